This is an optimization exercise on Yosys and OpenROAD, whose aim is small area, not a production implementation. At most, simulation tests tie the RTL to the original design; equivalence was not proved. Runs are listed by start time; runs that overlapped did not see each other's results, and the first one shown may already differ from the original design. Not every run is shown, and edits may drop behaviour that the tests do not exercise. No functional check of the RTL was part of runs 2 to 8. The flow treats the clock pin as an ideal source, which a real chip does not have. No activity file was given, so power comes from the tool's default toggle rates.

`flow/run.sh`:
```
#!/bin/bash
# synth_recipe.tcl (not shown) runs the flow's synth.tcl, then flattens the netlist and writes it again
# the make line also repeats each setting of config.mk as NAME=value (left out here)
make -C /OpenROAD-flow-scripts/flow DESIGN_CONFIG=/design/flow/config.mk WORK_HOME=/design/flow/orfs CLKGATE_MAP_FILE= SYNTH_SCRIPT=/design/flow/synth_recipe.tcl finish
```
`flow/config.mk`:
```
export PLATFORM = sky130hd
export DESIGN_NAME = sd_slv_top
export DESIGN_NICKNAME = sd_slv_top
export VERILOG_FILES = /design/flow/design.v
export SDC_FILE = /design/flow/constraint.sdc
export NUM_CORES = 4
export LEC_CHECK = 0
export CAP_MARGIN = 20
export CORE_MARGIN = 2
export CORE_UTILIZATION = 40
export PLACE_DENSITY = 0.6
export SLEW_MARGIN = 20
```
`flow/constraint.sdc`:
```
create_clock -name core_clock -period 10.0 [get_ports {CLK}]
set_input_delay 2.0000 -clock core_clock [delete_from_list [all_inputs] [get_ports {CLK}]]
set_output_delay 2.0000 -clock core_clock [all_outputs]
set_load 0.01 [all_outputs]
```
`flow/design.v`:
```
module sd_slv_reg(
  rst, clk, 
  csdR
);
input          rst;
input          clk;
output [126:0] csdR;
reg    [126:0] csdR;
always @ (posedge clk or posedge rst) begin
  if(rst) begin
    csdR <= 127'h0;
  end
  else begin
    csdR <= {
      2'b00,
      6'b00_0000,
      8'h00,
      8'h00,
      8'h32,
      12'b010110110101,
      4'h0,
      1'b1,
      1'b0,
      1'b0,
      1'b0,
      2'b00,
      12'h000,
      3'b000,
      3'b000,
      3'b000,
      3'b000,
      3'b000,
      1'b0,
      7'b0000000,
      7'b0000000,
      1'b0,
      2'b00,
      3'b000,
      4'h0,
      1'b0,
      5'b00000,
      1'b0,
      1'b0,
      1'b0,
      1'b0,
      2'b00,
      2'b00,
      7'b0000000
    };
  end
end
endmodule
module sd_slv_cmr(
  rst, clk, cmd_in, ind_clr, size, ind, arg, ok, rsp_end, acmd_06, c_state,
  crc_clrq, cmd_inq2, crc_calc_enq, crc_clac, rca_q, 
  cmd_16, cmd_17, blk_len_by, bus_width, start_add_q
);
input         rst;
input         clk;    
input         cmd_in; 
input        ind_clr; 
input         size  ; 
output [ 5:0] ind;    
output [31:0] arg;    
output        ok;     
output   rsp_end;     
input    acmd_06;
input  [3:0] c_state; 
output        crc_clrq;
output        cmd_inq2;
output        crc_calc_enq;
input   [6:0] crc_clac;
output [15:0]    rca_q;
input         cmd_16;
input         cmd_17;
output [31:0] blk_len_by;
output [ 1:0] bus_width;
output [31:0] start_add_q;
reg           ok;     
wire          ok1;
wire          oki;
reg       rsp_end;    
wire      rsp_endi;   
reg [1:0] ps, ns;
parameter IDLE=2'b00;
parameter CINP=2'b01; 
parameter CRCM=2'b10; 
reg        crc_calc_enq;  
wire       crc_calc_eni;  
reg        crc_from_cmq;  
wire       crc_from_cmi;  
reg  [6:0] crc_regq;
wire [6:0] crc_regi;
reg        cmd_q;
wire       cmd_start;
wire       rsp_start;
reg  [7:0] rsp_cnt_q;
wire [7:0] rsp_cnt_i;
reg  [7:0] cmd_cnt_q;
wire [7:0] cmd_cnt_i;
reg  crc_clrq;
wire crc_clri;
reg  cmd_inq1, cmd_inq2;
reg         ind_shiftq;
wire        ind_shifti;
reg  [ 5:0] ind;    
wire [ 5:0] indi; 
reg         arg_shiftq;
wire        arg_shifti;
reg  [31:0] arg;    
wire [31:0] argi; 
reg  [15:0] rca_q;
wire [15:0] rca_i;
reg         rca_shift_q;
wire        rca_shift_i;
reg  [31:0] blk_len_by;
wire [31:0] blk_len_byi;
reg  [31:0] cmd_reg_in_q;
wire [31:0] cmd_reg_in_i;
reg         reg_shift_q;
wire        reg_shift_i;
reg  [ 1:0] bus_width;
wire [ 1:0] bus_widthi;
reg  [ 1:0] bus_width_q;
wire [ 1:0] bus_width_i;
reg  [31:0] start_add_q;
wire [31:0] start_add_i;
assign rca_shift_i=
(!rca_shift_q && cmd_cnt_q == 8'd8) || (rca_shift_q && cmd_cnt_q != 8'd23);
assign rca_i=rca_shift_q ? {rca_q[14:0], cmd_in} : rca_q;
assign reg_shift_i=
(!reg_shift_q && cmd_cnt_q == 8'd8) || (reg_shift_q && cmd_cnt_q != 8'd39);
assign cmd_reg_in_i=reg_shift_q ? {cmd_reg_in_q[30:0], cmd_in} : cmd_reg_in_q;
assign blk_len_byi=cmd_16  ? cmd_reg_in_q      : blk_len_by;
assign start_add_i=cmd_17  ? cmd_reg_in_q      : start_add_q;
assign bus_widthi =acmd_06 ? cmd_reg_in_q[1:0] : bus_width;
assign crc_calc_eni=
(!crc_calc_enq && cmd_start) || 
( crc_calc_enq && cmd_cnt_q != 8'd41  && !size) ||
( crc_calc_enq && cmd_cnt_q != 8'd129 &&  size);
assign crc_regi    =crc_from_cmq ? {crc_regq[5:0], cmd_in} : crc_regq;
assign crc_from_cmi=
(!crc_from_cmq && cmd_cnt_q == 8'd39  && !size) || 
(!crc_from_cmq && cmd_cnt_q == 8'd127 &&  size) || 
( crc_from_cmq && cmd_cnt_q != 8'd46  && !size) ||
( crc_from_cmq && cmd_cnt_q != 8'd134 &&  size);
assign cmd_start=!(|cmd_cnt_q) && !(|rsp_cnt_q) && ( cmd_in && !cmd_q);
assign rsp_start=!(|cmd_cnt_q) && !(|rsp_cnt_q) && (!cmd_in && !cmd_q);
assign rsp_endi =rsp_cnt_q == 8'd135;
assign rsp_cnt_i=
( rsp_cnt_q == 8'd0   && rsp_start) ? 8'd2              : 
( rsp_cnt_q == 8'd47  && !size    ) ? 8'd0              :
( rsp_cnt_q == 8'd135 &&  size    ) ? 8'd0              :
(|rsp_cnt_q)                        ?(rsp_cnt_q + 8'd1) :
rsp_cnt_q;
assign cmd_cnt_i=
( cmd_cnt_q == 8'd0   && cmd_start) ? 8'd2              : 
( cmd_cnt_q == 8'd47  && !size    ) ? 8'd0              :
( cmd_cnt_q == 8'd135 &&  size    ) ? 8'd0              :
(|cmd_cnt_q)                        ?(cmd_cnt_q + 8'd1) :
cmd_cnt_q;
assign crc_clri=(
  (!size && cmd_cnt_q == 8'd46) || (size && cmd_cnt_q == 8'd133) ||
  (!size && rsp_cnt_q == 8'd46) || (size && rsp_cnt_q == 8'd133)
);
assign oki     =crc_clrq && (crc_clac == crc_regq);
assign ind_shifti=
(!ind_shiftq && cmd_start) || (ind_shiftq && cmd_cnt_q != 8'd7);
assign indi=
ind_clr    ? 6'd0               :
ind_shiftq ? {ind[4:0], cmd_in} : 
ind;
assign arg_shifti=
(!arg_shiftq && cmd_cnt_q == 8'd7) || 
( arg_shiftq && cmd_cnt_q != 8'd39);
assign argi=arg_shiftq ? {arg[30:0], cmd_in} : arg;
always @ (posedge clk or posedge rst) begin
  if(rst) begin
    cmd_q       <= 1'b1;
    cmd_cnt_q   <= 8'd0;
    rsp_cnt_q   <= 8'd0;
    crc_calc_enq<= 1'b0;
    crc_regq    <= 7'h0;
    crc_from_cmq<= 1'b0;
    cmd_inq1    <= 1'b1;
    cmd_inq2    <= 1'b1;
    crc_clrq    <= 1'b0;
    ok          <= 1'b0;
    ind_shiftq  <= 1'b0;
    ind         <= 6'h0;
    arg_shiftq  <= 1'b0;
    arg         <=32'h0;
    rsp_end     <= 1'b0;
    rca_q       <=16'h0;
    rca_shift_q <= 1'b0;
    blk_len_by  <=32'h0;
    start_add_q <= 1'b0;
    cmd_reg_in_q<=32'h0;
    bus_width   <= 1'b0;
    bus_width_q <= 1'b0;
    reg_shift_q <= 1'b0;
  end else begin
    cmd_q       <= cmd_in;
    cmd_cnt_q   <= cmd_cnt_i;
    rsp_cnt_q   <= rsp_cnt_i;
    crc_calc_enq<= crc_calc_eni;
    crc_regq    <= crc_regi;
    crc_from_cmq<= crc_from_cmi;
    cmd_inq1    <= cmd_in;
    cmd_inq2    <= cmd_inq1;
    crc_clrq    <= crc_clri;
    ok          <= oki;
    ind_shiftq  <= ind_shifti;
    ind         <= indi;
    arg_shiftq  <= arg_shifti;
    arg         <= argi;
    rsp_end     <= rsp_endi;
    rca_q       <= rca_i;
    rca_shift_q <= rca_shift_i;
    blk_len_by  <= blk_len_byi;
    start_add_q <= start_add_i;
    cmd_reg_in_q<= cmd_reg_in_i;
    bus_width   <= bus_widthi;
    bus_width_q <= bus_width_i;
    reg_shift_q <= reg_shift_i;
  end
end
endmodule
module sd_slv_fsm(
  rst, clk, ind, arg, ok, clr, rsp_end, rca_q,
  ocr_o, 
  cmd_55, acmd_41, e_acmd_41, acmd_06, cmd_02, cmd_03, cmd_07, cmd_09, cmd_10, 
  cmd_16, cmd_17,
  size, c_state
);
  input         rst;
  input         clk;    
  input  [ 5:0] ind;    
  input  [31:0] arg;    
  input         ok;     
  input        clr;     
  input    rsp_end;     
  input [ 15:0] rca_q;
  output        ocr_o;  
  output        cmd_55; 
  output       acmd_41; 
  output     e_acmd_41; 
  output       acmd_06; 
  output        cmd_02; 
  output        cmd_03; 
  output        cmd_07; 
  output        cmd_09; 
  output        cmd_10; 
  output        cmd_16; 
  output        cmd_17; 
  output          size; 
  output [3:0] c_state; 
  reg           ocr_o;  
  wire          ocr_i;  
  reg [3:0] c_state;  
  reg [3:0] n_state;  
  parameter CS_IDLE =4'd0;
  parameter CS_RDEAY=4'd1;
  parameter CS_IDENT=4'd2;
  parameter CS_STBY =4'd3;
  parameter CS_TRAN =4'd4;
  parameter CS_DATA =4'd5;
  parameter CS_RCV  =4'd6;
  parameter CS_PRG  =4'd7;
  parameter CS_DIS  =4'd8;
  reg    cmd_00;
  wire   cmd_00i;
  reg    cmd_55;
  wire   cmd_55i;
  reg    acmd_41;
  wire   acmd_41i;
  reg  e_acmd_41; 
  wire e_acmd_41i; 
  reg    acmd_06;
  wire   acmd_06i;
  reg    cmd_02;
  wire   cmd_02i;
  reg    cmd_03;
  wire   cmd_03i;
  reg    cmd_07;
  wire   cmd_07i;
  reg    cmd_09;
  wire   cmd_09i;
  reg    cmd_10;
  wire   cmd_10i;
  reg    cmd_16;
  wire   cmd_16i;
  reg    cmd_17;
  wire   cmd_17i;
  reg    size;
  wire   sizei;
  assign  cmd_00i=
  ok ? (ind == 6'd0 ) :  cmd_00;
  assign  cmd_02i=ok ? (ind == 6'd2 ) : cmd_02  ? 1'b0 : cmd_02;
  assign  cmd_03i=ok ? (ind == 6'd3 ) : cmd_03  ? 1'b0 : cmd_03;
  assign  cmd_07i=ok ? (ind == 6'd7 ) : cmd_07  ? 1'b0 : cmd_07;
  assign  cmd_09i=ok ? (ind == 6'd9 ) : cmd_09  ? 1'b0 : cmd_09;
  assign  cmd_10i=ok ? (ind == 6'd10) : cmd_10  ? 1'b0 : cmd_10;
  assign  cmd_16i=ok ? (ind == 6'd16) : cmd_16  ? 1'b0 : cmd_16;
  assign  cmd_17i=ok ? (ind == 6'd17) : cmd_17  ? 1'b0 : cmd_17;
  assign  cmd_55i=ok ? (ind == 6'd55) : cmd_55  ? 1'b0 : cmd_55;
  assign acmd_41i=ok ? (ind == 6'd41) : acmd_41 ? 1'b0 : acmd_41;
  assign acmd_06i=ok ? (ind == 6'd6 ) : acmd_06 ? 1'b0 : acmd_06;
  assign ocr_i=cmd_55 & acmd_41;
  assign sizei=
  (ok && (ind == 6'd55 || ind == 6'd41)) ? 1'b0 :
  (ok && (ind == 6'd2  || ind == 6'd10 || ind == 6'd9)) ? 1'b1 :
  (rsp_end                             ) ? 1'b0 :
  size;
  assign e_acmd_41i=(ok && ind == 6'd41) || (e_acmd_41 && !clr);
  always @(*) begin
    n_state=c_state;
    case (c_state)
      CS_IDLE : begin
        if(acmd_41) n_state=CS_RDEAY;
	else        n_state=CS_IDLE;
      end
      CS_RDEAY: begin
        if(cmd_00) n_state=CS_IDLE;
	else begin
          if(cmd_02) n_state=CS_IDENT;
	  else       n_state=CS_RDEAY;
	end
      end
      CS_IDENT: begin
        if(cmd_00) n_state=CS_IDLE;
	else begin
          if(cmd_03) n_state=CS_STBY;
	  else       n_state=CS_IDENT;
	end
      end
      CS_STBY : begin
        if(cmd_00) n_state=CS_IDLE;
	else begin
          if(cmd_07 && rca_q == 16'h1234) n_state=CS_TRAN;
	  else                        n_state=CS_STBY;
	end
      end
      CS_TRAN : begin
        if(cmd_00) n_state=CS_IDLE;
      end
      CS_DATA : begin
        if(cmd_00) n_state=CS_IDLE;
      end
      CS_RCV  : begin
        if(cmd_00) n_state=CS_IDLE;
      end
      CS_PRG  : begin
        if(cmd_00) n_state=CS_IDLE;
      end
      CS_DIS  : begin
        if(cmd_00) n_state=CS_IDLE;
      end
      default : begin
        n_state=CS_IDLE;
      end
    endcase
  end  
  always @ (posedge clk or posedge rst) begin
    if(rst) begin
      c_state <= CS_IDLE;
       cmd_00 <= 1'b0;
       cmd_55 <= 1'b0;
       cmd_02 <= 1'b0;
       cmd_03 <= 1'b0;
       cmd_07 <= 1'b0;
       cmd_09 <= 1'b0;
       cmd_10 <= 1'b0;
       cmd_16 <= 1'b0;
       cmd_17 <= 1'b0;
      acmd_41 <= 1'b0;
    e_acmd_41 <= 1'b0;
      acmd_06 <= 1'b0;
      ocr_o   <= 1'b0;
         size <= 1'b0;
    end else begin
      c_state <= n_state;
       cmd_00 <=    cmd_00i;
       cmd_55 <=    cmd_55i;
       cmd_02 <=    cmd_02i;
       cmd_03 <=    cmd_03i;
       cmd_07 <=    cmd_07i;
       cmd_09 <=    cmd_09i;
       cmd_10 <=    cmd_10i;
       cmd_16 <=    cmd_16i;
       cmd_17 <=    cmd_17i;
      acmd_41 <=   acmd_41i;
    e_acmd_41 <= e_acmd_41i;
      acmd_06 <=   acmd_06i;
      ocr_o   <=   ocr_i;
         size <=   sizei;
    end
  end
endmodule
module sd_slv_rsp (
  rst, clk, din, size, crc, start, 
  cmd_od, cmd_oe, cmd_od1, cmd_oe1, 
  crc_calc, crc_clrq, ind_clr
);
  input          rst;
  input          clk;    
  input  [135:0] din;    
  input         size;    
  input  [  6:0] crc;    
  input        start;    
  output      cmd_od;    
  output      cmd_oe;    
  output      cmd_od1;   
  output      cmd_oe1;   
  output      crc_calc;
  output      crc_clrq;
  output      ind_clr;
  reg        start_q;
  reg  [  7:0] cnt_q;
  wire [  7:0] cnt_i;
  reg  [135:0] din_q;    
  wire [135:0] din_i;    
  reg          cmd_oe;
  wire         cmd_oei;
  reg          crc_clrq;
  wire         crc_clri;
  reg          cmd_oe1;
  wire         cmd_oe1i;
  reg          cmd_od1;
  wire         cmd_od1i;
  reg          cmd_od0;
  reg          crc_calc;
  wire         crc_calci;
  reg          crc_mux;
  wire         crc_muxi;
  reg  [  6:0] crc_q;
  wire [  6:0] crc_i;
  reg          ind_clr;
  wire         ind_clri;
  assign cnt_i=
  (start && !start_q &&  size) ? 8'd137 :
  (start && !start_q && !size) ? 8'd49  :
  (|cnt_q)                     ? (cnt_q - 8'd1) :
  cnt_q;
  assign din_i  =!(|cnt_q) ? din : {din_q[134:0], 1'b0};
  assign cmd_oei=(!cmd_oe && start && !start_q) || (cmd_oe && cnt_q != 8'd2);
  assign cmd_od=din_q[135];
  assign crc_clri=(cnt_q == 8'd1);
  assign cmd_oe1i =
  (!size && !cmd_oe1 && cnt_q == 8'd48 ) || 
  ( size && !cmd_oe1 && cnt_q == 8'd136) || 
  (          cmd_oe1 && cnt_q != 8'd0 );
  assign ind_clri=cmd_oe1i & ~cmd_oe1;
  assign crc_calci=
  (!crc_calc && start && !start_q && !size) || 
  (!crc_calc && cnt_q == 8'd130   &&  size) || 
  ( crc_calc && cnt_q != 8'd10);
  assign crc_muxi=(!crc_mux && cnt_q == 8'd9) || (crc_mux && cnt_q != 8'd2);
  assign cmd_od1i=!crc_mux ? cmd_od0 : crc_q[6];
  assign crc_i   =!crc_mux ? crc : {crc_q[6:0], 1'b0};
  always @ (posedge clk or posedge rst) begin
    if(rst) begin
      cnt_q   <= 8'h0;
      start_q <= 1'b0;
      din_q   <= 136'h0;
      cmd_oe  <= 1'b0;
      crc_clrq<= 1'b0;
      cmd_oe1 <= 1'b0;
      ind_clr <= 1'b0;
      cmd_od1 <= 1'b0;
      cmd_od0 <= 1'b0;
      crc_calc<= 1'b0;
      crc_mux <= 1'b0;
      crc_q   <= 7'd0;
    end else begin
      cnt_q   <= cnt_i;
      start_q <= start;
      din_q   <= din_i;
      cmd_oe  <= cmd_oei;
      crc_clrq<= crc_clri;
      cmd_oe1 <= cmd_oe1i;
      ind_clr <= ind_clri;
      cmd_od1 <= cmd_od1i;
      cmd_od0 <= cmd_od;
      crc_calc<= crc_calci;
      crc_mux <= crc_muxi;
      crc_q   <= crc_i;
    end
  end  
endmodule
module sd_slv_cr7(rst, clk, clr, din, cen, all_one, crc);
  input        rst;
  input        clk;
  input        clr;
  input        din;
  input        cen;
  input        all_one;  
  output [6:0] crc;
  reg  q6, q5, q4, q3, q2, q1, q0;
  wire d6, d5, d4, d3, d2, d1, d0;
  assign d0=din^q6;
  assign d1=q0;
  assign d2=q1;
  assign d3=q2^d0;
  assign d4=q3;
  assign d5=q4;
  assign d6=q5;
  assign crc={q6, q5, q4, q3, q2, q1, q0};
always @ (posedge clk or posedge rst) begin
  if(rst) begin
    q0<=1'b0;
    q1<=1'b0;
    q2<=1'b0;
    q3<=1'b0;
    q4<=1'b0;
    q5<=1'b0;
    q6<=1'b0;
  end else begin
    if(clr) begin
        q0<=1'b0;
        q1<=1'b0;
        q2<=1'b0;
        q3<=1'b0;
        q4<=1'b0;
        q5<=1'b0;
        q6<=1'b0;
    end else begin
      if(all_one) begin
        q0<=1'b1;
        q1<=1'b1;
        q2<=1'b1;
        q3<=1'b1;
        q4<=1'b1;
        q5<=1'b1;
        q6<=1'b1;
      end else begin
        if(cen) begin
          q0<=d0;
          q1<=d1;
          q2<=d2;
          q3<=d3;
          q4<=d4;
          q5<=d5;
          q6<=d6;
        end
      end
    end
  end
end
endmodule
module sd_slv_c16(rst, clk, clr, din, cen, sft, q);
  input         rst;
  input         clk;
  input         clr;
  input         din;
  input         cen;
  input         sft;  
  output        q  ;
  reg  [15:0] C;
  wire [15:0] d;
  wire [15:0] dCrc;
  wire i;
  assign q=C[15];
  assign i=din ^ C[15];
  assign d=cen ? dCrc : sft ? {C[14:0], 1'b0} : C;
  assign dCrc=
  {C[14:12], C[11], C[10:5]  , C[4], C[3:0] , 1'b0} ^
  {3'b000  , i    , 6'b000000, i   , 4'b0000, i   };
always @ (posedge clk or posedge rst) begin
  if(rst) begin
    C <= 16'h0;
  end else begin
    if(clr) begin
      C <= 16'h0;
    end else begin
      C<=d;
    end
  end
end
endmodule
module sd_slv_rom(a, e, s, q, ck);
  input  [ 9:0] a;  
  input         e;  
  input         s;  
  output [ 3:0] q;
  input         ck;
  wire   [15:0] O;
  wire   [ 3:0] d;
  reg    [ 3:0] q;
  always @ (posedge ck) q <= d;
  assign d=
  (e && ~s && a[9:8] == 2'h0) ? O[ 3: 0] :
  (e && ~s && a[9:8] == 2'h1) ? O[ 7: 4] :
  (e && ~s && a[9:8] == 2'h2) ? O[11: 8] :
  (e && ~s && a[9:8] == 2'h3) ? O[15:12] :
  (e &&  s                  ) ? {q[0], q[3:1]} : 
  4'b1111;  
  localparam [255:0] INIT0 =
    256'b1010101010101010101010101010101010101010101010101010101010101010101010101010101010101010101010101010101010101010101010101010101010101010101010101010101010101010101010101010101010101010101010101010101010101010101010101010101010101010101010101010101010101010;
  localparam [255:0] INIT1 =
    256'b1100110011001100110011001100110011001100110011001100110011001100110011001100110011001100110011001100110011001100110011001100110011001100110011001100110011001100110011001100110011001100110011001100110011001100110011001100110011001100110011001100110011001101;
  localparam [255:0] INIT2 =
    256'b1111000011110000111100001111000011110000111100001111000011110000111100001111000011110000111100001111000011110000111100001111000011110000111100001111000011110000111100001111000011110000111100001111000011110000111100001111000011110000111100001111000011110000;
  localparam [255:0] INIT3 =
    256'b1111111100000000111111110000000011111111000000001111111100000000111111110000000011111111000000001111111100000000111111110000000011111111000000001111111100000000111111110000000011111111000000001111111100000000111111110000000011111111000000001111111100000001;
  localparam [255:0] INIT4 =
    256'b1111111111111111000000000000000011111111111111110000000000000000111111111111111100000000000000001111111111111111000000000000000011111111111111110000000000000000111111111111111100000000000000001111111111111111000000000000000011111111111111110000000000000000;
  localparam [255:0] INIT5 =
    256'b1111111111111111111111111111111100000000000000000000000000000000111111111111111111111111111111110000000000000000000000000000000011111111111111111111111111111111000000000000000000000000000000001111111111111111111111111111111100000000000000000000000000000000;
  localparam [255:0] INIT6 =
    256'b1111111111111111111111111111111111111111111111111111111111111111000000000000000000000000000000000000000000000000000000000000000011111111111111111111111111111111111111111111111111111111111111110000000000000000000000000000000000000000000000000000000000000000;
  localparam [255:0] INIT7 =
    256'b1111111111111111111111111111111111111111111111111111111111111111111111111111111111111111111111111111111111111111111111111111111100000000000000000000000000000000000000000000000000000000000000000000000000000000000000000000000000000000000000000000000000000000;
  localparam [255:0] INIT8 =
    256'b1010101010101010101010101010101010101010101010101010101010101010101010101010101010101010101010101010101010101010101010101010101010101010101010101010101010101010101010101010101010101010101010101010101010101010101010101010101010101010101010101010101010101010;
  localparam [255:0] INIT9 =
    256'b1100110011001100110011001100110011001100110011001100110011001100110011001100110011001100110011001100110011001100110011001100110011001100110011001100110011001100110011001100110011001100110011001100110011001100110011001100110011001100110011001100110011001100;
  localparam [255:0] INIT10 =
    256'b1111000011110000111100001111000011110000111100001111000011110000111100001111000011110000111100001111000011110000111100001111000011110000111100001111000011110000111100001111000011110000111100001111000011110000111100001111000011110000111100001111000011110000;
  localparam [255:0] INIT11 =
    256'b1111111100000000111111110000000011111111000000001111111100000000111111110000000011111111000000001111111100000000111111110000000011111111000000001111111100000000111111110000000011111111000000001111111100000000111111110000000011111111000000001111111100000000;
  localparam [255:0] INIT12 =
    256'b1111111111111111000000000000000011111111111111110000000000000000111111111111111100000000000000001111111111111111000000000000000011111111111111110000000000000000111111111111111100000000000000001111111111111111000000000000000011111111111111110000000000000000;
  localparam [255:0] INIT13 =
    256'b1111111111111111111111111111111100000000000000000000000000000000111111111111111111111111111111110000000000000000000000000000000011111111111111111111111111111111000000000000000000000000000000001111111111111111111111111111111100000000000000000000000000000000;
  localparam [255:0] INIT14 =
    256'b1111111111111111111111111111111111111111111111111111111111111111000000000000000000000000000000000000000000000000000000000000000011111111111111111111111111111111111111111111111111111111111111110000000000000000000000000000000000000000000000000000000000000000;
  localparam [255:0] INIT15 =
    256'b1111111111111111111111111111111111111111111111111111111111111111111111111111111111111111111111111111111111111111111111111111111100000000000000000000000000000000000000000000000000000000000000000000000000000000000000000000000000000000000000000000000000000000;
  assign O[0] = INIT0[a[7:0]];
  assign O[1] = INIT1[a[7:0]];
  assign O[2] = INIT2[a[7:0]];
  assign O[3] = INIT3[a[7:0]];
  assign O[4] = INIT4[a[7:0]];
  assign O[5] = INIT5[a[7:0]];
  assign O[6] = INIT6[a[7:0]];
  assign O[7] = INIT7[a[7:0]];
  assign O[8] = INIT8[a[7:0]];
  assign O[9] = INIT9[a[7:0]];
  assign O[10] = INIT10[a[7:0]];
  assign O[11] = INIT11[a[7:0]];
  assign O[12] = INIT12[a[7:0]];
  assign O[13] = INIT13[a[7:0]];
  assign O[14] = INIT14[a[7:0]];
  assign O[15] = INIT15[a[7:0]];
endmodule
module sd_slv_adg (
  rst, clk, bus_width, read, ldad, adln,
  addr, shift, en_rom, sft, stop_en, readq, mem_enq, crc_enq
);
  input  rst;
  input  clk;
  input  [1:0] bus_width;  
  input        read     ;  
  input  [9:0] ldad     ;  
  input  [9:0] adln     ;  
  output [9:0] addr     ;  
  output       shift    ;  
  output       en_rom   ;  
  output       sft      ;  
  output       stop_en  ;  
  output       readq    ;  
  output       mem_enq  ;  
  output       crc_enq  ;  
  reg          readq    ;  
  reg          en_romq  ;  
  reg          en_rom   ;  
  wire         en_romi  ;  
  reg          sft      ;  
  wire         sfti     ;  
  reg          stop_en  ;  
  wire         stop_eni ;  
  reg    [9:0] addr     ;  
  wire   [9:0] addri    ;  
  reg    [9:0] addrend  ;  
  wire   [9:0] addrendi ;  
  reg    [1:0] bitCnt   ;  
  wire   [1:0] bitCnti  ;  
  reg   [10:0] bit1Cnt  ;  
  wire  [10:0] bit1Cnti ;  
  reg          shift    ;  
  wire         shifti   ;  
  reg    [9:0] add_lim;
  wire   [9:0] add_limi;
  reg    [3:0] crcCnt;
  wire   [3:0] crcCnti;
  reg          mem_enq;
  wire         mem_eni;
  reg          crc_enq;
  wire         crc_eni;
  wire         crc_endi;
  reg          crc_endq;
  assign crc_eni=
  (!crc_enq && en_rom && !en_romq) || 
  ( crc_enq && bit1Cnt !=  addrend         && bus_width == 2'b10) ||
  ( crc_enq && bit1Cnt != {addrend, 2'b00} && bus_width == 2'b00);
  assign mem_eni=en_rom;
  assign add_limi=(adln*2);
  assign addrendi=read ? (ldad + add_lim) : addrend;
  assign addri=
  read                                      ? ldad   :
  (en_rom && bus_width == 2'b10)            ? addr+1 :  
  (en_rom && bus_width == 2'b00 && &bitCnt) ? addr+1 :  
  addr;
  assign bitCnti=
  (bus_width == 2'b10          ) ?          2'b00 :
  (bus_width == 2'b00 && read  ) ? bitCnt + 2'b01 : 
  (bus_width == 2'b00 && en_rom) ? bitCnt + 2'b01 : 
  bitCnt;
  assign bit1Cnti=
  readq                                               ?           11'd1 :
  (bit1Cnt == {addrend, 2'b00} && bus_width == 2'b00) ?           11'd0 :
  (bit1Cnt ==  addrend         && bus_width == 2'b10) ?           11'd0 :
  (bit1Cnt   != 11'h0                               ) ? bit1Cnt + 11'd1 :
  bit1Cnt;
  assign shifti=
  (bitCnt != 2'b11 && bus_width == 2'b00) ? 1'b1 : 1'b0;
  assign en_romi=
  (!en_rom && read) || 
  ( en_rom && bit1Cnt != addrend          && bus_width == 2'b10) ||
  ( en_rom && bit1Cnt != {addrend, 2'b00} && bus_width == 2'b00);
  assign crc_endi=crcCnt != 4'd15;
  assign sfti=(
    (!sft && !crc_eni && crc_enq) ||  
    ( sft && crc_endq           )
  );
  assign stop_eni=~sfti & sft;
  assign crcCnti=
  (crcCnt != 4'd0) ? (crcCnt + 4'd1) :  
  sft              ?           4'd1  : crcCnt;
  always @ (posedge clk or posedge rst) begin
    if(rst) begin
      add_lim <= 10'h0;
      addr    <= 10'h0;
      addrend <= 10'h0;
      bitCnt  <=  2'h0;
      bit1Cnt <= 11'd0;
      shift   <=  1'b0;
      en_rom  <=  1'b0;
      en_romq <=  1'b0;
      sft     <=  1'b0;
      stop_en <=  1'b0;
      crcCnt  <=  4'd0;
      crc_endq<=  1'b0;
      readq   <=  1'b0;  
      mem_enq <=  1'b0;
      crc_enq <=  1'b0;
    end
    else begin
      add_lim <= add_limi;
      addr    <= addri;
      addrend <= addrendi;
      bitCnt  <= bitCnti;
      bit1Cnt <= bit1Cnti;
      shift   <= shifti;
      en_romq <= en_rom;
      en_rom  <= en_romi;
      sft     <= sfti;
      stop_en <= stop_eni;
      crcCnt  <= crcCnti;
      crc_endq<= crc_endi;
      readq   <= read;  
      mem_enq <= mem_eni;
      crc_enq <= crc_eni;
    end
  end
endmodule
module sd_slv_Rmx (
  rst, clk,
  read, cen, stop_en, cen_rom,
  din, crc,
  ei, e,
  crcC, dout
);
  input  rst;
  input  clk;
  input        read; 
  input        cen ; 
  input     stop_en; 
  input     cen_rom; 
  input  [3:0] din;  
  input  [3:0] crc;  
  input        ei ;
  output       e  ;
  output       crcC; 
  output [3:0] dout;
  reg    [3:0] dout;
  wire   [3:0] douti;
  reg    [3:0] dinq;
  reg          cen_romq;
  reg          readq   ;
  reg          cenq    ;
  reg          e       ;
  reg          stop_enq;
  reg    [3:0] crcq    ;  
  assign douti=
  readq   ? 4'h0 : 
  cen_romq? dinq : 
  stop_en ? 4'hf :
  cenq    ? crcq : 1'b1;
  assign crcC =read;
  always @ (posedge clk or posedge rst) begin
    if(rst) begin
      dinq    <= 4'h0;
      dout    <= 4'h0;
      e       <= 1'b0;
      readq   <= 1'b0;
      cen_romq<= 1'b0;
      cenq    <= 1'b0;
      crcq    <= 4'h0;
      stop_enq<= 1'b0;
    end else begin
      dinq    <= din;
      dout    <= douti;
      e       <= ei;
      readq   <= read;
      cen_romq<= cen_rom;
      cenq    <= cen;
      crcq    <= crc;
      stop_enq<= stop_en;
    end
  end
endmodule
module sd_slv_mem (
  rst, clk,
  bus_width, read, ldad, adln,
  e, q
);
  input  rst;
  input  clk;
  input  [1:0] bus_width;  
  input        read     ;  
  input  [9:0] ldad     ;  
  input  [9:0] adln     ;  
  output       e        ;  
  output [3:0] q        ;  
  wire   [9:0] addr     ;  
  wire         shift    ;  
  wire         sft      ;  
  wire   [3:0] qi       ;  
  wire         cen_rom  ;  
  wire         crcC     ;  
  wire [3:0]   crc_16   ;  
  wire         stop_en  ;
  wire         ei       ;
  wire mem_enq;
  wire readq;    
  wire crc_enq;  
  assign ei=mem_enq|sft|stop_en;
  sd_slv_adg u_adg (  
    .rst(rst),
    .clk(clk),
    .bus_width(bus_width),  
    .read     (read     ),  
    .ldad     (ldad     ),  
    .adln     (adln     ),  
    .addr     (addr     ),  
    .shift    (shift    ),  
    .en_rom   (cen_rom  ),  
    .sft      (sft      ),  
    .stop_en  (stop_en  ),  
    .readq    (readq    ),  
    .mem_enq  (mem_enq  ),  
    .crc_enq  (crc_enq  )   
  ); 
  sd_slv_rom u_rom (
    .a(addr   ),  
    .e(cen_rom),  
    .s(shift  ),  
    .q(qi     ),  
    .ck(clk   ) 
  ); 
  sd_slv_c16 u_c16A (
    .rst(rst    ),
    .clk(clk    ),
    .clr(crcC   ),
    .din(qi[0]  ),
    .cen(crc_enq), 
    .sft(sft    ), 
    .q  (crc_16[0]) 
  ); 
  sd_slv_c16 u_c16B (
    .rst(rst    ),
    .clk(clk    ),
    .clr(crcC   ),
    .din(qi[1]  ),
    .cen(crc_enq), 
    .sft(sft    ), 
    .q  (crc_16[1]) 
  ); 
  sd_slv_c16 u_c16C (
    .rst(rst    ),
    .clk(clk    ),
    .clr(crcC   ),
    .din(qi[2]  ),
    .cen(crc_enq), 
    .sft(sft    ), 
    .q  (crc_16[2]) 
  ); 
  sd_slv_c16 u_c16D (
    .rst(rst    ),
    .clk(clk    ),
    .clr(crcC   ),
    .din(qi[3]  ),
    .cen(crc_enq), 
    .sft(sft    ), 
    .q  (crc_16[3]) 
  ); 
  sd_slv_Rmx u_Rmx ( 
    .rst    (rst    ),
    .clk    (clk    ),
    .read   (readq  ),  
    .cen    (sft    ),  
    .stop_en(stop_en),  
    .cen_rom(cen_rom),  
    .din    (qi     ),  
    .crc    (crc_16 ),  
    .ei     (ei     ),
    .e      (e      ),
    .crcC(crcC  ),  
    .dout(q     )
  ); 
endmodule
module sd_slv_top(CLK, rst, CMD_i, CMD_o, CMD_oe, DATA_o, DATA_oe);
  input        CLK;
  input        rst;
  input        CMD_i;   
  output       CMD_o;   
  output       CMD_oe;  
  output [3:0] DATA_o;  
  output [3:0] DATA_oe; 
  wire         CMD;     
  wire  [ 5:0] ind;
  wire  [31:0] arg;
  wire         ok;
  wire         ocr_o;
  wire         cmd_55;
  wire         cmd_02;
  wire         cmd_03;
  wire         cmd_07;
  wire         cmd_09;
  wire         cmd_10;
  wire         cmd_16;
  wire         cmd_17;
  wire        acmd_41;
  wire      e_acmd_41;
  wire        acmd_06;
  wire [135:0] rsp;
  wire         size;
  wire         start_rsp;
  wire         rsp_end;
  wire         crc_clrq;
  wire         cmd_inq2;
  wire         crc_calc_enq;
  wire   [6:0] crc_clac;
  wire         rsp_oe;
  wire         rsp_od;
  wire         rsp_oe1;
  wire         rsp_od1;
  wire         crc_calc;
  wire         rsp_clrq;
  wire [ 15:0] rca_q;
  wire [126:0] csdR;
  wire [ 31:0] blk_len_by;
  wire [  1:0] bus_width;
  wire [  3:0] c_state;
  wire [ 31:0] start_add_q;
  wire       clr_mx;
  wire       din_mx;
  wire       cen_mx;
  wire       ind_clr;
  assign rsp=cmd_55 ? {
    27'b00_110111_0000000000000000000, c_state, 9'b000000000, 8'b0000000_1,
    88'h0
  } : 
  acmd_41 ? {
    27'b00_111111_0000000000000000000, c_state, 9'b000100000, 8'b1111111_1,
    88'h0
  } : 
  acmd_06 ? {
    27'b00_000110_0000000000000000000, c_state, 9'b000100000, 8'b0000000_1,
    88'h0
  } : 
  cmd_02                    ? {8'b00_111111, 127'h201234567, 1'b1} :
  (cmd_10 && rca_q == 16'h1234) ? {8'b00_111111, 127'h201234567, 1'b1} :
  (cmd_09 && rca_q == 16'h1234) ? {8'b00_111111, csdR, 1'b1} :
  cmd_03 ? {8'b00_000011, 16'h1234, 16'h0, 8'h01, 88'h0} :
  cmd_07 ? {
    27'b00_000111_0000000000000000000, c_state, 9'b000000000, 8'b0000000_1,
    88'h0
  } : 
  cmd_16 ? { 
    27'b00_010000_0000000000000000000, c_state, 9'b000000000, 8'b0000000_1,
    88'h0
  } : 
  cmd_17 ? { 
    27'b00_010001_0000000000000000000, c_state, 9'b000000000, 8'b0000000_1,
    88'h0
  } : 
  {136{1'b1}};
  assign start_rsp=
  cmd_55|acmd_41|cmd_02|cmd_03|cmd_10|cmd_09|cmd_07|cmd_16|acmd_06|cmd_17;
  assign CMD    = rsp_oe1 ? rsp_od1 : CMD_i;
  assign CMD_o  = rsp_od1;
  assign CMD_oe = rsp_oe1;
  sd_slv_reg u_reg (
    .rst(rst),
    .clk(CLK),
    .csdR(csdR)
  );  
  sd_slv_cmr u_cmr (
    .rst(rst),
    .clk(CLK),
    .cmd_in(CMD),
    .ind_clr(ind_clr),
    .size(size ), 
    .ind(ind),
    .arg(arg),
    .ok (ok ),
    .rsp_end(rsp_end),
    .acmd_06(acmd_06),
    .c_state(c_state),   
    .crc_clrq(crc_clrq),
    .cmd_inq2(cmd_inq2),
    .crc_calc_enq(crc_calc_enq),
    .crc_clac(crc_clac),
    .rca_q(rca_q),           
    .cmd_16     (cmd_16     ), 
    .cmd_17     (cmd_17     ), 
    .blk_len_by (blk_len_by ), 
    .bus_width  (bus_width  ), 
    .start_add_q(start_add_q)  
  ); 
  sd_slv_fsm u_fsm (
    .rst(rst),
    .clk(CLK),
    .ind(ind),
    .arg(arg),
    .ok (ok ),
    .clr(clr_mx),
    .rsp_end(rsp_end),
    .rca_q(rca_q),  
    .ocr_o  (ocr_o  ),
    .cmd_55 (cmd_55 ),
    .acmd_41(acmd_41),
    .e_acmd_41(e_acmd_41),
    .acmd_06(acmd_06),
    .cmd_02 (cmd_02 ),
    .cmd_03 (cmd_03 ),
    .cmd_07 (cmd_07 ),
    .cmd_09 (cmd_09 ),
    .cmd_10 (cmd_10 ),
    .cmd_16 (cmd_16 ),
    .cmd_17 (cmd_17 ),
    .size(size)      ,   
    .c_state(c_state)    
  ); 
  sd_slv_rsp u_rsp (
    .rst(rst),
    .clk(CLK),
    .din (rsp ),  
    .size(size),  
    .crc  (crc_clac ),
    .start(start_rsp),   
    .cmd_od (rsp_od ),   
    .cmd_oe (rsp_oe ),
    .cmd_od1(rsp_od1),   
    .cmd_oe1(rsp_oe1),
    .crc_calc(crc_calc),
    .crc_clrq(rsp_clrq),
    .ind_clr (ind_clr)
  ); 
  assign clr_mx=rsp_oe ? rsp_clrq : crc_clrq;
  assign din_mx=rsp_oe ? rsp_od   : cmd_inq2;
  assign cen_mx=rsp_oe ? crc_calc : crc_calc_enq;
  sd_slv_cr7 u_crc7 (
    .rst(rst),  
    .clk(CLK),  
    .clr(clr_mx),     
    .din(din_mx),     
    .cen(cen_mx),     
    .all_one(e_acmd_41),  
    .crc(crc_clac)    
  ); 
  wire [3:0] mem_data;
  wire       mem_Doen;
  sd_slv_mem u_mem (  
    .rst(rst),
    .clk(CLK),
    .bus_width(bus_width  ),
    .read     (cmd_17     ),
    .ldad(start_add_q[9:0]),
    .adln( blk_len_by[9:0]),
    .e(mem_Doen),
    .q(mem_data) 
  ); 
  assign DATA_o    = mem_data;
  assign DATA_oe[3] = bus_width == 2'b10 && mem_Doen;
  assign DATA_oe[2] = bus_width == 2'b10 && mem_Doen;
  assign DATA_oe[1] = bus_width == 2'b10 && mem_Doen;
  assign DATA_oe[0] =                       mem_Doen;
endmodule
```
==> results of run 1 <==
final cells by class:
cell class,instances,share of cell area (%)
Clock buffer,69,7.03
Clock inverter,10,0.499
Inverter,33,0.678
Multi-Input combinational cell,972,33.0
Sequential cell,407,54.0
Tap cell,539,3.58
Timing Repair Buffer,23,1.14
where the power goes:
group | switching, mW | internal [mW] | leakage [nW]
Sequential | 0.0297 | 1.72 | 4.80
Combinational | 0.263 | 0.179 | 2.46
Clock | 0.638 | 0.933 | 0.691
how the worst min path moves through the flow:
stage | startpoint | endpoint
after global routing | u_cmr.cmd_q | u_cmr.cmd_inq2
after CTS | u_cmr.cmd_q | u_cmr.cmd_inq2
final | u_cmr.blk_len_by[3] | u_mem.u_adg.add_lim[4]
after floorplan | u_cmr.blk_len_by[0] | u_mem.u_adg.add_lim[1]
after detailed placement | u_cmr.blk_len_by[3] | u_mem.u_adg.add_lim[4]
after global placement | u_cmr.blk_len_by[0] | u_mem.u_adg.add_lim[1]
logic make-up after synthesis:
family	synth area share, %
and+or+nand+nor	12.2
muxes	5.23
DFF	60.3
adders and majority gates	2.20
xor gates and xnor gates	4.26
buffers and inverters	2.97
other	0.0222
AOI/OAI and AO/OA	12.8
worst reg2reg max path, stage by stage, from the launching register on:
cell	delay (ns)
dfrtp_1	0.41
inv_1	0.12
ha_1	0.22
nand2b_1	0.19
or4_4	0.64
buf_4	0.69
nand2_1	0.19
xnor2_1	0.17
nor2_1	0.05
through the flow:
stage / cell area, um2 / worst slack (ns) / utilization, % / hold WS (ns) / cells
6_report: 18800 / 6.07 / 45.1 / 0.368 / 2053
5_1_grt: 18800 / 5.99 / 45.1 / 0.369 / 2053
4_1_cts: 18800 / 6.04 / 45.1 / 0.369 / 2053
3_5_place_dp: 17400 / 6.15 / 41.7 / 0.360 / 1974
3_3_place_gp: 17400 / 6.17 / 41.7 / 0.356 / 1974
2_1_floorplan: 16900 / 2.57 / - / 0.350 / 1499
sequential cells by signal, indices dropped and copies added (netlist names), 6 cells and up:
name and cells:
u_cmr.blk_len_by 9, u_cmr.cmd_cnt_q 8, u_cmr.cmd_reg_in_q 10, u_cmr.crc_regq 7, u_cmr.ind 6, u_cmr.rca_q 16
u_cmr.rsp_cnt_q 8, u_cmr.start_add_q 10, u_mem.u_adg.add_lim 9, u_mem.u_adg.addr 10, u_mem.u_adg.addrend 10, u_mem.u_adg.bit1Cnt 11
u_mem.u_c16A.C 16, u_mem.u_c16B.C 16, u_mem.u_c16C.C 16, u_mem.u_c16D.C 16, u_rsp.cnt_q 8, u_rsp.crc_q 7
u_rsp.din_q 136
layout by cell type, fill, tap and decap left out, types with 10 or more instances in the layout:
cell / synthesis / routed
a211oi_1: 11 / 11
a21o_1: 120 / 120
inv_1: 33 / 32
o21ai_0: 51 / 51
clkdlybuf4s50_1: 0 / 12
nand4_1: 15 / 15
nor2_1: 107 / 106
clkbuf_1: 59 / 11
a31oi_1: 15 / 15
a21oi_1: 97 / 96
clkbuf_8: 0 / 15
mux2_2: 65 / 65
dfrtp_1: 401 / 400
ha_1: 28 / 28
mux2i_1: 15 / 15
xnor2_1: 43 / 43
buf_4: 10 / 10
nand2_1: 187 / 187
nor3_1: 29 / 29
xor2_1: 39 / 39
nand3_1: 33 / 33
clkbuf_16: 0 / 43
metal layers:
layer	vias to the layer above	track usage, %	part of all wire, %
li1	5106	-	-
met1	5172	20.3	50
met2	121	21.5	45
met3	36	2.65	3.2
met4	0	4.38	1.9
met5	-	0	0
==> metrics.csv, run 1 <==
stage,metric,value,unit
cells_and_area,fillcell total,3856,
floorplan,I/O Pins,13,
route,antenna-violating nets left,0,
route,# DRC,0,
synthesis,area fraction of the dominant cell type after synthesis,59.5,%
synthesis,leading area contributor after synthesis,dfrtp_1,
timing,minimum clock period after layout,3.93,ns
placement,RePlAce Congestion,0.820,
worst_setup_path,arrival time worst endpoint,1.93,ns
synthesis,syn nets,1531,
timing,Final Hold Fails,0,
cts,clk root buf,clkbuf_16,
grt,first-pass GRT wire length,52.0,mm
synthesis,cell with the most instances after synthesis,dfrtp_1,
route,Starting DRT DRC Count,777,
floorplan,Die W,209,um
worst_setup_path,reg2reg end,u_rsp.cnt_q[2],
worst_setup_path,critical path depth,2,
grt,Total GRT Usage,14.0,%
worst_setup_path,crit path max-delay cell type,clkdlybuf4s50_1,
min_path,Worst Hold Class,flip-flop to flip-flop,
cts,CTS Hold Bufs,0,
synthesis,"Distinct cells, synth",67,
cts,clock-pin slew on the worst setup and hold paths,0.06,ns
job,max_cap viols,0,
synthesis,#FFs+latches synth,407,
timing,Slew Limit Fails,0,
run_status,status,"complete, no violations",
cells_and_area,ant diodes,0,
timing,fin crit share,39.3,%
synthesis,synth top area cells,"dfrtp_1 59%, a21o_1 5.3%, mux2_2 4.3%, nand2_1 4.2%, a21oi_1 2.9%",
power,Leakage,7.95,nW
cts,CTS tree,yes,
synthesis,post-synthesis sequential area ratio,60.3,%
cts,clock latency (worst-skew pair),0.55,ns
timing,max_slew headroom,34.2,%
worst_setup_path,worst flop-to-flop path startpoint,u_rsp.cnt_q[0],
timing,Fmax,254,MHz
synthesis,Mean Syn Cell Area,11.3,um2
route,drt wl/cell,14.4,um
worst_setup_path,r2r setup slk,7.16,ns
timing,RSZ-0062 raised after global routing,no,
synthesis,YS warnings,9,
synthesis,top_reg_cell synth,dfrtp_1,
timing,Sum Neg Setup Slack,0,ns
timing,Worst Skew,0.0212,ns
floorplan,placement row count,75,
worst_setup_path,"slowest stage delay, CP",0.55,ns
floorplan,core area,0.0418,mm2
route,Via density,5.08,
cts,H-tree Lvls,2,
synthesis,Post-synth top cells,"401 x dfrtp_1, 187 x nand2_1, 120 x a21o_1",
worst_setup_path,Worst Setup SP,u_cmr.bus_width[0],
synthesis,Netlist Area Pre-Place,0.0169,mm2
cells_and_area,area of the multi-input gates,0.00622,mm2
cts,CTS buffer count,43,
worst_setup_path,Worst Setup End Kind,primary output,
worst_setup_path,Top delay family on crit path,buffers and inverters,
worst_setup_path,Register-to-Register Path Depth,8,
grt,GRT overflow,0,
synthesis,number of enable flip-flop cells after synthesis,0,
worst_setup_path,Worst Setup Path Type,flip-flop to primary output,
power,total power,3.76,mW
worst_setup_path,Worst Setup EP,DATA_oe[1],
cts,Sink Count,407,
timing,Worst-Margin Slew,0.986,ns
cts,Clock Path Buffers,3,
cts,# resized after CTS,0,
placement,Post-DP HPWL,17.6,mm
power,"IR drop worst, VDD",140,uV
worst_setup_path,Required @ worst endpoint,8.00,ns
grt,antenna violations before repair,0,
power,P per Cell Area,200,mW/mm2
worst_setup_path,CP Cell Sequence,and3b_1 > clkdlybuf4s50_1,
route,Routed WL,29.6,mm
cts,number of post-CTS setup repair buffers,0,
route,DRT Pass-1 Iters,4,
worst_setup_path,WP buf/inv,1,
grt,vias in the first global route,10400,
worst_setup_path,crit-path max FO,12,
route,vias,10400,
synthesis,async set or reset register ratio after synthesis,99.0,%
synthesis,Post-Syn Instances,1499,
floorplan,Die Footprint,0.0438,mm2
placement,I/O Buffers,12,
cells_and_area,Register Area,0.0102,mm2
cells_and_area,Layout area overhead,11.6,%
floorplan,Die H,209,um
timing,Final setup viols,0,
min_path,Hold Path Depth,0,
floorplan,Initial Utilization,40.4,%
cells_and_area,Final #Nets,1512,
worst_setup_path,crit start category,flip-flop,
grt,pin count of the biggest net entering global routing,164,
cells_and_area,share of post-route cells with drive strength above 1,10.8,%
==> inputs of run 2 (changes only) <==
--- a/flow/design.v
+++ b/flow/design.v
@@ -51,7 +51,7 @@
 end
 endmodule
 module sd_slv_cmr(
-  rst, clk, cmd_in, ind_clr, size, ind, arg, ok, rsp_end, acmd_06, c_state,
+  rst, clk, cmd_in, ind_clr, size, ind, ok, rsp_end, acmd_06,
   crc_clrq, cmd_inq2, crc_calc_enq, crc_clac, rca_q, 
   cmd_16, cmd_17, blk_len_by, bus_width, start_add_q
 );
@@ -61,11 +61,9 @@
 input        ind_clr; 
 input         size  ; 
 output [ 5:0] ind;    
-output [31:0] arg;    
 output        ok;     
 output   rsp_end;     
 input    acmd_06;
-input  [3:0] c_state; 
 output        crc_clrq;
 output        cmd_inq2;
 output        crc_calc_enq;
@@ -73,338 +71,165 @@
 output [15:0]    rca_q;
 input         cmd_16;
 input         cmd_17;
-output [31:0] blk_len_by;
+output [ 9:0] blk_len_by;
 output [ 1:0] bus_width;
-output [31:0] start_add_q;
-reg           ok;     
-wire          ok1;
-wire          oki;
-reg       rsp_end;    
-wire      rsp_endi;   
-reg [1:0] ps, ns;
-parameter IDLE=2'b00;
-parameter CINP=2'b01; 
-parameter CRCM=2'b10; 
-reg        crc_calc_enq;  
-wire       crc_calc_eni;  
-reg        crc_from_cmq;  
-wire       crc_from_cmi;  
+output [ 9:0] start_add_q;
+reg           ok;
+reg       rsp_end;
+reg        crc_calc_enq;
+reg        crc_from_cmq;
 reg  [6:0] crc_regq;
-wire [6:0] crc_regi;
-reg        cmd_q;
-wire       cmd_start;
-wire       rsp_start;
-reg  [7:0] rsp_cnt_q;
-wire [7:0] rsp_cnt_i;
-reg  [7:0] cmd_cnt_q;
-wire [7:0] cmd_cnt_i;
-reg  crc_clrq;
-wire crc_clri;
-reg  cmd_inq1, cmd_inq2;
-reg         ind_shiftq;
-wire        ind_shifti;
-reg  [ 5:0] ind;    
-wire [ 5:0] indi; 
-reg         arg_shiftq;
-wire        arg_shifti;
-reg  [31:0] arg;    
-wire [31:0] argi; 
-reg  [15:0] rca_q;
-wire [15:0] rca_i;
-reg         rca_shift_q;
-wire        rca_shift_i;
-reg  [31:0] blk_len_by;
-wire [31:0] blk_len_byi;
-reg  [31:0] cmd_reg_in_q;
-wire [31:0] cmd_reg_in_i;
-reg         reg_shift_q;
-wire        reg_shift_i;
-reg  [ 1:0] bus_width;
-wire [ 1:0] bus_widthi;
-reg  [ 1:0] bus_width_q;
-wire [ 1:0] bus_width_i;
-reg  [31:0] start_add_q;
-wire [31:0] start_add_i;
-assign rca_shift_i=
-(!rca_shift_q && cmd_cnt_q == 8'd8) || (rca_shift_q && cmd_cnt_q != 8'd23);
-assign rca_i=rca_shift_q ? {rca_q[14:0], cmd_in} : rca_q;
-assign reg_shift_i=
-(!reg_shift_q && cmd_cnt_q == 8'd8) || (reg_shift_q && cmd_cnt_q != 8'd39);
-assign cmd_reg_in_i=reg_shift_q ? {cmd_reg_in_q[30:0], cmd_in} : cmd_reg_in_q;
-assign blk_len_byi=cmd_16  ? cmd_reg_in_q      : blk_len_by;
-assign start_add_i=cmd_17  ? cmd_reg_in_q      : start_add_q;
-assign bus_widthi =acmd_06 ? cmd_reg_in_q[1:0] : bus_width;
-assign crc_calc_eni=
-(!crc_calc_enq && cmd_start) || 
-( crc_calc_enq && cmd_cnt_q != 8'd41  && !size) ||
-( crc_calc_enq && cmd_cnt_q != 8'd129 &&  size);
-assign crc_regi    =crc_from_cmq ? {crc_regq[5:0], cmd_in} : crc_regq;
-assign crc_from_cmi=
-(!crc_from_cmq && cmd_cnt_q == 8'd39  && !size) || 
-(!crc_from_cmq && cmd_cnt_q == 8'd127 &&  size) || 
-( crc_from_cmq && cmd_cnt_q != 8'd46  && !size) ||
-( crc_from_cmq && cmd_cnt_q != 8'd134 &&  size);
-assign cmd_start=!(|cmd_cnt_q) && !(|rsp_cnt_q) && ( cmd_in && !cmd_q);
-assign rsp_start=!(|cmd_cnt_q) && !(|rsp_cnt_q) && (!cmd_in && !cmd_q);
-assign rsp_endi =rsp_cnt_q == 8'd135;
-assign rsp_cnt_i=
-( rsp_cnt_q == 8'd0   && rsp_start) ? 8'd2              : 
-( rsp_cnt_q == 8'd47  && !size    ) ? 8'd0              :
-( rsp_cnt_q == 8'd135 &&  size    ) ? 8'd0              :
-(|rsp_cnt_q)                        ?(rsp_cnt_q + 8'd1) :
-rsp_cnt_q;
-assign cmd_cnt_i=
-( cmd_cnt_q == 8'd0   && cmd_start) ? 8'd2              : 
-( cmd_cnt_q == 8'd47  && !size    ) ? 8'd0              :
-( cmd_cnt_q == 8'd135 &&  size    ) ? 8'd0              :
-(|cmd_cnt_q)                        ?(cmd_cnt_q + 8'd1) :
-cmd_cnt_q;
-assign crc_clri=(
-  (!size && cmd_cnt_q == 8'd46) || (size && cmd_cnt_q == 8'd133) ||
-  (!size && rsp_cnt_q == 8'd46) || (size && rsp_cnt_q == 8'd133)
-);
-assign oki     =crc_clrq && (crc_clac == crc_regq);
-assign ind_shifti=
-(!ind_shiftq && cmd_start) || (ind_shiftq && cmd_cnt_q != 8'd7);
-assign indi=
-ind_clr    ? 6'd0               :
-ind_shiftq ? {ind[4:0], cmd_in} : 
-ind;
-assign arg_shifti=
-(!arg_shiftq && cmd_cnt_q == 8'd7) || 
-( arg_shiftq && cmd_cnt_q != 8'd39);
-assign argi=arg_shiftq ? {arg[30:0], cmd_in} : arg;
+reg        cmd_q;       
+reg        cmd_inq2;    
+reg  [7:0] cnt_q;       
+reg        rsp_q;       
+reg        crc_clrq;
+reg  [5:0] ind;
+reg [15:0] rca_q;
+reg  [9:0] cmd_reg_in_q;
+reg  [9:0] blk_len_by;
+reg  [9:0] start_add_q;
+reg  [1:0] bus_width;
+wire       idle     =!(|cnt_q);
+wire       start    =idle && !cmd_q;
+wire [7:0] cmd_cnt  =rsp_q ? 8'd0 : cnt_q;
+wire       cnt_end  =(cnt_q == 8'd47 && !size) || (cnt_q == 8'd135 && size);
+wire       cmd_start=start &&  cmd_in;
+wire ind_shift=!rsp_q && cnt_q[7:3] == 5'd0 && cnt_q[2:1] != 2'd0;
+wire rca_shift=!rsp_q && cnt_q >= 8'd9 && cnt_q <= 8'd23;
+wire reg_shift=!rsp_q && cnt_q >= 8'd9 && cnt_q <= 8'd39;
+wire crc_calc_eni=
+  (!crc_calc_enq && cmd_start) ||
+  ( crc_calc_enq && cmd_cnt != 8'd41  && !size) ||
+  ( crc_calc_enq && cmd_cnt != 8'd129 &&  size);
+wire crc_from_cmi=
+  (!crc_from_cmq && cmd_cnt == 8'd39  && !size) || 
+  (!crc_from_cmq && cmd_cnt == 8'd127 &&  size) || 
+  ( crc_from_cmq && cmd_cnt != 8'd46  && !size) ||
+  ( crc_from_cmq && cmd_cnt != 8'd134 &&  size);
+wire crc_clri=(!size && cnt_q == 8'd46) || (size && cnt_q == 8'd133);
 always @ (posedge clk or posedge rst) begin
   if(rst) begin
     cmd_q       <= 1'b1;
-    cmd_cnt_q   <= 8'd0;
-    rsp_cnt_q   <= 8'd0;
+    cmd_inq2    <= 1'b1;
+    cnt_q       <= 8'd0;
+    rsp_q       <= 1'b0;
     crc_calc_enq<= 1'b0;
     crc_regq    <= 7'h0;
     crc_from_cmq<= 1'b0;
-    cmd_inq1    <= 1'b1;
-    cmd_inq2    <= 1'b1;
     crc_clrq    <= 1'b0;
     ok          <= 1'b0;
-    ind_shiftq  <= 1'b0;
     ind         <= 6'h0;
-    arg_shiftq  <= 1'b0;
-    arg         <=32'h0;
     rsp_end     <= 1'b0;
     rca_q       <=16'h0;
-    rca_shift_q <= 1'b0;
-    blk_len_by  <=32'h0;
-    start_add_q <= 1'b0;
-    cmd_reg_in_q<=32'h0;
-    bus_width   <= 1'b0;
-    bus_width_q <= 1'b0;
-    reg_shift_q <= 1'b0;
+    blk_len_by  <=10'h0;
+    start_add_q <=10'h0;
+    cmd_reg_in_q<=10'h0;
+    bus_width   <= 2'b0;
   end else begin
     cmd_q       <= cmd_in;
-    cmd_cnt_q   <= cmd_cnt_i;
-    rsp_cnt_q   <= rsp_cnt_i;
+    cmd_inq2    <= cmd_q;
+    cnt_q       <= start ? 8'd2 : (cnt_end || idle) ? 8'd0 : cnt_q + 8'd1;
+    if (start) rsp_q <= !cmd_in;
     crc_calc_enq<= crc_calc_eni;
-    crc_regq    <= crc_regi;
+    if (crc_from_cmq) crc_regq <= {crc_regq[5:0], cmd_in};
     crc_from_cmq<= crc_from_cmi;
-    cmd_inq1    <= cmd_in;
-    cmd_inq2    <= cmd_inq1;
     crc_clrq    <= crc_clri;
-    ok          <= oki;
-    ind_shiftq  <= ind_shifti;
-    ind         <= indi;
-    arg_shiftq  <= arg_shifti;
-    arg         <= argi;
-    rsp_end     <= rsp_endi;
-    rca_q       <= rca_i;
-    rca_shift_q <= rca_shift_i;
-    blk_len_by  <= blk_len_byi;
-    start_add_q <= start_add_i;
-    cmd_reg_in_q<= cmd_reg_in_i;
-    bus_width   <= bus_widthi;
-    bus_width_q <= bus_width_i;
-    reg_shift_q <= reg_shift_i;
+    ok          <= crc_clrq && (crc_clac == crc_regq);
+    if (ind_clr) ind <= 6'd0;
+    else if (ind_shift) ind <= {ind[4:0], cmd_in};
+    rsp_end     <= rsp_q && cnt_q == 8'd135;
+    if (rca_shift) rca_q <= {rca_q[14:0], cmd_in};
+    if (cmd_16)  blk_len_by  <= cmd_reg_in_q;
+    if (cmd_17)  start_add_q <= cmd_reg_in_q;
+    if (acmd_06) bus_width   <= cmd_reg_in_q[1:0];
+    if (reg_shift) cmd_reg_in_q <= {cmd_reg_in_q[8:0], cmd_in};
   end
 end
 endmodule
 module sd_slv_fsm(
-  rst, clk, ind, arg, ok, clr, rsp_end, rca_q,
-  ocr_o, 
-  cmd_55, acmd_41, e_acmd_41, acmd_06, cmd_02, cmd_03, cmd_07, cmd_09, cmd_10, 
-  cmd_16, cmd_17,
-  size, c_state
+  rst, clk, ind, ok, clr, rsp_end, rca_ok,
+  cmd_c, e_acmd_41, size, c_state
 );
   input         rst;
   input         clk;    
   input  [ 5:0] ind;    
-  input  [31:0] arg;    
   input         ok;     
   input        clr;     
   input    rsp_end;     
-  input [ 15:0] rca_q;
-  output        ocr_o;  
-  output        cmd_55; 
-  output       acmd_41; 
+  input     rca_ok;     
+  output [ 3:0] cmd_c;  
   output     e_acmd_41; 
-  output       acmd_06; 
-  output        cmd_02; 
-  output        cmd_03; 
-  output        cmd_07; 
-  output        cmd_09; 
-  output        cmd_10; 
-  output        cmd_16; 
-  output        cmd_17; 
   output          size; 
-  output [3:0] c_state; 
-  reg           ocr_o;  
-  wire          ocr_i;  
-  reg [3:0] c_state;  
-  reg [3:0] n_state;  
-  parameter CS_IDLE =4'd0;
-  parameter CS_RDEAY=4'd1;
-  parameter CS_IDENT=4'd2;
-  parameter CS_STBY =4'd3;
-  parameter CS_TRAN =4'd4;
-  parameter CS_DATA =4'd5;
-  parameter CS_RCV  =4'd6;
-  parameter CS_PRG  =4'd7;
-  parameter CS_DIS  =4'd8;
-  reg    cmd_00;
-  wire   cmd_00i;
-  reg    cmd_55;
-  wire   cmd_55i;
-  reg    acmd_41;
-  wire   acmd_41i;
-  reg  e_acmd_41; 
-  wire e_acmd_41i; 
-  reg    acmd_06;
-  wire   acmd_06i;
-  reg    cmd_02;
-  wire   cmd_02i;
-  reg    cmd_03;
-  wire   cmd_03i;
-  reg    cmd_07;
-  wire   cmd_07i;
-  reg    cmd_09;
-  wire   cmd_09i;
-  reg    cmd_10;
-  wire   cmd_10i;
-  reg    cmd_16;
-  wire   cmd_16i;
-  reg    cmd_17;
-  wire   cmd_17i;
-  reg    size;
-  wire   sizei;
-  assign  cmd_00i=
-  ok ? (ind == 6'd0 ) :  cmd_00;
-  assign  cmd_02i=ok ? (ind == 6'd2 ) : cmd_02  ? 1'b0 : cmd_02;
-  assign  cmd_03i=ok ? (ind == 6'd3 ) : cmd_03  ? 1'b0 : cmd_03;
-  assign  cmd_07i=ok ? (ind == 6'd7 ) : cmd_07  ? 1'b0 : cmd_07;
-  assign  cmd_09i=ok ? (ind == 6'd9 ) : cmd_09  ? 1'b0 : cmd_09;
-  assign  cmd_10i=ok ? (ind == 6'd10) : cmd_10  ? 1'b0 : cmd_10;
-  assign  cmd_16i=ok ? (ind == 6'd16) : cmd_16  ? 1'b0 : cmd_16;
-  assign  cmd_17i=ok ? (ind == 6'd17) : cmd_17  ? 1'b0 : cmd_17;
-  assign  cmd_55i=ok ? (ind == 6'd55) : cmd_55  ? 1'b0 : cmd_55;
-  assign acmd_41i=ok ? (ind == 6'd41) : acmd_41 ? 1'b0 : acmd_41;
-  assign acmd_06i=ok ? (ind == 6'd6 ) : acmd_06 ? 1'b0 : acmd_06;
-  assign ocr_i=cmd_55 & acmd_41;
-  assign sizei=
-  (ok && (ind == 6'd55 || ind == 6'd41)) ? 1'b0 :
-  (ok && (ind == 6'd2  || ind == 6'd10 || ind == 6'd9)) ? 1'b1 :
-  (rsp_end                             ) ? 1'b0 :
-  size;
-  assign e_acmd_41i=(ok && ind == 6'd41) || (e_acmd_41 && !clr);
+  output [ 2:0] c_state; 
+  localparam C_02=4'd0, C_NO=4'd1, C_55=4'd2, C_41=4'd3, C_06=4'd4,
+             C_07=4'd5, C_16=4'd6, C_17=4'd7, C_03=4'd8, C_09=4'd9,
+             C_10=4'd10;
+  parameter CS_IDLE =3'd0;
+  parameter CS_RDEAY=3'd1;
+  parameter CS_IDENT=3'd2;
+  parameter CS_STBY =3'd3;
+  parameter CS_TRAN =3'd4;
+  reg  [3:0] cmd_c;
+  reg  [3:0] cmd_ci;
+  reg        cmd_00;
+  reg  e_acmd_41;
+  reg        size;
+  reg  [2:0] c_state;
+  reg  [2:0] n_state;
+  always @(*) begin
+    case (ind)
+      6'd2   : cmd_ci=C_02;
+      6'd3   : cmd_ci=C_03;
+      6'd6   : cmd_ci=C_06;
+      6'd7   : cmd_ci=C_07;
+      6'd9   : cmd_ci=C_09;
+      6'd10  : cmd_ci=C_10;
+      6'd16  : cmd_ci=C_16;
+      6'd17  : cmd_ci=C_17;
+      6'd41  : cmd_ci=C_41;
+      6'd55  : cmd_ci=C_55;
+      default: cmd_ci=C_NO;
+    endcase
+  end
   always @(*) begin
     n_state=c_state;
     case (c_state)
-      CS_IDLE : begin
-        if(acmd_41) n_state=CS_RDEAY;
-	else        n_state=CS_IDLE;
-      end
-      CS_RDEAY: begin
-        if(cmd_00) n_state=CS_IDLE;
-	else begin
-          if(cmd_02) n_state=CS_IDENT;
-	  else       n_state=CS_RDEAY;
-	end
-      end
-      CS_IDENT: begin
-        if(cmd_00) n_state=CS_IDLE;
-	else begin
-          if(cmd_03) n_state=CS_STBY;
-	  else       n_state=CS_IDENT;
-	end
-      end
-      CS_STBY : begin
-        if(cmd_00) n_state=CS_IDLE;
-	else begin
-          if(cmd_07 && rca_q == 16'h1234) n_state=CS_TRAN;
-	  else                        n_state=CS_STBY;
-	end
-      end
-      CS_TRAN : begin
-        if(cmd_00) n_state=CS_IDLE;
-      end
-      CS_DATA : begin
-        if(cmd_00) n_state=CS_IDLE;
-      end
-      CS_RCV  : begin
-        if(cmd_00) n_state=CS_IDLE;
-      end
-      CS_PRG  : begin
-        if(cmd_00) n_state=CS_IDLE;
-      end
-      CS_DIS  : begin
-        if(cmd_00) n_state=CS_IDLE;
-      end
-      default : begin
-        n_state=CS_IDLE;
-      end
+      CS_IDLE : if(cmd_c == C_41) n_state=CS_RDEAY;
+      CS_RDEAY: if(cmd_00) n_state=CS_IDLE; else if(cmd_c == C_02) n_state=CS_IDENT;
+      CS_IDENT: if(cmd_00) n_state=CS_IDLE; else if(cmd_c == C_03) n_state=CS_STBY;
+      CS_STBY : if(cmd_00) n_state=CS_IDLE; else if(cmd_c == C_07 && rca_ok) n_state=CS_TRAN;
+      CS_TRAN : if(cmd_00) n_state=CS_IDLE;
+      default : n_state=CS_IDLE;
     endcase
-  end  
+  end
   always @ (posedge clk or posedge rst) begin
     if(rst) begin
-      c_state <= CS_IDLE;
-       cmd_00 <= 1'b0;
-       cmd_55 <= 1'b0;
-       cmd_02 <= 1'b0;
-       cmd_03 <= 1'b0;
-       cmd_07 <= 1'b0;
-       cmd_09 <= 1'b0;
-       cmd_10 <= 1'b0;
-       cmd_16 <= 1'b0;
-       cmd_17 <= 1'b0;
-      acmd_41 <= 1'b0;
-    e_acmd_41 <= 1'b0;
-      acmd_06 <= 1'b0;
-      ocr_o   <= 1'b0;
-         size <= 1'b0;
+      c_state   <= CS_IDLE;
+      cmd_c     <= C_NO;
+      cmd_00    <= 1'b0;
+      e_acmd_41 <= 1'b0;
+      size      <= 1'b0;
     end else begin
-      c_state <= n_state;
-       cmd_00 <=    cmd_00i;
-       cmd_55 <=    cmd_55i;
-       cmd_02 <=    cmd_02i;
-       cmd_03 <=    cmd_03i;
-       cmd_07 <=    cmd_07i;
-       cmd_09 <=    cmd_09i;
-       cmd_10 <=    cmd_10i;
-       cmd_16 <=    cmd_16i;
-       cmd_17 <=    cmd_17i;
-      acmd_41 <=   acmd_41i;
-    e_acmd_41 <= e_acmd_41i;
-      acmd_06 <=   acmd_06i;
-      ocr_o   <=   ocr_i;
-         size <=   sizei;
+      c_state   <= n_state;
+      cmd_c     <= ok ? cmd_ci : C_NO;
+      if (ok) cmd_00 <= ind == 6'd0;
+      e_acmd_41 <= (ok && ind == 6'd41) || (e_acmd_41 && !clr);
+      if (ok && (ind == 6'd55 || ind == 6'd41)) size <= 1'b0;
+      else if (ok && (ind == 6'd2 || ind == 6'd10 || ind == 6'd9)) size <= 1'b1;
+      else if (rsp_end) size <= 1'b0;
     end
   end
 endmodule
 module sd_slv_rsp (
-  rst, clk, din, size, crc, start, 
+  rst, clk, sel, cst, size, crc, start, 
   cmd_od, cmd_oe, cmd_od1, cmd_oe1, 
   crc_calc, crc_clrq, ind_clr
 );
   input          rst;
   input          clk;    
-  input  [135:0] din;    
+  input  [  3:0] sel;    
+  input  [  2:0] cst;    
   input         size;    
   input  [  6:0] crc;    
   input        start;    
@@ -415,11 +240,14 @@
   output      crc_calc;
   output      crc_clrq;
   output      ind_clr;
+  localparam S_CID=4'd0, S_ONE=4'd1, S_55=4'd2, S_41=4'd3, S_06=4'd4,
+             S_07=4'd5, S_16=4'd6, S_17=4'd7, S_03=4'd8, S_CSD=4'd9;
   reg        start_q;
   reg  [  7:0] cnt_q;
   wire [  7:0] cnt_i;
-  reg  [135:0] din_q;    
-  wire [135:0] din_i;    
+  reg  [  3:0] sel_q;
+  reg  [  2:0] cst_q;
+  reg  [  7:0] idx_q;
   reg          cmd_oe;
   wire         cmd_oei;
   reg          crc_clrq;
@@ -442,9 +270,23 @@
   (start && !start_q && !size) ? 8'd49  :
   (|cnt_q)                     ? (cnt_q - 8'd1) :
   cnt_q;
-  assign din_i  =!(|cnt_q) ? din : {din_q[134:0], 1'b0};
+  reg [135:0] v;
+  always @(*) begin
+    case (sel_q)
+      S_55 : v={2'b00,6'd55,19'd0,1'b0,cst_q,9'b000000000,8'b0000000_1,88'h0};
+      S_41 : v={2'b00,6'd63,19'd0,1'b0,cst_q,9'b000100000,8'b1111111_1,88'h0};
+      S_06 : v={2'b00,6'd6 ,19'd0,1'b0,cst_q,9'b000100000,8'b0000000_1,88'h0};
+      S_07 : v={2'b00,6'd7 ,19'd0,1'b0,cst_q,9'b000000000,8'b0000000_1,88'h0};
+      S_16 : v={2'b00,6'd16,19'd0,1'b0,cst_q,9'b000000000,8'b0000000_1,88'h0};
+      S_17 : v={2'b00,6'd17,19'd0,1'b0,cst_q,9'b000000000,8'b0000000_1,88'h0};
+      S_03 : v={8'b00_000011,16'h1234,16'h0,8'h01,88'h0};
+      S_CID: v={8'b00_111111,127'h201234567,1'b1};
+      S_CSD: v={8'b00_111111,127'h192da840000000000000000000,1'b1};
+      default: v={136{1'b1}};
+    endcase
+  end
+  assign cmd_od=(idx_q < 8'd136) ? v[8'd135 - idx_q] : 1'b0;
   assign cmd_oei=(!cmd_oe && start && !start_q) || (cmd_oe && cnt_q != 8'd2);
-  assign cmd_od=din_q[135];
   assign crc_clri=(cnt_q == 8'd1);
   assign cmd_oe1i =
   (!size && !cmd_oe1 && cnt_q == 8'd48 ) || 
@@ -462,7 +304,9 @@
     if(rst) begin
       cnt_q   <= 8'h0;
       start_q <= 1'b0;
-      din_q   <= 136'h0;
+      sel_q   <= S_CID;
+      cst_q   <= 3'd0;
+      idx_q   <= 8'd0;
       cmd_oe  <= 1'b0;
       crc_clrq<= 1'b0;
       cmd_oe1 <= 1'b0;
@@ -475,7 +319,13 @@
     end else begin
       cnt_q   <= cnt_i;
       start_q <= start;
-      din_q   <= din_i;
+      if (!(|cnt_q)) begin
+        sel_q <= sel;
+        cst_q <= cst;
+        idx_q <= 8'd0;
+      end else if (!(idx_q[7] && idx_q[3])) begin
+        idx_q <= idx_q + 8'd1;
+      end
       cmd_oe  <= cmd_oei;
       crc_clrq<= crc_clri;
       cmd_oe1 <= cmd_oe1i;
@@ -931,23 +781,10 @@
   output [3:0] DATA_oe; 
   wire         CMD;     
   wire  [ 5:0] ind;
-  wire  [31:0] arg;
   wire         ok;
-  wire         ocr_o;
-  wire         cmd_55;
-  wire         cmd_02;
-  wire         cmd_03;
-  wire         cmd_07;
-  wire         cmd_09;
-  wire         cmd_10;
-  wire         cmd_16;
-  wire         cmd_17;
-  wire        acmd_41;
+  wire  [ 3:0] cmd_c;
   wire      e_acmd_41;
-  wire        acmd_06;
-  wire [135:0] rsp;
   wire         size;
-  wire         start_rsp;
   wire         rsp_end;
   wire         crc_clrq;
   wire         cmd_inq2;
@@ -960,140 +797,97 @@
   wire         crc_calc;
   wire         rsp_clrq;
   wire [ 15:0] rca_q;
-  wire [126:0] csdR;
-  wire [ 31:0] blk_len_by;
+  wire [  9:0] blk_len_by;
   wire [  1:0] bus_width;
-  wire [  3:0] c_state;
-  wire [ 31:0] start_add_q;
+  wire [  2:0] c_state;
+  wire [  9:0] start_add_q;
   wire       clr_mx;
   wire       din_mx;
   wire       cen_mx;
   wire       ind_clr;
-  assign rsp=cmd_55 ? {
-    27'b00_110111_0000000000000000000, c_state, 9'b000000000, 8'b0000000_1,
-    88'h0
-  } : 
-  acmd_41 ? {
-    27'b00_111111_0000000000000000000, c_state, 9'b000100000, 8'b1111111_1,
-    88'h0
-  } : 
-  acmd_06 ? {
-    27'b00_000110_0000000000000000000, c_state, 9'b000100000, 8'b0000000_1,
-    88'h0
-  } : 
-  cmd_02                    ? {8'b00_111111, 127'h201234567, 1'b1} :
-  (cmd_10 && rca_q == 16'h1234) ? {8'b00_111111, 127'h201234567, 1'b1} :
-  (cmd_09 && rca_q == 16'h1234) ? {8'b00_111111, csdR, 1'b1} :
-  cmd_03 ? {8'b00_000011, 16'h1234, 16'h0, 8'h01, 88'h0} :
-  cmd_07 ? {
-    27'b00_000111_0000000000000000000, c_state, 9'b000000000, 8'b0000000_1,
-    88'h0
-  } : 
-  cmd_16 ? { 
-    27'b00_010000_0000000000000000000, c_state, 9'b000000000, 8'b0000000_1,
-    88'h0
-  } : 
-  cmd_17 ? { 
-    27'b00_010001_0000000000000000000, c_state, 9'b000000000, 8'b0000000_1,
-    88'h0
-  } : 
-  {136{1'b1}};
-  assign start_rsp=
-  cmd_55|acmd_41|cmd_02|cmd_03|cmd_10|cmd_09|cmd_07|cmd_16|acmd_06|cmd_17;
+  wire       rca_ok = rca_q == 16'h1234;
+  wire [3:0] rsp_sel =
+    (cmd_c == 4'd10) ? (rca_ok ? 4'd0 : 4'd1) :
+    (cmd_c == 4'd9 ) ? (rca_ok ? 4'd9 : 4'd1) :
+    cmd_c;
+  wire start_rsp = cmd_c != 4'd1;
   assign CMD    = rsp_oe1 ? rsp_od1 : CMD_i;
   assign CMD_o  = rsp_od1;
   assign CMD_oe = rsp_oe1;
-  sd_slv_reg u_reg (
-    .rst(rst),
-    .clk(CLK),
-    .csdR(csdR)
-  );  
   sd_slv_cmr u_cmr (
     .rst(rst),
     .clk(CLK),
     .cmd_in(CMD),
     .ind_clr(ind_clr),
-    .size(size ), 
+    .size(size ),
     .ind(ind),
-    .arg(arg),
     .ok (ok ),
     .rsp_end(rsp_end),
-    .acmd_06(acmd_06),
-    .c_state(c_state),   
+    .acmd_06(cmd_c == 4'd4),
     .crc_clrq(crc_clrq),
     .cmd_inq2(cmd_inq2),
     .crc_calc_enq(crc_calc_enq),
     .crc_clac(crc_clac),
-    .rca_q(rca_q),           
-    .cmd_16     (cmd_16     ), 
-    .cmd_17     (cmd_17     ), 
-    .blk_len_by (blk_len_by ), 
-    .bus_width  (bus_width  ), 
-    .start_add_q(start_add_q)  
-  ); 
+    .rca_q(rca_q),
+    .cmd_16     (cmd_c == 4'd6),
+    .cmd_17     (cmd_c == 4'd7),
+    .blk_len_by (blk_len_by ),
+    .bus_width  (bus_width  ),
+    .start_add_q(start_add_q)
+  );
   sd_slv_fsm u_fsm (
     .rst(rst),
     .clk(CLK),
     .ind(ind),
-    .arg(arg),
     .ok (ok ),
     .clr(clr_mx),
     .rsp_end(rsp_end),
-    .rca_q(rca_q),  
-    .ocr_o  (ocr_o  ),
-    .cmd_55 (cmd_55 ),
-    .acmd_41(acmd_41),
+    .rca_ok(rca_ok),
+    .cmd_c(cmd_c),
     .e_acmd_41(e_acmd_41),
-    .acmd_06(acmd_06),
-    .cmd_02 (cmd_02 ),
-    .cmd_03 (cmd_03 ),
-    .cmd_07 (cmd_07 ),
-    .cmd_09 (cmd_09 ),
-    .cmd_10 (cmd_10 ),
-    .cmd_16 (cmd_16 ),
-    .cmd_17 (cmd_17 ),
-    .size(size)      ,   
-    .c_state(c_state)    
-  ); 
+    .size(size),
+    .c_state(c_state)
+  );
   sd_slv_rsp u_rsp (
     .rst(rst),
     .clk(CLK),
-    .din (rsp ),  
-    .size(size),  
+    .sel (rsp_sel ),
+    .cst (c_state ),
+    .size(size),
     .crc  (crc_clac ),
-    .start(start_rsp),   
-    .cmd_od (rsp_od ),   
+    .start(start_rsp),
+    .cmd_od (rsp_od ),
     .cmd_oe (rsp_oe ),
-    .cmd_od1(rsp_od1),   
+    .cmd_od1(rsp_od1),
     .cmd_oe1(rsp_oe1),
     .crc_calc(crc_calc),
     .crc_clrq(rsp_clrq),
     .ind_clr (ind_clr)
-  ); 
+  );
   assign clr_mx=rsp_oe ? rsp_clrq : crc_clrq;
   assign din_mx=rsp_oe ? rsp_od   : cmd_inq2;
   assign cen_mx=rsp_oe ? crc_calc : crc_calc_enq;
   sd_slv_cr7 u_crc7 (
     .rst(rst),  
     .clk(CLK),  
-    .clr(clr_mx),     
-    .din(din_mx),     
-    .cen(cen_mx),     
-    .all_one(e_acmd_41),  
-    .crc(crc_clac)    
-  ); 
+    .clr(clr_mx),
+    .din(din_mx),
+    .cen(cen_mx),
+    .all_one(e_acmd_41),
+    .crc(crc_clac)
+  );
   wire [3:0] mem_data;
   wire       mem_Doen;
-  sd_slv_mem u_mem (  
+  sd_slv_mem u_mem (
     .rst(rst),
     .clk(CLK),
     .bus_width(bus_width  ),
-    .read     (cmd_17     ),
-    .ldad(start_add_q[9:0]),
-    .adln( blk_len_by[9:0]),
+    .read     (cmd_c == 4'd7),
+    .ldad(start_add_q),
+    .adln(blk_len_by ),
     .e(mem_Doen),
     .q(mem_data) 
-  ); 
+  );
   assign DATA_o    = mem_data;
   assign DATA_oe[3] = bus_width == 2'b10 && mem_Doen;
   assign DATA_oe[2] = bus_width == 2'b10 && mem_Doen;
==> run 2 against run 1 <==
Against the previous run:
- synthesized cell count shrank 15%
- global-route usage increased by 0.66 points
- synthesized area is 25% lower
- largest power group unchanged
- design area down 26%
==> metrics.csv, run 2 <==
stage,metric,value,unit,change
route,DRT Pass-1 Iters,5,,+1
synthesis,Netlist Area Pre-Place,0.0127,mm2,-25%
cells_and_area,most frequent cells in the layout,"261 x dfrtp_1, 245 x nand2_1, 96 x a21oi_1",,
placement,Area after DPL,0.0130,mm2,-25%
route,Starting DRT DRC Count,713,,-8.2%
worst_setup_path,"slowest stage delay, CP",0.56,ns,about the same
timing,minimum clock period after layout,3.83,ns,-0.0973 ns
floorplan,core area,0.0314,mm2,-25%
power,Logic pwr share,18.7,%,+6.9 points
power,Clk network pwr share,35.4,%,-6.4 points
placement,RePlAce Congestion,0.840,,+2.5%
cells_and_area,final instance area,0.0140,mm2,-26%
job,max_cap viols,0,,unchanged
cells_and_area,Layout area overhead,10.3,%,
route,Routed WL,23.5,mm,-21%
floorplan,I/O Pins,13,,unchanged
synthesis,#FFs+latches synth,269,,-34%
timing,Slew Limit Fails,0,,unchanged
floorplan,placement row count,65,,-13%
grt,first-pass GRT wire length,41.6,mm,-20%
placement,I/O Buffers,12,,unchanged
timing,Fmax,261,MHz,+2.5%
cts,clock-pin slew on the worst setup and hold paths,0.06,ns,about the same
route,antenna-violating nets left,0,,unchanged
worst_setup_path,crit path max-delay cell type,clkdlybuf4s50_1,,
synthesis,cell with the most instances after synthesis,dfrtp_1,,
synthesis,"Distinct cells, synth",78,,+16%
worst_setup_path,Required @ worst endpoint,8.00,ns,about the same
synthesis,post-synthesis sequential area ratio,52.9,%,-7.3 points
route,drt wl/cell,14.0,um,-2.6%
route,vias,8632,,-17%
min_path,Worst Hold Class,flip-flop to flip-flop,,
synthesis,syn nets,1313,,-14%
worst_setup_path,Register-to-Register Path Depth,10,,+2
synthesis,top_reg_cell synth,dfrtp_1,,
cts,clock latency (worst-skew pair),0.56,ns,about the same
timing,Worst-Margin Slew,0.918,ns,-0.0680 ns
cells_and_area,"most common cell after layout, fill and taps aside",dfrtp_1,,
synthesis,YS warnings,8,,-1
grt,pin count of the biggest net entering global routing,116,,-29%
floorplan,Die W,182,um,-13%
cts,CTS buffer count,29,,-33%
cells_and_area,share of post-route cells with drive strength above 1,10.1,%,-0.62 points
worst_setup_path,reg2reg end,u_crc7.q3,,
power,Int Pwr,2.13,mW,-25%
worst_setup_path,CP Cell Sequence,nand2_1 > nor2_1 > clkdlybuf4s50_1,,
timing,Sum Neg Setup Slack,0,ns,unchanged
worst_setup_path,crit start category,flip-flop,,
run_status,status,"complete, no violations",,
timing,Worst Skew,0.0201,ns,-0.00112 ns
route,Via density,5.16,,+1.5%
worst_setup_path,r2r setup slk,6.79,ns,-0.37 ns
timing,fin crit share,38.3,%,-0.97 points
timing,RSZ-0062 raised after global routing,no,,
synthesis,synth top area cells,"dfrtp_1 52%, nand2_1 7.2%, mux2_2 4.5%, xor2_1 3.9%, a21oi_1 3.8%",,
worst_setup_path,arrival time worst endpoint,1.83,ns,-0.10 ns
power,switching share of total power,29.9,%,+5.2 points
synthesis,Post-synth top cells,"262 x dfrtp_1, 245 x nand2_1, 96 x a21oi_1",,
floorplan,Initial Utilization,40.4,%,about the same
worst_setup_path,Worst Setup Path Type,flip-flop to primary output,,
floorplan,Die Footprint,0.0332,mm2,-24%
power,Leakage,6.36,nW,-20%
cts,# resized after CTS,0,,unchanged
cts,clk root buf,clkbuf_16,,
grt,vias in the first global route,8419,,-19%
timing,max_slew headroom,38.8,%,+4.5 points
cells_and_area,ant diodes,0,,unchanged
worst_setup_path,crit-path max FO,9,,-3
power,P per Cell Area,217,mW/mm2,+8.7%
timing,Final setup viols,0,,unchanged
synthesis,leading area contributor after synthesis,dfrtp_1,,
cts,Sink Count,269,,-34%
synthesis,Post-Syn Instances,1281,,-15%
grt,antenna violations before repair,0,,unchanged
cts,Clock Path Buffers,3,,unchanged
synthesis,Mean Syn Cell Area,9.91,um2,-12%
placement,Post-DP HPWL,14.8,mm,-16%
cts,H-tree Lvls,1,,-1
synthesis,number of enable flip-flop cells after synthesis,0,,unchanged
cts,CTS Hold Bufs,0,,unchanged
floorplan,Die H,182,um,-13%
grt,Total GRT Usage,14.7,%,+0.66 points
worst_setup_path,Worst Setup EP,DATA_oe[3],,
timing,Final Hold Fails,0,,unchanged
route,# DRC,0,,unchanged
power,Reg power frac,46.0,%,-0.4 points
grt,GRT overflow,0,,unchanged
power,"IR drop worst, VDD",184,uV,+31%
cts,CTS tree,yes,,
power,P_sw,910,uW,-2.2%
worst_setup_path,worst flop-to-flop path startpoint,u_rsp.idx_q[3],,
worst_setup_path,Worst Setup SP,u_cmr.bus_width[1],,
synthesis,area fraction of the dominant cell type after synthesis,51.7,%,-7.8 points
cells_and_area,Final #Nets,1282,,-15%
worst_setup_path,Worst Setup End Kind,primary output,,
synthesis,async set or reset register ratio after synthesis,98.5,%,-0.50 points
cts,number of post-CTS setup repair buffers,0,,unchanged
run 2: cell count changes in the layout (fill, tap and decap cells not counted), sizes merged, moves of 10 or more:
cell / previous run / this run
nor3: 29 / 16
nand2: 188 / 245
a31oi: 15 / 5
dfrtp: 401 / 262
xnor2: 43 / 29
nor2: 107 / 92
a21o: 120 / 4
o21ai: 52 / 64
clkbuf: 69 / 38
xor2: 39 / 56
mux2: 65 / 51
run 2: logic make-up (layout without fill, tap and decap cells):
kind of cell | Yosys count | after routing | share of synthesized area, %
and+or+nand+nor | 485 | 485 | 17.7
adders and majority gates | 29 | 29 | 2.92
DFF | 269 | 269 | 52.9
xor gates and xnor gates | 86 | 86 | 6.04
buffers and inverters | 120 | 110 | 4.16
AOI/OAI and AO/OA | 227 | 227 | 10.6
muxes | 65 | 65 | 5.63
run 2: per-layer routing:
metal	wire (um)	global-route usage [%]	part of all wire, %	vias to the layer above
met5	0	0	0	-
met3	692	2.22	2.9	30
li1	-	-	-	4298
met2	11100	24.0	47	99
met4	425	3.71	1.8	0
met1	11300	20.7	48	4205
run 2: power by group through the flow:
stage,sequential (mW),clock [mW],combinational (mW)
2_1_floorplan,1.31,0,0.550
3_3_place_gp,1.41,0,0.554
3_5_place_dp,1.42,0,0.568
4_1_cts,1.40,1.11,0.572
5_1_grt,1.42,1.16,0.653
6_report,1.40,1.07,0.568
run 2: worst min path at each step:
stage,from,end,slack [ns],cells past startpoint
after floorplan,u_cmr.blk_len_by[0],u_mem.u_adg.add_lim[1],0.35,0
after global placement,u_cmr.blk_len_by[8],u_mem.u_adg.add_lim[9],0.36,0
after detailed placement,u_cmr.blk_len_by[0],u_mem.u_adg.add_lim[1],0.36,0
after CTS,u_cmr.blk_len_by[5],u_mem.u_adg.add_lim[6],0.36,0
after global routing,u_cmr.blk_len_by[5],u_mem.u_adg.add_lim[6],0.36,0
final,u_cmr.blk_len_by[5],u_mem.u_adg.add_lim[6],0.35,0
run 2: cell type report:
class,count,area (um2)
clock buffer,38,800
fill,2999,17400
multi-input combinational,892,5470
timing repair buffer,20,200
inverter,38,150
clock inverter,14,165
sequential,269,6720
tap,402,503
run 2: worst max-delay path, delay by kind of cell, from the launching register on:
family / cells / cell delay, ns
flip-flops: 1 / 0.48
buffers and inverters: 1 / 0.56
AND/OR/NAND/NOR: 2 / 0.24
run 2: metrics by stage:
| stage | setup WS (ns) | cells | hold slack [ns] | util, % | power (mW) |
|---|---|---|---|---|---|
| after floorplan | 0.708 | 1281 | 0.350 | - | 1.86 |
| after global placement | 5.71 | 1620 | 0.357 | 41.4 | 1.97 |
| after detailed placement | 5.69 | 1620 | 0.359 | 41.4 | 1.98 |
| after CTS | 6.12 | 1672 | 0.362 | 44.5 | 3.08 |
| after global routing | 6.05 | 1673 | 0.361 | 44.6 | 3.24 |
| final | 6.17 | 1673 | 0.355 | 44.6 | 3.04 |
==> inputs of run 3 (changes only) <==
--- a/flow/design.v
+++ b/flow/design.v
@@ -52,7 +52,7 @@
 endmodule
 module sd_slv_cmr(
   rst, clk, cmd_in, ind_clr, size, ind, ok, rsp_end, acmd_06,
-  crc_clrq, cmd_inq2, crc_calc_enq, crc_clac, rca_q, 
+  crc_clrq, cmd_inq2, crc_calc_enq, crc_clac, rca_ok, 
   cmd_16, cmd_17, blk_len_by, bus_width, start_add_q
 );
 input         rst;
@@ -68,7 +68,7 @@
 output        cmd_inq2;
 output        crc_calc_enq;
 input   [6:0] crc_clac;
-output [15:0]    rca_q;
+output        rca_ok;    
 input         cmd_16;
 input         cmd_17;
 output [ 9:0] blk_len_by;
@@ -85,7 +85,9 @@
 reg        rsp_q;       
 reg        crc_clrq;
 reg  [5:0] ind;
-reg [15:0] rca_q;
+reg        rca_ok;
+reg        rca_lb;
+reg        rca_exp;
 reg  [9:0] cmd_reg_in_q;
 reg  [9:0] blk_len_by;
 reg  [9:0] start_add_q;
@@ -107,6 +109,12 @@
   (!crc_from_cmq && cmd_cnt == 8'd127 &&  size) || 
   ( crc_from_cmq && cmd_cnt != 8'd46  && !size) ||
   ( crc_from_cmq && cmd_cnt != 8'd134 &&  size);
+always @(*) begin
+  case (cnt_q[4:0])
+    5'd11, 5'd14, 5'd18, 5'd19, 5'd21: rca_exp=1'b1;
+    default: rca_exp=1'b0;
+  endcase
+end
 wire crc_clri=(!size && cnt_q == 8'd46) || (size && cnt_q == 8'd133);
 always @ (posedge clk or posedge rst) begin
   if(rst) begin
@@ -121,10 +129,10 @@
     ok          <= 1'b0;
     ind         <= 6'h0;
     rsp_end     <= 1'b0;
-    rca_q       <=16'h0;
+    rca_ok      <= 1'b0;
+    rca_lb      <= 1'b0;
     blk_len_by  <=10'h0;
     start_add_q <=10'h0;
-    cmd_reg_in_q<=10'h0;
     bus_width   <= 2'b0;
   end else begin
     cmd_q       <= cmd_in;
@@ -139,13 +147,18 @@
     if (ind_clr) ind <= 6'd0;
     else if (ind_shift) ind <= {ind[4:0], cmd_in};
     rsp_end     <= rsp_q && cnt_q == 8'd135;
-    if (rca_shift) rca_q <= {rca_q[14:0], cmd_in};
+    if (rca_shift) begin
+      rca_ok <= (cnt_q == 8'd9 ? !rca_lb : rca_ok) && (cmd_in == rca_exp);
+      if (cnt_q == 8'd23) rca_lb <= cmd_in;
+    end
     if (cmd_16)  blk_len_by  <= cmd_reg_in_q;
     if (cmd_17)  start_add_q <= cmd_reg_in_q;
     if (acmd_06) bus_width   <= cmd_reg_in_q[1:0];
-    if (reg_shift) cmd_reg_in_q <= {cmd_reg_in_q[8:0], cmd_in};
   end
 end
+always @ (posedge clk) begin
+  if (reg_shift) cmd_reg_in_q <= {cmd_reg_in_q[8:0], cmd_in};
+end
 endmodule
 module sd_slv_fsm(
   rst, clk, ind, ok, clr, rsp_end, rca_ok,
@@ -304,39 +317,35 @@
     if(rst) begin
       cnt_q   <= 8'h0;
       start_q <= 1'b0;
-      sel_q   <= S_CID;
-      cst_q   <= 3'd0;
-      idx_q   <= 8'd0;
       cmd_oe  <= 1'b0;
       crc_clrq<= 1'b0;
       cmd_oe1 <= 1'b0;
       ind_clr <= 1'b0;
-      cmd_od1 <= 1'b0;
-      cmd_od0 <= 1'b0;
       crc_calc<= 1'b0;
       crc_mux <= 1'b0;
-      crc_q   <= 7'd0;
     end else begin
       cnt_q   <= cnt_i;
       start_q <= start;
-      if (!(|cnt_q)) begin
-        sel_q <= sel;
-        cst_q <= cst;
-        idx_q <= 8'd0;
-      end else if (!(idx_q[7] && idx_q[3])) begin
-        idx_q <= idx_q + 8'd1;
-      end
       cmd_oe  <= cmd_oei;
       crc_clrq<= crc_clri;
       cmd_oe1 <= cmd_oe1i;
       ind_clr <= ind_clri;
-      cmd_od1 <= cmd_od1i;
-      cmd_od0 <= cmd_od;
       crc_calc<= crc_calci;
       crc_mux <= crc_muxi;
-      crc_q   <= crc_i;
     end
   end  
+  always @ (posedge clk) begin
+    if (!(|cnt_q)) begin
+      sel_q <= sel;
+      cst_q <= cst;
+      idx_q <= 8'd0;
+    end else if (!(idx_q[7] && idx_q[3])) begin
+      idx_q <= idx_q + 8'd1;
+    end
+    cmd_od1 <= cmd_od1i;
+    cmd_od0 <= cmd_od;
+    crc_q   <= crc_i;
+  end
 endmodule
 module sd_slv_cr7(rst, clk, clr, din, cen, all_one, crc);
   input        rst;
@@ -416,15 +425,11 @@
   assign dCrc=
   {C[14:12], C[11], C[10:5]  , C[4], C[3:0] , 1'b0} ^
   {3'b000  , i    , 6'b000000, i   , 4'b0000, i   };
-always @ (posedge clk or posedge rst) begin
-  if(rst) begin
+always @ (posedge clk) begin
+  if(clr) begin
     C <= 16'h0;
   end else begin
-    if(clr) begin
-      C <= 16'h0;
-    end else begin
-      C<=d;
-    end
+    C<=d;
   end
 end
 endmodule
@@ -546,7 +551,7 @@
   ( crc_enq && bit1Cnt != {addrend, 2'b00} && bus_width == 2'b00);
   assign mem_eni=en_rom;
   assign add_limi=(adln*2);
-  assign addrendi=read ? (ldad + add_lim) : addrend;
+  assign addrendi=read ? (ldad + {adln[8:0], 1'b0}) : addrend;
   assign addri=
   read                                      ? ldad   :
   (en_rom && bus_width == 2'b10)            ? addr+1 :  
@@ -580,12 +585,8 @@
   sft              ?           4'd1  : crcCnt;
   always @ (posedge clk or posedge rst) begin
     if(rst) begin
-      add_lim <= 10'h0;
-      addr    <= 10'h0;
-      addrend <= 10'h0;
       bitCnt  <=  2'h0;
       bit1Cnt <= 11'd0;
-      shift   <=  1'b0;
       en_rom  <=  1'b0;
       en_romq <=  1'b0;
       sft     <=  1'b0;
@@ -597,12 +598,8 @@
       crc_enq <=  1'b0;
     end
     else begin
-      add_lim <= add_limi;
-      addr    <= addri;
-      addrend <= addrendi;
       bitCnt  <= bitCnti;
       bit1Cnt <= bit1Cnti;
-      shift   <= shifti;
       en_romq <= en_rom;
       en_rom  <= en_romi;
       sft     <= sfti;
@@ -614,6 +611,11 @@
       crc_enq <= crc_eni;
     end
   end
+  always @ (posedge clk) begin
+    addr    <= addri;
+    addrend <= addrendi;
+    shift   <= shifti;
+  end
 endmodule
 module sd_slv_Rmx (
   rst, clk,
@@ -651,25 +653,22 @@
   assign crcC =read;
   always @ (posedge clk or posedge rst) begin
     if(rst) begin
-      dinq    <= 4'h0;
-      dout    <= 4'h0;
       e       <= 1'b0;
       readq   <= 1'b0;
       cen_romq<= 1'b0;
       cenq    <= 1'b0;
-      crcq    <= 4'h0;
-      stop_enq<= 1'b0;
     end else begin
-      dinq    <= din;
-      dout    <= douti;
       e       <= ei;
       readq   <= read;
       cen_romq<= cen_rom;
       cenq    <= cen;
-      crcq    <= crc;
-      stop_enq<= stop_en;
     end
   end
+  always @ (posedge clk) begin
+    dinq    <= din;
+    dout    <= douti;
+    crcq    <= crc;
+  end
 endmodule
 module sd_slv_mem (
   rst, clk,
@@ -796,7 +795,7 @@
   wire         rsp_od1;
   wire         crc_calc;
   wire         rsp_clrq;
-  wire [ 15:0] rca_q;
+  wire         rca_ok;
   wire [  9:0] blk_len_by;
   wire [  1:0] bus_width;
   wire [  2:0] c_state;
@@ -805,7 +804,6 @@
   wire       din_mx;
   wire       cen_mx;
   wire       ind_clr;
-  wire       rca_ok = rca_q == 16'h1234;
   wire [3:0] rsp_sel =
     (cmd_c == 4'd10) ? (rca_ok ? 4'd0 : 4'd1) :
     (cmd_c == 4'd9 ) ? (rca_ok ? 4'd9 : 4'd1) :
@@ -828,7 +826,7 @@
     .cmd_inq2(cmd_inq2),
     .crc_calc_enq(crc_calc_enq),
     .crc_clac(crc_clac),
-    .rca_q(rca_q),
+    .rca_ok(rca_ok),
     .cmd_16     (cmd_c == 4'd6),
     .cmd_17     (cmd_c == 4'd7),
     .blk_len_by (blk_len_by ),
--- a/flow/config.mk
+++ b/flow/config.mk
@@ -5,6 +5,7 @@
 export SDC_FILE = /design/flow/constraint.sdc
 export NUM_CORES = 4
 export LEC_CHECK = 0
+export ABC_AREA = 1
 export CAP_MARGIN = 20
 export CORE_MARGIN = 2
 export CORE_UTILIZATION = 40
==> run 3 against run 2 <==
Against the previous run:
- hold slack better by 0.014 ns
- wire length shrank 3.6%
- first-iteration DRC count decreased by 17%
- largest cell class unchanged
==> metrics.csv, run 3 <==
stage,metric,value,unit,change
worst_setup_path,CP Cell Sequence,inv_1 > nor2_1 > inv_1 > nor2_1 > clkdlybuf4s50_1,,
worst_setup_path,Required @ worst endpoint,8.00,ns,about the same
floorplan,I/O Pins,13,,unchanged
grt,vias in the first global route,8277,,-1.7%
route,vias,8861,,+2.7%
cts,clk root buf,clkbuf_16,,
synthesis,YS warnings,8,,unchanged
synthesis,Netlist Area Pre-Place,0.0114,mm2,-10%
route,drt wl/cell,12.6,um,-10%
synthesis,leading area contributor after synthesis,dfrtp_1,,
worst_setup_path,Register-to-Register Path Depth,18,,+8
placement,placed cells,1751,,+8.1%
min_path,Hold Path Depth,0,,unchanged
synthesis,area fraction of the dominant cell type after synthesis,23.7,%,-28 points
placement,Setup WS pre-CTS,6.11,ns,+0.421 ns
synthesis,post-synthesis sequential area ratio,51.3,%,-1.6 points
worst_setup_path,Worst Setup Path Type,flip-flop to primary output,,
synthesis,Mean Syn Cell Area,8.17,um2,-17%
worst_setup_path,crit-path max FO,5,,-4
timing,final worst slack,6.14,ns,-0.0304 ns
grt,routing usage on met2,24.7,%,+0.78 points
grt,grt peak-use layer,met2,,
placement,RePlAce Congestion,0.861,,+2.5%
synthesis,number of enable flip-flop cells after synthesis,37,,+37
floorplan,Die Footprint,0.0299,mm2,-9.8%
cts,clock-pin slew on the worst setup and hold paths,0.06,ns,about the same
synthesis,syn nets,1428,,+8.8%
timing,Slew Limit Fails,0,,unchanged
timing,max_slew headroom,36.9,%,-1.8 points
worst_setup_path,crit start category,flip-flop,,
timing,RSZ-0062 raised after global routing,no,,
floorplan,placement row count,61,,-6.2%
timing,Worst Skew,0.0109,ns,-0.00925 ns
cts,CTS buffer count,27,,-6.9%
route,antenna-violating nets left,0,,unchanged
route,# DRC,0,,unchanged
placement,Post-DP HPWL,15.6,mm,+5.2%
placement,Area after DPL,0.0119,mm2,-8.6%
route,Via density,4.92,,-4.6%
run_status,status,"complete, no violations",,
route,DRT Pass-1 Iters,5,,unchanged
cells_and_area,final instance area,0.0127,mm2,-9.3%
worst_setup_path,worst flop-to-flop path startpoint,u_rsp.idx_q[3],,
worst_setup_path,"slowest stage delay, CP",0.56,ns,about the same
cells_and_area,share of post-route cells with drive strength above 1,5.13,%,-5.0 points
timing,Sum Neg Setup Slack,0,ns,unchanged
grt,met3 GRT Util,2.40,%,+0.18 points
cells_and_area,Finished Layout Cells,1800,,+7.6%
timing,fin crit share,38.6,%,+0.30 points
floorplan,Die W,173,um,-5.1%
synthesis,Post-Syn Instances,1396,,+9.0%
synthesis,Post-synth top cells,"244 x nand2_1, 220 x nor2_1, 166 x inv_1",,
min_path,WHS Endpoint,u_cmr.cmd_inq2,,
cts,clock latency (worst-skew pair),0.52,ns,-0.04 ns
route,Routed WL,22.7,mm,-3.6%
cts,# resized after CTS,0,,unchanged
cts,CTS tree,yes,,
cts,Clock Path Buffers,3,,unchanged
grt,GRT overflow,0,,unchanged
worst_setup_path,Worst Setup End Kind,primary output,,
min_path,worst hold start,u_cmr.cmd_q,,
synthesis,top_reg_cell synth,dfrtp_1,,
min_path,Worst Hold Class,flip-flop to flip-flop,,
timing,Final Hold Fails,0,,unchanged
cells_and_area,Layout area overhead,11.3,%,
timing,Fmax,259,MHz,-0.79%
cells_and_area,"most common cell after layout, fill and taps aside",nand2_1,,
floorplan,core area,0.0279,mm2,-11%
worst_setup_path,r2r setup slk,7.26,ns,+0.47 ns
grt,first-pass GRT wire length,39.1,mm,-5.8%
worst_setup_path,reg2reg end,u_crc7.q3,,
timing,Worst-Margin Slew,0.946,ns,+0.0277 ns
grt,antenna violations before repair,0,,unchanged
grt,pin count of the biggest net entering global routing,84,,-28%
synthesis,async set or reset register ratio after synthesis,45.1,%,-53 points
job,max_cap viols,0,,unchanged
cells_and_area,Final #Nets,1434,,+12%
synthesis,"Distinct cells, synth",51,,-35%
placement,I/O Buffers,12,,unchanged
worst_setup_path,arrival time worst endpoint,1.86,ns,+0.03 ns
cts,number of post-CTS setup repair buffers,0,,unchanged
synthesis,cell with the most instances after synthesis,nand2_1,,
cells_and_area,ant diodes,0,,unchanged
cells_and_area,fillcell total,2807,,-6.4%
route,Starting DRT DRC Count,592,,-17%
floorplan,Die H,173,um,-5.1%
cts,Sink Count,246,,-8.6%
timing,Final setup viols,0,,unchanged
cts,CTS Hold Bufs,0,,unchanged
synthesis,synth top area cells,"dfrtp_1 24%, dfxtp_1 17%, edfxtp_1 9.7%, nand2_1 8.0%, nor2_1 7.2%",,
grt,Total GRT Usage,15.1,%,+0.45 points
cells_and_area,most frequent cells in the layout,"244 x nand2_1, 219 x nor2_1, 165 x inv_1",,
cts,H-tree Lvls,1,,unchanged
synthesis,#FFs+latches synth,246,,-8.6%
timing,minimum clock period after layout,3.86,ns,+0.0304 ns
worst_setup_path,crit path max-delay cell type,clkdlybuf4s50_1,,
floorplan,Initial Utilization,40.9,%,+0.43 points
grt,M1 GR Usage,21.2,%,+0.51 points
run 3: changes by cell type in the layout (fill, tap and decap cells not counted), moves of 26 or more:
cell / delta
nand3_1: +31
dfrtp_1: -153
mux2_2: -51
dfxtp_1: +94
nor2_1: +128
edfxtp_1: +37
o21ai_0: +91
xor2_1: -26
a21oi_1: -52
inv_1: +130
run 3: final cells by class:
cell class,count,area [um2],area share (%)
sequential,246,5850,46.1
multi-input combinational,937,4740,37.4
clock buffer,34,722,5.68
inverter,173,652,5.13
tap,378,473,3.72
timing repair buffer,17,161,1.27
clock inverter,15,92.6,0.729
run 3: per-layer routing:
metal | up-vias | part of all wire (%)
li1 | 4596 | -
met1 | 4068 | 50
met2 | 155 | 44
met3 | 42 | 4.0
met4 | 0 | 1.9
met5 | - | 0
run 3: logic make-up (layout without fill, tap and decap cells):
logic type,Yosys count,after routing,synth area share (%)
compound gates,269,269,13.2
xor+xnor,39,39,2.99
fa+ha+maj,29,29,3.25
buf+inv,213,239,7.19
flops,246,246,51.3
mux,1,1,0.0877
simple gates,599,599,22.0
run 3: worst max path at each step:
stage	start	endpoint	slack [ns]	depth (start not counted)
global placement	rst	u_rsp.cnt_q[3]	6.11	3
floorplan	rst	u_cmr.blk_len_by[0]	5.07	1
detailed placement	rst	u_rsp.cnt_q[7]	6.11	3
global route	u_cmr.bus_width[1]	DATA_oe[1]	6.01	5
CTS	u_cmr.bus_width[1]	DATA_oe[3]	6.12	5
finish	u_cmr.bus_width[1]	DATA_oe[3]	6.14	5
run 3: critical path, delay by kind of cell (launching register included):
kind | cells | cell delay [ns]
buffers and inverters | 3 | 0.70
DFF | 1 | 0.40
and+or+nand+nor | 2 | 0.24
run 3: through the flow:
step	hold WS, ns	util [%]
6_report	0.369	45.5
5_1_grt	0.372	45.5
4_1_cts	0.370	45.4
3_5_place_dp	0.360	42.5
3_3_place_gp	0.364	42.5
2_1_floorplan	0.354	-
Power of run 3 is not shown: the default activity estimate is doubtful for this run.
==> inputs of run 4 (changes only) <==
--- a/flow/config.mk
+++ b/flow/config.mk
@@ -9,5 +9,6 @@
 export CAP_MARGIN = 20
 export CORE_MARGIN = 2
 export CORE_UTILIZATION = 40
+export CTS_BUF_LIST = sky130_fd_sc_hd__clkbuf_4 sky130_fd_sc_hd__clkbuf_8
 export PLACE_DENSITY = 0.6
 export SLEW_MARGIN = 20
==> run 4 against run 3 <==
Against the previous run:
- flip-flop and latch count unchanged
- global-route usage up 0.32 points
- maximum frequency down 0.61%
- clock-buffer cell count up 36
- still clean
- synthesized cell count unchanged
- critical endpoint unchanged
- critical path type unchanged
==> metrics.csv, run 4 <==
stage,metric,value,unit,change
cts,Clock Path Buffers,3,,unchanged
timing,RSZ-0062 raised after global routing,no,,
grt,antenna violations before repair,0,,unchanged
worst_setup_path,crit start category,flip-flop,,
route,Starting DRT DRC Count,616,,+4.1%
synthesis,Post-synth top cells,"244 x nand2_1, 220 x nor2_1, 166 x inv_1",,
cts,Sink Count,246,,unchanged
timing,minimum clock period after layout,3.89,ns,+0.0238 ns
floorplan,Die Footprint,0.0299,mm2,unchanged
synthesis,synth top area cells,"dfrtp_1 24%, dfxtp_1 17%, edfxtp_1 9.7%, nand2_1 8.0%, nor2_1 7.2%",,
timing,Slew Limit Fails,0,,unchanged
synthesis,syn nets,1428,,unchanged
synthesis,Netlist Area Pre-Place,0.0114,mm2,unchanged
grt,first-pass GRT wire length,39.7,mm,+1.4%
cells_and_area,share of post-route cells with drive strength above 1,7.43,%,+2.3 points
worst_setup_path,Worst Setup Path Type,flip-flop to primary output,,
timing,Fmax,257,MHz,-0.61%
route,drt wl/cell,12.5,um,-0.62%
grt,vias in the first global route,8419,,+1.7%
synthesis,leading area contributor after synthesis,dfrtp_1,,
timing,Sum Neg Setup Slack,0,ns,unchanged
cells_and_area,"most common cell after layout, fill and taps aside",nand2_1,,
floorplan,Initial Utilization,40.9,%,unchanged
min_path,Worst Hold Class,flip-flop to flip-flop,,
grt,pin count of the biggest net entering global routing,84,,unchanged
run_status,status,"complete, no violations",,
timing,Final setup viols,0,,unchanged
synthesis,YS warnings,8,,unchanged
placement,Area after DPL,0.0119,mm2,unchanged
floorplan,I/O Pins,13,,unchanged
cts,CTS tree,yes,,
synthesis,"Distinct cells, synth",51,,unchanged
cts,CTS Hold Bufs,0,,unchanged
timing,max_slew headroom,38.0,%,+1.0 points
cells_and_area,fillcell total,2807,,unchanged
route,DRT Pass-1 Iters,5,,unchanged
synthesis,#FFs+latches synth,246,,unchanged
route,routed wl met2,10.2,mm,+1.8%
cts,clock latency (worst-skew pair),0.56,ns,+0.04 ns
route,Routed WL,22.9,mm,+1.1%
route,met3 wire length,838,um,-6.7%
cells_and_area,ant diodes,0,,unchanged
cells_and_area,final instance area,0.0128,mm2,+0.80%
placement,Post-DP HPWL,15.6,mm,unchanged
synthesis,Post-Syn Instances,1396,,unchanged
route,# DRC,0,,unchanged
timing,Worst-Margin Slew,0.931,ns,-0.0155 ns
worst_setup_path,Required @ worst endpoint,8.00,ns,about the same
cts,number of post-CTS setup repair buffers,0,,unchanged
route,antenna-violating nets left,0,,unchanged
route,Via density,4.91,,-0.28%
route,highest metal used,met4,,
cts,# resized after CTS,0,,unchanged
synthesis,Mean Syn Cell Area,8.17,um2,unchanged
route,Metal-1 WL,11.4,mm,+0.49%
floorplan,placement row count,61,,unchanged
timing,Final Hold Fails,0,,unchanged
grt,GRT overflow,0,,unchanged
synthesis,cell with the most instances after synthesis,nand2_1,,
cells_and_area,Final Util,45.8,%,+0.36 points
synthesis,post-synthesis sequential area ratio,51.3,%,unchanged
worst_setup_path,arrival time worst endpoint,1.89,ns,+0.03 ns
floorplan,Die H,173,um,unchanged
timing,fin crit share,38.9,%,+0.24 points
cells_and_area,Layout area overhead,12.2,%,
cts,clock-pin slew on the worst setup and hold paths,0.06,ns,about the same
synthesis,area fraction of the dominant cell type after synthesis,23.7,%,unchanged
floorplan,Die W,173,um,unchanged
route,vias,8988,,+1.4%
floorplan,core area,0.0279,mm2,unchanged
grt,Total GRT Usage,15.5,%,+0.32 points
cells_and_area,Final #Nets,1450,,+1.1%
timing,Worst Skew,0.0268,ns,+0.0159 ns
synthesis,number of enable flip-flop cells after synthesis,37,,unchanged
synthesis,async set or reset register ratio after synthesis,45.1,%,unchanged
worst_setup_path,Worst Setup End Kind,primary output,,
worst_setup_path,crit-path max FO,5,,unchanged
cts,clk root buf,clkbuf_8,,
cells_and_area,most frequent cells in the layout,"244 x nand2_1, 219 x nor2_1, 165 x inv_1",,
placement,RePlAce Congestion,0.861,,unchanged
cts,H-tree Lvls,2,,+1
placement,I/O Buffers,12,,unchanged
job,max_cap viols,0,,unchanged
synthesis,top_reg_cell synth,dfrtp_1,,
cts,CTS buffer count,43,,+59%
run 4: cell families (layout without fill, tap and decap cells):
| logic type | count (synthesis) | count (layout) | share of synthesized area [%] |
|---|---|---|---|
| AO/OA/AOI/OAI | 269 | 269 | 13.2 |
| XOR/XNOR | 39 | 39 | 2.99 |
| adder cells (fa/ha/maj) | 29 | 29 | 3.25 |
| buffers and inverters | 213 | 270 | 7.19 |
| flip-flops | 246 | 246 | 51.3 |
| multiplexers | 1 | 1 | 0.0877 |
| AND/OR/NAND/NOR | 599 | 599 | 22.0 |
run 4: layout make-up:
class	instances	area [um2]	share of cell area, %
clock buffers	70	826	6.45
clock inverters	10	90.1	0.704
inverters	173	652	5.09
multi-input cells	937	4740	37.1
flip-flops and latches	246	5850	45.7
well taps	378	473	3.69
repair buffers	17	161	1.26
run 4: worst max-delay path, stage by stage (launching register included):
cell	delay [ns]
dfrtp_1	0.39
inv_1	0.05
nor2_1	0.08
inv_1	0.10
nor2_1	0.16
clkdlybuf4s50_1	0.56
run 4: final timing paths:
path	start	to	slack, ns	cells past startpoint
max reg2reg	u_rsp.idx_q[3]	u_crc7.q3	7.26	18
min reg2reg	u_cmr.cmd_q	u_cmr.cmd_inq2	0.34	0
min	u_cmr.cmd_q	u_cmr.cmd_inq2	0.34	0
max	u_cmr.bus_width[1]	DATA_oe[3]	6.11	5
min in group asynchronous	rst	u_mem.u_adg.crcCnt[0]	1.83	2
max in group asynchronous	rst	u_cmr.crc_calc_enq	7.11	3
run 4: metrics by stage:
stage / hold slack (ns) / worst slack [ns] / std cells
floorplan: 0.354 / 5.07 / 1396
global placement: 0.364 / 6.11 / 1751
detailed placement: 0.360 / 6.11 / 1751
CTS: 0.349 / 6.07 / 1831
global route: 0.354 / 5.97 / 1831
finish: 0.343 / 6.11 / 1831
run 4: routing by layer:
metal,vias up,global-route usage [%]
met3,45,2.51
li1,4640,-
met4,0,5.23
met5,-,0
met2,151,24.8
met1,4152,21.3
Power of run 4 is not shown: the default activity estimate is doubtful for this run.
==> inputs of run 5 (changes only) <==
--- a/flow/design.v
+++ b/flow/design.v
@@ -417,19 +417,15 @@
   output        q  ;
   reg  [15:0] C;
   wire [15:0] d;
-  wire [15:0] dCrc;
   wire i;
   assign q=C[15];
-  assign i=din ^ C[15];
-  assign d=cen ? dCrc : sft ? {C[14:0], 1'b0} : C;
-  assign dCrc=
-  {C[14:12], C[11], C[10:5]  , C[4], C[3:0] , 1'b0} ^
-  {3'b000  , i    , 6'b000000, i   , 4'b0000, i   };
+  assign i=cen & (din ^ C[15]);
+  assign d={C[14:12], C[11]^i, C[10:5], C[4]^i, C[3:0], i};
 always @ (posedge clk) begin
   if(clr) begin
     C <= 16'h0;
   end else begin
-    C<=d;
+    C <= d;
   end
 end
 endmodule
==> flow/config.mk (replaced) <==
export PLATFORM = sky130hd
export DESIGN_NAME = sd_slv_top
export DESIGN_NICKNAME = sd_slv_top
export VERILOG_FILES = /design/flow/design.v
export SDC_FILE = /design/flow/constraint.sdc
export NUM_CORES = 4
export LEC_CHECK = 0
export CAP_MARGIN = 20
export CORE_MARGIN = 2
export CORE_UTILIZATION = 40
export CTS_CLUSTER_DIAMETER = 60
export CTS_CLUSTER_SIZE = 30
export PLACE_DENSITY = 0.6
export SLEW_MARGIN = 20
==> run 5 against run 4 <==
Against the previous run:
- still clean on timing, DRC and antenna
- synthesized area shrank 4.4%
- register-to-register slack lost 0.19 ns
- clock-buffer cell count down 46
- synthesized cell count shrank 23%
- hold slack improved by 0.022 ns
- first-iteration DRC count fell by 44%
- largest cell class unchanged
==> metrics.csv, run 5 <==
stage,metric,value,unit,change
power,Reg power frac,48.3,%,
route,Routed WL,20.1,mm,-12%
grt,pin count of the biggest net entering global routing,82,,-2.4%
route,vias,7253,,-19%
cts,CTS Hold Bufs,0,,unchanged
cells_and_area,Final #Nets,1095,,-24%
power,Clk network pwr share,43.3,%,
timing,Final setup viols,0,,unchanged
worst_setup_path,Top delay family on crit path,buffers and inverters,,
synthesis,synth top area cells,"dfrtp_1 25%, dfxtp_1 18%, edfxtp_1 10%, xor2_1 4.0%, nor2_1 3.9%",,
synthesis,Post-synth top cells,"113 x nor2_1, 108 x dfrtp_1, 104 x nand2_1",,
min_path,Worst Hold Class,flip-flop to flip-flop,,
timing,Final Hold Fails,0,,unchanged
power,"IR drop worst, VDD",172,uV,
floorplan,core area,0.0269,mm2,-3.8%
placement,Post-DP HPWL,13.5,mm,-14%
synthesis,"Distinct cells, synth",66,,+29%
timing,RSZ-0062 raised after global routing,no,,
power,P per Cell Area,191,mW/mm2,
synthesis,Post-Syn Instances,1080,,-23%
route,Starting DRT DRC Count,347,,-44%
timing,Worst Skew,0.0234,ns,-0.00347 ns
power,switching share of total power,28.8,%,
timing,final worst slack,6.12,ns,+0.00498 ns
placement,RePlAce Congestion,0.817,,-5.1%
cells_and_area,Layout area overhead,11.5,%,
floorplan,I/O Pins,13,,unchanged
worst_setup_path,Worst Setup SP,u_cmr.bus_width[0],,
worst_setup_path,crit path max-delay cell type,clkdlybuf4s50_1,,
cells_and_area,most frequent cells in the layout,"113 x nor2_1, 107 x dfrtp_1, 104 x nand2_1",,
timing,Worst-Margin Slew,1.05,ns,+0.123 ns
floorplan,Die W,169,um,-2.2%
synthesis,cell with the most instances after synthesis,nor2_1,,
route,drt wl/cell,14.1,um,+13%
job,max_cap viols,0,,unchanged
synthesis,async set or reset register ratio after synthesis,45.1,%,unchanged
timing,max_slew headroom,29.8,%,-8.2 points
worst_setup_path,Worst Setup Path Type,flip-flop to primary output,,
power,total power,2.32,mW,
synthesis,syn nets,1112,,-22%
synthesis,top_reg_cell synth,dfrtp_1,,
grt,antenna violations before repair,0,,unchanged
power,Leakage,5.18,nW,
grt,GRT overflow,0,,unchanged
route,antenna-violating nets left,0,,unchanged
worst_setup_path,arrival time worst endpoint,1.88,ns,about the same
synthesis,#FFs+latches synth,246,,unchanged
synthesis,Netlist Area Pre-Place,0.0109,mm2,-4.4%
timing,Sum Neg Setup Slack,0,ns,unchanged
cts,Sink Count,246,,unchanged
worst_setup_path,crit-path max FO,7,,+2
cts,# resized after CTS,0,,unchanged
cts,clock-pin slew on the worst setup and hold paths,0.08,ns,+0.02 ns
run_status,status,"complete, no violations",,
timing,hold_ws,0.366,ns,+0.0222 ns
cells_and_area,Finished Layout Cells,1422,,-22%
route,# DRC,0,,unchanged
synthesis,area fraction of the dominant cell type after synthesis,24.8,%,+1.1 points
worst_setup_path,critical path depth,3,,-2
cts,Clock Path Buffers,3,,unchanged
floorplan,Die Footprint,0.0286,mm2,-4.3%
placement,Setup WS pre-CTS,6.09,ns,-0.0270 ns
cts,number of post-CTS setup repair buffers,0,,unchanged
cts,clk root buf,clkbuf_16,,
worst_setup_path,Register-to-Register Path Depth,10,,-8
power,Logic pwr share,8.4,%,
placement,I/O Buffers,12,,unchanged
cts,CTS buffer count,24,,-44%
synthesis,leading area contributor after synthesis,dfrtp_1,,
cts,clock latency (worst-skew pair),0.55,ns,about the same
min_path,Hold Path Depth,0,,unchanged
worst_setup_path,crit start category,flip-flop,,
placement,placed cells,1378,,-21%
worst_setup_path,"slowest stage delay, CP",0.54,ns,-0.02 ns
grt,first-pass GRT wire length,34.1,mm,-14%
timing,Slew Limit Fails,0,,unchanged
cells_and_area,"most common cell after layout, fill and taps aside",nor2_1,,
worst_setup_path,WP buf/inv,2,,-1
power,P_sw,668,uW,
synthesis,YS warnings,8,,unchanged
timing,minimum clock period after layout,3.88,ns,-0.00498 ns
worst_setup_path,CP Cell Sequence,inv_1 > and3_1 > clkdlybuf4s50_1,,
cells_and_area,ant diodes,0,,unchanged
timing,fin crit share,38.8,%,-0.050 points
floorplan,Die H,169,um,-2.2%
synthesis,number of enable flip-flop cells after synthesis,37,,unchanged
floorplan,placement row count,60,,-1.6%
grt,Total GRT Usage,14.2,%,-1.2 points
worst_setup_path,reg2reg end,u_crc7.q0,,
worst_setup_path,worst flop-to-flop path startpoint,u_rsp.idx_q[3],,
route,Via density,5.10,,+3.9%
worst_setup_path,r2r setup slk,7.07,ns,-0.19 ns
worst_setup_path,Required @ worst endpoint,8.00,ns,about the same
worst_setup_path,Worst Setup EP,DATA_oe[3],,
cts,H-tree Lvls,1,,-1
synthesis,post-synthesis sequential area ratio,53.6,%,+2.3 points
route,DRT Pass-1 Iters,5,,unchanged
grt,vias in the first global route,6909,,-18%
timing,Fmax,258,MHz,+0.13%
worst_setup_path,Worst Setup End Kind,primary output,,
cells_and_area,share of post-route cells with drive strength above 1,8.14,%,+0.71 points
floorplan,Initial Utilization,40.6,%,-0.24 points
synthesis,Mean Syn Cell Area,10.1,um2,+24%
power,Int Pwr,1.65,mW,
cts,CTS tree,yes,,
-- run 5: cell count changes after synthesis, sizes merged, moves of 23 or more --
cell / before / now
o21ai: 157 / 53
inv: 170 / 42
nor2b: 0 / 65
mux2: 0 / 27
nor2: 224 / 113
xnor2: 9 / 32
nand2: 247 / 104
nand3: 63 / 32
-- run 5: worst min-delay path by stage --
stage / end / start / slack (ns)
2_1_floorplan: u_mem.u_Rmx.crcq[1] / u_mem.u_c16B.C[15] / 0.35
3_3_place_gp: u_mem.u_Rmx.crcq[1] / u_mem.u_c16B.C[15] / 0.35
3_5_place_dp: u_mem.u_Rmx.crcq[0] / u_mem.u_c16A.C[15] / 0.36
4_1_cts: u_mem.u_Rmx.crcq[2] / u_mem.u_c16C.C[15] / 0.37
5_1_grt: u_mem.u_Rmx.dinq[3] / u_mem.u_rom.q[3] / 0.38
6_report: u_mem.u_Rmx.crcq[2] / u_mem.u_c16C.C[15] / 0.37
-- run 5: power by group through the flow --
| stage | Clock (mW) | Combinational [mW] | Sequential (mW) |
|---|---|---|---|
| 6_report | 1.00 | 0.194 | 1.12 |
| 5_1_grt | 1.07 | 0.224 | 1.13 |
| 4_1_cts | 1.04 | 0.195 | 1.12 |
| 3_5_place_dp | 0 | 0.194 | 1.14 |
| 3_3_place_gp | 0 | 0.191 | 1.14 |
| 2_1_floorplan | 0 | 0.183 | 1.10 |
-- run 5: cells by family (layout without fill, tap and decap cells) --
kind of cell	after synthesis	count (layout)	synth area share, %
flops	246	246	53.6
fa+ha+maj	30	30	3.49
compound gates	160	160	9.16
mux	39	39	3.89
simple gates	422	422	19.3
xor+xnor	83	83	6.79
buf+inv	100	101	3.73
-- run 5: layout make-up --
class / count / area, um2
Multi-Input combinational cell: 734 / 4660
Clock inverter: 20 / 314
Timing Repair Buffer: 15 / 146
Tap cell: 341 / 427
Fill cell: 2544 / 14700
Inverter: 42 / 160
Clock buffer: 24 / 601
Sequential cell: 246 / 5860
-- run 5: through the flow --
step / util, % / area [um2]
detailed placement: 41.8 / 11200
global route: 45.3 / 12200
finish: 45.3 / 12200
CTS: 45.2 / 12200
global placement: 41.8 / 11200
floorplan: - / 10900
-- run 5: per-layer routing --
layer  GRT usage [%]  wire (um)  vias to the layer above
met1            20.0      10000                     3470
li1                -          -                     3664
met4            3.79        476                        0
met2            22.8       9000                       93
met3            2.47        629                       26
met5               0          0                        -
==> inputs of run 6 (changes only) <==
--- a/flow/config.mk
+++ b/flow/config.mk
@@ -7,8 +7,8 @@
 export LEC_CHECK = 0
 export CAP_MARGIN = 20
 export CORE_MARGIN = 2
-export CORE_UTILIZATION = 40
+export CORE_UTILIZATION = 70
 export CTS_CLUSTER_DIAMETER = 60
 export CTS_CLUSTER_SIZE = 30
-export PLACE_DENSITY = 0.6
+export PLACE_DENSITY = 0.85
 export SLEW_MARGIN = 20
==> run 6 against run 5 <==
Against the previous run:
- flip-flop and latch count stayed put
- hold slack better by 0.0036 ns
- synthesized cell count stayed put
- first-iteration DRC count is 21% higher
- largest power group unchanged
- clock power is 34% lower
- utilization is 31 points higher
- highest routed layer unchanged
- maximum frequency is 1.3% higher
- combinational power hardly changed
==> metrics.csv, run 6 <==
stage,metric,value,unit,change
synthesis,number of enable flip-flop cells after synthesis,37,,unchanged
synthesis,synth top area cells,"dfrtp_1 25%, dfxtp_1 18%, edfxtp_1 10%, xor2_1 4.0%, nor2_1 3.9%",,
synthesis,#FFs+latches synth,246,,unchanged
power,Leakage,4.97,nW,-3.9%
power,"IR drop worst, VDD",129,uV,-25%
power,P per Cell Area,171,mW/mm2,-10%
timing,fin crit share,38.3,%,-0.50 points
min_path,worst hold start,u_mem.u_c16B.C[15],,
floorplan,Initial Utilization,71.8,%,+31 points
grt,GRT overflow,0,,unchanged
floorplan,I/O Pins,13,,unchanged
placement,Setup WS pre-CTS,6.22,ns,+0.134 ns
cells_and_area,"most common cell after layout, fill and taps aside",nor2_1,,
cells_and_area,share of post-route cells with drive strength above 1,6.40,%,-1.7 points
timing,RSZ-0062 raised after global routing,no,,
synthesis,Netlist Area Pre-Place,0.0109,mm2,unchanged
synthesis,YS warnings,8,,unchanged
route,antenna-violating nets left,0,,unchanged
route,# DRC,0,,unchanged
route,drt wl/cell,15.3,um,+8.2%
grt,vias in the first global route,6658,,-3.6%
cts,CTS tree,yes,,
floorplan,Die W,129,um,-24%
grt,pin count of the biggest net entering global routing,76,,-7.3%
timing,max_slew headroom,30.6,%,+0.81 points
timing,final worst slack,6.17,ns,+0.0501 ns
cells_and_area,most frequent cells in the layout,"113 x nor2_1, 107 x dfrtp_1, 104 x nand2_1",,
worst_setup_path,crit start category,flip-flop,,
grt,Total GRT Usage,23.9,%,+9.7 points
cells_and_area,Layout area overhead,5.85,%,
floorplan,Die H,129,um,-24%
worst_setup_path,"slowest stage delay, CP",0.54,ns,about the same
cts,clk root buf,clkbuf_16,,
cts,H-tree Lvls,1,,unchanged
floorplan,Die Footprint,0.0166,mm2,-42%
synthesis,area fraction of the dominant cell type after synthesis,24.8,%,unchanged
timing,Final setup viols,0,,unchanged
timing,minimum clock period after layout,3.83,ns,-0.0501 ns
placement,Post-DP HPWL,12.9,mm,-3.9%
worst_setup_path,crit path max-delay cell type,clkdlybuf4s50_1,,
route,Via density,5.89,,+16%
cts,clock latency (worst-skew pair),0.50,ns,-0.05 ns
cts,CTS Hold Bufs,0,,unchanged
cts,number of post-CTS setup repair buffers,0,,unchanged
cts,Sink Count,246,,unchanged
synthesis,async set or reset register ratio after synthesis,45.1,%,unchanged
cts,CTS buffer count,15,,-38%
cts,# resized after CTS,0,,unchanged
floorplan,core area,0.0152,mm2,-43%
route,DRT Pass-1 Iters,5,,unchanged
placement,RePlAce Congestion,0.900,,+10%
cts,clock-pin slew on the worst setup and hold paths,0.10,ns,+0.02 ns
timing,Sum Neg Setup Slack,0,ns,unchanged
grt,antenna violations before repair,0,,unchanged
worst_setup_path,worst flop-to-flop path startpoint,u_rsp.idx_q[3],,
placement,I/O Buffers,12,,unchanged
cells_and_area,Final #Nets,1086,,-0.82%
synthesis,Post-Syn Instances,1080,,unchanged
min_path,Worst Hold Class,flip-flop to flip-flop,,
worst_setup_path,crit-path max FO,7,,unchanged
cells_and_area,ant diodes,0,,unchanged
route,vias,7372,,+1.6%
synthesis,post-synthesis sequential area ratio,53.6,%,unchanged
synthesis,leading area contributor after synthesis,dfrtp_1,,
job,max_cap viols,0,,unchanged
worst_setup_path,Worst Setup End Kind,primary output,,
synthesis,syn nets,1112,,unchanged
worst_setup_path,Worst Setup Path Type,flip-flop to primary output,,
synthesis,cell with the most instances after synthesis,nor2_1,,
worst_setup_path,Required @ worst endpoint,8.00,ns,about the same
cells_and_area,Final Util,76.0,%,+31 points
cts,Clock Path Buffers,3,,unchanged
timing,Fmax,261,MHz,+1.3%
run_status,status,"complete, no violations",,
worst_setup_path,arrival time worst endpoint,1.83,ns,-0.05 ns
timing,Slew Limit Fails,0,,unchanged
timing,Worst-Margin Slew,1.03,ns,-0.0256 ns
worst_setup_path,CP Cell Sequence,inv_1 > and3_1 > clkdlybuf4s50_1,,
route,Routed WL,19.1,mm,-4.9%
floorplan,placement row count,45,,-25%
synthesis,"Distinct cells, synth",66,,unchanged
route,Starting DRT DRC Count,421,,+21%
timing,Final Hold Fails,0,,unchanged
grt,first-pass GRT wire length,32.3,mm,-5.2%
worst_setup_path,Worst Setup SP,u_cmr.bus_width[0],,
synthesis,Mean Syn Cell Area,10.1,um2,unchanged
synthesis,top_reg_cell synth,dfrtp_1,,
timing,Worst Skew,0.0312,ns,+0.00783 ns
synthesis,Post-synth top cells,"113 x nor2_1, 108 x dfrtp_1, 104 x nand2_1",,
-- run 6: cell counts after synthesis --
No cell type changed its count.
-- run 6: where the power goes --
group          switching (mW)  internal, mW  total (mW)
Sequential             0.0680          1.05        1.12
Clock                   0.359         0.302       0.660
Combinational           0.115        0.0791       0.194
Total                   0.542          1.43        1.98
-- run 6: layer usage --
layer	global-route usage (%)	part of all wire (%)	up-vias
li1	-	-	3633
met1	36.4	49	3553
met2	37.2	45	163
met3	3.20	4.2	23
met4	5.18	1.7	0
met5	0	0	-
-- run 6: critical path, delay by kind of cell (launching register included) --
family                 cells  cell delay, ns
AND/OR/NAND/NOR            1            0.21
buffers and inverters      2            0.68
flip-flops                 1            0.46
-- run 6: final cells by class --
class,instances,area [um2]
clock buffer,16,379
tap,188,235
sequential,246,5860
timing repair buffer,15,143
inverter,42,160
clock inverter,10,126
multi-input combinational,734,4650
fill,1027,3650
-- run 6: kinds of logic after synthesis --
family	after synthesis	synth area share, %
AO/OA/AOI/OAI	160	9.16
XOR/XNOR	83	6.79
adder cells (fa/ha/maj)	30	3.49
buffers and inverters	100	3.73
flip-flops	246	53.6
multiplexers	39	3.89
AND/OR/NAND/NOR	422	19.3
-- run 6: per-stage QoR --
step	instance area, um2	std cells	power (mW)	hold slack, ns
finish	11600	1251	1.98	0.369
global route	11600	1251	2.06	0.377
CTS	11600	1251	1.99	0.370
detailed placement	11000	1225	1.33	0.354
global placement	11000	1225	1.32	0.353
floorplan	10900	1080	1.28	0.349
-- run 6: path summary, 6_finish.rpt --
kind,end,slack (ns),depth (start not counted)
worst max-delay path,DATA_oe[1],6.17,3
worst min-delay path,u_mem.u_Rmx.crcq[1],0.37,0
worst max register to register,u_crc7.q0,7.10,10
worst min register to register,u_mem.u_Rmx.crcq[1],0.37,0
max in group asynchronous,u_crc7.q0,6.84,3
min in group asynchronous,u_cmr.start_add_q[7],1.87,2
==> inputs of run 7 (changes only) <==
--- a/flow/design.v
+++ b/flow/design.v
@@ -255,7 +255,6 @@
   output      ind_clr;
   localparam S_CID=4'd0, S_ONE=4'd1, S_55=4'd2, S_41=4'd3, S_06=4'd4,
              S_07=4'd5, S_16=4'd6, S_17=4'd7, S_03=4'd8, S_CSD=4'd9;
-  reg        start_q;
   reg  [  7:0] cnt_q;
   wire [  7:0] cnt_i;
   reg  [  3:0] sel_q;
@@ -279,8 +278,8 @@
   reg          ind_clr;
   wire         ind_clri;
   assign cnt_i=
-  (start && !start_q &&  size) ? 8'd137 :
-  (start && !start_q && !size) ? 8'd49  :
+  (start &&  size) ? 8'd137 :
+  (start && !size) ? 8'd49  :
   (|cnt_q)                     ? (cnt_q - 8'd1) :
   cnt_q;
   reg [135:0] v;
@@ -299,7 +298,7 @@
     endcase
   end
   assign cmd_od=(idx_q < 8'd136) ? v[8'd135 - idx_q] : 1'b0;
-  assign cmd_oei=(!cmd_oe && start && !start_q) || (cmd_oe && cnt_q != 8'd2);
+  assign cmd_oei=(!cmd_oe && start) || (cmd_oe && cnt_q != 8'd2);
   assign crc_clri=(cnt_q == 8'd1);
   assign cmd_oe1i =
   (!size && !cmd_oe1 && cnt_q == 8'd48 ) || 
@@ -307,7 +306,7 @@
   (          cmd_oe1 && cnt_q != 8'd0 );
   assign ind_clri=cmd_oe1i & ~cmd_oe1;
   assign crc_calci=
-  (!crc_calc && start && !start_q && !size) || 
+  (!crc_calc && start && !size) || 
   (!crc_calc && cnt_q == 8'd130   &&  size) || 
   ( crc_calc && cnt_q != 8'd10);
   assign crc_muxi=(!crc_mux && cnt_q == 8'd9) || (crc_mux && cnt_q != 8'd2);
@@ -316,7 +315,6 @@
   always @ (posedge clk or posedge rst) begin
     if(rst) begin
       cnt_q   <= 8'h0;
-      start_q <= 1'b0;
       cmd_oe  <= 1'b0;
       crc_clrq<= 1'b0;
       cmd_oe1 <= 1'b0;
@@ -325,7 +323,6 @@
       crc_mux <= 1'b0;
     end else begin
       cnt_q   <= cnt_i;
-      start_q <= start;
       cmd_oe  <= cmd_oei;
       crc_clrq<= crc_clri;
       cmd_oe1 <= cmd_oe1i;
--- a/flow/config.mk
+++ b/flow/config.mk
@@ -8,7 +8,7 @@
 export CAP_MARGIN = 20
 export CORE_MARGIN = 2
 export CORE_UTILIZATION = 70
-export CTS_CLUSTER_DIAMETER = 60
-export CTS_CLUSTER_SIZE = 30
+export CTS_CLUSTER_DIAMETER = 50
+export CTS_CLUSTER_SIZE = 40
 export PLACE_DENSITY = 0.85
 export SLEW_MARGIN = 20
==> run 7 against run 6 <==
Against the previous run:
- still clean on timing, DRC and antenna
- total power is 12% higher
- clock power is 33% higher
- maximum frequency is 1.3% lower
- via count is 1.7% higher
- setup slack worse by 0.049 ns
- hold slack worse by 0.0075 ns
- clock-buffer cell count is 6 higher
- final cell count is 0.64% higher
- critical path depth is 1 lower
- critical path type unchanged
==> metrics.csv, run 7 <==
stage,metric,value,unit,change
cells_and_area,Layout area overhead,8.72,%,
timing,Sum Neg Setup Slack,0,ns,unchanged
floorplan,Die W,128,um,-0.48%
power,Reg power frac,51.4,%,-5.3 points
floorplan,Die H,128,um,-0.48%
worst_setup_path,CP Cell Sequence,and3_1 > clkdlybuf4s50_1,,
synthesis,cell with the most instances after synthesis,nand2_1,,
timing,final worst slack,6.12,ns,-0.0493 ns
power,Leakage,5.02,nW,+0.88%
timing,minimum clock period after layout,3.88,ns,+0.0493 ns
cells_and_area,Final #Nets,1088,,+0.18%
grt,vias in the first global route,7055,,+6.0%
floorplan,Initial Utilization,71.4,%,-0.44 points
timing,Final Hold Fails,0,,unchanged
job,max_cap viols,0,,unchanged
route,antenna-violating nets left,0,,unchanged
grt,antenna violations before repair,0,,unchanged
cts,# resized after CTS,0,,unchanged
timing,max_slew headroom,31.7,%,+1.1 points
synthesis,post-synthesis sequential area ratio,53.9,%,+0.30 points
floorplan,placement row count,45,,unchanged
placement,Setup WS pre-CTS,6.22,ns,+0.00182 ns
placement,placed cells,1221,,-0.33%
cts,clk root buf,clkbuf_16,,
min_path,Worst Hold Class,flip-flop to flip-flop,,
timing,Slew Limit Fails,0,,unchanged
route,Starting DRT DRC Count,589,,+40%
cells_and_area,Finished Layout Cells,1259,,+0.64%
synthesis,Mean Syn Cell Area,10.1,um2,-0.15%
floorplan,Die Footprint,0.0164,mm2,-0.95%
placement,I/O Buffers,12,,unchanged
route,vias,7499,,+1.7%
placement,Post-DP HPWL,13.2,mm,+2.5%
grt,first-pass GRT wire length,34.2,mm,+6.0%
cts,CTS buffer count,21,,+6
synthesis,area fraction of the dominant cell type after synthesis,24.8,%,about the same
worst_setup_path,crit start category,flip-flop,,
synthesis,Netlist Area Pre-Place,0.0108,mm2,-0.99%
grt,GRT overflow,0,,unchanged
timing,fin crit share,38.8,%,+0.49 points
cells_and_area,most frequent cells in the layout,"108 x nand2_1, 106 x nor2_1, 106 x dfrtp_1",,
synthesis,synth top area cells,"dfrtp_1 25%, dfxtp_1 18%, edfxtp_1 10%, nand2_1 3.8%, xnor2_1 3.7%",,
timing,Worst Skew,0.0263,ns,-0.00487 ns
route,Via density,5.96,,+1.1%
timing,Final setup viols,0,,unchanged
worst_setup_path,Worst Setup Path Type,flip-flop to primary output,,
grt,Total GRT Usage,25.6,%,+1.7 points
worst_setup_path,"slowest stage delay, CP",0.56,ns,+0.02 ns
cells_and_area,final instance area,0.0117,mm2,+1.7%
placement,Area after DPL,0.0110,mm2,-0.54%
power,"IR drop worst, VDD",168,uV,+30%
worst_setup_path,Required @ worst endpoint,8.00,ns,about the same
cts,Sink Count,245,,-0.41%
route,DRT Pass-1 Iters,5,,unchanged
cts,H-tree Lvls,1,,unchanged
worst_setup_path,Worst Setup End Kind,primary output,,
timing,RSZ-0062 raised after global routing,no,,
cells_and_area,"most common cell after layout, fill and taps aside",nand2_1,,
synthesis,Post-Syn Instances,1071,,-0.83%
synthesis,async set or reset register ratio after synthesis,44.9,%,-0.22 points
worst_setup_path,arrival time worst endpoint,1.88,ns,+0.05 ns
timing,Worst-Margin Slew,1.03,ns,-0.00282 ns
run_status,status,"complete, no violations",,
power,Int Pwr,1.59,mW,+11%
route,Routed WL,20.6,mm,+7.4%
synthesis,syn nets,1103,,-0.81%
floorplan,core area,0.0151,mm2,-0.37%
synthesis,number of enable flip-flop cells after synthesis,37,,unchanged
worst_setup_path,crit path max-delay cell type,clkdlybuf4s50_1,,
power,switching share of total power,27.9,%,+0.49 points
route,drt wl/cell,16.3,um,+6.8%
synthesis,Post-synth top cells,"108 x nand2_1, 107 x dfrtp_1, 106 x nor2_1",,
worst_setup_path,crit-path max FO,9,,+2
synthesis,leading area contributor after synthesis,dfrtp_1,,
grt,pin count of the biggest net entering global routing,65,,-14%
timing,Fmax,258,MHz,-1.3%
power,Logic pwr share,8.8,%,-1.0 points
synthesis,YS warnings,8,,unchanged
cells_and_area,fillcell total,969,,-5.6%
synthesis,"Distinct cells, synth",66,,unchanged
route,# DRC,0,,unchanged
synthesis,top_reg_cell synth,dfrtp_1,,
synthesis,#FFs+latches synth,245,,-0.41%
floorplan,I/O Pins,13,,unchanged
power,Clk network pwr share,39.8,%,+6.4 points
cts,clock-pin slew on the worst setup and hold paths,0.08,ns,-0.02 ns
power,P per Cell Area,188,mW/mm2,+9.9%
power,P_sw,616,uW,+14%
cts,number of post-CTS setup repair buffers,0,,unchanged
cells_and_area,share of post-route cells with drive strength above 1,7.38,%,+0.98 points
cts,CTS Hold Bufs,0,,unchanged
cts,CTS tree,yes,,
placement,RePlAce Congestion,0.854,,-5.1%
cells_and_area,ant diodes,0,,unchanged
cts,Clock Path Buffers,3,,unchanged
cts,clock latency (worst-skew pair),0.52,ns,+0.02 ns
==> run 7: path summary, 6_finish.rpt <==
path / start / to / slack, ns / cells past startpoint
hold reg to reg: u_cmr.cmd_q / u_cmr.cmd_inq2 / 0.36 / 0
min in group asynchronous: rst / u_mem.u_adg.crcCnt[1] / 1.95 / 2
setup / recovery: u_cmr.bus_width[1] / DATA_oe[1] / 6.12 / 2
max in group asynchronous: rst / u_mem.u_adg.readq / 6.94 / 3
hold / removal: u_cmr.cmd_q / u_cmr.cmd_inq2 / 0.36 / 0
setup reg to reg: u_rsp.idx_q[3] / u_crc7.q0 / 6.74 / 9
==> run 7: area by class of cell <==
class | instances | area, um2 | area share (%)
sequential | 245 | 5830 | 49.6
tap | 188 | 235 | 2.00
clock buffer | 22 | 551 | 4.69
inverter | 39 | 149 | 1.27
clock inverter | 16 | 206 | 1.76
multi-input combinational | 733 | 4630 | 39.4
timing repair buffer | 16 | 150 | 1.28
==> run 7: power by group through the flow <==
| stage | Clock [mW] | Sequential [mW] | Combinational [mW] |
|---|---|---|---|
| 3_5_place_dp | 0 | 1.15 | 0.190 |
| 2_1_floorplan | 0 | 1.10 | 0.179 |
| 4_1_cts | 0.891 | 1.13 | 0.194 |
| 3_3_place_gp | 0 | 1.15 | 0.180 |
| 6_report | 0.877 | 1.13 | 0.194 |
| 5_1_grt | 0.927 | 1.14 | 0.220 |
==> run 7: cell families after synthesis <==
group           count (synthesis)  share of synthesized area (%)
mux                            37                           3.70
fa+ha+maj                      29                           3.43
flops                         245                           53.9
buf+inv                        93                           3.35
simple gates                  420                           19.2
compound gates                161                           9.25
xor+xnor                       86                           7.10
==> run 7: layer usage <==
metal | wire [um] | share of wire [%] | vias to the layer above | track usage (%)
met5 | 0 | 0 | - | 0
met4 | 396 | 1.9 | 0 | 7.37
met3 | 787 | 3.8 | 36 | 3.26
met2 | 9980 | 49 | 170 | 42.7
met1 | 9390 | 46 | 3655 | 35.6
li1 | - | - | 3638 | -
==> run 7: critical path, delay by kind of cell, from the launching register on <==
family	cells	cell delay, ns
buffers and inverters	1	0.56
DFF	1	0.53
and+or+nand+nor	1	0.26
==> run 7: per-stage QoR <==
| step | utilization, % | total power, mW | hold slack (ns) |
|---|---|---|---|
| 2_1_floorplan | - | 1.28 | 0.349 |
| 3_3_place_gp | 72.5 | 1.33 | 0.351 |
| 3_5_place_dp | 72.5 | 1.34 | 0.354 |
| 4_1_cts | 77.5 | 2.22 | 0.358 |
| 5_1_grt | 77.6 | 2.29 | 0.364 |
| 6_report | 77.6 | 2.21 | 0.362 |
==> inputs of run 8 (changes only) <==
--- a/flow/config.mk
+++ b/flow/config.mk
@@ -7,8 +7,8 @@
 export LEC_CHECK = 0
 export CAP_MARGIN = 20
 export CORE_MARGIN = 2
-export CORE_UTILIZATION = 70
-export CTS_CLUSTER_DIAMETER = 50
-export CTS_CLUSTER_SIZE = 40
-export PLACE_DENSITY = 0.85
+export CORE_UTILIZATION = 80
+export CTS_CLUSTER_DIAMETER = 60
+export CTS_CLUSTER_SIZE = 30
+export PLACE_DENSITY = 0.9
 export SLEW_MARGIN = 20
==> run 8 against run 7 <==
Against the previous run:
- synthesized area unchanged
- die area fell by 12%
- combinational power about the same
- largest cell class unchanged
- wire length rose by 9.0%
- critical endpoint is now DATA_oe[3]
- critical path type unchanged
- clock power is 21% lower
- still clean
- clock skew up 0.0085 ns
- critical path depth grew 1
- non-clock buffer count down 1
- clock-buffer cell count decreased by 5
- utilization rose by 9.4 points
==> metrics.csv, run 8 <==
stage,metric,value,unit,change
run_status,status,"complete, no violations",,
timing,Worst Skew,0.0348,ns,+0.00846 ns
min_path,Worst Hold Class,flip-flop to flip-flop,,
timing,max_slew headroom,28.1,%,-3.6 points
synthesis,leading area contributor after synthesis,dfrtp_1,,
power,P per Cell Area,175,mW/mm2,-6.6%
cts,CTS Hold Bufs,0,,unchanged
route,# DRC,0,,unchanged
power,"IR drop worst, VDD",175,uV,+3.8%
worst_setup_path,Worst Setup End Kind,primary output,,
cells_and_area,share of post-route cells with drive strength above 1,6.05,%,-1.3 points
cts,CTS tree,yes,,
floorplan,core area,0.0132,mm2,-13%
cells_and_area,Layout area overhead,6.61,%,
synthesis,#FFs+latches synth,245,,unchanged
timing,Fmax,258,MHz,+0.29%
floorplan,Die W,120,um,-6.3%
timing,minimum clock period after layout,3.87,ns,-0.0114 ns
cells_and_area,area of the multi-input gates,0.00463,mm2,unchanged
timing,Sum Neg Setup Slack,0,ns,unchanged
worst_setup_path,crit path max-delay cell type,clkdlybuf4s50_1,,
cts,H-tree Lvls,1,,unchanged
timing,fin crit share,38.7,%,-0.11 points
placement,I/O Buffers,12,,unchanged
synthesis,Post-Syn Instances,1071,,unchanged
worst_setup_path,arrival time worst endpoint,1.87,ns,about the same
cells_and_area,most frequent cells in the layout,"108 x nand2_1, 106 x nor2_1, 106 x dfrtp_1",,
worst_setup_path,Register-to-Register Path Depth,9,,unchanged
floorplan,Die H,120,um,-6.3%
timing,hold_ws,0.372,ns,+0.0106 ns
cells_and_area,final instance area,0.0115,mm2,-1.9%
cts,number of post-CTS setup repair buffers,0,,unchanged
route,vias,7787,,+3.8%
synthesis,area fraction of the dominant cell type after synthesis,24.8,%,unchanged
placement,Setup WS pre-CTS,6.14,ns,-0.0787 ns
cells_and_area,fillcell total,669,,-31%
cts,clock latency (worst-skew pair),0.51,ns,about the same
route,antenna-violating nets left,0,,unchanged
cts,Clock Path Buffers,3,,unchanged
route,DRT Pass-1 Iters,6,,+1
grt,vias in the first global route,7471,,+5.9%
cells_and_area,ant diodes,0,,unchanged
placement,RePlAce Congestion,0.875,,+2.5%
synthesis,Mean Syn Cell Area,10.1,um2,unchanged
synthesis,top_reg_cell synth,dfrtp_1,,
synthesis,Netlist Area Pre-Place,0.0108,mm2,unchanged
timing,Worst-Margin Slew,1.08,ns,+0.0536 ns
cts,clock-pin slew on the worst setup and hold paths,0.11,ns,+0.03 ns
grt,GRT overflow,0,,unchanged
route,Starting DRT DRC Count,1024,,+74%
cts,# resized after CTS,0,,unchanged
timing,RSZ-0062 raised after global routing,no,,
synthesis,syn nets,1103,,unchanged
synthesis,async set or reset register ratio after synthesis,44.9,%,unchanged
worst_setup_path,worst flop-to-flop path startpoint,u_rsp.idx_q[3],,
route,drt wl/cell,18.2,um,+11%
timing,Final setup viols,0,,unchanged
placement,Area after DPL,0.0110,mm2,-0.27%
cells_and_area,"most common cell after layout, fill and taps aside",nand2_1,,
cells_and_area,Register Area,0.00583,mm2,unchanged
worst_setup_path,reg2reg end,u_crc7.q0,,
placement,Post-DP HPWL,13.8,mm,+4.3%
worst_setup_path,r2r setup slk,6.60,ns,-0.14 ns
route,Routed WL,22.4,mm,+9.0%
timing,Final Hold Fails,0,,unchanged
synthesis,synth top area cells,"dfrtp_1 25%, dfxtp_1 18%, edfxtp_1 10%, nand2_1 3.8%, xnor2_1 3.7%",,
grt,Total GRT Usage,31.7,%,+6.1 points
worst_setup_path,crit-path max FO,7,,-2
floorplan,Initial Utilization,81.6,%,+10 points
cts,Sink Count,245,,unchanged
grt,pin count of the biggest net entering global routing,80,,+23%
synthesis,number of enable flip-flop cells after synthesis,37,,unchanged
grt,first-pass GRT wire length,37.0,mm,+7.9%
min_path,worst hold start,u_mem.u_c16C.C[15],,
floorplan,placement row count,42,,-6.7%
worst_setup_path,Required @ worst endpoint,8.00,ns,about the same
cts,clk root buf,clkbuf_16,,
worst_setup_path,CP Cell Sequence,inv_1 > and3_1 > clkdlybuf4s50_1,,
route,Via density,6.31,,+5.9%
synthesis,cell with the most instances after synthesis,nand2_1,,
grt,antenna violations before repair,0,,unchanged
synthesis,"Distinct cells, synth",66,,unchanged
worst_setup_path,crit start category,flip-flop,,
power,Leakage,4.91,nW,-2.2%
worst_setup_path,Worst Setup Path Type,flip-flop to primary output,,
synthesis,YS warnings,8,,unchanged
timing,Slew Limit Fails,0,,unchanged
synthesis,Post-synth top cells,"108 x nand2_1, 107 x dfrtp_1, 106 x nor2_1",,
min_path,WHS Endpoint,u_mem.u_Rmx.crcq[2],,
cells_and_area,Final #Nets,1081,,-0.64%
floorplan,I/O Pins,13,,unchanged
cts,CTS buffer count,15,,-29%
floorplan,Die Footprint,0.0145,mm2,-12%
timing,final worst slack,6.13,ns,+0.0114 ns
min_path,Hold Path Depth,0,,unchanged
cells_and_area,Final Util,87.0,%,+9.4 points
synthesis,post-synthesis sequential area ratio,53.9,%,unchanged
worst_setup_path,"slowest stage delay, CP",0.56,ns,about the same
job,max_cap viols,0,,unchanged
-- run 8: cell counts after synthesis --
Identical to the previous run, type by type.
-- run 8: metrics by stage --
stage | std cells | power (mW)
floorplan | 1071 | 1.28
global placement | 1207 | 1.33
detailed placement | 1207 | 1.34
CTS | 1233 | 2.02
global route | 1234 | 2.09
finish | 1234 | 2.02
-- run 8: cell families (layout without fill, tap and decap cells) --
logic type                 after synthesis  in the layout  synth area share (%)
AOI/OAI and AO/OA                      161            161                  9.25
adders and majority gates               29             29                  3.43
muxes                                   37             37                  3.70
xor gates and xnor gates                86             86                  7.10
buffers and inverters                   93             80                  3.35
and+or+nand+nor                        420            420                  19.2
DFF                                    245            245                  53.9
-- run 8: worst max-delay path by stage --
stage,startpoint,end,slack (ns),depth (start not counted)
global placement,rst,u_mem.u_adg.readq,6.20,3
global route,u_cmr.bus_width[0],DATA_oe[1],6.03,3
CTS,u_cmr.bus_width[0],DATA_oe[3],6.13,3
floorplan,rst,u_cmr.blk_len_by[0],5.10,1
finish,u_cmr.bus_width[0],DATA_oe[3],6.13,3
detailed placement,rst,u_mem.u_adg.readq,6.14,3
-- run 8: where the power goes --
group / switching, mW / internal, mW
clock network: 0.379 / 0.310
logic: 0.118 / 0.0766
registers: 0.0816 / 1.06
-- run 8: metal layers --
metal	routed length, um	GRT usage (%)
met2	10800	51.1
met1	9520	45.2
met3	1340	4.43
met4	726	10.5
met5	0	0
-- run 8: critical path, delay by kind of cell (launching register included) --
family	cells	cell delay, ns
buf+inv	2	0.69
flops	1	0.47
simple gates	1	0.21
-- run 8: layout make-up --
type | count | area share, %
clock buffers | 17 | 3.32
clock inverters | 9 | 1.29
inverters | 39 | 1.29
multi-input cells | 733 | 40.2
flip-flops and latches | 245 | 50.6
well taps | 176 | 1.91
repair buffers | 15 | 1.41
==> inputs of run 9 (changes only) <==
--- a/flow/design.v
+++ b/flow/design.v
@@ -432,65 +432,16 @@
   input         s;  
   output [ 3:0] q;
   input         ck;
-  wire   [15:0] O;
+  wire   [ 3:0] O;
   wire   [ 3:0] d;
   reg    [ 3:0] q;
   always @ (posedge ck) q <= d;
+  wire   z = a == 10'd0;
+  assign O = a[8] ? a[7:4] : {a[3] | z, a[2], a[1] | z, a[0]};
   assign d=
-  (e && ~s && a[9:8] == 2'h0) ? O[ 3: 0] :
-  (e && ~s && a[9:8] == 2'h1) ? O[ 7: 4] :
-  (e && ~s && a[9:8] == 2'h2) ? O[11: 8] :
-  (e && ~s && a[9:8] == 2'h3) ? O[15:12] :
-  (e &&  s                  ) ? {q[0], q[3:1]} : 
+  (e && ~s) ? O :
+  (e &&  s) ? {q[0], q[3:1]} : 
   4'b1111;  
-  localparam [255:0] INIT0 =
-    256'b1010101010101010101010101010101010101010101010101010101010101010101010101010101010101010101010101010101010101010101010101010101010101010101010101010101010101010101010101010101010101010101010101010101010101010101010101010101010101010101010101010101010101010;
-  localparam [255:0] INIT1 =
-    256'b1100110011001100110011001100110011001100110011001100110011001100110011001100110011001100110011001100110011001100110011001100110011001100110011001100110011001100110011001100110011001100110011001100110011001100110011001100110011001100110011001100110011001101;
-  localparam [255:0] INIT2 =
-    256'b1111000011110000111100001111000011110000111100001111000011110000111100001111000011110000111100001111000011110000111100001111000011110000111100001111000011110000111100001111000011110000111100001111000011110000111100001111000011110000111100001111000011110000;
-  localparam [255:0] INIT3 =
-    256'b1111111100000000111111110000000011111111000000001111111100000000111111110000000011111111000000001111111100000000111111110000000011111111000000001111111100000000111111110000000011111111000000001111111100000000111111110000000011111111000000001111111100000001;
-  localparam [255:0] INIT4 =
-    256'b1111111111111111000000000000000011111111111111110000000000000000111111111111111100000000000000001111111111111111000000000000000011111111111111110000000000000000111111111111111100000000000000001111111111111111000000000000000011111111111111110000000000000000;
-  localparam [255:0] INIT5 =
-    256'b1111111111111111111111111111111100000000000000000000000000000000111111111111111111111111111111110000000000000000000000000000000011111111111111111111111111111111000000000000000000000000000000001111111111111111111111111111111100000000000000000000000000000000;
-  localparam [255:0] INIT6 =
-    256'b1111111111111111111111111111111111111111111111111111111111111111000000000000000000000000000000000000000000000000000000000000000011111111111111111111111111111111111111111111111111111111111111110000000000000000000000000000000000000000000000000000000000000000;
-  localparam [255:0] INIT7 =
-    256'b1111111111111111111111111111111111111111111111111111111111111111111111111111111111111111111111111111111111111111111111111111111100000000000000000000000000000000000000000000000000000000000000000000000000000000000000000000000000000000000000000000000000000000;
-  localparam [255:0] INIT8 =
-    256'b1010101010101010101010101010101010101010101010101010101010101010101010101010101010101010101010101010101010101010101010101010101010101010101010101010101010101010101010101010101010101010101010101010101010101010101010101010101010101010101010101010101010101010;
-  localparam [255:0] INIT9 =
-    256'b1100110011001100110011001100110011001100110011001100110011001100110011001100110011001100110011001100110011001100110011001100110011001100110011001100110011001100110011001100110011001100110011001100110011001100110011001100110011001100110011001100110011001100;
-  localparam [255:0] INIT10 =
-    256'b1111000011110000111100001111000011110000111100001111000011110000111100001111000011110000111100001111000011110000111100001111000011110000111100001111000011110000111100001111000011110000111100001111000011110000111100001111000011110000111100001111000011110000;
-  localparam [255:0] INIT11 =
-    256'b1111111100000000111111110000000011111111000000001111111100000000111111110000000011111111000000001111111100000000111111110000000011111111000000001111111100000000111111110000000011111111000000001111111100000000111111110000000011111111000000001111111100000000;
-  localparam [255:0] INIT12 =
-    256'b1111111111111111000000000000000011111111111111110000000000000000111111111111111100000000000000001111111111111111000000000000000011111111111111110000000000000000111111111111111100000000000000001111111111111111000000000000000011111111111111110000000000000000;
-  localparam [255:0] INIT13 =
-    256'b1111111111111111111111111111111100000000000000000000000000000000111111111111111111111111111111110000000000000000000000000000000011111111111111111111111111111111000000000000000000000000000000001111111111111111111111111111111100000000000000000000000000000000;
-  localparam [255:0] INIT14 =
-    256'b1111111111111111111111111111111111111111111111111111111111111111000000000000000000000000000000000000000000000000000000000000000011111111111111111111111111111111111111111111111111111111111111110000000000000000000000000000000000000000000000000000000000000000;
-  localparam [255:0] INIT15 =
-    256'b1111111111111111111111111111111111111111111111111111111111111111111111111111111111111111111111111111111111111111111111111111111100000000000000000000000000000000000000000000000000000000000000000000000000000000000000000000000000000000000000000000000000000000;
-  assign O[0] = INIT0[a[7:0]];
-  assign O[1] = INIT1[a[7:0]];
-  assign O[2] = INIT2[a[7:0]];
-  assign O[3] = INIT3[a[7:0]];
-  assign O[4] = INIT4[a[7:0]];
-  assign O[5] = INIT5[a[7:0]];
-  assign O[6] = INIT6[a[7:0]];
-  assign O[7] = INIT7[a[7:0]];
-  assign O[8] = INIT8[a[7:0]];
-  assign O[9] = INIT9[a[7:0]];
-  assign O[10] = INIT10[a[7:0]];
-  assign O[11] = INIT11[a[7:0]];
-  assign O[12] = INIT12[a[7:0]];
-  assign O[13] = INIT13[a[7:0]];
-  assign O[14] = INIT14[a[7:0]];
-  assign O[15] = INIT15[a[7:0]];
 endmodule
 module sd_slv_adg (
   rst, clk, bus_width, read, ldad, adln,
--- a/flow/config.mk
+++ b/flow/config.mk
@@ -7,8 +7,8 @@
 export LEC_CHECK = 0
 export CAP_MARGIN = 20
 export CORE_MARGIN = 2
-export CORE_UTILIZATION = 80
+export CORE_UTILIZATION = 70
 export CTS_CLUSTER_DIAMETER = 60
 export CTS_CLUSTER_SIZE = 30
-export PLACE_DENSITY = 0.9
+export PLACE_DENSITY = 0.85
 export SLEW_MARGIN = 20
==> run 9 against run 8 <==
Against the previous run:
- design area increased by 0.79%
- setup slack lost 0.041 ns
- synthesized cell count rose by 2.1%
- critical path type unchanged
- highest routed layer unchanged
==> metrics.csv, run 9 <==
stage,metric,value,unit,change
synthesis,adder-cell share of the synthesized area,3.27,%,-0.16 points
power,"IR drop worst, VDD",152,uV,-13%
route,antenna-violating nets left,0,,unchanged
timing,fin crit share,39.1,%,+0.41 points
cts,clock latency (worst-skew pair),0.49,ns,-0.02 ns
floorplan,Die H,129,um,+7.3%
min_path,Worst Hold Class,flip-flop to flip-flop,,
grt,antenna violations before repair,0,,unchanged
cts,CTS tree,yes,,
worst_setup_path,Register-to-Register Path Depth,10,,+1
grt,Total GRT Usage,24.7,%,-7.0 points
placement,RePlAce Congestion,0.883,,+0.93%
synthesis,async set or reset register ratio after synthesis,44.9,%,unchanged
cts,Sink Count,245,,unchanged
timing,Slew Limit Fails,0,,unchanged
cts,# resized after CTS,0,,unchanged
grt,GRT overflow,0,,unchanged
synthesis,Post-Syn Instances,1094,,+2.1%
placement,I/O Buffers,12,,unchanged
placement,Setup WS pre-CTS,6.23,ns,+0.0865 ns
cts,clk root buf,clkbuf_16,,
power,Leakage,4.95,nW,+0.98%
synthesis,post-synthesis sequential area ratio,53.3,%,-0.65 points
cells_and_area,Finished Layout Cells,1283,,+4.0%
cts,H-tree Lvls,1,,unchanged
synthesis,"Distinct cells, synth",69,,+4.5%
timing,RSZ-0062 raised after global routing,no,,
timing,max_slew headroom,39.9,%,+12 points
synthesis,fraction of synthesized area in multiplexers,3.64,%,-0.067 points
placement,Post-DP HPWL,13.6,mm,-1.7%
timing,Sum Neg Setup Slack,0,ns,unchanged
route,# DRC,0,,unchanged
placement,Area after DPL,0.0111,mm2,+1.3%
synthesis,synth top area cells,"dfrtp_1 24%, dfxtp_1 18%, edfxtp_1 10%, xor2_1 4.1%, nand2_1 3.8%",,
floorplan,Die W,129,um,+7.3%
timing,Worst-Margin Slew,0.900,ns,-0.178 ns
floorplan,I/O Pins,13,,unchanged
min_path,Hold Path Depth,0,,unchanged
floorplan,placement row count,45,,+7.1%
worst_setup_path,worst flop-to-flop path startpoint,u_rsp.idx_q[3],,
cts,Clock Path Buffers,3,,unchanged
synthesis,Mean Syn Cell Area,10.0,um2,-0.91%
floorplan,Initial Utilization,71.7,%,-9.9 points
placement,placed cells,1258,,+4.2%
cells_and_area,final instance area,0.0116,mm2,+0.79%
min_path,WHS Endpoint,u_mem.u_Rmx.crcq[1],,
floorplan,core area,0.0153,mm2,+15%
cells_and_area,Final #Nets,1095,,+1.3%
cells_and_area,Layout area overhead,6.17,%,
cts,number of post-CTS setup repair buffers,0,,unchanged
worst_setup_path,Worst Setup End Kind,primary output,,
job,max_cap viols,0,,unchanged
cells_and_area,ant diodes,0,,unchanged
synthesis,Synth Area in Compound Gates,9.35,%,+0.095 points
timing,Fmax,256,MHz,-1.0%
cells_and_area,share of post-route cells with drive strength above 1,5.69,%,-0.36 points
synthesis,YS warnings,8,,unchanged
synthesis,Post-synth top cells,"111 x nand2_1, 107 x dfrtp_1, 104 x nor2_1",,
worst_setup_path,reg2reg end,u_crc7.q0,,
min_path,worst hold start,u_mem.u_c16B.C[15],,
route,Starting DRT DRC Count,597,,-42%
floorplan,Die Footprint,0.0166,mm2,+15%
grt,first-pass GRT wire length,33.6,mm,-9.0%
worst_setup_path,Required @ worst endpoint,8.00,ns,about the same
route,vias,7446,,-4.4%
synthesis,cell with the most instances after synthesis,nand2_1,,
worst_setup_path,Worst Setup Path Type,flip-flop to primary output,,
synthesis,top_reg_cell synth,dfrtp_1,,
power,P per Cell Area,173,mW/mm2,-1.4%
route,drt wl/cell,15.4,um,-15%
run_status,status,"complete, no violations",,
route,Via density,5.80,,-8.0%
worst_setup_path,crit-path max FO,7,,unchanged
cts,CTS Hold Bufs,0,,unchanged
worst_setup_path,r2r setup slk,6.89,ns,+0.29 ns
synthesis,combinational family with the most area after synthesis,simple AND/OR/NAND/NOR gates,,
worst_setup_path,arrival time worst endpoint,1.91,ns,+0.04 ns
cts,clock-pin slew on the worst setup and hold paths,0.11,ns,about the same
synthesis,simple-gate share of the synthesized area,19.4,%,+0.19 points
timing,Final Hold Fails,0,,unchanged
cts,CTS buffer count,15,,unchanged
synthesis,area fraction of the dominant cell type after synthesis,24.5,%,-0.30 points
grt,vias in the first global route,6943,,-7.1%
grt,pin count of the biggest net entering global routing,84,,+5.0%
timing,minimum clock period after layout,3.91,ns,+0.0408 ns
synthesis,leading area contributor after synthesis,dfrtp_1,,
timing,final worst slack,6.09,ns,-0.0408 ns
synthesis,Netlist Area Pre-Place,0.0109,mm2,+1.2%
timing,Worst Skew,0.0217,ns,-0.0131 ns
synthesis,number of enable flip-flop cells after synthesis,37,,unchanged
route,Routed WL,19.8,mm,-12%
synthesis,syn nets,1125,,+2.0%
worst_setup_path,crit start category,flip-flop,,
route,DRT Pass-1 Iters,5,,-1
synthesis,Synth Area in XOR/XNOR,7.17,%,+0.075 points
timing,Final setup viols,0,,unchanged
synthesis,#FFs+latches synth,245,,unchanged
cells_and_area,most frequent cells in the layout,"111 x nand2_1, 106 x dfrtp_1, 104 x nor2_1",,
cells_and_area,"most common cell after layout, fill and taps aside",nand2_1,,
## run 9: cell count changes in the layout (fill, tap and decap cells not counted), moves of 5 or more
cell     delta
xor2_1     +12
xnor2_1    -10
a21oi_1     +6
inv_1       +6
nand4_1     -6
nor3_1      +6
inv_12      +5
## run 9: area by class of cell
type | count | area, um2
multi-input combinational | 743 | 4690
clock inverter | 9 | 134
timing repair buffer | 16 | 154
tap | 211 | 264
fill | 1030 | 3650
sequential | 245 | 5830
clock buffer | 16 | 379
inverter | 43 | 164
## run 9: per-layer routing
metal	wire length, um	GRT usage [%]
met5	0	0
met4	271	3.90
met3	841	3.04
met2	9080	39.4
met1	9600	37.6
## run 9: worst max-delay path, cell delays in order, from the launching register on
cell             delay (ns)
dfrtp_1                0.46
inv_1                  0.13
and3_1                 0.24
clkdlybuf4s50_1        0.58
## run 9: kinds of logic after synthesis
family	Yosys count
compound gates	164
xor+xnor	88
fa+ha+maj	28
buf+inv	106
flops	245
mux	37
simple gates	426
## run 9: metrics by stage
step / hold WS (ns) / util, % / total power [mW]
after detailed placement: 0.356 / 72.7 / 1.35
final: 0.372 / 76.1 / 2.01
after global placement: 0.350 / 72.7 / 1.34
after global routing: 0.383 / 76.1 / 2.10
after floorplan: 0.349 / - / 1.30
after CTS: 0.371 / 76.1 / 2.02
## run 9: how the worst max path moves through the flow
| stage | slack, ns | start | end |
|---|---|---|---|
| finish | 6.09 | u_cmr.bus_width[0] | DATA_oe[3] |
| global route | 6.01 | u_cmr.bus_width[0] | DATA_oe[3] |
| CTS | 6.08 | u_cmr.bus_width[0] | DATA_oe[3] |
| detailed placement | 6.23 | rst | u_rsp.cnt_q[2] |
| global placement | 6.26 | rst | u_rsp.cnt_q[2] |
| floorplan | 5.10 | rst | u_cmr.blk_len_by[0] |
## run 9: power by group
part	leakage [nW]	internal, mW	switching, mW
logic	2.15	0.0798	0.121
registers	2.56	1.06	0.0776
clock network	0.246	0.306	0.366
==> inputs of run 10 (changes only) <==
==> flow/flow/run.sh (new file) <==
#!/bin/bash
# Own flow: the standard layout, with the clock tree built without
# dummy load cells (CTS_ARGS replaces ORFS's clock_tree_synthesis arguments).
set -euo pipefail
export CTS_ARGS="-sink_clustering_enable -repair_clock_nets -sink_clustering_size 30 -sink_clustering_max_diameter 60 -dont_use_dummy_load"
bash standard.sh > standard.log 2>&1
==> flow/standard.sh (new file) <==
#!/bin/bash
# synth_recipe.tcl (not shown) runs the flow's synth.tcl, then flattens the netlist and writes it again
# the make line also repeats each setting of config.mk as NAME=value (left out here)
make -C /OpenROAD-flow-scripts/flow DESIGN_CONFIG=/design/flow/config.mk WORK_HOME=/design/flow/orfs CLKGATE_MAP_FILE= SYNTH_SCRIPT=/design/flow/synth_recipe.tcl "${@:-finish}"
--- a/flow/config.mk
+++ b/flow/config.mk
@@ -8,7 +8,5 @@
 export CAP_MARGIN = 20
 export CORE_MARGIN = 2
 export CORE_UTILIZATION = 70
-export CTS_CLUSTER_DIAMETER = 60
-export CTS_CLUSTER_SIZE = 30
 export PLACE_DENSITY = 0.85
 export SLEW_MARGIN = 20
removed: flow/run.sh
==> run 10 against run 9 <==
Against the previous run:
- clock power decreased by 16%
- critical path type unchanged
- maximum frequency increased by 0.34%
- sequential power about the same
- clock skew increased by 0.019 ns
==> metrics.csv, run 10 <==
stage,metric,value,unit,change
timing,Sum Neg Setup Slack,0,ns,unchanged
min_path,Worst Hold Class,flip-flop to flip-flop,,
timing,Slew Limit Fails,0,,unchanged
route,Routed WL,19.8,mm,about the same
synthesis,#FFs+latches synth,245,,unchanged
job,max_cap viols,0,,unchanged
worst_setup_path,Required @ worst endpoint,8.00,ns,about the same
grt,GRT overflow,0,,unchanged
cells_and_area,Finished Layout Cells,1273,,-0.78%
cells_and_area,fillcell total,1061,,+3.0%
cts,Sink Count,245,,unchanged
cells_and_area,final instance area,0.0115,mm2,-1.2%
timing,RSZ-0062 raised after global routing,no,,
synthesis,YS warnings,8,,unchanged
worst_setup_path,arrival time worst endpoint,1.90,ns,about the same
cells_and_area,"most common cell after layout, fill and taps aside",nand2_1,,
grt,pin count of the biggest net entering global routing,84,,unchanged
timing,Worst-Margin Slew,0.898,ns,-0.00217 ns
synthesis,post-synthesis sequential area ratio,53.3,%,unchanged
timing,hold_ws,0.371,ns,-0.00101 ns
worst_setup_path,Worst Setup Path Type,flip-flop to primary output,,
power,Leakage,4.89,nW,-1.2%
placement,RePlAce Congestion,0.883,,unchanged
cells_and_area,Register Area,0.00583,mm2,unchanged
route,Starting DRT DRC Count,591,,-1.0%
timing,max_slew headroom,40.0,%,+0.15 points
synthesis,cell with the most instances after synthesis,nand2_1,,
timing,Final setup viols,0,,unchanged
placement,placed cells,1258,,unchanged
timing,minimum clock period after layout,3.90,ns,-0.0131 ns
synthesis,Post-synth top cells,"111 x nand2_1, 107 x dfrtp_1, 104 x nor2_1",,
cells_and_area,Final #Nets,1095,,unchanged
worst_setup_path,Worst Setup End Kind,primary output,,
timing,fin crit share,39.0,%,-0.13 points
cells_and_area,most frequent cells in the layout,"111 x nand2_1, 106 x dfrtp_1, 104 x nor2_1",,
floorplan,Initial Utilization,71.7,%,unchanged
cells_and_area,Layout area overhead,4.91,%,
power,total power,1.90,mW,-5.3%
cts,clock-pin slew on the worst setup and hold paths,0.11,ns,about the same
route,# DRC,0,,unchanged
worst_setup_path,crit-path max FO,7,,unchanged
route,drt wl/cell,15.6,um,+0.86%
synthesis,area fraction of the dominant cell type after synthesis,24.5,%,unchanged
floorplan,Die W,129,um,unchanged
cts,number of post-CTS setup repair buffers,0,,unchanged
grt,first-pass GRT wire length,33.6,mm,-0.12%
placement,Post-DP HPWL,13.6,mm,unchanged
grt,antenna violations before repair,0,,unchanged
floorplan,core area,0.0153,mm2,unchanged
cts,# resized after CTS,0,,unchanged
timing,Fmax,257,MHz,+0.34%
route,vias,7426,,-0.27%
cts,CTS buffer count,15,,unchanged
placement,I/O Buffers,12,,unchanged
cts,CTS tree,yes,,
cells_and_area,ant diodes,0,,unchanged
cts,CTS Hold Bufs,0,,unchanged
cells_and_area,area of the multi-input gates,0.00469,mm2,unchanged
synthesis,leading area contributor after synthesis,dfrtp_1,,
synthesis,syn nets,1125,,unchanged
route,Via density,5.83,,+0.51%
grt,Total GRT Usage,24.7,%,about the same
synthesis,top_reg_cell synth,dfrtp_1,,
floorplan,I/O Pins,13,,unchanged
run_status,status,"complete, no violations",,
worst_setup_path,crit start category,flip-flop,,
floorplan,placement row count,45,,unchanged
power,P per Cell Area,166,mW/mm2,-4.2%
synthesis,Netlist Area Pre-Place,0.0109,mm2,unchanged
synthesis,Post-Syn Instances,1094,,unchanged
floorplan,Die H,129,um,unchanged
route,antenna-violating nets left,0,,unchanged
synthesis,async set or reset register ratio after synthesis,44.9,%,unchanged
synthesis,"Distinct cells, synth",69,,unchanged
floorplan,Die Footprint,0.0166,mm2,unchanged
synthesis,synth top area cells,"dfrtp_1 24%, dfxtp_1 18%, edfxtp_1 10%, xor2_1 4.1%, nand2_1 3.8%",,
timing,Worst Skew,0.0403,ns,+0.0186 ns
timing,Final Hold Fails,0,,unchanged
placement,Area after DPL,0.0111,mm2,unchanged
route,DRT Pass-1 Iters,5,,unchanged
cells_and_area,share of post-route cells with drive strength above 1,4.90,%,-0.79 points
grt,vias in the first global route,6953,,+0.14%
synthesis,Mean Syn Cell Area,10.0,um2,unchanged
synthesis,number of enable flip-flop cells after synthesis,37,,unchanged
power,"IR drop worst, VDD",179,uV,+17%
cts,clock latency (worst-skew pair),0.49,ns,about the same
==> run 10: cell count changes in the layout (fill, tap and decap cells not counted) <==
cell,previous run,this run
clkinv_4,1,0
inv_12,5,0
clkbuf_1,1,0
inv_8,1,0
clkinv_8,2,0
==> run 10: per-layer routing <==
| metal | GRT usage, % | share of wire (%) |
|---|---|---|
| met5 | 0 | 0 |
| met4 | 4.28 | 1.5 |
| met2 | 39.3 | 46 |
| met3 | 3.24 | 4.2 |
| met1 | 37.3 | 49 |
==> run 10: final cells by class <==
class / count / area share, %
repair buffers: 16 / 1.34
clock buffers: 15 / 3.27
flip-flops and latches: 245 / 50.8
well taps: 211 / 2.30
multi-input cells: 743 / 40.8
inverters: 43 / 1.43
==> run 10: cell families (layout without fill, tap and decap cells) <==
logic type / Yosys count / after routing / share of synthesized area, %
buffers and inverters: 106 / 74 / 3.85
AOI/OAI and AO/OA: 164 / 164 / 9.35
DFF: 245 / 245 / 53.3
xor gates and xnor gates: 88 / 88 / 7.17
adders and majority gates: 28 / 28 / 3.27
muxes: 37 / 37 / 3.64
and+or+nand+nor: 426 / 426 / 19.4
==> run 10: worst max-delay path, stage by stage (launching register included) <==
cell and delay (ns):
dfrtp_1 0.46, inv_1 0.13, and3_1 0.24, clkdlybuf4s50_1 0.57
==> run 10: final timing paths <==
kind | from | end | slack (ns) | cells after the start
worst max-delay path | u_cmr.bus_width[0] | DATA_oe[3] | 6.10 | 3
worst min-delay path | u_mem.u_c16B.C[15] | u_mem.u_Rmx.crcq[1] | 0.37 | 0
worst max register to register | u_rsp.idx_q[3] | u_crc7.q0 | 6.89 | 10
worst min register to register | u_mem.u_c16B.C[15] | u_mem.u_Rmx.crcq[1] | 0.37 | 0
max in group asynchronous | rst | u_crc7.q2 | 7.12 | 3
min in group asynchronous | rst | u_mem.u_adg.bitCnt[1] | 1.82 | 2
==> run 10: where the power goes <==
| part | switching [mW] | internal (mW) | leakage [nW] |
|---|---|---|---|
| clock network | 0.298 | 0.268 | 0.185 |
| registers | 0.0770 | 1.06 | 2.56 |
| logic | 0.121 | 0.0798 | 2.15 |
| total | 0.496 | 1.41 | 4.89 |
==> run 10: metrics by stage <==
step / setup slack, ns / util (%)
floorplan: 5.10 / -
finish: 6.10 / 75.2
global route: 6.02 / 75.2
CTS: 6.08 / 75.2
detailed placement: 6.23 / 72.7
global placement: 6.26 / 72.7
==> inputs of run 11 (changes only) <==
==> flow/flow/run.sh (replaced) <==
#!/bin/bash
# Own flow: the standard layout, with the clock tree built without
# dummy load cells (CTS_ARGS replaces ORFS's clock_tree_synthesis arguments).
set -euo pipefail
export CTS_ARGS="-sink_clustering_enable -repair_clock_nets -sink_clustering_size 30 -sink_clustering_max_diameter 60 -dont_use_dummy_load -buf_list {sky130_fd_sc_hd__clkbuf_8 sky130_fd_sc_hd__clkbuf_16}"
bash standard.sh > standard.log 2>&1
==> run 11 against run 10 <==
Against the previous run:
- still clean
- non-clock buffer count did not move
- hold slack did not move
- register-to-register slack barely moved
- via count did not move
- critical endpoint unchanged
- largest cell class unchanged
==> metrics.csv, run 11 <==
stage,metric,value,unit,change
worst_setup_path,Required @ worst endpoint,8.00,ns,about the same
synthesis,leading area contributor after synthesis,dfrtp_1,,
power,Leakage,4.89,nW,unchanged
power,"IR drop worst, VDD",179,uV,unchanged
cells_and_area,Final #Nets,1095,,unchanged
min_path,Worst Hold Class,flip-flop to flip-flop,,
route,# DRC,0,,unchanged
worst_setup_path,crit-path max FO,7,,unchanged
cts,number of post-CTS setup repair buffers,0,,unchanged
timing,max_slew headroom,40.0,%,unchanged
cells_and_area,share of post-route cells with drive strength above 1,4.90,%,unchanged
synthesis,cell with the most instances after synthesis,nand2_1,,
timing,Sum Neg Setup Slack,0,ns,unchanged
grt,Total GRT Usage,24.7,%,unchanged
route,vias,7426,,unchanged
placement,I/O Buffers,12,,unchanged
route,Via density,5.83,,unchanged
synthesis,Mean Syn Cell Area,10.0,um2,unchanged
floorplan,Initial Utilization,71.7,%,unchanged
floorplan,core area,0.0153,mm2,unchanged
floorplan,Die W,129,um,unchanged
timing,fin crit share,39.0,%,unchanged
cells_and_area,most frequent cells in the layout,"111 x nand2_1, 106 x dfrtp_1, 104 x nor2_1",,
timing,Worst-Margin Slew,0.898,ns,unchanged
cts,# resized after CTS,0,,unchanged
timing,minimum clock period after layout,3.90,ns,unchanged
timing,hold_ws,0.371,ns,unchanged
timing,Final Hold Fails,0,,unchanged
worst_setup_path,crit start category,flip-flop,,
synthesis,number of enable flip-flop cells after synthesis,37,,unchanged
worst_setup_path,arrival time worst endpoint,1.90,ns,about the same
cells_and_area,"most common cell after layout, fill and taps aside",nand2_1,,
synthesis,top_reg_cell synth,dfrtp_1,,
placement,RePlAce Congestion,0.883,,unchanged
cells_and_area,Layout area overhead,4.91,%,unchanged
grt,GRT overflow,0,,unchanged
route,Starting DRT DRC Count,591,,unchanged
cells_and_area,Finished Layout Cells,1273,,unchanged
run_status,status,"complete, no violations",,
worst_setup_path,Worst Setup End Kind,primary output,,
cts,Sink Count,245,,unchanged
job,max_cap viols,0,,unchanged
synthesis,area fraction of the dominant cell type after synthesis,24.5,%,unchanged
synthesis,Netlist Area Pre-Place,0.0109,mm2,unchanged
grt,vias in the first global route,6953,,unchanged
timing,Final setup viols,0,,unchanged
cts,CTS tree,yes,,
grt,pin count of the biggest net entering global routing,84,,unchanged
power,P per Cell Area,166,mW/mm2,unchanged
timing,RSZ-0062 raised after global routing,no,,
route,drt wl/cell,15.6,um,unchanged
cts,CTS buffer count,15,,unchanged
synthesis,Post-synth top cells,"111 x nand2_1, 107 x dfrtp_1, 104 x nor2_1",,
floorplan,Die H,129,um,unchanged
floorplan,placement row count,45,,unchanged
synthesis,"Distinct cells, synth",69,,unchanged
placement,placed cells,1258,,unchanged
cts,CTS Hold Bufs,0,,unchanged
timing,Slew Limit Fails,0,,unchanged
synthesis,synth top area cells,"dfrtp_1 24%, dfxtp_1 18%, edfxtp_1 10%, xor2_1 4.1%, nand2_1 3.8%",,
timing,Fmax,257,MHz,unchanged
grt,first-pass GRT wire length,33.6,mm,unchanged
worst_setup_path,Worst Setup Path Type,flip-flop to primary output,,
route,Routed WL,19.8,mm,unchanged
synthesis,post-synthesis sequential area ratio,53.3,%,unchanged
floorplan,I/O Pins,13,,unchanged
timing,Worst Skew,0.0403,ns,unchanged
grt,antenna violations before repair,0,,unchanged
cells_and_area,fillcell total,1061,,unchanged
synthesis,async set or reset register ratio after synthesis,44.9,%,unchanged
synthesis,#FFs+latches synth,245,,unchanged
cts,clock latency (worst-skew pair),0.49,ns,about the same
cts,clock-pin slew on the worst setup and hold paths,0.11,ns,about the same
placement,Post-DP HPWL,13.6,mm,unchanged
synthesis,YS warnings,8,,unchanged
cells_and_area,Final Util,75.2,%,unchanged
route,antenna-violating nets left,0,,unchanged
route,DRT Pass-1 Iters,5,,unchanged
synthesis,Post-Syn Instances,1094,,unchanged
cells_and_area,ant diodes,0,,unchanged
floorplan,Die Footprint,0.0166,mm2,unchanged
synthesis,syn nets,1125,,unchanged
[run 11: critical path: stages, from the launching register on]
cell and delay (ns):
dfrtp_1 0.46, inv_1 0.13, and3_1 0.24, clkdlybuf4s50_1 0.57
[run 11: worst paths after layout]
path                                    startpoint               endpoint  slack [ns]  depth (start not counted)
worst max-delay path            u_cmr.bus_width[0]             DATA_oe[3]        6.10                          3
worst min-delay path            u_mem.u_c16B.C[15]    u_mem.u_Rmx.crcq[1]        0.37                          0
worst max register to register      u_rsp.idx_q[3]              u_crc7.q0        6.89                         10
worst min register to register  u_mem.u_c16B.C[15]    u_mem.u_Rmx.crcq[1]        0.37                          0
max in group asynchronous                      rst              u_crc7.q2        7.12                          3
min in group asynchronous                      rst  u_mem.u_adg.bitCnt[1]        1.82                          2
[run 11: layer usage]
metal / wire length [um] / share of wire [%] / vias to the layer above / global-route usage (%)
met5: 0 / 0 / - / 0
met4: 301 / 1.5 / 0 / 4.28
met3: 832 / 4.2 / 22 / 3.24
met2: 9020 / 46 / 171 / 39.3
met1: 9660 / 49 / 3589 / 37.3
li1: - / - / 3644 / -
[run 11: where the power goes]
group          switching [mW]  total [mW]  internal [mW]
logic                   0.121       0.200         0.0798
registers              0.0770        1.14           1.06
clock network           0.298       0.566          0.268
[run 11: cell families (layout without fill, tap and decap cells)]
family          Yosys count  count (layout)  share of synthesized area (%)
simple gates            426             426                           19.4
flops                   245             245                           53.3
compound gates          164             164                           9.35
buf+inv                 106              74                           3.85
xor+xnor                 88              88                           7.17
mux                      37              37                           3.64
fa+ha+maj                28              28                           3.27
[run 11: layout make-up]
cell class	instances	area (um2)	share of cell area [%]
clock buffers	15	375	3.27
inverters	43	164	1.43
multi-input cells	743	4690	40.8
flip-flops and latches	245	5830	50.8
well taps	211	264	2.30
repair buffers	16	154	1.34
[run 11: stage by stage]
step | setup WS [ns] | power, mW | cell area, um2
2_1_floorplan | 5.10 | 1.30 | 10900
3_3_place_gp | 6.26 | 1.34 | 11100
3_5_place_dp | 6.23 | 1.35 | 11100
4_1_cts | 6.08 | 1.91 | 11500
5_1_grt | 6.02 | 1.99 | 11500
6_report | 6.10 | 1.90 | 11500
==> inputs of run 12 (changes only) <==
==> flow/flow/run.sh (replaced) <==
#!/bin/bash
# Own flow: the standard layout (standard.sh), with two changes:
# - the clock tree is built without dummy load cells, with sink clusters of
#   up to 35 registers within 80 um (CTS_ARGS replaces ORFS's
#   clock_tree_synthesis arguments);
# - the port buffers are the smallest buffer (BUFFER_PORTS_ARGS).
set -euo pipefail
export CTS_ARGS="-sink_clustering_enable -repair_clock_nets -sink_clustering_size 35 -sink_clustering_max_diameter 80 -dont_use_dummy_load"
export BUFFER_PORTS_ARGS="-buffer_cell sky130_fd_sc_hd__buf_1"
bash standard.sh > standard.log 2>&1
==> run 12 against run 11 <==
Against the previous run:
- clock power is 11% lower
- hold slack worse by 0.014 ns
- maximum frequency is 12% higher
- setup slack better by 0.43 ns
- total power is 3.3% lower
- die area stayed put
- largest cell class unchanged
- sequential power hardly changed
- final cell count is 0.31% lower
- register-to-register slack better by 0.10 ns
- via count is 0.32% lower
- critical path depth stayed put
- highest routed layer unchanged
- global-route usage is 0.11 points lower
- critical endpoint unchanged
==> metrics.csv, run 12 <==
stage,metric,value,unit,change
placement,RePlAce Congestion,0.864,,-2.2%
cells_and_area,ant diodes,0,,unchanged
cts,Sink Count,245,,unchanged
placement,I/O Buffers,12,,unchanged
grt,pin count of the biggest net entering global routing,83,,-1.2%
synthesis,synth top area cells,"dfrtp_1 24%, dfxtp_1 18%, edfxtp_1 10%, xor2_1 4.1%, nand2_1 3.8%",,
synthesis,YS warnings,8,,unchanged
worst_setup_path,Top delay family on crit path,flip-flops,,
timing,Worst Skew,0.0648,ns,+0.0245 ns
synthesis,#FFs+latches synth,245,,unchanged
worst_setup_path,"slowest stage delay, CP",0.47,ns,-0.10 ns
cells_and_area,Final #Nets,1091,,-0.37%
worst_setup_path,crit path max-delay cell type,dfrtp_1,,
cts,clock-pin slew on the worst setup and hold paths,0.12,ns,about the same
worst_setup_path,crit start category,flip-flop,,
synthesis,leading area contributor after synthesis,dfrtp_1,,
worst_setup_path,Register-to-Register Path Depth,10,,unchanged
min_path,WHS Endpoint,u_mem.u_Rmx.crcq[1],,
floorplan,placement row count,45,,unchanged
cts,number of post-CTS setup repair buffers,0,,unchanged
route,Routed WL,19.5,mm,-1.4%
synthesis,Mean Syn Cell Area,10.0,um2,unchanged
synthesis,area fraction of the dominant cell type after synthesis,24.5,%,unchanged
route,vias,7402,,-0.32%
cells_and_area,share of post-route cells with drive strength above 1,4.54,%,-0.36 points
cts,clock latency (worst-skew pair),0.49,ns,about the same
cts,CTS Hold Bufs,0,,unchanged
min_path,Hold Path Depth,0,,unchanged
route,# DRC,0,,unchanged
grt,GRT overflow,0,,unchanged
cells_and_area,final instance area,0.0113,mm2,-1.4%
worst_setup_path,reg2reg end,u_crc7.q0,,
worst_setup_path,Worst Setup End Kind,primary output,,
floorplan,core area,0.0153,mm2,unchanged
timing,Slew Limit Fails,0,,unchanged
grt,Total GRT Usage,24.6,%,-0.11 points
cells_and_area,"most common cell after layout, fill and taps aside",nand2_1,,
timing,Final Hold Fails,0,,unchanged
floorplan,Die H,129,um,unchanged
worst_setup_path,r2r setup slk,6.99,ns,+0.10 ns
timing,Sum Neg Setup Slack,0,ns,unchanged
worst_setup_path,WP buf/inv,2,,unchanged
synthesis,async set or reset register ratio after synthesis,44.9,%,unchanged
grt,vias in the first global route,6965,,+0.17%
floorplan,I/O Pins,13,,unchanged
synthesis,Post-synth top cells,"111 x nand2_1, 107 x dfrtp_1, 104 x nor2_1",,
job,max_cap viols,0,,unchanged
timing,minimum clock period after layout,3.47,ns,-0.427 ns
worst_setup_path,crit-path max FO,7,,unchanged
cts,CTS tree,yes,,
worst_setup_path,Required @ worst endpoint,8.00,ns,about the same
min_path,Worst Hold Class,flip-flop to flip-flop,,
timing,Worst-Margin Slew,0.975,ns,+0.0766 ns
timing,RSZ-0062 raised after global routing,no,,
power,Leakage,4.82,nW,-1.5%
run_status,status,"complete, no violations",,
grt,antenna violations before repair,0,,unchanged
timing,fin crit share,34.7,%,-4.3 points
worst_setup_path,Worst Setup Path Type,flip-flop to primary output,,
synthesis,"Distinct cells, synth",69,,unchanged
route,antenna-violating nets left,0,,unchanged
synthesis,top_reg_cell synth,dfrtp_1,,
worst_setup_path,worst flop-to-flop path startpoint,u_rsp.idx_q[3],,
route,Via density,5.83,,about the same
placement,Area after DPL,0.0110,mm2,-0.74%
power,"IR drop worst, VDD",153,uV,-15%
cells_and_area,most frequent cells in the layout,"111 x nand2_1, 106 x dfrtp_1, 104 x nor2_1",,
floorplan,Die Footprint,0.0166,mm2,unchanged
worst_setup_path,CP Cell Sequence,inv_1 > and3_1 > buf_1,,
cts,CTS buffer count,12,,-3
synthesis,Netlist Area Pre-Place,0.0109,mm2,unchanged
placement,Post-DP HPWL,13.4,mm,-1.6%
timing,Fmax,288,MHz,+12%
timing,max_slew headroom,34.5,%,-5.5 points
route,drt wl/cell,15.4,um,-1.1%
synthesis,cell with the most instances after synthesis,nand2_1,,
synthesis,syn nets,1125,,unchanged
cts,# resized after CTS,0,,unchanged
grt,first-pass GRT wire length,33.3,mm,-0.88%
synthesis,post-synthesis sequential area ratio,53.3,%,unchanged
floorplan,Initial Utilization,71.7,%,unchanged
floorplan,Die W,129,um,unchanged
route,Starting DRT DRC Count,492,,-17%
route,DRT Pass-1 Iters,5,,unchanged
cells_and_area,Final Util,74.2,%,-1.0 points
timing,Final setup viols,0,,unchanged
cells_and_area,Layout area overhead,3.47,%,
synthesis,Post-Syn Instances,1094,,unchanged
min_path,worst hold start,u_mem.u_c16B.C[15],,
power,P per Cell Area,163,mW/mm2,-1.9%
worst_setup_path,arrival time worst endpoint,1.47,ns,-0.43 ns
synthesis,number of enable flip-flop cells after synthesis,37,,unchanged
-- run 12: changes by cell type in the layout (fill, tap and decap cells not counted), sizes merged --
| cell | previous run | this run |
|---|---|---|
| buf | 4 | 15 |
| clkbuf | 15 | 12 |
| clkdlybuf4s50 | 12 | 0 |
-- run 12: worst reg2reg max path, stage by stage, from the launching register on --
cell and delay (ns):
dfxtp_1 0.63, inv_1 0.18, ha_1 0.47, or2_0 0.14, a21oi_1 0.07, o31ai_1 0.28
a21oi_1 0.10, o311ai_1 0.60, nor4_1 0.10, nor4_1 0.26, o21ai_1 0.09
-- run 12: through the flow --
step                setup slack (ns)  power, mW  instances  hold WS (ns)
floorplan                       5.10       1.30       1094         0.349
global placement                6.54       1.34       1257         0.353
detailed placement              6.52       1.35       1257         0.355
CTS                             6.52       1.85       1269         0.352
global route                    6.44       1.93       1269         0.364
finish                          6.53       1.84       1269         0.357
-- run 12: report_power, final --
group | internal, mW | switching, mW
registers | 1.06 | 0.0765
clock network | 0.217 | 0.285
logic | 0.0798 | 0.124
total | 1.35 | 0.485
-- run 12: worst max-delay path by stage --
stage | cells after the start | endpoint | start
global placement | 3 | u_mem.u_adg.readq | rst
CTS | 3 | DATA_oe[3] | u_cmr.bus_width[0]
floorplan | 1 | u_cmr.blk_len_by[0] | rst
finish | 3 | DATA_oe[3] | u_cmr.bus_width[0]
global route | 3 | DATA_oe[2] | u_cmr.bus_width[0]
detailed placement | 3 | u_mem.u_adg.readq | rst
-- run 12: logic make-up after synthesis --
family | after synthesis | synth area share, %
flops | 245 | 53.3
simple gates | 426 | 19.4
buf+inv | 106 | 3.85
fa+ha+maj | 28 | 3.27
xor+xnor | 88 | 7.17
compound gates | 164 | 9.35
mux | 37 | 3.64
-- run 12: per-layer routing --
layer | wire (um) | share of wire, % | vias up | GRT usage [%]
li1 | - | - | 3649 | -
met1 | 9400 | 48 | 3544 | 37.4
met2 | 8940 | 46 | 182 | 38.4
met3 | 820 | 4.2 | 27 | 2.54
met4 | 372 | 1.9 | 0 | 6.39
met5 | 0 | 0 | - | 0
-- run 12: final cells by class --
cell class,instances,area (um2)
flip-flops and latches,245,5830
inverters,43,164
clock buffers,12,300
fillers,1066,3940
multi-input cells,743,4690
repair buffers,15,71.3
well taps,211,264
==> inputs of run 13 (changes only) <==
==> flow/flow/run.sh (replaced) <==
#!/bin/bash
# Own flow: the standard layout (standard.sh), with two changes:
# - the clock tree is built without dummy load cells, with sink clusters of
#   up to 30 registers within 100 um (CTS_ARGS replaces ORFS's
#   clock_tree_synthesis arguments);
# - the port buffers are the smallest buffer (BUFFER_PORTS_ARGS).
set -euo pipefail
export CTS_ARGS="-sink_clustering_enable -repair_clock_nets -sink_clustering_size 30 -sink_clustering_max_diameter 100 -dont_use_dummy_load"
export BUFFER_PORTS_ARGS="-buffer_cell sky130_fd_sc_hd__buf_1"
bash standard.sh > standard.log 2>&1
==> run 13 against run 12 <==
Against the previous run:
- largest power group unchanged
- utilization stayed put
- clock skew fell by 0.022 ns
- critical path type unchanged
- critical endpoint unchanged
- highest routed layer unchanged
- hold slack better by 0.013 ns
==> metrics.csv, run 13 <==
stage,metric,value,unit,change
run_status,status,"complete, no violations",,
worst_setup_path,critical path depth,3,,unchanged
power,P per Cell Area,163,mW/mm2,about the same
placement,RePlAce Congestion,0.864,,unchanged
cts,CTS Hold Bufs,0,,unchanged
floorplan,Initial Utilization,71.7,%,unchanged
cells_and_area,Layout area overhead,3.47,%,unchanged
cells_and_area,most frequent cells in the layout,"111 x nand2_1, 106 x dfrtp_1, 104 x nor2_1",,
worst_setup_path,worst flop-to-flop path startpoint,u_rsp.idx_q[3],,
cts,# resized after CTS,0,,unchanged
timing,fin crit share,34.7,%,about the same
cts,number of post-CTS setup repair buffers,0,,unchanged
route,Metal-1 WL,9.50,mm,+1.1%
worst_setup_path,Required @ worst endpoint,8.00,ns,about the same
job,max_cap viols,0,,unchanged
synthesis,Post-Syn Instances,1094,,unchanged
worst_setup_path,CP Cell Sequence,inv_1 > and3_1 > buf_1,,
worst_setup_path,"slowest stage delay, CP",0.46,ns,about the same
power,"IR drop worst, VDD",171,uV,+12%
synthesis,Mean Syn Cell Area,10.0,um2,unchanged
cells_and_area,ant diodes,0,,unchanged
grt,GRT overflow,0,,unchanged
synthesis,cell with the most instances after synthesis,nand2_1,,
synthesis,syn nets,1125,,unchanged
timing,Worst Skew,0.0430,ns,-0.0218 ns
timing,minimum clock period after layout,3.47,ns,+0.00105 ns
worst_setup_path,crit-path max FO,7,,unchanged
synthesis,Netlist Area Pre-Place,0.0109,mm2,unchanged
route,DRT Pass-1 Iters,5,,unchanged
worst_setup_path,reg2reg end,u_crc7.q0,,
route,highest metal used,met4,,
timing,Fmax,288,MHz,about the same
worst_setup_path,crit path max-delay cell type,dfrtp_1,,
min_path,worst hold start,u_mem.u_c16A.C[15],,
floorplan,Die H,129,um,unchanged
timing,hold_ws,0.370,ns,+0.0131 ns
floorplan,core area,0.0153,mm2,unchanged
placement,I/O Buffers,12,,unchanged
synthesis,area fraction of the dominant cell type after synthesis,24.5,%,unchanged
synthesis,synth top area cells,"dfrtp_1 24%, dfxtp_1 18%, edfxtp_1 10%, xor2_1 4.1%, nand2_1 3.8%",,
worst_setup_path,Top delay family on crit path,flip-flops,,
cells_and_area,"most common cell after layout, fill and taps aside",nand2_1,,
power,Int Pwr,1.36,mW,about the same
timing,RSZ-0062 raised after global routing,no,,
placement,Post-DP HPWL,13.4,mm,unchanged
floorplan,Die Footprint,0.0166,mm2,unchanged
power,Leakage,4.82,nW,unchanged
grt,antenna violations before repair,0,,unchanged
cts,clock-pin slew on the worst setup and hold paths,0.11,ns,about the same
worst_setup_path,WP buf/inv,2,,unchanged
route,# DRC,0,,unchanged
power,switching share of total power,26.3,%,about the same
timing,Worst-Margin Slew,0.993,ns,+0.0179 ns
cts,clock latency (worst-skew pair),0.47,ns,-0.02 ns
floorplan,Die W,129,um,unchanged
cts,Sink Count,245,,unchanged
grt,vias in the first global route,6893,,-1.0%
cts,CTS buffer count,12,,unchanged
cells_and_area,share of post-route cells with drive strength above 1,4.54,%,unchanged
route,vias,7348,,-0.73%
route,Routed WL,19.5,mm,about the same
timing,Sum Neg Setup Slack,0,ns,unchanged
synthesis,async set or reset register ratio after synthesis,44.9,%,unchanged
synthesis,Post-synth top cells,"111 x nand2_1, 107 x dfrtp_1, 104 x nor2_1",,
synthesis,leading area contributor after synthesis,dfrtp_1,,
cells_and_area,Final Util,74.2,%,unchanged
worst_setup_path,Worst Setup Path Type,flip-flop to primary output,,
synthesis,#FFs+latches synth,245,,unchanged
power,Reg power frac,61.7,%,about the same
worst_setup_path,Worst Setup EP,DATA_oe[3],,
grt,Total GRT Usage,24.4,%,-0.22 points
power,Logic pwr share,10.9,%,-0.2 points
worst_setup_path,Worst Setup End Kind,primary output,,
power,P_sw,484,uW,about the same
timing,Final Hold Fails,0,,unchanged
synthesis,number of enable flip-flop cells after synthesis,37,,unchanged
floorplan,I/O Pins,13,,unchanged
synthesis,top_reg_cell synth,dfrtp_1,,
route,antenna-violating nets left,0,,unchanged
timing,Slew Limit Fails,0,,unchanged
cells_and_area,Final #Nets,1091,,unchanged
min_path,Worst Hold Class,flip-flop to flip-flop,,
route,routed wl met2,8.87,mm,-0.68%
route,drt wl/cell,15.4,um,about the same
worst_setup_path,Register-to-Register Path Depth,10,,unchanged
synthesis,YS warnings,8,,unchanged
floorplan,placement row count,45,,unchanged
grt,pin count of the biggest net entering global routing,83,,unchanged
synthesis,post-synthesis sequential area ratio,53.3,%,unchanged
route,met3 wire length,847,um,+3.3%
timing,max_slew headroom,33.3,%,-1.2 points
cts,CTS tree,yes,,
timing,Final setup viols,0,,unchanged
grt,first-pass GRT wire length,33.1,mm,-0.60%
route,Starting DRT DRC Count,541,,+10%
worst_setup_path,Worst Setup SP,u_cmr.bus_width[0],,
worst_setup_path,arrival time worst endpoint,1.47,ns,about the same
route,Via density,5.79,,-0.73%
power,Clk network pwr share,27.4,%,about the same
worst_setup_path,crit start category,flip-flop,,
synthesis,"Distinct cells, synth",69,,unchanged
worst_setup_path,r2r setup slk,7.04,ns,+0.05 ns
-- run 13: metal layers --
layer / vias to the layer above / global-route usage (%)
met5: - / 0
met4: 0 / 5.43
met3: 26 / 2.79
met2: 180 / 38.4
met1: 3496 / 37.0
li1: 3646 / -
-- run 13: layout make-up --
class / count / area (um2)
Clock buffer: 12 / 300
Fill cell: 1071 / 3940
Inverter: 43 / 164
Multi-Input combinational cell: 743 / 4690
Sequential cell: 245 / 5830
Tap cell: 211 / 264
Timing Repair Buffer: 15 / 71.3
-- run 13: cells by family (layout without fill, tap and decap cells) --
logic type / count (synthesis) / after routing / share of synthesized area [%]
xor gates and xnor gates: 88 / 88 / 7.17
adders and majority gates: 28 / 28 / 3.27
and+or+nand+nor: 426 / 426 / 19.4
muxes: 37 / 37 / 3.64
DFF: 245 / 245 / 53.3
AOI/OAI and AO/OA: 164 / 164 / 9.35
buffers and inverters: 106 / 70 / 3.85
-- run 13: how the worst min path moves through the flow --
stage,cells after the start,to
after detailed placement,0,u_mem.u_Rmx.crcq[0]
after CTS,0,u_mem.u_Rmx.crcq[0]
after global routing,0,u_mem.u_Rmx.crcq[0]
after global placement,0,u_mem.u_Rmx.crcq[0]
final,0,u_mem.u_Rmx.crcq[0]
after floorplan,0,u_mem.u_Rmx.crcq[1]
-- run 13: worst register-to-register path, stage by stage, from the launching register on --
cell      delay, ns
dfxtp_1        0.63
inv_1          0.18
ha_1           0.47
or2_0          0.14
a21oi_1        0.07
o31ai_1        0.25
a21oi_1        0.10
o311ai_1       0.59
nor4_1         0.10
nor4_1         0.26
o21ai_1        0.09
-- run 13: per-stage QoR --
step	cells	cell area, um2	worst slack (ns)	power [mW]
2_1_floorplan	1094	10900	5.10	1.30
3_3_place_gp	1257	11000	6.54	1.34
3_5_place_dp	1257	11000	6.52	1.35
4_1_cts	1269	11300	6.52	1.85
5_1_grt	1269	11300	6.44	1.93
6_report	1269	11300	6.53	1.84
-- run 13: power by group through the flow --
| stage | Sequential (mW) | Combinational, mW | Clock [mW] |
|---|---|---|---|
| after floorplan | 1.11 | 0.195 | 0 |
| final | 1.13 | 0.201 | 0.503 |
| after CTS | 1.13 | 0.201 | 0.515 |
| after global routing | 1.14 | 0.231 | 0.552 |
| after detailed placement | 1.15 | 0.201 | 0 |
| after global placement | 1.15 | 0.189 | 0 |
==> inputs of run 14 (changes only) <==
==> flow/flow/run.sh (replaced) <==
#!/bin/bash
# Own flow: the standard layout (standard.sh) with three changes.
# 1. After the standard synthesis, the combinational logic is mapped again
#    by Yosys/ABC for area (reopt.tcl). The flip-flops are left exactly as
#    the standard synthesis made them: same instances, names and cells.
# 2. The clock tree is built without dummy load cells, with sink clusters of
#    up to 30 registers within 100 um (CTS_ARGS replaces ORFS's
#    clock_tree_synthesis arguments).
# 3. The port buffers are the smallest buffer (BUFFER_PORTS_ARGS).
# Each tool's output goes to a log of its own in the work folder.
set -euo pipefail
export CTS_ARGS="-sink_clustering_enable -repair_clock_nets -sink_clustering_size 30 -sink_clustering_max_diameter 100 -dont_use_dummy_load"
export BUFFER_PORTS_ARGS="-buffer_cell sky130_fd_sc_hd__buf_1"

bash standard.sh synth > synth.log 2>&1

R=orfs/results/sky130hd/sd_slv_top/base
cp "$R/1_2_yosys.v" 1_2_yosys_standard.v
YOSYS=yosys
if [[ -x "$FLOW_HOME/../tools/install/yosys/bin/yosys" ]]; then
  YOSYS="$FLOW_HOME/../tools/install/yosys/bin/yosys"
fi
export REOPT_LIB="$FLOW_HOME/platforms/sky130hd/lib/sky130_fd_sc_hd__tt_025C_1v80.lib"
export REOPT_IN=1_2_yosys_standard.v
export REOPT_OUT=1_2_yosys_reopt.v
"$YOSYS" -c flow/reopt.tcl > reopt.log 2>&1
cp 1_2_yosys_reopt.v "$R/1_2_yosys.v"
rm -f "$R/1_synth.odb" "$R/1_synth.sdc"

bash standard.sh > standard.log 2>&1
==> flow/flow/reopt.tcl (new file) <==
# Map the combinational logic of the standard synthesis again, for area.
# The flip-flop cells are read as black boxes, so they and their names stay
# as they are; every other cell is read as its Liberty function and mapped
# again by ABC, without the platform's don't-use cells.
yosys -import
set lib $::env(REOPT_LIB)
set dont_use {
  sky130_fd_sc_hd__probe_p_8 sky130_fd_sc_hd__probec_p_8
  sky130_fd_sc_hd__lpflow_bleeder_1
  sky130_fd_sc_hd__lpflow_clkbufkapwr_1 sky130_fd_sc_hd__lpflow_clkbufkapwr_16
  sky130_fd_sc_hd__lpflow_clkbufkapwr_2 sky130_fd_sc_hd__lpflow_clkbufkapwr_4
  sky130_fd_sc_hd__lpflow_clkbufkapwr_8
  sky130_fd_sc_hd__lpflow_clkinvkapwr_1 sky130_fd_sc_hd__lpflow_clkinvkapwr_16
  sky130_fd_sc_hd__lpflow_clkinvkapwr_2 sky130_fd_sc_hd__lpflow_clkinvkapwr_4
  sky130_fd_sc_hd__lpflow_clkinvkapwr_8
  sky130_fd_sc_hd__lpflow_decapkapwr_12 sky130_fd_sc_hd__lpflow_decapkapwr_3
  sky130_fd_sc_hd__lpflow_decapkapwr_4 sky130_fd_sc_hd__lpflow_decapkapwr_6
  sky130_fd_sc_hd__lpflow_decapkapwr_8
  sky130_fd_sc_hd__lpflow_inputiso0n_1 sky130_fd_sc_hd__lpflow_inputiso0p_1
  sky130_fd_sc_hd__lpflow_inputiso1n_1 sky130_fd_sc_hd__lpflow_inputiso1p_1
  sky130_fd_sc_hd__lpflow_inputisolatch_1
  sky130_fd_sc_hd__lpflow_isobufsrc_1 sky130_fd_sc_hd__lpflow_isobufsrc_16
  sky130_fd_sc_hd__lpflow_isobufsrc_2 sky130_fd_sc_hd__lpflow_isobufsrc_4
  sky130_fd_sc_hd__lpflow_isobufsrc_8 sky130_fd_sc_hd__lpflow_isobufsrckapwr_16
  sky130_fd_sc_hd__lpflow_lsbuf_lh_hl_isowell_tap_1
  sky130_fd_sc_hd__lpflow_lsbuf_lh_hl_isowell_tap_2
  sky130_fd_sc_hd__lpflow_lsbuf_lh_hl_isowell_tap_4
  sky130_fd_sc_hd__lpflow_lsbuf_lh_isowell_4
  sky130_fd_sc_hd__lpflow_lsbuf_lh_isowell_tap_1
  sky130_fd_sc_hd__lpflow_lsbuf_lh_isowell_tap_2
  sky130_fd_sc_hd__lpflow_lsbuf_lh_isowell_tap_4
}
set du_args {}
foreach c $dont_use { lappend du_args -dont_use $c }

read_liberty -ignore_miss_func $lib
blackbox sky130_fd_sc_hd__df* sky130_fd_sc_hd__edf* sky130_fd_sc_hd__sdf* sky130_fd_sc_hd__dl* sky130_fd_sc_hd__conb_1
read_verilog $::env(REOPT_IN)
hierarchy -top sd_slv_top
tee -o reopt_stat_before.txt stat -liberty $lib
flatten
opt_clean
# the cells ABC places need their interfaces
read_liberty -lib -overwrite -ignore_miss_func $lib
abc -liberty $lib {*}$du_args
opt_clean -purge
setundef -zero
splitnets
opt_clean -purge
hilomap -singleton -hicell sky130_fd_sc_hd__conb_1 HI -locell sky130_fd_sc_hd__conb_1 LO
insbuf -buf sky130_fd_sc_hd__buf_4 A X
hierarchy -top sd_slv_top
check -assert -mapped
tee -o reopt_stat_after.txt stat -liberty $lib
write_verilog -noattr -nohex -nodec $::env(REOPT_OUT)
==> run 14 against run 13 <==
Against the previous run:
- critical path type is now flip-flop to flip-flop
- non-clock buffer count increased by 5
- hold slack improved by 0.0026 ns
- total power increased by 27%
- setup slack got worse by 0.050 ns
- sequential share of layout area increased by 3.7 points
- die area decreased by 8.8%
- critical endpoint is now u_mem.u_adg.addrend[9]
- combinational power increased by 140%
- still clean
- via count decreased by 5.4%
- largest power group unchanged
- global-route usage increased by 0.89 points
==> metrics.csv, run 14 <==
stage,metric,value,unit,change
worst_setup_path,arrival time worst endpoint,3.74,ns,+2.27 ns
cells_and_area,ant diodes,0,,unchanged
cts,CTS Hold Bufs,0,,unchanged
timing,max_slew headroom,42.2,%,+8.8 points
power,"IR drop worst, VDD",235,uV,+37%
timing,Sum Neg Setup Slack,0,ns,unchanged
grt,first-pass GRT wire length,31.0,mm,-6.4%
route,Starting DRT DRC Count,665,,+23%
floorplan,placement row count,43,,-4.4%
cells_and_area,Finished Layout Cells,1145,,-9.8%
grt,Total GRT Usage,25.3,%,+0.89 points
cts,clock latency (worst-skew pair),0.47,ns,about the same
synthesis,syn nets,940,,-16%
cells_and_area,Register Area,0.00583,mm2,unchanged
timing,Final Hold Fails,0,,unchanged
cts,CTS buffer count,12,,unchanged
cts,Sink Count,245,,unchanged
floorplan,Die W,123,um,-4.5%
route,DRT Pass-1 Iters,5,,unchanged
cells_and_area,"most common cell after layout, fill and taps aside",dfrtp_1,,
timing,fin crit share,35.2,%,+0.50 points
route,Via density,6.07,,+4.9%
route,Routed WL,18.5,mm,-5.0%
timing,Final setup viols,0,,unchanged
cts,clock-pin slew on the worst setup and hold paths,0.11,ns,about the same
route,drt wl/cell,16.2,um,+5.3%
worst_setup_path,crit start category,flip-flop,,
worst_setup_path,Worst Setup Path Type,flip-flop to flip-flop,,
route,vias,6953,,-5.4%
cells_and_area,Layout area overhead,6.07,%,
floorplan,Initial Utilization,71.7,%,about the same
timing,Fmax,284,MHz,-1.4%
worst_setup_path,Worst Setup End Kind,flip-flop,,
grt,antenna violations before repair,0,,unchanged
synthesis,Netlist Area Pre-Place,0.00995,mm2,-9.0%
worst_setup_path,Required @ worst endpoint,10.22,ns,+2.22 ns
timing,Slew Limit Fails,0,,unchanged
synthesis,YS warnings,8,,unchanged
power,Leakage,4.30,nW,-11%
floorplan,Die Footprint,0.0152,mm2,-8.8%
floorplan,I/O Pins,13,,unchanged
placement,placed cells,1133,,-9.9%
floorplan,core area,0.0139,mm2,-9.0%
run_status,status,"complete, no violations",,
floorplan,Die H,123,um,-4.5%
power,P per Cell Area,222,mW/mm2,+36%
timing,Worst Skew,0.0451,ns,+0.00207 ns
cells_and_area,area of the multi-input gates,0.00399,mm2,-15%
power,total power,2.34,mW,+27%
timing,Worst-Margin Slew,0.868,ns,-0.125 ns
job,max_cap viols,0,,unchanged
worst_setup_path,crit-path max FO,4,,-3
cts,CTS tree,yes,,
min_path,Worst Hold Class,flip-flop to flip-flop,,
placement,RePlAce Congestion,0.920,,+6.4%
cts,# resized after CTS,0,,unchanged
synthesis,Post-Syn Instances,937,,-14%
timing,minimum clock period after layout,3.52,ns,+0.0503 ns
grt,GRT overflow,0,,unchanged
synthesis,Mean Syn Cell Area,10.6,um2,+6.2%
route,# DRC,0,,unchanged
grt,pin count of the biggest net entering global routing,69,,-17%
cells_and_area,Final #Nets,970,,-11%
cts,number of post-CTS setup repair buffers,0,,unchanged
cells_and_area,Final Util,76.0,%,+1.9 points
grt,vias in the first global route,6460,,-6.3%
cells_and_area,fillcell total,956,,-11%
placement,I/O Buffers,12,,unchanged
cells_and_area,share of post-route cells with drive strength above 1,2.59,%,-1.9 points
route,antenna-violating nets left,0,,unchanged
cells_and_area,most frequent cells in the layout,"106 x dfrtp_1, 105 x nor2_1, 98 x dfxtp_1",,
timing,RSZ-0062 raised after global routing,no,,
placement,Post-DP HPWL,12.4,mm,-7.2%
## run 14: cell types whose count changed in the layout (fill, tap and decap cells not counted), moves of 9 or more
| cell | previous run | this run |
|---|---|---|
| xnor2_1 | 36 | 45 |
| nand2_1 | 111 | 90 |
| xor2_1 | 51 | 18 |
| mux2_1 | 0 | 22 |
| mux2_2 | 22 | 0 |
| inv_1 | 42 | 0 |
| nand3_1 | 34 | 15 |
| nor3_1 | 24 | 41 |
| ha_1 | 27 | 0 |
| clkinv_1 | 0 | 26 |
| o21ai_0 | 49 | 36 |
## run 14: final cells by class
| class | instances | area share [%] |
|---|---|---|
| clock buffers | 12 | 2.85 |
| repair buffers | 20 | 0.996 |
| flip-flops and latches | 245 | 55.2 |
| well taps | 180 | 2.13 |
| inverters | 27 | 0.984 |
| multi-input cells | 661 | 37.8 |
## run 14: per-layer routing
layer | up-vias | routed length, um | track usage, % | share of wire (%)
li1 | 3364 | - | - | -
met1 | 3339 | 8240 | 34.6 | 44
met2 | 213 | 9040 | 43.4 | 49
met3 | 37 | 844 | 2.77 | 4.6
met4 | 0 | 419 | 6.61 | 2.3
met5 | - | 0 | 0 | 0
## run 14: metrics by stage
| stage | hold WS [ns] | setup slack (ns) | cell area (um2) |
|---|---|---|---|
| floorplan | 0.346 | 6.11 | 9950 |
| global placement | 0.353 | 6.58 | 10300 |
| detailed placement | 0.354 | 6.52 | 10300 |
| CTS | 0.375 | 6.48 | 10600 |
| global route | 0.383 | 6.37 | 10600 |
| finish | 0.373 | 6.48 | 10600 |
## run 14: critical path: stages, from the launching register on
cell and delay [ns]:
dfrtp_1 0.43, nor2_1 0.14, o21ai_0 0.14, maj3_1 0.41, maj3_1 0.40, maj3_1 0.41, maj3_1 0.41, maj3_1 0.41
maj3_1 0.39, xnor2_1 0.14
## run 14: power breakdown
part           leakage, nW  switching (mW)  internal (mW)
combinational         1.60           0.265          0.215
clock                0.148           0.284          0.217
sequential            2.55           0.205           1.15
## run 14: worst paths after layout
check	startpoint	end	slack (ns)	cells after the start
worst min register to register	u_mem.u_c16C.C[15]	u_mem.u_Rmx.crcq[2]	0.37	0
max in group asynchronous	rst	u_crc7.q4	7.16	3
min in group asynchronous	rst	u_cmr.cnt_q[7]	1.55	2
worst min-delay path	u_mem.u_c16C.C[15]	u_mem.u_Rmx.crcq[2]	0.37	0
worst max register to register	u_cmr.start_add_q[2]	u_mem.u_adg.addrend[9]	6.48	9
worst max-delay path	u_cmr.start_add_q[2]	u_mem.u_adg.addrend[9]	6.48	9
==> inputs of run 15 (changes only) <==
--- a/flow/flow/run.sh
+++ b/flow/flow/run.sh
@@ -9,7 +9,7 @@
 # 3. The port buffers are the smallest buffer (BUFFER_PORTS_ARGS).
 # Each tool's output goes to a log of its own in the work folder.
 set -euo pipefail
-export CTS_ARGS="-sink_clustering_enable -repair_clock_nets -sink_clustering_size 30 -sink_clustering_max_diameter 100 -dont_use_dummy_load"
+export CTS_ARGS="-sink_clustering_enable -repair_clock_nets -sink_clustering_size 30 -sink_clustering_max_diameter 100 -dont_use_dummy_load -root_buf sky130_fd_sc_hd__clkbuf_8 -sink_clustering_buffer sky130_fd_sc_hd__clkbuf_16"
 export BUFFER_PORTS_ARGS="-buffer_cell sky130_fd_sc_hd__buf_1"
 
 bash standard.sh synth > synth.log 2>&1
==> run 15 against run 14 <==
Against the previous run:
- largest cell class unchanged
- clock power shrank 6.4%
- global-route usage shrank 0.22 points
- critical endpoint unchanged
- synthesized area is the same
- flip-flop and latch count is the same
- utilization shrank 0.24 points
- total power shrank 1.4%
- die area is the same
==> metrics.csv, run 15 <==
stage,metric,value,unit,change
synthesis,Mean Syn Cell Area,10.6,um2,unchanged
cts,CTS Hold Bufs,0,,unchanged
cells_and_area,"most common cell after layout, fill and taps aside",dfrtp_1,,
min_path,Hold Path Depth,0,,unchanged
cts,CTS buffer count,12,,unchanged
worst_setup_path,CP Cell Sequence,nor2_1 > o21ai_0 > maj3_1 > maj3_1 > maj3_1 > maj3_1 > maj3_1 > maj3_1 > xnor2_1,,
power,Int Pwr,1.56,mW,-1.7%
cells_and_area,ant diodes,0,,unchanged
grt,pin count of the biggest net entering global routing,69,,unchanged
power,Leakage,4.28,nW,-0.36%
timing,final worst slack,6.50,ns,+0.0190 ns
cts,Sink Count,245,,unchanged
worst_setup_path,crit-path most repeated cell,maj3_1,,
placement,Setup WS pre-CTS,6.52,ns,unchanged
floorplan,I/O Pins,13,,unchanged
grt,GRT overflow,0,,unchanged
floorplan,Die H,123,um,unchanged
timing,Final setup viols,0,,unchanged
worst_setup_path,Worst Setup Path Type,flip-flop to flip-flop,,
route,vias,6934,,-0.27%
worst_setup_path,arrival time worst endpoint,3.75,ns,about the same
timing,RSZ-0062 raised after global routing,no,,
worst_setup_path,"slowest stage delay, CP",0.41,ns,-0.02 ns
timing,max_slew headroom,42.4,%,+0.29 points
timing,Worst-Margin Slew,0.863,ns,-0.00430 ns
floorplan,Die Footprint,0.0152,mm2,unchanged
min_path,WHS Endpoint,u_mem.u_Rmx.crcq[2],,
route,drt wl/cell,16.1,um,-0.83%
worst_setup_path,critical path depth,9,,unchanged
job,max_cap viols,0,,unchanged
cells_and_area,area of the multi-input gates,0.00399,mm2,unchanged
timing,Final Hold Fails,0,,unchanged
worst_setup_path,Top delay family on crit path,adder cells,,
cells_and_area,fillcell total,964,,+0.84%
placement,Post-DP HPWL,12.4,mm,unchanged
cts,# resized after CTS,0,,unchanged
cells_and_area,Register Area,0.00583,mm2,unchanged
synthesis,Netlist Area Pre-Place,0.00995,mm2,unchanged
cts,CTS tree,yes,,
route,# DRC,0,,unchanged
route,Routed WL,18.4,mm,-0.83%
route,highest metal used,met4,,
worst_setup_path,crit path max-delay cell type,dfrtp_1,,
min_path,worst hold start,u_mem.u_c16C.C[15],,
timing,Slew Limit Fails,0,,unchanged
timing,fin crit share,35.0,%,-0.19 points
route,met3 wire length,749,um,-11%
grt,Total GRT Usage,25.1,%,-0.22 points
power,Clk network pwr share,20.3,%,-1.1 points
cells_and_area,Final #Nets,970,,unchanged
floorplan,placement row count,43,,unchanged
route,Via density,6.06,,-0.27%
route,antenna-violating nets left,0,,unchanged
placement,I/O Buffers,12,,unchanged
timing,hold_ws,0.369,ns,-0.00443 ns
cells_and_area,Finished Layout Cells,1145,,unchanged
worst_setup_path,reg2reg end,u_mem.u_adg.addrend[9],,
worst_setup_path,WP buf/inv,0,,unchanged
power,total power,2.31,mW,-1.4%
cells_and_area,share of post-route cells with drive strength above 1,2.59,%,unchanged
run_status,status,"complete, no violations",,
timing,minimum clock period after layout,3.50,ns,-0.0190 ns
synthesis,YS warnings,8,,unchanged
worst_setup_path,worst flop-to-flop path startpoint,u_cmr.start_add_q[2],,
power,Reg power frac,58.8,%,+0.8 points
synthesis,syn nets,940,,unchanged
route,routed wl met2,8.97,mm,-0.84%
cts,clock latency (worst-skew pair),0.51,ns,+0.04 ns
timing,Sum Neg Setup Slack,0,ns,unchanged
cts,number of post-CTS setup repair buffers,0,,unchanged
floorplan,Die W,123,um,unchanged
cts,clock-pin slew on the worst setup and hold paths,0.11,ns,about the same
worst_setup_path,crit-path max FO,4,,unchanged
grt,vias in the first global route,6442,,-0.28%
floorplan,core area,0.0139,mm2,unchanged
power,Logic pwr share,20.8,%,+0.3 points
cells_and_area,Layout area overhead,5.73,%,
worst_setup_path,Required @ worst endpoint,10.25,ns,+0.03 ns
placement,RePlAce Congestion,0.920,,unchanged
power,switching share of total power,32.4,%,+0.23 points
worst_setup_path,r2r setup slk,6.50,ns,+0.02 ns
synthesis,Post-Syn Instances,937,,unchanged
power,P_sw,748,uW,-0.68%
power,"IR drop worst, VDD",232,uV,-1.4%
route,DRT Pass-1 Iters,6,,+1
timing,Fmax,286,MHz,+0.54%
placement,Area after DPL,0.0103,mm2,unchanged
worst_setup_path,crit start category,flip-flop,,
route,Metal-1 WL,8.28,mm,+0.46%
timing,Worst Skew,0.0460,ns,+0.000893 ns
worst_setup_path,Register-to-Register Path Depth,9,,unchanged
route,Starting DRT DRC Count,669,,+0.60%
worst_setup_path,Worst Setup End Kind,flip-flop,,
power,P per Cell Area,219,mW/mm2,-1.1%
cells_and_area,Final Util,75.8,%,-0.24 points
cells_and_area,final instance area,0.0105,mm2,-0.32%
cells_and_area,most frequent cells in the layout,"106 x dfrtp_1, 105 x nor2_1, 98 x dfxtp_1",,
floorplan,Initial Utilization,71.7,%,unchanged
min_path,Worst Hold Class,flip-flop to flip-flop,,
placement,placed cells,1133,,unchanged
grt,first-pass GRT wire length,30.8,mm,-0.53%
grt,antenna violations before repair,0,,unchanged
## run 15: area by class of cell
class	count	area share (%)
repair buffers	20	0.999
clock buffers	12	2.53
inverters	27	0.987
well taps	180	2.14
multi-input cells	661	37.9
flip-flops and latches	245	55.4
## run 15: power groups by stage
stage / Sequential [mW] / Clock [mW] / Combinational, mW
after floorplan: 1.31 / 0 / 0.379
after global placement: 1.37 / 0 / 0.449
after detailed placement: 1.37 / 0 / 0.470
after CTS: 1.35 / 0.477 / 0.477
after global routing: 1.38 / 0.512 / 0.538
final: 1.36 / 0.469 / 0.481
## run 15: worst max path at each step
stage / startpoint / to / slack (ns)
after CTS: u_cmr.bus_width[0] / DATA_oe[2] / 6.49
after global placement: u_cmr.start_add_q[2] / u_mem.u_adg.addrend[9] / 6.58
after global routing: u_cmr.bus_width[0] / DATA_oe[2] / 6.36
final: u_cmr.start_add_q[2] / u_mem.u_adg.addrend[9] / 6.50
after floorplan: rst / u_cmr.blk_len_by[0] / 6.11
after detailed placement: u_cmr.start_add_q[2] / u_mem.u_adg.addrend[9] / 6.52
## run 15: routing by layer
metal	global-route usage (%)	vias up
met5	0	-
met4	6.32	0
met3	2.77	38
met2	42.9	195
met1	34.5	3344
li1	-	3357
==> inputs of run 16 (changes only) <==
--- a/flow/config.mk
+++ b/flow/config.mk
@@ -7,6 +7,6 @@
 export LEC_CHECK = 0
 export CAP_MARGIN = 20
 export CORE_MARGIN = 2
-export CORE_UTILIZATION = 70
-export PLACE_DENSITY = 0.85
+export CORE_UTILIZATION = 80
+export PLACE_DENSITY = 0.9
 export SLEW_MARGIN = 20
==> run 16 against run 15 <==
Against the previous run:
- global-route usage grew 8.8 points
- clock power is essentially flat
- still clean
- design area is essentially flat
- register-to-register slack lost 0.20 ns
==> metrics.csv, run 16 <==
stage,metric,value,unit,change
timing,minimum clock period after layout,3.71,ns,+0.203 ns
grt,vias in the first global route,7244,,+12%
synthesis,syn nets,940,,unchanged
timing,Worst-Margin Slew,1.05,ns,+0.192 ns
route,Starting DRT DRC Count,842,,+26%
route,DRT Pass-1 Iters,9,,+3
timing,Worst Skew,0.0570,ns,+0.0111 ns
timing,Final Hold Fails,0,,unchanged
power,"IR drop worst, VDD",261,uV,+13%
floorplan,I/O Pins,13,,unchanged
cells_and_area,ant diodes,0,,unchanged
grt,Total GRT Usage,33.8,%,+8.8 points
worst_setup_path,Worst Setup End Kind,flip-flop,,
route,drt wl/cell,19.1,um,+19%
cells_and_area,area of the multi-input gates,0.00399,mm2,about the same
timing,hold_ws,0.372,ns,+0.00370 ns
grt,antenna violations before repair,0,,unchanged
route,Routed WL,21.6,mm,+17%
timing,Slew Limit Fails,0,,unchanged
timing,Final setup viols,0,,unchanged
worst_setup_path,Top delay family on crit path,adder cells,,
placement,placed cells,1119,,-1.2%
synthesis,Mean Syn Cell Area,10.6,um2,unchanged
floorplan,core area,0.0121,mm2,-13%
worst_setup_path,crit path max-delay cell type,maj3_1,,
worst_setup_path,crit start category,flip-flop,,
route,antenna-violating nets left,0,,unchanged
floorplan,Die H,116,um,-6.2%
worst_setup_path,Required @ worst endpoint,10.26,ns,about the same
route,Via density,6.49,,+7.2%
cells_and_area,Register Area,0.00583,mm2,unchanged
cells_and_area,final instance area,0.0105,mm2,about the same
placement,RePlAce Congestion,0.916,,-0.36%
grt,first-pass GRT wire length,35.7,mm,+16%
placement,Area after DPL,0.0102,mm2,-0.29%
worst_setup_path,CP Cell Sequence,nor2_1 > o21ai_0 > maj3_1 > maj3_1 > maj3_1 > maj3_1 > maj3_1 > maj3_1 > xnor2_1,,
synthesis,YS warnings,8,,unchanged
route,# DRC,0,,unchanged
cells_and_area,Final #Nets,969,,-0.10%
timing,RSZ-0062 raised after global routing,no,,
synthesis,Netlist Area Pre-Place,0.00995,mm2,unchanged
worst_setup_path,WP buf/inv,0,,unchanged
job,max_cap viols,0,,unchanged
floorplan,Die Footprint,0.0133,mm2,-12%
synthesis,Post-Syn Instances,937,,unchanged
power,P per Cell Area,221,mW/mm2,+0.98%
cells_and_area,Layout area overhead,5.66,%,about the same
worst_setup_path,arrival time worst endpoint,3.97,ns,+0.22 ns
cts,clock latency (worst-skew pair),0.52,ns,about the same
cts,Sink Count,245,,unchanged
floorplan,Die W,116,um,-6.2%
route,vias,7347,,+6.0%
cts,CTS Hold Bufs,0,,unchanged
floorplan,Initial Utilization,82.5,%,+11 points
run_status,status,"complete, no violations",,
cts,CTS buffer count,12,,unchanged
grt,GRT overflow,0,,unchanged
worst_setup_path,crit-path max FO,4,,unchanged
worst_setup_path,crit-path most repeated cell,maj3_1,,
power,Leakage,4.28,nW,about the same
cells_and_area,share of post-route cells with drive strength above 1,2.59,%,+0.0027 points
grt,pin count of the biggest net entering global routing,82,,+19%
cts,number of post-CTS setup repair buffers,0,,unchanged
timing,fin crit share,37.1,%,+2.0 points
placement,I/O Buffers,12,,unchanged
placement,Setup WS pre-CTS,6.38,ns,-0.139 ns
cells_and_area,most frequent cells in the layout,"106 x dfrtp_1, 105 x nor2_1, 98 x dfxtp_1",,
timing,max_slew headroom,27.9,%,-15 points
cts,clock-pin slew on the worst setup and hold paths,0.12,ns,about the same
floorplan,placement row count,40,,-7.0%
worst_setup_path,Worst Setup Path Type,flip-flop to flip-flop,,
cells_and_area,fillcell total,575,,-40%
cts,# resized after CTS,0,,unchanged
cts,CTS tree,yes,,
placement,Post-DP HPWL,14.8,mm,+19%
timing,Sum Neg Setup Slack,0,ns,unchanged
cells_and_area,"most common cell after layout, fill and taps aside",dfrtp_1,,
worst_setup_path,"slowest stage delay, CP",0.44,ns,+0.03 ns
timing,final worst slack,6.29,ns,-0.203 ns
cells_and_area,Finished Layout Cells,1132,,-1.1%
timing,Fmax,270,MHz,-5.5%
min_path,Worst Hold Class,flip-flop to flip-flop,,
run 16: report_power, final:
group | switching [mW] | internal (mW)
sequential | 0.211 | 1.15
combinational | 0.278 | 0.213
clock | 0.282 | 0.190
total | 0.771 | 1.56
run 16: layout make-up:
cell class | instances | area share (%)
inverter | 27 | 0.988
clock buffer | 12 | 2.54
timing repair buffer | 19 | 1.04
sequential | 245 | 55.5
multi-input combinational | 661 | 38.0
tap | 168 | 2.00
run 16: worst register-to-register path, delay by kind of cell, from the launching register on:
kind / cells / cell delay [ns]
XOR/XNOR: 1 / 0.14
adder cells (fa/ha/maj): 6 / 2.53
AO/OA/AOI/OAI: 1 / 0.18
AND/OR/NAND/NOR: 1 / 0.17
flip-flops: 1 / 0.43
run 16: per-stage QoR:
step | util (%) | power (mW)
after global placement | 84.8 | 1.81
after detailed placement | 84.8 | 1.85
final | 87.2 | 2.33
after CTS | 87.0 | 2.31
after floorplan | - | 1.69
after global routing | 87.2 | 2.45
run 16: metal layers:
layer / up-vias / GRT usage [%] / wire length [um]
li1: 3355 / - / -
met1: 3538 / 43.3 / 8510
met2: 358 / 58.1 / 10900
met3: 96 / 4.76 / 1250
met4: 0 / 14.8 / 906
met5: - / 0 / 0
run 16: worst paths after layout:
check                                          start                     end  slack (ns)  depth (start not counted)
worst min register to register    u_mem.u_c16B.C[15]     u_mem.u_Rmx.crcq[1]        0.37                          0
worst max register to register  u_cmr.start_add_q[2]  u_mem.u_adg.addrend[9]        6.29                          9
min in group asynchronous                        rst      u_cmr.bus_width[1]        1.49                          2
max in group asynchronous                        rst          u_rsp.cnt_q[6]        7.41                          3
worst max-delay path            u_cmr.start_add_q[2]  u_mem.u_adg.addrend[9]        6.29                          9
worst min-delay path              u_mem.u_c16B.C[15]     u_mem.u_Rmx.crcq[1]        0.37                          0
==> inputs of run 17 (changes only) <==
--- a/flow/design.v
+++ b/flow/design.v
@@ -479,8 +479,6 @@
   wire  [10:0] bit1Cnti ;  
   reg          shift    ;  
   wire         shifti   ;  
-  reg    [9:0] add_lim;
-  wire   [9:0] add_limi;
   reg    [3:0] crcCnt;
   wire   [3:0] crcCnti;
   reg          mem_enq;
@@ -494,7 +492,6 @@
   ( crc_enq && bit1Cnt !=  addrend         && bus_width == 2'b10) ||
   ( crc_enq && bit1Cnt != {addrend, 2'b00} && bus_width == 2'b00);
   assign mem_eni=en_rom;
-  assign add_limi=(adln*2);
   assign addrendi=read ? (ldad + {adln[8:0], 1'b0}) : addrend;
   assign addri=
   read                                      ? ldad   :
--- a/flow/config.mk
+++ b/flow/config.mk
@@ -7,6 +7,6 @@
 export LEC_CHECK = 0
 export CAP_MARGIN = 20
 export CORE_MARGIN = 2
-export CORE_UTILIZATION = 80
-export PLACE_DENSITY = 0.9
+export CORE_UTILIZATION = 70
+export PLACE_DENSITY = 0.85
 export SLEW_MARGIN = 20
==> run 17 against run 16 <==
Against the previous run:
- design area about the same
- clock skew up 0.0029 ns
- sequential share of layout area fell by 0.053 points
==> metrics.csv, run 17 <==
stage,metric,value,unit,change
run_status,status,"complete, no violations",,
synthesis,Post-Syn Instances,937,,unchanged
synthesis,Mean Syn Cell Area,10.6,um2,about the same
timing,final worst slack,6.45,ns,+0.156 ns
cts,number of post-CTS setup repair buffers,0,,unchanged
cells_and_area,most frequent cells in the layout,"106 x dfrtp_1, 99 x nor2_1, 98 x dfxtp_1",,
worst_setup_path,CP Cell Sequence,nor2b_1 > and2_0 > buf_1,,
grt,GRT overflow,0,,unchanged
floorplan,I/O Pins,13,,unchanged
cts,CTS tree,yes,,
synthesis,syn nets,940,,unchanged
grt,pin count of the biggest net entering global routing,74,,-9.8%
cells_and_area,ant diodes,0,,unchanged
floorplan,Initial Utilization,71.7,%,-11 points
grt,antenna violations before repair,0,,unchanged
worst_setup_path,"slowest stage delay, CP",0.45,ns,about the same
floorplan,placement row count,43,,+7.5%
worst_setup_path,worst flop-to-flop path startpoint,u_rsp.idx_q[3],,
worst_setup_path,WP buf/inv,1,,+1
cts,clock-pin slew on the worst setup and hold paths,0.11,ns,about the same
grt,vias in the first global route,6300,,-13%
placement,Post-DP HPWL,12.3,mm,-17%
placement,placed cells,1131,,+1.1%
worst_setup_path,Register-to-Register Path Depth,11,,+2
timing,minimum clock period after layout,3.55,ns,-0.156 ns
route,# DRC,0,,unchanged
min_path,worst hold start,u_mem.u_c16C.C[15],,
route,DRT Pass-1 Iters,6,,-3
worst_setup_path,Top delay family on crit path,flip-flops,,
cts,CTS Hold Bufs,0,,unchanged
min_path,Worst Hold Class,flip-flop to flip-flop,,
placement,I/O Buffers,12,,unchanged
synthesis,Netlist Area Pre-Place,0.00995,mm2,about the same
worst_setup_path,crit-path max FO,7,,+3
cells_and_area,"most common cell after layout, fill and taps aside",dfrtp_1,,
timing,RSZ-0062 raised after global routing,no,,
power,"IR drop worst, VDD",204,uV,-22%
route,Metal-1 WL,8.74,mm,+2.7%
timing,Sum Neg Setup Slack,0,ns,unchanged
placement,Setup WS pre-CTS,6.55,ns,+0.164 ns
cells_and_area,Finished Layout Cells,1143,,+0.97%
route,Routed WL,17.9,mm,-17%
cts,CTS buffer count,12,,unchanged
route,routed wl met2,8.24,mm,-25%
cts,# resized after CTS,0,,unchanged
min_path,WHS Endpoint,u_mem.u_Rmx.crcq[2],,
worst_setup_path,Worst Setup Path Type,flip-flop to primary output,,
timing,Worst Skew,0.0600,ns,+0.00291 ns
cells_and_area,Layout area overhead,5.73,%,about the same
cells_and_area,Final #Nets,968,,-0.10%
timing,Fmax,282,MHz,+4.4%
route,vias,6760,,-8.0%
timing,Final setup viols,0,,unchanged
worst_setup_path,arrival time worst endpoint,1.55,ns,-2.42 ns
synthesis,YS warnings,8,,unchanged
floorplan,Die W,123,um,+6.7%
cells_and_area,share of post-route cells with drive strength above 1,2.49,%,-0.10 points
power,total power,1.90,mW,-18%
worst_setup_path,Worst Setup End Kind,primary output,,
route,highest metal used,met4,,
timing,max_slew headroom,41.0,%,+13 points
timing,fin crit share,35.5,%,-1.6 points
worst_setup_path,crit start category,flip-flop,,
timing,Slew Limit Fails,0,,unchanged
grt,first-pass GRT wire length,29.7,mm,-17%
floorplan,Die Footprint,0.0152,mm2,+14%
power,P per Cell Area,181,mW/mm2,-18%
route,drt wl/cell,15.6,um,-18%
worst_setup_path,crit path max-delay cell type,dfrtp_1,,
timing,Worst-Margin Slew,0.885,ns,-0.170 ns
grt,Total GRT Usage,24.1,%,-9.8 points
worst_setup_path,Required @ worst endpoint,8.00,ns,-2.26 ns
cts,clock latency (worst-skew pair),0.51,ns,about the same
route,antenna-violating nets left,0,,unchanged
route,Starting DRT DRC Count,519,,-38%
worst_setup_path,reg2reg end,u_crc7.q3,,
floorplan,core area,0.0139,mm2,+15%
route,met3 wire length,588,um,-53%
min_path,Hold Path Depth,0,,unchanged
route,Via density,5.91,,-8.9%
placement,RePlAce Congestion,0.907,,-1.0%
job,max_cap viols,0,,unchanged
timing,Final Hold Fails,0,,unchanged
cts,Sink Count,245,,unchanged
worst_setup_path,r2r setup slk,6.99,ns,+0.70 ns
floorplan,Die H,123,um,+6.7%
power,Leakage,4.29,nW,+0.23%
run 17: cell count changes in the layout (fill, tap and decap cells not counted), sizes merged, moves of 5 or more:
cell   change
maj3       -5
a21oi      +6
nor2       -6
mux2i      -6
nor3      -14
and2       +6
o21ai      +5
nor2b      +9
run 17: worst max path at each step:
stage	from	endpoint	slack [ns]	cells after the start
after detailed placement	rst	u_mem.u_adg.readq	6.55	3
after global routing	u_cmr.bus_width[0]	DATA_oe[2]	6.32	3
final	u_cmr.bus_width[0]	DATA_oe[1]	6.45	3
after floorplan	rst	u_cmr.blk_len_by[0]	6.11	1
after global placement	rst	u_mem.u_adg.readq	6.56	3
after CTS	u_cmr.bus_width[0]	DATA_oe[1]	6.43	3
run 17: metrics by stage:
step | util (%) | area [um2] | hold slack [ns]
after floorplan | - | 9950 | 0.346
after global placement | 73.8 | 10200 | 0.355
after detailed placement | 73.9 | 10300 | 0.359
after CTS | 75.8 | 10500 | 0.377
after global routing | 75.8 | 10500 | 0.387
final | 75.8 | 10500 | 0.374
run 17: layout make-up:
cell class / count / area (um2)
clock buffers: 12 / 267
fillers: 930 / 3360
inverters: 24 / 92.6
multi-input cells: 664 / 4020
flip-flops and latches: 245 / 5830
well taps: 180 / 225
repair buffers: 18 / 90.1
run 17: routing by layer:
layer	track usage (%)	up-vias
met5	0	-
met4	4.69	0
met3	2.63	22
met2	38.7	136
met1	36.0	3235
li1	-	3367
run 17: power by group:
part	leakage, nW	total, mW	internal (mW)	switching, mW
Clock	0.132	0.472	0.190	0.282
Sequential	2.57	1.20	1.08	0.114
Combinational	1.59	0.230	0.100	0.129
==> inputs of run 18 (changes only) <==
==> flow/flow/run.sh (replaced) <==
#!/bin/bash
# Own flow: the standard layout (standard.sh) with three changes.
# 1. After the standard synthesis, the combinational logic is optimised and
#    mapped again by Yosys/ABC for area (reopt.tcl). The flip-flops are left
#    exactly as the standard synthesis made them: same instances, names and
#    cells. The new netlist is used only if Yosys proves it equivalent to the
#    standard one (reopt_equiv.tcl); otherwise the standard netlist is kept.
# 2. The clock tree is built without dummy load cells, with a clkbuf_8 root
#    and clkbuf_16 sink buffers over clusters of up to 30 registers within
#    100 um (CTS_ARGS replaces ORFS's clock_tree_synthesis arguments).
# 3. The port buffers are the smallest buffer (BUFFER_PORTS_ARGS).
# Each tool's output goes to a log of its own in the work folder.
set -euo pipefail
export CTS_ARGS="-sink_clustering_enable -repair_clock_nets -sink_clustering_size 30 -sink_clustering_max_diameter 100 -dont_use_dummy_load -root_buf sky130_fd_sc_hd__clkbuf_8 -sink_clustering_buffer sky130_fd_sc_hd__clkbuf_16"
export BUFFER_PORTS_ARGS="-buffer_cell sky130_fd_sc_hd__buf_1"

bash standard.sh synth > synth.log 2>&1

R=orfs/results/sky130hd/sd_slv_top/base
cp "$R/1_2_yosys.v" 1_2_yosys_standard.v
YOSYS=yosys
if [[ -x "$FLOW_HOME/../tools/install/yosys/bin/yosys" ]]; then
  YOSYS="$FLOW_HOME/../tools/install/yosys/bin/yosys"
fi
export REOPT_LIB="$FLOW_HOME/platforms/sky130hd/lib/sky130_fd_sc_hd__tt_025C_1v80.lib"
export REOPT_SCRIPT="$PWD/flow/reopt.abc"
export REOPT_IN=1_2_yosys_standard.v
export REOPT_OUT=1_2_yosys_reopt.v
if "$YOSYS" -c flow/reopt.tcl > reopt.log 2>&1 &&
   "$YOSYS" -c flow/reopt_equiv.tcl > reopt_equiv.log 2>&1; then
  echo "using the re-optimised netlist" > reopt_result.txt
  cp 1_2_yosys_reopt.v "$R/1_2_yosys.v"
  rm -f "$R/1_synth.odb" "$R/1_synth.sdc"
else
  echo "keeping the standard netlist" > reopt_result.txt
fi

bash standard.sh > standard.log 2>&1
==> flow/flow/reopt.abc (new file) <==
strash
&get -n
&deepsyn -T 180
&put
&get -n
&dch -f
&nf -R 1000
&put
--- a/flow/flow/reopt.tcl
+++ b/flow/flow/reopt.tcl
@@ -42,7 +42,7 @@
 opt_clean
 # the cells ABC places need their interfaces
 read_liberty -lib -overwrite -ignore_miss_func $lib
-abc -liberty $lib {*}$du_args
+abc -liberty $lib {*}$du_args -script $::env(REOPT_SCRIPT)
 opt_clean -purge
 setundef -zero
 splitnets
==> flow/flow/reopt_equiv.tcl (new file) <==
# Prove the re-optimised netlist equivalent to the standard one: both read
# with the cells' Liberty functions, registers paired by their (unchanged)
# instance names, the auto-named internal nets hidden so only real names pair.
yosys -import
read_liberty -ignore_miss_func $::env(REOPT_LIB)
read_verilog $::env(REOPT_IN)
yosys rename sd_slv_top gold
read_verilog $::env(REOPT_OUT)
yosys rename sd_slv_top gate
flatten gold gate
opt_clean gold gate
yosys rename -hide gold/w:_* gate/w:_*
async2sync
equiv_make gold gate equiv
hierarchy -top equiv
equiv_simple -seq 2 equiv
equiv_induct equiv
equiv_status -assert equiv
==> run 18 against run 17 <==
Against the previous run:
- flip-flop and latch count is the same
- non-clock buffer count down 2
- clock skew shrank 0.0029 ns
- sequential share of layout area is 2.4 points higher
- utilization is essentially flat
- synthesized cell count decreased by 4.2%
- register-to-register slack improved by 0.11 ns
- die area is 4.0% lower
- global-route usage rose by 1.5 points
- wire length is 0.60% higher
- design area decreased by 4.2%
- hold slack lost 0.00081 ns
- largest power group unchanged
==> metrics.csv, run 18 <==
stage,metric,value,unit,change
cts,CTS tree,yes,,
power,Leakage,4.16,nW,-2.9%
route,DRT Pass-1 Iters,7,,+1
timing,Worst Skew,0.0571,ns,-0.00287 ns
synthesis,YS warnings,8,,unchanged
floorplan,core area,0.0133,mm2,-4.2%
worst_setup_path,Worst Setup Path Type,flip-flop to primary output,,
timing,final worst slack,6.46,ns,+0.0137 ns
cts,clock latency (worst-skew pair),0.50,ns,about the same
cells_and_area,ant diodes,0,,unchanged
floorplan,Initial Utilization,71.8,%,+0.090 points
route,antenna-violating nets left,0,,unchanged
floorplan,I/O Pins,13,,unchanged
power,Logic pwr share,19.0,%,+6.9 points
grt,first-pass GRT wire length,30.4,mm,+2.2%
synthesis,Mean Syn Cell Area,10.6,um2,about the same
placement,Post-DP HPWL,12.7,mm,+3.7%
synthesis,syn nets,901,,-4.1%
timing,Final Hold Fails,0,,unchanged
worst_setup_path,r2r setup slk,7.10,ns,+0.11 ns
cts,CTS Hold Bufs,0,,unchanged
placement,I/O Buffers,12,,unchanged
power,switching share of total power,31.3,%,+3.7 points
route,Via density,5.96,,+0.79%
grt,vias in the first global route,6336,,+0.57%
floorplan,Die H,121,um,-2.0%
floorplan,Die Footprint,0.0146,mm2,-4.0%
route,Routed WL,18.0,mm,+0.60%
worst_setup_path,Worst Setup End Kind,primary output,,
timing,max_slew headroom,37.1,%,-3.9 points
worst_setup_path,WP buf/inv,2,,+1
worst_setup_path,crit start category,flip-flop,,
cts,clock-pin slew on the worst setup and hold paths,0.11,ns,about the same
min_path,WHS Endpoint,u_mem.u_Rmx.crcq[1],,
floorplan,placement row count,42,,-2.3%
min_path,worst hold start,u_mem.u_c16B.C[15],,
job,max_cap viols,0,,unchanged
worst_setup_path,CP Cell Sequence,clkinv_1 > nor3b_1 > buf_1,,
min_path,Worst Hold Class,flip-flop to flip-flop,,
cts,# resized after CTS,0,,unchanged
route,Starting DRT DRC Count,565,,+8.9%
power,"IR drop worst, VDD",180,uV,-12%
worst_setup_path,Register-to-Register Path Depth,14,,+3
cts,CTS buffer count,12,,unchanged
power,Reg power frac,60.0,%,-3.1 points
worst_setup_path,critical path depth,3,,unchanged
timing,Sum Neg Setup Slack,0,ns,unchanged
cts,Sink Count,245,,unchanged
synthesis,Netlist Area Pre-Place,0.00954,mm2,-4.1%
cells_and_area,Final #Nets,927,,-4.2%
grt,Total GRT Usage,25.6,%,+1.5 points
power,P_sw,690,uW,+31%
worst_setup_path,reg2reg end,u_crc7.q3,,
cells_and_area,most frequent cells in the layout,"111 x nor2_1, 107 x dfrtp_1, 98 x dfxtp_1",,
placement,Setup WS pre-CTS,6.64,ns,+0.0953 ns
power,P per Cell Area,218,mW/mm2,+21%
grt,antenna violations before repair,0,,unchanged
timing,Slew Limit Fails,0,,unchanged
worst_setup_path,"slowest stage delay, CP",0.42,ns,-0.03 ns
cells_and_area,"most common cell after layout, fill and taps aside",nor2_1,,
cells_and_area,share of post-route cells with drive strength above 1,2.28,%,-0.21 points
timing,Fmax,283,MHz,+0.39%
synthesis,Post-Syn Instances,898,,-4.2%
worst_setup_path,crit path max-delay cell type,dfrtp_1,,
worst_setup_path,arrival time worst endpoint,1.54,ns,about the same
worst_setup_path,worst flop-to-flop path startpoint,u_rsp.idx_q[1],,
timing,minimum clock period after layout,3.54,ns,-0.0137 ns
floorplan,Die W,121,um,-2.0%
cts,number of post-CTS setup repair buffers,0,,unchanged
route,vias,6545,,-3.2%
grt,pin count of the biggest net entering global routing,64,,-14%
run_status,status,"complete, no violations",,
cells_and_area,Layout area overhead,5.66,%,about the same
grt,GRT overflow,0,,unchanged
worst_setup_path,Top delay family on crit path,flip-flops,,
route,drt wl/cell,16.4,um,+4.7%
worst_setup_path,crit-path max FO,4,,-3
worst_setup_path,Required @ worst endpoint,8.00,ns,about the same
timing,Final setup viols,0,,unchanged
placement,RePlAce Congestion,0.906,,about the same
power,Int Pwr,1.51,mW,+9.9%
timing,RSZ-0062 raised after global routing,no,,
timing,Worst-Margin Slew,0.934,ns,+0.0491 ns
timing,fin crit share,35.4,%,-0.14 points
route,# DRC,0,,unchanged
min_path,Hold Path Depth,0,,unchanged
power,Clk network pwr share,21.0,%,-3.8 points
run 18: worst register-to-register path, delay by kind of cell (launching register included):
kind / cells / cell delay, ns
flops: 1 / 0.61
compound gates: 8 / 1.06
mux: 1 / 0.14
xor+xnor: 1 / 0.30
simple gates: 4 / 0.64
run 18: metrics by stage:
step                      std cells  utilization, %  total power [mW]  area [um2]  hold WS [ns]
after detailed placement       1086            73.8              1.74        9810         0.359
final                          1098            75.9              2.20       10100         0.374
after global placement         1086            73.8              1.70        9810         0.357
after floorplan                 898               -              1.61        9540         0.350
after CTS                      1098            75.8              2.20       10100         0.374
after global routing           1098            75.9              2.32       10100         0.391
run 18: cell type report:
| type | instances | area, um2 |
|---|---|---|
| Tap cell | 176 | 220 |
| Fill cell | 920 | 3210 |
| Timing Repair Buffer | 16 | 75.1 |
| Clock buffer | 12 | 267 |
| Sequential cell | 245 | 5830 |
| Inverter | 34 | 130 |
| Multi-Input combinational cell | 615 | 3560 |
run 18: worst max-delay path by stage:
stage	to	start	slack, ns
floorplan	u_cmr.blk_len_by[0]	rst	6.11
global placement	u_cmr.crc_regq[1]	rst	6.69
detailed placement	u_cmr.crc_regq[3]	rst	6.64
CTS	DATA_oe[3]	u_cmr.bus_width[1]	6.46
global route	DATA_oe[3]	u_cmr.bus_width[1]	6.32
finish	DATA_oe[3]	u_cmr.bus_width[1]	6.46
run 18: metal layers:
layer	share of wire (%)	vias to the layer above	GRT usage, %
li1	-	3184	-
met4	3.0	0	8.36
met5	0	-	0
met1	46	3115	36.8
met3	4.1	49	3.21
met2	47	197	40.9
run 18: power groups by stage:
stage	clock network, mW	registers [mW]	logic, mW
after floorplan	0	1.28	0.327
after global placement	0	1.32	0.380
after detailed placement	0	1.33	0.408
after CTS	0.471	1.31	0.413
after global routing	0.506	1.34	0.473
final	0.463	1.32	0.417
==> inputs of run 19 (changes only) <==
--- a/flow/config.mk
+++ b/flow/config.mk
@@ -8,5 +8,6 @@
 export CAP_MARGIN = 20
 export CORE_MARGIN = 2
 export CORE_UTILIZATION = 70
+export GPL_TIMING_DRIVEN = 0
 export PLACE_DENSITY = 0.85
 export SLEW_MARGIN = 20
==> run 19 against run 18 <==
Against the previous run:
- register-to-register slack worse by 0.10 ns
- largest power group unchanged
- combinational power down 1%
- flip-flop and latch count unchanged
- clock skew up 0.017 ns
- global-route usage up 1.2 points
- sequential share of layout area down 0.44 points
- final cell count up 0.27%
- critical path depth up 1
- synthesized area unchanged
- still clean
- utilization up 0.59 points
==> metrics.csv, run 19 <==
stage,metric,value,unit,change
run_status,status,"complete, no violations",,
power,Reg power frac,59.8,%,-0.2 points
floorplan,I/O Pins,13,,unchanged
worst_setup_path,Worst Setup Path Type,flip-flop to primary output,,
worst_setup_path,Required @ worst endpoint,8.00,ns,about the same
route,# DRC,0,,unchanged
job,max_cap viols,0,,unchanged
synthesis,syn nets,901,,unchanged
timing,fin crit share,37.7,%,+2.3 points
placement,placed cells,1088,,+0.18%
power,P_sw,684,uW,-0.82%
route,antenna-violating nets left,0,,unchanged
worst_setup_path,crit start category,flip-flop,,
cells_and_area,Layout area overhead,6.49,%,
floorplan,Die W,121,um,unchanged
min_path,Hold Path Depth,2,,+2
worst_setup_path,CP Cell Sequence,clkinv_1 > nor3b_1 > buf_4 > buf_1,,
floorplan,Die H,121,um,unchanged
power,Logic pwr share,18.8,%,-0.2 points
worst_setup_path,Worst Setup End Kind,primary output,,
min_path,Worst Hold Class,flip-flop to flip-flop,,
cells_and_area,"most common cell after layout, fill and taps aside",nor2_1,,
synthesis,Post-Syn Instances,898,,unchanged
cts,number of post-CTS setup repair buffers,0,,unchanged
floorplan,core area,0.0133,mm2,unchanged
power,total power,2.20,mW,-0.21%
power,P per Cell Area,216,mW/mm2,-0.98%
cells_and_area,ant diodes,0,,unchanged
timing,Worst Skew,0.0740,ns,+0.0169 ns
floorplan,Die Footprint,0.0146,mm2,unchanged
grt,pin count of the biggest net entering global routing,76,,+19%
power,Leakage,4.19,nW,+0.74%
worst_setup_path,Register-to-Register Path Depth,9,,-5
route,DRT Pass-1 Iters,5,,-2
cts,# resized after CTS,0,,unchanged
cts,clock latency (worst-skew pair),0.51,ns,about the same
timing,Fmax,265,MHz,-6.2%
cells_and_area,Finished Layout Cells,1101,,+0.27%
timing,Slew Limit Fails,0,,unchanged
timing,max_slew headroom,36.4,%,-0.72 points
grt,antenna violations before repair,0,,unchanged
cells_and_area,most frequent cells in the layout,"111 x nor2_1, 106 x dfrtp_1, 98 x dfxtp_1",,
route,vias,6572,,+0.41%
route,Routed WL,18.5,mm,+2.9%
route,Starting DRT DRC Count,434,,-23%
cts,CTS tree,yes,,
synthesis,Mean Syn Cell Area,10.6,um2,unchanged
floorplan,Initial Utilization,71.8,%,unchanged
timing,Final Hold Fails,0,,unchanged
cells_and_area,share of post-route cells with drive strength above 1,2.70,%,+0.43 points
cts,clock-pin slew on the worst setup and hold paths,0.11,ns,about the same
timing,minimum clock period after layout,3.77,ns,+0.234 ns
placement,Setup WS pre-CTS,6.64,ns,+0.00257 ns
synthesis,Netlist Area Pre-Place,0.00954,mm2,unchanged
worst_setup_path,"slowest stage delay, CP",0.43,ns,about the same
worst_setup_path,crit-path max FO,4,,unchanged
timing,final worst slack,6.23,ns,-0.234 ns
timing,hold_ws,0.372,ns,-0.00160 ns
synthesis,YS warnings,8,,unchanged
cts,CTS buffer count,12,,unchanged
worst_setup_path,crit path max-delay cell type,dfrtp_1,,
timing,Worst-Margin Slew,0.945,ns,+0.0106 ns
power,switching share of total power,31.2,%,-0.19 points
grt,first-pass GRT wire length,31.7,mm,+4.3%
grt,vias in the first global route,6575,,+3.8%
cells_and_area,Final #Nets,930,,+0.32%
cts,CTS Hold Bufs,0,,unchanged
timing,RSZ-0062 raised after global routing,no,,
worst_setup_path,arrival time worst endpoint,1.77,ns,+0.23 ns
route,drt wl/cell,16.8,um,+2.7%
grt,Total GRT Usage,26.8,%,+1.2 points
power,"IR drop worst, VDD",212,uV,+18%
timing,Final setup viols,0,,unchanged
placement,I/O Buffers,12,,unchanged
cts,Sink Count,245,,unchanged
floorplan,placement row count,42,,unchanged
placement,RePlAce Congestion,0.931,,+2.8%
placement,Post-DP HPWL,12.6,mm,-1.0%
power,Clk network pwr share,21.4,%,+0.4 points
power,Int Pwr,1.51,mW,about the same
timing,Sum Neg Setup Slack,0,ns,unchanged
grt,GRT overflow,0,,unchanged
route,Via density,5.97,,+0.14%
run 19: cell type report:
type                    count  area, um2
fillers                   903       3130
flip-flops and latches    245       5830
multi-input cells         615       3560
repair buffers             15        120
inverters                  34        133
well taps                 176        220
clock buffers              12        267
plain buffers               4       30.0
run 19: critical path: cells and delay by family (launching register included):
family | cells | cell delay, ns
buffers and inverters | 3 | 0.45
flip-flops | 1 | 0.43
AND/OR/NAND/NOR | 1 | 0.37
run 19: path summary, 6_finish.rpt:
check	from	endpoint	slack (ns)
worst max-delay path	u_cmr.bus_width[1]	DATA_oe[1]	6.23
worst min-delay path	u_rsp.crc_q[1]	u_rsp.crc_q[2]	0.37
worst max register to register	u_fsm.cmd_c[0]	u_mem.u_adg.bitCnt[1]	7.00
worst min register to register	u_rsp.crc_q[1]	u_rsp.crc_q[2]	0.37
max in group asynchronous	rst	u_cmr.cmd_inq2	7.86
min in group asynchronous	rst	u_cmr.cnt_q[4]	1.44
run 19: routing by layer:
layer  vias to the layer above  GRT usage [%]  share of wire [%]
li1                       3195              -                  -
met1                      3193           35.4                 43
met2                       157           48.0                 52
met3                        27           2.83                3.6
met4                         0           6.10                1.6
met5                         -              0                  0
run 19: stage by stage:
| stage | cell area, um2 | util [%] |
|---|---|---|
| after floorplan | 9540 | - |
| after global placement | 9810 | 73.8 |
| after CTS | 10100 | 76.2 |
| after global routing | 10200 | 76.4 |
| final | 10200 | 76.4 |
| after detailed placement | 9860 | 74.2 |
run 19: power groups by stage:
stage               combinational, mW  sequential (mW)  clock (mW)
CTS                             0.410             1.31       0.479
detailed placement              0.408             1.33           0
global placement                0.387             1.32           0
finish                          0.412             1.31       0.471
global route                    0.469             1.34       0.513
floorplan                       0.327             1.28           0
==> inputs of run 20 (changes only) <==
--- a/flow/design.v
+++ b/flow/design.v
@@ -83,7 +83,7 @@
 reg        cmd_inq2;    
 reg  [7:0] cnt_q;       
 reg        rsp_q;       
-reg        crc_clrq;
+wire       crc_clrq;
 reg  [5:0] ind;
 reg        rca_ok;
 reg        rca_lb;
@@ -115,17 +115,15 @@
     default: rca_exp=1'b0;
   endcase
 end
-wire crc_clri=(!size && cnt_q == 8'd46) || (size && cnt_q == 8'd133);
+assign crc_clrq=(!size && cnt_q == 8'd47) || (size && cnt_q == 8'd134);
 always @ (posedge clk or posedge rst) begin
   if(rst) begin
     cmd_q       <= 1'b1;
-    cmd_inq2    <= 1'b1;
     cnt_q       <= 8'd0;
     rsp_q       <= 1'b0;
     crc_calc_enq<= 1'b0;
     crc_regq    <= 7'h0;
     crc_from_cmq<= 1'b0;
-    crc_clrq    <= 1'b0;
     ok          <= 1'b0;
     ind         <= 6'h0;
     rsp_end     <= 1'b0;
@@ -136,13 +134,11 @@
     bus_width   <= 2'b0;
   end else begin
     cmd_q       <= cmd_in;
-    cmd_inq2    <= cmd_q;
     cnt_q       <= start ? 8'd2 : (cnt_end || idle) ? 8'd0 : cnt_q + 8'd1;
     if (start) rsp_q <= !cmd_in;
     crc_calc_enq<= crc_calc_eni;
     if (crc_from_cmq) crc_regq <= {crc_regq[5:0], cmd_in};
     crc_from_cmq<= crc_from_cmi;
-    crc_clrq    <= crc_clri;
     ok          <= crc_clrq && (crc_clac == crc_regq);
     if (ind_clr) ind <= 6'd0;
     else if (ind_shift) ind <= {ind[4:0], cmd_in};
@@ -157,6 +153,7 @@
   end
 end
 always @ (posedge clk) begin
+  cmd_inq2 <= cmd_q;
   if (reg_shift) cmd_reg_in_q <= {cmd_reg_in_q[8:0], cmd_in};
 end
 endmodule
@@ -445,7 +442,7 @@
 endmodule
 module sd_slv_adg (
   rst, clk, bus_width, read, ldad, adln,
-  addr, shift, en_rom, sft, stop_en, readq, mem_enq, crc_enq
+  addr, shift, en_rom, sft, readq, mem_enq, crc_enq
 );
   input  rst;
   input  clk;
@@ -457,7 +454,6 @@
   output       shift    ;  
   output       en_rom   ;  
   output       sft      ;  
-  output       stop_en  ;  
   output       readq    ;  
   output       mem_enq  ;  
   output       crc_enq  ;  
@@ -467,8 +463,6 @@
   wire         en_romi  ;  
   reg          sft      ;  
   wire         sfti     ;  
-  reg          stop_en  ;  
-  wire         stop_eni ;  
   reg    [9:0] addr     ;  
   wire   [9:0] addri    ;  
   reg    [9:0] addrend  ;  
@@ -520,7 +514,6 @@
     (!sft && !crc_eni && crc_enq) ||  
     ( sft && crc_endq           )
   );
-  assign stop_eni=~sfti & sft;
   assign crcCnti=
   (crcCnt != 4'd0) ? (crcCnt + 4'd1) :  
   sft              ?           4'd1  : crcCnt;
@@ -531,7 +524,6 @@
       en_rom  <=  1'b0;
       en_romq <=  1'b0;
       sft     <=  1'b0;
-      stop_en <=  1'b0;
       crcCnt  <=  4'd0;
       crc_endq<=  1'b0;
       readq   <=  1'b0;  
@@ -544,7 +536,6 @@
       en_romq <= en_rom;
       en_rom  <= en_romi;
       sft     <= sfti;
-      stop_en <= stop_eni;
       crcCnt  <= crcCnti;
       crc_endq<= crc_endi;
       readq   <= read;  
@@ -560,20 +551,18 @@
 endmodule
 module sd_slv_Rmx (
   rst, clk,
-  read, cen, stop_en, cen_rom,
+  read, cen, cen_rom,
   din, crc,
-  ei, e,
+  e,
   crcC, dout
 );
   input  rst;
   input  clk;
   input        read; 
   input        cen ; 
-  input     stop_en; 
   input     cen_rom; 
   input  [3:0] din;  
   input  [3:0] crc;  
-  input        ei ;
   output       e  ;
   output       crcC; 
   output [3:0] dout;
@@ -584,8 +573,9 @@
   reg          readq   ;
   reg          cenq    ;
   reg          e       ;
-  reg          stop_enq;
   reg    [3:0] crcq    ;  
+  wire stop_en = cenq & ~cen;
+  wire ei = cen_romq | cen | cenq;
   assign douti=
   readq   ? 4'h0 : 
   cen_romq? dinq : 
@@ -631,12 +621,9 @@
   wire         cen_rom  ;  
   wire         crcC     ;  
   wire [3:0]   crc_16   ;  
-  wire         stop_en  ;
-  wire         ei       ;
   wire mem_enq;
   wire readq;    
   wire crc_enq;  
-  assign ei=mem_enq|sft|stop_en;
   sd_slv_adg u_adg (  
     .rst(rst),
     .clk(clk),
@@ -648,7 +635,6 @@
     .shift    (shift    ),  
     .en_rom   (cen_rom  ),  
     .sft      (sft      ),  
-    .stop_en  (stop_en  ),  
     .readq    (readq    ),  
     .mem_enq  (mem_enq  ),  
     .crc_enq  (crc_enq  )   
@@ -701,11 +687,9 @@
     .clk    (clk    ),
     .read   (readq  ),  
     .cen    (sft    ),  
-    .stop_en(stop_en),  
     .cen_rom(cen_rom),  
     .din    (qi     ),  
     .crc    (crc_16 ),  
-    .ei     (ei     ),
     .e      (e      ),
     .crcC(crcC  ),  
     .dout(q     )
--- a/flow/config.mk
+++ b/flow/config.mk
@@ -8,6 +8,5 @@
 export CAP_MARGIN = 20
 export CORE_MARGIN = 2
 export CORE_UTILIZATION = 70
-export GPL_TIMING_DRIVEN = 0
 export PLACE_DENSITY = 0.85
 export SLEW_MARGIN = 20
==> run 20 against run 19 <==
Against the previous run:
- die area barely moved
- synthesized cell count fell by 1.1%
- synthesized area barely moved
- global-route usage fell by 0.92 points
- clock skew rose by 0.0042 ns
==> metrics.csv, run 20 <==
stage,metric,value,unit,change
run_status,status,"complete, no violations",,
route,Via density,6.11,,+2.3%
worst_setup_path,"slowest stage delay, CP",0.40,ns,-0.03 ns
route,routed wl met2,8.89,mm,-7.2%
cells_and_area,"most common cell after layout, fill and taps aside",nor2_1,,
synthesis,YS warnings,8,,unchanged
route,met3 wire length,753,um,+15%
timing,Fmax,280,MHz,+5.4%
timing,fin crit share,35.7,%,-1.9 points
route,Starting DRT DRC Count,662,,+53%
cells_and_area,Register Area,0.00577,mm2,-0.99%
cells_and_area,area of the multi-input gates,0.00365,mm2,+2.3%
synthesis,syn nets,891,,-1.1%
route,vias,6638,,+1.0%
cells_and_area,most frequent cells in the layout,"128 x nor2_1, 105 x dfrtp_1, 99 x dfxtp_1",,
job,max_cap viols,0,,unchanged
placement,I/O Buffers,12,,unchanged
worst_setup_path,crit-path max FO,4,,unchanged
timing,RSZ-0062 raised after global routing,no,,
route,# DRC,0,,unchanged
timing,hold_ws,0.374,ns,+0.00207 ns
worst_setup_path,Register-to-Register Path Depth,9,,unchanged
synthesis,Post-Syn Instances,888,,-1.1%
cells_and_area,Layout area overhead,5.72,%,
cts,Sink Count,243,,-0.82%
grt,antenna violations before repair,0,,unchanged
cells_and_area,Finished Layout Cells,1087,,-1.3%
cts,clock-pin slew on the worst setup and hold paths,0.11,ns,about the same
worst_setup_path,Required @ worst endpoint,8.00,ns,about the same
route,Routed WL,17.9,mm,-3.2%
power,Leakage,4.21,nW,+0.43%
floorplan,Die W,121,um,about the same
synthesis,Netlist Area Pre-Place,0.00954,mm2,about the same
grt,first-pass GRT wire length,30.8,mm,-2.8%
power,P per Cell Area,209,mW/mm2,-3.4%
grt,Total GRT Usage,25.9,%,-0.92 points
floorplan,I/O Pins,13,,unchanged
floorplan,Die Footprint,0.0146,mm2,about the same
worst_setup_path,critical path depth,3,,-1
timing,Final setup viols,0,,unchanged
worst_setup_path,Top delay family on crit path,flip-flops,,
floorplan,core area,0.0133,mm2,unchanged
cts,CTS tree,yes,,
cells_and_area,share of post-route cells with drive strength above 1,2.31,%,-0.40 points
worst_setup_path,WP buf/inv,2,,-1
route,Metal-1 WL,7.68,mm,-3.5%
worst_setup_path,Worst Setup Path Type,flip-flop to primary output,,
cells_and_area,ant diodes,0,,unchanged
floorplan,placement row count,42,,unchanged
worst_setup_path,crit path max-delay cell type,dfrtp_1,,
route,highest metal used,met4,,
power,"IR drop worst, VDD",193,uV,-8.9%
placement,placed cells,1075,,-1.2%
grt,GRT overflow,0,,unchanged
timing,Sum Neg Setup Slack,0,ns,unchanged
min_path,Hold Path Depth,0,,-2
min_path,Worst Hold Class,flip-flop to flip-flop,,
worst_setup_path,Worst Setup End Kind,primary output,,
worst_setup_path,crit start category,flip-flop,,
route,DRT Pass-1 Iters,6,,+1
timing,Slew Limit Fails,0,,unchanged
timing,Worst Skew,0.0782,ns,+0.00421 ns
timing,Worst-Margin Slew,0.937,ns,-0.00746 ns
timing,max_slew headroom,37.5,%,+1.2 points
worst_setup_path,arrival time worst endpoint,1.57,ns,-0.20 ns
route,antenna-violating nets left,0,,unchanged
placement,RePlAce Congestion,0.912,,-2.1%
timing,minimum clock period after layout,3.57,ns,-0.195 ns
route,drt wl/cell,16.5,um,-2.0%
cts,number of post-CTS setup repair buffers,0,,unchanged
floorplan,Initial Utilization,71.7,%,about the same
cells_and_area,Final Util,75.8,%,-0.62 points
cells_and_area,fillcell total,865,,-4.2%
synthesis,Mean Syn Cell Area,10.7,um2,+1.0%
cells_and_area,Final #Nets,916,,-1.5%
floorplan,Die H,121,um,about the same
worst_setup_path,CP Cell Sequence,clkinv_1 > nor3b_1 > buf_1,,
placement,Post-DP HPWL,12.2,mm,-3.2%
cts,clock latency (worst-skew pair),0.52,ns,about the same
grt,vias in the first global route,6535,,-0.61%
cts,CTS Hold Bufs,0,,unchanged
cts,# resized after CTS,0,,unchanged
grt,pin count of the biggest net entering global routing,78,,+2.6%
cts,CTS buffer count,12,,unchanged
timing,Final Hold Fails,0,,unchanged
## run 20: cell type report
class | count | area share (%)
clock buffer | 12 | 2.64
timing repair buffer | 15 | 0.670
inverter | 28 | 1.07
multi-input combinational | 613 | 36.2
sequential | 243 | 57.3
tap | 176 | 2.18
## run 20: report_power, final
group	switching (mW)	internal [mW]
clock	0.278	0.190
combinational	0.206	0.161
sequential	0.156	1.11
total	0.640	1.47
## run 20: worst paths after layout
kind	slack [ns]	endpoint	from
setup / recovery	6.43	DATA_oe[3]	u_cmr.bus_width[1]
hold / removal	0.37	u_mem.u_Rmx.crcq[1]	u_mem.u_c16B.C[15]
setup reg to reg	6.80	u_mem.u_adg.bitCnt[1]	u_fsm.cmd_c[2]
hold reg to reg	0.37	u_mem.u_Rmx.crcq[1]	u_mem.u_c16B.C[15]
max in group asynchronous	7.18	u_cmr.cnt_q[5]	rst
min in group asynchronous	1.47	u_fsm.c_state[2]	rst
## run 20: metal layers
| metal | track usage [%] | up-vias |
|---|---|---|
| li1 | - | 3155 |
| met1 | 33.7 | 3174 |
| met2 | 45.4 | 245 |
| met3 | 2.83 | 64 |
| met4 | 8.72 | 0 |
| met5 | 0 | - |
## run 20: worst reg2reg max path, stage by stage, from the launching register on
cell,delay [ns]
dfrtp_1,0.47
nor2b_1,0.17
nand3_1,0.52
clkinv_1,0.95
nor2_1,0.40
nor2_1,0.09
xor2_1,0.12
o21ai_0,0.15
a21oi_1,0.18
a21oi_1,0.05
## run 20: per-stage QoR
| step | area, um2 | setup WS [ns] | total power [mW] |
|---|---|---|---|
| 2_1_floorplan | 9540 | 6.17 | 1.53 |
| 3_3_place_gp | 9800 | 6.68 | 1.62 |
| 3_5_place_dp | 9800 | 6.62 | 1.65 |
| 4_1_cts | 10100 | 6.40 | 2.11 |
| 5_1_grt | 10100 | 6.28 | 2.22 |
| 6_report | 10100 | 6.43 | 2.11 |
==> inputs of run 21 (changes only) <==
--- a/flow/flow/run.sh
+++ b/flow/flow/run.sh
@@ -11,7 +11,7 @@
 # 3. The port buffers are the smallest buffer (BUFFER_PORTS_ARGS).
 # Each tool's output goes to a log of its own in the work folder.
 set -euo pipefail
-export CTS_ARGS="-sink_clustering_enable -repair_clock_nets -sink_clustering_size 30 -sink_clustering_max_diameter 100 -dont_use_dummy_load -root_buf sky130_fd_sc_hd__clkbuf_8 -sink_clustering_buffer sky130_fd_sc_hd__clkbuf_16"
+export CTS_ARGS="-sink_clustering_enable -repair_clock_nets -sink_clustering_size 30 -sink_clustering_max_diameter 100 -dont_use_dummy_load -root_buf sky130_fd_sc_hd__clkbuf_8 -tree_buf sky130_fd_sc_hd__clkbuf_8 -sink_clustering_buffer sky130_fd_sc_hd__clkbuf_16"
 export BUFFER_PORTS_ARGS="-buffer_cell sky130_fd_sc_hd__buf_1"
 
 bash standard.sh synth > synth.log 2>&1
==> run 21 against run 20 <==
Against the previous run:
- clock power about the same
- maximum frequency unchanged
- non-clock buffer count unchanged
- via count unchanged
- critical path depth unchanged
- total power unchanged
==> metrics.csv, run 21 <==
stage,metric,value,unit,change
min_path,Hold Path Depth,0,,unchanged
route,Via density,6.11,,unchanged
synthesis,YS warnings,8,,unchanged
synthesis,syn nets,891,,unchanged
timing,Fmax,280,MHz,unchanged
timing,max_slew headroom,37.5,%,unchanged
route,drt wl/cell,16.5,um,unchanged
timing,Final Hold Fails,0,,unchanged
timing,Slew Limit Fails,0,,unchanged
timing,hold_ws,0.374,ns,unchanged
min_path,Worst Hold Class,flip-flop to flip-flop,,
route,antenna-violating nets left,0,,unchanged
worst_setup_path,reg2reg end,u_mem.u_adg.bitCnt[1],,
cells_and_area,"most common cell after layout, fill and taps aside",nor2_1,,
power,"IR drop worst, VDD",193,uV,unchanged
cts,clock-pin slew on the worst setup and hold paths,0.11,ns,about the same
floorplan,Die Footprint,0.0146,mm2,unchanged
placement,placed cells,1075,,unchanged
route,Starting DRT DRC Count,662,,unchanged
job,max_cap viols,0,,unchanged
route,Routed WL,17.9,mm,unchanged
cells_and_area,Layout area overhead,5.72,%,unchanged
cts,clock latency (worst-skew pair),0.52,ns,about the same
timing,Sum Neg Setup Slack,0,ns,unchanged
floorplan,Die W,121,um,unchanged
run_status,status,"complete, no violations",,
timing,RSZ-0062 raised after global routing,no,,
min_path,worst hold start,u_mem.u_c16B.C[15],,
cts,Sink Count,243,,unchanged
worst_setup_path,arrival time worst endpoint,1.57,ns,about the same
cells_and_area,most frequent cells in the layout,"128 x nor2_1, 105 x dfrtp_1, 99 x dfxtp_1",,
placement,RePlAce Congestion,0.912,,unchanged
timing,Worst Skew,0.0782,ns,unchanged
min_path,WHS Endpoint,u_mem.u_Rmx.crcq[1],,
power,P per Cell Area,209,mW/mm2,unchanged
worst_setup_path,r2r setup slk,6.80,ns,about the same
cts,CTS buffer count,12,,unchanged
route,# DRC,0,,unchanged
grt,antenna violations before repair,0,,unchanged
worst_setup_path,Worst Setup End Kind,primary output,,
timing,minimum clock period after layout,3.57,ns,unchanged
synthesis,Post-Syn Instances,888,,unchanged
cts,# resized after CTS,0,,unchanged
grt,GRT overflow,0,,unchanged
timing,final worst slack,6.43,ns,unchanged
worst_setup_path,worst flop-to-flop path startpoint,u_fsm.cmd_c[2],,
synthesis,Mean Syn Cell Area,10.7,um2,unchanged
worst_setup_path,crit-path max FO,4,,unchanged
route,DRT Pass-1 Iters,6,,unchanged
floorplan,I/O Pins,13,,unchanged
floorplan,Initial Utilization,71.7,%,unchanged
grt,vias in the first global route,6535,,unchanged
worst_setup_path,Required @ worst endpoint,8.00,ns,about the same
placement,Post-DP HPWL,12.2,mm,unchanged
cells_and_area,Final Util,75.8,%,unchanged
cts,CTS tree,yes,,
worst_setup_path,crit start category,flip-flop,,
worst_setup_path,Register-to-Register Path Depth,9,,unchanged
route,vias,6638,,unchanged
timing,Worst-Margin Slew,0.937,ns,unchanged
cells_and_area,Finished Layout Cells,1087,,unchanged
cells_and_area,Final #Nets,916,,unchanged
worst_setup_path,Worst Setup Path Type,flip-flop to primary output,,
timing,fin crit share,35.7,%,unchanged
timing,Final setup viols,0,,unchanged
placement,I/O Buffers,12,,unchanged
grt,first-pass GRT wire length,30.8,mm,unchanged
grt,pin count of the biggest net entering global routing,78,,unchanged
floorplan,Die H,121,um,unchanged
cells_and_area,share of post-route cells with drive strength above 1,2.31,%,unchanged
power,Leakage,4.21,nW,unchanged
placement,Setup WS pre-CTS,6.62,ns,unchanged
floorplan,placement row count,42,,unchanged
cts,CTS Hold Bufs,0,,unchanged
cts,number of post-CTS setup repair buffers,0,,unchanged
floorplan,core area,0.0133,mm2,unchanged
cells_and_area,ant diodes,0,,unchanged
synthesis,Netlist Area Pre-Place,0.00954,mm2,unchanged
grt,Total GRT Usage,25.9,%,unchanged
run 21: cell counts in the layout (fill, tap and decap cells not counted):
No cell type changed its count.
run 21: worst max-delay path by stage:
stage | cells past startpoint | to | start
floorplan | 1 | u_cmr.blk_len_by[0] | rst
global placement | 3 | u_cmr.blk_len_by[7] | rst
detailed placement | 3 | u_cmr.crc_from_cmq | rst
CTS | 3 | DATA_oe[3] | u_cmr.bus_width[1]
global route | 3 | DATA_oe[2] | u_cmr.bus_width[1]
finish | 3 | DATA_oe[3] | u_cmr.bus_width[1]
run 21: report_power, final:
part / leakage [nW] / switching [mW] / internal, mW
clock network: 0.132 / 0.278 / 0.190
registers: 2.55 / 0.156 / 1.11
logic: 1.53 / 0.206 / 0.161
total: 4.21 / 0.640 / 1.47
run 21: final cells by class:
| class | count | area [um2] |
|---|---|---|
| sequential | 243 | 5770 |
| inverter | 28 | 108 |
| multi-input combinational | 613 | 3650 |
| tap | 176 | 220 |
| fill | 865 | 3210 |
| timing repair buffer | 15 | 67.6 |
| clock buffer | 12 | 267 |
run 21: critical path, stage by stage (launching register included):
cell and delay, ns:
dfrtp_1 0.40, clkinv_1 0.13, nor3b_1 0.33, buf_1 0.19
run 21: metal layers:
metal,track usage [%],vias up,part of all wire (%)
met1,33.7,3174,43
met4,8.72,0,3.2
met5,0,-,0
met2,45.4,245,50
li1,-,3155,-
met3,2.83,64,4.2
run 21: through the flow:
step           power, mW  cell area [um2]
2_1_floorplan       1.53             9540
3_3_place_gp        1.62             9800
3_5_place_dp        1.65             9800
4_1_cts             2.11            10100
5_1_grt             2.22            10100
6_report            2.11            10100
==> inputs of run 22 (changes only) <==
--- a/flow/flow/run.sh
+++ b/flow/flow/run.sh
@@ -11,7 +11,7 @@
 # 3. The port buffers are the smallest buffer (BUFFER_PORTS_ARGS).
 # Each tool's output goes to a log of its own in the work folder.
 set -euo pipefail
-export CTS_ARGS="-sink_clustering_enable -repair_clock_nets -sink_clustering_size 30 -sink_clustering_max_diameter 100 -dont_use_dummy_load -root_buf sky130_fd_sc_hd__clkbuf_8 -tree_buf sky130_fd_sc_hd__clkbuf_8 -sink_clustering_buffer sky130_fd_sc_hd__clkbuf_16"
+export CTS_ARGS="-sink_clustering_enable -repair_clock_nets -sink_clustering_size 30 -sink_clustering_max_diameter 100 -dont_use_dummy_load -root_buf sky130_fd_sc_hd__clkbuf_8 -sink_clustering_buffer sky130_fd_sc_hd__clkbuf_16"
 export BUFFER_PORTS_ARGS="-buffer_cell sky130_fd_sc_hd__buf_1"
 
 bash standard.sh synth > synth.log 2>&1
==> flow/flow/reopt.abc (replaced) <==
strash
&get -n
&deepsyn -T 180
&put
&get -n
&dch -f
&nf -R 1000 -p -C 32
&put
==> run 22 against run 21 <==
Against the previous run:
- still clean
- wire length increased by 0.44%
- final cell count decreased by 0.55%
- sequential share of layout area increased by 0.17 points
- total power decreased by 6.0%
- combinational power decreased by about 20%
- synthesized cell count decreased by 0.68%
- clock power about the same
- flip-flop and latch count unchanged
- register-to-register slack got worse by 0.12 ns
- setup slack improved by 0.016 ns
- utilization increased by 0.074 points
- critical endpoint is now DATA_oe[1]
- largest cell class unchanged
- highest routed layer unchanged
==> metrics.csv, run 22 <==
stage,metric,value,unit,change
cts,clock latency (worst-skew pair),0.51,ns,about the same
worst_setup_path,Worst Setup End Kind,primary output,,
floorplan,core area,0.0132,mm2,-0.40%
cells_and_area,share of post-route cells with drive strength above 1,2.21,%,-0.095 points
worst_setup_path,Required @ worst endpoint,8.00,ns,about the same
floorplan,Initial Utilization,71.8,%,+0.096 points
placement,RePlAce Congestion,0.915,,+0.41%
route,DRT Pass-1 Iters,5,,-1
run_status,status,"complete, no violations",,
timing,Worst Skew,0.0725,ns,-0.00567 ns
cells_and_area,Layout area overhead,5.68,%,about the same
cts,CTS tree,yes,,
worst_setup_path,"slowest stage delay, CP",0.38,ns,-0.02 ns
worst_setup_path,Worst Setup EP,DATA_oe[1],,
worst_setup_path,arrival time worst endpoint,1.56,ns,about the same
route,Via density,6.14,,+0.60%
synthesis,syn nets,885,,-0.67%
timing,Final Hold Fails,0,,unchanged
job,max_cap viols,0,,unchanged
cells_and_area,Final Util,75.9,%,about the same
synthesis,YS warnings,8,,unchanged
cts,clock-pin slew on the worst setup and hold paths,0.10,ns,about the same
route,vias,6641,,+0.045%
power,"IR drop worst, VDD",181,uV,-6.1%
placement,I/O Buffers,12,,unchanged
cells_and_area,ant diodes,0,,unchanged
worst_setup_path,worst flop-to-flop path startpoint,u_fsm.cmd_c[2],,
floorplan,placement row count,42,,unchanged
cts,CTS buffer count,12,,unchanged
worst_setup_path,Worst Setup Path Type,flip-flop to primary output,,
timing,Sum Neg Setup Slack,0,ns,unchanged
cells_and_area,fillcell total,921,,+6.5%
route,met3 wire length,771,um,+2.4%
cts,number of post-CTS setup repair buffers,0,,unchanged
worst_setup_path,Worst Setup SP,u_cmr.bus_width[1],,
synthesis,Mean Syn Cell Area,10.8,um2,+0.42%
cells_and_area,Final #Nets,910,,-0.66%
cts,CTS Hold Bufs,0,,unchanged
route,Metal-1 WL,7.71,mm,+0.34%
worst_setup_path,CP Cell Sequence,clkinv_1 > nor3b_1 > buf_1,,
timing,hold_ws,0.375,ns,+0.00129 ns
floorplan,Die W,121,um,-0.13%
timing,Worst-Margin Slew,0.991,ns,+0.0535 ns
worst_setup_path,crit start category,flip-flop,,
timing,max_slew headroom,33.4,%,-4.1 points
route,Routed WL,18.0,mm,+0.44%
worst_setup_path,r2r setup slk,6.68,ns,-0.12 ns
cts,# resized after CTS,0,,unchanged
timing,RSZ-0062 raised after global routing,no,,
grt,GRT overflow,0,,unchanged
route,antenna-violating nets left,0,,unchanged
worst_setup_path,Register-to-Register Path Depth,9,,unchanged
worst_setup_path,crit path max-delay cell type,dfrtp_1,,
route,# DRC,0,,unchanged
cts,Sink Count,243,,unchanged
cells_and_area,most frequent cells in the layout,"125 x nor2_1, 105 x dfrtp_1, 99 x dfxtp_1",,
grt,Total GRT Usage,25.5,%,-0.36 points
timing,Fmax,281,MHz,+0.46%
grt,pin count of the biggest net entering global routing,61,,-22%
grt,vias in the first global route,6416,,-1.8%
timing,final worst slack,6.44,ns,+0.0162 ns
floorplan,I/O Pins,13,,unchanged
timing,Slew Limit Fails,0,,unchanged
synthesis,Netlist Area Pre-Place,0.00951,mm2,-0.26%
placement,Setup WS pre-CTS,6.66,ns,+0.0429 ns
route,routed wl met2,9.06,mm,+1.9%
timing,Final setup viols,0,,unchanged
power,Leakage,4.09,nW,-2.8%
synthesis,Post-Syn Instances,882,,-0.68%
timing,fin crit share,35.6,%,-0.16 points
route,Starting DRT DRC Count,581,,-12%
grt,first-pass GRT wire length,30.4,mm,-1.3%
floorplan,Die H,121,um,-0.13%
cells_and_area,"most common cell after layout, fill and taps aside",nor2_1,,
worst_setup_path,reg2reg end,u_mem.u_adg.bitCnt[1],,
route,drt wl/cell,16.6,um,+1.0%
timing,minimum clock period after layout,3.56,ns,-0.0162 ns
route,highest metal used,met4,,
grt,antenna violations before repair,0,,unchanged
worst_setup_path,crit-path max FO,4,,unchanged
floorplan,Die Footprint,0.0145,mm2,-0.26%
min_path,Worst Hold Class,flip-flop to flip-flop,,
placement,Post-DP HPWL,12.4,mm,+1.7%
power,P per Cell Area,197,mW/mm2,-5.7%
==> run 22: cell count changes in the layout (fill, tap and decap cells not counted), sizes merged, moves of 2 or more <==
cell	change
nor2	-3
mux2	+2
nand4b	-2
o21ai	+5
a22o	-2
nand3	-2
xor2	-6
a221oi	+3
nand2	-2
nor2b	+5
nor4	-3
==> run 22: where the power goes <==
group	switching (mW)	total [mW]	internal (mW)
registers	0.121	1.22	1.10
logic	0.167	0.293	0.125
clock network	0.279	0.469	0.190
==> run 22: final cells by class <==
| class | count | area (um2) | share of cell area (%) |
|---|---|---|---|
| flip-flops and latches | 243 | 5770 | 57.4 |
| multi-input cells | 608 | 3620 | 36.0 |
| clock buffers | 12 | 267 | 2.65 |
| well taps | 176 | 220 | 2.19 |
| inverters | 27 | 104 | 1.03 |
| repair buffers | 15 | 67.6 | 0.672 |
==> run 22: per-layer routing <==
layer	global-route usage (%)	vias up
met5	0	-
met4	8.14	0
met3	2.55	35
met2	43.8	214
met1	34.6	3234
li1	-	3158
==> run 22: stage by stage <==
stage,area [um2],total power [mW],std cells
floorplan,9510,1.43,882
finish,10100,1.98,1081
global route,10100,2.07,1081
CTS,10000,1.98,1081
detailed placement,9780,1.53,1069
global placement,9780,1.50,1069
==> run 22: worst min path at each step <==
| stage | to | slack, ns | from | cells after the start |
|---|---|---|---|---|
| CTS | u_mem.u_Rmx.crcq[1] | 0.37 | u_mem.u_c16B.C[15] | 0 |
| global route | u_mem.u_Rmx.crcq[1] | 0.39 | u_mem.u_c16B.C[15] | 0 |
| floorplan | u_mem.u_Rmx.crcq[1] | 0.35 | u_mem.u_c16B.C[15] | 0 |
| finish | u_mem.u_Rmx.crcq[2] | 0.38 | u_mem.u_c16C.C[15] | 0 |
| global placement | u_mem.u_Rmx.crcq[1] | 0.36 | u_mem.u_c16B.C[15] | 0 |
| detailed placement | u_mem.u_Rmx.crcq[1] | 0.36 | u_mem.u_c16B.C[15] | 0 |
==> run 22: critical path, delay by kind of cell, from the launching register on <==
family / cells / cell delay [ns]
simple gates: 1 / 0.35
buf+inv: 2 / 0.33
flops: 1 / 0.38
==> inputs of run 23 (changes only) <==
--- a/flow/flow/run.sh
+++ b/flow/flow/run.sh
@@ -5,6 +5,7 @@
 #    exactly as the standard synthesis made them: same instances, names and
 #    cells. The new netlist is used only if Yosys proves it equivalent to the
 #    standard one (reopt_equiv.tcl); otherwise the standard netlist is kept.
+#    It runs with three ABC seeds and keeps the smallest proven netlist.
 # 2. The clock tree is built without dummy load cells, with a clkbuf_8 root
 #    and clkbuf_16 sink buffers over clusters of up to 30 registers within
 #    100 um (CTS_ARGS replaces ORFS's clock_tree_synthesis arguments).
@@ -23,13 +24,34 @@
   YOSYS="$FLOW_HOME/../tools/install/yosys/bin/yosys"
 fi
 export REOPT_LIB="$FLOW_HOME/platforms/sky130hd/lib/sky130_fd_sc_hd__tt_025C_1v80.lib"
-export REOPT_SCRIPT="$PWD/flow/reopt.abc"
 export REOPT_IN=1_2_yosys_standard.v
-export REOPT_OUT=1_2_yosys_reopt.v
-if "$YOSYS" -c flow/reopt.tcl > reopt.log 2>&1 &&
-   "$YOSYS" -c flow/reopt_equiv.tcl > reopt_equiv.log 2>&1; then
-  echo "using the re-optimised netlist" > reopt_result.txt
-  cp 1_2_yosys_reopt.v "$R/1_2_yosys.v"
+# Three runs of the re-optimisation with different ABC seeds, in parallel;
+# the smallest netlist that Yosys proves equivalent is used.
+for s in 0 1 2; do
+  mkdir -p reopt_$s
+  sed "s/@SEED@/$s/" flow/reopt.abc > reopt_$s/reopt.abc
+  ( cd reopt_$s &&
+    REOPT_SCRIPT="$PWD/reopt.abc" REOPT_IN=../1_2_yosys_standard.v \
+    REOPT_OUT=1_2_yosys_reopt.v "$YOSYS" -c ../flow/reopt.tcl > reopt.log 2>&1 &&
+    REOPT_IN=../1_2_yosys_standard.v REOPT_OUT=1_2_yosys_reopt.v \
+    "$YOSYS" -c ../flow/reopt_equiv.tcl > reopt_equiv.log 2>&1 &&
+    grep 'Chip area' reopt_stat_after.txt | tail -1 | awk '{print $NF}' > area.txt ) &
+done
+wait
+best=""
+best_area=""
+for s in 0 1 2; do
+  if [[ -s reopt_$s/area.txt ]]; then
+    a=$(cat reopt_$s/area.txt)
+    if [[ -z "$best" ]] || awk -v a="$a" -v b="$best_area" 'BEGIN{exit !(a < b)}'; then
+      best=$s
+      best_area=$a
+    fi
+  fi
+done
+if [[ -n "$best" ]]; then
+  echo "using the re-optimised netlist of seed $best (area $best_area)" > reopt_result.txt
+  cp reopt_$best/1_2_yosys_reopt.v "$R/1_2_yosys.v"
   rm -f "$R/1_synth.odb" "$R/1_synth.sdc"
 else
   echo "keeping the standard netlist" > reopt_result.txt
==> flow/flow/reopt.abc (replaced) <==
strash
&get -n
&deepsyn -T 180 -S @SEED@
&put
&get -n
&dch -f
&nf -R 1000 -p -C 32
&put
==> run 23 against run 22 <==
Against the previous run:
- still clean on timing, DRC and antenna
- synthesized cell count fell by 0.23%
- flip-flop and latch count is the same
- wire length is 2.0% lower
- utilization is 0.22 points lower
- critical path depth grew 6
- largest power group unchanged
==> metrics.csv, run 23 <==
stage,metric,value,unit,change
synthesis,Mean Syn Cell Area,10.8,um2,-0.12%
worst_setup_path,"slowest stage delay, CP",1.08,ns,+0.70 ns
timing,fin crit share,37.0,%,+1.4 points
floorplan,Die Footprint,0.0145,mm2,-0.33%
route,DRT Pass-1 Iters,5,,unchanged
worst_setup_path,crit start category,flip-flop,,
cts,clock latency (worst-skew pair),0.53,ns,+0.02 ns
grt,vias in the first global route,6406,,-0.16%
timing,Final Hold Fails,0,,unchanged
route,# DRC,0,,unchanged
worst_setup_path,Top delay family on crit path,simple AND/OR/NAND/NOR gates,,
floorplan,placement row count,42,,unchanged
cells_and_area,Layout area overhead,5.74,%,about the same
min_path,WHS Endpoint,u_mem.u_Rmx.crcq[2],,
worst_setup_path,Register-to-Register Path Depth,9,,unchanged
synthesis,syn nets,883,,-0.23%
cells_and_area,"most common cell after layout, fill and taps aside",nor2_1,,
job,max_cap viols,0,,unchanged
placement,Setup WS pre-CTS,6.40,ns,-0.263 ns
timing,max_slew headroom,34.2,%,+0.75 points
cts,# resized after CTS,0,,unchanged
grt,antenna violations before repair,0,,unchanged
route,antenna-violating nets left,0,,unchanged
placement,Post-DP HPWL,12.1,mm,-2.4%
placement,I/O Buffers,12,,unchanged
cts,Sink Count,243,,unchanged
route,Starting DRT DRC Count,584,,+0.52%
power,total power,1.86,mW,-6.0%
grt,GRT overflow,0,,unchanged
route,Via density,6.10,,-0.78%
placement,RePlAce Congestion,0.883,,-3.5%
cells_and_area,Final Util,75.7,%,-0.22 points
timing,Fmax,270,MHz,-3.8%
timing,Slew Limit Fails,0,,unchanged
floorplan,core area,0.0132,mm2,unchanged
power,"IR drop worst, VDD",190,uV,+4.7%
worst_setup_path,r2r setup slk,6.30,ns,-0.38 ns
cts,CTS tree,yes,,
timing,Sum Neg Setup Slack,0,ns,unchanged
timing,final worst slack,6.30,ns,-0.140 ns
timing,Worst Skew,0.0711,ns,-0.00140 ns
cells_and_area,share of post-route cells with drive strength above 1,2.11,%,-0.10 points
worst_setup_path,worst flop-to-flop path startpoint,u_fsm.cmd_c[3],,
cts,CTS buffer count,12,,unchanged
worst_setup_path,CP Cell Sequence,nand2b_1 > or2_0 > clkinv_1 > nor2_1 > nor2_1 > xor2_1 > o21ai_0 > a21oi_1 > a21oi_1,,
worst_setup_path,Required @ worst endpoint,10.37,ns,+2.37 ns
cts,clock-pin slew on the worst setup and hold paths,0.11,ns,about the same
run_status,status,"complete, no violations",,
timing,minimum clock period after layout,3.70,ns,+0.140 ns
grt,pin count of the biggest net entering global routing,75,,+23%
worst_setup_path,Worst Setup End Kind,flip-flop,,
route,drt wl/cell,16.3,um,-1.7%
min_path,Hold Path Depth,0,,unchanged
timing,Worst-Margin Slew,0.981,ns,-0.00975 ns
min_path,Worst Hold Class,flip-flop to flip-flop,,
power,P per Cell Area,186,mW/mm2,-5.8%
floorplan,Die H,120,um,-0.17%
floorplan,Initial Utilization,71.6,%,-0.25 points
floorplan,I/O Pins,13,,unchanged
worst_setup_path,crit path max-delay cell type,clkinv_1,,
worst_setup_path,Worst Setup Path Type,flip-flop to flip-flop,,
synthesis,Netlist Area Pre-Place,0.00948,mm2,-0.34%
cells_and_area,Final #Nets,907,,-0.33%
power,Leakage,4.06,nW,-0.79%
synthesis,Post-Syn Instances,880,,-0.23%
cts,number of post-CTS setup repair buffers,0,,unchanged
worst_setup_path,WP buf/inv,1,,-1
worst_setup_path,crit-path max FO,36,,+32
grt,Total GRT Usage,24.7,%,-0.83 points
cells_and_area,ant diodes,0,,unchanged
route,Routed WL,17.6,mm,-2.0%
timing,Final setup viols,0,,unchanged
timing,RSZ-0062 raised after global routing,no,,
floorplan,Die W,120,um,-0.17%
worst_setup_path,arrival time worst endpoint,4.07,ns,+2.51 ns
route,vias,6571,,-1.1%
synthesis,YS warnings,8,,unchanged
grt,first-pass GRT wire length,29.5,mm,-3.0%
cells_and_area,most frequent cells in the layout,"111 x nor2_1, 105 x dfrtp_1, 99 x dfxtp_1",,
cts,CTS Hold Bufs,0,,unchanged
min_path,worst hold start,u_mem.u_c16C.C[15],,
worst_setup_path,reg2reg end,u_mem.u_adg.bitCnt[1],,
## run 23: worst max-delay path by stage
| stage | startpoint | endpoint | slack [ns] | depth (start not counted) |
|---|---|---|---|---|
| after floorplan | rst | u_cmr.blk_len_by[0] | 6.17 | 1 |
| after global placement | CMD_i | u_cmr.rca_ok | 6.59 | 7 |
| after detailed placement | u_fsm.cmd_c[2] | u_mem.u_adg.bitCnt[1] | 6.40 | 9 |
| after CTS | u_fsm.cmd_c[2] | u_mem.u_adg.bitCnt[1] | 6.34 | 9 |
| after global routing | u_fsm.cmd_c[3] | u_mem.u_adg.bitCnt[1] | 5.98 | 9 |
| final | u_fsm.cmd_c[3] | u_mem.u_adg.bitCnt[1] | 6.30 | 9 |
## run 23: final cells by class
cell class	instances	area, um2
well taps	176	220
clock buffers	12	267
flip-flops and latches	243	5770
repair buffers	14	60.1
inverters	31	119
fillers	914	3220
multi-input cells	602	3580
## run 23: report_power, final
group,switching (mW),internal (mW)
Sequential,0.102,1.07
Combinational,0.124,0.0978
Clock,0.278,0.190
Total,0.504,1.36
## run 23: per-stage QoR
| stage | instances | hold slack (ns) | instance area (um2) |
|---|---|---|---|
| after floorplan | 880 | 0.346 | 9480 |
| after global placement | 1066 | 0.354 | 9740 |
| after detailed placement | 1066 | 0.356 | 9750 |
| after CTS | 1078 | 0.373 | 10000 |
| after global routing | 1078 | 0.383 | 10000 |
| final | 1078 | 0.371 | 10000 |
## run 23: per-layer routing
metal  routed length [um]  GRT usage, %  part of all wire, %
met1                 7440          31.5                   42
met2                 9080          44.3                   52
met3                  674          3.02                  3.8
met4                  429          7.05                  2.4
met5                    0             0                    0
==> inputs of run 24 (changes only) <==
--- a/flow/flow/run.sh
+++ b/flow/flow/run.sh
@@ -5,7 +5,7 @@
 #    exactly as the standard synthesis made them: same instances, names and
 #    cells. The new netlist is used only if Yosys proves it equivalent to the
 #    standard one (reopt_equiv.tcl); otherwise the standard netlist is kept.
-#    It runs with three ABC seeds and keeps the smallest proven netlist.
+#    It runs with four ABC seeds and keeps the smallest proven netlist.
 # 2. The clock tree is built without dummy load cells, with a clkbuf_8 root
 #    and clkbuf_16 sink buffers over clusters of up to 30 registers within
 #    100 um (CTS_ARGS replaces ORFS's clock_tree_synthesis arguments).
@@ -25,9 +25,9 @@
 fi
 export REOPT_LIB="$FLOW_HOME/platforms/sky130hd/lib/sky130_fd_sc_hd__tt_025C_1v80.lib"
 export REOPT_IN=1_2_yosys_standard.v
-# Three runs of the re-optimisation with different ABC seeds, in parallel;
+# Four runs of the re-optimisation with different ABC seeds, in parallel;
 # the smallest netlist that Yosys proves equivalent is used.
-for s in 0 1 2; do
+for s in 0 1 2 3; do
   mkdir -p reopt_$s
   sed "s/@SEED@/$s/" flow/reopt.abc > reopt_$s/reopt.abc
   ( cd reopt_$s &&
@@ -40,7 +40,7 @@
 wait
 best=""
 best_area=""
-for s in 0 1 2; do
+for s in 0 1 2 3; do
   if [[ -s reopt_$s/area.txt ]]; then
     a=$(cat reopt_$s/area.txt)
     if [[ -z "$best" ]] || awk -v a="$a" -v b="$best_area" 'BEGIN{exit !(a < b)}'; then
==> flow/flow/reopt.abc (replaced) <==
strash
&get -n
&deepsyn -T 240 -S @SEED@
&put
&get -n
&dch -f
&nf -R 1000 -p -C 32
&put
==> run 24 against run 23 <==
Against the previous run:
- design area unchanged
- clock skew unchanged
- clock power about the same
- via count unchanged
- total power unchanged
- sequential power about the same
- critical endpoint unchanged
- still clean
- highest routed layer unchanged
==> metrics.csv, run 24 <==
stage,metric,value,unit,change
timing,Slew Limit Fails,0,,unchanged
worst_setup_path,reg2reg end,u_mem.u_adg.bitCnt[1],,
floorplan,Die W,120,um,unchanged
worst_setup_path,crit path max-delay cell type,clkinv_1,,
timing,Sum Neg Setup Slack,0,ns,unchanged
timing,fin crit share,37.0,%,unchanged
floorplan,Die Footprint,0.0145,mm2,unchanged
grt,pin count of the biggest net entering global routing,75,,unchanged
worst_setup_path,crit start category,flip-flop,,
cells_and_area,Layout area overhead,5.74,%,unchanged
worst_setup_path,CP Cell Sequence,nand2b_1 > or2_0 > clkinv_1 > nor2_1 > nor2_1 > xor2_1 > o21ai_0 > a21oi_1 > a21oi_1,,
synthesis,syn nets,883,,unchanged
run_status,status,"complete, no violations",,
cts,number of post-CTS setup repair buffers,0,,unchanged
worst_setup_path,Worst Setup Path Type,flip-flop to flip-flop,,
min_path,Worst Hold Class,flip-flop to flip-flop,,
worst_setup_path,Required @ worst endpoint,10.37,ns,about the same
route,Via density,6.10,,unchanged
power,P per Cell Area,186,mW/mm2,unchanged
placement,Area after DPL,0.00975,mm2,unchanged
floorplan,Die H,120,um,unchanged
floorplan,core area,0.0132,mm2,unchanged
worst_setup_path,r2r setup slk,6.30,ns,about the same
floorplan,Initial Utilization,71.6,%,unchanged
cells_and_area,fillcell total,914,,unchanged
worst_setup_path,Worst Setup End Kind,flip-flop,,
grt,vias in the first global route,6406,,unchanged
timing,RSZ-0062 raised after global routing,no,,
synthesis,Mean Syn Cell Area,10.8,um2,unchanged
placement,Post-DP HPWL,12.1,mm,unchanged
cts,clock latency (worst-skew pair),0.53,ns,about the same
timing,Worst Skew,0.0711,ns,unchanged
cells_and_area,final instance area,0.0100,mm2,unchanged
power,P_sw,504,uW,unchanged
grt,GRT overflow,0,,unchanged
timing,Final Hold Fails,0,,unchanged
cells_and_area,share of post-route cells with drive strength above 1,2.11,%,unchanged
floorplan,placement row count,42,,unchanged
synthesis,Netlist Area Pre-Place,0.00948,mm2,unchanged
grt,first-pass GRT wire length,29.5,mm,unchanged
route,Routed WL,17.6,mm,unchanged
cts,# resized after CTS,0,,unchanged
route,vias,6571,,unchanged
synthesis,Post-Syn Instances,880,,unchanged
power,Reg power frac,62.9,%,about the same
worst_setup_path,arrival time worst endpoint,4.07,ns,about the same
cts,CTS buffer count,12,,unchanged
power,Leakage,4.06,nW,unchanged
placement,placed cells,1066,,unchanged
grt,Total GRT Usage,24.7,%,unchanged
worst_setup_path,"slowest stage delay, CP",1.08,ns,about the same
route,# DRC,0,,unchanged
route,DRT Pass-1 Iters,5,,unchanged
min_path,worst hold start,u_mem.u_c16C.C[15],,
cts,clock-pin slew on the worst setup and hold paths,0.11,ns,about the same
route,antenna-violating nets left,0,,unchanged
placement,RePlAce Congestion,0.883,,unchanged
cells_and_area,Finished Layout Cells,1078,,unchanged
power,Int Pwr,1.36,mW,unchanged
power,Clk network pwr share,25.1,%,about the same
worst_setup_path,crit-path max FO,36,,unchanged
worst_setup_path,Register-to-Register Path Depth,9,,unchanged
synthesis,YS warnings,8,,unchanged
cts,Sink Count,243,,unchanged
cts,CTS tree,yes,,
cts,CTS Hold Bufs,0,,unchanged
cells_and_area,Final #Nets,907,,unchanged
timing,Final setup viols,0,,unchanged
min_path,Hold Path Depth,0,,unchanged
timing,minimum clock period after layout,3.70,ns,unchanged
route,drt wl/cell,16.3,um,unchanged
power,Logic pwr share,11.9,%,about the same
cells_and_area,ant diodes,0,,unchanged
cells_and_area,most frequent cells in the layout,"111 x nor2_1, 105 x dfrtp_1, 99 x dfxtp_1",,
cells_and_area,"most common cell after layout, fill and taps aside",nor2_1,,
power,"IR drop worst, VDD",190,uV,unchanged
min_path,WHS Endpoint,u_mem.u_Rmx.crcq[2],,
timing,max_slew headroom,34.2,%,unchanged
worst_setup_path,worst flop-to-flop path startpoint,u_fsm.cmd_c[3],,
placement,I/O Buffers,12,,unchanged
floorplan,I/O Pins,13,,unchanged
job,max_cap viols,0,,unchanged
grt,antenna violations before repair,0,,unchanged
route,Starting DRT DRC Count,584,,unchanged
power,switching share of total power,27.1,%,unchanged
timing,Worst-Margin Slew,0.981,ns,unchanged
timing,Fmax,270,MHz,unchanged
-- run 24: layout make-up --
class,instances,area [um2],share of cell area (%)
clock buffers,12,267,2.66
well taps,176,220,2.20
inverters,31,119,1.19
multi-input cells,602,3580,35.8
repair buffers,14,60.1,0.599
flip-flops and latches,243,5770,57.6
-- run 24: per-layer routing --
metal  GRT usage [%]  share of wire (%)
met5               0                  0
met4            7.05                2.4
met3            3.02                3.8
met2            44.3                 52
met1            31.5                 42
-- run 24: through the flow --
step	setup slack (ns)	hold slack, ns	utilization [%]	power (mW)
after floorplan	6.17	0.346	-	1.33
after global placement	6.59	0.354	73.5	1.39
after detailed placement	6.40	0.356	73.6	1.41
after CTS	6.34	0.373	75.6	1.86
after global routing	5.98	0.383	75.7	1.94
final	6.30	0.371	75.7	1.86
-- run 24: power groups by stage --
stage	Combinational [mW]	Sequential [mW]	Clock [mW]
3_3_place_gp	0.203	1.18	0
3_5_place_dp	0.219	1.19	0
2_1_floorplan	0.174	1.16	0
6_report	0.222	1.17	0.468
4_1_cts	0.219	1.17	0.475
5_1_grt	0.248	1.19	0.504
-- run 24: worst max-delay path by stage --
stage / slack (ns) / start / endpoint
global route: 5.98 / u_fsm.cmd_c[3] / u_mem.u_adg.bitCnt[1]
CTS: 6.34 / u_fsm.cmd_c[2] / u_mem.u_adg.bitCnt[1]
detailed placement: 6.40 / u_fsm.cmd_c[2] / u_mem.u_adg.bitCnt[1]
floorplan: 6.17 / rst / u_cmr.blk_len_by[0]
finish: 6.30 / u_fsm.cmd_c[3] / u_mem.u_adg.bitCnt[1]
global placement: 6.59 / CMD_i / u_cmr.rca_ok
-- run 24: worst max-delay path, delay by kind of cell, from the launching register on --
| kind | cells | cell delay (ns) |
|---|---|---|
| flops | 1 | 0.43 |
| simple gates | 4 | 1.48 |
| xor+xnor | 1 | 0.13 |
| compound gates | 3 | 0.41 |
| buf+inv | 1 | 1.08 |

## what the ideal ports hide
In the flow no input, the clock included, has a driving cell. The finished layouts below were timed again as built, in two steps.
Step 1 assumes that a clkbuf_16 drives the clock port and a buf_2 every other input.
Step 2, shift: input delay + t, output delay - t, t = (earliest + latest rising clock arrival at the registers) / 2. This alone moves slack from input paths to output paths.
Slacks: ideal / step 1 / step 2; pairs: ideal / step 1.
run	shift t [ns]	setup WS [ns]	slew at the worst register clock pin (ns)	worst data-port slew with drivers (ns)	pins driven straight from the clock port
run 1	0.593	6.070 / 6.020 / 6.248	0.06 / 0.06	0.03	1
run 2	0.597	6.168 / 6.122 / 6.038	0.06 / 0.06	0.03	1
run 3	0.567	6.137 / 6.089 / 6.379	0.06 / 0.06	0.03	1
run 4	0.589	6.113 / 6.071 / 6.455	0.06 / 0.06	0.03	1
run 5	0.579	6.118 / 6.076 / 6.285	0.09 / 0.09	0.03	1
run 6	0.532	6.168 / 6.125 / 6.332	0.10 / 0.10	0.03	1
run 7	0.552	6.119 / 6.077 / 6.219	0.08 / 0.08	0.03	1
run 8	0.532	6.130 / 6.090 / 6.287	0.11 / 0.11	0.03	1
run 9	0.529	6.090 / 6.045 / 6.302	0.11 / 0.11	0.03	1
run 10	0.516	6.103 / 6.058 / 6.318	0.11 / 0.11	0.03	1
run 11	0.516	6.103 / 6.058 / 6.318	0.11 / 0.11	0.03	1
run 12	0.508	6.530 / 6.484 / 6.514	0.12 / 0.12	0.03	1
run 13	0.496	6.529 / 6.486 / 6.504	0.11 / 0.11	0.03	1
run 14	0.492	6.479 / 6.479 / 6.479	0.11 / 0.11	0.03	1
run 15	0.524	6.498 / 6.490 / 6.498	0.11 / 0.11	0.03	1
run 16	0.528	6.295 / 6.295 / 6.295	0.12 / 0.12	0.05	1
run 17	0.524	6.451 / 6.410 / 6.689	0.11 / 0.11	0.03	1
run 18	0.511	6.464 / 6.428 / 6.682	0.11 / 0.11	0.03	1
run 19	0.519	6.230 / 6.191 / 6.643	0.12 / 0.12	0.04	1
run 20	0.517	6.425 / 6.387 / 6.675	0.11 / 0.11	0.03	1
run 21	0.517	6.425 / 6.387 / 6.675	0.11 / 0.11	0.03	1
run 22	0.514	6.441 / 6.405 / 6.683	0.11 / 0.11	0.03	1
run 23	0.526	6.301 / 6.301 / 6.301	0.11 / 0.11	0.03	1
run 24	0.526	6.301 / 6.301 / 6.301	0.11 / 0.11	0.03	1
After both steps setup and hold are still met in every run listed. For run 2, which loses most, drivers alone change the setup slack by -0.046 ns; drivers and shift together by -0.130 ns. The worst setup slack also covers recovery checks on asynchronous resets.
